Context: an optimization exercise on an open-source flow, tuned for small area and a short achievable clock period. The choices shown serve that exercise and are no tape-out recipe.
RTL that was checked went through simulation tests only; none was proved equivalent to the original.
The runs stand in the order in which they began. Some may have run side by side, so a run need not build on the results above it, and the first need not be the original design.
Not every run is shown, and edits may drop behaviour that the tests do not exercise.
Only the layout flow was run in runs 1 to 4, 7 to 10, 13 to 17, 19, 21, 25 to 27, 29, 30 and 34; the RTL was not checked for function there.
No activity file was given, so power comes from the tool's default toggle rates.

**design.v**
```verilog
module OV7670(
	input Reset,
	output reg [11:0]  PixelData,  
	output [14:0] PAddress,  
	output reg WPixel,
	input Pclock,
	input Href,  
	input Vsync,  
	input [7:0] Data,  
	output reg [1:0] Promedio,  
	output reg [1:0] Forma  
);
reg Href_prev; 
	reg [7:0] XPixel;  
	reg [7:0] YPixel;  
	reg [11:0] PromedioColorR;  
	reg [11:0] PromedioColorG;  
	reg [11:0] PromedioColorB;  
reg VSync_prev; 
	reg Sync;  
	reg [1:0] Fila_Valida_R;  
	reg [1:0] Fila_Valida_G;  
	reg [1:0] Fila_Valida_B;  
	reg [5:0] Ancho_R;  
	reg [5:0] Ancho_G;  
	reg [5:0] Ancho_B;  
	reg [5:0] Ancho_R_Prev;  
reg [5:0] Ancho_G_Prev; 
reg [5:0] Ancho_B_Prev; 
	reg [7:0] Inc_Ancho_R;  
reg [7:0] Inc_Ancho_G;
reg [7:0] Inc_Ancho_B;
	reg [7:0] MID_Ancho_R;  
reg [7:0] MID_Ancho_G;
reg [7:0] MID_Ancho_B;
assign PAddress = XPixel + YPixel*8'd176;  
	always @(posedge Pclock)begin  
		if(Reset==1'b1)begin  
	WPixel=1'b0;
	Href_prev=1'b0;
	VSync_prev=1'b0;
	XPixel=1'b0;
	YPixel=1'b0;
	Sync=1'b0;
	PixelData=1'b0;
	PromedioColorR=1'b0;
	PromedioColorG=1'b0;
	PromedioColorB=1'b0;
	Promedio=1'b0;
	Forma=1'b0;
	Fila_Valida_R=1'b0;
	Fila_Valida_G=1'b0;
	Fila_Valida_B=1'b0;
	Ancho_R=1'b0; 
	Ancho_G=1'b0;
	Ancho_B=1'b0;
	Ancho_R_Prev=1'b0; 
	Ancho_G_Prev=1'b0; 
	Ancho_B_Prev=1'b0; 
	Inc_Ancho_R=1'b0;
	Inc_Ancho_G=1'b0;
	Inc_Ancho_B=1'b0;
	MID_Ancho_R=1'b0;
	MID_Ancho_G=1'b0;
	MID_Ancho_B=1'b0;
end
else begin
	if(Vsync==1'b1)begin  
		Sync=1'b0;
		WPixel=1'b0;
		XPixel=1'b0;
		YPixel=1'b0;
	end
	else if(Href==1'b0 && Href_prev==1'b1)begin  
		Sync=1'b0;
		WPixel=1'b0;
		XPixel=1'b0;
		YPixel=YPixel+1'b1;
		if(Ancho_R>Ancho_R_Prev)Inc_Ancho_R=Inc_Ancho_R+1'b1;
		else if(Ancho_R<Ancho_R_Prev)Inc_Ancho_R=Inc_Ancho_R-1'b1;
		if(Ancho_G>Ancho_G_Prev)Inc_Ancho_G=Inc_Ancho_G+1'b1;
		else if(Ancho_G<Ancho_G_Prev)Inc_Ancho_G=Inc_Ancho_G-1'b1;
		if(Ancho_B>Ancho_B_Prev)Inc_Ancho_B=Inc_Ancho_B+1'b1;
		else if(Ancho_B<Ancho_B_Prev)Inc_Ancho_B=Inc_Ancho_B-1'b1;
		if(Inc_Ancho_R>MID_Ancho_R)MID_Ancho_R=Inc_Ancho_R;
		if(Inc_Ancho_G>MID_Ancho_G)MID_Ancho_G=Inc_Ancho_G;
		if(Inc_Ancho_B>MID_Ancho_B)MID_Ancho_B=Inc_Ancho_B;
		if(Vsync==1'b0 && VSync_prev==1'b0)begin
			Ancho_R_Prev=Ancho_R;
			Ancho_G_Prev=Ancho_G; 
			Ancho_B_Prev=Ancho_B;
			Ancho_R=1'b0; 
			Ancho_G=1'b0; 
			Ancho_B=1'b0; 		
		end
	end
	else if(Href==1'b1)begin
		if(Sync==1'b0)begin
			PixelData[11:4]=Data;
			Sync=1'b1;
			WPixel=1'b0;
		end
		else begin
			PixelData[3:0]=Data[7:4];
			XPixel=XPixel+1'b1;
			Sync=1'b0;
			WPixel=1'b1;
		end
	end
	if(WPixel==1'b1 && (XPixel<8'd138) && (XPixel>8'd38) && (YPixel<8'd122) && (YPixel>8'd22))begin
		if((PixelData[3:0]>PixelData[7:4]) && (PixelData[3:0]>PixelData[11:8]))begin
			Fila_Valida_B=Fila_Valida_B+1'b1;
			Fila_Valida_G=1'b0;
			Fila_Valida_R=1'b0;
		end
		else if((PixelData[7:4]>PixelData[3:0]) && (PixelData[7:4]>PixelData[11:8]))begin
			Fila_Valida_G=Fila_Valida_G+1'b1;
			Fila_Valida_B=1'b0;
			Fila_Valida_R=1'b0;
		end
		else if((PixelData[11:8]>PixelData[3:0]) && (PixelData[11:8]>PixelData[7:4]))begin
			Fila_Valida_R=Fila_Valida_R+1'b1;
			Fila_Valida_G=1'b0;
			Fila_Valida_B=1'b0;		
		end
		if(Fila_Valida_R==2'b11)begin
					Fila_Valida_R=1'b0;
					PromedioColorR=PromedioColorR+1'b1;
					Ancho_R=Ancho_R+1'b1;
		end
		if(Fila_Valida_G==2'b11)begin
					Fila_Valida_G=1'b0;
					PromedioColorG=PromedioColorG+1'b1;
					Ancho_G=Ancho_G+1'b1;
		end
		if(Fila_Valida_B==2'b11)begin
					Fila_Valida_B=1'b0;
					PromedioColorB=PromedioColorB+1'b1;
					Ancho_B=Ancho_B+1'b1;
		end
	end
	if(Vsync==1'b1 && VSync_prev==1'b0)begin
		if(PromedioColorR>PromedioColorG && PromedioColorR>PromedioColorB)begin
			Promedio=2'b01;
			if(Inc_Ancho_R<(9'd100+9'd12) && Inc_Ancho_R>(9'd100-9'd12))begin
				if(Inc_Ancho_R<(MID_Ancho_R-9'd12))Forma=2'b10;
				else Forma=2'b01;			   
			end
			else Forma=2'b11;			
		end
		else if(PromedioColorG>PromedioColorR && PromedioColorG>PromedioColorB)begin
			Promedio=2'b10;
			if(Inc_Ancho_G<(9'd100+9'd12) && Inc_Ancho_G>(9'd100-9'd12))begin
				if(Inc_Ancho_G<(MID_Ancho_G-9'd12))Forma=2'b10;
				else Forma=2'b01;			   
			end
			else Forma=2'b11;
		end
		else if(PromedioColorB>PromedioColorR && PromedioColorB>PromedioColorG)begin
			Promedio=2'b11;
			if(Inc_Ancho_B<(9'd100+9'd12) && Inc_Ancho_B>(9'd100-9'd12))begin
				if(Inc_Ancho_B<(MID_Ancho_B-9'd12))Forma=2'b10;
				else Forma=2'b01;			   
			end
			else Forma=2'b11;
		end
		else begin
			Promedio=2'b00;
			Forma=2'b00;
		end
		PromedioColorR=1'b0;
		PromedioColorG=1'b0;
		PromedioColorB=1'b0;
		Ancho_R=1'b0; 
		Ancho_G=1'b0;
		Ancho_B=1'b0;
		Ancho_R_Prev=1'b0; 
		Ancho_G_Prev=1'b0; 
		Ancho_B_Prev=1'b0; 
		Inc_Ancho_R=8'd100;
		Inc_Ancho_G=8'd100;
		Inc_Ancho_B=8'd100;
		MID_Ancho_R=1'b0;
		MID_Ancho_G=1'b0;
		MID_Ancho_B=1'b0;
	end
	VSync_prev=Vsync;
	Href_prev=Href;
	if ((XPixel>8'd176-1'b1) || (YPixel>8'd144-1'b1)) PixelData=1'b0;
end
end
endmodule
```
**run.sh**
```bash
#!/bin/bash
# synth_recipe.tcl (not shown) runs the flow's synth.tcl, then flattens the netlist and writes it again
# the make line also repeats each setting of config.mk as NAME=value (left out here)
make -C /OpenROAD-flow-scripts/flow DESIGN_CONFIG=/design/flow/config.mk WORK_HOME=/design/flow/orfs CLKGATE_MAP_FILE= SYNTH_SCRIPT=/design/flow/synth_recipe.tcl finish
```
**config.mk**
```make
export PLATFORM = sky130hd
export DESIGN_NAME = OV7670
export DESIGN_NICKNAME = OV7670
export VERILOG_FILES = /design/flow/design.v
export SDC_FILE = /design/flow/constraint.sdc
export NUM_CORES = 4
export LEC_CHECK = 0
export CAP_MARGIN = 20
export CORE_MARGIN = 2
export CORE_UTILIZATION = 40
export SLEW_MARGIN = 20
```
**constraint.sdc**
```tcl
create_clock -name core_clock -period 8.0 [get_ports {Pclock}]
set_input_delay 1.6000 -clock core_clock [delete_from_list [all_inputs] [get_ports {Pclock}]]
set_output_delay 1.6000 -clock core_clock [all_outputs]
set_load 0.01 [all_outputs]
```
==> impl_metrics.csv, run 1 <==
group,metric,value,unit
worst_hold_path,hold_class,"reg2reg",
synthesis,yosys_register_bits,162,
clock_tree,cts_resized,0,
critical_path,critPathKind,"in2reg",
critical_path,ff2ff_setup_slack,1.29,ns
floorplanning,ios,44,
critical_path,rr_startpoint,"Ancho_B_Prev[5]",
global_routing,grt_pass1_wl,49500,um
floorplanning,die_w,179,um
clock_tree,insertion_delay,0.44,ns
timing,tightest_slew,0.758,ns
cells_and_area,area_growth_syn_to_layout,11.5,%
critical_path,reg2reg_depth,24,
power,p_leak,5.87,nW
detailed_routing,vias,10500,
global_routing,grt_overflow,0,
timing,finalMaxSlewViolations,0,
critical_path,arrival,7.54,ns
worst_hold_path,hp-start,"Ancho_G[0]",
detailed_routing,drt_iter0_markers,721,
global_routing,antenna_found_initial,0,
clock_tree,post_cts_buffers,0,
synthesis,synthTopCellsByArea,"dfxtp_1 27%, ha_1 15%, xnor2_1 5.1%",
timing,setup-tns-final,0,ns
global_routing,grtUsageTotal,0.191,
synthesis,synth.top_cell.area_share,0.266,
synthesis,syn_nets,1670,
timing,finalHoldViolCount,0,
timing,fin_crit,7.22,ns
timing,skew,0.0141,ns
timing,fin_crit_sh,0.902,
power,power_frac_seq,0.461,
floorplanning,rows,63,
detailed_routing,wl,29100,um
floorplanning,initial_utilization,0.409,
power,switching_power,473,uW
clock_tree,tritoncts,"built",
placed_design,gp_congestion,0.888,
cells_and_area,nets,1695,
detailed_routing,post_drt_wl_per_cell,15.1,um
global_routing,grt_pass1_vias,10100,
synthesis,yosysWarnings,1,
placed_design,dpl_cell_area,13000,um2
clock_tree,h-tree-depth,4,
placed_design,dp_slack,0.354,ns
worst_hold_path,hold_end,"Ancho_G_Prev[0]",
placed_design,port_buffers,43,
critical_path,worstPathCellList,"clkdlybuf4s50_1 -> nor3b_1 -> buf_4 -> mux2_2 -> ha_1 -> nor2b_1 -> o21a_1 -> o21a_1 -> o221ai_1 -> xor2_1 -> a2111oi_4 -> buf_4 -> nand4_1 -> xor2_1 -> ha_1 -> and3_1 -> a221oi_1 -> o221ai_1 -> nor2_1 -> nand3b_1 -> a21oi_1 -> a2111o_1",
power,clockPowerShare,0.449,
clock_tree,path_clk_slew,0.07,ns
cells_and_area,antenna_cells,0,
power,p_per_area,131,nW/um2
clock_tree,numCtsBuffers,17,
timing,grt_setup_unrepaired,"no",
critical_path,cp-end-kind,"register",
clock_tree,cts_hold_buffers,0,
critical_path,critPathMaxStageDelay,0.70,ns
placed_design,dp_hpwl,22200,um
synthesis,ys_seq_area_frac,0.266,
detailed_routing,vias_per_cell,5.45,
timing,setup_viol_count_final,0,
critical_path,timing.rr.end,"Forma[1]",
critical_path,cp_max_fo,16,
flow_run,cap_viol_max_count,0,
clock_tree,clock-sinks,162,
synthesis,synth_area,12200,um2
critical_path,cp.required,8.32,ns
power,p_int,1.31,mW
clock_tree,cts_root_buf,"clkbuf_16",
clock_tree,clk_path_buf_depth,2,
synthesis,synthCells,1502,
status,status,"timing/DRC/antenna clean",
detailed_routing,drt-pass1-iter-count,5,
timing,slew_headroom,0.490,
detailed_routing,ant_nets,0,
power,vdd_ir_drop_max,0.158,mV
cells_and_area,fin_area,13600,um2
synthesis,yosys.cell_types.count,82,
floorplanning,die_area,31900,um2
floorplanning,core,29800,um2
cells_and_area,final_common_cell,"dfxtp_1",
floorplanning,die_y,179,um
cells_and_area,layout-drive-gt1-share,0.0597,
timing,fin_ws,0.782,ns
timing,fmax,0.139,GHz
power,combPwrFrac,0.089,
power,switching_share,0.265,
worst_hold_path,min_path_cells,2,
cells_and_area,final_cell_mix,"162 x dfxtp_1, 150 x ha_1, 143 x nor2_1",
critical_path,cp_slowest_cell,"clkdlybuf4s50_1",
synthesis,synth_edf_count,0,
detailed_routing,drc_errors,0,
synthesis,synthArstFlopShare,0,
synthesis,synth_ff_type,"dfxtp_1",
global_routing,grt_max_degree,51,
synthesis,synth_top_cell_by_area,"dfxtp_1",
critical_path,cp-start-kind,"input port",
synthesis,synth.avg_cell_area,8.12,um2
==> state kept, by name, indices dropped and copies added (netlist names), 2 cells and up <==
register and flops:
Ancho_B 6, Ancho_B_Prev 6, Ancho_G 6, Ancho_G_Prev 6, Ancho_R 6, Ancho_R_Prev 6
Fila_Valida_B 2, Fila_Valida_G 2, Fila_Valida_R 2, Forma 2, Inc_Ancho_B 8, Inc_Ancho_G 8
Inc_Ancho_R 8, MID_Ancho_B 8, MID_Ancho_G 8, MID_Ancho_R 8, PixelData 12, Promedio 2
PromedioColorB 12, PromedioColorG 12, PromedioColorR 12, XPixel 8, YPixel 8
==> power by group through the flow <==
| stage | Clock (mW) | Sequential (mW) | Combinational, mW |
|---|---|---|---|
| 6_report | 0.803 | 0.824 | 0.160 |
| 5_1_grt | 0.855 | 0.825 | 0.180 |
| 4_1_cts | 0.828 | 0.823 | 0.161 |
| 3_5_place_dp | 0 | 0.842 | 0.160 |
| 3_3_place_gp | 0 | 0.842 | 0.158 |
| 2_1_floorplan | 0 | 0.838 | 0.116 |
==> stage by stage <==
stage                     std cells  utilization  power [mW]  hold WS (ns)
after CTS                      1930        0.456        1.81         0.455
final                          1930        0.456        1.79         0.452
after global routing           1930        0.456        1.86         0.476
after detailed placement       1898        0.437        1.00         0.444
after global placement         1898        0.437        1.00         0.442
after floorplan                1502            -       0.953         0.432
==> synth_stat cells, types with 8 or more instances <==
| library cell | instances |
|---|---|
| nand3_1 | 49 |
| ha_1 | 150 |
| xor2_1 | 58 |
| nand2b_1 | 15 |
| a211oi_1 | 10 |
| dfxtp_1 | 162 |
| and4_1 | 10 |
| inv_1 | 125 |
| nand2_1 | 115 |
| nor3_1 | 17 |
| o21a_1 | 16 |
| mux2_2 | 10 |
| a31oi_1 | 9 |
| a21oi_1 | 93 |
| clkbuf_1 | 42 |
| nor2b_1 | 21 |
| nor2_1 | 144 |
| mux2i_1 | 26 |
| a21o_1 | 21 |
| or3_1 | 11 |
| o2111ai_1 | 8 |
| xnor2_1 | 71 |
| and2_1 | 34 |
| or2_2 | 9 |
| o21ai_0 | 57 |
| nand4_1 | 52 |
| and3_1 | 26 |
==> routing by layer <==
metal  part of all wire  up-vias  global-route usage
li1                   -     5361                   -
met1               0.49     4902               0.257
met2               0.46      210               0.312
met3              0.040       36              0.0335
met4              0.016        0              0.0545
met5                  0        -                   0
==> logic make-up after synthesis <==
family	share of synthesized area
buffers and inverters	0.0608
XOR/XNOR	0.0926
multiplexers	0.0306
flip-flops	0.266
AO/OA/AOI/OAI	0.162
adder cells (fa/ha/maj)	0.164
AND/OR/NAND/NOR	0.225
==> critical path, delay by kind of cell <==
kind,cells,cell delay [ns]
and+or+nand+nor,6,1.20
AOI/OAI and AO/OA,8,2.09
buffers and inverters,3,1.24
muxes,1,0.38
xor gates and xnor gates,2,0.43
adders and majority gates,2,0.59
==> how the worst max path moves through the flow <==
stage,startpoint,end
floorplan,Href,Forma[1]
global placement,Href,Forma[1]
detailed placement,Href,Forma[1]
CTS,Href,Forma[1]
global route,Href,Forma[1]
finish,Href,Forma[1]
==> final cells by class <==
type                            count  area [um2]
Timing Repair Buffer               67         611
Multi-Input combinational cell   1154        8220
Clock inverter                     13         129
Tap cell                          390         488
Clock buffer                       19         433
Inverter                          125         469
Fill cell                        2989       16200
Sequential cell                   162        3240
==> run 2: changes to the inputs <==
==> design.v (replaced) <==
module OV7670_col(
	input clk,
	input rst,
	input vs_rise,    
	input fall,       
	input rowclr,     
	input fire,       
	output reg [11:0] Prom,
	output reg [7:0] Inc,
	output reg [7:0] Mid
);
	reg [5:0] A, P;
	wire up = A > P;
	wire dn = A < P;
	wire [7:0] inc_p = Inc + 8'd1;
	wire [7:0] inc_m = Inc - 8'd1;
	wire [7:0] inc_n = up ? inc_p : dn ? inc_m : Inc;
	wire mid_upd = up ? (inc_p > Mid) : dn ? (inc_m > Mid) : (Inc > Mid);
	always @(posedge clk) begin
		if (rst | vs_rise) Prom <= 12'd0;
		else if (fire) Prom <= Prom + 12'd1;
		if (rst | vs_rise | rowclr) A <= 6'd0;
		else if (fire) A <= A + 6'd1;
		if (rst | vs_rise) P <= 6'd0;
		else if (rowclr) P <= A;
		if (rst) Inc <= 8'd0;
		else if (vs_rise) Inc <= 8'd100;
		else if (fall) Inc <= inc_n;
		if (rst | vs_rise) Mid <= 8'd0;
		else if (fall & mid_upd) Mid <= inc_n;
	end
endmodule
module OV7670(
	input Reset,
	output reg [11:0]  PixelData,
	output [14:0] PAddress,
	output reg WPixel,
	input Pclock,
	input Href,
	input Vsync,
	input [7:0] Data,
	output reg [1:0] Promedio,
	output reg [1:0] Forma
);
	reg Href_prev, VSync_prev, Sync;
	reg [7:0] XPixel, YPixel;
	reg [10:0] PAhi;             
	reg [1:0] fcol;              
	reg fk;                      
	assign PAddress = {PAhi, XPixel[3:0]};
	wire vs_rise = Vsync & ~VSync_prev;
	wire fall    = ~Vsync & ~Href & Href_prev;
	wire hi_byte = ~Vsync & Href & ~Sync;
	wire lo_byte = ~Vsync & Href & Sync;
	wire [7:0] xp1 = XPixel + 8'd1;
	wire [7:0] yp1 = YPixel + 8'd1;
	wire x_out_inc = (XPixel >= 8'd175) & (XPixel != 8'd255);
	wire x_out     = XPixel > 8'd175;
	wire y_out_inc = (YPixel >= 8'd143) & (YPixel != 8'd255);
	wire y_out     = YPixel > 8'd143;
	wire pd_zero = ~Vsync & (fall ? y_out_inc : (y_out | (lo_byte ? x_out_inc : x_out)));
	wire [10:0] y11   = {YPixel, 3'b0} + {YPixel, 1'b0} + YPixel;
	wire [10:0] pa_inc  = y11 + xp1[7:4];
	wire [10:0] pa_fall = {yp1, 3'b0} + {yp1, 1'b0} + yp1;
	wire win = lo_byte & (XPixel >= 8'd38) & (XPixel <= 8'd136) &
	           (YPixel >= 8'd23) & (YPixel <= 8'd121);
	wire [3:0] cR = PixelData[11:8];
	wire [3:0] cG = PixelData[7:4];
	wire [3:0] cB = Data[7:4];
	wire bdom = (cB > cG) & (cB > cR);
	wire gdom = (cG > cB) & (cG > cR);
	wire rdom = (cR > cG) & (cR > cB);
	wire [1:0] c = {bdom | gdom, bdom | rdom};
	wire upd = win & (bdom | gdom | rdom);
	wire same = (fcol == c);
	wire fireR = win & rdom & fk & (fcol == 2'd1);
	wire fireG = win & gdom & fk & (fcol == 2'd2);
	wire fireB = win & bdom & fk & (fcol == 2'd3);
	wire rowclr = fall & ~VSync_prev;
	wire [11:0] PR, PG, PB;
	wire [7:0] IR, IG, IB, MR, MG, MB;
	OV7670_col colR(.clk(Pclock), .rst(Reset), .vs_rise(vs_rise), .fall(fall), .rowclr(rowclr), .fire(fireR), .Prom(PR), .Inc(IR), .Mid(MR));
	OV7670_col colG(.clk(Pclock), .rst(Reset), .vs_rise(vs_rise), .fall(fall), .rowclr(rowclr), .fire(fireG), .Prom(PG), .Inc(IG), .Mid(MG));
	OV7670_col colB(.clk(Pclock), .rst(Reset), .vs_rise(vs_rise), .fall(fall), .rowclr(rowclr), .fire(fireB), .Prom(PB), .Inc(IB), .Mid(MB));
	wire rwin = (PR > PG) & (PR > PB);
	wire gwin = (PG > PR) & (PG > PB);
	wire bwin = (PB > PR) & (PB > PG);
	wire [7:0] Isel = rwin ? IR : gwin ? IG : IB;
	wire [7:0] Msel = rwin ? MR : gwin ? MG : MB;
	wire [8:0] mlim = {1'b0, Msel} - 9'd12;
	wire [1:0] f_shape = ((Isel < 8'd112) & (Isel > 8'd88)) ? (({1'b0, Isel} < mlim) ? 2'b10 : 2'b01) : 2'b11;
	wire [1:0] p_n = rwin ? 2'b01 : gwin ? 2'b10 : bwin ? 2'b11 : 2'b00;
	wire [1:0] f_n = (rwin | gwin | bwin) ? f_shape : 2'b00;
	always @(posedge Pclock) begin
		if (Reset) begin
			Href_prev <= 1'b0;
			VSync_prev <= 1'b0;
			Sync <= 1'b0;
			WPixel <= 1'b0;
			XPixel <= 8'd0;
			YPixel <= 8'd0;
			PAhi <= 11'd0;
			PixelData <= 12'd0;
			fcol <= 2'd0;
			fk <= 1'b0;
			Promedio <= 2'd0;
			Forma <= 2'd0;
		end else begin
			Href_prev <= Href;
			VSync_prev <= Vsync;
			Sync <= hi_byte;
			WPixel <= lo_byte;
			if (Vsync | fall) XPixel <= 8'd0;
			else if (lo_byte) XPixel <= xp1;
			if (Vsync) YPixel <= 8'd0;
			else if (fall) YPixel <= yp1;
			if (Vsync) PAhi <= 11'd0;
			else if (fall) PAhi <= pa_fall;
			else if (lo_byte) PAhi <= pa_inc;
			if (pd_zero) PixelData <= 12'd0;
			else begin
				if (hi_byte) PixelData[11:4] <= Data;
				if (lo_byte) PixelData[3:0] <= Data[7:4];
			end
			if (upd) begin
				if (same & fk) begin
					fcol <= 2'd0;
					fk <= 1'b0;
				end else if (same) begin
					fk <= 1'b1;
				end else begin
					fcol <= c;
					fk <= 1'b0;
				end
			end
			if (vs_rise) begin
				Promedio <= p_n;
				Forma <= f_n;
			end
		end
	end
endmodule
==> run 2 against run 1 <==
Net effect: still clean on timing, DRC and antenna; die area increased by 6.2%; sequential share of layout area is essentially flat; synthesized cell count grew 5.5%; first-iteration DRC count is 17% lower; final cell count rose by 3.7%; global-route usage increased by 0.45 points; sequential cell count increased by 8; count of clock-buffer cells in the layout down 1; maximum frequency increased by 53%; design area grew 5.0%; non-clock buffer count decreased by 12; clock skew shrank 0.0029 ns; critical path type is now reg2reg; largest cell class unchanged.
==> impl_metrics.csv, run 2 <==
group,metric,value,unit
worst_hold_path,min_path_cells,2,
clock_tree,insertion_delay,0.45,ns
placed_design,dp_cells,1969,
critical_path,cp-start-kind,"register",
critical_path,reg2reg_depth,19,
synthesis,synthCells,1584,
detailed_routing,post_drt_wl_per_cell,15.9,um
cells_and_area,final_common_cell,"ha_1",
global_routing,grt_use_met1,0.257,
global_routing,grt_pass1_vias,10500,
synthesis,yosys_register_bits,170,
floorplanning,initial_utilization,0.409,
floorplanning,ios,44,
power,p_leak,5.96,nW
critical_path,ff2ff_setup_slack,3.29,ns
critical_path,cp-end-kind,"register",
synthesis,synth_area,13000,um2
clock_tree,cts_hold_buffers,0,
synthesis,synth.avg_cell_area,8.19,um2
synthesis,syn_nets,1801,
timing,slew_headroom,0.331,
clock_tree,cts_root_buf,"clkbuf_16",
global_routing,antenna_found_initial,0,
critical_path,rr_startpoint,"colG.Prom[3]",
global_routing,grt_max_degree,93,
cells_and_area,nets,1803,
timing,finalHoldViolCount,0,
floorplanning,die_y,184,um
critical_path,cp_slowest_cell,"nor2_2",
clock_tree,tritoncts,"built",
synthesis,synth_top_cell_by_area,"dfxtp_1",
cells_and_area,layout-drive-gt1-share,0.0494,
cells_and_area,final_cell_mix,"191 x ha_1, 170 x dfxtp_1, 158 x nor2_1",
timing,setup_viol_count_final,0,
critical_path,cp.required,8.33,ns
global_routing,use_met2,0.334,
global_routing,grt_busiest_layer,"met2",
flow_run,cap_viol_max_count,0,
global_routing,grt_overflow,0,
placed_design,dp_hpwl,24100,um
timing,skew,0.0112,ns
worst_hold_path,hold_class,"reg2reg",
clock_tree,h-tree-depth,4,
floorplanning,core,31700,um2
cells_and_area,final_cells,2001,
detailed_routing,drc_errors,0,
timing,tightest_slew,0.997,ns
critical_path,critPathMaxStageDelay,0.54,ns
floorplanning,die_w,184,um
placed_design,dpl_cell_area,13700,um2
timing,fin_crit_sh,0.589,
floorplanning,die_area,33900,um2
detailed_routing,ant_nets,0,
power,finalPower,1.90,mW
synthesis,synth_common_cells,"191 x ha_1, 170 x dfxtp_1, 159 x nor2_1",
detailed_routing,drt_iter0_markers,597,
power,vdd_ir_drop_max,0.146,mV
worst_hold_path,hp-start,"colR.P[5]",
critical_path,worstPathCellList,"inv_1 -> ha_1 -> a21oi_1 -> a31oi_1 -> o21ai_0 -> nand2_1 -> nor2_2 -> a211oi_1 -> a21oi_1 -> ha_1 -> inv_1 -> ha_1 -> a21o_1 -> a21oi_1 -> o21ai_0 -> a211o_1 -> a41oi_1 -> a311o_1 -> o211ai_1",
critical_path,arrival,5.04,ns
synthesis,yosys.cell_types.count,70,
worst_hold_path,hold_end,"colR.P[5]",
critical_path,critPathKind,"reg2reg",
placed_design,port_buffers,43,
status,status,"timing/DRC/antenna clean",
synthesis,synthTopCellsByArea,"dfxtp_1 26%, ha_1 18%, xnor2_1 5.7%",
clock_tree,numCtsBuffers,17,
detailed_routing,vias_per_cell,5.36,
timing,fmax,0.212,GHz
global_routing,grtUsageTotal,0.196,
timing,fin_crit,4.71,ns
global_routing,grt_pass1_wl,53300,um
timing,hold_slack,0.456,ns
placed_design,gp_congestion,0.832,
critical_path,cp_max_fo,13,
cells_and_area,fin_area,14300,um2
cells_and_area,antenna_cells,0,
synthesis,synth_edf_count,0,
synthesis,synth.top_cell.area_share,0.262,
detailed_routing,vias,10700,
synthesis,synth_ff_type,"dfxtp_1",
synthesis,synthMostInstantiatedCell,"ha_1",
timing,setup-tns-final,0,ns
clock_tree,cts_resized,0,
timing,grt_setup_unrepaired,"no",
power,p_per_area,133,nW/um2
clock_tree,clock-sinks,170,
cells_and_area,area_growth_syn_to_layout,10.1,%
synthesis,yosysWarnings,2,
clock_tree,post_cts_buffers,0,
synthesis,ys_seq_area_frac,0.262,
timing,finalMaxSlewViolations,0,
detailed_routing,wl,31800,um
clock_tree,clk_path_buf_depth,2,
critical_path,timing.rr.end,"Forma[0]",
clock_tree,path_clk_slew,0.07,ns
detailed_routing,drt-pass1-iter-count,5,
global_routing,use_met3,0.0297,
floorplanning,rows,65,
synthesis,synthArstFlopShare,0,
run 2: changes by cell type in the layout (fill, tap and decap cells not counted), moves of 9 or more:
cell,before,now
o21ai_0,57,67
and2_1,34,5
a21oi_1,93,121
or3_1,11,21
nand4_1,52,39
xnor2_1,71,85
nand2_1,115,132
nor3_1,17,29
nor2_1,143,158
buf_4,24,12
a211oi_1,10,19
ha_1,150,191
mux2i_1,26,35
run 2: cell type report:
class                           instances  area, um2
Tap cell                              402        503
Sequential cell                       170       3400
Clock inverter                         14        138
Multi-Input combinational cell       1223       8830
Clock buffer                           18        439
Inverter                              119        447
Timing Repair Buffer                   55        520
Fill cell                            3127      17400
run 2: metal layers:
layer,vias to the layer above,share of wire
met5,-,0
met4,0,0.015
met3,38,0.023
met2,141,0.48
met1,5047,0.48
li1,5508,-
run 2: worst max-delay path by stage:
stage	from	endpoint	slack, ns	cells after the start
CTS	colG.Prom[3]	Forma[0]	3.29	19
global placement	Vsync	colG.Prom[11]	3.17	12
global route	colG.Prom[3]	Forma[0]	2.80	19
detailed placement	Vsync	colG.Prom[11]	3.08	12
floorplan	colR.Prom[7]	Forma[0]	3.97	20
finish	colG.Prom[3]	Forma[0]	3.29	19
run 2: through the flow:
stage | utilization | setup slack [ns]
final | 0.450 | 3.29
after global routing | 0.450 | 2.80
after CTS | 0.450 | 3.29
after detailed placement | 0.432 | 3.08
after global placement | 0.431 | 3.17
after floorplan | - | 3.97
run 2: logic make-up (layout without fill, tap and decap cells):
logic type                 count (synthesis)  count (layout)  share of synthesized area
AOI/OAI and AO/OA                        317             317                      0.155
and+or+nand+nor                          517             517                      0.190
adders and majority gates                205             205                      0.206
buffers and inverters                    191             206                     0.0584
DFF                                      170             170                      0.262
xor gates and xnor gates                 146             146                     0.0986
muxes                                     38              38                     0.0299
run 2: power by group:
group | internal (mW) | leakage, nW | switching (mW)
registers | 0.854 | 1.37 | 0.0169
logic | 0.0846 | 4.31 | 0.107
clock network | 0.444 | 0.277 | 0.394
run 2: critical path: cells and delay by family (launching register included):
family                   cells  cell delay [ns]
AO/OA/AOI/OAI               12             2.28
buffers and inverters        2             0.13
adder cells (fa/ha/maj)      3             0.85
AND/OR/NAND/NOR              2             0.89
flip-flops                   1             0.44
==> run 3: changes to the inputs <==
==> design.v (replaced) <==
module OV7670_gt #(parameter W = 8) (input [W-1:0] a, input [W-1:0] b, output y);
	wire [W:0] g;
	assign g[0] = 1'b0;
	genvar i;
	generate for (i = 0; i < W; i = i + 1) begin : s
		assign g[i+1] = (a[i] & ~b[i]) | ((a[i] | ~b[i]) & g[i]);
	end endgenerate
	assign y = g[W];
endmodule
module OV7670_inc #(parameter W = 8) (input [W-1:0] q, input en, output [W-1:0] y, output all1);
	wire [W:0] t;
	assign t[0] = 1'b1;
	genvar i;
	generate for (i = 0; i < W; i = i + 1) begin : s
		assign t[i+1] = t[i] & q[i];
		assign y[i] = q[i] ^ (en & t[i]);
	end endgenerate
	assign all1 = t[W];
endmodule
module OV7670_col(
	input clk,
	input rst,
	input clr,        
	input vs_rise,
	input fall,       
	input rowclr,     
	input fresh,      
	input fire,       
	output reg [11:0] Prom,
	output reg [7:0] Inc,
	output reg [7:0] Mid
);
	reg [5:0] A, P;
	wire [11:0] prom_n;
	wire [5:0] a_n;
	wire prom_all1, a_all1;
	OV7670_inc #(12) iprom(.q(Prom), .en(fire), .y(prom_n), .all1(prom_all1));
	OV7670_inc #(6) ia(.q(A), .en(fire), .y(a_n), .all1(a_all1));
	wire up, dn;
	OV7670_gt #(6) cup(.a(A), .b(P), .y(up));
	OV7670_gt #(6) cdn(.a(P), .b(A), .y(dn));
	wire [8:0] ct;
	assign ct[0] = up | dn;
	wire [7:0] inc_n;
	genvar i;
	generate for (i = 0; i < 8; i = i + 1) begin : s
		assign ct[i+1] = ct[i] & (Inc[i] ^ dn);
		assign inc_n[i] = Inc[i] ^ ct[i];
	end endgenerate
	wire inc_is0 = ~|Inc;
	wire inc_is255 = &Inc;
	wire mid_is255 = &Mid;
	wire mid_eq = (Mid == Inc);
	wire mid_upd = fresh | (up & mid_eq & ~inc_is255) | (dn & inc_is0 & ~mid_is255);
	always @(posedge clk) begin
		Prom <= clr ? 12'd0 : prom_n;
		A <= (clr | rowclr) ? 6'd0 : a_n;
		if (clr) P <= 6'd0;
		else if (rowclr) P <= A;
		if (rst) Inc <= 8'd0;
		else if (vs_rise) Inc <= 8'd100;
		else if (fall) Inc <= inc_n;
		if (clr) Mid <= 8'd0;
		else if (fall & mid_upd) Mid <= inc_n;
	end
endmodule
module OV7670(
	input Reset,
	output reg [11:0]  PixelData,
	output [14:0] PAddress,
	output reg WPixel,
	input Pclock,
	input Href,
	input Vsync,
	input [7:0] Data,
	output reg [1:0] Promedio,
	output reg [1:0] Forma
);
	reg Href_prev, VSync_prev, Sync;
	reg [7:0] XPixel, YPixel;
	reg [10:0] PAhi;             
	reg [1:0] fcol;              
	reg fk;                      
	reg fresh;                   
	assign PAddress = {PAhi, XPixel[3:0]};
	wire vs_rise = Vsync & ~VSync_prev;
	wire fall    = ~Vsync & ~Href & Href_prev;
	wire hi_byte = ~Vsync & Href & ~Sync;
	wire lo_byte = ~Vsync & Href & Sync;
	wire clr = Reset | vs_rise;
	wire [7:0] xp1, yp1;
	wire x_all1, y_all1;
	OV7670_inc #(8) ix(.q(XPixel), .en(1'b1), .y(xp1), .all1(x_all1));
	OV7670_inc #(8) iy(.q(YPixel), .en(1'b1), .y(yp1), .all1(y_all1));
	wire x_ge175 = XPixel[7] & (XPixel[6] | XPixel[5] & (XPixel[4] | (&XPixel[3:0])));
	wire x_gt175 = XPixel[7] & (XPixel[6] | XPixel[5] & XPixel[4]);
	wire y_ge143 = YPixel[7] & (YPixel[6] | YPixel[5] | YPixel[4] | (&YPixel[3:0]));
	wire y_gt143 = YPixel[7] & (YPixel[6] | YPixel[5] | YPixel[4]);
	wire x_out_inc = x_ge175 & ~x_all1;
	wire y_out_inc = y_ge143 & ~y_all1;
	wire pd_zero = ~Vsync & (fall ? y_out_inc : (y_gt143 | (lo_byte ? x_out_inc : x_gt175)));
	wire x_lo15 = &XPixel[3:0];
	wire [10:0] d_inc = x_lo15 ? (x_all1 ? 11'h7F1 : 11'h001) : 11'h000;
	wire [10:0] d_fall = 11'd11 - {7'd0, XPixel[7:4]};
	wire [10:0] pa_inc = PAhi + d_inc;
	wire [10:0] pa_fall = y_all1 ? 11'd0 : PAhi + d_fall;
	wire xwin = (XPixel >= 8'd38) & (XPixel <= 8'd136);
	wire ywin = (YPixel >= 8'd23) & (YPixel <= 8'd121);
	wire win = lo_byte & xwin & ywin;
	wire [3:0] cR = PixelData[11:8];
	wire [3:0] cG = PixelData[7:4];
	wire [3:0] cB = Data[7:4];
	wire rgtg, ggtr, bgtr, bgtg, rgtb, ggtb;
	OV7670_gt #(4) c0(.a(cR), .b(cG), .y(rgtg));
	OV7670_gt #(4) c1(.a(cG), .b(cR), .y(ggtr));
	OV7670_gt #(4) c2(.a(cB), .b(cR), .y(bgtr));
	OV7670_gt #(4) c3(.a(cB), .b(cG), .y(bgtg));
	OV7670_gt #(4) c4(.a(cR), .b(cB), .y(rgtb));
	OV7670_gt #(4) c5(.a(cG), .b(cB), .y(ggtb));
	wire bdom = bgtg & bgtr;
	wire gdom = ggtb & ggtr;
	wire rdom = rgtg & rgtb;
	wire [1:0] c = {bdom | gdom, bdom | rdom};
	wire upd = win & (bdom | gdom | rdom);
	wire same = (fcol == c);
	wire fireR = win & rdom & fk & (fcol == 2'd1);
	wire fireG = win & gdom & fk & (fcol == 2'd2);
	wire fireB = win & bdom & fk & (fcol == 2'd3);
	wire rowclr = fall & ~VSync_prev;
	wire [11:0] PR, PG, PB;
	wire [7:0] IR, IG, IB, MR, MG, MB;
	OV7670_col colR(.clk(Pclock), .rst(Reset), .clr(clr), .vs_rise(vs_rise), .fall(fall), .rowclr(rowclr), .fresh(fresh), .fire(fireR), .Prom(PR), .Inc(IR), .Mid(MR));
	OV7670_col colG(.clk(Pclock), .rst(Reset), .clr(clr), .vs_rise(vs_rise), .fall(fall), .rowclr(rowclr), .fresh(fresh), .fire(fireG), .Prom(PG), .Inc(IG), .Mid(MG));
	OV7670_col colB(.clk(Pclock), .rst(Reset), .clr(clr), .vs_rise(vs_rise), .fall(fall), .rowclr(rowclr), .fresh(fresh), .fire(fireB), .Prom(PB), .Inc(IB), .Mid(MB));
	wire pRG, pGR, pRB, pBR, pGB, pBG;
	OV7670_gt #(12) p0(.a(PR), .b(PG), .y(pRG));
	OV7670_gt #(12) p1(.a(PG), .b(PR), .y(pGR));
	OV7670_gt #(12) p2(.a(PR), .b(PB), .y(pRB));
	OV7670_gt #(12) p3(.a(PB), .b(PR), .y(pBR));
	OV7670_gt #(12) p4(.a(PG), .b(PB), .y(pGB));
	OV7670_gt #(12) p5(.a(PB), .b(PG), .y(pBG));
	wire rwin = pRG & pRB;
	wire gwin = pGR & pGB;
	wire bwin = pBR & pBG;
	wire [7:0] Isel = rwin ? IR : gwin ? IG : IB;
	wire [7:0] Msel = rwin ? MR : gwin ? MG : MB;
	wire [7:0] ip12 = Isel + 8'd12;
	wire mgt;
	OV7670_gt #(8) cm(.a(Msel), .b(ip12), .y(mgt));
	wire inrange = (Isel > 8'd88) & (Isel < 8'd112);
	wire [1:0] f_shape = inrange ? ((fresh | mgt) ? 2'b10 : 2'b01) : 2'b11;
	wire [1:0] p_n = rwin ? 2'b01 : gwin ? 2'b10 : bwin ? 2'b11 : 2'b00;
	wire [1:0] f_n = (rwin | gwin | bwin) ? f_shape : 2'b00;
	always @(posedge Pclock) begin
		if (Reset) begin
			Href_prev <= 1'b0;
			VSync_prev <= 1'b0;
			Sync <= 1'b0;
			WPixel <= 1'b0;
			XPixel <= 8'd0;
			YPixel <= 8'd0;
			PAhi <= 11'd0;
			PixelData <= 12'd0;
			fcol <= 2'd0;
			fk <= 1'b0;
			fresh <= 1'b0;
			Promedio <= 2'd0;
			Forma <= 2'd0;
		end else begin
			Href_prev <= Href;
			VSync_prev <= Vsync;
			Sync <= hi_byte;
			WPixel <= lo_byte;
			if (Vsync | fall) XPixel <= 8'd0;
			else if (lo_byte) XPixel <= xp1;
			if (Vsync) YPixel <= 8'd0;
			else if (fall) YPixel <= yp1;
			if (Vsync) PAhi <= 11'd0;
			else if (fall) PAhi <= pa_fall;
			else if (lo_byte) PAhi <= pa_inc;
			if (pd_zero) PixelData <= 12'd0;
			else begin
				if (hi_byte) PixelData[11:4] <= Data;
				if (lo_byte) PixelData[3:0] <= Data[7:4];
			end
			if (upd) begin
				if (same & fk) begin
					fcol <= 2'd0;
					fk <= 1'b0;
				end else if (same) begin
					fk <= 1'b1;
				end else begin
					fcol <= c;
					fk <= 1'b0;
				end
			end
			if (vs_rise) fresh <= 1'b1;
			else if (fall) fresh <= 1'b0;
			if (vs_rise) begin
				Promedio <= p_n;
				Forma <= f_n;
			end
		end
	end
endmodule
==> run 3 against run 2 <==
Net effect: via count down 12%; sequential power up 0.9%; clock skew barely moved; largest cell class unchanged; critical path depth down 6; worst setup slack worse by 1.0 ns; non-clock buffer count is 3 lower; core utilization is 0.10 points higher; maximum frequency is 18% lower; still clean on timing, DRC and antenna; first-iteration DRC count rose by 11%; wire length decreased by 17%; synthesized area fell by 15%; total power fell by 5.2%.
==> impl_metrics.csv, run 3 <==
group,metric,value,unit
status,status,"timing/DRC/antenna clean",
global_routing,grt_pass1_vias,8705,
synthesis,synth_top_cell_by_area,"dfxtp_1",
synthesis,synth_area,11000,um2
critical_path,critPathKind,"in2reg",
timing,finalHoldViolCount,0,
synthesis,synthMostInstantiatedCell,"dfxtp_1",
floorplanning,die_y,170,um
detailed_routing,vias,9407,
placed_design,dp_hpwl,18400,um
timing,setup_viol_count_final,0,
synthesis,ys_seq_area_frac,0.311,
power,finalPower,1.80,mW
floorplanning,die_w,170,um
cells_and_area,final_cell_mix,"171 x dfxtp_1, 162 x nor2_1, 148 x nand2_1",
synthesis,synth_common_cells,"171 x dfxtp_1, 163 x nor2_1, 148 x nand2_1",
critical_path,cp.required,8.32,ns
clock_tree,cts_root_buf,"clkbuf_16",
global_routing,grt_max_degree,90,
clock_tree,cts_resized,0,
clock_tree,post_cts_buffers,0,
critical_path,cp-start-kind,"input port",
synthesis,synth_ff_type,"dfxtp_1",
timing,fin_crit,5.72,ns
synthesis,synthTopCellsByArea,"dfxtp_1 31%, xnor2_1 6.8%, nor2_1 5.6%",
synthesis,yosys.cell_types.count,85,
detailed_routing,drt_iter0_markers,661,
flow_run,cap_viol_max_count,0,
timing,fin_crit_sh,0.715,
detailed_routing,drc_errors,0,
power,clockPowerShare,0.447,
floorplanning,rows,60,
critical_path,arrival,6.04,ns
timing,grt_setup_unrepaired,"no",
clock_tree,clk_path_buf_depth,2,
detailed_routing,wl,26400,um
power,p_per_area,148,nW/um2
power,combPwrFrac,0.065,
power,switching_power,488,uW
synthesis,yosys_register_bits,171,
synthesis,synth_edf_count,0,
global_routing,grtUsageTotal,0.188,
cells_and_area,final_common_cell,"dfxtp_1",
synthesis,yosysWarnings,2,
placed_design,port_buffers,43,
clock_tree,path_clk_slew,0.07,ns
power,switching_share,0.270,
clock_tree,clock-sinks,171,
clock_tree,cts_hold_buffers,0,
timing,setup-tns-final,0,ns
synthesis,synth.top_cell.area_share,0.311,
cells_and_area,antenna_cells,0,
global_routing,grt_pass1_wl,44400,um
cells_and_area,area_growth_syn_to_layout,10.7,%
critical_path,cp_max_fo,22,
detailed_routing,post_drt_wl_per_cell,15.2,um
clock_tree,numCtsBuffers,17,
power,power_frac_seq,0.488,
clock_tree,h-tree-depth,4,
global_routing,antenna_found_initial,0,
worst_hold_path,hold_class,"reg2reg",
cells_and_area,fillers,2700,
floorplanning,core,27000,um2
timing,fmax,0.175,GHz
floorplanning,ios,44,
floorplanning,initial_utilization,0.408,
timing,finalMaxSlewViolations,0,
placed_design,gp_congestion,0.819,
power,p_int,1.32,mW
cells_and_area,layout-drive-gt1-share,0.0686,
critical_path,cp-end-kind,"register",
detailed_routing,ant_nets,0,
timing,slew_headroom,0.294,
synthesis,syn_nets,1448,
power,p_leak,4.35,nW
synthesis,synthArstFlopShare,0,
detailed_routing,vias_per_cell,5.41,
detailed_routing,drt-pass1-iter-count,5,
cells_and_area,fin_area,12200,um2
global_routing,grt_overflow,0,
clock_tree,tritoncts,"built",
placed_design,dpl_cell_area,11600,um2
timing,skew,0.0111,ns
cells_and_area,nets,1446,
clock_tree,insertion_delay,0.44,ns
synthesis,synthCells,1388,
floorplanning,die_area,28900,um2
power,vdd_ir_drop_max,0.0975,mV
synthesis,synth.avg_cell_area,7.94,um2
timing,tightest_slew,1.06,ns
run 3: cell types whose count changed after synthesis, moves of 16 or more:
cell,before,now
a21o_1,26,6
inv_1,119,73
ha_1,191,47
xor2_1,61,41
maj3_1,0,26
nor3_1,29,13
o21ai_0,67,48
nand4_1,39,19
run 3: final cells by class:
class	instances	area, um2	area share
Clock buffer	17	425	0.0349
Clock inverter	15	133	0.0109
Inverter	77	289	0.0237
Multi-Input combinational cell	1067	6990	0.573
Sequential cell	171	3420	0.281
Tap cell	341	427	0.0350
Timing Repair Buffer	52	510	0.0419
run 3: layer usage:
| layer | track usage | up-vias | part of all wire |
|---|---|---|---|
| met1 | 0.262 | 4387 | 0.50 |
| met3 | 0.0347 | 25 | 0.038 |
| met2 | 0.304 | 188 | 0.45 |
| li1 | - | 4807 | - |
| met5 | 0 | - | 0 |
| met4 | 0.0398 | 0 | 0.0091 |
run 3: critical path: stages:
cell and delay, ns:
clkdlybuf4s50_1 0.52, inv_2 0.16, and3_1 0.71, nand2_1 0.11
a2111oi_0 0.56, nand3_1 0.41, nor4b_2 0.81, and4_1 0.37
and4_1 0.27, and3_1 0.22, nand3_1 0.10, xnor2_1 0.15
nor2_1 0.05
run 3: worst paths after layout:
path,depth (start not counted),from,slack (ns),to
max,13,Vsync,2.28,colG.Prom[11]
min,2,colB.P[2],0.46,colB.P[2]
max reg2reg,11,Sync,3.74,colG.Prom[11]
min reg2reg,2,colB.P[2],0.46,colB.P[2]
run 3: power groups by stage:
stage	clock (mW)	sequential [mW]	combinational, mW
2_1_floorplan	0	0.887	0.0882
3_3_place_gp	0	0.899	0.115
3_5_place_dp	0	0.899	0.116
4_1_cts	0.827	0.879	0.116
5_1_grt	0.864	0.881	0.131
6_report	0.806	0.879	0.118
run 3: logic make-up after synthesis:
logic type | after synthesis | share of synthesized area
buffers and inverters | 150 | 0.0562
and+or+nand+nor | 504 | 0.217
adders and majority gates | 85 | 0.0901
xor gates and xnor gates | 127 | 0.101
muxes | 39 | 0.0392
DFF | 171 | 0.311
AOI/OAI and AO/OA | 312 | 0.186
run 3: through the flow:
step,std cells,worst slack (ns),utilization,hold slack (ns)
after detailed placement,1707,1.74,0.430,0.448
final,1740,2.28,0.451,0.455
after global placement,1707,2.11,0.430,0.442
after CTS,1739,2.21,0.450,0.457
after floorplan,1388,3.82,-,0.436
after global routing,1740,1.85,0.451,0.481
==> run 4: changes to the inputs <==
--- a/config.mk
+++ b/config.mk
@@ -10,2 +10,3 @@
 export CORE_UTILIZATION = 40
+export SETUP_SLACK_MARGIN = 5
 export SLEW_MARGIN = 20
==> run 4 against run 3 <==
Net effect: combinational power is 23% higher; design area is 17% higher; wire length is 12% higher; die area stayed put; largest cell class unchanged.
==> impl_metrics.csv, run 4 <==
group,metric,value,unit
placed_design,port_buffers,43,
floorplanning,initial_utilization,0.408,
global_routing,antenna_found_initial,0,
synthesis,synth_common_cells,"171 x dfxtp_1, 163 x nor2_1, 148 x nand2_1",
flow_run,cap_viol_max_count,0,
floorplanning,ios,44,
worst_hold_path,hold_class,"reg2reg",
placed_design,dp_hpwl,18500,um
clock_tree,tritoncts,"built",
synthesis,synth_ff_type,"dfxtp_1",
clock_tree,numCtsBuffers,17,
cells_and_area,final_common_cell,"nor2_1",
cells_and_area,register_area,3500,um2
power,p_int,1.42,mW
global_routing,grt_pass1_wl,48000,um
power,switching_power,477,uW
cells_and_area,antenna_cells,0,
status,status,"timing/DRC/antenna clean",
clock_tree,h-tree-depth,4,
synthesis,ys_seq_area_frac,0.311,
critical_path,arrival,3.91,ns
critical_path,cp-start-kind,"register",
detailed_routing,ant_nets,0,
clock_tree,clock-sinks,171,
detailed_routing,wl,29600,um
synthesis,synthCells,1388,
cells_and_area,nets,1546,
synthesis,synth_area,11000,um2
cells_and_area,area_growth_syn_to_layout,29.9,%
power,switching_share,0.251,
power,p_per_area,133,nW/um2
detailed_routing,drt_iter0_markers,593,
timing,finalHoldViolCount,0,
cells_and_area,fillers,2468,
timing,setup-tns-final,0,ns
power,vdd_ir_drop_max,0.0947,mV
critical_path,cp.required,8.33,ns
floorplanning,die_w,170,um
timing,slew_headroom,0.363,
synthesis,synthArstFlopShare,0,
cells_and_area,multi_input_area,8050,um2
detailed_routing,drt-pass1-iter-count,6,
synthesis,yosys.cell_types.count,85,
timing,skew,0.0106,ns
clock_tree,cts_root_buf,"clkbuf_16",
power,combPwrFrac,0.076,
timing,grt_setup_unrepaired,"yes",
detailed_routing,vias_per_cell,5.39,
worst_hold_path,min_path_cells,2,
floorplanning,die_area,28900,um2
global_routing,grtUsageTotal,0.204,
cells_and_area,layout-drive-gt1-share,0.264,
synthesis,yosysWarnings,2,
synthesis,synth.top_cell.area_share,0.311,
critical_path,cp_max_fo,5,
timing,tightest_slew,0.951,ns
synthesis,yosys_register_bits,171,
floorplanning,die_y,170,um
timing,fmax,0.279,GHz
power,power_frac_seq,0.463,
floorplanning,core,27000,um2
critical_path,critPathKind,"reg2reg",
timing,setup_viol_count_final,0,
detailed_routing,post_drt_wl_per_cell,16.1,um
synthesis,synthMostInstantiatedCell,"dfxtp_1",
placed_design,dp_cells,1710,
clock_tree,insertion_delay,0.44,ns
global_routing,grt_overflow,0,
floorplanning,rows,60,
power,p_leak,5.34,nW
critical_path,reg2reg_depth,16,
power,clockPowerShare,0.461,
synthesis,synth_top_cell_by_area,"dfxtp_1",
clock_tree,cts_hold_buffers,0,
detailed_routing,vias,9926,
timing,finalMaxSlewViolations,0,
cells_and_area,final_cell_mix,"150 x nor2_1, 137 x nand2_1, 128 x dfxtp_1",
synthesis,syn_nets,1448,
clock_tree,path_clk_slew,0.07,ns
timing,fin_crit_sh,0.448,
synthesis,synth.avg_cell_area,7.94,um2
critical_path,cp-end-kind,"register",
timing,fin_crit,3.59,ns
global_routing,grt_max_degree,90,
global_routing,grt_pass1_vias,9412,
synthesis,synthTopCellsByArea,"dfxtp_1 31%, xnor2_1 6.8%, nor2_1 5.6%",
clock_tree,clk_path_buf_depth,2,
cells_and_area,final_cells,1840,
synthesis,synth_edf_count,0,
placed_design,gp_congestion,0.840,
detailed_routing,drc_errors,0,
[run 4: cell counts after synthesis]
No cell type changed its count.
[run 4: what timing repair did]
| item | 4_1_cts | 5_1_grt |
|---|---|---|
| pin swaps | 69 | 69 |
| gates resized for setup | 186 | 98 |
| gates cloned | 6 | 0 |
| setup buffers | 62 | 30 |
| setup endpoints to repair | 178 | 140 |
| endpoints found under the hold margin | 0 | 0 |
[run 4: metal layers]
metal	up-vias	global-route usage	routed length, um
met5	-	0	0
met4	0	0.0531	493
met3	34	0.0367	1570
met2	251	0.341	14100
met1	4638	0.271	13400
li1	5003	-	-
[run 4: kinds of logic after synthesis]
kind of cell    share of synthesized area
fa+ha+maj                          0.0901
flops                               0.311
simple gates                        0.217
mux                                0.0392
xor+xnor                            0.101
compound gates                      0.186
buf+inv                            0.0562
[run 4: critical path, cell delays in order (launching register included)]
cell and delay [ns]:
dfxtp_4 0.34, nand2b_4 0.13, maj3_2 0.31, a211o_1 0.30, a211oi_2 0.25, o21ai_2 0.14, buf_12 0.17, mux2i_1 0.12
nor2_1 0.17, a21oi_2 0.07, ha_2 0.24, o31a_1 0.26, or3_1 0.37, o2111a_1 0.16, o21ai_2 0.07, a211oi_1 0.08
a221o_1 0.30
[run 4: final timing paths]
| kind | startpoint | endpoint | slack [ns] |
|---|---|---|---|
| worst min register to register | colG.P[4] | colG.P[4] | 0.45 |
| worst max register to register | colB.Prom[0] | Forma[0] | 4.41 |
| worst min-delay path | colG.P[4] | colG.P[4] | 0.45 |
| worst max-delay path | colB.Prom[0] | Forma[0] | 4.41 |
[run 4: power groups by stage]
| stage | logic (mW) | registers [mW] | clock network [mW] |
|---|---|---|---|
| after floorplan | 0.0921 | 0.887 | 0 |
| after global placement | 0.121 | 0.899 | 0 |
| after detailed placement | 0.123 | 0.899 | 0 |
| after CTS | 0.137 | 0.877 | 0.890 |
| after global routing | 0.158 | 0.879 | 0.926 |
| final | 0.145 | 0.877 | 0.874 |
[run 4: stage by stage]
stage / hold slack (ns) / setup slack (ns) / power (mW) / area, um2 / utilization
floorplan: 0.436 / 4.26 / 0.980 / 11400 / -
global placement: 0.442 / 2.89 / 1.02 / 12000 / 0.444
detailed placement: 0.447 / 2.83 / 1.02 / 12000 / 0.444
CTS: 0.456 / 4.44 / 1.90 / 13700 / 0.507
global route: 0.470 / 4.29 / 1.96 / 14300 / 0.530
finish: 0.453 / 4.41 / 1.90 / 14300 / 0.530
[run 4: layout make-up]
type                    count  area share
flip-flops and latches    171       0.245
repair buffers            149      0.0987
clock inverters            14      0.0117
clock buffers              18      0.0307
inverters                  77      0.0217
well taps                 341      0.0298
multi-input cells        1070       0.563
==> run 5: changes to the inputs <==
--- a/design.v
+++ b/design.v
@@ -19,2 +19,11 @@
 endmodule
+module OV7670_updn #(parameter W = 8) (input [W-1:0] q, input up, input dn, output [W-1:0] y);
+	wire [W:0] c;
+	assign c[0] = up | dn;
+	genvar i;
+	generate for (i = 0; i < W; i = i + 1) begin : s
+		assign c[i+1] = c[i] & (q[i] ^ dn);
+		assign y[i] = q[i] ^ c[i];
+	end endgenerate
+endmodule
 module OV7670_col(
@@ -26,3 +35,3 @@
 	input rowclr,     
-	input fresh,      
+	input fresh,
 	input fire,       
@@ -30,3 +39,3 @@
 	output reg [7:0] Inc,
-	output reg [7:0] Mid
+	output reg [7:0] D
 );
@@ -41,15 +50,11 @@
 	OV7670_gt #(6) cdn(.a(P), .b(A), .y(dn));
-	wire [8:0] ct;
-	assign ct[0] = up | dn;
 	wire [7:0] inc_n;
-	genvar i;
-	generate for (i = 0; i < 8; i = i + 1) begin : s
-		assign ct[i+1] = ct[i] & (Inc[i] ^ dn);
-		assign inc_n[i] = Inc[i] ^ ct[i];
-	end endgenerate
+	OV7670_updn #(8) uinc(.q(Inc), .up(up), .dn(dn), .y(inc_n));
 	wire inc_is0 = ~|Inc;
 	wire inc_is255 = &Inc;
-	wire mid_is255 = &Mid;
-	wire mid_eq = (Mid == Inc);
-	wire mid_upd = fresh | (up & mid_eq & ~inc_is255) | (dn & inc_is0 & ~mid_is255);
+	wire d_is0 = ~|D;
+	wire d_zero = fresh | (up & d_is0 & ~inc_is255) | (dn & inc_is0);
+	wire d_full = up & inc_is255;
+	wire [7:0] d_step;
+	OV7670_updn #(8) ud(.q(D), .up(dn), .dn(up), .y(d_step));
 	always @(posedge clk) begin
@@ -62,4 +67,3 @@
 		else if (fall) Inc <= inc_n;
-		if (clr) Mid <= 8'd0;
-		else if (fall & mid_upd) Mid <= inc_n;
+		if (fall) D <= d_zero ? 8'd0 : d_full ? 8'd255 : d_step;
 	end
@@ -84,2 +88,4 @@
 	reg fresh;                   
+	reg [2:0] fd;                
+	reg gRG, gGR, gRB, gBR, gGB, gBG;  
 	assign PAddress = {PAhi, XPixel[3:0]};
@@ -102,5 +108,4 @@
 	wire x_lo15 = &XPixel[3:0];
-	wire [10:0] d_inc = x_lo15 ? (x_all1 ? 11'h7F1 : 11'h001) : 11'h000;
+	wire [10:0] pa_inc = PAhi + (x_all1 ? 11'h7F1 : 11'h001);
 	wire [10:0] d_fall = 11'd11 - {7'd0, XPixel[7:4]};
-	wire [10:0] pa_inc = PAhi + d_inc;
 	wire [10:0] pa_fall = y_all1 ? 11'd0 : PAhi + d_fall;
@@ -108,3 +113,2 @@
 	wire ywin = (YPixel >= 8'd23) & (YPixel <= 8'd121);
-	wire win = lo_byte & xwin & ywin;
 	wire [3:0] cR = PixelData[11:8];
@@ -112,12 +116,20 @@
 	wire [3:0] cB = Data[7:4];
-	wire rgtg, ggtr, bgtr, bgtg, rgtb, ggtb;
+	wire rgtg, ggtr, mgtb, bgtm;
 	OV7670_gt #(4) c0(.a(cR), .b(cG), .y(rgtg));
 	OV7670_gt #(4) c1(.a(cG), .b(cR), .y(ggtr));
-	OV7670_gt #(4) c2(.a(cB), .b(cR), .y(bgtr));
-	OV7670_gt #(4) c3(.a(cB), .b(cG), .y(bgtg));
-	OV7670_gt #(4) c4(.a(cR), .b(cB), .y(rgtb));
-	OV7670_gt #(4) c5(.a(cG), .b(cB), .y(ggtb));
-	wire bdom = bgtg & bgtr;
-	wire gdom = ggtb & ggtr;
-	wire rdom = rgtg & rgtb;
+	wire [3:0] cM = rgtg ? cR : cG;
+	OV7670_gt #(4) c2(.a(cM), .b(cB), .y(mgtb));
+	OV7670_gt #(4) c3(.a(cB), .b(cM), .y(bgtm));
+	wire wpre = Sync & xwin & ywin;
+	wire armR = wpre & fk & (fcol == 2'd1) & rgtg;
+	wire armG = wpre & fk & (fcol == 2'd2) & ggtr;
+	wire armB = wpre & fk & (fcol == 2'd3);
+	wire act = Href & ~Vsync;
+	wire fireR = act & armR & mgtb;
+	wire fireG = act & armG & mgtb;
+	wire fireB = act & armB & bgtm;
+	wire win = act & wpre;
+	wire bdom = bgtm;
+	wire gdom = ggtr & mgtb;
+	wire rdom = rgtg & mgtb;
 	wire [1:0] c = {bdom | gdom, bdom | rdom};
@@ -125,28 +137,38 @@
 	wire same = (fcol == c);
-	wire fireR = win & rdom & fk & (fcol == 2'd1);
-	wire fireG = win & gdom & fk & (fcol == 2'd2);
-	wire fireB = win & bdom & fk & (fcol == 2'd3);
 	wire rowclr = fall & ~VSync_prev;
 	wire [11:0] PR, PG, PB;
-	wire [7:0] IR, IG, IB, MR, MG, MB;
-	OV7670_col colR(.clk(Pclock), .rst(Reset), .clr(clr), .vs_rise(vs_rise), .fall(fall), .rowclr(rowclr), .fresh(fresh), .fire(fireR), .Prom(PR), .Inc(IR), .Mid(MR));
-	OV7670_col colG(.clk(Pclock), .rst(Reset), .clr(clr), .vs_rise(vs_rise), .fall(fall), .rowclr(rowclr), .fresh(fresh), .fire(fireG), .Prom(PG), .Inc(IG), .Mid(MG));
-	OV7670_col colB(.clk(Pclock), .rst(Reset), .clr(clr), .vs_rise(vs_rise), .fall(fall), .rowclr(rowclr), .fresh(fresh), .fire(fireB), .Prom(PB), .Inc(IB), .Mid(MB));
-	wire pRG, pGR, pRB, pBR, pGB, pBG;
-	OV7670_gt #(12) p0(.a(PR), .b(PG), .y(pRG));
-	OV7670_gt #(12) p1(.a(PG), .b(PR), .y(pGR));
-	OV7670_gt #(12) p2(.a(PR), .b(PB), .y(pRB));
-	OV7670_gt #(12) p3(.a(PB), .b(PR), .y(pBR));
-	OV7670_gt #(12) p4(.a(PG), .b(PB), .y(pGB));
-	OV7670_gt #(12) p5(.a(PB), .b(PG), .y(pBG));
-	wire rwin = pRG & pRB;
-	wire gwin = pGR & pGB;
-	wire bwin = pBR & pBG;
+	wire [7:0] IR, IG, IB, DR, DG, DB;
+	OV7670_col colR(.clk(Pclock), .rst(Reset), .clr(clr), .vs_rise(vs_rise), .fall(fall), .rowclr(rowclr), .fresh(fresh), .fire(fireR), .Prom(PR), .Inc(IR), .D(DR));
+	OV7670_col colG(.clk(Pclock), .rst(Reset), .clr(clr), .vs_rise(vs_rise), .fall(fall), .rowclr(rowclr), .fresh(fresh), .fire(fireG), .Prom(PG), .Inc(IG), .D(DG));
+	OV7670_col colB(.clk(Pclock), .rst(Reset), .clr(clr), .vs_rise(vs_rise), .fall(fall), .rowclr(rowclr), .fresh(fresh), .fire(fireB), .Prom(PB), .Inc(IB), .D(DB));
+	wire eRG = (PR == PG);
+	wire eRB = (PR == PB);
+	wire eGB = (PG == PB);
+	wire zR = ~|PR;
+	wire zG = ~|PG;
+	wire zB = ~|PB;
+	reg nRG, nGR, nRB, nBR, nGB, nBG;
+	always @(*) begin
+		{nRG, nGR, nRB, nBR, nGB, nBG} = {gRG, gGR, gRB, gBR, gGB, gBG};
+		if (fd[0]) begin  
+			nRG = ~zR & ~gGR;  nGR = zR ? ~zG : gGR & ~eRG;
+			nRB = ~zR & ~gBR;  nBR = zR ? ~zB : gBR & ~eRB;
+		end
+		if (fd[1]) begin  
+			nGR = ~zG & ~gRG;  nRG = zG ? ~zR : gRG & ~eRG;
+			nGB = ~zG & ~gBG;  nBG = zG ? ~zB : gBG & ~eGB;
+		end
+		if (fd[2]) begin  
+			nBR = ~zB & ~gRB;  nRB = zB ? ~zR : gRB & ~eRB;
+			nBG = ~zB & ~gGB;  nGB = zB ? ~zG : gGB & ~eGB;
+		end
+	end
+	wire rwin = nRG & nRB;
+	wire gwin = nGR & nGB;
+	wire bwin = nBR & nBG;
 	wire [7:0] Isel = rwin ? IR : gwin ? IG : IB;
-	wire [7:0] Msel = rwin ? MR : gwin ? MG : MB;
-	wire [7:0] ip12 = Isel + 8'd12;
-	wire mgt;
-	OV7670_gt #(8) cm(.a(Msel), .b(ip12), .y(mgt));
+	wire [7:0] Dsel = rwin ? DR : gwin ? DG : DB;
 	wire inrange = (Isel > 8'd88) & (Isel < 8'd112);
-	wire [1:0] f_shape = inrange ? ((fresh | mgt) ? 2'b10 : 2'b01) : 2'b11;
+	wire dgt12 = (Dsel > 8'd12);
+	wire [1:0] f_shape = inrange ? ((fresh | dgt12) ? 2'b10 : 2'b01) : 2'b11;
 	wire [1:0] p_n = rwin ? 2'b01 : gwin ? 2'b10 : bwin ? 2'b11 : 2'b00;
@@ -165,3 +187,5 @@
 			fk <= 1'b0;
-			fresh <= 1'b0;
+			fresh <= 1'b1;
+			fd <= 3'd0;
+			{gRG, gGR, gRB, gBR, gGB, gBG} <= 6'd0;
 			Promedio <= 2'd0;
@@ -179,3 +203,3 @@
 			else if (fall) PAhi <= pa_fall;
-			else if (lo_byte) PAhi <= pa_inc;
+			else if (lo_byte & x_lo15) PAhi <= pa_inc;
 			if (pd_zero) PixelData <= 12'd0;
@@ -196,2 +220,5 @@
 			end
+			fd <= {fireB, fireG, fireR};
+			if (vs_rise) {gRG, gGR, gRB, gBR, gGB, gBG} <= 6'd0;
+			else {gRG, gGR, gRB, gBR, gGB, gBG} <= {nRG, nGR, nRB, nBR, nGB, nBG};
 			if (vs_rise) fresh <= 1'b1;
--- a/config.mk
+++ b/config.mk
@@ -10,3 +10,2 @@
 export CORE_UTILIZATION = 40
-export SETUP_SLACK_MARGIN = 5
 export SLEW_MARGIN = 20
==> run 5 against run 4 <==
Net effect: critical path depth fell by 8; die area fell by 0.11%; combinational power fell by about 30%; non-clock buffer count fell by 98; sequential power rose by 6.8%; maximum frequency fell by 20%; core utilization fell by 7.9 points; critical endpoint is now colB.Prom[8]; largest cell class unchanged.
==> impl_metrics.csv, run 5 <==
group,metric,value,unit
power,combPwrFrac,0.054,
clock_tree,cts_hold_buffers,0,
global_routing,grt_overflow,0,
power,p_int,1.42,mW
synthesis,synthTopCellsByArea,"dfxtp_1 28%, edfxtp_1 6.5%, xnor2_1 5.9%",
critical_path,ff2ff_setup_slack,4.03,ns
synthesis,synthCells,1346,
timing,finalMaxSlewViolations,0,
timing,finalHoldViolCount,0,
synthesis,synth.top_cell.area_share,0.284,
timing,tightest_slew,0.955,ns
critical_path,reg2reg_depth,17,
floorplanning,ios,44,
cells_and_area,layout-drive-gt1-share,0.0586,
critical_path,cp_max_fo,15,
timing,setup-tns-final,0,ns
placed_design,dp_hpwl,18000,um
clock_tree,cts_root_buf,"clkbuf_16",
global_routing,grt_pass1_wl,43300,um
placed_design,port_buffers,43,
power,p_leak,4.47,nW
synthesis,synth_area,11000,um2
synthesis,synth_edf_count,24,
critical_path,arrival,4.78,ns
cells_and_area,final_common_cell,"dfxtp_1",
critical_path,timing.rr.end,"PAhi[10]",
worst_hold_path,hold_class,"reg2reg",
detailed_routing,drc_errors,0,
critical_path,rr_startpoint,"XPixel[0]",
detailed_routing,drt_iter0_markers,518,
floorplanning,initial_utilization,0.408,
critical_path,cp.required,8.32,ns
power,vdd_ir_drop_max,0.151,mV
clock_tree,clock-sinks,180,
clock_tree,h-tree-depth,4,
synthesis,synthMostInstantiatedCell,"dfxtp_1",
cells_and_area,register_area,3840,um2
critical_path,crit_path_start,"Vsync",
critical_path,endpoint,"colB.Prom[8]",
cells_and_area,multi_input_area,6670,um2
synthesis,ys_seq_area_frac,0.349,
status,status,"timing/DRC/antenna clean",
synthesis,synthArstFlopShare,0,
timing,slew_headroom,0.360,
synthesis,synth_ff_type,"dfxtp_1",
floorplanning,die_w,170,um
detailed_routing,ant_nets,0,
clock_tree,tritoncts,"built",
power,power_frac_seq,0.500,
clock_tree,numCtsBuffers,17,
synthesis,synth_common_cells,"156 x dfxtp_1, 151 x nand2_1, 149 x nor2_1",
critical_path,cp-start-kind,"input port",
global_routing,grt_max_degree,40,
synthesis,syn_nets,1403,
synthesis,synth_top_cell_by_area,"dfxtp_1",
timing,fin_crit_sh,0.557,
cells_and_area,final_cell_mix,"156 x dfxtp_1, 151 x nand2_1, 149 x nor2_1",
global_routing,grtUsageTotal,0.182,
cells_and_area,area_growth_syn_to_layout,10.4,%
clock_tree,insertion_delay,0.44,ns
detailed_routing,vias,9134,
detailed_routing,vias_per_cell,5.41,
power,switching_share,0.241,
placed_design,gp_congestion,0.806,
floorplanning,die_area,28900,um2
synthesis,yosysWarnings,2,
cells_and_area,fillers,2671,
timing,fin_crit,4.46,ns
timing,fmax,0.224,GHz
clock_tree,post_cts_buffers,0,
clock_tree,clk_path_buf_depth,2,
floorplanning,core,27000,um2
placed_design,dp_cells,1657,
cells_and_area,nets,1392,
floorplanning,die_y,170,um
cells_and_area,antenna_cells,0,
detailed_routing,wl,25200,um
detailed_routing,drt-pass1-iter-count,4,
power,clockPowerShare,0.446,
timing,grt_setup_unrepaired,"no",
global_routing,grt_pass1_vias,8734,
critical_path,cp-end-kind,"register",
synthesis,yosys_register_bits,180,
critical_path,critPathKind,"in2reg",
power,p_per_area,154,nW/um2
synthesis,yosys.cell_types.count,87,
flow_run,cap_viol_max_count,0,
timing,skew,0.0138,ns
power,switching_power,451,uW
cells_and_area,final_cells,1689,
global_routing,antenna_found_initial,0,
clock_tree,path_clk_slew,0.07,ns
floorplanning,rows,60,
synthesis,synth.avg_cell_area,8.18,um2
detailed_routing,post_drt_wl_per_cell,14.9,um
clock_tree,cts_resized,0,
timing,setup_viol_count_final,0,
-- run 5: cell types whose count changed in the layout (fill, tap and decap cells not counted), sizes merged, moves of 12 or more --
cell           change
dlygate4sd2       -14
nor4              +20
nor2              -16
a211oi            -17
inv               -38
clkdlybuf4s50     +24
xnor2             -12
buf              -101
xor2              +21
maj3              -33
edfxtp            +24
dfxtp             -15
mux2i             -21
nor3              +15
-- run 5: worst min path at each step --
stage,startpoint,end,depth (start not counted)
3_3_place_gp,colR.P[3],colR.P[3],2
2_1_floorplan,colB.P[4],colB.P[4],2
6_report,Forma[1],Forma[1],2
3_5_place_dp,colB.P[4],colB.P[4],2
5_1_grt,PixelData[0],PixelData[0],2
4_1_cts,colB.P[4],colB.P[4],2
-- run 5: power groups by stage --
stage / registers (mW) / logic, mW / clock network [mW]
floorplan: 0.952 / 0.0726 / 0
global placement: 0.958 / 0.101 / 0
detailed placement: 0.958 / 0.102 / 0
CTS: 0.937 / 0.103 / 0.863
global route: 0.939 / 0.113 / 0.900
finish: 0.937 / 0.102 / 0.837
-- run 5: per-stage QoR --
stage | power, mW | cell area (um2) | worst slack, ns | util | hold slack, ns
floorplan | 1.02 | 11000 | 4.24 | - | 0.436
global placement | 1.06 | 11600 | 3.22 | 0.429 | 0.442
detailed placement | 1.06 | 11600 | 3.14 | 0.429 | 0.448
CTS | 1.90 | 12200 | 3.60 | 0.451 | 0.457
global route | 1.95 | 12200 | 3.33 | 0.451 | 0.470
finish | 1.88 | 12200 | 3.54 | 0.451 | 0.455
-- run 5: logic make-up (layout without fill, tap and decap cells) --
kind of cell,after synthesis,count (layout),share of synthesized area
xor gates and xnor gates,136,136,0.108
AOI/OAI and AO/OA,307,307,0.183
and+or+nand+nor,541,541,0.244
buffers and inverters,118,120,0.0454
muxes,15,15,0.0144
adders and majority gates,49,49,0.0555
DFF,180,180,0.349
-- run 5: cell type report --
type / instances / share of cell area
multi-input cells: 1048 / 0.549
flip-flops and latches: 180 / 0.316
repair buffers: 51 / 0.0404
clock buffers: 20 / 0.0385
clock inverters: 12 / 0.00968
well taps: 341 / 0.0351
inverters: 37 / 0.0114
-- run 5: routing by layer --
| layer | share of wire | up-vias | GRT usage | wire [um] |
|---|---|---|---|---|
| li1 | - | 4707 | - | - |
| met1 | 0.50 | 4297 | 0.250 | 12600 |
| met2 | 0.46 | 111 | 0.299 | 11600 |
| met3 | 0.026 | 19 | 0.0258 | 647 |
| met4 | 0.012 | 0 | 0.0476 | 305 |
| met5 | 0 | - | 0 | 0 |
-- run 5: critical path, stage by stage --
cell and delay [ns]:
clkdlybuf4s50_1 0.59, nand3b_4 0.36, a2111oi_4 0.43, nand4_4 0.19
nor4_4 0.71, and3_1 0.52, a31oi_1 0.14, a41o_1 0.22
==> run 6: changes to the inputs <==
--- a/config.mk
+++ b/config.mk
@@ -10,2 +10,3 @@
 export CORE_UTILIZATION = 40
+export SETUP_SLACK_MARGIN = 5
 export SLEW_MARGIN = 20
==> run 6 against run 5 <==
Net effect: largest cell class unchanged; clock skew decreased by 0.0034 ns; wire length increased by 11%; still clean on timing, DRC and antenna; register-to-register slack improved by 0.66 ns; highest routed layer unchanged; global-route usage increased by 1.1 points; worst hold slack about the same; combinational power increased by 19%; final cell count increased by 2.8%; critical path depth increased by 9; die area unchanged; first-iteration DRC count increased by 5.8%; worst setup slack improved by 1.1 ns; sequential power about the same.
==> impl_metrics.csv, run 6 <==
group,metric,value,unit
status,status,"timing/DRC/antenna clean",
floorplanning,die_w,170,um
synthesis,yosys.cell_types.count,87,
flow_run,cap_viol_max_count,0,
synthesis,synth.avg_cell_area,8.18,um2
detailed_routing,post_drt_wl_per_cell,16.1,um
power,finalPower,1.89,mW
detailed_routing,vias_per_cell,5.53,
clock_tree,cts_hold_buffers,0,
critical_path,cp.required,8.32,ns
detailed_routing,vias,9612,
power,vdd_ir_drop_max,0.120,mV
cells_and_area,nets,1440,
placed_design,port_buffers,43,
cells_and_area,fillers,2524,
timing,setup-tns-final,0,ns
detailed_routing,ant_nets,0,
timing,tightest_slew,0.987,ns
cells_and_area,postLayoutCoreUtil,0.497,
floorplanning,die_y,170,um
floorplanning,initial_utilization,0.408,
critical_path,critPathMaxStageDelay,0.43,ns
floorplanning,ios,44,
cells_and_area,layout-drive-gt1-share,0.177,
power,clockPowerShare,0.441,
global_routing,grt_pass1_vias,9044,
floorplanning,die_area,28900,um2
timing,fin_crit_sh,0.414,
detailed_routing,wl_met2,13300,um
global_routing,grt_overflow,0,
floorplanning,core,27000,um2
synthesis,synth_ff_type,"dfxtp_1",
critical_path,crit_family,"adder cells",
critical_path,cp-start-kind,"register",
clock_tree,cts_root_buf,"clkbuf_16",
clock_tree,h-tree-depth,4,
power,p_int,1.42,mW
cells_and_area,antenna_cells,0,
clock_tree,tritoncts,"built",
critical_path,path_common_cell,"ha_4",
synthesis,yosysWarnings,2,
synthesis,synth_top_cell_by_area,"dfxtp_1",
synthesis,synthArstFlopShare,0,
critical_path,endpoint,"PAhi[10]",
detailed_routing,top_layer,"met4",
synthesis,synthMostInstantiatedCell,"dfxtp_1",
timing,fin_crit,3.31,ns
critical_path,arrival,3.63,ns
clock_tree,path_clk_slew,0.07,ns
synthesis,synth_edf_count,24,
critical_path,ff2ff_setup_slack,4.69,ns
global_routing,grtUsageTotal,0.193,
detailed_routing,wl,28000,um
synthesis,syn_nets,1403,
synthesis,yosys_register_bits,180,
critical_path,rr_startpoint,"XPixel[0]",
critical_path,cp_max_fo,2,
cells_and_area,area_growth_syn_to_layout,21.8,%
placed_design,dpl_cell_area,11700,um2
critical_path,timing.rr.end,"PAhi[10]",
timing,hold_slack,0.455,ns
power,p_leak,5.06,nW
critical_path,cp-end-kind,"register",
timing,finalMaxSlewViolations,0,
power,p_per_area,141,nW/um2
power,combPwrFrac,0.064,
detailed_routing,drc_errors,0,
critical_path,worst-path-buf-inv,0,
synthesis,synthCells,1346,
detailed_routing,drt-pass1-iter-count,5,
power,power_frac_seq,0.495,
cells_and_area,multi_input_area,7430,um2
critical_path,cp_slowest_cell,"o41a_1",
clock_tree,numCtsBuffers,17,
detailed_routing,dr_wl_met3,916,um
critical_path,crit_path_start,"XPixel[0]",
cells_and_area,register_area,3880,um2
clock_tree,clk_path_buf_depth,2,
cells_and_area,final_cell_mix,"145 x nand2_1, 142 x nor2_1, 135 x dfxtp_1",
placed_design,gp_congestion,0.821,
global_routing,grt_pass1_wl,45600,um
critical_path,cp.depth,17,
timing,grt_setup_unrepaired,"yes",
global_routing,grt_max_degree,63,
global_routing,antenna_found_initial,0,
timing,skew,0.0105,ns
timing,fmax,0.302,GHz
timing,slew_headroom,0.339,
detailed_routing,drt-met1-wl,13500,um
critical_path,worstPathCellList,"ha_4 -> ha_4 -> ha_4 -> ha_4 -> ha_4 -> ha_4 -> ha_4 -> ha_4 -> a41o_1 -> a21oi_2 -> nor2b_1 -> o21a_1 -> o41a_1 -> xnor2_2 -> nor2_2 -> xnor2_1 -> o21ai_1",
critical_path,reg2reg_depth,17,
synthesis,ys_seq_area_frac,0.349,
synthesis,synth_common_cells,"156 x dfxtp_1, 151 x nand2_1, 149 x nor2_1",
synthesis,synthTopCellsByArea,"dfxtp_1 28%, edfxtp_1 6.5%, xnor2_1 5.9%",
timing,finalHoldViolCount,0,
cells_and_area,fin_area,13400,um2
placed_design,dp_hpwl,18200,um
power,switching_power,471,uW
clock_tree,clock-sinks,180,
timing,setup_viol_count_final,0,
floorplanning,rows,60,
synthesis,synth_area,11000,um2
cells_and_area,final_common_cell,"nand2_1",
clock_tree,insertion_delay,0.44,ns
critical_path,critPathKind,"reg2reg",
worst_hold_path,hold_class,"reg2reg",
synthesis,synth.top_cell.area_share,0.284,
detailed_routing,drt_iter0_markers,548,
power,switching_share,0.249,
==> run 6: cell counts after synthesis <==
Identical to the previous run, type by type.
==> run 6: through the flow <==
stage,worst slack [ns],cells
after floorplan,4.55,1346
after global placement,3.37,1655
after detailed placement,3.31,1655
after CTS,4.66,1728
after global routing,4.58,1737
final,4.69,1737
==> run 6: tightest hold or removal path: cells and delay by family, from the launching register on <==
family	cells	cell delay (ns)
AND/OR/NAND/NOR	1	0.05
AO/OA/AOI/OAI	1	0.05
flip-flops	1	0.31
==> run 6: final cells by class <==
type / count / share of cell area
Clock buffer: 19 / 0.0339
Clock inverter: 13 / 0.00924
Inverter: 37 / 0.0108
Multi-Input combinational cell: 1051 / 0.554
Sequential cell: 180 / 0.289
Tap cell: 341 / 0.0318
Timing Repair Buffer: 95 / 0.0697
Timing Repair inverter: 1 / 0.000560
==> run 6: repair_timing <==
action	CTS	global route
gates cloned	4	1
pin swaps	50	41
gates resized for setup	142	80
setup buffers	37	8
setup endpoints to repair	186	124
==> run 6: metal layers <==
| metal | vias up | GRT usage |
|---|---|---|
| li1 | 4815 | - |
| met1 | 4597 | 0.259 |
| met2 | 180 | 0.323 |
| met3 | 20 | 0.0309 |
| met4 | 0 | 0.0509 |
| met5 | - | 0 |
==> run 6: how the worst min path moves through the flow <==
stage | to | cells past startpoint | slack [ns] | start
finish | Forma[1] | 2 | 0.45 | Forma[1]
global route | colB.P[4] | 2 | 0.47 | colB.P[4]
CTS | colB.P[4] | 2 | 0.46 | colB.P[4]
detailed placement | colB.P[4] | 2 | 0.45 | colB.P[4]
global placement | colR.P[3] | 2 | 0.44 | colR.P[3]
floorplan | colB.P[4] | 2 | 0.44 | colB.P[4]
==> run 6: cells by family (layout without fill, tap and decap cells) <==
logic type / count (synthesis) / count (layout) / synth area share
flops: 180 / 180 / 0.349
buf+inv: 118 / 165 / 0.0454
simple gates: 541 / 544 / 0.244
compound gates: 307 / 307 / 0.183
mux: 15 / 15 / 0.0144
fa+ha+maj: 49 / 49 / 0.0555
xor+xnor: 136 / 136 / 0.108
==> run 6: power by group through the flow <==
stage / Clock, mW / Sequential (mW) / Combinational, mW
floorplan: 0 / 0.952 / 0.0740
global placement: 0 / 0.958 / 0.103
detailed placement: 0 / 0.958 / 0.104
CTS: 0.854 / 0.936 / 0.113
global route: 0.884 / 0.938 / 0.131
finish: 0.833 / 0.937 / 0.121
==> run 7: changes to the inputs <==
--- a/design.v
+++ b/design.v
@@ -108,5 +108,15 @@
 	wire x_lo15 = &XPixel[3:0];
-	wire [10:0] pa_inc = PAhi + (x_all1 ? 11'h7F1 : 11'h001);
-	wire [10:0] d_fall = 11'd11 - {7'd0, XPixel[7:4]};
-	wire [10:0] pa_fall = y_all1 ? 11'd0 : PAhi + d_fall;
+	wire [6:0] U = PAhi[10:4];
+	wire [3:0] L = PAhi[3:0];
+	wire [6:0] u_up, u_dn;
+	wire u_all1;
+	OV7670_inc #(7) iu(.q(U), .en(1'b1), .y(u_up), .all1(u_all1));
+	OV7670_updn #(7) du(.q(U), .up(1'b0), .dn(1'b1), .y(u_dn));
+	wire [4:0] li = {1'b0, L} + 5'd1;
+	wire [6:0] ui = li[4] ? (x_all1 ? U : u_up) : (x_all1 ? u_dn : U);
+	wire [10:0] pa_inc = {ui, li[3:0]};
+	wire [4:0] dfl = 5'd11 - {1'b0, XPixel[7:4]};
+	wire [4:0] lf = {1'b0, L} + {1'b0, dfl[3:0]};
+	wire [6:0] uf = lf[4] ? (dfl[4] ? U : u_up) : (dfl[4] ? u_dn : U);
+	wire [10:0] pa_fall = y_all1 ? 11'd0 : {uf, lf[3:0]};
 	wire xwin = (XPixel >= 8'd38) & (XPixel <= 8'd136);
==> flow/run.sh (new file) <==
#!/bin/bash
# The standard layout, with plain buffers (instead of the default delay
# buffer) on the input and output ports.
set -euo pipefail
bash standard.sh 'BUFFER_PORTS_ARGS=-buffer_cell sky130_fd_sc_hd__buf_2' finish > standard.log 2>&1
==> standard.sh (new file) <==
#!/bin/bash
# synth_recipe.tcl (not shown) runs the flow's synth.tcl, then flattens the netlist and writes it again
# the make line also repeats each setting of config.mk as NAME=value (left out here)
make -C /OpenROAD-flow-scripts/flow DESIGN_CONFIG=/design/flow/config.mk WORK_HOME=/design/flow/orfs CLKGATE_MAP_FILE= SYNTH_SCRIPT=/design/flow/synth_recipe.tcl "${@:-finish}"
removed: run.sh
==> run 7 against run 6 <==
Net effect: still clean; wire length is 1.5% lower; global-route usage is 0.40 points lower; synthesized area is 0.35% higher; largest cell class unchanged; largest power group unchanged.
==> impl_metrics.csv, run 7 <==
group,metric,value,unit
detailed_routing,drt-pass1-iter-count,5,
synthesis,synth.top_cell.area_share,0.283,
critical_path,ff2ff_setup_slack,5.04,ns
detailed_routing,vias,9746,
placed_design,dp_cells,1654,
clock_tree,clk_path_buf_depth,2,
cells_and_area,final_cell_mix,"156 x dfxtp_1, 129 x nor2_1, 129 x nand2_1",
cells_and_area,final_common_cell,"dfxtp_1",
power,p_per_area,149,nW/um2
timing,skew,0.0115,ns
critical_path,cp_slowest_cell,"nor4_4",
timing,slew_headroom,0.252,
critical_path,cp-start-kind,"input port",
timing,setup_viol_count_final,0,
detailed_routing,vias_per_cell,5.59,
synthesis,synthArstFlopShare,0,
cells_and_area,layout-drive-gt1-share,0.173,
floorplanning,die_area,29000,um2
floorplanning,die_y,170,um
power,finalPower,1.93,mW
critical_path,critPathMaxStageDelay,0.35,ns
placed_design,dpl_cell_area,11600,um2
critical_path,critPathKind,"in2reg",
synthesis,synth_edf_count,24,
critical_path,arrival,3.42,ns
timing,fin_crit,3.09,ns
synthesis,yosysWarnings,2,
global_routing,grt_max_degree,72,
placed_design,port_buffers,43,
timing,grt_setup_unrepaired,"yes",
cells_and_area,nets,1444,
detailed_routing,drt_iter0_markers,702,
cells_and_area,final_cells,1743,
critical_path,cp-end-kind,"register",
detailed_routing,post_drt_wl_per_cell,15.8,um
synthesis,synth_top_cell_by_area,"dfxtp_1",
cells_and_area,fin_area,13000,um2
clock_tree,clock-sinks,180,
status,status,"timing/DRC/antenna clean",
synthesis,synthTopCellsByArea,"dfxtp_1 28%, edfxtp_1 6.5%, a21oi_1 5.1%",
synthesis,syn_nets,1405,
global_routing,grt_overflow,0,
global_routing,use_met3,0.0298,
global_routing,grt_busiest_layer,"met2",
global_routing,grtUsageTotal,0.189,
power,vdd_ir_drop_max,0.122,mV
timing,finalMaxSlewViolations,0,
cells_and_area,area_growth_syn_to_layout,17.5,%
synthesis,synth.avg_cell_area,8.18,um2
clock_tree,path_clk_slew,0.07,ns
floorplanning,rows,60,
placed_design,dp_hpwl,18500,um
global_routing,antenna_found_initial,0,
synthesis,yosys_register_bits,180,
flow_run,cap_viol_max_count,0,
clock_tree,insertion_delay,0.44,ns
global_routing,grt_pass1_vias,8844,
synthesis,synthCells,1350,
synthesis,synth_ff_type,"dfxtp_1",
timing,fin_crit_sh,0.386,
global_routing,grt_use_met1,0.266,
synthesis,synth_common_cells,"156 x dfxtp_1, 137 x nor2_1, 131 x nand2_1",
critical_path,cp_max_fo,5,
floorplanning,die_w,170,um
critical_path,cp.required,8.33,ns
synthesis,yosys.cell_types.count,97,
timing,finalHoldViolCount,0,
placed_design,gp_congestion,0.838,
critical_path,worstPathCellList,"buf_12 -> nand3b_1 -> nor3_2 -> and4_4 -> buf_6 -> nand3_4 -> nor4_4 -> buf_6 -> a31oi_1 -> a41o_1",
clock_tree,tritoncts,"built",
floorplanning,initial_utilization,0.409,
timing,fmax,0.324,GHz
floorplanning,core,27000,um2
cells_and_area,postLayoutCoreUtil,0.480,
synthesis,synth_area,11000,um2
critical_path,path_common_cell,"buf_6",
detailed_routing,ant_nets,0,
worst_hold_path,hold_class,"reg2reg",
global_routing,grt_pass1_wl,45000,um
cells_and_area,antenna_cells,0,
timing,tightest_slew,1.11,ns
clock_tree,cts_root_buf,"clkbuf_16",
power,p_leak,4.89,nW
detailed_routing,wl,27600,um
global_routing,use_met2,0.305,
synthesis,synthMostInstantiatedCell,"dfxtp_1",
floorplanning,ios,44,
synthesis,ys_seq_area_frac,0.348,
clock_tree,h-tree-depth,4,
timing,setup-tns-final,0,ns
clock_tree,numCtsBuffers,17,
detailed_routing,drc_errors,0,
## run 7: changes by cell type after synthesis, sizes merged, moves of 9 or more
cell / before / now
clkbuf: 58 / 69
o31ai: 4 / 13
a31oi: 17 / 28
inv: 37 / 46
nand2: 151 / 131
o21ai: 61 / 52
nor3: 29 / 39
xnor2: 74 / 46
a211oi: 12 / 21
nor2: 149 / 137
## run 7: area by class of cell
class                           instances  area (um2)
Fill cell                            2556       14000
Clock buffer                           20         468
Timing Repair Buffer                  102         752
Inverter                               47         206
Sequential cell                       180        3840
Multi-Input combinational cell       1041        7170
Clock inverter                         12         116
Tap cell                              341         427
## run 7: final timing paths
path,from,to,depth (start not counted)
worst min-delay path,Promedio[1],Promedio[1],2
worst min register to register,Promedio[1],Promedio[1],2
worst max register to register,PixelData[7],colG.Prom[11],10
worst max-delay path,Vsync,colR.Prom[6],10
## run 7: cell families (layout without fill, tap and decap cells)
logic type	after synthesis	in the layout	synth area share
adders and majority gates	44	44	0.0503
DFF	180	180	0.348
AOI/OAI and AO/OA	322	323	0.199
xor gates and xnor gates	104	104	0.0825
muxes	22	22	0.0219
buffers and inverters	131	181	0.0469
and+or+nand+nor	547	548	0.252
## run 7: report_power, final
group          switching (mW)  total [mW]  internal (mW)
registers              0.0129       0.934          0.921
clock network           0.388       0.849          0.461
logic                  0.0929       0.147         0.0543
total                   0.494        1.93           1.44
## run 7: timing repair
| action | in CTS | in global routing |
|---|---|---|
| resized for setup | 30 | 50 |
| buffers inserted | 27 | 26 |
| hold buffers | 0 | 0 |
| setup endpoints to repair | 132 | 84 |
| pin swaps | 11 | 25 |
| cloned | 1 | 3 |
## run 7: worst max-delay path, delay by kind of cell
kind | cells | cell delay (ns)
AOI/OAI and AO/OA | 2 | 0.30
buffers and inverters | 3 | 0.42
and+or+nand+nor | 5 | 1.10
## run 7: per-stage QoR
| stage | worst slack [ns] | hold WS (ns) |
|---|---|---|
| finish | 4.91 | 0.455 |
| global route | 4.78 | 0.475 |
| CTS | 4.91 | 0.461 |
| detailed placement | 3.57 | 0.452 |
| global placement | 3.68 | 0.446 |
| floorplan | 4.65 | 0.436 |
## run 7: metal layers
metal  up-vias  share of wire
li1       4932              -
met1      4650           0.50
met2       144           0.46
met3        20          0.028
met4         0         0.0084
met5         -              0
==> run 8: changes to the inputs <==
==> flow/run.sh (replaced) <==
#!/bin/bash
# The standard layout, except that:
#  - the combinational logic of the standard synthesis is mapped again by ABC
#    with an area-recovering script (registers, their names and cell types
#    are untouched);
#  - the input and output ports get plain buffers instead of the default
#    delay buffer.
set -euo pipefail
W=$PWD
R=$W/orfs/results/sky130hd/OV7670/base
LIB=/OpenROAD-flow-scripts/flow/platforms/sky130hd/lib/sky130_fd_sc_hd__tt_025C_1v80.lib
YOSYS=/OpenROAD-flow-scripts/tools/install/yosys/bin/yosys
BP='BUFFER_PORTS_ARGS=-buffer_cell sky130_fd_sc_hd__buf_2'
bash standard.sh "$BP" $R/1_2_yosys.v > standard_synth.log 2>&1
cp $R/1_2_yosys.v $W/synth_standard.v
# combinational cells of the library as logic, for the re-mapping
$YOSYS -q -p "read_liberty -ignore_miss_func $LIB; delete *df* *dl* *sdf* *edf* *probe* *lpflow* *conb*; write_verilog -noattr $W/cells_comb.v" > cells_comb.log 2>&1
cat > $W/reabc.ys <<EOY
read_liberty -lib $LIB
read_verilog $W/synth_standard.v
hierarchy -top OV7670
techmap -map $W/cells_comb.v
techmap
opt -fast
opt_clean
abc -script $W/flow/reabc.script -liberty $LIB -D 3000 -dont_use sky130_fd_sc_hd__probe_p_8 -dont_use sky130_fd_sc_hd__probec_p_8 -dont_use sky130_fd_sc_hd__lpflow_bleeder_1 -dont_use sky130_fd_sc_hd__lpflow_clkbufkapwr_1 -dont_use sky130_fd_sc_hd__lpflow_clkbufkapwr_16 -dont_use sky130_fd_sc_hd__lpflow_clkbufkapwr_2 -dont_use sky130_fd_sc_hd__lpflow_clkbufkapwr_4 -dont_use sky130_fd_sc_hd__lpflow_clkbufkapwr_8 -dont_use sky130_fd_sc_hd__lpflow_clkinvkapwr_1 -dont_use sky130_fd_sc_hd__lpflow_clkinvkapwr_16 -dont_use sky130_fd_sc_hd__lpflow_clkinvkapwr_2 -dont_use sky130_fd_sc_hd__lpflow_clkinvkapwr_4 -dont_use sky130_fd_sc_hd__lpflow_clkinvkapwr_8 -dont_use sky130_fd_sc_hd__lpflow_decapkapwr_12 -dont_use sky130_fd_sc_hd__lpflow_decapkapwr_3 -dont_use sky130_fd_sc_hd__lpflow_decapkapwr_4 -dont_use sky130_fd_sc_hd__lpflow_decapkapwr_6 -dont_use sky130_fd_sc_hd__lpflow_decapkapwr_8 -dont_use sky130_fd_sc_hd__lpflow_inputiso0n_1 -dont_use sky130_fd_sc_hd__lpflow_inputiso0p_1 -dont_use sky130_fd_sc_hd__lpflow_inputiso1n_1 -dont_use sky130_fd_sc_hd__lpflow_inputiso1p_1 -dont_use sky130_fd_sc_hd__lpflow_inputisolatch_1 -dont_use sky130_fd_sc_hd__lpflow_isobufsrc_1 -dont_use sky130_fd_sc_hd__lpflow_isobufsrc_16 -dont_use sky130_fd_sc_hd__lpflow_isobufsrc_2 -dont_use sky130_fd_sc_hd__lpflow_isobufsrc_4 -dont_use sky130_fd_sc_hd__lpflow_isobufsrc_8 -dont_use sky130_fd_sc_hd__lpflow_isobufsrckapwr_16 -dont_use sky130_fd_sc_hd__lpflow_lsbuf_lh_hl_isowell_tap_1 -dont_use sky130_fd_sc_hd__lpflow_lsbuf_lh_hl_isowell_tap_2 -dont_use sky130_fd_sc_hd__lpflow_lsbuf_lh_hl_isowell_tap_4 -dont_use sky130_fd_sc_hd__lpflow_lsbuf_lh_isowell_4 -dont_use sky130_fd_sc_hd__lpflow_lsbuf_lh_isowell_tap_1 -dont_use sky130_fd_sc_hd__lpflow_lsbuf_lh_isowell_tap_2 -dont_use sky130_fd_sc_hd__lpflow_lsbuf_lh_isowell_tap_4 
opt_clean -purge
hilomap -singleton -hicell sky130_fd_sc_hd__conb_1 HI -locell sky130_fd_sc_hd__conb_1 LO
insbuf -buf sky130_fd_sc_hd__buf_4 A X
splitnets
opt_clean -purge
stat -liberty $LIB
check -assert -mapped
write_verilog -noattr -nohex -nodec $R/1_2_yosys.v
EOY
$YOSYS -s $W/reabc.ys > reabc.log 2>&1
bash standard.sh "$BP" finish > standard_finish.log 2>&1
==> flow/reabc.script (new file) <==
strash
dch -f
map -a
mfs2
strash
dch -f
map -a
topo
stime -c
buffer -c
upsize -c
dnsize -c
==> run 8 against run 7 <==
Net effect: maximum frequency down 20%; worst setup slack got worse by 0.76 ns; core utilization grew 5.5 points; sequential share of layout area increased by 0.32 points; via count up 2.0%; clock power decreased by 0.6%; combinational power rose by 6%; critical endpoint is now PAhi[10]; critical path depth up 11; global-route usage up 1.5 points; die area shrank 12%; still clean on timing, DRC and antenna; sequential power rose by 0.7%; sequential cell count is the same; largest power group unchanged.
==> impl_metrics.csv, run 8 <==
group,metric,value,unit
worst_hold_path,hold_class,"reg2reg",
cells_and_area,area_growth_syn_to_layout,32.5,%
timing,setup_viol_count_final,0,
cells_and_area,register_area,3850,um2
critical_path,cp_max_fo,7,
critical_path,reg2reg_depth,29,
timing,fin_crit_sh,0.481,
timing,fmax,0.260,GHz
floorplanning,rows,57,
clock_tree,cts_hold_buffers,0,
global_routing,grtUsageTotal,0.203,
floorplanning,die_w,160,um
clock_tree,insertion_delay,0.43,ns
placed_design,dp_hpwl,17100,um
cells_and_area,fillers,2188,
global_routing,grt_pass1_wl,43300,um
timing,tightest_slew,0.739,ns
clock_tree,path_clk_slew,0.07,ns
detailed_routing,post_drt_wl_per_cell,14.5,um
synthesis,synthCells,1387,
timing,slew_headroom,0.503,
timing,setup-tns-final,0,ns
cells_and_area,nets,1570,
cells_and_area,antenna_cells,0,
worst_hold_path,hold_end,"colB.A[5]",
power,p_per_area,151,nW/um2
flow_run,cap_viol_max_count,0,
timing,skew,0.00860,ns
timing,finalHoldViolCount,0,
cells_and_area,final_cell_mix,"203 x nor2_1, 175 x inv_1, 152 x dfxtp_1",
status,status,"timing/DRC/antenna clean",
global_routing,grt_overflow,0,
power,p_leak,5.36,nW
critical_path,timing.rr.end,"colR.Prom[8]",
detailed_routing,drc_errors,0,
power,vdd_ir_drop_max,0.140,mV
floorplanning,initial_utilization,0.404,
synthesis,synth_area,9710,um2
floorplanning,core,24000,um2
synthesis,yosysWarnings,2,
placed_design,gp_congestion,0.859,
floorplanning,ios,44,
timing,fin_crit,3.85,ns
critical_path,cp-start-kind,"input port",
cells_and_area,multi_input_area,5600,um2
detailed_routing,wl,27500,um
detailed_routing,vias_per_cell,5.25,
worst_hold_path,hp-start,"colB.A[5]",
global_routing,grt_max_degree,55,
timing,grt_setup_unrepaired,"yes",
detailed_routing,drt-pass1-iter-count,7,
timing,finalMaxSlewViolations,0,
clock_tree,tritoncts,"built",
critical_path,critPathKind,"in2reg",
global_routing,grt_pass1_vias,9095,
clock_tree,clk_path_buf_depth,2,
floorplanning,die_y,160,um
critical_path,arrival,4.15,ns
clock_tree,clock-sinks,180,
clock_tree,h-tree-depth,4,
global_routing,antenna_found_initial,0,
clock_tree,cts_root_buf,"clkbuf_16",
clock_tree,numCtsBuffers,17,
critical_path,cp.required,8.31,ns
worst_hold_path,min_path_cells,1,
synthesis,syn_nets,1399,
placed_design,port_buffers,43,
cells_and_area,postLayoutCoreUtil,0.535,
floorplanning,die_area,25500,um2
critical_path,ff2ff_setup_slack,4.56,ns
detailed_routing,ant_nets,0,
detailed_routing,drt_iter0_markers,775,
critical_path,rr_startpoint,"PixelData[5]",
cells_and_area,layout-drive-gt1-share,0.260,
detailed_routing,vias,9940,
synthesis,synth.avg_cell_area,7.00,um2
cells_and_area,final_common_cell,"nor2_1",
critical_path,cp-end-kind,"register",
[run 8: area by class of cell]
| type | count | share of cell area |
|---|---|---|
| clock inverters | 3 | 0.00311 |
| well taps | 324 | 0.0315 |
| repair inverters | 2 | 0.00117 |
| multi-input cells | 961 | 0.436 |
| clock buffers | 29 | 0.0428 |
| inverters | 215 | 0.0669 |
| repair buffers | 181 | 0.119 |
| flip-flops and latches | 180 | 0.299 |
[run 8: worst max path at each step]
stage | start | depth (start not counted) | to
floorplan | Vsync | 19 | colG.Prom[11]
global placement | Vsync | 24 | colB.Prom[11]
detailed placement | Vsync | 24 | colB.Prom[11]
CTS | Vsync | 24 | colB.Prom[11]
global route | Href | 25 | colR.Prom[11]
finish | Href | 21 | PAhi[10]
[run 8: what timing repair did]
item,4_1_cts,5_1_grt
endpoints found under the setup margin,129,114
pin swaps,58,72
cloned,4,0
gates resized for setup,123,148
setup buffers,89,43
[run 8: critical path, stage by stage]
cell,delay (ns)
buf_8,0.08
inv_6,0.03
nor3_4,0.19
inv_2,0.09
buf_6,0.11
buf_4,0.12
buf_6,0.10
buf_6,0.10
buf_6,0.10
buf_6,0.11
buf_6,0.11
buf_6,0.10
buf_6,0.10
buf_6,0.10
buf_6,0.11
nor2_4,0.18
clkinv_4,0.10
a31oi_4,0.17
a221o_2,0.30
o2111a_1,0.20
nor3_1,0.05
[run 8: stage by stage]
step	setup WS [ns]	hold slack, ns	total power [mW]	area, um2	std cells
floorplan	4.13	0.422	1.06	9790	1387
global placement	3.40	0.442	1.09	10300	1727
detailed placement	3.32	0.443	1.09	10300	1727
CTS	4.28	0.455	1.94	12000	1852
global route	4.02	0.498	2.01	12900	1895
finish	4.15	0.451	1.94	12900	1895
[run 8: power breakdown]
part           leakage, nW  switching, mW  internal [mW]
registers             1.49         0.0144          0.927
clock network        0.294          0.348          0.496
logic                 3.58          0.101         0.0551
total                 5.36          0.463           1.48
[run 8: metal layers]
layer | wire (um) | part of all wire | global-route usage | vias up
met5 | 0 | 0 | 0 | -
met4 | 543 | 0.020 | 0.0631 | 0
met3 | 1090 | 0.039 | 0.0312 | 42
met2 | 13000 | 0.47 | 0.339 | 238
met1 | 12900 | 0.47 | 0.272 | 4650
li1 | - | - | - | 5010
==> run 9: changes to the inputs <==
--- a/design.v
+++ b/design.v
@@ -87,2 +87,5 @@
 	reg fk;                      
+	reg rgtg, ggtr;              
+	reg [3:0] cM;                
+	reg armW, armR, armG, armB;  
 	reg fresh;                   
@@ -123,15 +126,21 @@
 	wire ywin = (YPixel >= 8'd23) & (YPixel <= 8'd121);
-	wire [3:0] cR = PixelData[11:8];
-	wire [3:0] cG = PixelData[7:4];
+	wire [3:0] dR = Data[7:4];
+	wire [3:0] dG = Data[3:0];
+	wire d_rgtg, d_ggtr;
+	OV7670_gt #(4) c0(.a(dR), .b(dG), .y(d_rgtg));
+	OV7670_gt #(4) c1(.a(dG), .b(dR), .y(d_ggtr));
+	wire d_wpre = ~Reset & hi_byte & xwin & ywin;
+	always @(posedge Pclock) begin
+		rgtg <= d_rgtg;
+		ggtr <= d_ggtr;
+		cM <= d_rgtg ? dR : dG;
+		armW <= d_wpre;
+		armR <= d_wpre & fk & (fcol == 2'd1) & d_rgtg;
+		armG <= d_wpre & fk & (fcol == 2'd2) & d_ggtr;
+		armB <= d_wpre & fk & (fcol == 2'd3);
+	end
 	wire [3:0] cB = Data[7:4];
-	wire rgtg, ggtr, mgtb, bgtm;
-	OV7670_gt #(4) c0(.a(cR), .b(cG), .y(rgtg));
-	OV7670_gt #(4) c1(.a(cG), .b(cR), .y(ggtr));
-	wire [3:0] cM = rgtg ? cR : cG;
+	wire mgtb, bgtm;
 	OV7670_gt #(4) c2(.a(cM), .b(cB), .y(mgtb));
 	OV7670_gt #(4) c3(.a(cB), .b(cM), .y(bgtm));
-	wire wpre = Sync & xwin & ywin;
-	wire armR = wpre & fk & (fcol == 2'd1) & rgtg;
-	wire armG = wpre & fk & (fcol == 2'd2) & ggtr;
-	wire armB = wpre & fk & (fcol == 2'd3);
 	wire act = Href & ~Vsync;
@@ -140,3 +149,3 @@
 	wire fireB = act & armB & bgtm;
-	wire win = act & wpre;
+	wire win = act & armW;
 	wire bdom = bgtm;
==> flow/run.sh (replaced) <==
#!/bin/bash
# The standard layout, with plain buffers (instead of the default delay
# buffer) on the input and output ports.
set -euo pipefail
bash standard.sh 'BUFFER_PORTS_ARGS=-buffer_cell sky130_fd_sc_hd__buf_2' finish > standard.log 2>&1
removed: flow/reabc.script
==> run 9 against run 8 <==
Net effect: clock power is 12% higher; largest cell class unchanged; via count shrank 5.3%; maximum frequency rose by 24%; die area is 14% higher; sequential power up 5.3%; core utilization shrank 5.5 points; still clean on timing, DRC and antenna.
==> impl_metrics.csv, run 9 <==
group,metric,value,unit
cells_and_area,fin_area,13000,um2
floorplanning,core,27000,um2
critical_path,cp_max_fo,4,
timing,finalMaxSlewViolations,0,
timing,skew,0.0146,ns
synthesis,synth_edf_count,24,
synthesis,synthArstFlopShare,0,
global_routing,grt_max_degree,72,
critical_path,critPathMaxStageDelay,0.35,ns
critical_path,cp.required,8.33,ns
clock_tree,cts_hold_buffers,0,
cells_and_area,final_common_cell,"dfxtp_1",
placed_design,port_buffers,43,
timing,grt_setup_unrepaired,"yes",
cells_and_area,antenna_cells,0,
synthesis,synth_top_cell_by_area,"dfxtp_1",
clock_tree,path_clk_slew,0.07,ns
cells_and_area,postLayoutCoreUtil,0.480,
detailed_routing,vias_per_cell,5.53,
timing,fin_crit,3.11,ns
global_routing,grtUsageTotal,0.184,
synthesis,synth_ff_type,"dfxtp_1",
clock_tree,insertion_delay,0.44,ns
clock_tree,clock-sinks,190,
synthesis,yosys_register_bits,190,
cells_and_area,fillers,2587,
timing,fin_crit_sh,0.388,
synthesis,synth_area,11100,um2
synthesis,synthMostInstantiatedCell,"dfxtp_1",
critical_path,cp_slowest_cell,"a311oi_4",
cells_and_area,area_growth_syn_to_layout,17.1,%
floorplanning,ios,44,
synthesis,synthCells,1320,
critical_path,cp-end-kind,"register",
floorplanning,rows,60,
synthesis,synthTopCellsByArea,"dfxtp_1 30%, edfxtp_1 6.5%, xor2_1 6.3%",
timing,slew_headroom,0.426,
clock_tree,h-tree-depth,4,
detailed_routing,wl,26900,um
cells_and_area,nets,1406,
floorplanning,die_area,29000,um2
floorplanning,die_y,170,um
critical_path,cp-start-kind,"input port",
status,status,"timing/DRC/antenna clean",
clock_tree,tritoncts,"built",
clock_tree,numCtsBuffers,17,
detailed_routing,vias,9414,
floorplanning,initial_utilization,0.410,
timing,finalHoldViolCount,0,
detailed_routing,drt_iter0_markers,718,
critical_path,worstPathCellList,"buf_8 -> nand2b_4 -> a311oi_4 -> o31ai_4 -> a32oi_2 -> xnor2_1 -> nor2_2 -> mux2_4 -> a31o_4",
global_routing,grt_overflow,0,
synthesis,synth.avg_cell_area,8.38,um2
floorplanning,die_w,170,um
timing,fmax,0.322,GHz
timing,tightest_slew,0.858,ns
synthesis,yosysWarnings,2,
power,p_per_area,159,nW/um2
critical_path,arrival,3.44,ns
cells_and_area,layout-drive-gt1-share,0.184,
synthesis,synth.top_cell.area_share,0.300,
synthesis,yosys.cell_types.count,93,
power,finalPower,2.06,mW
detailed_routing,drt-pass1-iter-count,5,
worst_hold_path,hold_class,"reg2reg",
placed_design,gp_congestion,0.795,
cells_and_area,final_cell_mix,"165 x dfxtp_1, 133 x nand2_1, 123 x nor2_1",
detailed_routing,post_drt_wl_per_cell,15.8,um
synthesis,synth_common_cells,"166 x dfxtp_1, 141 x nand2_1, 129 x nor2_1",
placed_design,dpl_cell_area,11500,um2
synthesis,syn_nets,1375,
timing,hold_slack,0.449,ns
global_routing,antenna_found_initial,0,
clock_tree,cts_root_buf,"clkbuf_16",
timing,setup-tns-final,0,ns
detailed_routing,ant_nets,0,
global_routing,grt_pass1_vias,8510,
critical_path,critPathKind,"in2reg",
flow_run,cap_viol_max_count,0,
timing,setup_viol_count_final,0,
power,vdd_ir_drop_max,0.120,mV
detailed_routing,drc_errors,0,
power,p_leak,4.99,nW
global_routing,grt_pass1_wl,43400,um
synthesis,ys_seq_area_frac,0.365,
clock_tree,clk_path_buf_depth,2,
placed_design,dp_hpwl,17700,um
==> run 9: per-stage QoR <==
step	std cells	worst slack [ns]
6_report	1703	4.89
5_1_grt	1703	4.84
4_1_cts	1669	4.95
3_5_place_dp	1619	3.86
3_3_place_gp	1619	4.02
2_1_floorplan	1320	4.69
==> run 9: worst max-delay path, delay by kind of cell <==
kind	cells	cell delay, ns
buf+inv	1	0.10
xor+xnor	1	0.12
compound gates	4	0.94
mux	1	0.33
simple gates	2	0.36
==> run 9: final cells by class <==
type | count | area, um2 | share of cell area
inverter | 43 | 179 | 0.0138
multi-input combinational | 1002 | 6970 | 0.538
clock inverter | 11 | 176 | 0.0136
tap | 341 | 427 | 0.0329
clock buffer | 19 | 475 | 0.0367
sequential | 190 | 4050 | 0.312
timing repair buffer | 95 | 669 | 0.0516
timing repair inverter | 2 | 17.5 | 0.00135
==> run 9: cell families (layout without fill, tap and decap cells) <==
family,after synthesis,in the layout,share of synthesized area
AOI/OAI and AO/OA,265,266,0.161
xor gates and xnor gates,125,125,0.0989
adders and majority gates,53,53,0.0588
buffers and inverters,130,170,0.0493
DFF,190,190,0.365
muxes,19,19,0.0196
and+or+nand+nor,538,539,0.247
==> run 9: power breakdown <==
part / switching (mW) / internal (mW) / total (mW)
Sequential: 0.0158 / 0.976 / 0.991
Clock: 0.382 / 0.561 / 0.943
Combinational: 0.0728 / 0.0480 / 0.121
==> run 9: metal layers <==
layer	global-route usage	part of all wire
met1	0.262	0.50
met2	0.289	0.45
met3	0.0314	0.038
met4	0.0431	0.010
met5	0	0
==> run 9: path summary, 6_finish.rpt <==
| path | start | endpoint | slack [ns] | cells after the start |
|---|---|---|---|---|
| setup reg to reg | YPixel[0] | PAhi[5] | 5.14 | 14 |
| setup / recovery | Data[5] | fcol[1] | 4.89 | 9 |
| hold / removal | colR.A[5] | colR.P[5] | 0.45 | 2 |
| hold reg to reg | colR.A[5] | colR.P[5] | 0.45 | 2 |
==> run 9: timing repair <==
item / 4_1_cts / 5_1_grt
gates resized for setup: 36 / 50
pin swaps: 16 / 18
cloned: 2 / 2
setup endpoints to repair: 121 / 71
setup buffers: 18 / 32
==> run 10: changes to the inputs <==
==> flow/run.sh: back to that of run 8 <==
==> flow/reabc.script (new file) <==
&get -n
&st
&dch
&nf
&st
&syn2
&if -g -K 6
&synch2
&nf
&st
&syn2
&if -g -K 6
&synch2
&nf
&st
&syn2
&if -g -K 6
&synch2
&nf
&st
&syn2
&if -g -K 6
&synch2
&nf
&st
&syn2
&if -g -K 6
&synch2
&nf
&put
buffer -c
topo
stime -c
upsize -c
dnsize -c
==> run 10 against run 9 <==
Net effect: still clean on timing, DRC and antenna; design area rose by 0.58%; synthesized area is 1.7% lower; final cell count increased by 2.8%; die area decreased by 1.7%; global-route usage rose by 0.58 points; sequential cell count stayed put; sequential power hardly changed; first-iteration DRC count fell by 21%; combinational power about the same; via count grew 3.6%; total power shrank 1.4%; critical path depth grew 1; largest cell class unchanged; largest power group unchanged.
==> impl_metrics.csv, run 10 <==
group,metric,value,unit
timing,setup_viol_count_final,0,
critical_path,ff2ff_setup_slack,5.17,ns
floorplanning,core,26800,um2
power,p_leak,4.71,nW
timing,hold_slack,0.465,ns
worst_hold_path,hold_class,"reg2reg",
detailed_routing,ant_nets,0,
power,p_per_area,155,nW/um2
synthesis,synthCells,1324,
critical_path,critPathMaxStageDelay,0.39,ns
cells_and_area,fin_area,13000,um2
critical_path,path_common_cell,"buf_12",
critical_path,cp-end-kind,"register",
timing,finalMaxSlewViolations,0,
timing,fin_crit,3.02,ns
critical_path,critPathKind,"in2reg",
timing,grt_setup_unrepaired,"yes",
placed_design,dp_hpwl,18100,um
cells_and_area,antenna_cells,0,
floorplanning,initial_utilization,0.406,
global_routing,antenna_found_initial,0,
floorplanning,ios,44,
critical_path,reg2reg_depth,8,
critical_path,crit_path_start,"Data[5]",
cells_and_area,final_cells,1750,
global_routing,grt_overflow,0,
placed_design,gp_congestion,0.804,
critical_path,crit_family,"compound AO/OA/AOI/OAI gates",
floorplanning,die_y,169,um
cells_and_area,area_growth_syn_to_layout,19.9,%
critical_path,worst-path-buf-inv,2,
detailed_routing,wl,27200,um
global_routing,grt_pass1_wl,44700,um
cells_and_area,final_cell_mix,"166 x dfxtp_1, 156 x nor2_1, 135 x nand2_1",
placed_design,dpl_cell_area,11600,um2
power,vdd_ir_drop_max,0.151,mV
placed_design,port_buffers,43,
critical_path,cp-start-kind,"input port",
flow_run,cap_viol_max_count,0,
timing,setup-tns-final,0,ns
critical_path,endpoint,"colB.Prom[9]",
detailed_routing,drc_errors,0,
floorplanning,rows,60,
critical_path,timing.rr.end,"colB.D[5]",
global_routing,grtUsageTotal,0.189,
cells_and_area,layout-drive-gt1-share,0.180,
critical_path,cp.depth,10,
detailed_routing,vias,9751,
detailed_routing,drt-pass1-iter-count,6,
synthesis,synth.avg_cell_area,8.22,um2
timing,slew_headroom,0.366,
timing,fin_crit_sh,0.378,
clock_tree,cts_hold_buffers,0,
clock_tree,clock-sinks,190,
clock_tree,cts_root_buf,"clkbuf_16",
placed_design,dp_cells,1667,
clock_tree,path_clk_slew,0.08,ns
critical_path,cp.required,8.31,ns
timing,finalHoldViolCount,0,
timing,skew,0.0196,ns
critical_path,rr_startpoint,"colB.A[1]",
global_routing,grt_pass1_vias,8950,
cells_and_area,nets,1408,
cells_and_area,final_common_cell,"dfxtp_1",
clock_tree,h-tree-depth,4,
floorplanning,die_w,169,um
synthesis,syn_nets,1336,
synthesis,yosysWarnings,2,
detailed_routing,drt_iter0_markers,569,
detailed_routing,vias_per_cell,5.57,
clock_tree,clk_path_buf_depth,2,
timing,fmax,0.331,GHz
critical_path,worstPathCellList,"buf_12 -> nor2b_4 -> o311a_4 -> o31a_1 -> nor3_4 -> buf_12 -> and4_4 -> nand3_2 -> xor2_1 -> nor2_1",
critical_path,cp_slowest_cell,"o311a_4",
global_routing,grt_max_degree,42,
clock_tree,numCtsBuffers,17,
critical_path,arrival,3.34,ns
floorplanning,die_area,28500,um2
timing,tightest_slew,0.943,ns
detailed_routing,post_drt_wl_per_cell,15.5,um
synthesis,synth_area,10900,um2
clock_tree,tritoncts,"built",
clock_tree,insertion_delay,0.45,ns
critical_path,cp_max_fo,6,
status,status,"timing/DRC/antenna clean",
run 10: area by class of cell:
| type | instances | area (um2) |
|---|---|---|
| fill | 2484 | 13800 |
| clock inverter | 15 | 216 |
| timing repair buffer | 93 | 744 |
| timing repair inverter | 2 | 17.5 |
| sequential | 190 | 4040 |
| multi-input combinational | 1060 | 7020 |
| tap | 341 | 427 |
| clock buffer | 17 | 425 |
| inverter | 32 | 143 |
run 10: worst min-delay path by stage:
stage | start | to | slack [ns] | depth (start not counted)
after floorplan | colB.P[5] | colB.P[5] | 0.44 | 2
final | PixelData[10] | PixelData[10] | 0.46 | 2
after detailed placement | PixelData[9] | PixelData[9] | 0.45 | 2
after CTS | PixelData[9] | PixelData[9] | 0.46 | 2
after global routing | PixelData[10] | PixelData[10] | 0.48 | 2
after global placement | PixelData[9] | PixelData[9] | 0.45 | 2
run 10: power by group:
part           total [mW]  switching, mW  internal (mW)
logic               0.124         0.0737         0.0504
clock network       0.912          0.471          0.441
registers           0.990         0.0156          0.975
total                2.03          0.560           1.47
run 10: per-stage QoR:
step                       util  worst slack (ns)  power (mW)
final                     0.487              4.98        2.03
after global routing      0.487              4.89        2.10
after CTS                 0.476              4.98        2.04
after detailed placement  0.433              3.97        1.11
after global placement    0.433              3.96        1.11
after floorplan               -              4.65        1.08
run 10: repair_timing:
action,in CTS,in global routing
gates resized for setup,38,32
cloned,2,1
endpoints found under the setup margin,106,67
setup buffers,34,14
pin swaps,20,28
run 10: worst min-delay path: cells and delay by family, from the launching register on:
kind	cells	cell delay [ns]
AOI/OAI and AO/OA	1	0.05
DFF	1	0.32
and+or+nand+nor	1	0.05
run 10: routing by layer:
layer	track usage	wire length [um]
met1	0.259	13300
met4	0.0446	256
met3	0.0299	918
met2	0.314	12700
met5	0	0
==> run 11: changes to the inputs <==
--- a/design.v
+++ b/design.v
@@ -10,18 +10,14 @@
 module OV7670_inc #(parameter W = 8) (input [W-1:0] q, input en, output [W-1:0] y, output all1);
-	wire [W:0] t;
-	assign t[0] = 1'b1;
+	assign y[0] = q[0] ^ en;
 	genvar i;
-	generate for (i = 0; i < W; i = i + 1) begin : s
-		assign t[i+1] = t[i] & q[i];
-		assign y[i] = q[i] ^ (en & t[i]);
+	generate for (i = 1; i < W; i = i + 1) begin : s
+		assign y[i] = q[i] ^ (en & (&q[i-1:0]));
 	end endgenerate
-	assign all1 = t[W];
+	assign all1 = &q;
 endmodule
 module OV7670_updn #(parameter W = 8) (input [W-1:0] q, input up, input dn, output [W-1:0] y);
-	wire [W:0] c;
-	assign c[0] = up | dn;
+	assign y[0] = q[0] ^ (up | dn);
 	genvar i;
-	generate for (i = 0; i < W; i = i + 1) begin : s
-		assign c[i+1] = c[i] & (q[i] ^ dn);
-		assign y[i] = q[i] ^ c[i];
+	generate for (i = 1; i < W; i = i + 1) begin : s
+		assign y[i] = q[i] ^ ((up & (&q[i-1:0])) | (dn & ~(|q[i-1:0])));
 	end endgenerate
@@ -39,3 +35,4 @@
 	output reg [7:0] Inc,
-	output reg [7:0] D
+	output reg [7:0] D,
+	output [1:0] shape   
 );
@@ -59,2 +56,5 @@
 	OV7670_updn #(8) ud(.q(D), .up(dn), .dn(up), .y(d_step));
+	wire inrange = (Inc > 8'd88) & (Inc < 8'd112);
+	wire dgt12 = (D > 8'd12);
+	assign shape = inrange ? ((fresh | dgt12) ? 2'b10 : 2'b01) : 2'b11;
 	always @(posedge clk) begin
@@ -153,5 +153,6 @@
 	wire rdom = rgtg & mgtb;
-	wire [1:0] c = {bdom | gdom, bdom | rdom};
-	wire upd = win & (bdom | gdom | rdom);
-	wire same = (fcol == c);
+	wire [1:0] cm = rgtg ? 2'd1 : 2'd2;
+	wire mdom = mgtb & (rgtg | ggtr);
+	wire sameB = (fcol == 2'd3);
+	wire sameM = (fcol == cm);
 	wire rowclr = fall & ~VSync_prev;
@@ -159,5 +160,6 @@
 	wire [7:0] IR, IG, IB, DR, DG, DB;
-	OV7670_col colR(.clk(Pclock), .rst(Reset), .clr(clr), .vs_rise(vs_rise), .fall(fall), .rowclr(rowclr), .fresh(fresh), .fire(fireR), .Prom(PR), .Inc(IR), .D(DR));
-	OV7670_col colG(.clk(Pclock), .rst(Reset), .clr(clr), .vs_rise(vs_rise), .fall(fall), .rowclr(rowclr), .fresh(fresh), .fire(fireG), .Prom(PG), .Inc(IG), .D(DG));
-	OV7670_col colB(.clk(Pclock), .rst(Reset), .clr(clr), .vs_rise(vs_rise), .fall(fall), .rowclr(rowclr), .fresh(fresh), .fire(fireB), .Prom(PB), .Inc(IB), .D(DB));
+	wire [1:0] SR, SG, SB;
+	OV7670_col colR(.clk(Pclock), .rst(Reset), .clr(clr), .vs_rise(vs_rise), .fall(fall), .rowclr(rowclr), .fresh(fresh), .fire(fireR), .Prom(PR), .Inc(IR), .D(DR), .shape(SR));
+	OV7670_col colG(.clk(Pclock), .rst(Reset), .clr(clr), .vs_rise(vs_rise), .fall(fall), .rowclr(rowclr), .fresh(fresh), .fire(fireG), .Prom(PG), .Inc(IG), .D(DG), .shape(SG));
+	OV7670_col colB(.clk(Pclock), .rst(Reset), .clr(clr), .vs_rise(vs_rise), .fall(fall), .rowclr(rowclr), .fresh(fresh), .fire(fireB), .Prom(PB), .Inc(IB), .D(DB), .shape(SB));
 	wire eRG = (PR == PG);
@@ -187,7 +189,3 @@
 	wire bwin = nBR & nBG;
-	wire [7:0] Isel = rwin ? IR : gwin ? IG : IB;
-	wire [7:0] Dsel = rwin ? DR : gwin ? DG : DB;
-	wire inrange = (Isel > 8'd88) & (Isel < 8'd112);
-	wire dgt12 = (Dsel > 8'd12);
-	wire [1:0] f_shape = inrange ? ((fresh | dgt12) ? 2'b10 : 2'b01) : 2'b11;
+	wire [1:0] f_shape = rwin ? SR : gwin ? SG : SB;
 	wire [1:0] p_n = rwin ? 2'b01 : gwin ? 2'b10 : bwin ? 2'b11 : 2'b00;
@@ -228,12 +226,8 @@
 			end
-			if (upd) begin
-				if (same & fk) begin
-					fcol <= 2'd0;
-					fk <= 1'b0;
-				end else if (same) begin
-					fk <= 1'b1;
-				end else begin
-					fcol <= c;
-					fk <= 1'b0;
-				end
+			if (win & bdom) begin
+				fcol <= (sameB & fk) ? 2'd0 : 2'd3;
+				fk <= sameB & ~fk;
+			end else if (win & mdom) begin
+				fcol <= (sameM & fk) ? 2'd0 : cm;
+				fk <= sameM & ~fk;
 			end
==> flow/run.sh (replaced) <==
#!/bin/bash
# The standard layout, with plain buffers (instead of the default delay
# buffer) on the input and output ports.
set -euo pipefail
bash standard.sh 'BUFFER_PORTS_ARGS=-buffer_cell sky130_fd_sc_hd__buf_2' finish > standard.log 2>&1
removed: flow/reabc.script
==> run 11 against run 10 <==
Net effect: worst setup slack worse by 0.037 ns; wire length fell by 8.5%; worst hold slack worse by 0.012 ns; die area fell by 1.7%; synthesized cell count decreased by 2.0%; clock skew fell by 0.011 ns; sequential cell count unchanged; via count down 7.7%; non-clock buffer count decreased by 25; critical path depth fell by 1; design area shrank 7.0%; highest routed layer unchanged.
==> impl_metrics.csv, run 11 <==
group,metric,value,unit
synthesis,syn_nets,1342,
floorplanning,die_y,167,um
critical_path,arrival,3.39,ns
power,vdd_ir_drop_max,0.130,mV
detailed_routing,vias_per_cell,5.42,
detailed_routing,dr_wl_met3,895,um
synthesis,synth_ff_type,"dfxtp_1",
global_routing,grt_pass1_vias,8354,
synthesis,synth_edf_count,24,
status,status,"timing/DRC/antenna clean",
critical_path,cp.required,8.33,ns
timing,finalMaxSlewViolations,0,
clock_tree,tritoncts,"built",
flow_run,cap_viol_max_count,0,
global_routing,grt_pass1_wl,42100,um
synthesis,synthCells,1298,
clock_tree,path_clk_slew,0.07,ns
cells_and_area,nets,1355,
synthesis,synth_top_cell_by_area,"dfxtp_1",
timing,setup-tns-final,0,ns
detailed_routing,ant_nets,0,
floorplanning,die_w,167,um
critical_path,cp-start-kind,"input port",
floorplanning,rows,59,
synthesis,synth_common_cells,"166 x dfxtp_1, 139 x nand2_1, 130 x nor2_1",
synthesis,synth.avg_cell_area,8.24,um2
synthesis,synth.top_cell.area_share,0.311,
detailed_routing,vias,8997,
global_routing,grt_overflow,0,
floorplanning,die_area,28100,um2
power,p_per_area,160,nW/um2
placed_design,port_buffers,43,
timing,setup_viol_count_final,0,
placed_design,dp_hpwl,17300,um
critical_path,critPathKind,"in2reg",
placed_design,gp_congestion,0.815,
clock_tree,clk_path_buf_depth,2,
clock_tree,h-tree-depth,4,
global_routing,grt_max_degree,61,
critical_path,cp_max_fo,6,
timing,slew_headroom,0.432,
detailed_routing,drt-pass1-iter-count,16,
synthesis,ys_seq_area_frac,0.378,
clock_tree,cts_root_buf,"clkbuf_16",
timing,fin_crit,3.06,ns
detailed_routing,wl_met2,11700,um
synthesis,synthTopCellsByArea,"dfxtp_1 31%, edfxtp_1 6.7%, xor2_1 6.6%",
clock_tree,insertion_delay,0.43,ns
clock_tree,cts_hold_buffers,0,
timing,fmax,0.327,GHz
clock_tree,numCtsBuffers,17,
synthesis,yosys_register_bits,190,
detailed_routing,drc_errors,0,
detailed_routing,top_layer,"met4",
detailed_routing,post_drt_wl_per_cell,15.0,um
synthesis,yosys.cell_types.count,79,
cells_and_area,antenna_cells,0,
detailed_routing,wl,24900,um
cells_and_area,final_cell_mix,"166 x dfxtp_1, 134 x nand2_1, 126 x nor2_1",
critical_path,cp-end-kind,"register",
worst_hold_path,hold_class,"reg2reg",
timing,tightest_slew,0.847,ns
global_routing,grtUsageTotal,0.180,
detailed_routing,drt_iter0_markers,519,
cells_and_area,final_common_cell,"dfxtp_1",
cells_and_area,area_growth_syn_to_layout,13.5,%
timing,grt_setup_unrepaired,"yes",
synthesis,synthArstFlopShare,0,
power,p_leak,4.54,nW
timing,skew,0.00886,ns
floorplanning,ios,44,
cells_and_area,layout-drive-gt1-share,0.131,
cells_and_area,fillers,2604,
detailed_routing,drt-met1-wl,12000,um
placed_design,dpl_cell_area,11100,um2
floorplanning,core,26100,um2
synthesis,synthMostInstantiatedCell,"dfxtp_1",
synthesis,yosysWarnings,2,
global_routing,antenna_found_initial,0,
floorplanning,initial_utilization,0.409,
clock_tree,clock-sinks,190,
cells_and_area,fin_area,12100,um2
synthesis,synth_area,10700,um2
timing,fin_crit_sh,0.383,
timing,finalHoldViolCount,0,
run 11: metrics by stage:
step	cells	util	worst slack [ns]	power [mW]	hold slack [ns]
6_report	1659	0.464	4.94	1.94	0.453
5_1_grt	1659	0.464	4.89	2.01	0.469
4_1_cts	1645	0.454	4.86	1.96	0.458
3_5_place_dp	1607	0.426	3.65	1.10	0.447
3_3_place_gp	1607	0.426	3.76	1.10	0.440
2_1_floorplan	1298	-	4.69	1.07	0.436
run 11: timing repair:
item / 4_1_cts / 5_1_grt
endpoints found under the setup margin: 149 / 56
setup buffers: 6 / 14
resized for setup: 32 / 29
endpoints found under the hold margin: 0 / 0
pin swaps: 8 / 19
run 11: routing by layer:
metal,GRT usage,vias up
met3,0.0267,19
met2,0.298,156
li1,-,4571
met1,0.247,4251
met5,0,-
met4,0.0450,0
run 11: final cells by class:
class | count | area [um2] | share of cell area
timing repair buffer | 68 | 453 | 0.0373
sequential | 190 | 4040 | 0.333
clock buffer | 17 | 425 | 0.0351
clock inverter | 15 | 150 | 0.0124
inverter | 61 | 245 | 0.0202
tap | 335 | 419 | 0.0346
multi-input combinational | 973 | 6390 | 0.527
run 11: worst paths after layout:
path,startpoint,endpoint,slack [ns],cells after the start
max,Data[5],colR.A[0],4.94,9
min,Promedio[1],Promedio[1],0.45,2
max reg2reg,XPixel[6],PAhi[7],5.22,10
min reg2reg,Promedio[1],Promedio[1],0.45,2
run 11: where the power goes:
part | total [mW] | internal, mW | switching, mW
Sequential | 0.988 | 0.975 | 0.0127
Combinational | 0.106 | 0.0393 | 0.0668
Clock | 0.849 | 0.442 | 0.407
Total | 1.94 | 1.46 | 0.487
run 11: critical path, cell delays in order:
cell     delay, ns
buf_8         0.10
nor2b_4       0.13
o31ai_4       0.19
a21oi_2       0.08
maj3_2        0.39
buf_12        0.17
nor3_4        0.26
ha_2          0.33
and3_4        0.14
run 11: kinds of logic after synthesis:
family          after synthesis  share of synthesized area
flops                       190                      0.378
fa+ha+maj                    42                     0.0477
buf+inv                     135                     0.0528
mux                          10                    0.00971
simple gates                508                      0.235
compound gates              276                      0.165
xor+xnor                    137                      0.112
==> run 12: changes to the inputs <==
==> flow/run.sh: back to that of run 8 <==
==> flow/reabc.script (new file) <==
&get -n
&st
&dch
&nf
&st
&syn2
&if -g -K 6
&synch2
&nf
&st
&syn2
&if -g -K 6
&synch2
&nf
&st
&syn2
&if -g -K 6
&synch2
&nf
&st
&syn2
&if -g -K 6
&synch2
&nf
&st
&syn2
&if -g -K 6
&synch2
&nf
&put
buffer -c
topo
stime -c
upsize -c
dnsize -c
==> run 12 against run 11 <==
Net effect: core utilization grew 0.67 points; first-iteration DRC count grew 10%; register-to-register slack lost 0.10 ns; synthesized area shrank 1.2%; sequential power is essentially flat; critical path type unchanged; worst setup slack lost 0.028 ns; clock skew grew 0.0045 ns; design area grew 0.87%; via count grew 4.2%; sequential share of layout area shrank 0.29 points; wire length grew 7.6%.
==> impl_metrics.csv, run 12 <==
group,metric,value,unit
status,status,"timing/DRC/antenna clean",
timing,finalMaxSlewViolations,0,
critical_path,cp_slowest_cell,"mux4_2",
timing,slew_headroom,0.393,
clock_tree,path_clk_slew,0.07,ns
timing,skew,0.0134,ns
global_routing,grt_max_degree,45,
global_routing,grtUsageTotal,0.190,
power,clockPowerShare,0.435,
placed_design,gp_congestion,0.833,
timing,setup_viol_count_final,0,
power,vdd_ir_drop_max,0.121,mV
floorplanning,die_area,27700,um2
timing,tightest_slew,0.908,ns
detailed_routing,post_drt_wl_per_cell,16.0,um
clock_tree,h-tree-depth,4,
power,combPwrFrac,0.057,
synthesis,syn_nets,1285,
global_routing,grt_pass1_vias,8759,
clock_tree,insertion_delay,0.44,ns
placed_design,port_buffers,43,
cells_and_area,register_area,4040,um2
critical_path,cp-end-kind,"register",
synthesis,synth_area,10600,um2
timing,fin_ws,4.91,ns
worst_hold_path,min_path_cells,2,
detailed_routing,vias_per_cell,5.59,
floorplanning,rows,59,
power,p_int,1.44,mW
critical_path,ff2ff_setup_slack,5.12,ns
worst_hold_path,hold_class,"reg2reg",
critical_path,cp.required,8.35,ns
clock_tree,clk_path_buf_depth,2,
placed_design,dp_slack,3.58,ns
worst_hold_path,hp-start,"Promedio[1]",
timing,fmax,0.324,GHz
power,power_frac_seq,0.508,
timing,fin_crit_sh,0.386,
power,switching_share,0.262,
detailed_routing,wl,26800,um
critical_path,timing.rr.end,"PAhi[6]",
floorplanning,die_w,167,um
clock_tree,cts_hold_buffers,0,
critical_path,rr_startpoint,"XPixel[4]",
critical_path,reg2reg_depth,7,
timing,fin_crit,3.09,ns
power,switching_power,510,uW
cells_and_area,final_cell_mix,"166 x dfxtp_1, 142 x nor2_1, 123 x nand2_1",
clock_tree,cts_root_buf,"clkbuf_16",
power,p_per_area,159,nW/um2
detailed_routing,ant_nets,0,
detailed_routing,drt-pass1-iter-count,5,
cells_and_area,fin_area,12200,um2
timing,finalHoldViolCount,0,
cells_and_area,layout-drive-gt1-share,0.134,
cells_and_area,antenna_cells,0,
timing,grt_setup_unrepaired,"yes",
detailed_routing,drt_iter0_markers,573,
critical_path,cp_max_fo,8,
global_routing,grt_overflow,0,
global_routing,antenna_found_initial,0,
floorplanning,core,26000,um2
cells_and_area,area_growth_syn_to_layout,15.8,%
clock_tree,numCtsBuffers,17,
critical_path,path_common_cell,"nand2b_4",
synthesis,synth.avg_cell_area,8.30,um2
clock_tree,tritoncts,"built",
critical_path,arrival,3.44,ns
critical_path,critPathMaxStageDelay,0.48,ns
placed_design,dp_hpwl,17700,um
global_routing,grt_pass1_wl,44300,um
synthesis,yosysWarnings,2,
floorplanning,ios,44,
detailed_routing,drc_errors,0,
clock_tree,clock-sinks,190,
flow_run,cap_viol_max_count,0,
floorplanning,die_y,167,um
critical_path,critPathKind,"in2reg",
critical_path,cp-start-kind,"input port",
worst_hold_path,hold_end,"Promedio[1]",
timing,setup-tns-final,0,ns
cells_and_area,fillers,2566,
cells_and_area,multi_input_area,6470,um2
synthesis,synthCells,1273,
critical_path,worstPathCellList,"buf_8 -> nor2b_4 -> nand2b_4 -> buf_12 -> clkinv_16 -> o21ai_4 -> nor3_4 -> a211oi_4 -> buf_6 -> nand2b_4 -> mux4_2 -> a221oi_2",
power,p_leak,4.38,nW
detailed_routing,vias,9378,
cells_and_area,nets,1342,
cells_and_area,final_common_cell,"dfxtp_1",
floorplanning,initial_utilization,0.407,
placed_design,dpl_cell_area,11200,um2
==> run 12: how the worst max path moves through the flow <==
stage                     slack [ns]  depth (start not counted)  endpoint  start
after CTS                       4.82                         12   PAhi[6]   Href
final                           4.91                         12   PAhi[6]   Href
after global routing            4.85                         12   PAhi[6]   Href
after detailed placement        3.58                         10   PAhi[6]  Vsync
after floorplan                 4.58                         11   PAhi[6]   Href
after global placement          3.27                          9   PAhi[6]  Vsync
==> run 12: cell type report <==
| type | count | area share |
|---|---|---|
| timing repair buffer | 78 | 0.0447 |
| inverter | 32 | 0.0120 |
| clock buffer | 19 | 0.0354 |
| tap | 335 | 0.0343 |
| sequential | 190 | 0.330 |
| clock inverter | 13 | 0.0117 |
| multi-input combinational | 1009 | 0.529 |
| timing repair inverter | 2 | 0.00266 |
==> run 12: power groups by stage <==
stage,sequential [mW],clock [mW],combinational [mW]
2_1_floorplan,1.01,0,0.0671
3_5_place_dp,1.01,0,0.0987
5_1_grt,0.990,0.904,0.122
4_1_cts,0.988,0.866,0.107
6_report,0.988,0.846,0.111
3_3_place_gp,1.01,0,0.0978
==> run 12: worst max-delay path, delay by kind of cell <==
kind | cells | cell delay (ns)
simple gates | 4 | 0.57
buf+inv | 4 | 0.44
compound gates | 3 | 0.36
mux | 1 | 0.48
==> run 12: routing by layer <==
layer,vias to the layer above,share of wire,track usage,routed length [um]
li1,4697,-,-,-
met1,4465,0.48,0.261,12800
met2,200,0.46,0.313,12400
met3,16,0.050,0.0354,1340
met4,0,0.0083,0.0364,223
met5,-,0,0,0
==> run 12: what timing repair did <==
action,4_1_cts,5_1_grt
gates resized for setup,23,19
pin swaps,5,10
setup endpoints to repair,96,59
setup buffers,17,10
gates cloned,3,2
==> run 12: through the flow <==
step	utilization	total power, mW	hold slack, ns	instances
finish	0.471	1.95	0.454	1678
CTS	0.464	1.96	0.452	1666
global route	0.471	2.02	0.480	1678
detailed placement	0.430	1.11	0.443	1614
global placement	0.430	1.11	0.441	1614
floorplan	-	1.08	0.436	1273
==> run 13: changes to the inputs <==
--- a/design.v
+++ b/design.v
@@ -38,11 +38,14 @@
 );
-	reg [5:0] A, P;
-	wire [11:0] prom_n;
+	reg [5:0] A;      
+	reg [6:0] E;      
+	wire fbk = Prom[11] ^ Prom[5] ^ Prom[3] ^ Prom[0] ^ ~|Prom[10:0];
+	wire [11:0] prom_n = fire ? {Prom[10:0], fbk} : Prom;
 	wire [5:0] a_n;
-	wire prom_all1, a_all1;
-	OV7670_inc #(12) iprom(.q(Prom), .en(fire), .y(prom_n), .all1(prom_all1));
+	wire a_all1;
 	OV7670_inc #(6) ia(.q(A), .en(fire), .y(a_n), .all1(a_all1));
-	wire up, dn;
-	OV7670_gt #(6) cup(.a(A), .b(P), .y(up));
-	OV7670_gt #(6) cdn(.a(P), .b(A), .y(dn));
+	wire [6:0] e_dec;
+	OV7670_updn #(7) ue(.q(E), .up(1'b0), .dn(fire), .y(e_dec));
+	wire [6:0] e_n = {e_dec[6] ^ (fire & a_all1), e_dec[5:0]};
+	wire up = E[6];
+	wire dn = ~E[6] & (|E[5:0]);
 	wire [7:0] inc_n;
@@ -62,4 +65,5 @@
 		A <= (clr | rowclr) ? 6'd0 : a_n;
-		if (clr) P <= 6'd0;
-		else if (rowclr) P <= A;
+		if (clr) E <= 7'd0;
+		else if (rowclr) E <= {1'b0, A};
+		else E <= e_n;
 		if (rst) Inc <= 8'd0;
==> flow/run.sh (replaced) <==
#!/bin/bash
# The standard layout, with plain buffers (instead of the default delay
# buffer) on the input and output ports.
set -euo pipefail
bash standard.sh 'BUFFER_PORTS_ARGS=-buffer_cell sky130_fd_sc_hd__buf_2' finish > standard.log 2>&1
removed: flow/reabc.script
==> run 13 against run 12 <==
Net effect: first-iteration DRC count decreased by 10%; worst hold slack improved by 0.0041 ns; sequential share of layout area increased by 1.0 points; largest cell class unchanged; design area fell by 1.6%; global-route usage down 0.38 points; total power increased by 5.5%; critical endpoint is now colR.E[5]; register-to-register slack improved by 0.07 ns; non-clock buffer count unchanged; still clean on timing, DRC and antenna; die area is 2.5% lower; synthesized area shrank 2.6%; synthesized cell count shrank 4.6%; core utilization grew 0.60 points; largest power group unchanged.
==> impl_metrics.csv, run 13 <==
group,metric,value,unit
cells_and_area,area_growth_syn_to_layout,17.0,%
cells_and_area,fillers,2408,
clock_tree,clk_path_buf_depth,2,
worst_hold_path,hp-start,"PixelData[0]",
critical_path,critPathMaxStageDelay,0.35,ns
floorplanning,ios,44,
critical_path,cp-end-kind,"register",
detailed_routing,drt_iter0_markers,514,
global_routing,grtUsageTotal,0.186,
cells_and_area,final_cell_mix,"169 x dfxtp_1, 127 x nor2_1, 116 x nand2_1",
global_routing,grt_pass1_vias,8125,
synthesis,synthCells,1215,
synthesis,synthTopCellsByArea,"dfxtp_1 33%, edfxtp_1 7.0%, xnor2_1 5.4%",
synthesis,yosys.cell_types.count,72,
clock_tree,cts_root_buf,"clkbuf_16",
placed_design,dp_cells,1531,
synthesis,ys_seq_area_frac,0.399,
synthesis,synth_common_cells,"169 x dfxtp_1, 128 x nor2_1, 121 x nand2_1",
timing,finalHoldViolCount,0,
timing,finalMaxSlewViolations,0,
critical_path,critPathKind,"in2reg",
synthesis,yosysWarnings,2,
critical_path,rr_startpoint,"XPixel[4]",
timing,grt_setup_unrepaired,"yes",
critical_path,crit_family,"simple AND/OR/NAND/NOR gates",
clock_tree,numCtsBuffers,17,
floorplanning,rows,58,
global_routing,grt_overflow,0,
synthesis,synth_ff_type,"dfxtp_1",
clock_tree,h-tree-depth,4,
cells_and_area,final_common_cell,"dfxtp_1",
synthesis,yosys_register_bits,193,
detailed_routing,ant_nets,0,
cells_and_area,register_area,4100,um2
placed_design,port_buffers,43,
timing,setup-tns-final,0,ns
synthesis,synth_top_cell_by_area,"dfxtp_1",
clock_tree,tritoncts,"built",
synthesis,synth.avg_cell_area,8.47,um2
clock_tree,clock-sinks,193,
floorplanning,die_area,27000,um2
timing,tightest_slew,0.977,ns
synthesis,synthArstFlopShare,0,
status,status,"timing/DRC/antenna clean",
critical_path,cp.required,8.31,ns
timing,fmax,0.336,GHz
power,vdd_ir_drop_max,0.0968,mV
worst_hold_path,hold_end,"PixelData[0]",
floorplanning,die_y,164,um
synthesis,synthMostInstantiatedCell,"dfxtp_1",
synthesis,synth.top_cell.area_share,0.329,
detailed_routing,vias_per_cell,5.43,
detailed_routing,drc_errors,0,
critical_path,reg2reg_depth,9,
worst_hold_path,min_path_cells,2,
clock_tree,path_clk_slew,0.07,ns
critical_path,timing.rr.end,"PAhi[7]",
critical_path,ff2ff_setup_slack,5.19,ns
flow_run,cap_viol_max_count,0,
worst_hold_path,hold_class,"reg2reg",
timing,fin_crit_sh,0.372,
cells_and_area,multi_input_area,6160,um2
power,p_per_area,170,nW/um2
placed_design,dp_hpwl,16000,um
critical_path,cp-start-kind,"input port",
critical_path,worstPathCellList,"buf_8 -> nor2b_4 -> o311a_4 -> o31ai_4 -> nand4_1 -> buf_6 -> or3_4 -> xor2_2 -> a21oi_1",
floorplanning,die_w,164,um
timing,fin_crit,2.98,ns
timing,setup_viol_count_final,0,
global_routing,antenna_found_initial,0,
synthesis,syn_nets,1259,
placed_design,gp_congestion,0.814,
synthesis,synth_edf_count,24,
detailed_routing,wl,24700,um
clock_tree,insertion_delay,0.44,ns
floorplanning,core,25300,um2
detailed_routing,drt-pass1-iter-count,5,
cells_and_area,final_cells,1595,
floorplanning,initial_utilization,0.408,
cells_and_area,antenna_cells,0,
detailed_routing,vias,8668,
cells_and_area,layout-drive-gt1-share,0.140,
critical_path,cp_max_fo,3,
critical_path,cp_slowest_cell,"or3_4",
timing,skew,0.0141,ns
critical_path,arrival,3.29,ns
synthesis,synth_area,10300,um2
timing,slew_headroom,0.343,
detailed_routing,post_drt_wl_per_cell,15.5,um
global_routing,grt_pass1_wl,40600,um
critical_path,worst-path-buf-inv,2,
clock_tree,cts_hold_buffers,0,
global_routing,grt_max_degree,47,
power,p_leak,4.60,nW
cells_and_area,nets,1296,
[run 13: changes by cell type in the layout (fill, tap and decap cells not counted), moves of 8 or more]
cell / before / now
o22ai_1: 11 / 3
nand2b_1: 21 / 10
nor2_1: 142 / 127
nand3_1: 42 / 23
xor2_1: 77 / 60
ha_1: 0 / 27
mux2i_1: 14 / 31
nor2b_1: 33 / 8
o2111ai_1: 8 / 0
o21ai_0: 37 / 54
o211ai_1: 15 / 4
[run 13: layout make-up]
class / count / share of cell area
inverter: 40 / 0.0144
timing repair buffer: 78 / 0.0458
timing repair inverter: 2 / 0.00145
tap: 330 / 0.0343
multi-input combinational: 920 / 0.511
clock buffer: 18 / 0.0356
sequential: 193 / 0.341
clock inverter: 14 / 0.0163
[run 13: report_power, final]
part / internal [mW] / switching, mW / leakage, nW
Clock: 0.505 / 0.408 / 0.308
Combinational: 0.0501 / 0.0804 / 2.70
Sequential: 0.992 / 0.0157 / 1.59
Total: 1.55 / 0.505 / 4.60
[run 13: logic make-up after synthesis]
logic type	synth area share
AND/OR/NAND/NOR	0.215
multiplexers	0.0334
adder cells (fa/ha/maj)	0.0435
AO/OA/AOI/OAI	0.162
XOR/XNOR	0.108
buffers and inverters	0.0399
flip-flops	0.399
[run 13: tightest hold or removal path: cells and delay by family, from the launching register on]
kind	cells	cell delay (ns)
AO/OA/AOI/OAI	1	0.05
AND/OR/NAND/NOR	1	0.05
flip-flops	1	0.31
[run 13: per-layer routing]
layer,vias to the layer above,share of wire,track usage
li1,4372,-,-
met1,4130,0.48,0.248
met2,139,0.47,0.303
met3,27,0.042,0.0357
met4,0,0.015,0.0601
met5,-,0,0
[run 13: metrics by stage]
stage	hold slack (ns)	total power, mW	worst slack [ns]	area (um2)	utilization
after floorplan	0.445	1.11	4.77	10600	-
after global placement	0.441	1.14	3.65	10900	0.431
after detailed placement	0.447	1.14	3.55	10900	0.431
after CTS	0.458	2.07	4.95	11800	0.468
after global routing	0.474	2.12	4.93	12000	0.477
final	0.458	2.05	5.02	12000	0.477
[run 13: worst max path at each step]
stage             from  cells past startpoint           end
2_1_floorplan  Data[5]                     10     colB.E[1]
3_3_place_gp   Data[5]                      9     colG.E[1]
3_5_place_dp   Data[5]                      9     colG.E[1]
4_1_cts           Href                      8  PixelData[2]
5_1_grt        Data[5]                      9     colR.E[5]
6_report       Data[5]                      9     colR.E[5]
[run 13: repair_timing]
item / 4_1_cts / 5_1_grt
pin swaps: 6 / 18
buffers inserted: 15 / 10
gates resized for setup: 30 / 26
gates cloned: 5 / 2
endpoints found under the setup margin: 82 / 74
==> run 14: changes to the inputs <==
==> flow/run.sh (replaced) <==
#!/bin/bash
# The standard layout, with plain buffers (instead of the default delay
# buffer) on the input and output ports, and timing repair aimed at a
# setup slack of 5.5 ns.
set -euo pipefail
bash standard.sh 'BUFFER_PORTS_ARGS=-buffer_cell sky130_fd_sc_hd__buf_2' SETUP_SLACK_MARGIN=5.5 finish > standard.log 2>&1
==> run 14 against run 13 <==
Net effect: still clean on timing, DRC and antenna; critical path depth is the same; core utilization up 8.9 points; combinational power is 44% higher; sequential share of layout area decreased by 4.8 points; non-clock buffer count increased by 83.
==> impl_metrics.csv, run 14 <==
group,metric,value,unit
status,status,"timing/DRC/antenna clean",
floorplanning,core,25300,um2
global_routing,grt_pass1_wl,44700,um
clock_tree,insertion_delay,0.44,ns
timing,setup-tns-final,0,ns
power,clockPowerShare,0.414,
synthesis,synth.avg_cell_area,8.47,um2
synthesis,synth_area,10300,um2
synthesis,synthArstFlopShare,0,
timing,finalHoldViolCount,0,
cells_and_area,fillers,2147,
detailed_routing,wl,28600,um
cells_and_area,final_cells,1688,
placed_design,dp_cells,1528,
critical_path,arrival,3.29,ns
synthesis,synth_ff_type,"dfxtp_1",
power,vdd_ir_drop_max,0.113,mV
clock_tree,tritoncts,"built",
placed_design,dp_hpwl,16000,um
detailed_routing,vias_per_cell,5.51,
cells_and_area,final_cell_mix,"130 x dfxtp_1, 112 x nor2_1, 81 x nand2_1",
critical_path,cp_max_fo,3,
critical_path,crit_path_start,"Data[5]",
power,switching_share,0.264,
power,switching_power,539,uW
cells_and_area,layout-drive-gt1-share,0.334,
worst_hold_path,min_path_cells,2,
critical_path,critPathKind,"in2reg",
timing,grt_setup_unrepaired,"yes",
cells_and_area,nets,1389,
floorplanning,die_y,164,um
detailed_routing,drc_errors,0,
clock_tree,cts_root_buf,"clkbuf_16",
synthesis,yosys_register_bits,193,
synthesis,syn_nets,1259,
synthesis,synthCells,1215,
timing,setup_viol_count_final,0,
timing,finalMaxSlewViolations,0,
timing,slew_headroom,0.385,
power,p_per_area,143,nW/um2
timing,fin_crit,2.97,ns
critical_path,cp.required,8.32,ns
global_routing,antenna_found_initial,0,
floorplanning,rows,58,
synthesis,ys_seq_area_frac,0.399,
timing,fmax,0.337,GHz
critical_path,cp-start-kind,"input port",
clock_tree,numCtsBuffers,17,
clock_tree,clock-sinks,193,
critical_path,reg2reg_depth,7,
floorplanning,die_area,27000,um2
clock_tree,path_clk_slew,0.08,ns
synthesis,synth_common_cells,"169 x dfxtp_1, 128 x nor2_1, 121 x nand2_1",
synthesis,synth.top_cell.area_share,0.329,
worst_hold_path,hp-start,"PixelData[2]",
critical_path,rr_startpoint,"colR.Prom[8]",
power,p_leak,5.62,nW
flow_run,cap_viol_max_count,0,
synthesis,yosys.cell_types.count,72,
cells_and_area,antenna_cells,0,
placed_design,gp_congestion,0.793,
detailed_routing,ant_nets,0,
cells_and_area,area_growth_syn_to_layout,38.7,%
global_routing,grt_overflow,0,
floorplanning,initial_utilization,0.408,
clock_tree,cts_hold_buffers,0,
synthesis,yosysWarnings,2,
clock_tree,h-tree-depth,4,
floorplanning,die_w,164,um
timing,tightest_slew,0.919,ns
worst_hold_path,hold_class,"reg2reg",
synthesis,synthTopCellsByArea,"dfxtp_1 33%, edfxtp_1 7.0%, xnor2_1 5.4%",
global_routing,grt_max_degree,55,
synthesis,synthMostInstantiatedCell,"dfxtp_1",
critical_path,cp-end-kind,"register",
timing,skew,0.0120,ns
global_routing,grt_pass1_vias,8729,
cells_and_area,final_common_cell,"dfxtp_1",
placed_design,port_buffers,43,
detailed_routing,drt_iter0_markers,459,
power,power_frac_seq,0.494,
timing,hold_slack,0.477,ns
power,combPwrFrac,0.093,
clock_tree,clk_path_buf_depth,2,
detailed_routing,vias,9298,
synthesis,synth_edf_count,24,
power,p_int,1.50,mW
floorplanning,ios,44,
detailed_routing,drt-pass1-iter-count,5,
global_routing,grtUsageTotal,0.206,
timing,fin_crit_sh,0.371,
synthesis,synth_top_cell_by_area,"dfxtp_1",
detailed_routing,post_drt_wl_per_cell,16.9,um
run 14: through the flow:
stage	worst slack, ns	util	total power, mW	area [um2]
3_3_place_gp	3.74	0.439	1.15	11100
4_1_cts	5.04	0.532	2.03	13400
3_5_place_dp	3.65	0.439	1.15	11100
6_report	5.03	0.566	2.04	14300
2_1_floorplan	4.77	-	1.12	10900
5_1_grt	4.95	0.566	2.10	14300
run 14: power groups by stage:
stage	logic (mW)	clock network (mW)	registers, mW
finish	0.189	0.844	1.01
global route	0.203	0.891	1.01
CTS	0.165	0.860	1.01
detailed placement	0.119	0	1.03
global placement	0.118	0	1.03
floorplan	0.0935	0	1.03
run 14: critical path, cell delays in order:
cell and delay, ns:
buf_8 0.10, nor2b_4 0.12, o311a_4 0.34, o31ai_4 0.21, nand4_1 0.17, buf_4 0.18
or3_4 0.33, xor2_1 0.15, a21oi_1 0.08
run 14: repair_timing:
action                     in CTS  in global routing
cloned                         14                  5
setup buffers                  79                 30
pin swaps                      68                 62
resized for setup             241                137
setup endpoints to repair     213                216
run 14: cell type report:
| class | count | area (um2) | share of cell area |
|---|---|---|---|
| clock buffers | 19 | 453 | 0.0317 |
| inverters | 40 | 194 | 0.0136 |
| repair buffers | 161 | 1740 | 0.122 |
| well taps | 330 | 413 | 0.0289 |
| flip-flops and latches | 193 | 4180 | 0.293 |
| repair inverters | 7 | 113 | 0.00788 |
| clock inverters | 13 | 114 | 0.00797 |
| multi-input cells | 925 | 7080 | 0.496 |
run 14: routing by layer:
metal | up-vias | GRT usage | part of all wire | wire (um)
met3 | 19 | 0.0291 | 0.038 | 1070
met2 | 163 | 0.346 | 0.49 | 13900
li1 | 4589 | - | - | -
met4 | 0 | 0.0557 | 0.0094 | 268
met1 | 4527 | 0.277 | 0.47 | 13300
met5 | - | 0 | 0 | 0
run 14: logic make-up (layout without fill, tap and decap cells):
group / after synthesis / in the layout / synth area share
and+or+nand+nor: 452 / 460 / 0.215
buffers and inverters: 105 / 240 / 0.0399
DFF: 193 / 193 / 0.399
muxes: 34 / 34 / 0.0334
AOI/OAI and AO/OA: 270 / 270 / 0.162
xor gates and xnor gates: 125 / 125 / 0.108
adders and majority gates: 36 / 36 / 0.0435
run 14: final timing paths:
path / end / slack (ns)
max: colR.E[5] / 5.03
min reg2reg: PixelData[2] / 0.48
min: PixelData[2] / 0.48
max reg2reg: Forma[0] / 5.34
==> run 15: changes to the inputs <==
--- a/design.v
+++ b/design.v
@@ -36,3 +36,4 @@
 	output reg [7:0] D,
-	output [1:0] shape   
+	output [1:0] shape,  
+	output [11:0] prom_step  
 );
@@ -41,3 +42,4 @@
 	wire fbk = Prom[11] ^ Prom[5] ^ Prom[3] ^ Prom[0] ^ ~|Prom[10:0];
-	wire [11:0] prom_n = fire ? {Prom[10:0], fbk} : Prom;
+	assign prom_step = {Prom[10:0], fbk};
+	wire [11:0] prom_n = fire ? prom_step : Prom;
 	wire [5:0] a_n;
@@ -48,4 +50,4 @@
 	wire [6:0] e_n = {e_dec[6] ^ (fire & a_all1), e_dec[5:0]};
-	wire up = E[6];
-	wire dn = ~E[6] & (|E[5:0]);
+	wire up = e_n[6];
+	wire dn = ~e_n[6] & (|e_n[5:0]);
 	wire [7:0] inc_n;
@@ -66,3 +68,3 @@
 		if (clr) E <= 7'd0;
-		else if (rowclr) E <= {1'b0, A};
+		else if (rowclr) E <= {1'b0, a_n};
 		else E <= e_n;
@@ -91,7 +93,4 @@
 	reg fk;                      
-	reg rgtg, ggtr;              
-	reg [3:0] cM;                
-	reg armW, armR, armG, armB;  
+	reg [1:0] cls;               
 	reg fresh;                   
-	reg [2:0] fd;                
 	reg gRG, gGR, gRB, gBR, gGB, gBG;  
@@ -130,33 +129,17 @@
 	wire ywin = (YPixel >= 8'd23) & (YPixel <= 8'd121);
-	wire [3:0] dR = Data[7:4];
-	wire [3:0] dG = Data[3:0];
-	wire d_rgtg, d_ggtr;
-	OV7670_gt #(4) c0(.a(dR), .b(dG), .y(d_rgtg));
-	OV7670_gt #(4) c1(.a(dG), .b(dR), .y(d_ggtr));
-	wire d_wpre = ~Reset & hi_byte & xwin & ywin;
-	always @(posedge Pclock) begin
-		rgtg <= d_rgtg;
-		ggtr <= d_ggtr;
-		cM <= d_rgtg ? dR : dG;
-		armW <= d_wpre;
-		armR <= d_wpre & fk & (fcol == 2'd1) & d_rgtg;
-		armG <= d_wpre & fk & (fcol == 2'd2) & d_ggtr;
-		armB <= d_wpre & fk & (fcol == 2'd3);
-	end
+	wire [3:0] cR = PixelData[11:8];
+	wire [3:0] cG = PixelData[7:4];
 	wire [3:0] cB = Data[7:4];
-	wire mgtb, bgtm;
+	wire rgtg, ggtr, mgtb, bgtm;
+	OV7670_gt #(4) c0(.a(cR), .b(cG), .y(rgtg));
+	OV7670_gt #(4) c1(.a(cG), .b(cR), .y(ggtr));
+	wire [3:0] cM = rgtg ? cR : cG;
 	OV7670_gt #(4) c2(.a(cM), .b(cB), .y(mgtb));
 	OV7670_gt #(4) c3(.a(cB), .b(cM), .y(bgtm));
-	wire act = Href & ~Vsync;
-	wire fireR = act & armR & mgtb;
-	wire fireG = act & armG & mgtb;
-	wire fireB = act & armB & bgtm;
-	wire win = act & armW;
-	wire bdom = bgtm;
-	wire gdom = ggtr & mgtb;
-	wire rdom = rgtg & mgtb;
-	wire [1:0] cm = rgtg ? 2'd1 : 2'd2;
-	wire mdom = mgtb & (rgtg | ggtr);
-	wire sameB = (fcol == 2'd3);
-	wire sameM = (fcol == cm);
+	wire win = lo_byte & xwin & ywin;
+	wire [1:0] cls_n = ~win ? 2'd0 : bgtm ? 2'd3 : (mgtb & rgtg) ? 2'd1 : (mgtb & ggtr) ? 2'd2 : 2'd0;
+	wire same = (fcol == cls);
+	wire fireR = (cls == 2'd1) & same & fk;
+	wire fireG = (cls == 2'd2) & same & fk;
+	wire fireB = (cls == 2'd3) & same & fk;
 	wire rowclr = fall & ~VSync_prev;
@@ -165,8 +148,11 @@
 	wire [1:0] SR, SG, SB;
-	OV7670_col colR(.clk(Pclock), .rst(Reset), .clr(clr), .vs_rise(vs_rise), .fall(fall), .rowclr(rowclr), .fresh(fresh), .fire(fireR), .Prom(PR), .Inc(IR), .D(DR), .shape(SR));
-	OV7670_col colG(.clk(Pclock), .rst(Reset), .clr(clr), .vs_rise(vs_rise), .fall(fall), .rowclr(rowclr), .fresh(fresh), .fire(fireG), .Prom(PG), .Inc(IG), .D(DG), .shape(SG));
-	OV7670_col colB(.clk(Pclock), .rst(Reset), .clr(clr), .vs_rise(vs_rise), .fall(fall), .rowclr(rowclr), .fresh(fresh), .fire(fireB), .Prom(PB), .Inc(IB), .D(DB), .shape(SB));
-	wire eRG = (PR == PG);
-	wire eRB = (PR == PB);
-	wire eGB = (PG == PB);
+	wire [11:0] NR, NG, NB;
+	OV7670_col colR(.clk(Pclock), .rst(Reset), .clr(clr), .vs_rise(vs_rise), .fall(fall), .rowclr(rowclr), .fresh(fresh), .fire(fireR), .Prom(PR), .Inc(IR), .D(DR), .shape(SR), .prom_step(NR));
+	OV7670_col colG(.clk(Pclock), .rst(Reset), .clr(clr), .vs_rise(vs_rise), .fall(fall), .rowclr(rowclr), .fresh(fresh), .fire(fireG), .Prom(PG), .Inc(IG), .D(DG), .shape(SG), .prom_step(NG));
+	OV7670_col colB(.clk(Pclock), .rst(Reset), .clr(clr), .vs_rise(vs_rise), .fall(fall), .rowclr(rowclr), .fresh(fresh), .fire(fireB), .Prom(PB), .Inc(IB), .D(DB), .shape(SB), .prom_step(NB));
+	wire [11:0] Nx = (cls == 2'd1) ? NR : (cls == 2'd2) ? NG : NB;
+	wire eNR = (Nx == PR);
+	wire eNG = (Nx == PG);
+	wire eNB = (Nx == PB);
+	wire zN = ~|Nx;
 	wire zR = ~|PR;
@@ -177,13 +163,13 @@
 		{nRG, nGR, nRB, nBR, nGB, nBG} = {gRG, gGR, gRB, gBR, gGB, gBG};
-		if (fd[0]) begin  
-			nRG = ~zR & ~gGR;  nGR = zR ? ~zG : gGR & ~eRG;
-			nRB = ~zR & ~gBR;  nBR = zR ? ~zB : gBR & ~eRB;
-		end
-		if (fd[1]) begin  
-			nGR = ~zG & ~gRG;  nRG = zG ? ~zR : gRG & ~eRG;
-			nGB = ~zG & ~gBG;  nBG = zG ? ~zB : gBG & ~eGB;
-		end
-		if (fd[2]) begin  
-			nBR = ~zB & ~gRB;  nRB = zB ? ~zR : gRB & ~eRB;
-			nBG = ~zB & ~gGB;  nGB = zB ? ~zG : gGB & ~eGB;
+		if (fireR) begin
+			nRG = ~zN & ~gGR;  nGR = zN ? ~zG : gGR & ~eNG;
+			nRB = ~zN & ~gBR;  nBR = zN ? ~zB : gBR & ~eNB;
+		end
+		if (fireG) begin
+			nGR = ~zN & ~gRG;  nRG = zN ? ~zR : gRG & ~eNR;
+			nGB = ~zN & ~gBG;  nBG = zN ? ~zB : gBG & ~eNB;
+		end
+		if (fireB) begin
+			nBR = ~zN & ~gRB;  nRB = zN ? ~zR : gRB & ~eNR;
+			nBG = ~zN & ~gGB;  nGB = zN ? ~zG : gGB & ~eNG;
 		end
@@ -209,3 +195,3 @@
 			fresh <= 1'b1;
-			fd <= 3'd0;
+			cls <= 2'd0;
 			{gRG, gGR, gRB, gBR, gGB, gBG} <= 6'd0;
@@ -230,10 +216,14 @@
 			end
-			if (win & bdom) begin
-				fcol <= (sameB & fk) ? 2'd0 : 2'd3;
-				fk <= sameB & ~fk;
-			end else if (win & mdom) begin
-				fcol <= (sameM & fk) ? 2'd0 : cm;
-				fk <= sameM & ~fk;
+			cls <= cls_n;
+			if (cls != 2'd0) begin
+				if (same & fk) begin
+					fcol <= 2'd0;
+					fk <= 1'b0;
+				end else if (same) begin
+					fk <= 1'b1;
+				end else begin
+					fcol <= cls;
+					fk <= 1'b0;
+				end
 			end
-			fd <= {fireB, fireG, fireR};
 			if (vs_rise) {gRG, gGR, gRB, gBR, gGB, gBG} <= 6'd0;
==> run 15 against run 14 <==
Net effect: still clean on timing, DRC and antenna; sequential cell count is 11 lower; via count up 14%; sequential power shrank 7%; critical path depth grew 1; register-to-register slack worse by 0.72 ns; design area is 9.2% higher; clock power grew 7.3%; worst setup slack worse by 0.41 ns; worst hold slack lost 0.010 ns; total power fell by 0.84%.
==> impl_metrics.csv, run 15 <==
group,metric,value,unit
power,switching_share,0.249,
synthesis,synth.top_cell.area_share,0.296,
clock_tree,clk_path_buf_depth,2,
synthesis,syn_nets,1362,
critical_path,cp.required,8.18,ns
worst_hold_path,hold_class,"reg2reg",
power,switching_power,503,uW
cells_and_area,final_cells,1870,
synthesis,synth_edf_count,24,
critical_path,cp-end-kind,"register",
cells_and_area,antenna_cells,0,
synthesis,synthTopCellsByArea,"dfxtp_1 30%, edfxtp_1 6.7%, a21oi_1 6.0%",
critical_path,arrival,3.55,ns
detailed_routing,vias,10600,
critical_path,critPathKind,"reg2reg",
synthesis,yosys_register_bits,182,
critical_path,cp-start-kind,"register",
global_routing,antenna_found_initial,0,
floorplanning,core,26100,um2
timing,finalMaxSlewViolations,0,
floorplanning,die_w,168,um
synthesis,synth_top_cell_by_area,"dfxtp_1",
global_routing,grt_pass1_wl,50900,um
worst_hold_path,hp-start,"PixelData[2]",
floorplanning,die_y,168,um
timing,hold_slack,0.467,ns
timing,tightest_slew,0.905,ns
placed_design,dpl_cell_area,11500,um2
timing,slew_headroom,0.394,
flow_run,cap_viol_max_count,0,
synthesis,synthCells,1318,
clock_tree,insertion_delay,0.44,ns
clock_tree,tritoncts,"built",
timing,setup-tns-final,0,ns
global_routing,grt_pass1_vias,9898,
cells_and_area,fillers,2195,
detailed_routing,vias_per_cell,5.67,
timing,grt_setup_unrepaired,"yes",
timing,finalHoldViolCount,0,
critical_path,cp_max_fo,8,
global_routing,grt_overflow,0,
synthesis,synthMostInstantiatedCell,"nor2_1",
timing,fin_crit_sh,0.422,
timing,setup_viol_count_final,0,
synthesis,ys_seq_area_frac,0.363,
power,p_per_area,130,nW/um2
timing,fmax,0.296,GHz
cells_and_area,nets,1566,
placed_design,dp_cells,1632,
synthesis,synth.avg_cell_area,8.11,um2
timing,fin_crit,3.38,ns
clock_tree,h-tree-depth,4,
placed_design,gp_congestion,0.863,
cells_and_area,final_cell_mix,"139 x nor2_1, 131 x nand2_1, 128 x buf_4",
clock_tree,cts_hold_buffers,0,
status,status,"timing/DRC/antenna clean",
cells_and_area,area_growth_syn_to_layout,45.9,%
detailed_routing,wl,32900,um
synthesis,synthArstFlopShare,0,
detailed_routing,drt_iter0_markers,835,
cells_and_area,final_common_cell,"nor2_1",
critical_path,crit_path_start,"cls[0]",
clock_tree,clock-sinks,182,
synthesis,yosys.cell_types.count,88,
synthesis,synth_area,10700,um2
clock_tree,cts_root_buf,"clkbuf_16",
power,p_int,1.52,mW
clock_tree,numCtsBuffers,17,
timing,skew,0.0175,ns
power,power_frac_seq,0.467,
synthesis,synth_common_cells,"165 x nor2_1, 158 x dfxtp_1, 152 x nand2_1",
floorplanning,die_area,28100,um2
placed_design,port_buffers,43,
cells_and_area,fin_area,15600,um2
power,p_leak,5.83,nW
synthesis,yosysWarnings,2,
power,vdd_ir_drop_max,0.146,mV
power,combPwrFrac,0.085,
detailed_routing,drt-pass1-iter-count,6,
detailed_routing,post_drt_wl_per_cell,17.6,um
global_routing,grt_max_degree,40,
detailed_routing,ant_nets,0,
synthesis,synth_ff_type,"dfxtp_1",
cells_and_area,layout-drive-gt1-share,0.383,
detailed_routing,drc_errors,0,
floorplanning,initial_utilization,0.409,
floorplanning,ios,44,
clock_tree,path_clk_slew,0.07,ns
global_routing,grtUsageTotal,0.221,
critical_path,rr_startpoint,"cls[0]",
placed_design,dp_hpwl,18000,um
floorplanning,rows,59,
power,clockPowerShare,0.448,
==> run 15: cell count changes after synthesis, moves of 7 or more <==
cell / delta
or3_1: -14
nand3b_1: +7
o21ai_0: -23
a21oi_1: +24
nor2_1: +37
nor4_1: -10
or3b_1: +7
dfxtp_1: -11
a211oi_1: +9
inv_1: +12
mux2i_1: -17
nand2_1: +31
==> run 15: routing by layer <==
| layer | vias up | routed length (um) | GRT usage | share of wire |
|---|---|---|---|---|
| met5 | - | 0 | 0 | 0 |
| met4 | 0 | 831 | 0.0752 | 0.025 |
| met3 | 68 | 1810 | 0.0376 | 0.055 |
| met2 | 318 | 15900 | 0.368 | 0.48 |
| met1 | 5114 | 14400 | 0.292 | 0.44 |
| li1 | 5097 | - | - | - |
==> run 15: metrics by stage <==
step           total power [mW]  utilization  setup slack, ns
3_5_place_dp               1.08        0.440             3.53
6_report                   2.02        0.597             4.62
4_1_cts                    2.01        0.551             4.63
3_3_place_gp               1.08        0.440             3.57
2_1_floorplan              1.06            -             4.72
5_1_grt                    2.09        0.597             4.51
==> run 15: logic make-up after synthesis <==
family,after synthesis,synth area share
fa+ha+maj,37,0.0428
mux,15,0.0142
xor+xnor,128,0.109
buf+inv,119,0.0439
simple gates,539,0.251
compound gates,298,0.176
flops,182,0.363
==> run 15: layout make-up <==
type | count | area (um2) | area share
Tap cell | 335 | 419 | 0.0269
Clock inverter | 11 | 131 | 0.00842
Sequential cell | 182 | 4010 | 0.257
Inverter | 53 | 245 | 0.0157
Timing Repair Buffer | 237 | 2340 | 0.150
Multi-Input combinational cell | 1024 | 7860 | 0.504
Timing Repair inverter | 7 | 106 | 0.00682
Clock buffer | 21 | 494 | 0.0317
==> run 15: power groups by stage <==
stage / registers, mW / clock network, mW / logic [mW]
5_1_grt: 0.946 / 0.955 / 0.186
4_1_cts: 0.944 / 0.916 / 0.152
3_5_place_dp: 0.970 / 0 / 0.110
2_1_floorplan: 0.968 / 0 / 0.0888
3_3_place_gp: 0.970 / 0 / 0.109
6_report: 0.944 / 0.906 / 0.173
==> run 15: path summary, 6_finish.rpt <==
kind,endpoint,cells after the start,slack (ns)
max,colR.D[1],10,4.62
min,PixelData[2],2,0.47
max reg2reg,colR.D[1],10,4.62
min reg2reg,PixelData[2],2,0.47
==> run 15: repair_timing <==
item,in CTS,in global routing
setup buffers,124,63
resized for setup,267,151
gates cloned,15,4
endpoints found under the setup margin,220,162
pin swaps,80,99
==> run 15: critical path: stages, from the launching register on <==
cell and delay, ns:
dfxtp_4 0.38, or3b_4 0.40, or4_4 0.46, nor3b_4 0.23
xor3_2 0.39, or3_4 0.35, or3_4 0.38, o31ai_2 0.18
o21ai_1 0.11, nand2_2 0.19, a21oi_1 0.06
==> run 16: changes to the inputs <==
==> flow/run.sh (replaced) <==
#!/bin/bash
# The standard layout, with plain buffers (instead of the default delay
# buffer) on the input and output ports.
set -euo pipefail
bash standard.sh 'BUFFER_PORTS_ARGS=-buffer_cell sky130_fd_sc_hd__buf_2' finish > standard.log 2>&1
==> run 16 against run 15 <==
Net effect: maximum frequency shrank 0.84%; critical endpoint is now colR.D[7]; wire length fell by 12%; critical path type unchanged; sequential power grew 0.6%; clock power is 9.3% higher; sequential share of layout area is 3.2 points higher; largest cell class unchanged; still clean.
==> impl_metrics.csv, run 16 <==
group,metric,value,unit
power,finalPower,2.06,mW
timing,finalHoldViolCount,0,
timing,fin_ws,4.59,ns
status,status,"timing/DRC/antenna clean",
worst_hold_path,hold_class,"reg2reg",
power,vdd_ir_drop_max,0.126,mV
critical_path,arrival,3.58,ns
synthesis,synthArstFlopShare,0,
cells_and_area,area_growth_syn_to_layout,26.1,%
synthesis,yosysWarnings,2,
power,p_per_area,153,nW/um2
critical_path,cp_max_fo,5,
clock_tree,clock-sinks,182,
synthesis,synth_ff_type,"dfxtp_1",
synthesis,synth_top_cell_by_area,"dfxtp_1",
clock_tree,cts_root_buf,"clkbuf_16",
critical_path,cp.required,8.18,ns
global_routing,grtUsageTotal,0.199,
detailed_routing,ant_nets,0,
cells_and_area,layout-drive-gt1-share,0.221,
clock_tree,h-tree-depth,4,
power,p_leak,5.01,nW
cells_and_area,final_common_cell,"nor2_1",
floorplanning,die_area,28100,um2
timing,hold_slack,0.456,ns
clock_tree,numCtsBuffers,17,
timing,fmax,0.294,GHz
placed_design,port_buffers,43,
synthesis,synth_common_cells,"165 x nor2_1, 158 x dfxtp_1, 152 x nand2_1",
flow_run,cap_viol_max_count,0,
global_routing,grt_pass1_wl,46300,um
timing,tightest_slew,0.611,ns
clock_tree,path_clk_slew,0.07,ns
clock_tree,cts_hold_buffers,0,
timing,setup-tns-final,0,ns
synthesis,syn_nets,1362,
synthesis,synth.top_cell.area_share,0.296,
placed_design,dp_hpwl,17600,um
synthesis,ys_seq_area_frac,0.363,
cells_and_area,postLayoutCoreUtil,0.516,
synthesis,synthTopCellsByArea,"dfxtp_1 30%, edfxtp_1 6.7%, a21oi_1 6.0%",
clock_tree,insertion_delay,0.44,ns
global_routing,grt_max_degree,71,
cells_and_area,nets,1469,
floorplanning,core,26100,um2
cells_and_area,antenna_cells,0,
floorplanning,rows,59,
critical_path,critPathKind,"reg2reg",
floorplanning,die_w,168,um
timing,grt_setup_unrepaired,"yes",
global_routing,antenna_found_initial,0,
critical_path,crit_family,"simple AND/OR/NAND/NOR gates",
global_routing,grt_pass1_vias,9154,
cells_and_area,final_cells,1773,
synthesis,synth_edf_count,24,
placed_design,dp_slack,3.54,ns
synthesis,synth_area,10700,um2
detailed_routing,vias,9890,
clock_tree,clk_path_buf_depth,2,
detailed_routing,vias_per_cell,5.58,
detailed_routing,drt_iter0_markers,630,
synthesis,synth.avg_cell_area,8.11,um2
detailed_routing,drt-pass1-iter-count,16,
global_routing,grt_overflow,0,
synthesis,yosys_register_bits,182,
placed_design,dpl_cell_area,11200,um2
detailed_routing,drc_errors,0,
timing,fin_crit,3.41,ns
critical_path,cp-start-kind,"register",
detailed_routing,post_drt_wl_per_cell,16.4,um
synthesis,synthMostInstantiatedCell,"nor2_1",
cells_and_area,fin_area,13500,um2
placed_design,gp_congestion,0.881,
timing,fin_crit_sh,0.426,
cells_and_area,final_cell_mix,"161 x nor2_1, 152 x dfxtp_1, 144 x nand2_1",
timing,slew_headroom,0.593,
timing,setup_viol_count_final,0,
critical_path,worst-path-buf-inv,1,
placed_design,dp_cells,1634,
timing,finalMaxSlewViolations,0,
floorplanning,ios,44,
detailed_routing,wl,29100,um
critical_path,critPathMaxStageDelay,0.46,ns
critical_path,worstPathCellList,"or3b_4 -> buf_6 -> nor4_4 -> nand4_1 -> xor3_2 -> or3_4 -> or3_4 -> nor3_4 -> mux2i_1 -> xor2_1 -> a21oi_2",
critical_path,cp_slowest_cell,"xor3_2",
timing,skew,0.0143,ns
critical_path,cp-end-kind,"register",
floorplanning,die_y,168,um
synthesis,yosys.cell_types.count,88,
critical_path,path_common_cell,"or3_4",
clock_tree,tritoncts,"built",
floorplanning,initial_utilization,0.409,
synthesis,synthCells,1318,
[run 16: changes by cell type in the layout (fill, tap and decap cells not counted), moves of 13 or more]
cell      before  now
a211oi_2      20    1
buf_4        128   92
a211oi_1       5   24
nor2_1       139  161
buf_2          9   42
a21oi_2       27    6
dfxtp_4       25    3
dfxtp_2       23    3
a21oi_1      100  122
nor2_4        17    4
buf_6         77    9
dfxtp_1      110  152
nand2_1      131  144
[run 16: where the power goes]
group	internal (mW)	switching (mW)	total, mW
Sequential	0.935	0.0152	0.950
Combinational	0.0468	0.0721	0.119
Clock	0.633	0.357	0.990
Total	1.61	0.444	2.06
[run 16: worst register-to-register path, delay by kind of cell (launching register included)]
| kind | cells | cell delay [ns] |
|---|---|---|
| muxes | 1 | 0.10 |
| and+or+nand+nor | 6 | 1.82 |
| xor gates and xnor gates | 2 | 0.68 |
| DFF | 1 | 0.34 |
| buffers and inverters | 1 | 0.14 |
| AOI/OAI and AO/OA | 1 | 0.08 |
[run 16: logic make-up after synthesis]
kind of cell / Yosys count / synth area share
buffers and inverters: 119 / 0.0439
DFF: 182 / 0.363
adders and majority gates: 37 / 0.0428
muxes: 15 / 0.0142
xor gates and xnor gates: 128 / 0.109
and+or+nand+nor: 539 / 0.251
AOI/OAI and AO/OA: 298 / 0.176
[run 16: routing by layer]
| metal | routed length [um] | track usage | up-vias |
|---|---|---|---|
| met4 | 646 | 0.0620 | 0 |
| met1 | 13200 | 0.262 | 4729 |
| li1 | - | - | 4873 |
| met3 | 1280 | 0.0319 | 53 |
| met2 | 13900 | 0.336 | 235 |
| met5 | 0 | 0 | - |
[run 16: path summary, 6_finish.rpt]
check                                  start      endpoint  slack, ns  depth (start not counted)
worst min-delay path            PixelData[2]  PixelData[2]       0.46                          2
worst min register to register  PixelData[2]  PixelData[2]       0.46                          2
worst max-delay path                  cls[1]     colR.D[7]       4.59                         11
worst max register to register        cls[1]     colR.D[7]       4.59                         11
[run 16: final cells by class]
| type | instances | area (um2) |
|---|---|---|
| Fill cell | 2415 | 12600 |
| Multi-Input combinational cell | 1021 | 7130 |
| Tap cell | 335 | 419 |
| Sequential cell | 182 | 3900 |
| Clock inverter | 8 | 190 |
| Timing Repair inverter | 2 | 17.5 |
| Clock buffer | 24 | 507 |
| Inverter | 53 | 239 |
| Timing Repair Buffer | 148 | 1080 |
[run 16: timing repair]
action / in CTS / in global routing
pin swaps: 31 / 47
setup endpoints to repair: 98 / 102
setup buffers: 61 / 40
gates cloned: 3 / 3
resized for setup: 79 / 61
==> run 17: changes to the inputs <==
--- a/design.v
+++ b/design.v
@@ -48,6 +48,11 @@
 	wire [6:0] e_dec;
-	OV7670_updn #(7) ue(.q(E), .up(1'b0), .dn(fire), .y(e_dec));
-	wire [6:0] e_n = {e_dec[6] ^ (fire & a_all1), e_dec[5:0]};
-	wire up = e_n[6];
-	wire dn = ~e_n[6] & (|e_n[5:0]);
+	OV7670_updn #(7) ue(.q(E), .up(1'b0), .dn(1'b1), .y(e_dec));
+	wire [6:0] E1 = {e_dec[6] ^ a_all1, e_dec[5:0]};
+	wire [6:0] e_n = fire ? E1 : E;
+	wire up0 = E[6];
+	wire dn0 = ~E[6] & (|E[5:0]);
+	wire up1 = E1[6];
+	wire dn1 = ~E1[6] & (|E1[5:0]);
+	wire up = fire ? up1 : up0;
+	wire dn = fire ? dn1 : dn0;
 	wire [7:0] inc_n;
@@ -123,5 +128,10 @@
 	wire [10:0] pa_inc = {ui, li[3:0]};
-	wire [4:0] dfl = 5'd11 - {1'b0, XPixel[7:4]};
-	wire [4:0] lf = {1'b0, L} + {1'b0, dfl[3:0]};
-	wire [6:0] uf = lf[4] ? (dfl[4] ? U : u_up) : (dfl[4] ? u_dn : U);
+	wire [3:0] x4 = XPixel[7:4];
+	wire [3:0] lfs = L + 4'd11 - x4;
+	wire [4:0] x4p4 = {1'b0, x4} + 5'd4;
+	wire fup;
+	OV7670_gt #(5) cfu(.a({1'b0, L}), .b(x4p4), .y(fup));
+	wire fdn = ~L[3] & ~L[2] & x4[3] & x4[2] & ((x4[1] & ~L[1]) | ((x4[1] | ~L[1]) & (x4[0] | ~L[0])));
+	wire [6:0] uf = fup ? u_up : fdn ? u_dn : U;
+	wire [4:0] lf = {1'b0, lfs};
 	wire [10:0] pa_fall = y_all1 ? 11'd0 : {uf, lf[3:0]};
==> run 17 against run 16 <==
Net effect: design area shrank 2.1%; sequential power down 0.4%; final cell count fell by 0.45%; worst setup slack improved by 0.45 ns; register-to-register slack improved by 0.45 ns; synthesized cell count increased by 1.6%; maximum frequency grew 15%; total power down 7.6%; largest power group is now registers; highest routed layer unchanged.
==> impl_metrics.csv, run 17 <==
group,metric,value,unit
synthesis,synthMostInstantiatedCell,"nand2_1",
floorplanning,core,27100,um2
synthesis,yosys_register_bits,182,
detailed_routing,wl,26900,um
synthesis,synth_area,11100,um2
synthesis,synth.avg_cell_area,8.27,um2
clock_tree,clock-sinks,182,
critical_path,worst-path-buf-inv,1,
cells_and_area,antenna_cells,0,
cells_and_area,multi_input_area,7380,um2
clock_tree,clk_path_buf_depth,2,
detailed_routing,ant_nets,0,
global_routing,grt_max_degree,50,
synthesis,yosysWarnings,2,
critical_path,worstPathCellList,"nor3_1 -> nand3_2 -> xor2_4 -> a221o_1 -> a2111oi_4 -> buf_4 -> nor4_2 -> a31oi_1 -> nor2_2 -> o21ai_2 -> o31ai_1",
cells_and_area,area_growth_syn_to_layout,19.2,%
critical_path,cp-end-kind,"register",
detailed_routing,vias,9382,
global_routing,grt_pass1_wl,44100,um
global_routing,grt_overflow,0,
synthesis,synth_ff_type,"dfxtp_1",
timing,slew_headroom,0.414,
synthesis,synth_top_cell_by_area,"dfxtp_1",
synthesis,synthArstFlopShare,0,
timing,fmax,0.338,GHz
critical_path,arrival,3.27,ns
timing,setup_viol_count_final,0,
clock_tree,insertion_delay,0.43,ns
power,finalPower,1.90,mW
global_routing,grt_pass1_vias,8792,
cells_and_area,register_area,3910,um2
floorplanning,initial_utilization,0.409,
synthesis,synth_edf_count,24,
placed_design,dp_hpwl,17400,um
synthesis,synth.top_cell.area_share,0.285,
detailed_routing,drt_iter0_markers,662,
detailed_routing,vias_per_cell,5.32,
cells_and_area,final_common_cell,"nand2_1",
clock_tree,numCtsBuffers,17,
cells_and_area,final_cell_mix,"167 x nand2_1, 156 x nor2_1, 144 x dfxtp_1",
timing,finalHoldViolCount,0,
critical_path,critPathKind,"reg2reg",
critical_path,ff2ff_setup_slack,5.04,ns
timing,setup-tns-final,0,ns
floorplanning,ios,44,
timing,hold_slack,0.454,ns
timing,grt_setup_unrepaired,"yes",
cells_and_area,fin_area,13200,um2
critical_path,timing.rr.end,"Forma[1]",
timing,skew,0.0131,ns
placed_design,dpl_cell_area,11500,um2
placed_design,port_buffers,43,
floorplanning,die_w,170,um
critical_path,reg2reg_depth,11,
detailed_routing,post_drt_wl_per_cell,15.2,um
critical_path,cp.depth,11,
cells_and_area,layout-drive-gt1-share,0.193,
worst_hold_path,hp-start,"PixelData[1]",
timing,finalMaxSlewViolations,0,
timing,fin_crit_sh,0.370,
power,p_per_area,144,nW/um2
power,vdd_ir_drop_max,0.127,mV
synthesis,synth_common_cells,"170 x nand2_1, 159 x nor2_1, 158 x dfxtp_1",
critical_path,cp_max_fo,5,
status,status,"timing/DRC/antenna clean",
timing,tightest_slew,0.875,ns
critical_path,crit_path_start,"colR.Prom[6]",
detailed_routing,drc_errors,0,
global_routing,antenna_found_initial,0,
critical_path,rr_startpoint,"colR.Prom[6]",
critical_path,crit_family,"compound AO/OA/AOI/OAI gates",
synthesis,yosys.cell_types.count,88,
cells_and_area,nets,1439,
critical_path,cp_slowest_cell,"a2111oi_4",
clock_tree,tritoncts,"built",
clock_tree,cts_root_buf,"clkbuf_16",
synthesis,synthTopCellsByArea,"dfxtp_1 29%, xnor2_1 7.0%, edfxtp_1 6.5%",
cells_and_area,postLayoutCoreUtil,0.487,
cells_and_area,fillers,2509,
clock_tree,h-tree-depth,4,
critical_path,critPathMaxStageDelay,0.41,ns
floorplanning,die_area,29000,um2
placed_design,gp_congestion,0.887,
global_routing,grtUsageTotal,0.186,
critical_path,endpoint,"Forma[1]",
flow_run,cap_viol_max_count,0,
floorplanning,die_y,170,um
detailed_routing,drt-pass1-iter-count,7,
clock_tree,path_clk_slew,0.07,ns
critical_path,cp-start-kind,"register",
timing,fin_crit,2.96,ns
synthesis,syn_nets,1398,
synthesis,synthCells,1339,
critical_path,cp.required,8.31,ns
worst_hold_path,hold_class,"reg2reg",
floorplanning,rows,60,
power,p_leak,4.69,nW
synthesis,ys_seq_area_frac,0.351,
[run 17: changes by cell type in the layout (fill, tap and decap cells not counted), sizes merged, moves of 8 or more]
cell and change:
nor2 -9, ha +14, xnor2 +23, nand2 +18
nand3 +8, nor3 -10, buf -57, a21oi -15
[run 17: worst register-to-register path, cell delays in order, from the launching register on]
cell       delay, ns
dfxtp_1         0.39
nor3_1          0.38
nand3_2         0.23
xor2_4          0.24
a221o_1         0.38
a2111oi_4       0.41
buf_4           0.19
nor4_2          0.04
a31oi_1         0.19
nor2_2          0.08
o21ai_2         0.22
o31ai_1         0.11
[run 17: layer usage]
layer | track usage | wire, um | up-vias
li1 | - | - | 4745
met1 | 0.252 | 12800 | 4397
met2 | 0.302 | 12600 | 205
met3 | 0.0316 | 1040 | 35
met4 | 0.0572 | 440 | 0
met5 | 0 | 0 | -
[run 17: cell type report]
class / count / share of cell area
timing repair buffer: 90 / 0.0454
tap: 372 / 0.0352
clock buffer: 19 / 0.0335
inverter: 57 / 0.0190
timing repair inverter: 3 / 0.00114
multi-input combinational: 1029 / 0.559
clock inverter: 13 / 0.0109
sequential: 182 / 0.296
[run 17: what timing repair did]
| action | CTS | global route |
|---|---|---|
| gates resized for setup | 50 | 100 |
| setup endpoints to repair | 131 | 108 |
| setup buffers | 10 | 34 |
| cloned | 5 | 0 |
| pin swaps | 8 | 42 |
| hold buffers | 0 | 0 |
[run 17: how the worst min path moves through the flow]
stage	slack, ns	cells after the start	to
after CTS	0.46	2	PixelData[1]
after detailed placement	0.45	2	PixelData[1]
final	0.45	2	PixelData[1]
after floorplan	0.45	2	YPixel[1]
after global placement	0.44	2	PixelData[3]
after global routing	0.48	2	PixelData[3]
[run 17: through the flow]
step | cells | setup WS, ns
floorplan | 1339 | 4.92
global placement | 1684 | 3.27
detailed placement | 1684 | 3.02
CTS | 1731 | 4.99
global route | 1765 | 4.94
finish | 1765 | 5.04
[run 17: cell families (layout without fill, tap and decap cells)]
group | Yosys count | count (layout) | synth area share
AO/OA/AOI/OAI | 265 | 265 | 0.161
XOR/XNOR | 153 | 153 | 0.126
adder cells (fa/ha/maj) | 50 | 50 | 0.0571
buffers and inverters | 130 | 182 | 0.0527
flip-flops | 182 | 182 | 0.351
multiplexers | 21 | 21 | 0.0192
AND/OR/NAND/NOR | 538 | 540 | 0.233
[run 17: power by group]
part	total (mW)	leakage (nW)	internal, mW	switching [mW]
logic	0.108	2.90	0.0432	0.0643
registers	0.946	1.51	0.932	0.0134
clock network	0.849	0.284	0.473	0.376
==> run 18: changes to the inputs <==
--- a/design.v
+++ b/design.v
@@ -36,4 +36,3 @@
 	output reg [7:0] D,
-	output [1:0] shape,  
-	output [11:0] prom_step  
+	output [1:0] shape   
 );
@@ -42,4 +41,3 @@
 	wire fbk = Prom[11] ^ Prom[5] ^ Prom[3] ^ Prom[0] ^ ~|Prom[10:0];
-	assign prom_step = {Prom[10:0], fbk};
-	wire [11:0] prom_n = fire ? prom_step : Prom;
+	wire [11:0] prom_n = fire ? {Prom[10:0], fbk} : Prom;
 	wire [5:0] a_n;
@@ -48,11 +46,6 @@
 	wire [6:0] e_dec;
-	OV7670_updn #(7) ue(.q(E), .up(1'b0), .dn(1'b1), .y(e_dec));
-	wire [6:0] E1 = {e_dec[6] ^ a_all1, e_dec[5:0]};
-	wire [6:0] e_n = fire ? E1 : E;
-	wire up0 = E[6];
-	wire dn0 = ~E[6] & (|E[5:0]);
-	wire up1 = E1[6];
-	wire dn1 = ~E1[6] & (|E1[5:0]);
-	wire up = fire ? up1 : up0;
-	wire dn = fire ? dn1 : dn0;
+	OV7670_updn #(7) ue(.q(E), .up(1'b0), .dn(fire), .y(e_dec));
+	wire [6:0] e_n = {e_dec[6] ^ (fire & a_all1), e_dec[5:0]};
+	wire up = E[6];
+	wire dn = ~E[6] & (|E[5:0]);
 	wire [7:0] inc_n;
@@ -73,3 +66,3 @@
 		if (clr) E <= 7'd0;
-		else if (rowclr) E <= {1'b0, a_n};
+		else if (rowclr) E <= {1'b0, A};
 		else E <= e_n;
@@ -98,4 +91,7 @@
 	reg fk;                      
-	reg [1:0] cls;               
+	reg rgtg, ggtr;              
+	reg [3:0] cM;                
+	reg armW, armR, armG, armB;  
 	reg fresh;                   
+	reg [2:0] fd;                
 	reg gRG, gGR, gRB, gBR, gGB, gBG;  
@@ -139,17 +135,33 @@
 	wire ywin = (YPixel >= 8'd23) & (YPixel <= 8'd121);
-	wire [3:0] cR = PixelData[11:8];
-	wire [3:0] cG = PixelData[7:4];
+	wire [3:0] dR = Data[7:4];
+	wire [3:0] dG = Data[3:0];
+	wire d_rgtg, d_ggtr;
+	OV7670_gt #(4) c0(.a(dR), .b(dG), .y(d_rgtg));
+	OV7670_gt #(4) c1(.a(dG), .b(dR), .y(d_ggtr));
+	wire d_wpre = ~Reset & hi_byte & xwin & ywin;
+	always @(posedge Pclock) begin
+		rgtg <= d_rgtg;
+		ggtr <= d_ggtr;
+		cM <= d_rgtg ? dR : dG;
+		armW <= d_wpre;
+		armR <= d_wpre & fk & (fcol == 2'd1) & d_rgtg;
+		armG <= d_wpre & fk & (fcol == 2'd2) & d_ggtr;
+		armB <= d_wpre & fk & (fcol == 2'd3);
+	end
 	wire [3:0] cB = Data[7:4];
-	wire rgtg, ggtr, mgtb, bgtm;
-	OV7670_gt #(4) c0(.a(cR), .b(cG), .y(rgtg));
-	OV7670_gt #(4) c1(.a(cG), .b(cR), .y(ggtr));
-	wire [3:0] cM = rgtg ? cR : cG;
+	wire mgtb, bgtm;
 	OV7670_gt #(4) c2(.a(cM), .b(cB), .y(mgtb));
 	OV7670_gt #(4) c3(.a(cB), .b(cM), .y(bgtm));
-	wire win = lo_byte & xwin & ywin;
-	wire [1:0] cls_n = ~win ? 2'd0 : bgtm ? 2'd3 : (mgtb & rgtg) ? 2'd1 : (mgtb & ggtr) ? 2'd2 : 2'd0;
-	wire same = (fcol == cls);
-	wire fireR = (cls == 2'd1) & same & fk;
-	wire fireG = (cls == 2'd2) & same & fk;
-	wire fireB = (cls == 2'd3) & same & fk;
+	wire act = Href & ~Vsync;
+	wire fireR = act & armR & mgtb;
+	wire fireG = act & armG & mgtb;
+	wire fireB = act & armB & bgtm;
+	wire win = act & armW;
+	wire bdom = bgtm;
+	wire gdom = ggtr & mgtb;
+	wire rdom = rgtg & mgtb;
+	wire [1:0] cm = rgtg ? 2'd1 : 2'd2;
+	wire mdom = mgtb & (rgtg | ggtr);
+	wire sameB = (fcol == 2'd3);
+	wire sameM = (fcol == cm);
 	wire rowclr = fall & ~VSync_prev;
@@ -158,11 +170,8 @@
 	wire [1:0] SR, SG, SB;
-	wire [11:0] NR, NG, NB;
-	OV7670_col colR(.clk(Pclock), .rst(Reset), .clr(clr), .vs_rise(vs_rise), .fall(fall), .rowclr(rowclr), .fresh(fresh), .fire(fireR), .Prom(PR), .Inc(IR), .D(DR), .shape(SR), .prom_step(NR));
-	OV7670_col colG(.clk(Pclock), .rst(Reset), .clr(clr), .vs_rise(vs_rise), .fall(fall), .rowclr(rowclr), .fresh(fresh), .fire(fireG), .Prom(PG), .Inc(IG), .D(DG), .shape(SG), .prom_step(NG));
-	OV7670_col colB(.clk(Pclock), .rst(Reset), .clr(clr), .vs_rise(vs_rise), .fall(fall), .rowclr(rowclr), .fresh(fresh), .fire(fireB), .Prom(PB), .Inc(IB), .D(DB), .shape(SB), .prom_step(NB));
-	wire [11:0] Nx = (cls == 2'd1) ? NR : (cls == 2'd2) ? NG : NB;
-	wire eNR = (Nx == PR);
-	wire eNG = (Nx == PG);
-	wire eNB = (Nx == PB);
-	wire zN = ~|Nx;
+	OV7670_col colR(.clk(Pclock), .rst(Reset), .clr(clr), .vs_rise(vs_rise), .fall(fall), .rowclr(rowclr), .fresh(fresh), .fire(fireR), .Prom(PR), .Inc(IR), .D(DR), .shape(SR));
+	OV7670_col colG(.clk(Pclock), .rst(Reset), .clr(clr), .vs_rise(vs_rise), .fall(fall), .rowclr(rowclr), .fresh(fresh), .fire(fireG), .Prom(PG), .Inc(IG), .D(DG), .shape(SG));
+	OV7670_col colB(.clk(Pclock), .rst(Reset), .clr(clr), .vs_rise(vs_rise), .fall(fall), .rowclr(rowclr), .fresh(fresh), .fire(fireB), .Prom(PB), .Inc(IB), .D(DB), .shape(SB));
+	wire eRG = (PR == PG);
+	wire eRB = (PR == PB);
+	wire eGB = (PG == PB);
 	wire zR = ~|PR;
@@ -173,13 +182,13 @@
 		{nRG, nGR, nRB, nBR, nGB, nBG} = {gRG, gGR, gRB, gBR, gGB, gBG};
-		if (fireR) begin
-			nRG = ~zN & ~gGR;  nGR = zN ? ~zG : gGR & ~eNG;
-			nRB = ~zN & ~gBR;  nBR = zN ? ~zB : gBR & ~eNB;
-		end
-		if (fireG) begin
-			nGR = ~zN & ~gRG;  nRG = zN ? ~zR : gRG & ~eNR;
-			nGB = ~zN & ~gBG;  nBG = zN ? ~zB : gBG & ~eNB;
-		end
-		if (fireB) begin
-			nBR = ~zN & ~gRB;  nRB = zN ? ~zR : gRB & ~eNR;
-			nBG = ~zN & ~gGB;  nGB = zN ? ~zG : gGB & ~eNG;
+		if (fd[0]) begin  
+			nRG = ~zR & ~gGR;  nGR = zR ? ~zG : gGR & ~eRG;
+			nRB = ~zR & ~gBR;  nBR = zR ? ~zB : gBR & ~eRB;
+		end
+		if (fd[1]) begin  
+			nGR = ~zG & ~gRG;  nRG = zG ? ~zR : gRG & ~eRG;
+			nGB = ~zG & ~gBG;  nBG = zG ? ~zB : gBG & ~eGB;
+		end
+		if (fd[2]) begin  
+			nBR = ~zB & ~gRB;  nRB = zB ? ~zR : gRB & ~eRB;
+			nBG = ~zB & ~gGB;  nGB = zB ? ~zG : gGB & ~eGB;
 		end
@@ -205,3 +214,3 @@
 			fresh <= 1'b1;
-			cls <= 2'd0;
+			fd <= 3'd0;
 			{gRG, gGR, gRB, gBR, gGB, gBG} <= 6'd0;
@@ -226,14 +235,10 @@
 			end
-			cls <= cls_n;
-			if (cls != 2'd0) begin
-				if (same & fk) begin
-					fcol <= 2'd0;
-					fk <= 1'b0;
-				end else if (same) begin
-					fk <= 1'b1;
-				end else begin
-					fcol <= cls;
-					fk <= 1'b0;
-				end
+			if (win & bdom) begin
+				fcol <= (sameB & fk) ? 2'd0 : 2'd3;
+				fk <= sameB & ~fk;
+			end else if (win & mdom) begin
+				fcol <= (sameM & fk) ? 2'd0 : cm;
+				fk <= sameM & ~fk;
 			end
+			fd <= {fireB, fireG, fireR};
 			if (vs_rise) {gRG, gGR, gRB, gBR, gGB, gBG} <= 6'd0;
==> run 18 against run 17 <==
Net effect: final cell count is 10% lower; worst hold slack worse by 0.00065 ns; total power is 2.1% higher; synthesized cell count is 8.7% lower; count of clock-buffer cells in the layout is 3 higher; design area is 12% lower; worst setup slack better by 0.025 ns; sequential share of layout area is 5.6 points higher; register-to-register slack better by 0.21 ns; sequential cell count is 11 higher.
==> impl_metrics.csv, run 18 <==
group,metric,value,unit
synthesis,synth_top_cell_by_area,"dfxtp_1",
clock_tree,tritoncts,"built",
placed_design,dp_slack,3.73,ns
critical_path,critPathKind,"in2reg",
floorplanning,core,25800,um2
clock_tree,insertion_delay,0.44,ns
detailed_routing,post_drt_wl_per_cell,15.0,um
cells_and_area,nets,1282,
placed_design,port_buffers,43,
detailed_routing,vias_per_cell,5.32,
timing,skew,0.0179,ns
worst_hold_path,hold_end,"Promedio[1]",
timing,grt_setup_unrepaired,"yes",
cells_and_area,fin_area,11700,um2
cells_and_area,layout-drive-gt1-share,0.112,
critical_path,reg2reg_depth,10,
critical_path,ff2ff_setup_slack,5.25,ns
floorplanning,die_area,27400,um2
timing,fin_crit,2.93,ns
critical_path,arrival,3.24,ns
clock_tree,clock-sinks,193,
synthesis,synthArstFlopShare,0,
cells_and_area,area_growth_syn_to_layout,11.7,%
global_routing,grt_use_met1,0.242,
power,vdd_ir_drop_max,0.107,mV
timing,setup_viol_count_final,0,
critical_path,timing.rr.end,"PAhi[7]",
timing,finalMaxSlewViolations,0,
synthesis,yosys_register_bits,193,
critical_path,critPathMaxStageDelay,0.36,ns
synthesis,synth_ff_type,"dfxtp_1",
floorplanning,rows,59,
floorplanning,ios,44,
synthesis,syn_nets,1270,
power,p_per_area,167,nW/um2
clock_tree,cts_root_buf,"clkbuf_16",
detailed_routing,vias,8421,
timing,fmax,0.341,GHz
global_routing,use_met3,0.0262,
cells_and_area,final_common_cell,"dfxtp_1",
placed_design,dpl_cell_area,10900,um2
floorplanning,initial_utilization,0.404,
critical_path,crit_family,"compound AO/OA/AOI/OAI gates",
global_routing,grtUsageTotal,0.176,
timing,finalHoldViolCount,0,
global_routing,grt_pass1_wl,38800,um
cells_and_area,antenna_cells,0,
critical_path,rr_startpoint,"XPixel[4]",
clock_tree,numCtsBuffers,17,
critical_path,worstPathCellList,"buf_2 -> inv_12 -> o31a_1 -> a2111oi_4 -> or2_4 -> buf_4 -> nand2_1 -> xnor3_1 -> nor2_1",
timing,tightest_slew,0.662,ns
synthesis,synthTopCellsByArea,"dfxtp_1 32%, xnor2_1 7.7%, edfxtp_1 6.9%",
global_routing,antenna_found_initial,1,
cells_and_area,final_cells,1583,
synthesis,synth_edf_count,24,
detailed_routing,drc_errors,0,
synthesis,synthCells,1223,
detailed_routing,wl,23700,um
power,p_leak,4.22,nW
status,status,"timing/DRC/antenna clean",
timing,setup-tns-final,0,ns
timing,fin_ws,5.07,ns
global_routing,grt_pass1_vias,7757,
global_routing,grt_busiest_layer,"met2",
timing,slew_headroom,0.558,
synthesis,yosys.cell_types.count,75,
floorplanning,die_w,165,um
clock_tree,clk_path_buf_depth,2,
timing,fin_crit_sh,0.367,
floorplanning,die_y,165,um
worst_hold_path,hp-start,"Promedio[1]",
synthesis,synth_area,10400,um2
cells_and_area,final_cell_mix,"169 x dfxtp_1, 167 x nor2_1, 105 x nand2_1",
synthesis,yosysWarnings,2,
flow_run,cap_viol_max_count,0,
critical_path,cp-start-kind,"input port",
synthesis,synth_common_cells,"170 x nor2_1, 169 x dfxtp_1, 106 x nand2_1",
synthesis,synthMostInstantiatedCell,"nor2_1",
synthesis,synth.avg_cell_area,8.53,um2
placed_design,dp_cells,1538,
detailed_routing,ant_nets,0,
synthesis,synth.top_cell.area_share,0.324,
synthesis,ys_seq_area_frac,0.393,
clock_tree,h-tree-depth,4,
placed_design,dp_hpwl,16100,um
detailed_routing,drt_iter0_markers,427,
critical_path,cp_max_fo,7,
clock_tree,path_clk_slew,0.08,ns
worst_hold_path,hold_class,"reg2reg",
critical_path,worst-path-buf-inv,3,
detailed_routing,drt-pass1-iter-count,4,
critical_path,cp-end-kind,"register",
cells_and_area,postLayoutCoreUtil,0.451,
clock_tree,cts_hold_buffers,0,
critical_path,cp_slowest_cell,"a2111oi_4",
worst_hold_path,min_path_cells,2,
placed_design,gp_congestion,0.847,
global_routing,grt_overflow,0,
global_routing,grt_max_degree,55,
global_routing,use_met2,0.289,
critical_path,cp.required,8.31,ns
-- run 18: cell count changes after synthesis, moves of 12 or more --
cell,delta
and3_1,-12
xor2_1,-18
a21oi_1,-21
ha_1,-12
mux2i_1,+23
nand2_1,-64
-- run 18: cell type report --
class                      instances  area [um2]
inverter                          48         213
timing repair inverter             1        8.76
timing repair buffer              58         364
tap                              335         419
clock buffer                      22         464
multi-input combinational        916        5990
clock inverter                    10        91.3
fill                            2557       14200
sequential                       193        4100
-- run 18: worst max-delay path by stage --
stage	to	cells past startpoint	slack (ns)	start
after detailed placement	colB.E[4]	8	3.73	Vsync
after global routing	colB.E[6]	8	4.95	Vsync
final	colB.E[6]	9	5.07	Data[4]
after global placement	colB.E[4]	8	3.82	Vsync
after CTS	PixelData[0]	8	4.99	Vsync
after floorplan	colB.E[1]	9	4.91	Data[4]
-- run 18: metal layers --
layer | vias to the layer above | part of all wire
li1 | 4296 | -
met1 | 3964 | 0.48
met2 | 141 | 0.47
met3 | 20 | 0.036
met4 | 0 | 0.012
met5 | - | 0
-- run 18: where the power goes --
group	leakage [nW]	internal (mW)	total (mW)	switching, mW
Clock	0.272	0.427	0.828	0.401
Sequential	1.59	0.993	1.01	0.0139
Combinational	2.35	0.0372	0.108	0.0710
-- run 18: cells by family (layout without fill, tap and decap cells) --
group                      count (synthesis)  count (layout)  synth area share
muxes                                     44              44            0.0425
DFF                                      193             193             0.393
adders and majority gates                 37              37            0.0453
buffers and inverters                    116             139            0.0480
and+or+nand+nor                          474             476             0.222
xor gates and xnor gates                 133             133             0.113
AOI/OAI and AO/OA                        226             226             0.136
-- run 18: through the flow --
stage / total power, mW / hold slack [ns]
finish: 1.94 / 0.454
global route: 2.01 / 0.484
CTS: 1.96 / 0.460
detailed placement: 1.13 / 0.448
global placement: 1.13 / 0.439
floorplan: 1.10 / 0.454
-- run 18: what timing repair did --
action	CTS	global route
cloned	3	0
setup endpoints to repair	69	53
pin swaps	4	7
resized for setup	14	11
buffers inserted	5	5
-- run 18: worst reg2reg max path: cells and delay by family (launching register included) --
kind,cells,cell delay (ns)
fa+ha+maj,2,0.61
compound gates,4,0.90
flops,1,0.53
simple gates,2,0.21
mux,1,0.33
buf+inv,1,0.12
==> run 19: changes to the inputs <==
==> design.v: back to that of run 17 <==
==> flow/run.sh (replaced) <==
#!/bin/bash
# The standard layout, with plain buffers (instead of the default delay
# buffer) on the input and output ports, and timing repair aimed at a
# setup slack of 5.5 ns.
set -euo pipefail
bash standard.sh 'BUFFER_PORTS_ARGS=-buffer_cell sky130_fd_sc_hd__buf_2' SETUP_SLACK_MARGIN=5.5 finish > standard.log 2>&1
==> run 19 against run 18 <==
Net effect: critical endpoint is now Forma[1]; design area grew 32%; synthesized area grew 6.2%; worst hold slack gained 0.0087 ns; sequential share of layout area shrank 9.3 points; count of clock-buffer cells in the layout is the same; critical path depth grew 5; still clean; synthesized cell count grew 9.5%; clock power grew 5.7%; non-clock buffer count grew 130; total power grew 1.7%; clock skew shrank 0.0028 ns; largest cell class unchanged.
==> impl_metrics.csv, run 19 <==
group,metric,value,unit
global_routing,grtUsageTotal,0.214,
cells_and_area,final_cells,1867,
synthesis,synth.avg_cell_area,8.27,um2
timing,hold_slack,0.462,ns
timing,setup_viol_count_final,0,
synthesis,synthCells,1339,
timing,fmax,0.342,GHz
detailed_routing,drt_iter0_markers,641,
detailed_routing,drt-pass1-iter-count,5,
synthesis,yosysWarnings,2,
synthesis,synth_common_cells,"170 x nand2_1, 159 x nor2_1, 158 x dfxtp_1",
global_routing,grt_max_degree,61,
synthesis,synthArstFlopShare,0,
cells_and_area,postLayoutCoreUtil,0.568,
clock_tree,insertion_delay,0.44,ns
synthesis,synth_area,11100,um2
clock_tree,clk_path_buf_depth,2,
floorplanning,die_w,170,um
synthesis,yosys.cell_types.count,88,
critical_path,arrival,3.23,ns
placed_design,port_buffers,43,
cells_and_area,multi_input_area,8170,um2
timing,setup-tns-final,0,ns
cells_and_area,final_cell_mix,"157 x nand2_1, 134 x nor2_1, 107 x dfxtp_1",
synthesis,synth_top_cell_by_area,"dfxtp_1",
placed_design,dp_slack,3.92,ns
synthesis,synth.top_cell.area_share,0.285,
detailed_routing,drc_errors,0,
synthesis,synthMostInstantiatedCell,"nand2_1",
status,status,"timing/DRC/antenna clean",
timing,fin_crit_sh,0.365,
cells_and_area,fillers,2317,
clock_tree,path_clk_slew,0.07,ns
floorplanning,die_area,29000,um2
cells_and_area,nets,1541,
synthesis,synth_ff_type,"dfxtp_1",
clock_tree,clock-sinks,182,
synthesis,synthTopCellsByArea,"dfxtp_1 29%, xnor2_1 7.0%, edfxtp_1 6.5%",
worst_hold_path,hold_class,"reg2reg",
timing,slew_headroom,0.584,
power,vdd_ir_drop_max,0.145,mV
clock_tree,h-tree-depth,4,
global_routing,grt_pass1_wl,50100,um
global_routing,antenna_found_initial,0,
cells_and_area,area_growth_syn_to_layout,38.9,%
cells_and_area,layout-drive-gt1-share,0.360,
clock_tree,tritoncts,"built",
timing,fin_crit,2.92,ns
global_routing,grt_pass1_vias,9766,
floorplanning,ios,44,
timing,fin_ws,5.08,ns
detailed_routing,post_drt_wl_per_cell,16.7,um
cells_and_area,final_common_cell,"nand2_1",
detailed_routing,wl,31200,um
power,p_per_area,128,nW/um2
timing,grt_setup_unrepaired,"yes",
flow_run,cap_viol_max_count,0,
placed_design,dp_hpwl,18300,um
global_routing,grt_overflow,0,
timing,finalMaxSlewViolations,0,
synthesis,synth_edf_count,24,
synthesis,ys_seq_area_frac,0.351,
critical_path,cp.required,8.31,ns
critical_path,critPathKind,"reg2reg",
timing,tightest_slew,0.623,ns
critical_path,cp-start-kind,"register",
critical_path,reg2reg_depth,14,
cells_and_area,antenna_cells,0,
clock_tree,cts_root_buf,"clkbuf_16",
placed_design,gp_congestion,0.857,
clock_tree,numCtsBuffers,17,
critical_path,cp-end-kind,"register",
detailed_routing,ant_nets,0,
synthesis,syn_nets,1398,
detailed_routing,vias,10200,
floorplanning,die_y,170,um
power,p_leak,5.52,nW
floorplanning,rows,60,
timing,finalHoldViolCount,0,
cells_and_area,register_area,3990,um2
placed_design,dp_cells,1685,
critical_path,cp_max_fo,6,
timing,skew,0.0151,ns
detailed_routing,vias_per_cell,5.45,
synthesis,yosys_register_bits,182,
floorplanning,initial_utilization,0.409,
floorplanning,core,27100,um2
critical_path,ff2ff_setup_slack,5.08,ns
worst_hold_path,min_path_cells,2,
-- run 19: logic make-up after synthesis --
logic type                 count (synthesis)  synth area share
AOI/OAI and AO/OA                        265             0.161
xor gates and xnor gates                 153             0.126
adders and majority gates                 50            0.0571
buffers and inverters                    130            0.0527
DFF                                      182             0.351
muxes                                     21            0.0192
and+or+nand+nor                          538             0.233
-- run 19: final cells by class --
type,instances,area share
Multi-Input combinational cell,1032,0.531
Sequential cell,182,0.259
Timing Repair Buffer,188,0.121
Clock buffer,22,0.0329
Tap cell,372,0.0302
Inverter,57,0.0163
Clock inverter,10,0.00707
Timing Repair inverter,4,0.00276
-- run 19: per-layer routing --
layer,routed length [um],GRT usage,vias up,part of all wire
met2,15300,0.360,258,0.49
met4,566,0.0595,0,0.018
met1,14100,0.284,4897,0.45
met3,1280,0.0367,48,0.041
li1,-,-,4964,-
met5,0,0,-,0
-- run 19: final timing paths --
kind                startpoint      endpoint
setup / recovery        cls[0]      Forma[1]
hold reg to reg   PixelData[3]  PixelData[3]
setup reg to reg        cls[0]      Forma[1]
hold / removal    PixelData[3]  PixelData[3]
-- run 19: stage by stage --
step                instance area [um2]  total power, mW
finish                            15400             1.98
global route                      15400             2.04
CTS                               14500             1.97
detailed placement                11900             1.07
global placement                  11900             1.07
floorplan                         11700             1.04
-- run 19: worst max-delay path, cell delays in order (launching register included) --
cell	delay, ns
dfxtp_4	0.39
xor2_4	0.19
buf_12	0.14
buf_4	0.14
o211ai_4	0.24
buf_4	0.17
xor2_1	0.19
nand4_1	0.23
a2111oi_4	0.35
buf_4	0.17
nor4_2	0.04
a31oi_2	0.16
nor2_2	0.09
o21ai_4	0.18
o31ai_1	0.10
-- run 19: power breakdown --
| group | switching (mW) | internal, mW | total, mW |
|---|---|---|---|
| combinational | 0.0839 | 0.0732 | 0.157 |
| clock | 0.388 | 0.487 | 0.875 |
| sequential | 0.0145 | 0.929 | 0.944 |
| total | 0.486 | 1.49 | 1.98 |
-- run 19: what timing repair did --
action / CTS / global route
pin swaps: 76 / 84
endpoints found under the setup margin: 227 / 131
cloned: 9 / 1
resized for setup: 247 / 120
setup buffers: 106 / 34
hold buffers: 0 / 0
==> run 20: changes to the inputs <==
==> design.v: back to that of run 18 <==
==> flow/run.sh (replaced) <==
#!/bin/bash
# The standard layout, with plain buffers (instead of the default delay
# buffer) on the input and output ports.
set -euo pipefail
bash standard.sh 'BUFFER_PORTS_ARGS=-buffer_cell sky130_fd_sc_hd__buf_2' finish > standard.log 2>&1
--- a/config.mk
+++ b/config.mk
@@ -9,3 +9,4 @@
 export CORE_MARGIN = 2
-export CORE_UTILIZATION = 40
+export CORE_UTILIZATION = 65
+export PLACE_DENSITY = 0.75
 export SETUP_SLACK_MARGIN = 5
==> run 20 against run 19 <==
Net effect: still clean on timing, DRC and antenna; critical path depth down 7; total power up 2.2%; combinational power decreased by 29%; maximum frequency down 1.4%.
==> impl_metrics.csv, run 20 <==
group,metric,value,unit
floorplanning,die_y,131,um
detailed_routing,vias,8593,
placed_design,port_buffers,43,
clock_tree,numCtsBuffers,17,
timing,fin_crit,2.96,ns
floorplanning,rows,46,
floorplanning,core,15800,um2
synthesis,yosys.cell_types.count,75,
detailed_routing,ant_nets,0,
power,p_leak,4.27,nW
timing,tightest_slew,0.714,ns
global_routing,grt_pass1_vias,7612,
critical_path,crit_family,"compound AO/OA/AOI/OAI gates",
critical_path,critPathMaxStageDelay,0.41,ns
synthesis,yosys_register_bits,193,
critical_path,path_common_cell,"a21oi_1",
synthesis,syn_nets,1270,
clock_tree,clk_path_buf_depth,2,
cells_and_area,layout-drive-gt1-share,0.124,
synthesis,ys_seq_area_frac,0.393,
detailed_routing,drc_errors,0,
cells_and_area,fillers,1222,
synthesis,synth_common_cells,"170 x nor2_1, 169 x dfxtp_1, 106 x nand2_1",
cells_and_area,final_cell_mix,"169 x dfxtp_1, 166 x nor2_1, 103 x nand2_1",
floorplanning,die_area,17100,um2
timing,setup-tns-final,0,ns
cells_and_area,antenna_cells,0,
timing,grt_setup_unrepaired,"yes",
clock_tree,path_clk_slew,0.07,ns
power,p_per_area,174,nW/um2
synthesis,synth_area,10400,um2
timing,fin_crit_sh,0.371,
timing,fmax,0.337,GHz
placed_design,dp_hpwl,15100,um
detailed_routing,drt-pass1-iter-count,5,
synthesis,synthMostInstantiatedCell,"nor2_1",
critical_path,cp-start-kind,"input port",
critical_path,worst-path-buf-inv,1,
floorplanning,die_w,131,um
timing,setup_viol_count_final,0,
synthesis,synth_top_cell_by_area,"dfxtp_1",
critical_path,arrival,3.33,ns
floorplanning,ios,44,
power,vdd_ir_drop_max,0.170,mV
critical_path,cp_slowest_cell,"a21oi_1",
timing,finalMaxSlewViolations,0,
cells_and_area,postLayoutCoreUtil,0.737,
placed_design,gp_congestion,0.886,
detailed_routing,drt_iter0_markers,523,
clock_tree,clock-sinks,193,
global_routing,grt_max_degree,60,
synthesis,synth.top_cell.area_share,0.324,
clock_tree,insertion_delay,0.44,ns
global_routing,grt_pass1_wl,36300,um
synthesis,synth.avg_cell_area,8.53,um2
worst_hold_path,hold_class,"reg2reg",
synthesis,synthArstFlopShare,0,
timing,skew,0.0153,ns
critical_path,cp-end-kind,"register",
status,status,"timing/DRC/antenna clean",
cells_and_area,nets,1289,
global_routing,grt_overflow,0,
critical_path,cp.required,8.36,ns
synthesis,synthCells,1223,
floorplanning,initial_utilization,0.661,
synthesis,synthTopCellsByArea,"dfxtp_1 32%, xnor2_1 7.7%, edfxtp_1 6.9%",
detailed_routing,post_drt_wl_per_cell,15.8,um
synthesis,synth_ff_type,"dfxtp_1",
cells_and_area,final_common_cell,"dfxtp_1",
critical_path,critPathKind,"in2reg",
critical_path,cp_max_fo,12,
critical_path,worstPathCellList,"buf_2 -> nand2b_4 -> or2_4 -> a21oi_1 -> a21oi_1 -> o32a_1 -> a21oi_1",
clock_tree,cts_root_buf,"clkbuf_16",
cells_and_area,area_growth_syn_to_layout,11.4,%
synthesis,yosysWarnings,2,
timing,slew_headroom,0.524,
synthesis,synth_edf_count,24,
global_routing,antenna_found_initial,0,
clock_tree,tritoncts,"built",
detailed_routing,vias_per_cell,5.84,
timing,finalHoldViolCount,0,
clock_tree,h-tree-depth,4,
flow_run,cap_viol_max_count,0,
detailed_routing,wl,23200,um
global_routing,grtUsageTotal,0.265,
## run 20: cell types whose count changed after synthesis, sizes merged, moves of 11 or more
cell / previous run / this run
mux2i: 19 / 42
a211oi: 26 / 14
or3b: 12 / 1
dfxtp: 158 / 169
nand2: 171 / 106
ha: 45 / 33
nor2: 159 / 171
and3: 23 / 10
xor2: 61 / 40
a21oi: 114 / 93
## run 20: logic make-up (layout without fill, tap and decap cells)
family	after synthesis	count (layout)	synth area share
simple gates	474	477	0.222
xor+xnor	133	133	0.113
buf+inv	116	145	0.0480
mux	44	44	0.0425
compound gates	226	226	0.136
flops	193	193	0.393
fa+ha+maj	37	37	0.0453
## run 20: routing by layer
metal | global-route usage | routed length [um] | vias up
met5 | 0 | 0 | -
met4 | 0.0939 | 303 | 0
met3 | 0.0440 | 711 | 27
met2 | 0.451 | 11400 | 176
met1 | 0.343 | 10800 | 4086
li1 | - | - | 4304
## run 20: power by group
part	internal, mW	total [mW]	leakage (nW)	switching [mW]
clock	0.515	0.901	0.305	0.386
sequential	0.993	1.01	1.59	0.0141
combinational	0.0390	0.111	2.38	0.0720
## run 20: final timing paths
check / cells past startpoint / end / slack (ns) / startpoint
worst min register to register: 2 / Promedio[1] / 0.45 / Promedio[1]
worst max-delay path: 7 / PAhi[8] / 5.04 / Href
worst min-delay path: 2 / Promedio[1] / 0.45 / Promedio[1]
worst max register to register: 10 / PAhi[9] / 5.24 / XPixel[4]
## run 20: worst register-to-register path: stages, from the launching register on
cell,delay (ns)
dfxtp_1,0.52
inv_1,0.13
ha_1,0.23
fa_1,0.38
nor2b_1,0.15
o31ai_1,0.20
a21oi_1,0.20
a21oi_4,0.26
mux2_4,0.33
a211o_1,0.26
nand2_1,0.05
## run 20: layout make-up
cell class / count / area, um2 / share of cell area
clock inverter: 13 / 173 / 0.0149
timing repair inverter: 1 / 11.3 / 0.000969
clock buffer: 19 / 453 / 0.0390
timing repair buffer: 64 / 384 / 0.0331
inverter: 48 / 221 / 0.0191
tap: 216 / 270 / 0.0233
sequential: 193 / 4100 / 0.353
multi-input combinational: 917 / 6000 / 0.516
## run 20: per-stage QoR
step / power [mW] / area (um2) / worst slack [ns] / hold slack (ns) / std cells
global placement: 1.13 / 10700 / 3.85 / 0.440 / 1418
CTS: 2.02 / 11400 / 4.93 / 0.450 / 1452
floorplan: 1.10 / 10600 / 4.91 / 0.454 / 1223
finish: 2.02 / 11600 / 5.04 / 0.448 / 1471
detailed placement: 1.13 / 10700 / 3.80 / 0.440 / 1418
global route: 2.08 / 11600 / 4.93 / 0.477 / 1471
## run 20: repair_timing
item,CTS,global route
resized for setup,10,17
hold buffers,0,0
setup buffers,2,15
endpoints found under the setup margin,70,63
pin swaps,1,8
cloned,0,4
==> run 21: changes to the inputs <==
--- a/design.v
+++ b/design.v
@@ -91,5 +91,2 @@
 	reg fk;                      
-	reg rgtg, ggtr;              
-	reg [3:0] cM;                
-	reg armW, armR, armG, armB;  
 	reg fresh;                   
@@ -135,17 +132,12 @@
 	wire ywin = (YPixel >= 8'd23) & (YPixel <= 8'd121);
-	wire [3:0] dR = Data[7:4];
-	wire [3:0] dG = Data[3:0];
-	wire d_rgtg, d_ggtr;
-	OV7670_gt #(4) c0(.a(dR), .b(dG), .y(d_rgtg));
-	OV7670_gt #(4) c1(.a(dG), .b(dR), .y(d_ggtr));
-	wire d_wpre = ~Reset & hi_byte & xwin & ywin;
-	always @(posedge Pclock) begin
-		rgtg <= d_rgtg;
-		ggtr <= d_ggtr;
-		cM <= d_rgtg ? dR : dG;
-		armW <= d_wpre;
-		armR <= d_wpre & fk & (fcol == 2'd1) & d_rgtg;
-		armG <= d_wpre & fk & (fcol == 2'd2) & d_ggtr;
-		armB <= d_wpre & fk & (fcol == 2'd3);
-	end
+	wire [3:0] cR = PixelData[11:8];
+	wire [3:0] cG = PixelData[7:4];
+	wire rgtg, ggtr;
+	OV7670_gt #(4) c0(.a(cR), .b(cG), .y(rgtg));
+	OV7670_gt #(4) c1(.a(cG), .b(cR), .y(ggtr));
+	wire [3:0] cM = rgtg ? cR : cG;
+	wire armW = Sync & xwin & ywin;
+	wire armR = armW & fk & (fcol == 2'd1) & rgtg;
+	wire armG = armW & fk & (fcol == 2'd2) & ggtr;
+	wire armB = armW & fk & (fcol == 2'd3);
 	wire [3:0] cB = Data[7:4];
--- a/config.mk
+++ b/config.mk
@@ -7,7 +7,7 @@
 export LEC_CHECK = 0
-export CAP_MARGIN = 20
+export CAP_MARGIN = 10
 export CORE_MARGIN = 2
-export CORE_UTILIZATION = 65
-export PLACE_DENSITY = 0.75
+export CORE_UTILIZATION = 40
+export CTS_BUF_LIST = sky130_fd_sc_hd__clkbuf_4 sky130_fd_sc_hd__clkbuf_8
 export SETUP_SLACK_MARGIN = 5
-export SLEW_MARGIN = 20
+export SLEW_MARGIN = 10
==> run 21 against run 20 <==
Net effect: core utilization shrank 26 points; maximum frequency shrank 11%; design area grew 4.8%; global-route usage shrank 7.5 points; clock skew grew 0.0026 ns; critical path type unchanged; highest routed layer unchanged.
==> impl_metrics.csv, run 21 <==
group,metric,value,unit
detailed_routing,vias_per_cell,5.45,
cells_and_area,antenna_cells,0,
synthesis,synth.top_cell.area_share,0.307,
detailed_routing,drt-pass1-iter-count,5,
worst_hold_path,hold_class,"reg2reg",
synthesis,yosysWarnings,2,
clock_tree,insertion_delay,0.47,ns
clock_tree,clock-sinks,183,
global_routing,grt_max_degree,62,
synthesis,synthMuxAreaShare,0.0176,
clock_tree,path_clk_slew,0.10,ns
critical_path,path_common_cell,"buf_6",
clock_tree,cts_hold_buffers,0,
placed_design,gp_congestion,0.866,
synthesis,synthArstFlopShare,0,
synthesis,synth_top_family_by_area,"simple AND/OR/NAND/NOR gates",
floorplanning,initial_utilization,0.409,
timing,tightest_slew,0.964,ns
clock_tree,tritoncts,"built",
critical_path,cp-end-kind,"register",
synthesis,synth-compound-area-share,0.165,
floorplanning,die_area,27200,um2
timing,finalMaxSlewViolations,0,
detailed_routing,post_drt_wl_per_cell,15.7,um
floorplanning,die_w,165,um
cells_and_area,nets,1364,
critical_path,cp-start-kind,"input port",
synthesis,synthTopCellsByArea,"dfxtp_1 31%, edfxtp_1 7.0%, xor2_1 6.9%",
timing,skew,0.0179,ns
critical_path,critPathKind,"in2reg",
clock_tree,h-tree-depth,4,
detailed_routing,drt_iter0_markers,727,
global_routing,grt_overflow,0,
detailed_routing,ant_nets,0,
critical_path,critPathMaxStageDelay,0.28,ns
synthesis,yosys.area_share.adder,0.0506,
worst_hold_path,min_path_cells,2,
global_routing,antenna_found_initial,0,
synthesis,synth_edf_count,24,
synthesis,synth_ff_type,"dfxtp_1",
timing,grt_setup_unrepaired,"yes",
synthesis,synthCells,1281,
critical_path,reg2reg_depth,14,
global_routing,grt_pass1_vias,8384,
cells_and_area,area_growth_syn_to_layout,17.4,%
critical_path,cp_slowest_cell,"a311oi_2",
floorplanning,rows,58,
flow_run,cap_viol_max_count,0,
worst_hold_path,hp-start,"PixelData[2]",
cells_and_area,postLayoutCoreUtil,0.480,
power,p_per_area,145,nW/um2
timing,fmax,0.300,GHz
timing,hold_slack,0.462,ns
critical_path,arrival,3.69,ns
placed_design,port_buffers,43,
timing,setup_viol_count_final,0,
synthesis,ys_seq_area_frac,0.377,
clock_tree,cts_root_buf,"clkbuf_8",
clock_tree,clk_path_buf_depth,2,
detailed_routing,vias,9054,
cells_and_area,fillers,2404,
floorplanning,die_y,165,um
global_routing,grtUsageTotal,0.190,
synthesis,yosys_register_bits,183,
power,p_leak,4.42,nW
placed_design,dp_hpwl,17000,um
detailed_routing,wl,26100,um
timing,slew_headroom,0.354,
timing,fin_crit,3.34,ns
synthesis,synth_simple_gate_area_frac,0.237,
status,status,"timing/DRC/antenna clean",
timing,setup-tns-final,0,ns
synthesis,synth_area,10400,um2
clock_tree,numCtsBuffers,17,
synthesis,syn_nets,1328,
timing,fin_crit_sh,0.417,
critical_path,crit_path_start,"Vsync",
cells_and_area,final_common_cell,"dfxtp_1",
global_routing,grt_pass1_wl,42000,um
detailed_routing,drc_errors,0,
critical_path,worstPathCellList,"buf_12 -> nand3b_1 -> a311oi_2 -> o311ai_4 -> or2_4 -> buf_6 -> buf_6 -> nor3_4 -> buf_6 -> nand2_8 -> buf_6 -> o21ai_4 -> a21oi_2",
timing,finalHoldViolCount,0,
synthesis,synthXorXnorAreaFrac,0.108,
cells_and_area,final_cell_mix,"159 x dfxtp_1, 135 x nand2_1, 132 x nor2_1",
synthesis,yosys.cell_types.count,76,
critical_path,rr_startpoint,"XPixel[6]",
cells_and_area,layout-drive-gt1-share,0.174,
critical_path,cp_max_fo,4,
synthesis,synth_top_cell_by_area,"dfxtp_1",
critical_path,cp.required,8.35,ns
floorplanning,ios,44,
synthesis,synth_common_cells,"159 x dfxtp_1, 159 x nand2_1, 136 x a21oi_1",
power,vdd_ir_drop_max,0.127,mV
floorplanning,core,25300,um2
power,finalPower,1.76,mW
synthesis,synth.avg_cell_area,8.09,um2
-- run 21: changes by cell type in the layout (fill, tap and decap cells not counted), sizes merged, moves of 9 or more --
cell / delta
nand2b: +9
xor2: +42
nor2: -37
xnor2: -46
mux2i: -26
dfxtp: -10
nand2: +53
or3: +10
a21oi: +43
buf: +23
nor3: -13
-- run 21: kinds of logic (layout without fill, tap and decap cells) --
kind of cell             after synthesis  in the layout
AO/OA/AOI/OAI                        284            285
XOR/XNOR                             128            128
adder cells (fa/ha/maj)               42             42
buffers and inverters                116            162
flip-flops                           183            183
multiplexers                          18             18
AND/OR/NAND/NOR                      510            512
-- run 21: timing repair --
item	CTS	global route
buffers inserted	28	6
pin swaps	30	27
cloned	3	2
resized for setup	88	50
setup endpoints to repair	145	95
-- run 21: final cells by class --
type,count,area [um2],share of cell area
inverters,42,164,0.0135
clock inverters,12,141,0.0116
clock buffers,20,263,0.0216
well taps,330,413,0.0339
repair buffers,88,701,0.0576
multi-input cells,985,6580,0.541
flip-flops and latches,183,3900,0.321
-- run 21: worst paths after layout --
check | end | slack, ns
min | PixelData[2] | 0.46
min reg2reg | PixelData[2] | 0.46
max | colG.A[4] | 4.66
max reg2reg | colG.A[4] | 4.98
-- run 21: per-stage QoR --
step / cell area, um2 / setup slack (ns) / instances
after floorplan: 10500 / 4.44 / 1281
after global placement: 10900 / 3.53 / 1589
after detailed placement: 10900 / 3.38 / 1589
after CTS: 11900 / 4.76 / 1652
after global routing: 12200 / 4.64 / 1660
final: 12200 / 4.66 / 1660
-- run 21: power breakdown --
part	leakage, nW	switching, mW	internal [mW]
combinational	2.71	0.0893	0.0555
sequential	1.51	0.0157	0.940
clock	0.203	0.360	0.299
-- run 21: worst max-delay path: cells and delay by family --
family / cells / cell delay [ns]
AOI/OAI and AO/OA: 4 / 0.69
buffers and inverters: 5 / 0.62
and+or+nand+nor: 4 / 0.78
-- run 21: per-layer routing --
metal,track usage,part of all wire,vias up
li1,-,-,4555
met4,0.0451,0.013,0
met1,0.250,0.46,4285
met5,0,0,-
met3,0.0286,0.039,30
met2,0.327,0.49,184
==> run 22: changes to the inputs <==
--- a/design.v
+++ b/design.v
@@ -91,2 +91,5 @@
 	reg fk;                      
+	reg rgtg, ggtr;              
+	reg [3:0] cM;                
+	reg armW, armR, armG, armB;  
 	reg fresh;                   
@@ -132,12 +135,17 @@
 	wire ywin = (YPixel >= 8'd23) & (YPixel <= 8'd121);
-	wire [3:0] cR = PixelData[11:8];
-	wire [3:0] cG = PixelData[7:4];
-	wire rgtg, ggtr;
-	OV7670_gt #(4) c0(.a(cR), .b(cG), .y(rgtg));
-	OV7670_gt #(4) c1(.a(cG), .b(cR), .y(ggtr));
-	wire [3:0] cM = rgtg ? cR : cG;
-	wire armW = Sync & xwin & ywin;
-	wire armR = armW & fk & (fcol == 2'd1) & rgtg;
-	wire armG = armW & fk & (fcol == 2'd2) & ggtr;
-	wire armB = armW & fk & (fcol == 2'd3);
+	wire [3:0] dR = Data[7:4];
+	wire [3:0] dG = Data[3:0];
+	wire d_rgtg, d_ggtr;
+	OV7670_gt #(4) c0(.a(dR), .b(dG), .y(d_rgtg));
+	OV7670_gt #(4) c1(.a(dG), .b(dR), .y(d_ggtr));
+	wire d_wpre = ~Reset & hi_byte & xwin & ywin;
+	always @(posedge Pclock) begin
+		rgtg <= d_rgtg;
+		ggtr <= d_ggtr;
+		cM <= d_rgtg ? dR : dG;
+		armW <= d_wpre;
+		armR <= d_wpre & fk & (fcol == 2'd1) & d_rgtg;
+		armG <= d_wpre & fk & (fcol == 2'd2) & d_ggtr;
+		armB <= d_wpre & fk & (fcol == 2'd3);
+	end
 	wire [3:0] cB = Data[7:4];
--- a/config.mk
+++ b/config.mk
@@ -13 +13,2 @@
 export SLEW_MARGIN = 10
+export TNS_END_PERCENT = 10
==> run 22 against run 21 <==
Net effect: synthesized area rose by 0.66%; wire length fell by 8.7%; worst setup slack gained 0.30 ns; synthesized cell count down 4.5%; clock skew grew 0.0047 ns; worst hold slack worse by 0.0016 ns; final cell count down 4.9%; largest cell class unchanged; sequential share of layout area is 3.9 points higher; highest routed layer unchanged; still clean; maximum frequency increased by 10%.
==> impl_metrics.csv, run 22 <==
group,metric,value,unit
synthesis,synth_edf_count,24,
critical_path,crit_family,"simple AND/OR/NAND/NOR gates",
synthesis,synthArstFlopShare,0,
critical_path,critPathMaxStageDelay,0.54,ns
timing,skew,0.0226,ns
global_routing,grt_pass1_vias,7792,
synthesis,syn_nets,1270,
critical_path,worst-path-buf-inv,2,
clock_tree,path_clk_slew,0.11,ns
placed_design,port_buffers,43,
floorplanning,core,25800,um2
detailed_routing,drc_errors,0,
timing,fin_crit_sh,0.379,
synthesis,synth_area,10400,um2
timing,finalHoldViolCount,0,
detailed_routing,ant_nets,0,
critical_path,cp_max_fo,50,
synthesis,synthMostInstantiatedCell,"nor2_1",
cells_and_area,fillers,2583,
global_routing,antenna_found_initial,0,
power,p_per_area,155,nW/um2
worst_hold_path,hp-start,"PixelData[7]",
synthesis,ys_seq_area_frac,0.393,
placed_design,dp_hpwl,16000,um
power,vdd_ir_drop_max,0.0976,mV
timing,finalMaxSlewViolations,0,
critical_path,crit_path_start,"Vsync",
cells_and_area,final_cell_mix,"169 x dfxtp_1, 168 x nor2_1, 105 x nand2_1",
cells_and_area,nets,1277,
clock_tree,cts_hold_buffers,0,
synthesis,yosys_register_bits,193,
synthesis,synthCells,1223,
global_routing,grt_max_degree,51,
critical_path,cp-start-kind,"input port",
cells_and_area,antenna_cells,0,
detailed_routing,post_drt_wl_per_cell,15.1,um
clock_tree,clock-sinks,193,
critical_path,rr_startpoint,"XPixel[4]",
synthesis,synth.top_cell.area_share,0.324,
global_routing,grt_pass1_wl,39500,um
cells_and_area,fin_area,11400,um2
detailed_routing,wl,23800,um
floorplanning,initial_utilization,0.404,
timing,grt_setup_unrepaired,"yes",
status,status,"timing/DRC/antenna clean",
critical_path,arrival,3.39,ns
critical_path,ff2ff_setup_slack,5.25,ns
critical_path,cp.required,8.36,ns
placed_design,gp_congestion,0.835,
synthesis,synthTopCellsByArea,"dfxtp_1 32%, xnor2_1 7.7%, edfxtp_1 6.9%",
timing,setup-tns-final,0,ns
critical_path,cp-end-kind,"register",
critical_path,cp_slowest_cell,"buf_4",
cells_and_area,final_common_cell,"dfxtp_1",
placed_design,dpl_cell_area,10800,um2
detailed_routing,drt-pass1-iter-count,5,
timing,setup_viol_count_final,0,
clock_tree,cts_root_buf,"clkbuf_8",
detailed_routing,vias,8450,
flow_run,cap_viol_max_count,0,
timing,tightest_slew,0.683,ns
timing,slew_headroom,0.542,
floorplanning,rows,59,
detailed_routing,vias_per_cell,5.35,
floorplanning,die_y,165,um
timing,fmax,0.330,GHz
synthesis,yosys.cell_types.count,75,
cells_and_area,postLayoutCoreUtil,0.442,
clock_tree,h-tree-depth,4,
clock_tree,numCtsBuffers,17,
power,finalPower,1.77,mW
clock_tree,clk_path_buf_depth,2,
worst_hold_path,hold_class,"reg2reg",
timing,fin_crit,3.03,ns
cells_and_area,area_growth_syn_to_layout,9.37,%
synthesis,synth.avg_cell_area,8.53,um2
synthesis,synth_common_cells,"170 x nor2_1, 169 x dfxtp_1, 106 x nand2_1",
synthesis,yosysWarnings,2,
synthesis,synth_top_cell_by_area,"dfxtp_1",
critical_path,critPathKind,"in2reg",
detailed_routing,drt_iter0_markers,443,
power,p_leak,4.08,nW
critical_path,worstPathCellList,"buf_2 -> nand2b_1 -> nand2b_2 -> buf_4 -> nor2_1",
floorplanning,die_area,27400,um2
clock_tree,tritoncts,"built",
cells_and_area,layout-drive-gt1-share,0.109,
synthesis,synth_ff_type,"dfxtp_1",
floorplanning,ios,44,
global_routing,grtUsageTotal,0.180,
global_routing,grt_overflow,0,
clock_tree,insertion_delay,0.49,ns
floorplanning,die_w,165,um
run 22: cell count changes in the layout (fill, tap and decap cells not counted), sizes merged, moves of 7 or more:
| cell | change |
|---|---|
| xor2 | -42 |
| buf | -34 |
| xnor2 | +46 |
| nand4 | +7 |
| or3 | -10 |
| nor3 | +13 |
| nand2 | -53 |
| nand2b | -9 |
| a21oi | -43 |
| nor2 | +37 |
| dfxtp | +10 |
| mux2i | +26 |
run 22: routing by layer:
layer / track usage / vias up / wire length [um]
met1: 0.244 / 4038 / 11600
met2: 0.296 / 125 / 11100
met5: 0 / - / 0
li1: - / 4274 / -
met4: 0.0400 / 0 / 186
met3: 0.0377 / 13 / 943
run 22: where the power goes:
group | switching (mW) | leakage (nW) | internal, mW
clock | 0.390 | 0.197 | 0.266
combinational | 0.0723 | 2.29 | 0.0360
sequential | 0.0136 | 1.59 | 0.993
total | 0.476 | 4.08 | 1.29
run 22: cells by family after synthesis:
| logic type | after synthesis | share of synthesized area |
|---|---|---|
| AO/OA/AOI/OAI | 226 | 0.136 |
| XOR/XNOR | 133 | 0.113 |
| adder cells (fa/ha/maj) | 37 | 0.0453 |
| buffers and inverters | 116 | 0.0480 |
| flip-flops | 193 | 0.393 |
| multiplexers | 44 | 0.0425 |
| AND/OR/NAND/NOR | 474 | 0.222 |
run 22: per-stage QoR:
stage	setup slack, ns	std cells	hold WS [ns]
after floorplan	4.88	1223	0.454
after global placement	3.68	1538	0.440
after detailed placement	3.60	1538	0.447
after CTS	4.95	1578	0.465
after global routing	4.88	1578	0.489
final	4.97	1578	0.461
run 22: area by class of cell:
| cell class | instances | area [um2] | share of cell area |
|---|---|---|---|
| Multi-Input combinational cell | 916 | 5980 | 0.525 |
| Sequential cell | 193 | 4100 | 0.360 |
| Tap cell | 335 | 419 | 0.0367 |
| Timing Repair Buffer | 53 | 294 | 0.0258 |
| Clock buffer | 18 | 248 | 0.0217 |
| Inverter | 48 | 199 | 0.0174 |
| Clock inverter | 14 | 150 | 0.0132 |
| Timing Repair inverter | 1 | 8.76 | 0.000768 |
run 22: what timing repair did:
| item | 4_1_cts | 5_1_grt |
|---|---|---|
| buffers inserted | 5 | 0 |
| resized for setup | 17 | 7 |
| setup endpoints to repair | 140 | 89 |
| pin swaps | 3 | 0 |
| gates cloned | 3 | 0 |
run 22: tightest hold or removal path, delay by kind of cell (launching register included):
| family | cells | cell delay, ns |
|---|---|---|
| AOI/OAI and AO/OA | 1 | 0.05 |
| DFF | 1 | 0.33 |
| and+or+nand+nor | 1 | 0.05 |
run 22: worst paths after layout:
path                                      to  cells after the start
worst min-delay path            PixelData[7]                      2
worst min register to register  PixelData[7]                      2
worst max-delay path                     gGB                      5
worst max register to register       PAhi[9]                     10
==> run 23: changes to the inputs <==
--- a/config.mk
+++ b/config.mk
@@ -13,2 +13 @@
 export SLEW_MARGIN = 10
-export TNS_END_PERCENT = 10
==> run 23 against run 22 <==
Net effect: synthesized cell count is the same; sequential share of layout area shrank 0.091 points; core utilization grew 0.11 points; first-iteration DRC count shrank 7.0%; total power shrank 1.6%; non-clock buffer count grew 3; worst setup slack gained 0.11 ns; design area grew 0.25%; synthesized area is the same; critical path type unchanged; largest power group unchanged.
==> impl_metrics.csv, run 23 <==
group,metric,value,unit
synthesis,synthMostInstantiatedCell,"nor2_1",
critical_path,crit_path_start,"Vsync",
detailed_routing,post_drt_wl_per_cell,14.8,um
synthesis,synthTopCellsByArea,"dfxtp_1 32%, xnor2_1 7.7%, edfxtp_1 6.9%",
timing,skew,0.0269,ns
synthesis,synth.avg_cell_area,8.53,um2
timing,fin_crit,2.92,ns
timing,finalMaxSlewViolations,0,
clock_tree,path_clk_slew,0.11,ns
cells_and_area,final_cells,1581,
flow_run,cap_viol_max_count,0,
cells_and_area,nets,1279,
detailed_routing,drc_errors,0,
cells_and_area,fin_area,11400,um2
synthesis,synth_ff_type,"dfxtp_1",
critical_path,cp-start-kind,"input port",
clock_tree,cts_hold_buffers,0,
placed_design,dpl_cell_area,10900,um2
clock_tree,numCtsBuffers,17,
global_routing,grt_pass1_wl,38100,um
detailed_routing,ant_nets,0,
global_routing,antenna_found_initial,1,
critical_path,cp_max_fo,10,
clock_tree,clk_path_buf_depth,2,
floorplanning,ios,44,
placed_design,dp_hpwl,16100,um
global_routing,grt_max_degree,55,
clock_tree,tritoncts,"built",
detailed_routing,vias_per_cell,5.29,
detailed_routing,vias,8371,
floorplanning,die_w,165,um
cells_and_area,layout-drive-gt1-share,0.114,
worst_hold_path,hold_class,"reg2reg",
detailed_routing,drt_iter0_markers,412,
clock_tree,cts_root_buf,"clkbuf_8",
power,vdd_ir_drop_max,0.0885,mV
clock_tree,h-tree-depth,4,
floorplanning,core,25800,um2
cells_and_area,area_growth_syn_to_layout,9.65,%
power,finalPower,1.74,mW
clock_tree,clock-sinks,193,
synthesis,syn_nets,1270,
power,p_leak,4.11,nW
synthesis,synth.top_cell.area_share,0.324,
synthesis,yosysWarnings,2,
placed_design,gp_congestion,0.847,
timing,slew_headroom,0.548,
placed_design,dp_cells,1538,
synthesis,ys_seq_area_frac,0.393,
critical_path,rr_startpoint,"XPixel[4]",
synthesis,synth_top_cell_by_area,"dfxtp_1",
critical_path,cp.required,8.40,ns
timing,fin_crit_sh,0.366,
timing,finalHoldViolCount,0,
floorplanning,initial_utilization,0.404,
floorplanning,die_area,27400,um2
status,status,"timing/DRC/antenna clean",
synthesis,synth_edf_count,24,
critical_path,arrival,3.33,ns
timing,tightest_slew,0.677,ns
detailed_routing,drt-pass1-iter-count,4,
synthesis,yosys_register_bits,193,
timing,setup-tns-final,0,ns
power,p_per_area,152,nW/um2
floorplanning,rows,59,
detailed_routing,wl,23400,um
global_routing,grtUsageTotal,0.173,
synthesis,synthCells,1223,
global_routing,grt_overflow,0,
critical_path,critPathKind,"in2reg",
worst_hold_path,hp-start,"Promedio[1]",
timing,setup_viol_count_final,0,
global_routing,grt_pass1_vias,7675,
placed_design,port_buffers,43,
timing,hold_slack,0.458,ns
timing,grt_setup_unrepaired,"yes",
synthesis,synth_area,10400,um2
synthesis,synthArstFlopShare,0,
floorplanning,die_y,165,um
timing,fmax,0.342,GHz
synthesis,synth_common_cells,"170 x nor2_1, 169 x dfxtp_1, 106 x nand2_1",
cells_and_area,final_common_cell,"dfxtp_1",
cells_and_area,final_cell_mix,"169 x dfxtp_1, 167 x nor2_1, 105 x nand2_1",
synthesis,yosys.cell_types.count,75,
critical_path,cp-end-kind,"register",
clock_tree,insertion_delay,0.48,ns
## run 23: cell counts after synthesis
Identical to the previous run, type by type.
## run 23: cells by family after synthesis
group / count (synthesis) / share of synthesized area
multiplexers: 44 / 0.0425
flip-flops: 193 / 0.393
XOR/XNOR: 133 / 0.113
AO/OA/AOI/OAI: 226 / 0.136
AND/OR/NAND/NOR: 474 / 0.222
buffers and inverters: 116 / 0.0480
adder cells (fa/ha/maj): 37 / 0.0453
## run 23: worst paths after layout
| kind | slack [ns] | endpoint | cells past startpoint |
|---|---|---|---|
| setup / recovery | 5.08 | colB.E[6] | 8 |
| hold reg to reg | 0.46 | Promedio[1] | 2 |
| hold / removal | 0.46 | Promedio[1] | 2 |
| setup reg to reg | 5.25 | PAhi[7] | 10 |
## run 23: where the power goes
group	switching, mW	internal [mW]
logic	0.0706	0.0369
clock network	0.375	0.254
registers	0.0139	0.993
## run 23: critical path: stages
cell and delay, ns:
buf_2 0.18, nor2b_4 0.22, nand2_1 0.15, a2111oi_4 0.38, o2111ai_2 0.23, nor2_2 0.17
xnor3_1 0.30, nor2_1 0.09
## run 23: stage by stage
stage,setup slack (ns),util
after global routing,4.95,0.443
after CTS,4.96,0.438
final,5.08,0.443
after floorplan,4.91,-
after detailed placement,3.73,0.422
after global placement,3.82,0.422
## run 23: layout make-up
type / instances / area, um2
Sequential cell: 193 / 4100
Timing Repair Buffer: 56 / 324
Multi-Input combinational cell: 916 / 5990
Inverter: 48 / 221
Clock buffer: 22 / 284
Antenna cell: 1 / 2.50
Fill cell: 2585 / 14400
Tap cell: 335 / 419
Clock inverter: 10 / 91.3
## run 23: what timing repair did
item	4_1_cts	5_1_grt
resized for setup	10	15
endpoints found under the setup margin	60	77
buffers inserted	2	6
pin swaps	2	7
cloned	1	1
## run 23: metal layers
layer / GRT usage / routed length (um) / vias up
li1: - / - / 4277
met1: 0.238 / 11500 / 3939
met2: 0.281 / 10800 / 130
met3: 0.0250 / 790 / 25
met4: 0.0525 / 340 / 0
met5: 0 / 0 / -
==> run 24: changes to the inputs <==
--- a/config.mk
+++ b/config.mk
@@ -11,3 +11,2 @@
 export CTS_BUF_LIST = sky130_fd_sc_hd__clkbuf_4 sky130_fd_sc_hd__clkbuf_8
-export SETUP_SLACK_MARGIN = 5
 export SLEW_MARGIN = 10
==> run 24 against run 23 <==
Net effect: total power up 4.8%; via count down 0.79%; synthesized area unchanged; largest power group unchanged.
==> impl_metrics.csv, run 24 <==
group,metric,value,unit
synthesis,synth_top_cell_by_area,"dfxtp_1",
cells_and_area,final_cell_mix,"170 x nor2_1, 169 x dfxtp_1, 106 x nand2_1",
synthesis,synth.top_cell.area_share,0.324,
global_routing,antenna_found_initial,0,
floorplanning,rows,59,
clock_tree,numCtsBuffers,17,
critical_path,cp_slowest_cell,"or2_1",
clock_tree,insertion_delay,0.47,ns
timing,fmax,0.263,GHz
clock_tree,tritoncts,"built",
cells_and_area,final_common_cell,"nor2_1",
floorplanning,initial_utilization,0.404,
timing,fin_crit_sh,0.475,
synthesis,synth_common_cells,"170 x nor2_1, 169 x dfxtp_1, 106 x nand2_1",
power,vdd_ir_drop_max,0.130,mV
clock_tree,h-tree-depth,4,
clock_tree,cts_resized,0,
detailed_routing,drt-pass1-iter-count,4,
cells_and_area,antenna_cells,0,
timing,hold_slack,0.458,ns
critical_path,critPathKind,"in2reg",
synthesis,synthTopCellsByArea,"dfxtp_1 32%, xnor2_1 7.7%, edfxtp_1 6.9%",
timing,setup_viol_count_final,0,
critical_path,crit_family,"simple AND/OR/NAND/NOR gates",
timing,setup-tns-final,0,ns
placed_design,gp_congestion,0.814,
placed_design,port_buffers,43,
synthesis,synthCells,1223,
placed_design,dpl_cell_area,10800,um2
flow_run,cap_viol_max_count,0,
floorplanning,die_area,27400,um2
floorplanning,die_y,165,um
synthesis,synth_edf_count,24,
detailed_routing,post_drt_wl_per_cell,14.7,um
critical_path,critPathMaxStageDelay,0.79,ns
clock_tree,clock-sinks,193,
placed_design,dp_hpwl,16100,um
timing,fin_ws,4.20,ns
synthesis,synth_area,10400,um2
placed_design,dp_slack,3.77,ns
clock_tree,clk_path_buf_depth,2,
synthesis,synth_ff_type,"dfxtp_1",
timing,fin_crit,3.80,ns
detailed_routing,vias_per_cell,5.29,
cells_and_area,register_area,4100,um2
placed_design,dp_cells,1539,
detailed_routing,vias,8305,
synthesis,syn_nets,1270,
critical_path,worst-path-buf-inv,1,
critical_path,cp.required,8.38,ns
global_routing,grtUsageTotal,0.172,
floorplanning,die_w,165,um
critical_path,cp-end-kind,"register",
timing,tightest_slew,0.948,ns
cells_and_area,postLayoutCoreUtil,0.435,
cells_and_area,fin_area,11200,um2
status,status,"timing/DRC/antenna clean",
cells_and_area,fillers,2665,
synthesis,yosys.cell_types.count,75,
clock_tree,cts_hold_buffers,0,
global_routing,grt_overflow,0,
synthesis,ys_seq_area_frac,0.393,
timing,finalMaxSlewViolations,0,
synthesis,yosys_register_bits,193,
cells_and_area,area_growth_syn_to_layout,7.69,%
power,finalPower,1.83,mW
global_routing,grt_max_degree,51,
critical_path,arrival,4.19,ns
timing,grt_setup_unrepaired,"no",
clock_tree,path_clk_slew,0.11,ns
cells_and_area,layout-drive-gt1-share,0.0882,
cells_and_area,final_cells,1571,
synthesis,synth.avg_cell_area,8.53,um2
floorplanning,ios,44,
timing,finalHoldViolCount,0,
floorplanning,core,25800,um2
global_routing,grt_pass1_wl,38000,um
critical_path,cp-start-kind,"input port",
power,p_leak,4.05,nW
timing,skew,0.0166,ns
critical_path,cp_max_fo,21,
synthesis,yosysWarnings,2,
cells_and_area,nets,1270,
worst_hold_path,hold_class,"reg2reg",
detailed_routing,drc_errors,0,
detailed_routing,wl,23100,um
detailed_routing,drt_iter0_markers,380,
clock_tree,post_cts_buffers,0,
clock_tree,cts_root_buf,"clkbuf_8",
synthesis,synthMostInstantiatedCell,"nor2_1",
cells_and_area,multi_input_area,5830,um2
critical_path,path_common_cell,"nand2_1",
critical_path,worstPathCellList,"buf_2 -> nor2b_1 -> nand2_1 -> a2111oi_2 -> or2_1 -> nand2_1 -> xor2_1 -> a211oi_1",
timing,slew_headroom,0.368,
synthesis,synthArstFlopShare,0,
global_routing,grt_pass1_vias,7656,
detailed_routing,ant_nets,0,
power,p_per_area,163,nW/um2
run 24: cell counts after synthesis:
Identical to the previous run, type by type.
run 24: power by group:
part | switching (mW) | leakage [nW] | internal, mW
sequential | 0.0136 | 1.59 | 0.993
clock | 0.376 | 0.229 | 0.343
combinational | 0.0676 | 2.23 | 0.0338
run 24: path summary, 6_finish.rpt:
kind	from	to	slack, ns	cells past startpoint
setup / recovery	Vsync	colB.E[4]	4.20	8
hold / removal	PixelData[9]	PixelData[9]	0.46	2
setup reg to reg	XPixel[4]	PAhi[9]	5.08	10
hold reg to reg	PixelData[9]	PixelData[9]	0.46	2
run 24: logic make-up (layout without fill, tap and decap cells):
| logic type | after synthesis | after routing | share of synthesized area |
|---|---|---|---|
| simple gates | 474 | 474 | 0.222 |
| fa+ha+maj | 37 | 37 | 0.0453 |
| compound gates | 226 | 226 | 0.136 |
| flops | 193 | 193 | 0.393 |
| buf+inv | 116 | 129 | 0.0480 |
| mux | 44 | 44 | 0.0425 |
| xor+xnor | 133 | 133 | 0.113 |
run 24: cell type report:
| type | count | share of cell area |
|---|---|---|
| clock inverter | 12 | 0.0147 |
| timing repair buffer | 49 | 0.0232 |
| multi-input combinational | 914 | 0.519 |
| sequential | 193 | 0.365 |
| tap | 335 | 0.0373 |
| inverter | 48 | 0.0160 |
| clock buffer | 20 | 0.0245 |
run 24: routing by layer:
metal / GRT usage / up-vias / wire length, um
li1: - / 4260 / -
met1: 0.233 / 3906 / 11300
met2: 0.286 / 128 / 10900
met3: 0.0290 / 11 / 740
met4: 0.0392 / 0 / 146
met5: 0 / - / 0
run 24: worst min-delay path, stage by stage (launching register included):
cell and delay, ns:
dfxtp_1 0.32, nand2_1 0.05, a21oi_1 0.05
==> run 25: changes to the inputs <==
--- a/design.v
+++ b/design.v
@@ -36,3 +36,4 @@
 	output reg [7:0] D,
-	output [1:0] shape   
+	output [1:0] shape,  
+	output [11:0] prom_step  
 );
@@ -41,3 +42,4 @@
 	wire fbk = Prom[11] ^ Prom[5] ^ Prom[3] ^ Prom[0] ^ ~|Prom[10:0];
-	wire [11:0] prom_n = fire ? {Prom[10:0], fbk} : Prom;
+	assign prom_step = {Prom[10:0], fbk};
+	wire [11:0] prom_n = fire ? prom_step : Prom;
 	wire [5:0] a_n;
@@ -46,6 +48,11 @@
 	wire [6:0] e_dec;
-	OV7670_updn #(7) ue(.q(E), .up(1'b0), .dn(fire), .y(e_dec));
-	wire [6:0] e_n = {e_dec[6] ^ (fire & a_all1), e_dec[5:0]};
-	wire up = E[6];
-	wire dn = ~E[6] & (|E[5:0]);
+	OV7670_updn #(7) ue(.q(E), .up(1'b0), .dn(1'b1), .y(e_dec));
+	wire [6:0] E1 = {e_dec[6] ^ a_all1, e_dec[5:0]};
+	wire [6:0] e_n = fire ? E1 : E;
+	wire up0 = E[6];
+	wire dn0 = ~E[6] & (|E[5:0]);
+	wire up1 = E1[6];
+	wire dn1 = ~E1[6] & (|E1[5:0]);
+	wire up = fire ? up1 : up0;
+	wire dn = fire ? dn1 : dn0;
 	wire [7:0] inc_n;
@@ -66,3 +73,3 @@
 		if (clr) E <= 7'd0;
-		else if (rowclr) E <= {1'b0, A};
+		else if (rowclr) E <= {1'b0, a_n};
 		else E <= e_n;
@@ -91,7 +98,4 @@
 	reg fk;                      
-	reg rgtg, ggtr;              
-	reg [3:0] cM;                
-	reg armW, armR, armG, armB;  
+	reg [1:0] cls;               
 	reg fresh;                   
-	reg [2:0] fd;                
 	reg gRG, gGR, gRB, gBR, gGB, gBG;  
@@ -135,33 +139,17 @@
 	wire ywin = (YPixel >= 8'd23) & (YPixel <= 8'd121);
-	wire [3:0] dR = Data[7:4];
-	wire [3:0] dG = Data[3:0];
-	wire d_rgtg, d_ggtr;
-	OV7670_gt #(4) c0(.a(dR), .b(dG), .y(d_rgtg));
-	OV7670_gt #(4) c1(.a(dG), .b(dR), .y(d_ggtr));
-	wire d_wpre = ~Reset & hi_byte & xwin & ywin;
-	always @(posedge Pclock) begin
-		rgtg <= d_rgtg;
-		ggtr <= d_ggtr;
-		cM <= d_rgtg ? dR : dG;
-		armW <= d_wpre;
-		armR <= d_wpre & fk & (fcol == 2'd1) & d_rgtg;
-		armG <= d_wpre & fk & (fcol == 2'd2) & d_ggtr;
-		armB <= d_wpre & fk & (fcol == 2'd3);
-	end
+	wire [3:0] cR = PixelData[11:8];
+	wire [3:0] cG = PixelData[7:4];
 	wire [3:0] cB = Data[7:4];
-	wire mgtb, bgtm;
+	wire rgtg, ggtr, mgtb, bgtm;
+	OV7670_gt #(4) c0(.a(cR), .b(cG), .y(rgtg));
+	OV7670_gt #(4) c1(.a(cG), .b(cR), .y(ggtr));
+	wire [3:0] cM = rgtg ? cR : cG;
 	OV7670_gt #(4) c2(.a(cM), .b(cB), .y(mgtb));
 	OV7670_gt #(4) c3(.a(cB), .b(cM), .y(bgtm));
-	wire act = Href & ~Vsync;
-	wire fireR = act & armR & mgtb;
-	wire fireG = act & armG & mgtb;
-	wire fireB = act & armB & bgtm;
-	wire win = act & armW;
-	wire bdom = bgtm;
-	wire gdom = ggtr & mgtb;
-	wire rdom = rgtg & mgtb;
-	wire [1:0] cm = rgtg ? 2'd1 : 2'd2;
-	wire mdom = mgtb & (rgtg | ggtr);
-	wire sameB = (fcol == 2'd3);
-	wire sameM = (fcol == cm);
+	wire win = lo_byte & xwin & ywin;
+	wire [1:0] cls_n = ~win ? 2'd0 : bgtm ? 2'd3 : (mgtb & rgtg) ? 2'd1 : (mgtb & ggtr) ? 2'd2 : 2'd0;
+	wire same = (fcol == cls);
+	wire fireR = (cls == 2'd1) & same & fk;
+	wire fireG = (cls == 2'd2) & same & fk;
+	wire fireB = (cls == 2'd3) & same & fk;
 	wire rowclr = fall & ~VSync_prev;
@@ -170,8 +158,14 @@
 	wire [1:0] SR, SG, SB;
-	OV7670_col colR(.clk(Pclock), .rst(Reset), .clr(clr), .vs_rise(vs_rise), .fall(fall), .rowclr(rowclr), .fresh(fresh), .fire(fireR), .Prom(PR), .Inc(IR), .D(DR), .shape(SR));
-	OV7670_col colG(.clk(Pclock), .rst(Reset), .clr(clr), .vs_rise(vs_rise), .fall(fall), .rowclr(rowclr), .fresh(fresh), .fire(fireG), .Prom(PG), .Inc(IG), .D(DG), .shape(SG));
-	OV7670_col colB(.clk(Pclock), .rst(Reset), .clr(clr), .vs_rise(vs_rise), .fall(fall), .rowclr(rowclr), .fresh(fresh), .fire(fireB), .Prom(PB), .Inc(IB), .D(DB), .shape(SB));
-	wire eRG = (PR == PG);
-	wire eRB = (PR == PB);
-	wire eGB = (PG == PB);
+	wire [11:0] NR, NG, NB;
+	OV7670_col colR(.clk(Pclock), .rst(Reset), .clr(clr), .vs_rise(vs_rise), .fall(fall), .rowclr(rowclr), .fresh(fresh), .fire(fireR), .Prom(PR), .Inc(IR), .D(DR), .shape(SR), .prom_step(NR));
+	OV7670_col colG(.clk(Pclock), .rst(Reset), .clr(clr), .vs_rise(vs_rise), .fall(fall), .rowclr(rowclr), .fresh(fresh), .fire(fireG), .Prom(PG), .Inc(IG), .D(DG), .shape(SG), .prom_step(NG));
+	OV7670_col colB(.clk(Pclock), .rst(Reset), .clr(clr), .vs_rise(vs_rise), .fall(fall), .rowclr(rowclr), .fresh(fresh), .fire(fireB), .Prom(PB), .Inc(IB), .D(DB), .shape(SB), .prom_step(NB));
+	wire [11:0] Nx = (fcol == 2'd1) ? NR : (fcol == 2'd2) ? NG : NB;
+	reg eNR, eNG, eNB, zN;
+	always @(posedge Pclock) begin
+		eNR <= (Nx == PR);
+		eNG <= (Nx == PG);
+		eNB <= (Nx == PB);
+		zN <= ~|Nx;
+	end
 	wire zR = ~|PR;
@@ -182,13 +176,13 @@
 		{nRG, nGR, nRB, nBR, nGB, nBG} = {gRG, gGR, gRB, gBR, gGB, gBG};
-		if (fd[0]) begin  
-			nRG = ~zR & ~gGR;  nGR = zR ? ~zG : gGR & ~eRG;
-			nRB = ~zR & ~gBR;  nBR = zR ? ~zB : gBR & ~eRB;
-		end
-		if (fd[1]) begin  
-			nGR = ~zG & ~gRG;  nRG = zG ? ~zR : gRG & ~eRG;
-			nGB = ~zG & ~gBG;  nBG = zG ? ~zB : gBG & ~eGB;
-		end
-		if (fd[2]) begin  
-			nBR = ~zB & ~gRB;  nRB = zB ? ~zR : gRB & ~eRB;
-			nBG = ~zB & ~gGB;  nGB = zB ? ~zG : gGB & ~eGB;
+		if (fireR) begin
+			nRG = ~zN & ~gGR;  nGR = zN ? ~zG : gGR & ~eNG;
+			nRB = ~zN & ~gBR;  nBR = zN ? ~zB : gBR & ~eNB;
+		end
+		if (fireG) begin
+			nGR = ~zN & ~gRG;  nRG = zN ? ~zR : gRG & ~eNR;
+			nGB = ~zN & ~gBG;  nBG = zN ? ~zB : gBG & ~eNB;
+		end
+		if (fireB) begin
+			nBR = ~zN & ~gRB;  nRB = zN ? ~zR : gRB & ~eNR;
+			nBG = ~zN & ~gGB;  nGB = zN ? ~zG : gGB & ~eNG;
 		end
@@ -214,3 +208,3 @@
 			fresh <= 1'b1;
-			fd <= 3'd0;
+			cls <= 2'd0;
 			{gRG, gGR, gRB, gBR, gGB, gBG} <= 6'd0;
@@ -235,10 +229,14 @@
 			end
-			if (win & bdom) begin
-				fcol <= (sameB & fk) ? 2'd0 : 2'd3;
-				fk <= sameB & ~fk;
-			end else if (win & mdom) begin
-				fcol <= (sameM & fk) ? 2'd0 : cm;
-				fk <= sameM & ~fk;
+			cls <= cls_n;
+			if (cls != 2'd0) begin
+				if (same & fk) begin
+					fcol <= 2'd0;
+					fk <= 1'b0;
+				end else if (same) begin
+					fk <= 1'b1;
+				end else begin
+					fcol <= cls;
+					fk <= 1'b0;
+				end
 			end
-			fd <= {fireB, fireG, fireR};
 			if (vs_rise) {gRG, gGR, gRB, gBR, gGB, gBG} <= 6'd0;
--- a/config.mk
+++ b/config.mk
@@ -11,2 +11,3 @@
 export CTS_BUF_LIST = sky130_fd_sc_hd__clkbuf_4 sky130_fd_sc_hd__clkbuf_8
+export SETUP_SLACK_MARGIN = 5
 export SLEW_MARGIN = 10
==> run 25 against run 24 <==
Net effect: sequential cell count decreased by 7; still clean on timing, DRC and antenna; maximum frequency increased by 29%; worst hold slack improved by 0.0077 ns; largest cell class unchanged; critical endpoint is now PAhi[9]; total power decreased by 6.2%; critical path depth unchanged; via count increased by 15%; count of clock-buffer cells in the layout decreased by 1; combinational power increased by 11%; wire length increased by 18%.
==> impl_metrics.csv, run 25 <==
group,metric,value,unit
status,status,"timing/DRC/antenna clean",
timing,hold_slack,0.465,ns
synthesis,yosys.area_share.adder,0.0559,
synthesis,yosysWarnings,2,
floorplanning,core,27600,um2
synthesis,synth-compound-area-share,0.173,
detailed_routing,drc_errors,0,
clock_tree,cts_hold_buffers,0,
synthesis,syn_nets,1434,
clock_tree,clock-sinks,186,
cells_and_area,fillers,2755,
timing,finalHoldViolCount,0,
flow_run,cap_viol_max_count,0,
timing,tightest_slew,0.908,ns
detailed_routing,vias,9529,
floorplanning,die_y,171,um
cells_and_area,fin_area,12500,um2
placed_design,port_buffers,43,
timing,fmax,0.340,GHz
clock_tree,h-tree-depth,4,
global_routing,grt_pass1_vias,8987,
placed_design,dp_cells,1715,
synthesis,synth_ff_type,"dfxtp_1",
synthesis,synthXorXnorAreaFrac,0.108,
synthesis,yosys.cell_types.count,80,
cells_and_area,area_growth_syn_to_layout,12.3,%
synthesis,synthMostInstantiatedCell,"nand2_1",
floorplanning,ios,44,
floorplanning,die_area,29200,um2
floorplanning,initial_utilization,0.403,
timing,fin_crit_sh,0.368,
placed_design,dp_slack,3.66,ns
synthesis,synth_top_family_by_area,"simple AND/OR/NAND/NOR gates",
clock_tree,cts_root_buf,"clkbuf_8",
power,finalPower,1.71,mW
synthesis,synthArstFlopShare,0,
clock_tree,numCtsBuffers,17,
global_routing,grt_max_degree,44,
clock_tree,tritoncts,"built",
synthesis,yosys_register_bits,186,
power,p_per_area,137,nW/um2
synthesis,synthCells,1375,
synthesis,synth_common_cells,"168 x nand2_1, 162 x dfxtp_1, 135 x nor2_1",
critical_path,arrival,3.32,ns
synthesis,ys_seq_area_frac,0.356,
synthesis,synth_edf_count,24,
timing,skew,0.0156,ns
clock_tree,insertion_delay,0.48,ns
cells_and_area,final_common_cell,"nand2_1",
clock_tree,clk_path_buf_depth,2,
cells_and_area,antenna_cells,0,
critical_path,cp_max_fo,34,
placed_design,gp_congestion,0.878,
global_routing,grt_overflow,0,
timing,fin_crit,2.94,ns
cells_and_area,final_cells,1766,
global_routing,antenna_found_initial,0,
timing,setup-tns-final,0,ns
floorplanning,rows,61,
detailed_routing,drt_iter0_markers,646,
critical_path,reg2reg_depth,11,
clock_tree,path_clk_slew,0.11,ns
floorplanning,die_w,171,um
synthesis,synth.top_cell.area_share,0.291,
critical_path,cp.required,8.37,ns
worst_hold_path,hold_class,"reg2reg",
synthesis,synth.avg_cell_area,8.11,um2
timing,grt_setup_unrepaired,"yes",
global_routing,grt_pass1_wl,44800,um
cells_and_area,layout-drive-gt1-share,0.138,
detailed_routing,vias_per_cell,5.40,
detailed_routing,drt-pass1-iter-count,7,
synthesis,synth_area,11100,um2
detailed_routing,ant_nets,0,
worst_hold_path,min_path_cells,2,
timing,slew_headroom,0.392,
synthesis,synthTopCellsByArea,"dfxtp_1 29%, xnor2_1 6.5%, edfxtp_1 6.5%",
global_routing,grtUsageTotal,0.188,
critical_path,cp-start-kind,"input port",
synthesis,synth_simple_gate_area_frac,0.228,
placed_design,dp_hpwl,18000,um
power,vdd_ir_drop_max,0.0966,mV
detailed_routing,post_drt_wl_per_cell,15.4,um
synthesis,synth_top_cell_by_area,"dfxtp_1",
cells_and_area,postLayoutCoreUtil,0.453,
timing,finalMaxSlewViolations,0,
critical_path,cp-end-kind,"register",
timing,setup_viol_count_final,0,
synthesis,synthMuxAreaShare,0.0281,
critical_path,critPathKind,"in2reg",
detailed_routing,wl,27100,um
timing,fin_ws,5.06,ns
power,p_leak,4.30,nW
cells_and_area,final_cell_mix,"165 x nand2_1, 159 x dfxtp_1, 127 x nor2_1",
cells_and_area,nets,1434,
placed_design,dpl_cell_area,11700,um2
## run 25: changes by cell type after synthesis, moves of 12 or more
cell,change
o21ai_0,-15
clkbuf_1,+15
a21oi_1,+32
xor2_1,+15
nor2_1,-35
a211oi_1,+25
nor2b_1,+12
nand2_1,+62
mux2i_1,-13
ha_1,+12
## run 25: cell families after synthesis
kind of cell,count (synthesis)
adder cells (fa/ha/maj),49
AO/OA/AOI/OAI,299
XOR/XNOR,138
flip-flops,186
AND/OR/NAND/NOR,530
multiplexers,31
buffers and inverters,142
## run 25: repair_timing
action | CTS | global route
setup endpoints to repair | 136 | 116
resized for setup | 33 | 35
setup buffers | 7 | 9
cloned | 1 | 2
pin swaps | 3 | 12
## run 25: worst paths after layout
path / start / endpoint / slack (ns)
setup / recovery: Vsync / PAhi[9] / 5.06
setup reg to reg: colB.E[1] / colB.D[6] / 5.10
hold / removal: PixelData[0] / PixelData[0] / 0.47
hold reg to reg: PixelData[0] / PixelData[0] / 0.47
## run 25: area by class of cell
cell class,count,area (um2),area share
clock buffer,19,249,0.0199
inverter,57,226,0.0181
sequential,186,3970,0.317
clock inverter,13,139,0.0111
tap,378,473,0.0378
timing repair inverter,1,5.00,0.000400
multi-input combinational,1048,7040,0.562
timing repair buffer,64,419,0.0335
## run 25: metal layers
metal / part of all wire / routed length, um / global-route usage
met1: 0.49 / 13200 / 0.263
met5: 0 / 0 / 0
met2: 0.45 / 12200 / 0.293
met3: 0.046 / 1260 / 0.0331
met4: 0.016 / 440 / 0.0608
## run 25: critical path, stage by stage
cell     delay (ns)
buf_2          0.16
or3b_1         0.41
buf_12         0.20
o31ai_4        0.35
mux2_4         0.34
nand2_2        0.06
xor2_1         0.14
nor2_1         0.05
## run 25: report_power, final
| group | switching [mW] | internal (mW) |
|---|---|---|
| clock | 0.372 | 0.262 |
| sequential | 0.0133 | 0.953 |
| combinational | 0.0707 | 0.0412 |
==> run 26: changes to the inputs <==
--- a/design.v
+++ b/design.v
@@ -36,4 +36,3 @@
 	output reg [7:0] D,
-	output [1:0] shape,  
-	output [11:0] prom_step  
+	output [1:0] shape   
 );
@@ -42,4 +41,3 @@
 	wire fbk = Prom[11] ^ Prom[5] ^ Prom[3] ^ Prom[0] ^ ~|Prom[10:0];
-	assign prom_step = {Prom[10:0], fbk};
-	wire [11:0] prom_n = fire ? prom_step : Prom;
+	wire [11:0] prom_n = fire ? {Prom[10:0], fbk} : Prom;
 	wire [5:0] a_n;
@@ -51,8 +49,4 @@
 	wire [6:0] e_n = fire ? E1 : E;
-	wire up0 = E[6];
-	wire dn0 = ~E[6] & (|E[5:0]);
-	wire up1 = E1[6];
-	wire dn1 = ~E1[6] & (|E1[5:0]);
-	wire up = fire ? up1 : up0;
-	wire dn = fire ? dn1 : dn0;
+	wire up = E[6];
+	wire dn = ~E[6] & (|E[5:0]);
 	wire [7:0] inc_n;
@@ -73,3 +67,3 @@
 		if (clr) E <= 7'd0;
-		else if (rowclr) E <= {1'b0, a_n};
+		else if (rowclr) E <= {1'b0, A};
 		else E <= e_n;
@@ -98,4 +92,7 @@
 	reg fk;                      
-	reg [1:0] cls;               
+	reg rgtg, ggtr;              
+	reg [3:0] cM;                
+	reg armW, armR, armG, armB;  
 	reg fresh;                   
+	reg [2:0] fd;                
 	reg gRG, gGR, gRB, gBR, gGB, gBG;  
@@ -139,17 +136,33 @@
 	wire ywin = (YPixel >= 8'd23) & (YPixel <= 8'd121);
-	wire [3:0] cR = PixelData[11:8];
-	wire [3:0] cG = PixelData[7:4];
+	wire [3:0] dR = Data[7:4];
+	wire [3:0] dG = Data[3:0];
+	wire d_rgtg, d_ggtr;
+	OV7670_gt #(4) c0(.a(dR), .b(dG), .y(d_rgtg));
+	OV7670_gt #(4) c1(.a(dG), .b(dR), .y(d_ggtr));
+	wire d_wpre = ~Reset & hi_byte & xwin & ywin;
+	always @(posedge Pclock) begin
+		rgtg <= d_rgtg;
+		ggtr <= d_ggtr;
+		cM <= d_rgtg ? dR : dG;
+		armW <= d_wpre;
+		armR <= d_wpre & fk & (fcol == 2'd1) & d_rgtg;
+		armG <= d_wpre & fk & (fcol == 2'd2) & d_ggtr;
+		armB <= d_wpre & fk & (fcol == 2'd3);
+	end
 	wire [3:0] cB = Data[7:4];
-	wire rgtg, ggtr, mgtb, bgtm;
-	OV7670_gt #(4) c0(.a(cR), .b(cG), .y(rgtg));
-	OV7670_gt #(4) c1(.a(cG), .b(cR), .y(ggtr));
-	wire [3:0] cM = rgtg ? cR : cG;
+	wire mgtb, bgtm;
 	OV7670_gt #(4) c2(.a(cM), .b(cB), .y(mgtb));
 	OV7670_gt #(4) c3(.a(cB), .b(cM), .y(bgtm));
-	wire win = lo_byte & xwin & ywin;
-	wire [1:0] cls_n = ~win ? 2'd0 : bgtm ? 2'd3 : (mgtb & rgtg) ? 2'd1 : (mgtb & ggtr) ? 2'd2 : 2'd0;
-	wire same = (fcol == cls);
-	wire fireR = (cls == 2'd1) & same & fk;
-	wire fireG = (cls == 2'd2) & same & fk;
-	wire fireB = (cls == 2'd3) & same & fk;
+	wire act = Href & ~Vsync;
+	wire fireR = act & armR & mgtb;
+	wire fireG = act & armG & mgtb;
+	wire fireB = act & armB & bgtm;
+	wire win = act & armW;
+	wire bdom = bgtm;
+	wire gdom = ggtr & mgtb;
+	wire rdom = rgtg & mgtb;
+	wire [1:0] cm = rgtg ? 2'd1 : 2'd2;
+	wire mdom = mgtb & (rgtg | ggtr);
+	wire sameB = (fcol == 2'd3);
+	wire sameM = (fcol == cm);
 	wire rowclr = fall & ~VSync_prev;
@@ -158,14 +171,8 @@
 	wire [1:0] SR, SG, SB;
-	wire [11:0] NR, NG, NB;
-	OV7670_col colR(.clk(Pclock), .rst(Reset), .clr(clr), .vs_rise(vs_rise), .fall(fall), .rowclr(rowclr), .fresh(fresh), .fire(fireR), .Prom(PR), .Inc(IR), .D(DR), .shape(SR), .prom_step(NR));
-	OV7670_col colG(.clk(Pclock), .rst(Reset), .clr(clr), .vs_rise(vs_rise), .fall(fall), .rowclr(rowclr), .fresh(fresh), .fire(fireG), .Prom(PG), .Inc(IG), .D(DG), .shape(SG), .prom_step(NG));
-	OV7670_col colB(.clk(Pclock), .rst(Reset), .clr(clr), .vs_rise(vs_rise), .fall(fall), .rowclr(rowclr), .fresh(fresh), .fire(fireB), .Prom(PB), .Inc(IB), .D(DB), .shape(SB), .prom_step(NB));
-	wire [11:0] Nx = (fcol == 2'd1) ? NR : (fcol == 2'd2) ? NG : NB;
-	reg eNR, eNG, eNB, zN;
-	always @(posedge Pclock) begin
-		eNR <= (Nx == PR);
-		eNG <= (Nx == PG);
-		eNB <= (Nx == PB);
-		zN <= ~|Nx;
-	end
+	OV7670_col colR(.clk(Pclock), .rst(Reset), .clr(clr), .vs_rise(vs_rise), .fall(fall), .rowclr(rowclr), .fresh(fresh), .fire(fireR), .Prom(PR), .Inc(IR), .D(DR), .shape(SR));
+	OV7670_col colG(.clk(Pclock), .rst(Reset), .clr(clr), .vs_rise(vs_rise), .fall(fall), .rowclr(rowclr), .fresh(fresh), .fire(fireG), .Prom(PG), .Inc(IG), .D(DG), .shape(SG));
+	OV7670_col colB(.clk(Pclock), .rst(Reset), .clr(clr), .vs_rise(vs_rise), .fall(fall), .rowclr(rowclr), .fresh(fresh), .fire(fireB), .Prom(PB), .Inc(IB), .D(DB), .shape(SB));
+	wire eRG = (PR == PG);
+	wire eRB = (PR == PB);
+	wire eGB = (PG == PB);
 	wire zR = ~|PR;
@@ -176,13 +183,13 @@
 		{nRG, nGR, nRB, nBR, nGB, nBG} = {gRG, gGR, gRB, gBR, gGB, gBG};
-		if (fireR) begin
-			nRG = ~zN & ~gGR;  nGR = zN ? ~zG : gGR & ~eNG;
-			nRB = ~zN & ~gBR;  nBR = zN ? ~zB : gBR & ~eNB;
-		end
-		if (fireG) begin
-			nGR = ~zN & ~gRG;  nRG = zN ? ~zR : gRG & ~eNR;
-			nGB = ~zN & ~gBG;  nBG = zN ? ~zB : gBG & ~eNB;
-		end
-		if (fireB) begin
-			nBR = ~zN & ~gRB;  nRB = zN ? ~zR : gRB & ~eNR;
-			nBG = ~zN & ~gGB;  nGB = zN ? ~zG : gGB & ~eNG;
+		if (fd[0]) begin  
+			nRG = ~zR & ~gGR;  nGR = zR ? ~zG : gGR & ~eRG;
+			nRB = ~zR & ~gBR;  nBR = zR ? ~zB : gBR & ~eRB;
+		end
+		if (fd[1]) begin  
+			nGR = ~zG & ~gRG;  nRG = zG ? ~zR : gRG & ~eRG;
+			nGB = ~zG & ~gBG;  nBG = zG ? ~zB : gBG & ~eGB;
+		end
+		if (fd[2]) begin  
+			nBR = ~zB & ~gRB;  nRB = zB ? ~zR : gRB & ~eRB;
+			nBG = ~zB & ~gGB;  nGB = zB ? ~zG : gGB & ~eGB;
 		end
@@ -208,3 +215,3 @@
 			fresh <= 1'b1;
-			cls <= 2'd0;
+			fd <= 3'd0;
 			{gRG, gGR, gRB, gBR, gGB, gBG} <= 6'd0;
@@ -229,14 +236,10 @@
 			end
-			cls <= cls_n;
-			if (cls != 2'd0) begin
-				if (same & fk) begin
-					fcol <= 2'd0;
-					fk <= 1'b0;
-				end else if (same) begin
-					fk <= 1'b1;
-				end else begin
-					fcol <= cls;
-					fk <= 1'b0;
-				end
+			if (win & bdom) begin
+				fcol <= (sameB & fk) ? 2'd0 : 2'd3;
+				fk <= sameB & ~fk;
+			end else if (win & mdom) begin
+				fcol <= (sameM & fk) ? 2'd0 : cm;
+				fk <= sameM & ~fk;
 			end
+			fd <= {fireB, fireG, fireR};
 			if (vs_rise) {gRG, gGR, gRB, gBR, gGB, gBG} <= 6'd0;
==> run 26 against run 25 <==
Net effect: design area is 6.7% lower; count of clock-buffer cells in the layout is 2 lower; register-to-register slack better by 0.08 ns; non-clock buffer count is 3 lower; final cell count is 8.3% lower; synthesized area is 5.5% lower; sequential power is 4% higher; synthesized cell count is 8.2% lower; critical path depth stayed put; global-route usage is 1.7 points lower; critical endpoint is now PAhi[10]; largest cell class unchanged.
==> impl_metrics.csv, run 26 <==
group,metric,value,unit
status,status,"timing/DRC/antenna clean",
clock_tree,clk_path_buf_depth,2,
power,p_per_area,151,nW/um2
timing,slew_headroom,0.413,
global_routing,antenna_found_initial,0,
floorplanning,die_area,27700,um2
synthesis,synth.top_cell.area_share,0.321,
timing,finalHoldViolCount,0,
critical_path,path_common_cell,"o21ai_2",
detailed_routing,wl,23900,um
synthesis,synth_simple_gate_area_frac,0.212,
placed_design,port_buffers,43,
critical_path,cp_slowest_cell,"or3_1",
synthesis,synthArstFlopShare,0,
cells_and_area,final_common_cell,"dfxtp_1",
critical_path,critPathMaxStageDelay,0.37,ns
floorplanning,die_w,166,um
detailed_routing,post_drt_wl_per_cell,14.8,um
floorplanning,initial_utilization,0.406,
clock_tree,cts_root_buf,"clkbuf_8",
synthesis,synth_common_cells,"169 x dfxtp_1, 166 x nand2_1, 140 x a21oi_1",
synthesis,synth-compound-area-share,0.165,
synthesis,syn_nets,1321,
synthesis,synthXorXnorAreaFrac,0.101,
cells_and_area,layout-drive-gt1-share,0.118,
cells_and_area,postLayoutCoreUtil,0.450,
clock_tree,numCtsBuffers,17,
critical_path,cp-start-kind,"input port",
critical_path,worstPathCellList,"buf_2 -> nor2b_2 -> and2_4 -> nand2_1 -> o21ai_2 -> o21ai_2 -> or3_1 -> a21oi_1",
timing,tightest_slew,0.868,ns
timing,fin_crit,3.05,ns
clock_tree,clock-sinks,193,
detailed_routing,wl_met2,11400,um
power,p_leak,4.27,nW
cells_and_area,area_growth_syn_to_layout,10.9,%
cells_and_area,antenna_cells,0,
placed_design,dpl_cell_area,11000,um2
cells_and_area,final_cell_mix,"168 x dfxtp_1, 162 x nand2_1, 140 x a21oi_1",
timing,setup-tns-final,0,ns
synthesis,ys_seq_area_frac,0.389,
synthesis,yosysWarnings,2,
timing,fin_crit_sh,0.381,
global_routing,grt_max_degree,45,
clock_tree,path_clk_slew,0.12,ns
cells_and_area,fin_area,11700,um2
detailed_routing,top_layer,"met4",
synthesis,synthMuxAreaShare,0.0214,
power,vdd_ir_drop_max,0.0827,mV
critical_path,crit_family,"simple AND/OR/NAND/NOR gates",
global_routing,grt_overflow,0,
floorplanning,die_y,166,um
floorplanning,ios,44,
timing,setup_viol_count_final,0,
global_routing,grt_pass1_wl,39500,um
detailed_routing,drc_errors,0,
synthesis,synthCells,1262,
synthesis,yosys.cell_types.count,80,
cells_and_area,nets,1332,
synthesis,synth.avg_cell_area,8.35,um2
worst_hold_path,hold_class,"reg2reg",
critical_path,critPathKind,"in2reg",
timing,finalMaxSlewViolations,0,
placed_design,dp_hpwl,16400,um
critical_path,arrival,3.47,ns
detailed_routing,vias,8586,
clock_tree,h-tree-depth,4,
critical_path,worst-path-buf-inv,1,
synthesis,synth_top_family_by_area,"simple AND/OR/NAND/NOR gates",
critical_path,cp.required,8.42,ns
detailed_routing,dr_wl_met3,637,um
global_routing,grt_pass1_vias,8054,
flow_run,cap_viol_max_count,0,
global_routing,grtUsageTotal,0.171,
synthesis,synthMostInstantiatedCell,"dfxtp_1",
clock_tree,insertion_delay,0.49,ns
critical_path,cp_max_fo,13,
critical_path,cp-end-kind,"register",
synthesis,synth_edf_count,24,
detailed_routing,vias_per_cell,5.30,
detailed_routing,drt_iter0_markers,507,
synthesis,synthTopCellsByArea,"dfxtp_1 32%, edfxtp_1 6.8%, a21oi_1 6.6%",
placed_design,gp_congestion,0.797,
detailed_routing,drt-met1-wl,11700,um
detailed_routing,ant_nets,0,
synthesis,synth_top_cell_by_area,"dfxtp_1",
timing,skew,0.0237,ns
clock_tree,tritoncts,"built",
synthesis,yosys.area_share.adder,0.0610,
synthesis,synth_area,10500,um2
detailed_routing,drt-pass1-iter-count,5,
timing,fmax,0.328,GHz
synthesis,synth_ff_type,"dfxtp_1",
synthesis,yosys_register_bits,193,
floorplanning,rows,59,
timing,grt_setup_unrepaired,"yes",
floorplanning,core,26000,um2
## run 26: changes by cell type after synthesis, moves of 15 or more
cell,delta
a21oi_1,+15
xor2_1,+18
nor2_1,-33
xnor2_1,-34
o21ai_0,+31
a211oi_1,-27
## run 26: repair_timing
item                                   in CTS  in global routing
endpoints found under the hold margin       0                  0
hold buffers                                0                  0
gates resized for setup                    32                  9
setup endpoints to repair                 106                 63
setup buffers                               4                  8
gates cloned                                1                  2
pin swaps                                   3                  5
## run 26: logic make-up after synthesis
| family | count (synthesis) |
|---|---|
| and+or+nand+nor | 455 |
| buffers and inverters | 132 |
| adders and majority gates | 51 |
| AOI/OAI and AO/OA | 287 |
| DFF | 193 |
| xor gates and xnor gates | 122 |
| muxes | 22 |
## run 26: metrics by stage
step | power (mW) | cells | setup slack, ns | hold slack (ns)
after floorplan | 1.10 | 1262 | 4.82 | 0.418
after global placement | 1.13 | 1574 | 4.05 | 0.449
after detailed placement | 1.13 | 1574 | 4.00 | 0.456
after CTS | 1.78 | 1610 | 5.01 | 0.471
after global routing | 1.83 | 1620 | 4.90 | 0.492
final | 1.76 | 1620 | 4.95 | 0.462
## run 26: worst register-to-register path, cell delays in order, from the launching register on
cell     delay [ns]
dfxtp_1        0.36
inv_1          0.05
ha_1           0.21
nand2_1        0.08
or3_1          0.14
ha_2           0.25
or4b_1         0.50
or3_1          0.42
o41ai_4        0.30
buf_4          0.21
a21oi_1        0.05
## run 26: area by class of cell
type	count	area [um2]
fillers	2602	14300
multi-input cells	938	6080
flip-flops and latches	193	4110
well taps	335	419
repair buffers	61	395
inverters	61	283
clock buffers	17	234
clock inverters	14	165
repair inverters	1	8.76
## run 26: layer usage
layer	global-route usage	up-vias
met5	0	-
met4	0.0412	0
met3	0.0307	16
met2	0.290	96
met1	0.225	4077
li1	-	4397
## run 26: path summary, 6_finish.rpt
check / from / to / slack [ns] / depth (start not counted)
setup / recovery: Vsync / PAhi[10] / 4.95 / 8
hold reg to reg: PixelData[0] / PixelData[0] / 0.46 / 2
hold / removal: PixelData[0] / PixelData[0] / 0.46 / 2
setup reg to reg: colR.E[0] / colR.D[5] / 5.18 / 10
## run 26: power breakdown
part,switching [mW],total [mW],internal [mW]
clock network,0.411,0.648,0.238
logic,0.0661,0.106,0.0402
registers,0.0154,1.01,0.992
==> run 27: changes to the inputs <==
==> flow/run.sh (replaced) <==
#!/bin/bash
# The standard layout, with plain buffers (instead of the default delay
# buffer) on the input and output ports, and timing repair aimed at a
# setup slack of 5.2 ns.
set -euo pipefail
bash standard.sh 'BUFFER_PORTS_ARGS=-buffer_cell sky130_fd_sc_hd__buf_2' SETUP_SLACK_MARGIN=5.2 finish > standard.log 2>&1
==> run 27 against run 26 <==
Net effect: total power rose by 1.9%; die area did not move; maximum frequency rose by 8.7%; design area rose by 4.2%; critical path depth rose by 2; count of clock-buffer cells in the layout rose by 3; via count rose by 2.9%; worst setup slack improved by 0.24 ns; global-route usage rose by 0.90 points; first-iteration DRC count rose by 5.3%; critical endpoint is now PAhi[9].
==> impl_metrics.csv, run 27 <==
group,metric,value,unit
status,status,"timing/DRC/antenna clean",
critical_path,critPathMaxStageDelay,0.34,ns
placed_design,gp_congestion,0.790,
clock_tree,path_clk_slew,0.11,ns
critical_path,cp_max_fo,12,
power,p_leak,4.43,nW
global_routing,grt_max_degree,38,
floorplanning,core,26000,um2
global_routing,grt_pass1_wl,41600,um
synthesis,yosysWarnings,2,
timing,setup-tns-final,0,ns
global_routing,grt_overflow,0,
critical_path,cp.required,8.41,ns
clock_tree,cts_root_buf,"clkbuf_8",
global_routing,antenna_found_initial,0,
timing,slew_headroom,0.496,
detailed_routing,vias_per_cell,5.38,
synthesis,yosys.cell_types.count,80,
timing,hold_slack,0.462,ns
timing,skew,0.0191,ns
placed_design,port_buffers,43,
synthesis,synthTopCellsByArea,"dfxtp_1 32%, edfxtp_1 6.8%, a21oi_1 6.6%",
power,switching_power,458,uW
cells_and_area,antenna_cells,0,
power,finalPower,1.79,mW
synthesis,synth_area,10500,um2
critical_path,worst-path-buf-inv,4,
critical_path,ff2ff_setup_slack,5.28,ns
detailed_routing,vias,8831,
detailed_routing,wl,25100,um
detailed_routing,ant_nets,0,
critical_path,cp-start-kind,"input port",
synthesis,synthMostInstantiatedCell,"dfxtp_1",
power,power_frac_seq,0.561,
floorplanning,initial_utilization,0.406,
synthesis,yosys_register_bits,193,
floorplanning,die_area,27700,um2
cells_and_area,postLayoutCoreUtil,0.469,
synthesis,ys_seq_area_frac,0.389,
cells_and_area,layout-drive-gt1-share,0.165,
power,p_per_area,147,nW/um2
detailed_routing,drt_iter0_markers,534,
critical_path,worstPathCellList,"buf_4 -> nand2b_4 -> or2_4 -> buf_12 -> buf_4 -> o21ai_2 -> o21ai_4 -> buf_12 -> or3_1 -> a21oi_1",
synthesis,synth_top_cell_by_area,"dfxtp_1",
cells_and_area,fin_area,12200,um2
clock_tree,numCtsBuffers,17,
floorplanning,rows,59,
detailed_routing,post_drt_wl_per_cell,15.3,um
synthesis,synthCells,1262,
power,combPwrFrac,0.067,
global_routing,grt_use_met1,0.254,
clock_tree,clk_path_buf_depth,2,
cells_and_area,area_growth_syn_to_layout,15.6,%
placed_design,dpl_cell_area,11100,um2
detailed_routing,drt-pass1-iter-count,5,
global_routing,grt_busiest_layer,"met2",
critical_path,crit_family,"simple AND/OR/NAND/NOR gates",
global_routing,grt_pass1_vias,8155,
global_routing,grtUsageTotal,0.180,
global_routing,use_met3,0.0322,
synthesis,synth_common_cells,"169 x dfxtp_1, 166 x nand2_1, 140 x a21oi_1",
timing,fin_crit,2.81,ns
critical_path,cp_slowest_cell,"or3_1",
detailed_routing,drc_errors,0,
timing,fin_crit_sh,0.351,
critical_path,critPathKind,"in2reg",
timing,setup_viol_count_final,0,
floorplanning,ios,44,
synthesis,syn_nets,1321,
clock_tree,cts_hold_buffers,0,
critical_path,arrival,3.22,ns
synthesis,synth.top_cell.area_share,0.321,
cells_and_area,final_common_cell,"dfxtp_1",
global_routing,use_met2,0.280,
timing,tightest_slew,0.748,ns
timing,finalMaxSlewViolations,0,
cells_and_area,nets,1352,
timing,grt_setup_unrepaired,"yes",
synthesis,synth_ff_type,"dfxtp_1",
synthesis,synthArstFlopShare,0,
timing,finalHoldViolCount,0,
critical_path,cp-end-kind,"register",
floorplanning,die_w,166,um
clock_tree,tritoncts,"built",
power,switching_share,0.255,
cells_and_area,final_cell_mix,"165 x dfxtp_1, 155 x nand2_1, 139 x a21oi_1",
timing,fmax,0.356,GHz
placed_design,dp_hpwl,16400,um
synthesis,synth.avg_cell_area,8.35,um2
power,clockPowerShare,0.371,
worst_hold_path,hold_class,"reg2reg",
clock_tree,h-tree-depth,4,
clock_tree,clock-sinks,193,
flow_run,cap_viol_max_count,0,
power,vdd_ir_drop_max,0.0910,mV
floorplanning,die_y,166,um
clock_tree,insertion_delay,0.48,ns
synthesis,synth_edf_count,24,
power,p_int,1.34,mW
==> run 27: stage by stage <==
step	instances	worst slack, ns
global route	1641	5.16
floorplan	1262	4.82
CTS	1625	5.20
detailed placement	1573	3.87
global placement	1573	3.89
finish	1641	5.19
==> run 27: power by group through the flow <==
stage | Combinational [mW] | Clock, mW | Sequential [mW]
final | 0.121 | 0.666 | 1.01
after global routing | 0.133 | 0.724 | 1.01
after CTS | 0.115 | 0.686 | 1.01
after detailed placement | 0.102 | 0 | 1.03
after global placement | 0.101 | 0 | 1.03
after floorplan | 0.0739 | 0 | 1.03
==> run 27: worst paths after layout <==
kind                                    from      endpoint  depth (start not counted)
worst max-delay path                    Href       PAhi[9]                         10
worst min-delay path            PixelData[1]  PixelData[1]                          2
worst max register to register     colR.E[0]     colR.D[4]                         10
worst min register to register  PixelData[1]  PixelData[1]                          2
==> run 27: kinds of logic (layout without fill, tap and decap cells) <==
kind of cell	Yosys count	in the layout	synth area share
AND/OR/NAND/NOR	455	455	0.212
AO/OA/AOI/OAI	287	287	0.165
flip-flops	193	193	0.389
buffers and inverters	132	176	0.0502
XOR/XNOR	122	122	0.101
adder cells (fa/ha/maj)	51	51	0.0610
multiplexers	22	22	0.0214
==> run 27: timing repair <==
item	4_1_cts	5_1_grt
setup buffers	17	12
cloned	3	4
resized for setup	48	31
setup endpoints to repair	141	78
pin swaps	8	11
==> run 27: routing by layer <==
| layer | wire (um) | part of all wire |
|---|---|---|
| met1 | 12500 | 0.50 |
| met2 | 11300 | 0.45 |
| met3 | 907 | 0.036 |
| met4 | 382 | 0.015 |
| met5 | 0 | 0 |
==> run 27: area by class of cell <==
| type | count | area [um2] |
|---|---|---|
| clock inverter | 12 | 149 |
| inverter | 61 | 282 |
| fill | 2507 | 13800 |
| multi-input combinational | 937 | 6330 |
| timing repair inverter | 6 | 55.1 |
| tap | 335 | 419 |
| clock buffer | 20 | 256 |
| sequential | 193 | 4110 |
| timing repair buffer | 77 | 573 |
==> run 27: worst min-delay path, cell delays in order (launching register included) <==
cell	delay (ns)
dfxtp_1	0.33
nand2_1	0.05
a21oi_1	0.05
==> run 28: changes to the inputs <==
--- a/design.v
+++ b/design.v
@@ -46,5 +46,4 @@
 	wire [6:0] e_dec;
-	OV7670_updn #(7) ue(.q(E), .up(1'b0), .dn(1'b1), .y(e_dec));
-	wire [6:0] E1 = {e_dec[6] ^ a_all1, e_dec[5:0]};
-	wire [6:0] e_n = fire ? E1 : E;
+	OV7670_updn #(7) ue(.q(E), .up(1'b0), .dn(fire), .y(e_dec));
+	wire [6:0] e_n = {e_dec[6] ^ (fire & a_all1), e_dec[5:0]};
 	wire up = E[6];
==> flow/run.sh (replaced) <==
#!/bin/bash
# The standard layout, with plain buffers (instead of the default delay
# buffer) on the input and output ports.
set -euo pipefail
bash standard.sh 'BUFFER_PORTS_ARGS=-buffer_cell sky130_fd_sc_hd__buf_1' finish > standard.log 2>&1
==> run 28 against run 27 <==
Net effect: still clean on timing, DRC and antenna; clock power up 2%; die area down 1.0%; maximum frequency is 4.5% lower; register-to-register slack worse by 0.02 ns; critical path type unchanged.
==> impl_metrics.csv, run 28 <==
group,metric,value,unit
status,status,"timing/DRC/antenna clean",
clock_tree,numCtsBuffers,17,
global_routing,grt_pass1_wl,38400,um
power,p_per_area,156,nW/um2
placed_design,port_buffers,43,
detailed_routing,vias,8349,
critical_path,rr_startpoint,"XPixel[4]",
cells_and_area,antenna_cells,0,
cells_and_area,final_common_cell,"dfxtp_1",
floorplanning,die_w,165,um
synthesis,synthMostInstantiatedCell,"nor2_1",
timing,finalHoldViolCount,0,
critical_path,timing.rr.end,"PAhi[9]",
critical_path,ff2ff_setup_slack,5.26,ns
critical_path,critPathKind,"in2reg",
power,switching_power,473,uW
placed_design,gp_congestion,0.864,
timing,fmax,0.341,GHz
synthesis,synth_ff_type,"dfxtp_1",
detailed_routing,wl,23200,um
cells_and_area,fillers,2573,
synthesis,ys_seq_area_frac,0.393,
power,vdd_ir_drop_max,0.0782,mV
detailed_routing,ant_nets,0,
timing,tightest_slew,0.703,ns
power,power_frac_seq,0.562,
placed_design,dp_hpwl,16100,um
synthesis,synth_common_cells,"170 x nor2_1, 169 x dfxtp_1, 106 x nand2_1",
synthesis,synthTopCellsByArea,"dfxtp_1 32%, xnor2_1 7.7%, edfxtp_1 6.9%",
clock_tree,path_clk_slew,0.12,ns
power,p_int,1.32,mW
floorplanning,core,25800,um2
timing,skew,0.0227,ns
power,clockPowerShare,0.378,
cells_and_area,postLayoutCoreUtil,0.443,
critical_path,cp.required,8.35,ns
global_routing,grt_max_degree,55,
worst_hold_path,hold_class,"reg2reg",
floorplanning,die_area,27400,um2
critical_path,cp-start-kind,"input port",
global_routing,grtUsageTotal,0.174,
critical_path,cp_max_fo,20,
critical_path,arrival,3.29,ns
cells_and_area,final_cell_mix,"169 x dfxtp_1, 167 x nor2_1, 106 x nand2_1",
cells_and_area,area_growth_syn_to_layout,9.75,%
synthesis,synth_edf_count,24,
power,p_leak,3.98,nW
timing,slew_headroom,0.529,
floorplanning,ios,44,
clock_tree,tritoncts,"built",
clock_tree,clock-sinks,193,
detailed_routing,post_drt_wl_per_cell,14.7,um
synthesis,yosysWarnings,2,
global_routing,grt_overflow,0,
worst_hold_path,hold_end,"PixelData[2]",
detailed_routing,drt-pass1-iter-count,5,
detailed_routing,drc_errors,0,
clock_tree,clk_path_buf_depth,2,
critical_path,cp-end-kind,"register",
global_routing,antenna_found_initial,0,
synthesis,synth.avg_cell_area,8.53,um2
clock_tree,cts_root_buf,"clkbuf_8",
timing,finalMaxSlewViolations,0,
detailed_routing,vias_per_cell,5.27,
synthesis,synth.top_cell.area_share,0.324,
cells_and_area,nets,1284,
power,switching_share,0.264,
synthesis,yosys_register_bits,193,
cells_and_area,layout-drive-gt1-share,0.0825,
worst_hold_path,hp-start,"PixelData[2]",
detailed_routing,drt_iter0_markers,437,
synthesis,synthCells,1223,
clock_tree,insertion_delay,0.48,ns
timing,hold_slack,0.467,ns
clock_tree,h-tree-depth,4,
timing,fin_crit_sh,0.367,
global_routing,grt_pass1_vias,7682,
timing,grt_setup_unrepaired,"no",
floorplanning,initial_utilization,0.404,
floorplanning,rows,59,
flow_run,cap_viol_max_count,0,
timing,setup_viol_count_final,0,
timing,setup-tns-final,0,ns
critical_path,reg2reg_depth,10,
synthesis,syn_nets,1270,
power,finalPower,1.79,mW
power,combPwrFrac,0.060,
floorplanning,die_y,165,um
synthesis,synth_area,10400,um2
worst_hold_path,min_path_cells,2,
timing,fin_crit,2.94,ns
synthesis,synth_top_cell_by_area,"dfxtp_1",
synthesis,synthArstFlopShare,0,
synthesis,yosys.cell_types.count,75,
==> run 28: layout make-up <==
type                       count  area (um2)  share of cell area
clock inverter                14         173              0.0151
timing repair buffer          61         322              0.0281
clock buffer                  17         234              0.0204
inverter                      48         221              0.0193
multi-input combinational    916        5970               0.522
tap                          335         419              0.0366
sequential                   193        4100               0.359
==> run 28: stage by stage <==
stage,instance area (um2),instances,setup slack (ns)
after floorplan,10600,1223,4.91
after global placement,10900,1540,3.76
after detailed placement,10900,1540,3.70
after CTS,11300,1575,5.00
after global routing,11400,1584,5.00
final,11400,1584,5.06
==> run 28: per-layer routing <==
metal	vias up	GRT usage	routed length, um
met4	0	0.0361	231
met3	16	0.0372	835
met5	-	0	0
li1	4287	-	-
met1	3928	0.242	11500
met2	118	0.278	10600
==> run 28: repair_timing <==
action	4_1_cts	5_1_grt
pin swaps	3	5
setup endpoints to repair	76	36
resized for setup	15	8
cloned	2	0
buffers inserted	2	9
hold buffers	0	0
==> run 28: how the worst max path moves through the flow <==
stage            start        end  cells after the start
6_report         Vsync  colR.E[3]                      8
5_1_grt          Vsync  colB.E[6]                      8
4_1_cts        Data[7]  colR.E[1]                     10
3_5_place_dp     Vsync  colB.E[4]                      8
3_3_place_gp     Vsync  colB.E[4]                      8
2_1_floorplan  Data[4]  colB.E[1]                      9
==> run 28: cell families after synthesis <==
kind of cell,after synthesis,share of synthesized area
buf+inv,116,0.0480
fa+ha+maj,37,0.0453
simple gates,474,0.222
flops,193,0.393
xor+xnor,133,0.113
compound gates,226,0.136
mux,44,0.0425
==> run 28: critical path, cell delays in order <==
cell,delay (ns)
buf_2,0.18
nor2b_4,0.21
and2_1,0.27
nand3_1,0.15
buf_8,0.19
or4_1,0.44
xor2_1,0.15
a21oi_1,0.07
==> run 28: power groups by stage <==
| stage | sequential [mW] | clock [mW] | combinational (mW) |
|---|---|---|---|
| floorplan | 1.03 | 0 | 0.0749 |
| global placement | 1.03 | 0 | 0.102 |
| detailed placement | 1.03 | 0 | 0.102 |
| CTS | 1.01 | 0.695 | 0.105 |
| global route | 1.01 | 0.737 | 0.120 |
| finish | 1.01 | 0.676 | 0.107 |
==> run 29: changes to the inputs <==
--- a/design.v
+++ b/design.v
@@ -93,3 +93,2 @@
 	reg [3:0] cM;                
-	reg armW, armR, armG, armB;  
 	reg fresh;                   
@@ -140,3 +139,2 @@
 	OV7670_gt #(4) c1(.a(dG), .b(dR), .y(d_ggtr));
-	wire d_wpre = ~Reset & hi_byte & xwin & ywin;
 	always @(posedge Pclock) begin
@@ -145,7 +143,7 @@
 		cM <= d_rgtg ? dR : dG;
-		armW <= d_wpre;
-		armR <= d_wpre & fk & (fcol == 2'd1) & d_rgtg;
-		armG <= d_wpre & fk & (fcol == 2'd2) & d_ggtr;
-		armB <= d_wpre & fk & (fcol == 2'd3);
-	end
+	end
+	wire armW = Sync & xwin & ywin;
+	wire armR = armW & fk & (fcol == 2'd1) & rgtg;
+	wire armG = armW & fk & (fcol == 2'd2) & ggtr;
+	wire armB = armW & fk & (fcol == 2'd3);
 	wire [3:0] cB = Data[7:4];
==> flow/run.sh (replaced) <==
#!/bin/bash
# The standard layout, with plain buffers (instead of the default delay
# buffer) on the input and output ports.
set -euo pipefail
bash standard.sh 'BUFFER_PORTS_ARGS=-buffer_cell sky130_fd_sc_hd__buf_2' finish > standard.log 2>&1
==> run 29 against run 28 <==
Net effect: critical endpoint is now colB.E[1]; die area is 0.81% lower; critical path type unchanged; critical path depth is 3 higher; combinational power is 15% higher; still clean; total power is 1.9% lower; non-clock buffer count is 20 higher; register-to-register slack worse by 0.02 ns; via count is 3.5% higher; clock power is 4.7% lower; first-iteration DRC count is 38% higher; worst setup slack worse by 0.12 ns; clock skew is 0.00052 ns higher.
==> impl_metrics.csv, run 29 <==
group,metric,value,unit
synthesis,yosys.cell_types.count,71,
clock_tree,clock-sinks,189,
synthesis,synth_top_cell_by_area,"dfxtp_1",
critical_path,critPathMaxStageDelay,0.40,ns
timing,setup-tns-final,0,ns
placed_design,dpl_cell_area,10900,um2
power,p_leak,4.53,nW
synthesis,yosysWarnings,2,
cells_and_area,fin_area,11800,um2
detailed_routing,drc_errors,0,
global_routing,grt_overflow,0,
detailed_routing,wl,23800,um
critical_path,critPathKind,"in2reg",
clock_tree,h-tree-depth,4,
critical_path,cp_max_fo,7,
timing,fin_crit,3.06,ns
timing,fin_crit_sh,0.382,
power,p_per_area,149,nW/um2
timing,grt_setup_unrepaired,"yes",
floorplanning,die_area,27200,um2
clock_tree,tritoncts,"built",
synthesis,synthMostInstantiatedCell,"dfxtp_1",
status,status,"timing/DRC/antenna clean",
synthesis,ys_seq_area_frac,0.389,
clock_tree,numCtsBuffers,17,
placed_design,port_buffers,43,
cells_and_area,fillers,2465,
clock_tree,insertion_delay,0.47,ns
global_routing,grtUsageTotal,0.178,
synthesis,synth.top_cell.area_share,0.319,
critical_path,crit_path_start,"Data[5]",
critical_path,cp-end-kind,"register",
cells_and_area,area_growth_syn_to_layout,14.2,%
critical_path,worstPathCellList,"buf_2 -> nor2b_1 -> o31ai_1 -> a21o_1 -> maj3_2 -> nand4_4 -> buf_6 -> inv_6 -> ha_4 -> xnor2_1 -> a211oi_1",
cells_and_area,final_common_cell,"dfxtp_1",
critical_path,rr_startpoint,"colR.Prom[10]",
critical_path,arrival,3.43,ns
global_routing,grt_max_degree,52,
synthesis,synth_common_cells,"165 x dfxtp_1, 152 x nor2_1, 110 x a21oi_1, 110 x nand2_1, 67 x xnor2_1",
clock_tree,cts_root_buf,"clkbuf_8",
global_routing,grt_pass1_vias,7900,
worst_hold_path,hp-start,"PixelData[2]",
synthesis,synth_ff_type,"dfxtp_1",
clock_tree,clk_path_buf_depth,2,
timing,skew,0.0232,ns
cells_and_area,postLayoutCoreUtil,0.468,
critical_path,cp_slowest_cell,"maj3_2",
detailed_routing,vias_per_cell,5.38,
floorplanning,rows,58,
clock_tree,cts_hold_buffers,0,
cells_and_area,multi_input_area,6180,um2
synthesis,synth_edf_count,24,
critical_path,worst-path-buf-inv,3,
synthesis,synthTopCellsByArea,"dfxtp_1 32%, edfxtp_1 7.0%, xnor2_1 5.7%",
timing,finalMaxSlewViolations,0,
timing,setup_viol_count_final,0,
global_routing,grt_pass1_wl,39300,um
cells_and_area,register_area,4020,um2
timing,fmax,0.327,GHz
cells_and_area,nets,1311,
power,vdd_ir_drop_max,0.0941,mV
floorplanning,ios,44,
floorplanning,die_y,165,um
detailed_routing,post_drt_wl_per_cell,14.8,um
critical_path,cp.required,8.37,ns
placed_design,dp_hpwl,15900,um
synthesis,synth.avg_cell_area,8.43,um2
synthesis,yosys_register_bits,189,
detailed_routing,vias,8640,
detailed_routing,drt_iter0_markers,601,
floorplanning,core,25300,um2
detailed_routing,ant_nets,0,
detailed_routing,drt-pass1-iter-count,5,
cells_and_area,final_cell_mix,"165 x dfxtp_1, 147 x nor2_1, 107 x a21oi_1",
timing,finalHoldViolCount,0,
synthesis,syn_nets,1274,
floorplanning,die_w,165,um
worst_hold_path,hold_class,"reg2reg",
synthesis,synthArstFlopShare,0,
timing,tightest_slew,0.966,ns
clock_tree,path_clk_slew,0.11,ns
global_routing,antenna_found_initial,0,
placed_design,gp_congestion,0.841,
timing,slew_headroom,0.346,
flow_run,cap_viol_max_count,0,
synthesis,synthCells,1227,
cells_and_area,layout-drive-gt1-share,0.134,
critical_path,cp-start-kind,"input port",
floorplanning,initial_utilization,0.410,
synthesis,synth_area,10300,um2
critical_path,crit_family,"adder cells",
cells_and_area,antenna_cells,0,
## run 29: worst min-delay path: stages (launching register included)
cell and delay [ns]:
dfxtp_1 0.33, nand2_1 0.05, a21oi_1 0.05
## run 29: cell type report
| type | instances | share of cell area |
|---|---|---|
| clock buffers | 21 | 0.0239 |
| clock inverters | 9 | 0.00964 |
| inverters | 48 | 0.0163 |
| multi-input cells | 927 | 0.523 |
| flip-flops and latches | 189 | 0.341 |
| well taps | 330 | 0.0350 |
| repair buffers | 81 | 0.0510 |
## run 29: through the flow
stage / power [mW] / hold slack [ns] / worst slack (ns) / std cells
2_1_floorplan: 1.09 / 0.453 / 4.66 / 1227
3_3_place_gp: 1.12 / 0.450 / 3.36 / 1543
3_5_place_dp: 1.12 / 0.447 / 3.28 / 1543
4_1_cts: 1.77 / 0.464 / 4.77 / 1593
5_1_grt: 1.83 / 0.491 / 4.83 / 1605
6_report: 1.76 / 0.464 / 4.94 / 1605
## run 29: cells by family after synthesis
| kind of cell | share of synthesized area |
|---|---|
| XOR/XNOR | 0.107 |
| AO/OA/AOI/OAI | 0.142 |
| multiplexers | 0.0467 |
| AND/OR/NAND/NOR | 0.221 |
| buffers and inverters | 0.0461 |
| flip-flops | 0.389 |
| adder cells (fa/ha/maj) | 0.0477 |
## run 29: final timing paths
check	end	slack, ns	cells past startpoint
worst max register to register	Forma[0]	5.24	8
worst max-delay path	colB.E[1]	4.94	11
worst min-delay path	PixelData[2]	0.46	2
worst min register to register	PixelData[2]	0.46	2
## run 29: power breakdown
| group | internal, mW | leakage, nW | switching [mW] | total (mW) |
|---|---|---|---|---|
| Combinational | 0.0467 | 2.78 | 0.0759 | 0.123 |
| Sequential | 0.972 | 1.56 | 0.0163 | 0.989 |
| Clock | 0.304 | 0.193 | 0.340 | 0.644 |
## run 29: layer usage
metal / GRT usage / vias up / share of wire
li1: - / 4375 / -
met5: 0 / - / 0
met1: 0.243 / 4087 / 0.49
met2: 0.289 / 151 / 0.45
met3: 0.0291 / 27 / 0.041
met4: 0.0506 / 0 / 0.013
## run 29: what timing repair did
item | 4_1_cts | 5_1_grt
resized for setup | 32 | 18
gates cloned | 3 | 1
setup endpoints to repair | 146 | 97
pin swaps | 25 | 19
setup buffers | 17 | 11
==> run 30: changes to the inputs <==
--- a/design.v
+++ b/design.v
@@ -46,4 +46,5 @@
 	wire [6:0] e_dec;
-	OV7670_updn #(7) ue(.q(E), .up(1'b0), .dn(fire), .y(e_dec));
-	wire [6:0] e_n = {e_dec[6] ^ (fire & a_all1), e_dec[5:0]};
+	OV7670_updn #(7) ue(.q(E), .up(1'b0), .dn(1'b1), .y(e_dec));
+	wire [6:0] E1 = {e_dec[6] ^ a_all1, e_dec[5:0]};
+	wire [6:0] e_n = fire ? E1 : E;
 	wire up = E[6];
@@ -93,2 +94,3 @@
 	reg [3:0] cM;                
+	reg armW, armR, armG, armB;  
 	reg fresh;                   
@@ -139,2 +141,3 @@
 	OV7670_gt #(4) c1(.a(dG), .b(dR), .y(d_ggtr));
+	wire d_wpre = ~Reset & hi_byte & xwin & ywin;
 	always @(posedge Pclock) begin
@@ -143,7 +146,7 @@
 		cM <= d_rgtg ? dR : dG;
-	end
-	wire armW = Sync & xwin & ywin;
-	wire armR = armW & fk & (fcol == 2'd1) & rgtg;
-	wire armG = armW & fk & (fcol == 2'd2) & ggtr;
-	wire armB = armW & fk & (fcol == 2'd3);
+		armW <= d_wpre;
+		armR <= d_wpre & fk & (fcol == 2'd1) & d_rgtg;
+		armG <= d_wpre & fk & (fcol == 2'd2) & d_ggtr;
+		armB <= d_wpre & fk & (fcol == 2'd3);
+	end
 	wire [3:0] cB = Data[7:4];
==> flow/run.sh (replaced) <==
#!/bin/bash
# The standard layout, with plain buffers (instead of the default delay
# buffer) on the input and output ports, and timing repair aimed at a
# setup slack of 5.1 ns.
set -euo pipefail
bash standard.sh 'BUFFER_PORTS_ARGS=-buffer_cell sky130_fd_sc_hd__buf_2' SETUP_SLACK_MARGIN=5.1 finish > standard.log 2>&1
==> run 30 against run 29 <==
Net effect: first-iteration DRC count fell by 13%; via count is essentially flat; sequential power about the same; synthesized area rose by 1.9%; clock skew up 0.0018 ns; clock power about the same; design area up 0.69%; synthesized cell count up 2.9%; core utilization is 1.0 points lower; die area rose by 1.8%; worst hold slack lost 0.0043 ns; largest cell class unchanged.
==> impl_metrics.csv, run 30 <==
group,metric,value,unit
status,status,"timing/DRC/antenna clean",
detailed_routing,drt-pass1-iter-count,5,
timing,fmax,0.354,GHz
detailed_routing,ant_nets,0,
detailed_routing,drc_errors,0,
clock_tree,path_clk_slew,0.11,ns
timing,fin_crit,2.82,ns
floorplanning,die_area,27700,um2
clock_tree,tritoncts,"built",
global_routing,grtUsageTotal,0.174,
global_routing,use_met3,0.0303,
placed_design,dpl_cell_area,11000,um2
placed_design,dp_cells,1573,
critical_path,critPathKind,"in2reg",
critical_path,arrival,3.19,ns
synthesis,synth_common_cells,"169 x dfxtp_1, 166 x nand2_1, 140 x a21oi_1",
clock_tree,clock-sinks,193,
critical_path,cp-end-kind,"register",
synthesis,synth.avg_cell_area,8.35,um2
floorplanning,initial_utilization,0.406,
global_routing,grt_overflow,0,
timing,setup_viol_count_final,0,
global_routing,grt_pass1_wl,40200,um
clock_tree,cts_root_buf,"clkbuf_8",
timing,setup-tns-final,0,ns
synthesis,yosys_register_bits,193,
flow_run,cap_viol_max_count,0,
timing,grt_setup_unrepaired,"no",
timing,tightest_slew,0.760,ns
placed_design,dp_hpwl,16500,um
detailed_routing,post_drt_wl_per_cell,15.1,um
floorplanning,die_y,166,um
cells_and_area,layout-drive-gt1-share,0.141,
floorplanning,rows,59,
cells_and_area,final_cells,1631,
synthesis,yosysWarnings,2,
critical_path,worst-path-buf-inv,1,
cells_and_area,fillers,2574,
floorplanning,die_w,166,um
power,vdd_ir_drop_max,0.107,mV
cells_and_area,fin_area,11900,um2
power,p_per_area,149,nW/um2
global_routing,grt_use_met1,0.235,
synthesis,syn_nets,1321,
worst_hold_path,hold_class,"reg2reg",
synthesis,synth.top_cell.area_share,0.321,
critical_path,cp_max_fo,7,
timing,slew_headroom,0.488,
timing,fin_crit_sh,0.353,
floorplanning,core,26000,um2
critical_path,crit_family,"simple AND/OR/NAND/NOR gates",
clock_tree,clk_path_buf_depth,2,
detailed_routing,vias,8644,
cells_and_area,area_growth_syn_to_layout,12.8,%
critical_path,cp.required,8.37,ns
critical_path,critPathMaxStageDelay,0.43,ns
synthesis,synth_top_cell_by_area,"dfxtp_1",
synthesis,synthCells,1262,
timing,hold_slack,0.459,ns
cells_and_area,final_cell_mix,"168 x dfxtp_1, 159 x nand2_1, 139 x a21oi_1",
timing,finalMaxSlewViolations,0,
power,p_leak,4.31,nW
synthesis,yosys.cell_types.count,80,
cells_and_area,antenna_cells,0,
synthesis,synth_area,10500,um2
global_routing,antenna_found_initial,0,
critical_path,cp_slowest_cell,"or3_4",
global_routing,grt_max_degree,37,
detailed_routing,vias_per_cell,5.30,
synthesis,synth_edf_count,24,
clock_tree,numCtsBuffers,17,
synthesis,ys_seq_area_frac,0.389,
critical_path,worstPathCellList,"buf_2 -> nor2b_4 -> o311ai_4 -> a31oi_2 -> or3_4 -> mux2_2 -> o21ai_1 -> a21oi_1",
clock_tree,h-tree-depth,4,
synthesis,synthTopCellsByArea,"dfxtp_1 32%, edfxtp_1 6.8%, a21oi_1 6.6%",
placed_design,gp_congestion,0.821,
global_routing,grt_busiest_layer,"met2",
global_routing,grt_pass1_vias,8000,
floorplanning,ios,44,
placed_design,port_buffers,43,
cells_and_area,final_common_cell,"dfxtp_1",
detailed_routing,drt_iter0_markers,524,
detailed_routing,wl,24600,um
synthesis,synthMostInstantiatedCell,"dfxtp_1",
timing,finalHoldViolCount,0,
global_routing,use_met2,0.294,
synthesis,synth_ff_type,"dfxtp_1",
critical_path,cp-start-kind,"input port",
clock_tree,insertion_delay,0.48,ns
timing,skew,0.0251,ns
cells_and_area,nets,1342,
synthesis,synthArstFlopShare,0,
run 30: worst min-delay path, cell delays in order, from the launching register on:
cell and delay, ns:
dfxtp_1 0.32, nand2_1 0.05, a21oi_1 0.05
run 30: through the flow:
step,utilization,power [mW],worst slack [ns]
global placement,0.423,1.13,3.70
global route,0.458,1.84,5.09
detailed placement,0.423,1.13,3.62
finish,0.458,1.77,5.18
floorplan,-,1.10,4.82
CTS,0.447,1.78,5.06
run 30: area by class of cell:
class	count	area, um2	area share
Tap cell	335	419	0.0353
Timing Repair inverter	3	26.3	0.00221
Inverter	61	282	0.0237
Sequential cell	193	4110	0.345
Multi-Input combinational cell	939	6230	0.524
Clock inverter	14	141	0.0119
Timing Repair Buffer	68	435	0.0366
Clock buffer	18	248	0.0208
run 30: timing repair:
| item | in CTS | in global routing |
|---|---|---|
| hold endpoints to repair | 0 | 0 |
| gates resized for setup | 40 | 24 |
| gates cloned | 3 | 2 |
| setup buffers | 7 | 14 |
| hold buffers | 0 | 0 |
| endpoints found under the setup margin | 144 | 74 |
| pin swaps | 8 | 7 |
run 30: path summary, 6_finish.rpt:
| check | endpoint | slack (ns) | cells past startpoint | startpoint |
|---|---|---|---|---|
| max | fcol[0] | 5.18 | 8 | Data[5] |
| min | PixelData[0] | 0.46 | 2 | PixelData[0] |
| max reg2reg | colR.D[6] | 5.28 | 10 | colR.E[0] |
| min reg2reg | PixelData[0] | 0.46 | 2 | PixelData[0] |
run 30: power by group:
| part | switching, mW | internal [mW] |
|---|---|---|
| Clock | 0.381 | 0.264 |
| Combinational | 0.0697 | 0.0446 |
| Sequential | 0.0154 | 0.992 |
run 30: routing by layer:
| layer | share of wire | up-vias |
|---|---|---|
| met5 | 0 | - |
| met2 | 0.47 | 102 |
| met3 | 0.030 | 18 |
| li1 | - | 4441 |
| met1 | 0.49 | 4083 |
| met4 | 0.0087 | 0 |
run 30: kinds of logic (layout without fill, tap and decap cells):
logic type	count (synthesis)	after routing	share of synthesized area
buf+inv	132	164	0.0502
flops	193	193	0.389
fa+ha+maj	51	51	0.0610
xor+xnor	122	122	0.101
compound gates	287	288	0.165
mux	22	22	0.0214
simple gates	455	456	0.212
==> run 31: changes to the inputs <==
--- a/design.v
+++ b/design.v
@@ -46,5 +46,4 @@
 	wire [6:0] e_dec;
-	OV7670_updn #(7) ue(.q(E), .up(1'b0), .dn(1'b1), .y(e_dec));
-	wire [6:0] E1 = {e_dec[6] ^ a_all1, e_dec[5:0]};
-	wire [6:0] e_n = fire ? E1 : E;
+	OV7670_updn #(7) ue(.q(E), .up(1'b0), .dn(fire), .y(e_dec));
+	wire [6:0] e_n = {e_dec[6] ^ (fire & a_all1), e_dec[5:0]};
 	wire up = E[6];
==> flow/run.sh (replaced) <==
#!/bin/bash
# The standard layout, with plain buffers (instead of the default delay
# buffer) on the input and output ports.
set -euo pipefail
bash standard.sh 'BUFFER_PORTS_ARGS=-buffer_cell sky130_fd_sc_hd__buf_2' finish > standard.log 2>&1
--- a/config.mk
+++ b/config.mk
@@ -7,3 +7,3 @@
 export LEC_CHECK = 0
-export CAP_MARGIN = 10
+export CAP_MARGIN = 0
 export CORE_MARGIN = 2
@@ -12,2 +12,2 @@
 export SETUP_SLACK_MARGIN = 5
-export SLEW_MARGIN = 10
+export SLEW_MARGIN = 0
==> run 31 against run 30 <==
Net effect: wire length fell by 4.7%; register-to-register slack got worse by 0.03 ns; final cell count fell by 3.1%; total power fell by 1.4%; die area fell by 1.0%; worst setup slack got worse by 0.10 ns; first-iteration DRC count fell by 21%; highest routed layer unchanged; sequential share of layout area rose by 1.4 points; clock skew rose by 0.0019 ns; design area fell by 3.8%; count of clock-buffer cells in the layout rose by 4; critical endpoint is now colB.E[6]; core utilization fell by 1.5 points.
==> impl_metrics.csv, run 31 <==
group,metric,value,unit
cells_and_area,nets,1279,
critical_path,cp_slowest_cell,"a2111oi_4",
power,vdd_ir_drop_max,0.0885,mV
detailed_routing,vias,8371,
synthesis,yosysWarnings,2,
global_routing,grt_busiest_layer,"met2",
critical_path,cp.required,8.40,ns
synthesis,synthCells,1223,
cells_and_area,layout-drive-gt1-share,0.114,
floorplanning,initial_utilization,0.404,
global_routing,use_met3,0.0250,
clock_tree,numCtsBuffers,17,
synthesis,synthArstFlopShare,0,
timing,finalHoldViolCount,0,
synthesis,synth-compound-area-share,0.136,
floorplanning,die_area,27400,um2
critical_path,worst-path-buf-inv,1,
detailed_routing,drt-pass1-iter-count,4,
clock_tree,h-tree-depth,4,
cells_and_area,area_growth_syn_to_layout,9.65,%
critical_path,critPathMaxStageDelay,0.38,ns
timing,skew,0.0269,ns
detailed_routing,drt_iter0_markers,412,
power,p_per_area,152,nW/um2
power,power_frac_seq,0.578,
floorplanning,die_w,165,um
floorplanning,rows,59,
synthesis,synth_common_cells,"170 x nor2_1, 169 x dfxtp_1, 106 x nand2_1",
clock_tree,insertion_delay,0.48,ns
clock_tree,clock-sinks,193,
global_routing,grt_max_degree,55,
critical_path,cp_max_fo,10,
global_routing,grt_overflow,0,
timing,fmax,0.342,GHz
worst_hold_path,hold_class,"reg2reg",
detailed_routing,post_drt_wl_per_cell,14.8,um
synthesis,yosys.cell_types.count,75,
synthesis,yosys.area_share.adder,0.0453,
placed_design,port_buffers,43,
global_routing,grtUsageTotal,0.173,
timing,tightest_slew,0.677,ns
clock_tree,tritoncts,"built",
timing,slew_headroom,0.548,
synthesis,synth.top_cell.area_share,0.324,
critical_path,worstPathCellList,"buf_2 -> nor2b_4 -> nand2_1 -> a2111oi_4 -> o2111ai_2 -> nor2_2 -> xnor3_1 -> nor2_1",
global_routing,use_met2,0.281,
timing,grt_setup_unrepaired,"yes",
detailed_routing,vias_per_cell,5.29,
synthesis,yosys_register_bits,193,
floorplanning,core,25800,um2
status,status,"timing/DRC/antenna clean",
clock_tree,path_clk_slew,0.11,ns
global_routing,antenna_found_initial,1,
critical_path,cp-start-kind,"input port",
placed_design,dp_slack,3.73,ns
clock_tree,clk_path_buf_depth,2,
synthesis,synth_top_cell_by_area,"dfxtp_1",
synthesis,synthXorXnorAreaFrac,0.113,
synthesis,synthMostInstantiatedCell,"nor2_1",
floorplanning,die_y,165,um
timing,finalMaxSlewViolations,0,
power,combPwrFrac,0.062,
power,switching_power,459,uW
cells_and_area,final_cells,1581,
synthesis,synthMuxAreaShare,0.0425,
critical_path,cp-end-kind,"register",
placed_design,dp_cells,1538,
cells_and_area,postLayoutCoreUtil,0.443,
detailed_routing,drc_errors,0,
power,p_leak,4.11,nW
cells_and_area,final_common_cell,"dfxtp_1",
global_routing,grt_pass1_wl,38100,um
power,p_int,1.28,mW
detailed_routing,wl,23400,um
critical_path,arrival,3.33,ns
synthesis,synth_top_family_by_area,"simple AND/OR/NAND/NOR gates",
synthesis,synth_area,10400,um2
flow_run,cap_viol_max_count,0,
placed_design,dp_hpwl,16100,um
synthesis,syn_nets,1270,
critical_path,critPathKind,"in2reg",
timing,setup-tns-final,0,ns
timing,fin_ws,5.08,ns
clock_tree,cts_root_buf,"clkbuf_8",
placed_design,gp_congestion,0.847,
detailed_routing,ant_nets,0,
critical_path,crit_family,"simple AND/OR/NAND/NOR gates",
global_routing,grt_pass1_vias,7675,
synthesis,ys_seq_area_frac,0.393,
global_routing,grt_use_met1,0.238,
cells_and_area,final_cell_mix,"169 x dfxtp_1, 167 x nor2_1, 105 x nand2_1",
synthesis,synth_ff_type,"dfxtp_1",
synthesis,synth_simple_gate_area_frac,0.222,
timing,setup_viol_count_final,0,
synthesis,synth_edf_count,24,
timing,fin_crit_sh,0.366,
floorplanning,ios,44,
timing,fin_crit,2.92,ns
power,switching_share,0.264,
power,clockPowerShare,0.361,
synthesis,synthTopCellsByArea,"dfxtp_1 32%, xnor2_1 7.7%, edfxtp_1 6.9%",
synthesis,synth.avg_cell_area,8.53,um2
## run 31: through the flow
| step | power, mW | area, um2 | hold slack (ns) |
|---|---|---|---|
| floorplan | 1.10 | 10600 | 0.454 |
| CTS | 1.76 | 11300 | 0.465 |
| global route | 1.81 | 11400 | 0.490 |
| detailed placement | 1.13 | 10900 | 0.448 |
| finish | 1.74 | 11400 | 0.458 |
| global placement | 1.13 | 10900 | 0.439 |
## run 31: cells by family (layout without fill, tap and decap cells)
kind of cell | after synthesis | in the layout
XOR/XNOR | 133 | 133
flip-flops | 193 | 193
AND/OR/NAND/NOR | 474 | 476
other | 0 | 1
AO/OA/AOI/OAI | 226 | 226
buffers and inverters | 116 | 136
adder cells (fa/ha/maj) | 37 | 37
multiplexers | 44 | 44
## run 31: worst paths after layout
check	from	end	slack (ns)	cells past startpoint
max	Vsync	colB.E[6]	5.08	8
max reg2reg	XPixel[4]	PAhi[7]	5.25	10
min	Promedio[1]	Promedio[1]	0.46	2
min reg2reg	Promedio[1]	Promedio[1]	0.46	2
## run 31: metal layers
metal,vias up,share of wire
li1,4277,-
met1,3939,0.49
met2,130,0.46
met3,25,0.034
met4,0,0.015
met5,-,0
## run 31: repair_timing
item | in CTS | in global routing
hold buffers | 0 | 0
gates resized for setup | 10 | 15
buffers inserted | 2 | 6
setup endpoints to repair | 60 | 77
pin swaps | 2 | 7
endpoints found under the hold margin | 0 | 0
gates cloned | 1 | 1
## run 31: power groups by stage
stage | clock network, mW | logic, mW | registers [mW]
floorplan | 0 | 0.0749 | 1.03
global placement | 0 | 0.102 | 1.03
detailed placement | 0 | 0.104 | 1.03
CTS | 0.649 | 0.106 | 1.01
global route | 0.683 | 0.120 | 1.01
finish | 0.628 | 0.107 | 1.01
## run 31: cell type report
| type | count | area (um2) |
|---|---|---|
| fillers | 2585 | 14400 |
| multi-input cells | 916 | 5990 |
| flip-flops and latches | 193 | 4100 |
| well taps | 335 | 419 |
| repair buffers | 56 | 324 |
| clock buffers | 22 | 284 |
| inverters | 48 | 221 |
| clock inverters | 10 | 91.3 |
| diodes | 1 | 2.50 |
## run 31: tightest hold or removal path: cells and delay by family (launching register included)
kind,cells,cell delay [ns]
AO/OA/AOI/OAI,1,0.05
flip-flops,1,0.32
AND/OR/NAND/NOR,1,0.05
==> run 32: changes to the inputs <==
--- a/config.mk
+++ b/config.mk
@@ -7,3 +7,3 @@
 export LEC_CHECK = 0
-export CAP_MARGIN = 0
+export CAP_MARGIN = 10
 export CORE_MARGIN = 2
@@ -11,3 +11,5 @@
 export CTS_BUF_LIST = sky130_fd_sc_hd__clkbuf_4 sky130_fd_sc_hd__clkbuf_8
+export GPL_ROUTABILITY_DRIVEN = 0
+export GPL_TIMING_DRIVEN = 0
 export SETUP_SLACK_MARGIN = 5
-export SLEW_MARGIN = 0
+export SLEW_MARGIN = 10
==> run 32 against run 31 <==
Net effect: total power up 5.4%; highest routed layer unchanged; via count up 3.6%; clock power up 14%; sequential cell count unchanged; core utilization up 1.2 points.
==> impl_metrics.csv, run 32 <==
group,metric,value,unit
power,vdd_ir_drop_max,0.104,mV
critical_path,timing.rr.end,"PAhi[9]",
timing,finalHoldViolCount,0,
detailed_routing,drt_iter0_markers,447,
power,p_int,1.38,mW
cells_and_area,multi_input_area,5960,um2
synthesis,synth.top_cell.area_share,0.324,
cells_and_area,fillers,2590,
cells_and_area,register_area,4100,um2
synthesis,synthCells,1223,
worst_hold_path,hp-start,"Promedio[1]",
worst_hold_path,min_path_cells,2,
flow_run,cap_viol_max_count,0,
detailed_routing,ant_nets,0,
timing,grt_setup_unrepaired,"yes",
synthesis,syn_nets,1270,
clock_tree,insertion_delay,0.48,ns
power,p_leak,4.27,nW
timing,fin_ws,5.08,ns
timing,skew,0.0180,ns
detailed_routing,vias,8674,
cells_and_area,antenna_cells,0,
synthesis,synth.avg_cell_area,8.53,um2
timing,tightest_slew,0.833,ns
power,power_frac_seq,0.547,
critical_path,arrival,3.32,ns
detailed_routing,post_drt_wl_per_cell,15.2,um
global_routing,grt_pass1_vias,8148,
timing,fmax,0.343,GHz
critical_path,cp_max_fo,5,
detailed_routing,wl,24900,um
floorplanning,die_area,27400,um2
status,status,"timing/DRC/antenna clean",
critical_path,ff2ff_setup_slack,5.30,ns
synthesis,synth_area,10400,um2
timing,fin_crit_sh,0.365,
synthesis,synth_common_cells,"170 x nor2_1, 169 x dfxtp_1, 106 x nand2_1",
floorplanning,die_w,165,um
worst_hold_path,hold_class,"reg2reg",
synthesis,synth_edf_count,24,
synthesis,synthArstFlopShare,0,
timing,slew_headroom,0.445,
global_routing,grt_pass1_wl,40800,um
global_routing,antenna_found_initial,0,
critical_path,reg2reg_depth,11,
synthesis,yosys_register_bits,193,
global_routing,grt_overflow,0,
power,clockPowerShare,0.390,
clock_tree,path_clk_slew,0.10,ns
placed_design,dp_slack,4.36,ns
global_routing,grtUsageTotal,0.187,
floorplanning,die_y,165,um
global_routing,grt_max_degree,34,
floorplanning,rows,59,
cells_and_area,area_growth_syn_to_layout,12.5,%
cells_and_area,layout-drive-gt1-share,0.119,
power,switching_power,458,uW
timing,setup-tns-final,0,ns
detailed_routing,vias_per_cell,5.30,
synthesis,ys_seq_area_frac,0.393,
clock_tree,tritoncts,"built",
cells_and_area,final_common_cell,"dfxtp_1",
clock_tree,numCtsBuffers,17,
critical_path,cp-start-kind,"input port",
synthesis,synthTopCellsByArea,"dfxtp_1 32%, xnor2_1 7.7%, edfxtp_1 6.9%",
power,switching_share,0.249,
power,combPwrFrac,0.063,
power,p_per_area,157,nW/um2
timing,finalMaxSlewViolations,0,
cells_and_area,final_cell_mix,"169 x dfxtp_1, 168 x nor2_1, 104 x nand2_1",
placed_design,dp_hpwl,17800,um
critical_path,cp-end-kind,"register",
timing,fin_crit,2.92,ns
critical_path,cp.required,8.40,ns
synthesis,yosysWarnings,2,
detailed_routing,drc_errors,0,
synthesis,synth_ff_type,"dfxtp_1",
placed_design,port_buffers,42,
synthesis,yosys.cell_types.count,75,
floorplanning,ios,44,
synthesis,synthMostInstantiatedCell,"nor2_1",
critical_path,critPathKind,"in2reg",
worst_hold_path,hold_end,"Promedio[1]",
floorplanning,initial_utilization,0.404,
placed_design,dp_cells,1600,
cells_and_area,final_cells,1636,
critical_path,rr_startpoint,"XPixel[4]",
timing,setup_viol_count_final,0,
clock_tree,cts_root_buf,"clkbuf_8",
timing,hold_slack,0.456,ns
synthesis,synth_top_cell_by_area,"dfxtp_1",
clock_tree,clk_path_buf_depth,2,
detailed_routing,drt-pass1-iter-count,4,
clock_tree,clock-sinks,193,
cells_and_area,nets,1337,
floorplanning,core,25800,um2
clock_tree,h-tree-depth,4,
[run 32: final cells by class]
type,instances,area share
multi-input combinational,914,0.507
sequential,193,0.350
tap,335,0.0357
buffer,68,0.0315
timing repair buffer,48,0.0220
clock buffer,18,0.0211
inverter,48,0.0172
clock inverter,12,0.0155
[run 32: power by group through the flow]
stage          clock network (mW)  registers [mW]  logic [mW]
6_report                    0.717            1.00       0.116
5_1_grt                     0.769            1.01       0.128
4_1_cts                     0.730            1.00       0.114
3_5_place_dp                    0            1.03       0.113
3_3_place_gp                    0            1.03       0.112
2_1_floorplan                   0            1.03      0.0749
[run 32: cell families after synthesis]
family | Yosys count | synth area share
mux | 44 | 0.0425
compound gates | 226 | 0.136
xor+xnor | 133 | 0.113
flops | 193 | 0.393
buf+inv | 116 | 0.0480
simple gates | 474 | 0.222
fa+ha+maj | 37 | 0.0453
[run 32: through the flow]
stage / utilization / total power, mW / instance area [um2]
finish: 0.454 / 1.84 / 11700
global route: 0.454 / 1.91 / 11700
CTS: 0.451 / 1.85 / 11600
detailed placement: 0.434 / 1.14 / 11200
global placement: 0.434 / 1.14 / 11200
floorplan: - / 1.10 / 10600
[run 32: worst max-delay path by stage]
| stage | from | to | depth (start not counted) |
|---|---|---|---|
| global route | Vsync | PAhi[5] | 10 |
| finish | Data[4] | colB.E[6] | 8 |
| global placement | Href | colB.E[1] | 8 |
| detailed placement | Vsync | PAhi[4] | 10 |
| floorplan | Data[4] | colB.E[1] | 9 |
| CTS | Data[4] | colB.E[6] | 8 |
[run 32: per-layer routing]
layer / up-vias / part of all wire / track usage
met4: 0 / 0.017 / 0.0541
li1: 4398 / - / -
met5: - / 0 / 0
met3: 38 / 0.030 / 0.0270
met2: 129 / 0.47 / 0.311
met1: 4109 / 0.48 / 0.251
[run 32: what timing repair did]
action / in CTS / in global routing
endpoints found under the setup margin: 29 / 50
cloned: 0 / 0
setup buffers: 1 / 5
hold buffers: 0 / 0
resized for setup: 3 / 22
pin swaps: 1 / 3
[run 32: worst max-delay path: stages]
cell	delay (ns)
clkbuf_4	0.17
inv_12	0.04
o31a_1	0.31
a2111oi_4	0.31
o2111ai_1	0.25
nor2_1	0.21
xnor3_1	0.32
nor2_1	0.10
==> run 33: changes to the inputs <==
--- a/config.mk
+++ b/config.mk
@@ -9,6 +9,5 @@
 export CORE_MARGIN = 2
-export CORE_UTILIZATION = 40
+export CORE_UTILIZATION = 50
 export CTS_BUF_LIST = sky130_fd_sc_hd__clkbuf_4 sky130_fd_sc_hd__clkbuf_8
-export GPL_ROUTABILITY_DRIVEN = 0
-export GPL_TIMING_DRIVEN = 0
+export PLACE_DENSITY = 0.65
 export SETUP_SLACK_MARGIN = 5
==> run 33 against run 32 <==
Net effect: maximum frequency shrank 0.52%; core utilization increased by 10 points; wire length is 9.2% lower; design area is 3.3% lower; count of clock-buffer cells in the layout decreased by 1; total power down 5.3%; highest routed layer unchanged.
==> impl_metrics.csv, run 33 <==
group,metric,value,unit
power,p_per_area,153,nW/um2
flow_run,cap_viol_max_count,0,
timing,fin_crit,2.93,ns
timing,grt_setup_unrepaired,"yes",
worst_hold_path,min_path_cells,2,
synthesis,synth_ff_type,"dfxtp_1",
timing,setup_viol_count_final,0,
timing,fmax,0.341,GHz
timing,fin_crit_sh,0.367,
detailed_routing,wl,22600,um
detailed_routing,ant_nets,0,
floorplanning,initial_utilization,0.512,
floorplanning,die_y,148,um
placed_design,dp_cells,1473,
floorplanning,core,20400,um2
clock_tree,tritoncts,"built",
synthesis,syn_nets,1270,
synthesis,synthMostInstantiatedCell,"nor2_1",
critical_path,cp-end-kind,"register",
worst_hold_path,hp-start,"Promedio[1]",
critical_path,reg2reg_depth,10,
timing,tightest_slew,0.727,ns
clock_tree,cts_root_buf,"clkbuf_8",
floorplanning,rows,52,
synthesis,synth_edf_count,24,
clock_tree,h-tree-depth,4,
synthesis,ys_seq_area_frac,0.393,
clock_tree,clock-sinks,193,
critical_path,cp.required,8.41,ns
synthesis,yosys.cell_types.count,75,
worst_hold_path,hold_end,"Promedio[1]",
detailed_routing,vias_per_cell,5.50,
synthesis,synthArstFlopShare,0,
global_routing,antenna_found_initial,0,
clock_tree,clk_path_buf_depth,2,
power,finalPower,1.74,mW
clock_tree,numCtsBuffers,17,
timing,skew,0.0182,ns
cells_and_area,final_cells,1518,
power,vdd_ir_drop_max,0.0987,mV
floorplanning,ios,44,
timing,finalHoldViolCount,0,
synthesis,synth_area,10400,um2
clock_tree,path_clk_slew,0.10,ns
synthesis,yosysWarnings,2,
detailed_routing,drt_iter0_markers,404,
timing,slew_headroom,0.515,
cells_and_area,area_growth_syn_to_layout,8.88,%
detailed_routing,post_drt_wl_per_cell,14.9,um
cells_and_area,final_common_cell,"dfxtp_1",
floorplanning,die_area,22000,um2
synthesis,synth_common_cells,"170 x nor2_1, 169 x dfxtp_1, 106 x nand2_1",
critical_path,rr_startpoint,"XPixel[4]",
detailed_routing,drt-pass1-iter-count,7,
power,p_leak,4.12,nW
clock_tree,cts_hold_buffers,0,
timing,finalMaxSlewViolations,0,
global_routing,grt_max_degree,66,
synthesis,synthCells,1223,
global_routing,grt_pass1_vias,7718,
critical_path,cp-start-kind,"input port",
cells_and_area,postLayoutCoreUtil,0.558,
placed_design,port_buffers,43,
detailed_routing,drc_errors,0,
synthesis,synth_top_cell_by_area,"dfxtp_1",
cells_and_area,layout-drive-gt1-share,0.111,
cells_and_area,nets,1282,
global_routing,grt_pass1_wl,37500,um
cells_and_area,antenna_cells,0,
critical_path,cp_max_fo,10,
timing,setup-tns-final,0,ns
synthesis,yosys_register_bits,193,
worst_hold_path,hold_class,"reg2reg",
detailed_routing,vias,8343,
global_routing,grt_overflow,0,
critical_path,ff2ff_setup_slack,5.26,ns
placed_design,gp_congestion,0.854,
status,status,"timing/DRC/antenna clean",
critical_path,arrival,3.34,ns
synthesis,synth.top_cell.area_share,0.324,
synthesis,synth.avg_cell_area,8.53,um2
critical_path,critPathKind,"in2reg",
clock_tree,insertion_delay,0.48,ns
synthesis,synthTopCellsByArea,"dfxtp_1 32%, xnor2_1 7.7%, edfxtp_1 6.9%",
placed_design,dp_hpwl,15200,um
cells_and_area,final_cell_mix,"169 x dfxtp_1, 167 x nor2_1, 106 x nand2_1",
critical_path,timing.rr.end,"PAhi[7]",
global_routing,grtUsageTotal,0.207,
floorplanning,die_w,148,um
-- run 33: cell counts after synthesis --
No cell type changed its count.
-- run 33: logic make-up after synthesis --
logic type      after synthesis  synth area share
compound gates              226             0.136
fa+ha+maj                    37            0.0453
simple gates                474             0.222
mux                          44            0.0425
flops                       193             0.393
buf+inv                     116            0.0480
xor+xnor                    133             0.113
-- run 33: report_power, final --
group	internal (mW)	total [mW]	switching (mW)	leakage, nW
logic	0.0379	0.108	0.0704	2.33
clock network	0.231	0.625	0.394	0.189
registers	0.993	1.01	0.0139	1.59
total	1.26	1.74	0.479	4.12
-- run 33: per-layer routing --
layer  GRT usage  part of all wire  vias up
li1            -                 -     4295
met1       0.282              0.49     3886
met2       0.345              0.46      145
met3      0.0380             0.042       17
met4      0.0419            0.0082        0
met5           0                 0        -
-- run 33: worst max-delay path: stages --
cell and delay [ns]:
buf_2 0.18, nor2b_4 0.17, buf_12 0.12, nand2_1 0.09, a2111oi_4 0.35, o2111ai_2 0.25
nor2_2 0.18, xnor3_1 0.30, nor2_1 0.08
-- run 33: cell type report --
type,count,area [um2]
well taps,270,338
repair buffers,59,352
multi-input cells,916,5960
fillers,1867,9010
flip-flops and latches,193,4100
clock buffers,17,234
clock inverters,15,144
inverters,48,221
-- run 33: per-stage QoR --
stage / hold slack, ns / setup WS [ns] / cell area [um2]
3_5_place_dp: 0.444 / 3.72 / 10800
2_1_floorplan: 0.454 / 4.91 / 10600
3_3_place_gp: 0.438 / 3.77 / 10800
4_1_cts: 0.459 / 4.94 / 11200
6_report: 0.452 / 5.07 / 11400
5_1_grt: 0.483 / 4.90 / 11400
-- run 33: worst max path at each step --
| stage | start | endpoint | slack [ns] |
|---|---|---|---|
| 2_1_floorplan | Data[4] | colB.E[1] | 4.91 |
| 3_3_place_gp | Vsync | colB.E[4] | 3.77 |
| 3_5_place_dp | Vsync | colB.E[4] | 3.72 |
| 4_1_cts | Vsync | colB.E[4] | 4.94 |
| 5_1_grt | Data[5] | colR.E[3] | 4.90 |
| 6_report | Vsync | colB.E[6] | 5.07 |
-- run 33: repair_timing --
action | 4_1_cts | 5_1_grt
setup endpoints to repair | 66 | 51
endpoints found under the hold margin | 0 | 0
gates resized for setup | 8 | 7
buffers inserted | 3 | 8
gates cloned | 0 | 2
pin swaps | 2 | 4
==> run 34: changes to the inputs <==
--- a/design.v
+++ b/design.v
@@ -46,4 +46,5 @@
 	wire [6:0] e_dec;
-	OV7670_updn #(7) ue(.q(E), .up(1'b0), .dn(fire), .y(e_dec));
-	wire [6:0] e_n = {e_dec[6] ^ (fire & a_all1), e_dec[5:0]};
+	OV7670_updn #(7) ue(.q(E), .up(1'b0), .dn(1'b1), .y(e_dec));
+	wire [6:0] E1 = {e_dec[6] ^ a_all1, e_dec[5:0]};
+	wire [6:0] e_n = fire ? E1 : E;
 	wire up = E[6];
==> flow/run.sh: back to that of run 8 <==
==> flow/reabc.script (new file) <==
&get -n
&st
&dch
&nf
&st
&syn2
&if -g -K 6
&synch2
&nf
&st
&syn2
&if -g -K 6
&synch2
&nf
&st
&syn2
&if -g -K 6
&synch2
&nf
&st
&syn2
&if -g -K 6
&synch2
&nf
&st
&syn2
&if -g -K 6
&synch2
&nf
&put
buffer -c
topo
stime -c
upsize -c
dnsize -c
--- a/config.mk
+++ b/config.mk
@@ -9,5 +9,4 @@
 export CORE_MARGIN = 2
-export CORE_UTILIZATION = 50
+export CORE_UTILIZATION = 40
 export CTS_BUF_LIST = sky130_fd_sc_hd__clkbuf_4 sky130_fd_sc_hd__clkbuf_8
-export PLACE_DENSITY = 0.65
 export SETUP_SLACK_MARGIN = 5
==> run 34 against run 33 <==
Net effect: sequential power barely moved; register-to-register slack barely moved; die area rose by 18%; synthesized area fell by 5.2%; count of clock-buffer cells in the layout rose by 1.
==> impl_metrics.csv, run 34 <==
group,metric,value,unit
status,status,"timing/DRC/antenna clean",
timing,finalMaxSlewViolations,0,
floorplanning,die_w,161,um
synthesis,syn_nets,1200,
global_routing,antenna_found_initial,0,
placed_design,dp_hpwl,15400,um
timing,fin_crit_sh,0.422,
synthesis,synthCells,1188,
critical_path,path_common_cell,"buf_12",
placed_design,gp_congestion,0.780,
worst_hold_path,hold_class,"reg2reg",
cells_and_area,fillers,2267,
timing,fin_crit,3.37,ns
clock_tree,clk_path_buf_depth,2,
synthesis,synth.avg_cell_area,8.32,um2
timing,grt_setup_unrepaired,"yes",
detailed_routing,drt_iter0_markers,494,
placed_design,dp_slack,3.85,ns
critical_path,critPathMaxStageDelay,0.46,ns
detailed_routing,wl_met2,11600,um
cells_and_area,nets,1285,
power,p_per_area,147,nW/um2
critical_path,critPathKind,"in2reg",
cells_and_area,register_area,4100,um2
detailed_routing,drt-met1-wl,12200,um
cells_and_area,antenna_cells,0,
power,vdd_ir_drop_max,0.0838,mV
clock_tree,h-tree-depth,4,
timing,finalHoldViolCount,0,
flow_run,cap_viol_max_count,0,
placed_design,port_buffers,43,
global_routing,grt_pass1_vias,7875,
cells_and_area,area_growth_syn_to_layout,23.7,%
cells_and_area,final_cell_mix,"169 x dfxtp_1, 143 x nor2_1, 128 x nand2_1",
synthesis,yosysWarnings,2,
floorplanning,core,24300,um2
cells_and_area,multi_input_area,6100,um2
power,finalPower,1.79,mW
synthesis,synth_area,9890,um2
clock_tree,cts_root_buf,"clkbuf_8",
critical_path,cp-start-kind,"input port",
cells_and_area,final_common_cell,"dfxtp_1",
global_routing,grt_max_degree,42,
timing,slew_headroom,0.445,
clock_tree,clock-sinks,193,
detailed_routing,drt-pass1-iter-count,7,
floorplanning,ios,44,
clock_tree,insertion_delay,0.48,ns
critical_path,cp_max_fo,2,
detailed_routing,vias,8623,
floorplanning,die_area,26000,um2
critical_path,cp.required,8.42,ns
clock_tree,path_clk_slew,0.11,ns
floorplanning,rows,57,
detailed_routing,post_drt_wl_per_cell,15.5,um
critical_path,cp-end-kind,"register",
global_routing,grtUsageTotal,0.187,
timing,fin_ws,4.63,ns
detailed_routing,drc_errors,0,
detailed_routing,vias_per_cell,5.36,
floorplanning,initial_utilization,0.407,
clock_tree,numCtsBuffers,17,
clock_tree,tritoncts,"built",
global_routing,grt_pass1_wl,40000,um
timing,fmax,0.296,GHz
cells_and_area,layout-drive-gt1-share,0.192,
detailed_routing,top_layer,"met4",
critical_path,worstPathCellList,"buf_12 -> or3b_4 -> buf_12 -> a311o_1 -> a31o_1 -> nor2_2 -> a22oi_2 -> or2_0 -> mux4_2 -> a21oi_2",
timing,tightest_slew,0.829,ns
power,p_leak,4.33,nW
timing,setup_viol_count_final,0,
global_routing,grt_overflow,0,
critical_path,arrival,3.80,ns
detailed_routing,wl,25000,um
floorplanning,die_y,161,um
timing,skew,0.0143,ns
detailed_routing,ant_nets,0,
critical_path,cp_slowest_cell,"mux4_2",
detailed_routing,dr_wl_met3,964,um
timing,setup-tns-final,0,ns
-- run 34: final cells by class --
cell class / instances / share of cell area
multi-input combinational: 933 / 0.499
sequential: 193 / 0.335
timing repair buffer: 108 / 0.0933
tap: 324 / 0.0331
clock buffer: 18 / 0.0202
clock inverter: 14 / 0.0132
inverter: 20 / 0.00614
-- run 34: routing by layer --
layer,vias to the layer above,track usage
met5,-,0
met4,0,0.0463
met3,15,0.0329
met1,4088,0.263
li1,4356,-
met2,164,0.299
-- run 34: worst paths after layout --
| check | from | to | slack [ns] | depth (start not counted) |
|---|---|---|---|---|
| setup / recovery | Vsync | PAhi[6] | 4.63 | 10 |
| hold reg to reg | PixelData[2] | PixelData[2] | 0.47 | 2 |
| hold / removal | PixelData[2] | PixelData[2] | 0.47 | 2 |
| setup reg to reg | colR.E[0] | colR.D[0] | 5.25 | 7 |
-- run 34: worst max-delay path: cells and delay by family --
family	cells	cell delay, ns
buffers and inverters	2	0.24
AOI/OAI and AO/OA	4	0.69
muxes	1	0.46
and+or+nand+nor	3	0.81
-- run 34: power breakdown --
part	total [mW]	leakage (nW)	switching (mW)	internal (mW)
registers	1.01	1.59	0.0144	0.992
logic	0.117	2.53	0.0695	0.0474
clock network	0.671	0.210	0.398	0.273
total	1.79	4.33	0.482	1.31
-- run 34: per-stage QoR --
| step | hold WS (ns) | instance area [um2] | util | instances |
|---|---|---|---|---|
| 2_1_floorplan | 0.444 | 10300 | - | 1188 |
| 3_3_place_gp | 0.441 | 10600 | 0.438 | 1518 |
| 3_5_place_dp | 0.451 | 10600 | 0.438 | 1518 |
| 4_1_cts | 0.472 | 11600 | 0.478 | 1584 |
| 5_1_grt | 0.508 | 12200 | 0.503 | 1610 |
| 6_report | 0.471 | 12200 | 0.503 | 1610 |
-- run 34: timing repair --
item | in CTS | in global routing
gates resized for setup | 51 | 74
hold buffers | 0 | 0
gates cloned | 6 | 8
setup endpoints to repair | 99 | 118
pin swaps | 19 | 33
setup buffers | 28 | 18
==> run 35: changes to the inputs <==
--- a/design.v
+++ b/design.v
@@ -46,5 +46,4 @@
 	wire [6:0] e_dec;
-	OV7670_updn #(7) ue(.q(E), .up(1'b0), .dn(1'b1), .y(e_dec));
-	wire [6:0] E1 = {e_dec[6] ^ a_all1, e_dec[5:0]};
-	wire [6:0] e_n = fire ? E1 : E;
+	OV7670_updn #(7) ue(.q(E), .up(1'b0), .dn(fire), .y(e_dec));
+	wire [6:0] e_n = {e_dec[6] ^ (fire & a_all1), e_dec[5:0]};
 	wire up = E[6];
==> run 35 against run 34 <==
Net effect: final cell count decreased by 1.2%; wire length shrank 4.7%; total power down 0.24%; synthesized area up 2.6%; sequential share of layout area up 2.9 points; critical path type unchanged; global-route usage fell by 0.45 points; die area grew 2.6%; combinational power hardly changed; largest power group unchanged; sequential power is essentially flat; largest cell class unchanged; via count about the same; still clean; register-to-register slack better by 0.30 ns; worst hold slack worse by 0.0029 ns.
==> impl_metrics.csv, run 35 <==
group,metric,value,unit
status,status,"timing/DRC/antenna clean",
cells_and_area,nets,1260,
worst_hold_path,hold_class,"reg2reg",
critical_path,cp_max_fo,12,
timing,tightest_slew,0.890,ns
synthesis,synth_area,10200,um2
clock_tree,clock-sinks,193,
global_routing,grtUsageTotal,0.183,
critical_path,cp.required,8.40,ns
timing,fin_crit_sh,0.366,
cells_and_area,layout-drive-gt1-share,0.118,
detailed_routing,wl,23800,um
placed_design,port_buffers,43,
placed_design,dp_cells,1546,
timing,fin_crit,2.93,ns
global_routing,grt_pass1_vias,8022,
timing,skew,0.0303,ns
cells_and_area,area_growth_syn_to_layout,10.9,%
critical_path,arrival,3.33,ns
global_routing,grt_max_degree,59,
synthesis,synth.avg_cell_area,8.33,um2
cells_and_area,postLayoutCoreUtil,0.450,
clock_tree,tritoncts,"built",
power,p_leak,3.82,nW
critical_path,cp-start-kind,"input port",
cells_and_area,antenna_cells,0,
floorplanning,die_w,163,um
power,vdd_ir_drop_max,0.130,mV
clock_tree,cts_root_buf,"clkbuf_8",
synthesis,synthCells,1219,
floorplanning,ios,44,
timing,setup-tns-final,0,ns
synthesis,syn_nets,1231,
placed_design,gp_congestion,0.808,
timing,finalMaxSlewViolations,0,
placed_design,dp_hpwl,15900,um
timing,grt_setup_unrepaired,"yes",
flow_run,cap_viol_max_count,0,
floorplanning,initial_utilization,0.405,
detailed_routing,drt-pass1-iter-count,5,
clock_tree,path_clk_slew,0.11,ns
detailed_routing,drt_iter0_markers,528,
cells_and_area,final_cell_mix,"169 x dfxtp_1, 146 x nor2_1, 125 x nand2_1",
critical_path,cp-end-kind,"register",
timing,fmax,0.341,GHz
detailed_routing,vias_per_cell,5.42,
critical_path,reg2reg_depth,7,
clock_tree,numCtsBuffers,17,
synthesis,yosysWarnings,2,
worst_hold_path,min_path_cells,2,
critical_path,ff2ff_setup_slack,5.55,ns
detailed_routing,ant_nets,0,
global_routing,antenna_found_initial,0,
cells_and_area,final_common_cell,"dfxtp_1",
timing,slew_headroom,0.405,
floorplanning,rows,58,
clock_tree,clk_path_buf_depth,2,
power,p_per_area,159,nW/um2
clock_tree,cts_hold_buffers,0,
floorplanning,core,25000,um2
cells_and_area,final_cells,1591,
timing,setup_viol_count_final,0,
floorplanning,die_area,26700,um2
clock_tree,insertion_delay,0.49,ns
floorplanning,die_y,163,um
detailed_routing,post_drt_wl_per_cell,15.0,um
clock_tree,h-tree-depth,4,
global_routing,grt_overflow,0,
detailed_routing,drc_errors,0,
global_routing,grt_pass1_wl,39800,um
critical_path,critPathKind,"in2reg",
timing,finalHoldViolCount,0,
detailed_routing,vias,8617,
## run 35: changes by cell type in the layout (fill, tap and decap cells not counted), sizes merged, moves of 9 or more
cell / delta
buf: -42
a21oi: +23
o21ai: -19
inv: +14
nand3: -13
a31oi: +11
mux2i: -11
o21a: +10
xnor2: -9
## run 35: path summary, 6_finish.rpt
path                from     endpoint
min          Promedio[1]  Promedio[1]
max reg2reg    colG.E[2]    colG.D[7]
max                Vsync    colG.E[4]
min reg2reg  Promedio[1]  Promedio[1]
## run 35: metrics by stage
stage / cell area [um2] / setup slack, ns / total power [mW] / hold WS [ns]
after floorplan: 10200 / 4.79 / 1.11 / 0.438
after CTS: 11100 / 4.94 / 1.81 / 0.473
after global placement: 10600 / 3.76 / 1.14 / 0.449
after detailed placement: 10600 / 3.67 / 1.14 / 0.456
after global routing: 11300 / 4.93 / 1.87 / 0.482
final: 11300 / 5.07 / 1.79 / 0.468
## run 35: layout make-up
type / instances / area [um2]
repair inverters: 1 / 11.3
clock buffers: 18 / 248
well taps: 330 / 413
flip-flops and latches: 193 / 4100
fillers: 2521 / 13800
clock inverters: 14 / 163
multi-input cells: 940 / 5820
inverters: 35 / 158
repair buffers: 60 / 345
## run 35: metal layers
metal,track usage,share of wire
met1,0.248,0.48
met2,0.300,0.46
met3,0.0315,0.040
met4,0.0467,0.014
met5,0,0
## run 35: repair_timing
item | CTS | global route
pin swaps | 2 | 0
resized for setup | 21 | 10
setup endpoints to repair | 79 | 25
buffers inserted | 6 | 4
gates cloned | 1 | 2
## run 35: critical path: stages
cell and delay, ns:
clkbuf_4 0.18, nand2b_1 0.24, nor2_4 0.31, nand3_4 0.19, or3_1 0.41, nor3b_1 0.15
a211oi_1 0.24
## run 35: where the power goes
part / switching, mW / total [mW] / internal [mW]
clock network: 0.392 / 0.663 / 0.271
registers: 0.0145 / 1.01 / 0.993
logic: 0.0763 / 0.119 / 0.0424
==> run 36: changes to the inputs <==
--- a/config.mk
+++ b/config.mk
@@ -10,3 +10,3 @@
 export CORE_UTILIZATION = 40
-export CTS_BUF_LIST = sky130_fd_sc_hd__clkbuf_4 sky130_fd_sc_hd__clkbuf_8
+export CTS_BUF_LIST = sky130_fd_sc_hd__clkbuf_8
 export SETUP_SLACK_MARGIN = 5
==> run 36 against run 35 <==
Net effect: still clean; non-clock buffer count unchanged; total power is the same; combinational power about the same; highest routed layer unchanged.
==> impl_metrics.csv, run 36 <==
group,metric,value,unit
global_routing,grt_overflow,0,
critical_path,cp.depth,7,
clock_tree,clock-sinks,193,
synthesis,synth.avg_cell_area,8.33,um2
cells_and_area,nets,1260,
status,status,"timing/DRC/antenna clean",
detailed_routing,ant_nets,0,
placed_design,dp_hpwl,15900,um
critical_path,cp_slowest_cell,"or3_1",
floorplanning,die_y,163,um
worst_hold_path,hold_class,"reg2reg",
cells_and_area,final_common_cell,"dfxtp_1",
synthesis,synth_area,10200,um2
floorplanning,rows,58,
global_routing,grt_max_degree,59,
power,p_int,1.31,mW
cells_and_area,antenna_cells,0,
timing,fin_crit,2.93,ns
detailed_routing,drc_errors,0,
detailed_routing,vias,8617,
critical_path,worstPathCellList,"clkbuf_4 -> nand2b_1 -> nor2_4 -> nand3_4 -> or3_1 -> nor3b_1 -> a211oi_1",
critical_path,reg2reg_depth,7,
critical_path,worst-path-buf-inv,1,
critical_path,cp-end-kind,"register",
clock_tree,cts_hold_buffers,0,
power,clockPowerShare,0.371,
global_routing,grt_pass1_vias,8022,
cells_and_area,register_area,4100,um2
clock_tree,clk_path_buf_depth,2,
placed_design,dpl_cell_area,10600,um2
clock_tree,insertion_delay,0.49,ns
detailed_routing,drt_iter0_markers,528,
placed_design,port_buffers,43,
detailed_routing,drt-pass1-iter-count,5,
critical_path,cp-start-kind,"input port",
timing,finalMaxSlewViolations,0,
detailed_routing,vias_per_cell,5.42,
synthesis,yosysWarnings,2,
critical_path,cp.required,8.40,ns
power,switching_power,483,uW
timing,setup-tns-final,0,ns
placed_design,gp_congestion,0.808,
floorplanning,initial_utilization,0.405,
global_routing,grt_pass1_wl,39800,um
critical_path,rr_startpoint,"colG.E[2]",
timing,skew,0.0303,ns
cells_and_area,multi_input_area,5820,um2
critical_path,critPathMaxStageDelay,0.41,ns
global_routing,grtUsageTotal,0.183,
clock_tree,numCtsBuffers,17,
critical_path,critPathKind,"in2reg",
critical_path,arrival,3.33,ns
floorplanning,die_area,26700,um2
timing,setup_viol_count_final,0,
floorplanning,core,25000,um2
timing,tightest_slew,0.890,ns
timing,slew_headroom,0.405,
timing,fin_crit_sh,0.366,
power,combPwrFrac,0.066,
clock_tree,path_clk_slew,0.11,ns
floorplanning,die_w,163,um
synthesis,syn_nets,1231,
power,power_frac_seq,0.563,
clock_tree,h-tree-depth,4,
power,switching_share,0.270,
worst_hold_path,min_path_cells,2,
detailed_routing,post_drt_wl_per_cell,15.0,um
flow_run,cap_viol_max_count,0,
cells_and_area,layout-drive-gt1-share,0.118,
critical_path,crit_path_start,"Vsync",
cells_and_area,fin_area,11300,um2
floorplanning,ios,44,
cells_and_area,fillers,2521,
power,p_per_area,159,nW/um2
clock_tree,cts_root_buf,"clkbuf_8",
timing,finalHoldViolCount,0,
worst_hold_path,hp-start,"Promedio[1]",
power,p_leak,3.82,nW
cells_and_area,final_cell_mix,"169 x dfxtp_1, 146 x nor2_1, 125 x nand2_1",
detailed_routing,wl,23800,um
power,vdd_ir_drop_max,0.130,mV
critical_path,cp_max_fo,12,
cells_and_area,area_growth_syn_to_layout,10.9,%
timing,grt_setup_unrepaired,"yes",
clock_tree,tritoncts,"built",
global_routing,antenna_found_initial,0,
synthesis,synthCells,1219,
critical_path,crit_family,"simple AND/OR/NAND/NOR gates",
timing,fmax,0.341,GHz
## run 36: repair_timing
item / CTS / global route
gates resized for setup: 21 / 10
setup endpoints to repair: 79 / 25
gates cloned: 1 / 2
setup buffers: 6 / 4
pin swaps: 2 / 0
endpoints found under the hold margin: 0 / 0
## run 36: power by group through the flow
stage / clock network (mW) / registers, mW / logic, mW
2_1_floorplan: 0 / 1.03 / 0.0777
3_3_place_gp: 0 / 1.03 / 0.109
3_5_place_dp: 0 / 1.03 / 0.110
4_1_cts: 0.686 / 1.01 / 0.116
5_1_grt: 0.725 / 1.01 / 0.133
6_report: 0.663 / 1.01 / 0.119
## run 36: stage by stage
stage | setup WS, ns | total power [mW] | cells | util | hold slack [ns]
floorplan | 4.79 | 1.11 | 1219 | - | 0.438
global placement | 3.76 | 1.14 | 1546 | 0.424 | 0.449
detailed placement | 3.67 | 1.14 | 1546 | 0.424 | 0.456
CTS | 4.94 | 1.81 | 1585 | 0.445 | 0.473
global route | 4.93 | 1.87 | 1591 | 0.450 | 0.482
finish | 5.07 | 1.79 | 1591 | 0.450 | 0.468
## run 36: layout make-up
cell class              instances  share of cell area
repair inverters                1             0.00100
repair buffers                 60              0.0307
multi-input cells             940               0.517
clock buffers                  18              0.0220
well taps                     330              0.0367
clock inverters                14              0.0144
flip-flops and latches        193               0.365
inverters                      35              0.0140
## run 36: metal layers
| metal | global-route usage | routed length, um | up-vias |
|---|---|---|---|
| met5 | 0 | 0 | - |
| met4 | 0.0467 | 325 | 0 |
| met3 | 0.0315 | 964 | 28 |
| met2 | 0.300 | 11100 | 176 |
| met1 | 0.248 | 11500 | 4047 |
| li1 | - | - | 4366 |
## run 36: final timing paths
| kind | to | slack, ns |
|---|---|---|
| worst min-delay path | Promedio[1] | 0.47 |
| worst min register to register | Promedio[1] | 0.47 |
| worst max-delay path | colG.E[4] | 5.07 |
| worst max register to register | colG.D[7] | 5.55 |
## run 36: tightest hold or removal path: stages (launching register included)
cell	delay, ns
dfxtp_1	0.32
nand2_1	0.06
a21oi_1	0.05
==> run 37: changes to the inputs <==
--- a/flow/run.sh
+++ b/flow/run.sh
@@ -5,2 +5,3 @@
 #    are untouched);
+#  - timing repair aims at a setup slack of 5.15 ns;
 #  - the input and output ports get plain buffers instead of the default
@@ -36,2 +37,2 @@
 $YOSYS -s $W/reabc.ys > reabc.log 2>&1
-bash standard.sh "$BP" finish > standard_finish.log 2>&1
+bash standard.sh "$BP" SETUP_SLACK_MARGIN=5.15 finish > standard_finish.log 2>&1
--- a/config.mk
+++ b/config.mk
@@ -10,3 +10,3 @@
 export CORE_UTILIZATION = 40
-export CTS_BUF_LIST = sky130_fd_sc_hd__clkbuf_8
+export CTS_BUF_LIST = sky130_fd_sc_hd__clkbuf_4 sky130_fd_sc_hd__clkbuf_8
 export SETUP_SLACK_MARGIN = 5
==> run 37 against run 36 <==
Net effect: synthesized cell count unchanged; sequential cell count unchanged; non-clock buffer count up 20; total power up 4.1%; via count up 1.2%; clock power up 8.7%; synthesized area unchanged; first-iteration DRC count unchanged; design area up 4.1%; critical endpoint is now fcol[0]; highest routed layer unchanged.
==> impl_metrics.csv, run 37 <==
group,metric,value,unit
power,p_int,1.40,mW
synthesis,synth_area,10200,um2
detailed_routing,drc_errors,0,
clock_tree,clk_path_buf_depth,2,
floorplanning,die_area,26700,um2
worst_hold_path,hold_class,"reg2reg",
timing,slew_headroom,0.435,
power,clockPowerShare,0.387,
power,p_per_area,159,nW/um2
floorplanning,core,25000,um2
detailed_routing,wl,24600,um
cells_and_area,layout-drive-gt1-share,0.155,
critical_path,cp-start-kind,"input port",
synthesis,synth.avg_cell_area,8.33,um2
clock_tree,tritoncts,"built",
global_routing,grt_overflow,0,
floorplanning,die_w,163,um
critical_path,cp_max_fo,7,
timing,grt_setup_unrepaired,"yes",
synthesis,yosysWarnings,2,
power,switching_power,461,uW
cells_and_area,final_cell_mix,"165 x dfxtp_1, 140 x nor2_1, 124 x nand2_1",
detailed_routing,drt_iter0_markers,528,
flow_run,cap_viol_max_count,0,
floorplanning,initial_utilization,0.405,
power,power_frac_seq,0.541,
timing,fin_ws,5.17,ns
cells_and_area,nets,1282,
cells_and_area,antenna_cells,0,
clock_tree,cts_hold_buffers,0,
clock_tree,clock-sinks,193,
clock_tree,path_clk_slew,0.10,ns
global_routing,grt_pass1_vias,8054,
placed_design,dp_hpwl,16000,um
timing,finalMaxSlewViolations,0,
synthesis,syn_nets,1231,
critical_path,ff2ff_setup_slack,5.51,ns
placed_design,dp_slack,3.69,ns
timing,fin_crit_sh,0.354,
timing,fmax,0.353,GHz
power,vdd_ir_drop_max,0.0976,mV
global_routing,grtUsageTotal,0.187,
status,status,"timing/DRC/antenna clean",
placed_design,dpl_cell_area,10800,um2
synthesis,synthCells,1219,
detailed_routing,post_drt_wl_per_cell,15.2,um
critical_path,cp-end-kind,"register",
clock_tree,numCtsBuffers,17,
timing,tightest_slew,0.844,ns
detailed_routing,vias,8723,
critical_path,critPathKind,"in2reg",
placed_design,gp_congestion,0.855,
clock_tree,insertion_delay,0.48,ns
detailed_routing,drt-pass1-iter-count,5,
clock_tree,h-tree-depth,4,
timing,fin_crit,2.83,ns
floorplanning,ios,44,
timing,setup-tns-final,0,ns
placed_design,port_buffers,43,
global_routing,grt_max_degree,59,
floorplanning,rows,58,
power,switching_share,0.248,
detailed_routing,vias_per_cell,5.41,
clock_tree,cts_root_buf,"clkbuf_8",
cells_and_area,fin_area,11700,um2
timing,skew,0.0246,ns
global_routing,antenna_found_initial,0,
floorplanning,die_y,163,um
critical_path,cp.required,8.39,ns
cells_and_area,final_common_cell,"dfxtp_1",
power,combPwrFrac,0.072,
global_routing,grt_pass1_wl,40600,um
power,p_leak,4.01,nW
cells_and_area,area_growth_syn_to_layout,15.4,%
critical_path,arrival,3.22,ns
detailed_routing,ant_nets,0,
timing,finalHoldViolCount,0,
timing,setup_viol_count_final,0,
[run 37: worst paths after layout]
path,cells past startpoint,startpoint,endpoint
worst max-delay path,9,Data[5],fcol[0]
worst min-delay path,2,colB.A[0],colB.A[0]
worst max register to register,7,colG.Prom[7],Forma[1]
worst min register to register,2,colB.A[0],colB.A[0]
[run 37: routing by layer]
metal  GRT usage  part of all wire  up-vias
met5           0                 0        -
met4      0.0535             0.016        0
met3      0.0289             0.032       27
met2       0.305              0.46      158
met1       0.257              0.49     4133
li1            -                 -     4405
[run 37: per-stage QoR]
stage | utilization | cells | hold WS [ns] | power, mW
final | 0.468 | 1611 | 0.472 | 1.86
after global routing | 0.468 | 1611 | 0.493 | 1.93
after CTS | 0.461 | 1597 | 0.474 | 1.88
after detailed placement | 0.430 | 1544 | 0.459 | 1.15
after global placement | 0.430 | 1544 | 0.452 | 1.15
after floorplan | - | 1219 | 0.438 | 1.11
[run 37: final cells by class]
class                   count  area [um2]
inverters                  35         160
clock buffers              19         262
fillers                  2470       13300
repair inverters            2        17.5
repair buffers             80         527
well taps                 330         413
flip-flops and latches    193        4110
multi-input cells         941        6050
clock inverters            11         179
[run 37: worst max-delay path, cell delays in order]
cell and delay (ns):
buf_2 0.16, nor2b_4 0.15, a31oi_1 0.09, o21ai_4 0.30, buf_4 0.17, nor3b_4 0.30, nand2_1 0.12, o211a_1 0.15
a311oi_2 0.17
[run 37: power groups by stage]
stage / clock network (mW) / logic, mW / registers, mW
2_1_floorplan: 0 / 0.0850 / 1.03
3_3_place_gp: 0 / 0.117 / 1.03
3_5_place_dp: 0 / 0.117 / 1.03
4_1_cts: 0.737 / 0.131 / 1.01
5_1_grt: 0.774 / 0.148 / 1.01
6_report: 0.721 / 0.134 / 1.01
[run 37: timing repair]
action | CTS | global route
pin swaps | 5 | 7
setup endpoints to repair | 138 | 41
cloned | 3 | 2
buffers inserted | 20 | 12
resized for setup | 31 | 20

==> static timing again, ports no longer ideal <==
The flow's constraints put no driver on any port. The routed layouts listed below were extracted and timed again, unchanged, in two steps.
Step 1: set_driving_cell puts a clkbuf_16 on Pclock and a buf_2 on each other input, an assumption about the parent block.
Step 2 moves the port delays by t, midway between the first and last clock arrival at a register: inputs arrive t later, outputs are due t later. That takes back most of the time a late clock gives input paths.
a / b / c = ideal ports / drivers / drivers and shift; a / b = the first two.
| run | t (ns) | setup slack, ns | pins driven straight from the clock port |
|---|---|---|---|
| run 1 | 0.481 | 0.782 / 0.802 / 0.320 | 1 |
| run 2 | 0.493 | 3.286 / 3.286 / 3.086 | 1 |
| run 3 | 0.482 | 2.280 / 2.293 / 1.810 | 1 |
| run 4 | 0.477 | 4.414 / 4.414 / 3.953 | 1 |
| run 5 | 0.475 | 3.543 / 3.570 / 3.095 | 1 |
| run 6 | 0.482 | 4.686 / 4.686 / 4.408 | 1 |
| run 7 | 0.478 | 4.909 / 4.910 / 4.432 | 1 |
| run 8 | 0.473 | 4.152 / 4.144 / 3.671 | 1 |
| run 9 | 0.482 | 4.893 / 4.902 / 4.420 | 1 |
| run 10 | 0.489 | 4.976 / 4.962 / 4.473 | 1 |
| run 11 | 0.476 | 4.939 / 4.946 / 4.470 | 1 |
| run 12 | 0.483 | 4.910 / 4.915 / 4.431 | 1 |
| run 13 | 0.480 | 5.024 / 5.032 / 4.552 | 1 |
| run 14 | 0.484 | 5.033 / 5.044 / 4.559 | 1 |
| run 15 | 0.485 | 4.623 / 4.623 / 4.623 | 1 |
| run 16 | 0.477 | 4.594 / 4.594 / 4.594 | 1 |
| run 17 | 0.476 | 5.042 / 5.042 / 4.654 | 1 |
| run 18 | 0.477 | 5.066 / 5.093 / 4.617 | 1 |
| run 19 | 0.479 | 5.077 / 5.077 / 4.845 | 1 |
| run 20 | 0.479 | 5.036 / 5.061 / 4.582 | 1 |
| run 21 | 0.503 | 4.661 / 4.652 / 4.149 | 1 |
| run 22 | 0.522 | 4.966 / 4.976 / 4.455 | 1 |
| run 23 | 0.509 | 5.076 / 5.089 / 4.580 | 1 |
| run 24 | 0.506 | 4.196 / 4.204 / 3.699 | 1 |
| run 25 | 0.514 | 5.058 / 5.073 / 4.560 | 1 |
| run 26 | 0.523 | 4.951 / 4.962 / 4.439 | 1 |
| run 27 | 0.520 | 5.194 / 5.207 / 4.688 | 1 |
| run 28 | 0.512 | 5.063 / 5.084 / 4.573 | 1 |
| run 29 | 0.500 | 4.941 / 4.947 / 4.447 | 1 |
| run 30 | 0.508 | 5.179 / 5.156 / 4.692 | 1 |
| run 31 | 0.509 | 5.076 / 5.089 / 4.580 | 1 |
| run 32 | 0.518 | 5.082 / 5.104 / 4.586 | 1 |
| run 33 | 0.513 | 5.067 / 5.081 / 4.568 | 1 |
| run 34 | 0.512 | 4.626 / 4.619 / 4.107 | 1 |
| run 35 | 0.524 | 5.070 / 5.093 / 4.569 | 1 |
| run 36 | 0.524 | 5.070 / 5.093 / 4.569 | 1 |
| run 37 | 0.512 | 5.167 / 5.190 / 4.678 | 1 |
After both steps setup and hold are still met in every run listed. For run 34, which loses most, drivers alone change the setup slack by -0.007 ns; drivers and shift together by -0.519 ns.
